This is an optimization exercise on Yosys and OpenROAD, whose aim is small area, not a production implementation.
At most, simulation tests tie the RTL to the original design; equivalence was not proved.
Order is by start time. A run may have started before the one above it ended, and the first run may already hold edits.
The series may have gaps, and a smaller design here may also do less where the tests do not look.
The RTL of run 2 was laid out without a check of its function.
No activity file was given, so power comes from the tool's default toggle rates. The clock port is modelled as an ideal driver; clocking choices that lean on that would not hold on a real chip.

## flow/design.v

```verilog
module fir_stage1 (
    input  wire                   clk,       
    input  wire                   rst_n,
    input  wire                   en,        
    input  wire signed [15:0]    data_in, 
    output reg  signed [15:0]    data_out   
);
reg signed [15:0] shift_reg [0:101];
integer i;
always @(posedge clk or negedge rst_n) begin
    if (!rst_n) begin
        for (i=0; i<102; i=i+1) shift_reg[i] <= 0;
    end else if (en) begin   
        shift_reg[0] <= data_in;
        for (i=1; i<102; i=i+1) shift_reg[i] <= shift_reg[i-1];
    end
end
wire signed [16:0] pre_sum_0 = shift_reg[0] + shift_reg[101];
wire signed [16:0] pre_sum_1 = shift_reg[1] + shift_reg[100];
wire signed [16:0] pre_sum_2 = shift_reg[2] + shift_reg[99];
wire signed [16:0] pre_sum_3 = shift_reg[3] + shift_reg[98];
wire signed [16:0] pre_sum_4 = shift_reg[4] + shift_reg[97];
wire signed [16:0] pre_sum_5 = shift_reg[5] + shift_reg[96];
wire signed [16:0] pre_sum_6 = shift_reg[6] + shift_reg[95];
wire signed [16:0] pre_sum_7 = shift_reg[7] + shift_reg[94];
wire signed [16:0] pre_sum_8 = shift_reg[8] + shift_reg[93];
wire signed [16:0] pre_sum_9 = shift_reg[9] + shift_reg[92];
wire signed [16:0] pre_sum_10 = shift_reg[10] + shift_reg[91];
wire signed [16:0] pre_sum_11 = shift_reg[11] + shift_reg[90];
wire signed [16:0] pre_sum_12 = shift_reg[12] + shift_reg[89];
wire signed [16:0] pre_sum_13 = shift_reg[13] + shift_reg[88];
wire signed [16:0] pre_sum_14 = shift_reg[14] + shift_reg[87];
wire signed [16:0] pre_sum_15 = shift_reg[15] + shift_reg[86];
wire signed [16:0] pre_sum_16 = shift_reg[16] + shift_reg[85];
wire signed [16:0] pre_sum_17 = shift_reg[17] + shift_reg[84];
wire signed [16:0] pre_sum_18 = shift_reg[18] + shift_reg[83];
wire signed [16:0] pre_sum_19 = shift_reg[19] + shift_reg[82];
wire signed [16:0] pre_sum_20 = shift_reg[20] + shift_reg[81];
wire signed [16:0] pre_sum_21 = shift_reg[21] + shift_reg[80];
wire signed [16:0] pre_sum_22 = shift_reg[22] + shift_reg[79];
wire signed [16:0] pre_sum_23 = shift_reg[23] + shift_reg[78];
wire signed [16:0] pre_sum_24 = shift_reg[24] + shift_reg[77];
wire signed [16:0] pre_sum_25 = shift_reg[25] + shift_reg[76];
wire signed [16:0] pre_sum_26 = shift_reg[26] + shift_reg[75];
wire signed [16:0] pre_sum_27 = shift_reg[27] + shift_reg[74];
wire signed [16:0] pre_sum_28 = shift_reg[28] + shift_reg[73];
wire signed [16:0] pre_sum_29 = shift_reg[29] + shift_reg[72];
wire signed [16:0] pre_sum_30 = shift_reg[30] + shift_reg[71];
wire signed [16:0] pre_sum_31 = shift_reg[31] + shift_reg[70];
wire signed [16:0] pre_sum_32 = shift_reg[32] + shift_reg[69];
wire signed [16:0] pre_sum_33 = shift_reg[33] + shift_reg[68];
wire signed [16:0] pre_sum_34 = shift_reg[34] + shift_reg[67];
wire signed [16:0] pre_sum_35 = shift_reg[35] + shift_reg[66];
wire signed [16:0] pre_sum_36 = shift_reg[36] + shift_reg[65];
wire signed [16:0] pre_sum_37 = shift_reg[37] + shift_reg[64];
wire signed [16:0] pre_sum_38 = shift_reg[38] + shift_reg[63];
wire signed [16:0] pre_sum_39 = shift_reg[39] + shift_reg[62];
wire signed [16:0] pre_sum_40 = shift_reg[40] + shift_reg[61];
wire signed [16:0] pre_sum_41 = shift_reg[41] + shift_reg[60];
wire signed [16:0] pre_sum_42 = shift_reg[42] + shift_reg[59];
wire signed [16:0] pre_sum_43 = shift_reg[43] + shift_reg[58];
wire signed [16:0] pre_sum_44 = shift_reg[44] + shift_reg[57];
wire signed [16:0] pre_sum_45 = shift_reg[45] + shift_reg[56];
wire signed [16:0] pre_sum_46 = shift_reg[46] + shift_reg[55];
wire signed [16:0] pre_sum_47 = shift_reg[47] + shift_reg[54];
wire signed [16:0] pre_sum_48 = shift_reg[48] + shift_reg[53];
wire signed [16:0] pre_sum_49 = shift_reg[49] + shift_reg[52];
wire signed [16:0] pre_sum_50 = shift_reg[50] + shift_reg[51];
wire signed [34:0] prod_0 = -pre_sum_0;
wire signed [34:0] prod_1 = pre_sum_1;
wire signed [34:0] prod_2 = (pre_sum_2 << 2) - pre_sum_2;
wire signed [34:0] prod_3 = -(pre_sum_3 << 2) + pre_sum_3;
wire signed [34:0] prod_4 = -(pre_sum_4 << 2) - pre_sum_4;
wire signed [34:0] prod_5 = (pre_sum_5 << 3) - (pre_sum_5 << 1);
wire signed [34:0] prod_6 = (pre_sum_6 << 3) + (pre_sum_6 << 1);
wire signed [34:0] prod_7 = -(pre_sum_7 << 4) + (pre_sum_7 << 2) + pre_sum_7;
wire signed [34:0] prod_8 = -(pre_sum_8 << 4) - pre_sum_8;
wire signed [34:0] prod_9 = (pre_sum_9 << 4) + (pre_sum_9 << 2) - pre_sum_9;
wire signed [34:0] prod_10 = (pre_sum_10 << 5) - (pre_sum_10 << 2);
wire signed [34:0] prod_11 = -(pre_sum_11 << 5) + (pre_sum_11 << 1);
wire signed [34:0] prod_12 = -(pre_sum_12 << 6) + (pre_sum_12 << 4) + (pre_sum_12 << 2) + pre_sum_12;
wire signed [34:0] prod_13 = (pre_sum_13 << 6) - (pre_sum_13 << 4) - pre_sum_13;
wire signed [34:0] prod_14 = (pre_sum_14 << 6);
wire signed [34:0] prod_15 = -(pre_sum_15 << 6) - (pre_sum_15 << 2) - pre_sum_15;
wire signed [34:0] prod_16 = -(pre_sum_16 << 7) + (pre_sum_16 << 5) + (pre_sum_16 << 2) - pre_sum_16;
wire signed [34:0] prod_17 = (pre_sum_17 << 7) - (pre_sum_17 << 5) + (pre_sum_17 << 2);
wire signed [34:0] prod_18 = (pre_sum_18 << 7) + (pre_sum_18 << 2) - pre_sum_18;
wire signed [34:0] prod_19 = -(pre_sum_19 << 7) - (pre_sum_19 << 4) + (pre_sum_19 << 2) - pre_sum_19;
wire signed [34:0] prod_20 = -(pre_sum_20 << 8) + (pre_sum_20 << 6) + (pre_sum_20 << 4) - (pre_sum_20 << 2) - pre_sum_20;
wire signed [34:0] prod_21 = (pre_sum_21 << 8) - (pre_sum_21 << 6) + (pre_sum_21 << 1);
wire signed [34:0] prod_22 = (pre_sum_22 << 8) - (pre_sum_22 << 4) + (pre_sum_22 << 2);
wire signed [34:0] prod_23 = -(pre_sum_23 << 8) - (pre_sum_23 << 3) + (pre_sum_23 << 1);
wire signed [34:0] prod_24 = -(pre_sum_24 << 8) - (pre_sum_24 << 6) - (pre_sum_24 << 2) - pre_sum_24;
wire signed [34:0] prod_25 = (pre_sum_25 << 9) - (pre_sum_25 << 7) - (pre_sum_25 << 5) - (pre_sum_25 << 2);
wire signed [34:0] prod_26 = (pre_sum_26 << 9) - (pre_sum_26 << 7) + (pre_sum_26 << 5) + (pre_sum_26 << 3) + (pre_sum_26 << 1);
wire signed [34:0] prod_27 = -(pre_sum_27 << 9) + (pre_sum_27 << 6) - (pre_sum_27 << 3);
wire signed [34:0] prod_28 = -(pre_sum_28 << 9) - (pre_sum_28 << 5) - (pre_sum_28 << 3);
wire signed [34:0] prod_29 = (pre_sum_29 << 9) + (pre_sum_29 << 6) + (pre_sum_29 << 4) - pre_sum_29;
wire signed [34:0] prod_30 = (pre_sum_30 << 10) - (pre_sum_30 << 8) - (pre_sum_30 << 6) + (pre_sum_30 << 2) - pre_sum_30;
wire signed [34:0] prod_31 = -(pre_sum_31 << 10) + (pre_sum_31 << 8) + (pre_sum_31 << 3);
wire signed [34:0] prod_32 = -(pre_sum_32 << 10) + (pre_sum_32 << 7) - (pre_sum_32 << 2);
wire signed [34:0] prod_33 = (pre_sum_33 << 10) - (pre_sum_33 << 6) + (pre_sum_33 << 3) + pre_sum_33;
wire signed [34:0] prod_34 = (pre_sum_34 << 10) + (pre_sum_34 << 7) - (pre_sum_34 << 4) + (pre_sum_34 << 2);
wire signed [34:0] prod_35 = -(pre_sum_35 << 10) - (pre_sum_35 << 8) + (pre_sum_35 << 6) - (pre_sum_35 << 4) - (pre_sum_35 << 1);
wire signed [34:0] prod_36 = -(pre_sum_36 << 11) + (pre_sum_36 << 9) + (pre_sum_36 << 7) - (pre_sum_36 << 5) - (pre_sum_36 << 2) + pre_sum_36;
wire signed [34:0] prod_37 = (pre_sum_37 << 11) - (pre_sum_37 << 9) + (pre_sum_37 << 5) + (pre_sum_37 << 2);
wire signed [34:0] prod_38 = (pre_sum_38 << 11) - (pre_sum_38 << 8) + (pre_sum_38 << 6) - (pre_sum_38 << 4) - (pre_sum_38 << 2) - pre_sum_38;
wire signed [34:0] prod_39 = -(pre_sum_39 << 11) + (pre_sum_39 << 5) - (pre_sum_39 << 1);
wire signed [34:0] prod_40 = -(pre_sum_40 << 11) - (pre_sum_40 << 8) - (pre_sum_40 << 6) + (pre_sum_40 << 3) + pre_sum_40;
wire signed [34:0] prod_41 = (pre_sum_41 << 11) + (pre_sum_41 << 9) + (pre_sum_41 << 6) + (pre_sum_41 << 3) + pre_sum_41;
wire signed [34:0] prod_42 = (pre_sum_42 << 12) - (pre_sum_42 << 10) + (pre_sum_42 << 5) - (pre_sum_42 << 1);
wire signed [34:0] prod_43 = -(pre_sum_43 << 12) + (pre_sum_43 << 9) + (pre_sum_43 << 5) + (pre_sum_43 << 3) + pre_sum_43;
wire signed [34:0] prod_44 = -(pre_sum_44 << 12) - (pre_sum_44 << 7) - (pre_sum_44 << 5) - (pre_sum_44 << 2) + pre_sum_44;
wire signed [34:0] prod_45 = (pre_sum_45 << 12) + (pre_sum_45 << 10) - (pre_sum_45 << 6) + (pre_sum_45 << 3) - (pre_sum_45 << 1);
wire signed [34:0] prod_46 = (pre_sum_46 << 13) - (pre_sum_46 << 11) + (pre_sum_46 << 8) - (pre_sum_46 << 5) + (pre_sum_46 << 1);
wire signed [34:0] prod_47 = -(pre_sum_47 << 13) - (pre_sum_47 << 5) + (pre_sum_47 << 2) - pre_sum_47;
wire signed [34:0] prod_48 = -(pre_sum_48 << 14) + (pre_sum_48 << 12) + (pre_sum_48 << 9) + (pre_sum_48 << 6);
wire signed [34:0] prod_49 = (pre_sum_49 << 14) + (pre_sum_49 << 12) - (pre_sum_49 << 10) + (pre_sum_49 << 7) - (pre_sum_49 << 5) + (pre_sum_49 << 3) - (pre_sum_49 << 1);
wire signed [34:0] prod_50 = (pre_sum_50 << 16) - (pre_sum_50 << 13) + (pre_sum_50 << 11) - (pre_sum_50 << 9) + (pre_sum_50 << 7) + (pre_sum_50 << 2) + pre_sum_50;
wire signed [34:0] full_sum = 
    prod_0 + prod_1 + prod_2 + prod_3 + prod_4 + prod_5 + prod_6 + prod_7 + prod_8 + prod_9 + 
    prod_10 + prod_11 + prod_12 + prod_13 + prod_14 + prod_15 + prod_16 + prod_17 + prod_18 + prod_19 + 
    prod_20 + prod_21 + prod_22 + prod_23 + prod_24 + prod_25 + prod_26 + prod_27 + prod_28 + prod_29 + 
    prod_30 + prod_31 + prod_32 + prod_33 + prod_34 + prod_35 + prod_36 + prod_37 + prod_38 + prod_39 + 
    prod_40 + prod_41 + prod_42 + prod_43 + prod_44 + prod_45 + prod_46 + prod_47 + prod_48 + prod_49 + 
    prod_50;
always @(posedge clk or negedge rst_n) begin
    if (!rst_n) begin
        data_out <= 16'd0;
    end else if (en) begin
        data_out <= (full_sum + (1 << 16)) >>> 16;
    end
end
endmodule
module fir_stage2 (
    input  wire                   clk,       
    input  wire                   rst_n,
    input  wire                   en,        
    input  wire signed [15:0]    data_in, 
    output reg  signed [15:0]    data_out   
);
reg signed [15:0] shift_reg [0:41];
integer i;
always @(posedge clk or negedge rst_n) begin
    if (!rst_n) begin
        for (i=0; i<42; i=i+1) shift_reg[i] <= 0;
    end else if (en) begin
        shift_reg[0] <= data_in;
        for (i=1; i<42; i=i+1) shift_reg[i] <= shift_reg[i-1];
    end
end
wire signed [16:0] pre_sum_0 = shift_reg[0] + shift_reg[41];
wire signed [16:0] pre_sum_1 = shift_reg[1] + shift_reg[40];
wire signed [16:0] pre_sum_2 = shift_reg[2] + shift_reg[39];
wire signed [16:0] pre_sum_3 = shift_reg[3] + shift_reg[38];
wire signed [16:0] pre_sum_4 = shift_reg[4] + shift_reg[37];
wire signed [16:0] pre_sum_5 = shift_reg[5] + shift_reg[36];
wire signed [16:0] pre_sum_6 = shift_reg[6] + shift_reg[35];
wire signed [16:0] pre_sum_7 = shift_reg[7] + shift_reg[34];
wire signed [16:0] pre_sum_8 = shift_reg[8] + shift_reg[33];
wire signed [16:0] pre_sum_9 = shift_reg[9] + shift_reg[32];
wire signed [16:0] pre_sum_10 = shift_reg[10] + shift_reg[31];
wire signed [16:0] pre_sum_11 = shift_reg[11] + shift_reg[30];
wire signed [16:0] pre_sum_12 = shift_reg[12] + shift_reg[29];
wire signed [16:0] pre_sum_13 = shift_reg[13] + shift_reg[28];
wire signed [16:0] pre_sum_14 = shift_reg[14] + shift_reg[27];
wire signed [16:0] pre_sum_15 = shift_reg[15] + shift_reg[26];
wire signed [16:0] pre_sum_16 = shift_reg[16] + shift_reg[25];
wire signed [16:0] pre_sum_17 = shift_reg[17] + shift_reg[24];
wire signed [16:0] pre_sum_18 = shift_reg[18] + shift_reg[23];
wire signed [16:0] pre_sum_19 = shift_reg[19] + shift_reg[22];
wire signed [16:0] pre_sum_20 = shift_reg[20] + shift_reg[21];
wire signed [34:0] prod_0 = (pre_sum_0 << 2);
wire signed [34:0] prod_1 = (pre_sum_1 << 5) - (pre_sum_1 << 3) - pre_sum_1;
wire signed [34:0] prod_2 = (pre_sum_2 << 6) - (pre_sum_2 << 4) + pre_sum_2;
wire signed [34:0] prod_3 = (pre_sum_3 << 6) - (pre_sum_3 << 3);
wire signed [34:0] prod_4 = -(pre_sum_4 << 3);
wire signed [34:0] prod_5 = -(pre_sum_5 << 7) - (pre_sum_5 << 5) - (pre_sum_5 << 3) + (pre_sum_5 << 1);
wire signed [34:0] prod_6 = -(pre_sum_6 << 9) + (pre_sum_6 << 7) + (pre_sum_6 << 5) - (pre_sum_6 << 1);
wire signed [34:0] prod_7 = -(pre_sum_7 << 9) + (pre_sum_7 << 7) - (pre_sum_7 << 3) + (pre_sum_7 << 1);
wire signed [34:0] prod_8 = -(pre_sum_8 << 6) - (pre_sum_8 << 2) - pre_sum_8;
wire signed [34:0] prod_9 = (pre_sum_9 << 9) + (pre_sum_9 << 7) - (pre_sum_9 << 1);
wire signed [34:0] prod_10 = (pre_sum_10 << 11) - (pre_sum_10 << 9) - (pre_sum_10 << 7) - (pre_sum_10 << 3);
wire signed [34:0] prod_11 = (pre_sum_11 << 11) - (pre_sum_11 << 9) + (pre_sum_11 << 5) - (pre_sum_11 << 3);
wire signed [34:0] prod_12 = (pre_sum_12 << 9) - (pre_sum_12 << 3) - (pre_sum_12 << 1);
wire signed [34:0] prod_13 = -(pre_sum_13 << 11) + (pre_sum_13 << 8) + (pre_sum_13 << 4);
wire signed [34:0] prod_14 = -(pre_sum_14 << 12) - (pre_sum_14 << 7) - (pre_sum_14 << 5) + (pre_sum_14 << 3) - pre_sum_14;
wire signed [34:0] prod_15 = -(pre_sum_15 << 12) - (pre_sum_15 << 10) + (pre_sum_15 << 7) - (pre_sum_15 << 5) - (pre_sum_15 << 3);
wire signed [34:0] prod_16 = -(pre_sum_16 << 11) - (pre_sum_16 << 8) + (pre_sum_16 << 6) + (pre_sum_16 << 2) - pre_sum_16;
wire signed [34:0] prod_17 = (pre_sum_17 << 12) + (pre_sum_17 << 10) - (pre_sum_17 << 8) - (pre_sum_17 << 5) + (pre_sum_17 << 3) - pre_sum_17;
wire signed [34:0] prod_18 = (pre_sum_18 << 14) - (pre_sum_18 << 11) + (pre_sum_18 << 9) + (pre_sum_18 << 6) - (pre_sum_18 << 4);
wire signed [34:0] prod_19 = (pre_sum_19 << 15) - (pre_sum_19 << 13) + (pre_sum_19 << 8) + pre_sum_19;
wire signed [34:0] prod_20 = (pre_sum_20 << 15) - (pre_sum_20 << 11) + (pre_sum_20 << 8) + (pre_sum_20 << 5) + (pre_sum_20 << 3) + pre_sum_20;
wire signed [34:0] full_sum = 
    prod_0 + prod_1 + prod_2 + prod_3 + prod_4 + prod_5 + prod_6 + prod_7 + prod_8 + prod_9 + 
    prod_10 + prod_11 + prod_12 + prod_13 + prod_14 + prod_15 + prod_16 + prod_17 + prod_18 + prod_19 + 
    prod_20;
always @(posedge clk or negedge rst_n) begin
    if (!rst_n) begin
        data_out <= 16'd0;
    end else if (en) begin
        data_out <= (full_sum + (1 << 16)) >>> 15;
    end
end
endmodule
module interpolation_top (
    input  wire                   clk,       
    input  wire                   rst_n,
    input  wire signed [15:0]    data_in,   
    output wire signed [15:0]    data_out   
);
    reg [6:0] cnt;
    always @(posedge clk or negedge rst_n) begin
        if (!rst_n) cnt <= 7'd0;
        else cnt <= cnt + 7'd1;
    end
    wire en_50k  = (cnt[5:0] == 6'd0);    
    wire en_200k = (cnt[3:0] == 4'd0);    
    reg signed [15:0] s1_input;
    always @(*) begin
        if (cnt == 7'd0)      s1_input = data_in;  
        else if (cnt == 7'd64) s1_input = 16'd0;    
        else                   s1_input = 16'd0;
    end
    wire signed [15:0] s1_out;
    fir_stage1 u_stage1 (
        .clk(clk),
        .rst_n(rst_n),
        .en(en_50k),
        .data_in(s1_input),
        .data_out(s1_out)
    );
    reg signed [15:0] s2_input;
    always @(*) begin
        if (cnt == 7'd0 || cnt == 7'd64) 
            s2_input = s1_out;
        else if (cnt[3:0] == 4'd0)       
            s2_input = 16'd0;  
        else                             
            s2_input = 16'd0;
    end
    wire signed [15:0] s2_out;
    fir_stage2 u_stage2 (
        .clk(clk),
        .rst_n(rst_n),
        .en(en_200k),
        .data_in(s2_input),
        .data_out(s2_out)
    );
    reg signed [15:0] s3_hold;
    always @(posedge clk or negedge rst_n) begin
        if (!rst_n) s3_hold <= 16'd0;
        else if (en_200k) s3_hold <= s2_out;  
    end
    assign data_out = s3_hold;
endmodule
`timescale 1ns / 1ps
module sdm_cifb_3rd_4bit(
    input  wire        clk,         
    input  wire        rst_n,      
    input  wire signed [15:0] din_16,  
    output wire signed [3:0]  dout     
    );
    wire signed [31:0] din = {{7{din_16[15]}}, din_16, 9'd0}; 
    reg signed [31:0] int1, int2, int3;
    wire signed [31:0] v_fb;
    assign v_fb = {{7{dout[3]}}, dout, 21'd0}; 
    wire signed [31:0] term_a1_din = (din >>> 7)  + (din >>> 9)  + (din >>> 11);
    wire signed [31:0] term_a1_fb  = (v_fb >>> 7) + (v_fb >>> 9) + (v_fb >>> 11);
    wire signed [31:0] term_a2 = (v_fb >>> 5) - (v_fb >>> 7) + (v_fb >>> 11);
    wire signed [31:0] term_c1 = (int1 >>> 1) - (int1 >>> 3) + (int1 >>> 6) + (int1 >>> 7) - (int1 >>> 10);
    wire signed [31:0] term_c2 = int2 - (int2 >>> 2) + (int2 >>> 4) - (int2 >>> 7);
    wire signed [31:0] term_g1 = (int3 >>> 11) + (int3 >>> 17);
    wire signed [31:0] term_a3 = (v_fb >>> 4) - (v_fb >>> 6);
    wire signed [31:0] term_c3 = (int3 << 4) + (int3 << 2) - (int3 >>> 2);
    wire signed [31:0] sum_int1 = term_a1_din - term_a1_fb;
    wire signed [31:0] sum_int2 = term_c1 - term_a2 - term_g1;
    wire signed [31:0] sum_int3 = term_c2 - term_a3;
    always @(posedge clk or negedge rst_n) begin
        if (!rst_n) begin
            int1 <= 32'd0; int2 <= 32'd0; int3 <= 32'd0;
        end else begin
            int1 <= int1 + sum_int1;
            int2 <= int2 + sum_int2;
            int3 <= int3 + sum_int3;
        end
    end
    wire signed [31:0] quantizer_in = term_c3;
    wire signed [7:0]  int_part = quantizer_in[28:21];
    assign dout = (int_part > 8'sd7)  ? 4'sd7 :
                  (int_part < -8'sd8) ? -4'sd8 :
                  int_part[3:0];
endmodule
`timescale 1ns / 1ps
module system_top (
    input  wire               clk,      
    input  wire               rst_n,    
    input  wire signed [15:0] data_in,  
    output wire signed [3:0]  sdm_out    
);
    wire signed [15:0] interp_to_sdm; 
    interpolation_top u_interp_filter (
        .clk        (clk),
        .rst_n      (rst_n),
        .data_in    (data_in),      
        .data_out   (interp_to_sdm) 
    );
    sdm_cifb_3rd_4bit u_sdm_core (
        .clk        (clk),
        .rst_n      (rst_n),
        .din_16     (interp_to_sdm), 
        .dout       (sdm_out)        
    );
endmodule
```

## flow/run.sh

```bash
#!/bin/bash
# synth_recipe.tcl (not shown) runs the flow's synth.tcl, then flattens the netlist and writes it again
# the make line also repeats each setting of config.mk as NAME=value (left out here)
make -C /OpenROAD-flow-scripts/flow DESIGN_CONFIG=/design/flow/config.mk WORK_HOME=/design/flow/orfs CLKGATE_MAP_FILE= SYNTH_SCRIPT=/design/flow/synth_recipe.tcl finish
```

## flow/config.mk

```make
export PLATFORM = sky130hd
export DESIGN_NAME = system_top
export DESIGN_NICKNAME = system_top
export VERILOG_FILES = /design/flow/design.v
export SDC_FILE = /design/flow/constraint.sdc
export NUM_CORES = 4
export LEC_CHECK = 0
export CAP_MARGIN = 20
export CORE_MARGIN = 2
export CORE_UTILIZATION = 40
export PLACE_DENSITY = 0.6
export SLEW_MARGIN = 20
```

## flow/constraint.sdc

```tcl
create_clock -name core_clock -period 20.0 [get_ports {clk}]
set_input_delay 4.0000 -clock core_clock [delete_from_list [all_inputs] [get_ports {clk}]]
set_output_delay 4.0000 -clock core_clock [all_outputs]
set_load 0.01 [all_outputs]
```

==> run summary, run 1 <==
Setup path
The longest individual stage delay on the worst path is 790 ps. STA classifies the critical path startpoint as a register. The maximum fanout encountered on the critical timing path is 3. Counting both buffers and inverters, the worst setup path holds a total of 9. Among all stages on the critical path, the largest delay is contributed by sky130_fd_sc_hd__o41ai_1. The largest delay contributor family on the critical path is adder cells. The type of destination of the critical path is a register.

The most common cell type on the critical path is sky130_fd_sc_hd__fa_1. The required time reported for the critical path endpoint is 20,890 ps. The kind of critical path is register to register.

The data arrival time of the critical path is 15,310 ps.

Global routing
After global routing the overflow that remains totals 0. The number of antenna violations at the first check in global routing is 29. For this run, the total global-route usage over all layers was measured as 29.8%. The number of global-route vias before repair came to 213,000. The maximum number of pins on one net before global-route repair is 216. The global-route wire length before repair is 1,540,000 um.

Yosys
The cell accounting for the most synthesized area is sky130_fd_sc_hd__fa_1. The number of instances in the synthesized netlist is 29,700. Yosys attributes the largest share of cell area to sky130_fd_sc_hd__fa_1, sky130_fd_sc_hd__dfrtp_1, sky130_fd_sc_hd__nand2_1.

In the synthesized netlist the async set-or-reset flop fraction comes to 100%. The register area share after synthesis is 21.5%. The flip-flop cell with the highest count after synthesis is sky130_fd_sc_hd__dfrtp_1. The post-synthesis cell type count is 82. In this run, synthesis produced a sequential element count of 2,455.

The top cell type by area accounts for 39.3% of the synthesized area. The synthesized area divided by synthesized cell count is 9.65 um2. During synthesis, Yosys emitted a total of 6 warnings. After synthesis the cells add up to 286,000 um2.

The number of enable-type register cells in the synthesized netlist is 0.

Power
The relative contribution of sequential cells to total power is 39.2%. The proportion of total power due to net switching is 29.1%. Across the VDD grid, the largest voltage drop is 122 uV.

Overall power consumption after layout is estimated at 12.7 mW. The internal portion of the total power is 9.00 mW. Summed over all nets, the switching power comes to 3.69 mW. The reported leakage power is 166 nW. Power spread over the standard cell area amounts to 40.8 nW/um2. The share of total power in combinational logic is 12.9%. The power share of the clock group is 47.9%.

Route
In the routed design, unresolved DRC markers number 0. The wire length reported by the detailed router is 1,070,000 um. The average detailed-routed wire length per instance is 27.0 um. Across all layers, the routed design uses 204,000 vias. Before antenna repair, the detailed router went through 6 iterations. In the routed layout, each cell is associated on average with a via count of 5.15. The count of routing violations after the opening detailed-route iteration is 20,600. The number of antenna-violating nets in the routed design is 0.

Floorplanning
The placeable core area is 713,000 um2. From bottom edge to top edge, the die measures 850 um. The area enclosed by the die boundary is 723,000 um2. The floorplan has 310 rows. For this configuration, the core starts out at a cell density of 40.2%. The I/O pin count is 22. In this run the horizontal extent of the chip is 850 um.

STA
The final max-slew violation count is 0. The final count of hold timing violations is 0. Summed over all failing endpoints, the final setup total negative slack is 0 ps. At the pin with the least slew margin, the transition time is 1290 ps.

For this run, the top clock speed supported by timing is 69.3 MHz. Between clock sinks in the finished design, the worst skew comes to 108 ps. The final critical delay including setup and external delays is 14,420 ps. After layout, the worst path uses 72.1% of the clock period. The worst slew margin relative to its limit is 14.3%. Setup violations remaining at the end of the flow were counted as 0.

Setup repair after global routing left no endpoint under its margin.

Place
Detailed placement ended at an HPWL of 921,000 um. During placement, the flow inserted port buffers numbering 21. The congestion estimate from routability-driven global placement came to 1.07.

CTS
The clock tree from TritonCTS is yes. The clock transition at the registers of the reported paths is 60 ps. The number of buffers inserted by post-CTS setup repair is 0. The number of gates resized after CTS was 0. The clock tree synthesis step divided the H-tree into 5 levels. The clock passes through at most 4 buffers. The buffer type at the clock tree root is sky130_fd_sc_hd__clkbuf_16.

The clock reaches the later pin of the worst-skew pair after 1100 ps. The TritonCTS buffer count is 315. Clock tree synthesis found a total of 2,455 sinks. After clock tree synthesis, the flow added hold-fix buffers numbering 0.

Status
The flow ran to the end and the layout has no timing, DRC or antenna violations.

Min path
The path class of the lowest-slack min-delay path is register to register.

Finish
Of the cells placed in the final design, the portion with a size suffix greater than 1 is 3.93%. The layout-stage area growth over the synthesis result is 8.70%. The flip-flop count of the largest register after layout is 1,632. The net count of the finished layout is 37,400.

Run
The number of max-capacitance violations reported is 0.
[synth_stat cells (23+ instances only)]
library cell	instances
sky130_fd_sc_hd__a211oi_1	48
sky130_fd_sc_hd__mux2_2	25
sky130_fd_sc_hd__o31ai_1	28
sky130_fd_sc_hd__a31oi_1	35
sky130_fd_sc_hd__a21o_1	203
sky130_fd_sc_hd__dfrtp_1	2455
sky130_fd_sc_hd__clkbuf_1	532
sky130_fd_sc_hd__and3_1	69
sky130_fd_sc_hd__o41ai_1	44
sky130_fd_sc_hd__and2_1	32
sky130_fd_sc_hd__fa_1	5625
sky130_fd_sc_hd__o21bai_1	242
sky130_fd_sc_hd__inv_1	6920
sky130_fd_sc_hd__mux2i_1	30
sky130_fd_sc_hd__nand2b_1	104
sky130_fd_sc_hd__a21oi_1	671
sky130_fd_sc_hd__nor2b_1	108
sky130_fd_sc_hd__ha_1	1935
sky130_fd_sc_hd__nand3_1	160
sky130_fd_sc_hd__nor2_1	529
sky130_fd_sc_hd__o21a_1	89
sky130_fd_sc_hd__xor2_1	317
sky130_fd_sc_hd__nand4_1	28
sky130_fd_sc_hd__o211ai_1	46
sky130_fd_sc_hd__or2_2	88
sky130_fd_sc_hd__o21ai_0	509
sky130_fd_sc_hd__o21ai_1	57
sky130_fd_sc_hd__o31a_1	27
sky130_fd_sc_hd__nand2_1	7130
sky130_fd_sc_hd__or3_1	79
sky130_fd_sc_hd__xnor2_1	861
sky130_fd_sc_hd__a21boi_0	76
sky130_fd_sc_hd__o2111ai_1	36
sky130_fd_sc_hd__nor3_1	246
sky130_fd_sc_hd__nand3b_1	23
[power groups by stage]
stage	logic [mW]	registers, mW	clock network (mW)
detailed placement	1.62	5.07	0
global route	1.76	4.97	6.38
global placement	1.64	5.07	0
finish	1.64	4.98	6.08
floorplan	0.753	5.06	0
CTS	1.63	4.97	6.20
[routing by layer]
layer  vias to the layer above  share of wire (%)  global-route usage, %
met5                         -              0.014                      0
met4                        22                3.8                   8.95
met3                      1478                 10                   8.19
met2                      7603                 43                   43.7
met1                    107000                 44                   43.2
li1                      88400                  -                      -
[kinds of logic after synthesis]
logic type                 synth area share [%]
AOI/OAI and AO/OA                          5.09
xor gates and xnor gates                   3.62
adders and majority gates                  47.8
buffers and inverters                      9.79
DFF                                        21.5
muxes                                     0.203
and+or+nand+nor                            12.1
[per-stage QoR]
stage               instance area, um2  worst slack [ps]  hold WS [ps]  instances  util (%)
detailed placement              300000              5860           456      39000      42.1
finish                          311000              5580           470      39600      43.7
CTS                             311000              5760           472      39600      43.6
global placement                300000              5740           456      39000      42.1
floorplan                       286000              7110           439      29700         -
global route                    311000              5110           500      39600      43.7
[final cells by class]
| class | count | area, um2 |
|---|---|---|
| multi-input combinational | 19700 | 198000 |
| clock buffer | 430 | 9040 |
| timing repair buffer | 415 | 3430 |
| tap | 9516 | 11900 |
| clock inverter | 139 | 1690 |
| sequential | 2455 | 61400 |
| fill | 69400 | 402000 |
| antenna | 7 | 17.5 |
| inverter | 6921 | 26000 |
[cells in the final DEF (no fill, tap or decap), drive strengths merged, types with 50 or more instances in the layout]
master  netlist  layout
nor2        529     529
nand2b      104     104
o21ai       566     566
or2          90      90
fa         5625    5625
clkinv        0      77
a21boi       97      97
a21o        203     203
inv        6921    6942
or3          79      79
nor2b       108     108
xor2        318     318
nor3        247     247
nand2      7130    7130
a211oi       50      50
ha         1935    1935
a21oi       671     671
clkbuf      532     430
o21bai      242     242
and3         69      69
nand3       160     160
xnor2       861     861
buf          16     395
dfrtp      2455    2455
o21a         89      89
[worst min-delay path: stages (launching register included)]
cell,delay (ps)
sky130_fd_sc_hd__dfrtp_1,340
sky130_fd_sc_hd__nand2_1,50
sky130_fd_sc_hd__nand2_1,50
[path summary, 6_finish.rpt]
kind                                                      startpoint                                         to  cells after the start  slack (ps)
hold / removal                  u_interp_filter.u_stage2.data_out[1]                 u_interp_filter.s3_hold[1]                      2         470
setup / recovery           u_interp_filter.u_stage1.shift_reg[12][0]      u_interp_filter.u_stage1.data_out[15]                     46        5580
max in group asynchronous                                      rst_n                        u_sdm_core.int2[18]                      5       13290
min in group asynchronous                                      rst_n  u_interp_filter.u_stage1.shift_reg[57][7]                      1        2940
hold reg to reg                 u_interp_filter.u_stage2.data_out[1]                 u_interp_filter.s3_hold[1]                      2         470
setup reg to reg           u_interp_filter.u_stage1.shift_reg[12][0]      u_interp_filter.u_stage1.data_out[15]                     46        5580
## Run 2: large edit since run 1, in outline
flow/design.v: 314 -> 2281 lines; modules unchanged: 0
  system_top: edited, 20 -> 2273 lines, shown in part
  fa_cell: new, 4 lines
  ha_cell: new, 4 lines
  removed: fir_stage1, fir_stage2, interpolation_top, sdm_cifb_3rd_4bit
  code outside the modules changed too, not shown
==> module system_top, changes in run 2, first 55 of 2291 lines <==
@@ -1,20 +1,2273 @@
 module system_top (
-    input  wire               clk,      
-    input  wire               rst_n,    
-    input  wire signed [15:0] data_in,  
-    output wire signed [3:0]  sdm_out    
+    input  wire               clk,
+    input  wire               rst_n,
+    input  wire signed [15:0] data_in,
+    output wire signed [3:0]  sdm_out
 );
-    wire signed [15:0] interp_to_sdm; 
-    interpolation_top u_interp_filter (
-        .clk        (clk),
-        .rst_n      (rst_n),
-        .data_in    (data_in),      
-        .data_out   (interp_to_sdm) 
-    );
-    sdm_cifb_3rd_4bit u_sdm_core (
-        .clk        (clk),
-        .rst_n      (rst_n),
-        .din_16     (interp_to_sdm), 
-        .dout       (sdm_out)        
-    );
+    reg [6:0] cnt;
+    reg       fp;
+    always @(posedge clk or negedge rst_n) begin
+        if (!rst_n) begin cnt <= 7'd0; fp <= 1'b1; end
+        else begin
+            cnt <= cnt + 7'd1;
+            if (cnt == 7'd50) fp <= 1'b0;
+        end
+    end
+    wire c0 = (cnt == 7'd0);
+    reg [51*16-1:0] r1;
+    wire [15:0] r1_in = c0 ? data_in : (fp ? 16'd0 : r1[51*16-1:50*16]);
+    always @(posedge clk) r1 <= {r1[50*16-1:0], r1_in};
+    wire [15:0] x1 = r1[15:0];
+    reg [16:0] g1;
+    always @(*) begin
+        case (cnt)
+            7'd0: g1 = 17'd131069;
+            7'd14: g1 = 17'd59013;
+            7'd15: g1 = 17'd6370;
+            7'd16: g1 = 17'd3102;
+            7'd17: g1 = 17'd1835;
+            7'd18: g1 = 17'd1140;
+            7'd19: g1 = 17'd707;
+            7'd20: g1 = 17'd426;
+            7'd21: g1 = 17'd244;
+            7'd22: g1 = 17'd131;
+            7'd23: g1 = 17'd64;
+            7'd24: g1 = 17'd28;
+            7'd25: g1 = 17'd10;
+            7'd26: g1 = 17'd3;
==> module fa_cell as of run 2 <==
module fa_cell (input wire a, input wire b, input wire c, output wire s, output wire co);
    assign s  = a ^ b ^ c;
    assign co = (a & b) | (a & c) | (b & c);
endmodule
==> module ha_cell as of run 2 <==
module ha_cell (input wire a, input wire b, output wire s, output wire co);
    assign s  = a ^ b;
    assign co = a & b;
endmodule
--- a/flow/config.mk
+++ b/flow/config.mk
@@ -12 +12,2 @@
 export SLEW_MARGIN = 20
+export SYNTH_HIERARCHICAL = 1
==> run summary, run 2 <==
Status
The run finished with no timing, DRC or antenna violations.

Finish
The flip-flop count of the largest register after layout is 816 (-50%). The filler cell count in the final layout is 10,800 (-84%). The final standard cell count with taps included and fillers excluded is 5,296 (-87%). The ratio of cells with drive above 1 in the final layout is 7.95% (+4.0 points). The diode insertion count for antenna repair is 0 (-7). The most frequent standard cell in the layout excluding fill and tap cells is sky130_fd_sc_hd__dfxtp_1.

The net count of the finished layout is 4,445 (-88%). Relative to the synthesized area, the layout overhead comes to 11.5%. The top cell types in the final layout, fill and taps aside, are sky130_fd_sc_hd__dfxtp_1, sky130_fd_sc_hd__fa_1, sky130_fd_sc_hd__nand2_1, sky130_fd_sc_hd__inv_1, sky130_fd_sc_hd__dfrtp_1.

CTS
The TritonCTS buffer count was 110 (-65%). The maximum level of the CTS H-tree came to 3 (-2). The source-to-sink clock delay at the later pin of the worst-skew pair is 740 ps (-360 ps). The number of buffers inserted by post-CTS setup repair is 0 (unchanged). TritonCTS built the clock tree. The number of hold buffers added after cts came to 0 (unchanged).

The number of buffers on the longest clock path is 3 (-1). The clock transition at the registers of the reported paths is 60 ps (about the same). The post-cts gate resize count is 0 (unchanged). The buffer type at the clock tree root is sky130_fd_sc_hd__clkbuf_16.

The clock sink count is 1,178 (-52%).

STA
The summed negative setup slack over all endpoints is 0 ps (unchanged). The final count of hold timing violations came to 0 (unchanged). The final critical delay including setup and external delays is 17,840 ps (+3420 ps). The setup skew after layout is 58.5 ps (-49.8 ps).

The share of the clock period used by the worst path after layout came to 89.2% (+17 points). The number of setup violations in the final report was 0 (unchanged). The worst slew margin relative to its limit is 30.5% (+16 points). The upper clock frequency limit is 56.1 MHz (-19%).

Setup repair after global routing left no endpoint under its margin. The transition at the pin with the smallest max-transition slack came to 1040 ps (-243 ps). The final max-slew violation count was 0 (unchanged).

Floorplanning
The area enclosed by the die boundary is 123,000 um2 (-83%). The die boundary height was 351 um (-59%). The number of rows created at floorplan is 127 (-59%). The die width is 351 um (-59%).

The placeable core area is 120,000 um2 (-83%). The I/O pin count came to 22 (unchanged). The starting utilization of the core area is 40.3% (+0.12 points).

Global routing
The maximum number of pins on one net before global-route repair is 83 (-62%). The number of antenna violations at the first check in global routing was 1 (-97%). The remaining global-route overflow is 0 (unchanged). The global-route wire length before repair is 152,000 um (-90%). The number of global-route vias before repair is 27,200 (-87%).

The global routing usage summed across all routing layers came to 15.8% (-14 points).

Yosys
The post-synthesis cell type count is 91 (+11%). The area share of fa/ha/maj cells after synthesis is 33.1% (-15 points). After synthesis, the largest family of logic cells by area is adder cells. The synthesized-area fraction occupied by xor and xnor cells came to 0.942% (-2.7 points).

Yosys instantiated no cell more often than sky130_fd_sc_hd__dfxtp_1. The synthesized area divided by synthesized cell count was 13.5 um2 (+40%). The cell accounting for the most synthesized area is sky130_fd_sc_hd__dfxtp_1. The count of yosys warnings during synthesis came to 8 (+2).

Ranked by total cell area, the synthesized netlist is headed by sky130_fd_sc_hd__dfxtp_1, sky130_fd_sc_hd__fa_1, sky130_fd_sc_hd__dfrtp_1. The number of enable-type register cells in the synthesized netlist came to 0 (unchanged). The compound-gate portion of the synthesized area is 4.99% (-0.099 points). The multiplexer share of the synthesized area is 0.688% (+0.48 points). The fraction of synthesized cell area taken by the top area cell type was 43.3% (+4.0 points). The number of instances in the synthesized netlist is 3,568 (-88%). Counting instances in the post-synthesis netlist gives the leading cell types as sky130_fd_sc_hd__dfxtp_1, sky130_fd_sc_hd__fa_1, sky130_fd_sc_hd__nand2_1. The flip-flop cell with the highest count after synthesis is sky130_fd_sc_hd__dfxtp_1. The number of synthesized register bits is 1,178 (-52%). The proportion of register bits with asynchronous set or reset after synthesis came to 11.5% (-88 points). The post-synthesis instance area is 48,200 um2 (-83%). The simple-gate portion of the synthesized area was 6.46% (-5.6 points). The register area share after synthesis is 50.3% (+29 points).

Place
The number of cells in the design after placement was 5,095 (-87%). The count of buffers inserted at the top-level ports is 21 (unchanged). The final weighted congestion in routability-driven placement is 0.898 (-16%). The HPWL after detailed placement came to 63,200 um (-93%).

Route
The number of antenna-violating nets in the routed design came to 0 (unchanged). The via density per instance is 4.73 (-8.2%). The wire length reported by the detailed router came to 92,300 um (-91%).

The count of routing violations after the opening detailed-route iteration is 1,609 (-92%). The number of iterations in the first detailed-routing pass is 5 (-1). The total number of vias was 25,000 (-88%). The average detailed-routed wire length per instance was 17.4 um (-35%).

The total DRC errors in the routed layout is 0 (unchanged).

Setup path
The critical path is of the register to register type. The data arrival time of the critical path was 18,450 ps (+3140 ps). The required time reported for the critical path endpoint is 20,610 ps (-280 ps). Among all stages on the critical path, the largest delay is contributed by sky130_fd_sc_hd__fa_1.

The buffering stage count on the worst path with inverters included is 2 (-7). The largest delay contributor family on the critical path is adder cells. In this run the worst setup path begins at int3[14]. The longest individual stage delay on the worst path came to 550 ps (-240 ps). The category of the worst setup path launch point is a register. The worst register-to-register path begins at int3[14]. In this design, the critical path's most frequently occurring cell is sky130_fd_sc_hd__fa_1.

The type of destination of the critical path is a register. The maximum fanout encountered on the critical timing path is 18 (+15).

Run
The number of max-capacitance violations reported is 0 (unchanged).

Min path
The min-delay analysis places its worst path in the category register to register. The startpoint of the tightest hold check path is r1[84].
## run 2: cell count changes after synthesis, sizes merged, moves of 1042 or more
cell / delta
inv: -6663
dfxtp: +1042
nand2: -6695
fa: -4886
dfrtp: -2321
ha: -1842
## run 2: logic make-up (layout without fill, tap and decap cells)
| family | after synthesis | count (layout) |
|---|---|---|
| multiplexers | 29 | 29 |
| AO/OA/AOI/OAI | 365 | 365 |
| other | 2 | 7 |
| flip-flops | 1178 | 1178 |
| XOR/XNOR | 47 | 47 |
| AND/OR/NAND/NOR | 709 | 709 |
| buffers and inverters | 405 | 516 |
| adder cells (fa/ha/maj) | 833 | 833 |
## run 2: per-layer routing
metal  global-route usage, %  vias up  share of wire, %
li1                        -    11300                 -
met3                    2.53      160               5.2
met4                    5.21        0               2.7
met1                    22.0    13000                45
met5                       0        -                 0
met2                    25.3      656                47
## run 2: path summary, 6_finish.rpt
kind                       depth (start not counted)  endpoint  slack (ps)
min                                                0   r1[100]         300
min in group asynchronous                          1    cnt[0]        3380
min reg2reg                                        0   r1[100]         300
max reg2reg                                       45  int1[31]        2160
max                                               45  int1[31]        2160
max in group asynchronous                          2    cnt[4]       15280
## run 2: metrics by stage
step / hold slack [ps] / area, um2 / worst slack, ps / util, %
after floorplan: 310 / 48200 / 3600 / -
after global placement: 310 / 50100 / 2410 / 41.8
after detailed placement: 312 / 50100 / 2130 / 41.8
after CTS: 297 / 53700 / 2110 / 44.9
after global routing: 305 / 53700 / 1510 / 44.9
final: 301 / 53700 / 2160 / 44.9
## run 2: layout make-up
class                      instances  area, um2  area share, %
clock inverter                    55        651           1.21
tap                             1612       2020           3.75
sequential                      1178      24300           45.2
clock buffer                     146       3020           5.62
multi-input combinational       1990      22300           41.6
inverter                         258        971           1.81
timing repair buffer              57        482          0.896
## run 2: worst reg2reg max path, delay by kind of cell, from the launching register on
kind / cells / cell delay (ps)
simple gates: 4 / 950
xor+xnor: 4 / 970
buf+inv: 2 / 280
flops: 1 / 510
compound gates: 5 / 1350
fa+ha+maj: 30 / 13700
## run 2: Yosys stat by module, one instance, submodules excluded
module	cells	times used	cell area (um2)	flops+latches
system_top	2819	1	33300	1178
fa_cell	1	739	20.0	0
ha_cell	1	10	12.5	0
Power of run 2 is not shown: default switching activity piles up to over one toggle a cycle in this logic, so the estimate is an artifact.
--- run 3: outline of the changes from run 2 ---
flow/design.v: 2281 -> 2221 lines; modules unchanged: 2
  system_top: edited, 2273 -> 2213 lines, shown in part
==> module system_top, changes in run 3, first 30 of 1580 lines <==
@@ -686,21 +686,21 @@
     wire m_554, m_555;
-    fa_cell m_u554 (.a(m_257), .b(m_272), .c(m_515), .s(m_554), .co(m_555));
+    fa_cell m_u554 (.a(m_257), .b(m_272), .c(~x1[15]), .s(m_554), .co(m_555));
     wire m_556, m_557;
-    fa_cell m_u556 (.a(m_517), .b(m_519), .c(m_521), .s(m_556), .co(m_557));
+    fa_cell m_u556 (.a(m_515), .b(m_517), .c(m_519), .s(m_556), .co(m_557));
     wire m_558, m_559;
-    fa_cell m_u558 (.a(m_523), .b(m_544), .c(m_546), .s(m_558), .co(m_559));
+    fa_cell m_u558 (.a(m_521), .b(m_523), .c(m_544), .s(m_558), .co(m_559));
     wire m_560, m_561;
-    fa_cell m_u560 (.a(m_548), .b(m_550), .c(m_552), .s(m_560), .co(m_561));
+    fa_cell m_u560 (.a(m_546), .b(m_548), .c(m_550), .s(m_560), .co(m_561));
     wire m_562, m_563;
-    fa_cell m_u562 (.a(m_525), .b(m_527), .c(m_529), .s(m_562), .co(m_563));
+    fa_cell m_u562 (.a(m_552), .b(m_554), .c(m_525), .s(m_562), .co(m_563));
     wire m_564, m_565;
-    fa_cell m_u564 (.a(m_554), .b(m_556), .c(m_558), .s(m_564), .co(m_565));
+    fa_cell m_u564 (.a(m_527), .b(m_529), .c(m_556), .s(m_564), .co(m_565));
     wire m_566, m_567;
-    fa_cell m_u566 (.a(m_560), .b(m_531), .c(m_533), .s(m_566), .co(m_567));
+    fa_cell m_u566 (.a(m_558), .b(m_560), .c(m_531), .s(m_566), .co(m_567));
     wire m_568, m_569;
-    fa_cell m_u568 (.a(m_562), .b(m_564), .c(m_535), .s(m_568), .co(m_569));
+    fa_cell m_u568 (.a(m_533), .b(m_562), .c(m_564), .s(m_568), .co(m_569));
     wire m_570, m_571;
-    fa_cell m_u570 (.a(m_537), .b(m_566), .c(m_568), .s(m_570), .co(m_571));
+    fa_cell m_u570 (.a(m_535), .b(m_566), .c(m_537), .s(m_570), .co(m_571));
     wire m_572, m_573;
-    fa_cell m_u572 (.a(~x1[15]), .b(m_539), .c(m_570), .s(m_572), .co(m_573));
==> run summary, run 3 <==
Route
The routed metal-1 wirelength is 39,800 um (-4.0%). The average detailed-routed wire length per instance is 17.4 um (-0.28%). The wire length on met2 is 39,400 um (-9.5%). The number of antenna-violating nets in the routed design is 0 (unchanged). The via density per instance is 4.66 (-1.4%). The total DRC errors in the routed layout is 0 (unchanged). The total number of vias came to 23,300 (-7.1%). The detailed router used layers up to and including met4. The number of iterations in the first detailed-routing pass is 8 (+3). The sum of met3 wire segment lengths after detailed routing is 5390 um (+11%). The count of routing violations after the opening detailed-route iteration is 1,613 (+0.25%). The wire length reported by the detailed router is 86,700 um (-6.0%).

Setup path
The capture instance of the worst register-to-register path is int1[31]. The most common cell type on the critical path is sky130_fd_sc_hd__fa_1. The flop-to-flop setup slack is 2830 ps (+670 ps). The maximum fanout encountered on the critical timing path is 14 (-4). The longest individual stage delay on the worst path is 550 ps (about the same). The type of destination of the critical path is a register.

The end point of the critical path is int1[31]. The worst setup path is of the register to register kind. The startpoint of the most critical register-to-register path is int3[8]. The slowest library cell on the worst path is sky130_fd_sc_hd__fa_1. The start point of the critical path is int3[8]. The required time reported for the critical path endpoint is 20,630 ps (+20 ps). The category of the worst setup path launch point is a register.

The data arrival time of the critical path is 17,800 ps (-650 ps). The depth of the worst register-to-register path was 47 (+4.4%).

STA
The upper clock frequency limit is 58.2 MHz (+3.9%). The final max-slew violation count is 0 (unchanged). The setup skew after layout was 52.2 ps (-6.29 ps).

The share of the clock period used by the worst path after layout is 85.9% (-3.3 points). The transition at the pin with the smallest max-transition slack is 1210 ps (+167 ps). The worst slew margin relative to its limit is 19.2% (-11 points).

The final critical delay including setup and external delays is 17,170 ps (-666 ps). The summed negative setup slack over all endpoints is 0 ps (unchanged). The final count of hold timing violations is 0 (unchanged).

Setup repair after global routing left no endpoint under its margin. The number of setup violations in the final report is 0 (unchanged). The least setup slack across all paths after layout is 2830 ps (+666 ps).

Place
The count of buffers inserted at the top-level ports is 21 (unchanged). The HPWL after detailed placement is 59,600 um (-5.7%). The post-placement worst setup slack was 2750 ps (+619 ps). The number of cells in the design after placement was 4,785 (-6.1%). The final weighted congestion in routability-driven placement came to 0.865 (-3.7%).

CTS
The clock tree from TritonCTS is yes. The source-to-sink clock delay at the later pin of the worst-skew pair was 700 ps (-40 ps). The buffer type at the clock tree root is sky130_fd_sc_hd__clkbuf_16. The post-cts gate resize count is 0 (unchanged). The clock transition at the registers of the reported paths is 60 ps (about the same). The clock sink count came to 1,178 (unchanged). The number of buffers inserted by post-CTS setup repair is 0 (unchanged). The number of hold buffers added after cts is 0 (unchanged).

The TritonCTS buffer count was 109 (-0.91%). The maximum level of the CTS H-tree came to 3 (unchanged). The number of buffers on the longest clock path came to 3 (unchanged).

Floorplanning
The area enclosed by the die boundary is 120,000 um2 (-2.6%). The starting utilization of the core area is 40.4% (+0.10 points). The die boundary height is 347 um (-1.3%). The number of rows created at floorplan is 125 (-1.6%). The die width is 347 um (-1.3%).

The placeable core area was 116,000 um2 (-2.9%). The I/O pin count is 22 (unchanged).

Yosys
The fraction of synthesized cell area taken by the top area cell type is 44.5% (+1.2 points). The number of synthesized register bits is 1,178 (unchanged). The post-synthesis cell type count is 80 (-12%). In the synthesized netlist, the cells that appear most often are sky130_fd_sc_hd__dfxtp_1, sky130_fd_sc_hd__fa_1, sky130_fd_sc_hd__nand2_1.

By instance count, the leading cell after synthesis is sky130_fd_sc_hd__dfxtp_1. The register area share after synthesis is 51.8% (+1.5 points). The cell accounting for the most synthesized area is sky130_fd_sc_hd__dfxtp_1.

The post-synthesis instance area came to 46,900 um2 (-2.6%). In the synthesized netlist the dominant register cell turns out to be sky130_fd_sc_hd__dfxtp_1. The count of yosys warnings during synthesis is 8 (unchanged). The number of instances in the synthesized netlist was 3,320 (-7.0%). The proportion of register bits with asynchronous set or reset after synthesis came to 11.5% (unchanged).

The number of enable-type register cells in the synthesized netlist is 0 (unchanged). In the post-synthesis netlist, the biggest area contributors are sky130_fd_sc_hd__dfxtp_1, sky130_fd_sc_hd__fa_1, sky130_fd_sc_hd__dfrtp_1. The synthesized area divided by synthesized cell count is 14.1 um2 (+4.6%).

Finish
The most frequent standard cell in the layout excluding fill and tap cells is sky130_fd_sc_hd__dfxtp_1. The final standard cell count with taps included and fillers excluded was 4,990 (-5.8%). The top cell types in the final layout, fill and taps aside, are sky130_fd_sc_hd__dfxtp_1, sky130_fd_sc_hd__fa_1, sky130_fd_sc_hd__nand2_1, sky130_fd_sc_hd__inv_1, sky130_fd_sc_hd__clkbuf_16. The flip-flop count of the largest register after layout is 816 (unchanged). The net count of the finished layout is 4,200 (-5.5%). The layout-stage area growth over the synthesis result is 12.2%. The ratio of cells with drive above 1 in the final layout came to 10.5% (+2.5 points).

Status
The run finished with no timing, DRC or antenna violations.

Global routing
The number of global-route vias before repair came to 25,200 (-7.4%). The global routing usage summed across all routing layers is 15.2% (-0.60 points). The number of antenna violations at the first check in global routing is 3 (+2). The maximum number of pins on one net before global-route repair came to 82 (-1.2%).

The remaining global-route overflow is 0 (unchanged). The global-route wire length before repair is 143,000 um (-6.0%).

Min path
The min-delay analysis places its worst path in the category register to register.

Run
The number of max-capacitance violations reported is 0 (unchanged).
-- run 3: cells by family (layout without fill, tap and decap cells) --
| kind of cell | Yosys count | count (layout) | share of synthesized area, % |
|---|---|---|---|
| simple gates | 626 | 626 | 5.84 |
| compound gates | 306 | 306 | 4.30 |
| mux | 36 | 36 | 0.877 |
| xor+xnor | 47 | 47 | 0.965 |
| other cells | 1 | 6 | 0.00799 |
| buf+inv | 314 | 455 | 2.78 |
| flops | 1178 | 1178 | 51.8 |
| fa+ha+maj | 812 | 812 | 33.4 |
-- run 3: routing by layer --
layer / vias up / GRT usage [%]
met5: - / 0
met4: 0 / 4.75
met3: 154 / 3.20
met2: 608 / 23.3
met1: 12000 / 21.7
li1: 10500 / -
-- run 3: per-stage QoR --
step / hold slack [ps] / utilization (%) / cell area, um2
detailed placement: 312 / 42.0 / 48800
global route: 285 / 45.3 / 52600
finish: 283 / 45.3 / 52700
global placement: 309 / 42.0 / 48800
CTS: 277 / 45.3 / 52600
floorplan: 310 / - / 46900
-- run 3: per-module statistics from Yosys, one instance, submodules excluded --
module / flops+latches / cells inside
ha_cell: 0 / 1
fa_cell: 0 / 1
system_top: 1178 / 2573
-- run 3: cell type report --
| type | count | area, um2 |
|---|---|---|
| Multi-Input combinational cell | 1831 | 21300 |
| Inverter | 191 | 717 |
| Fill cell | 10200 | 63600 |
| Timing Repair Buffer | 61 | 512 |
| Tap cell | 1524 | 1910 |
| Sequential cell | 1178 | 24300 |
| Antenna cell | 2 | 5.00 |
| Clock inverter | 60 | 773 |
| Clock buffer | 143 | 3080 |
-- run 3: worst min-delay path by stage --
| stage | endpoint | cells past startpoint | start | slack (ps) |
|---|---|---|---|---|
| floorplan | r1[100] | 0 | r1[84] | 310 |
| global placement | r1[547] | 0 | r1[531] | 310 |
| finish | r1[92] | 0 | r1[76] | 280 |
| detailed placement | r1[102] | 0 | r1[86] | 310 |
| CTS | r1[139] | 0 | r1[123] | 280 |
| global route | r1[92] | 0 | r1[76] | 290 |
-- run 3: worst max-delay path, delay by kind of cell (launching register included) --
family / cells / cell delay (ps)
AOI/OAI and AO/OA: 4 / 800
buffers and inverters: 3 / 400
adders and majority gates: 31 / 13120
xor gates and xnor gates: 4 / 1010
DFF: 1 / 490
and+or+nand+nor: 5 / 1260
Power of run 3 is left out for the same reason.
==> inputs of run 4 (changes only) <==
--- a/flow/config.mk
+++ b/flow/config.mk
@@ -10,2 +10,3 @@
 export CORE_UTILIZATION = 40
+export CTS_BUF_LIST = sky130_fd_sc_hd__clkbuf_4
 export PLACE_DENSITY = 0.6
==> run summary, run 4 <==
Status
The run finished with no timing, DRC or antenna violations.

CTS
The number of buffers inserted by post-CTS setup repair was 0 (unchanged). The post-cts gate resize count is 0 (unchanged). The number of hold buffers added after cts is 0 (unchanged). The clock tree from TritonCTS is yes. The source-to-sink clock delay at the later pin of the worst-skew pair is 1200 ps (+500 ps). The tree is rooted in a sky130_fd_sc_hd__clkbuf_4. The number of buffers on the longest clock path was 4 (+1). The maximum level of the CTS H-tree is 5 (+2).

The clock sink count is 1,178 (unchanged). The TritonCTS buffer count was 303 (+180%). The clock transition at the registers of the reported paths is 70 ps (about the same).

Global routing
The maximum number of pins on one net before global-route repair is 82 (unchanged). The remaining global-route overflow is 0 (unchanged). The global routing usage summed across all routing layers was 15.5% (+0.34 points). The number of antenna violations at the first check in global routing was 4 (+1). The number of global-route vias before repair is 26,800 (+6.6%). The global-route wire length before repair was 145,000 um (+1.9%).

Floorplanning
The die width came to 347 um (unchanged). The number of rows created at floorplan is 125 (unchanged). The die boundary height is 347 um (unchanged). The placeable core area came to 116,000 um2 (unchanged). The starting utilization of the core area was 40.4% (unchanged). The area enclosed by the die boundary is 120,000 um2 (unchanged). The I/O pin count came to 22 (unchanged).

Route
The number of iterations in the first detailed-routing pass is 5 (-3). The average detailed-routed wire length per instance is 16.6 um (-4.7%). The via density per instance is 4.60 (-1.4%). The number of antenna-violating nets in the routed design is 0 (unchanged).

The routed metal-1 wirelength was 39,800 um (+0.12%). The count of routing violations after the opening detailed-route iteration is 1,502 (-6.9%). The total number of vias was 24,300 (+4.4%). The total DRC errors in the routed layout is 0 (unchanged). The highest metal layer used by the detailed router is met4. The sum of met3 wire segment lengths after detailed routing is 5300 um (-1.7%). The wire length reported by the detailed router was 87,600 um (+0.96%). The wire length on met2 is 40,200 um (+2.1%).

Finish
The flip-flop count of the largest register after layout was 816 (unchanged). The layout-stage area growth over the synthesis result is 11.8%. The area of all sequential standard cells is 24,300 um2 (unchanged).

The filler cell count in the final layout came to 10,400 (+2.0%). The area taken by multi-input logic gates is 21,300 um2 (unchanged). The most frequent standard cell in the layout excluding fill and tap cells is sky130_fd_sc_hd__dfxtp_1. The ratio of cells with drive above 1 in the final layout was 17.0% (+6.5 points). The net count of the finished layout is 4,394 (+4.6%). In the layout the commonest cells are sky130_fd_sc_hd__dfxtp_1, sky130_fd_sc_hd__fa_1, sky130_fd_sc_hd__clkbuf_4, sky130_fd_sc_hd__nand2_1, sky130_fd_sc_hd__inv_1.

The fraction of the core area covered by cells at the end of the flow is 45.2% (-0.15 points). The summed area of non-filler cells in the final layout was 52,500 um2 (-0.33%).

Yosys
The proportion of register bits with asynchronous set or reset after synthesis is 11.5% (unchanged). The register area share after synthesis is 51.8% (unchanged). The cell accounting for the most synthesized area is sky130_fd_sc_hd__dfxtp_1. The synthesized area divided by synthesized cell count was 14.1 um2 (unchanged). After synthesis, the cell types taking the most area are sky130_fd_sc_hd__dfxtp_1, sky130_fd_sc_hd__fa_1, sky130_fd_sc_hd__dfrtp_1.

The flip-flop cell with the highest count after synthesis is sky130_fd_sc_hd__dfxtp_1. The count of yosys warnings during synthesis is 8 (unchanged). The fraction of synthesized cell area taken by the top area cell type is 44.5% (unchanged). The number of enable-type register cells in the synthesized netlist was 0 (unchanged). In the synthesized netlist, the cells that appear most often are sky130_fd_sc_hd__dfxtp_1, sky130_fd_sc_hd__fa_1, sky130_fd_sc_hd__nand2_1. The number of synthesized register bits is 1,178 (unchanged).

The number of instances in the synthesized netlist was 3,320 (unchanged). The most instantiated library cell after synthesis is sky130_fd_sc_hd__dfxtp_1. The post-synthesis instance area was 46,900 um2 (unchanged). The post-synthesis cell type count is 80 (unchanged).

Setup path
The most common cell type on the critical path is sky130_fd_sc_hd__fa_1. The required time reported for the critical path endpoint is 21,090 ps (+460 ps). The kind of critical path is register to register.

The longest individual stage delay on the worst path is 550 ps (about the same). The data arrival time of the critical path was 18,160 ps (+360 ps). The worst setup path is launched from a register.

The maximum fanout encountered on the critical timing path is 14 (unchanged). STA classifies the critical path endpoint as a register. The slowest library cell on the worst path is sky130_fd_sc_hd__fa_1. The largest delay contributor family on the critical path is adder cells.

The buffering stage count on the worst path with inverters included came to 3 (unchanged).

STA
The final count of hold timing violations is 0 (unchanged). The final max-slew violation count is 0 (unchanged). The number of setup violations in the final report is 0 (unchanged).

The summed negative setup slack over all endpoints was 0 ps (unchanged). The setup skew after layout is 128 ps (+75.5 ps). The worst slew margin relative to its limit is 21.8% (+2.6 points).

The share of the clock period used by the worst path after layout is 85.4% (-0.49 points). The final critical delay including setup and external delays is 17,080 ps (-98.3 ps). Setup repair after global routing left no endpoint under its margin. The upper clock frequency limit was 58.6 MHz (+0.58%). The transition at the pin with the smallest max-transition slack is 1170 ps (-38.8 ps). The hold slack is 254 ps (-29.0 ps).

Place
The count of buffers inserted at the top-level ports came to 21 (unchanged). The HPWL after detailed placement was 59,600 um (unchanged). The placement-stage cell area is 48,800 um2 (unchanged).

The final weighted congestion in routability-driven placement is 0.865 (unchanged).

Min path
The worst hold path belongs to the class register to register.

Run
The number of max-capacitance violations reported is 0 (unchanged).
[run 4: area by class of cell]
cell class | instances | area share [%]
sequential | 1178 | 46.3
multi-input combinational | 1831 | 40.7
clock buffer | 441 | 6.31
tap | 1524 | 3.63
inverter | 191 | 1.37
timing repair buffer | 61 | 0.975
clock inverter | 55 | 0.691
antenna | 4 | 0.0191
[run 4: path summary, 6_finish.rpt]
| check | start | endpoint | slack (ps) | depth (start not counted) |
|---|---|---|---|---|
| hold reg to reg | r1[178] | r1[194] | 250 | 0 |
| min in group asynchronous | rst_n | int1[17] | 2910 | 1 |
| hold / removal | r1[178] | r1[194] | 250 | 0 |
| setup / recovery | int3[8] | int1[31] | 2920 | 47 |
| max in group asynchronous | rst_n | int2[0] | 15730 | 2 |
| setup reg to reg | int3[8] | int1[31] | 2920 | 47 |
[run 4: cells by family (layout without fill, tap and decap cells)]
family	after synthesis	in the layout	synth area share, %
DFF	1178	1178	51.8
other	1	8	0.00799
muxes	36	36	0.877
xor gates and xnor gates	47	47	0.965
AOI/OAI and AO/OA	306	306	4.30
buffers and inverters	314	748	2.78
and+or+nand+nor	626	626	5.84
adders and majority gates	812	812	33.4
[run 4: per-layer routing]
layer / vias to the layer above / track usage, %
met5: - / 0
met3: 162 / 4.35
met4: 0 / 6.03
li1: 11100 / -
met1: 12400 / 21.3
met2: 659 / 23.4
[run 4: per-module statistics from Yosys, one instance, submodules excluded]
module | cells | flops+latches | area [um2]
fa_cell | 1 | 0 | 20.0
system_top | 2573 | 1178 | 32000
ha_cell | 1 | 0 | 12.5
[run 4: through the flow]
| step | setup slack, ps | instances |
|---|---|---|
| 2_1_floorplan | 4230 | 3323 |
| 3_3_place_gp | 2920 | 4785 |
| 3_5_place_dp | 2750 | 4785 |
| 4_1_cts | 2820 | 5281 |
| 5_1_grt | 2090 | 5283 |
| 6_report | 2920 | 5285 |
Power of run 4 is left out for the same reason.
==> inputs of run 5 (changes only) <==
--- a/flow/config.mk
+++ b/flow/config.mk
@@ -10,3 +10,5 @@
 export CORE_UTILIZATION = 40
-export CTS_BUF_LIST = sky130_fd_sc_hd__clkbuf_4
+export CTS_BUF_LIST = sky130_fd_sc_hd__clkbuf_16
+export CTS_CLUSTER_DIAMETER = 100
+export CTS_CLUSTER_SIZE = 24
 export PLACE_DENSITY = 0.6
==> run summary, run 5 <==
Status
The run finished with no timing, DRC or antenna violations.

Finish
The flip-flop count of the largest register after layout was 816 (unchanged). The net count of the finished layout came to 4,152 (-5.5%). The library cell used most frequently in the layout, excluding fill and tap cells, is sky130_fd_sc_hd__dfxtp_1. The summed area of non-filler cells in the final layout is 50,600 um2 (-3.6%). The ratio of cells with drive above 1 in the final layout came to 7.47% (-9.5 points). The layout-stage area growth over the synthesis result is 7.85%. Leaving out fill and tap cells, the most frequent cells in the layout are sky130_fd_sc_hd__dfxtp_1, sky130_fd_sc_hd__fa_1, sky130_fd_sc_hd__nand2_1, sky130_fd_sc_hd__inv_1, sky130_fd_sc_hd__dfrtp_1.

Place
The final weighted congestion in routability-driven placement was 0.865 (unchanged). The HPWL after detailed placement is 59,600 um (unchanged). The count of buffers inserted at the top-level ports is 21 (unchanged). The placement-stage cell area came to 48,800 um2 (unchanged).

STA
The upper clock frequency limit is 58.2 MHz (-0.58%). The summed negative setup slack over all endpoints is 0 ps (unchanged). The setup skew after layout is 37.8 ps (-89.9 ps). The transition at the pin with the smallest max-transition slack is 1160 ps (-11.9 ps). The final count of hold timing violations is 0 (unchanged). The hold slack is 307 ps (+53.0 ps).

The share of the clock period used by the worst path after layout is 85.9% (+0.50 points). The final critical delay including setup and external delays came to 17,180 ps (+99.4 ps). The final max-slew violation count is 0 (unchanged). The worst slew margin relative to its limit is 22.6% (+0.79 points). Setup repair after global routing left no endpoint under its margin.

The number of setup violations in the final report is 0 (unchanged).

Yosys
The fraction of synthesized cell area taken by the top area cell type is 44.5% (unchanged). The proportion of register bits with asynchronous set or reset after synthesis is 11.5% (unchanged). The count of yosys warnings during synthesis is 8 (unchanged). The register area share after synthesis is 51.8% (unchanged).

The flip-flop cell with the highest count after synthesis is sky130_fd_sc_hd__dfxtp_1. The synthesized area divided by synthesized cell count is 14.1 um2 (unchanged). The number of synthesized register bits is 1,178 (unchanged). By area the synthesized netlist is led by sky130_fd_sc_hd__dfxtp_1, sky130_fd_sc_hd__fa_1, sky130_fd_sc_hd__dfrtp_1. The post-synthesis instance area is 46,900 um2 (unchanged). The most instantiated library cell after synthesis is sky130_fd_sc_hd__dfxtp_1. The cell accounting for the most synthesized area is sky130_fd_sc_hd__dfxtp_1. The post-synthesis cell type count came to 80 (unchanged). The number of instances in the synthesized netlist is 3,320 (unchanged). The number of enable-type register cells in the synthesized netlist is 0 (unchanged).

Sorting the synthesized cells by how often they occur yields sky130_fd_sc_hd__dfxtp_1, sky130_fd_sc_hd__fa_1, sky130_fd_sc_hd__nand2_1.

Floorplanning
The area enclosed by the die boundary came to 120,000 um2 (unchanged). The placeable core area was 116,000 um2 (unchanged). The starting utilization of the core area is 40.4% (unchanged). The die width is 347 um (unchanged).

The I/O pin count is 22 (unchanged). The number of rows created at floorplan is 125 (unchanged). The die boundary height is 347 um (unchanged).

CTS
The TritonCTS buffer count is 61 (-80%). The number of buffers inserted by post-CTS setup repair is 0 (unchanged). The maximum level of the CTS H-tree was 2 (-3).

The buffer type at the clock tree root is sky130_fd_sc_hd__clkbuf_16. The clock transition at the registers of the reported paths is 80 ps (about the same). The number of hold buffers added after cts is 0 (unchanged). The clock tree from TritonCTS is yes.

The number of buffers on the longest clock path is 3 (-1). The clock sink count is 1,178 (unchanged). The source-to-sink clock delay at the later pin of the worst-skew pair was 690 ps (-510 ps). The post-cts gate resize count came to 0 (unchanged).

Setup path
On the critical path, the stage with the largest delay is an instance of sky130_fd_sc_hd__fa_1. The most critical setup path has its endpoint at int1[31]. The most common cell type on the critical path is sky130_fd_sc_hd__fa_1. The kind of critical path is register to register. The data arrival time of the critical path is 17,770 ps (-390 ps). STA classifies the critical path startpoint as a register.

The depth of the worst register-to-register path is 47 (unchanged). STA classifies the critical path endpoint as a register. Tracing the worst setup path back leads to its startpoint at int3[8].

The startpoint identified for the worst register-to-register timing path is int3[8]. The flop-to-flop setup slack is 2820 ps (-100 ps). The capture instance of the worst register-to-register path is int1[31].

The required time reported for the critical path endpoint is 20,600 ps (-490 ps). The longest individual stage delay on the worst path is 550 ps (about the same). The maximum fanout encountered on the critical timing path was 14 (unchanged).

Min path
The startpoint of the tightest hold check path is r1[256]. The path class of the tightest hold or removal check is register to register. The number of cells on the worst hold path is 0 (unchanged).

Global routing
The number of global-route vias before repair came to 24,600 (-8.2%). The global routing usage summed across all routing layers is 14.9% (-0.66 points). The remaining global-route overflow was 0 (unchanged). The global-route wire length before repair is 140,000 um (-3.4%).

The maximum number of pins on one net before global-route repair was 82 (unchanged). The number of antenna violations at the first check in global routing is 3 (-1).

Route
The average detailed-routed wire length per instance is 17.5 um (+5.7%). The number of iterations in the first detailed-routing pass is 5 (unchanged). The total number of vias was 22,800 (-6.1%).

The count of routing violations after the opening detailed-route iteration is 1,457 (-3.0%). The number of antenna-violating nets in the routed design is 0 (unchanged). The wire length reported by the detailed router is 85,400 um (-2.5%). The total DRC errors in the routed layout was 0 (unchanged). The via density per instance is 4.68 (+1.9%).

Run
The number of max-capacitance violations reported is 0 (unchanged).
[run 5: cell counts after synthesis]
Identical to the previous run, type by type.
[run 5: final cells by class]
class	instances	area, um2
antenna	2	5.00
timing repair buffer	61	512
clock buffer	61	1530
clock inverter	26	284
sequential	1178	24300
inverter	191	717
tap	1524	1910
fill	10400	65600
multi-input combinational	1831	21300
[run 5: layer usage]
layer	share of wire (%)	track usage, %	up-vias
met1	47	21.7	11900
met4	2.3	3.89	0
li1	-	-	10300
met2	46	23.1	521
met3	5.3	2.50	115
met5	0	0	-
[run 5: how the worst min path moves through the flow]
stage,slack (ps),to
final,310,r1[272]
after global routing,300,r1[272]
after CTS,300,r1[165]
after detailed placement,310,r1[102]
after global placement,310,r1[547]
after floorplan,310,r1[100]
[run 5: per-module statistics from Yosys, one instance, submodules excluded]
module      flip-flops and latches  cells inside
system_top                    1178          2573
fa_cell                          0             1
ha_cell                          0             1
[run 5: logic make-up (layout without fill, tap and decap cells)]
kind of cell    after synthesis  count (layout)  synth area share, %
compound gates              306             306                 4.30
xor+xnor                     47              47                0.965
fa+ha+maj                   812             812                 33.4
buf+inv                     314             339                 2.78
flops                      1178            1178                 51.8
mux                          36              36                0.877
other cells                   1               6              0.00799
simple gates                626             626                 5.84
[run 5: worst max-delay path, delay by kind of cell, from the launching register on]
kind | cells | cell delay (ps)
compound gates | 4 | 810
xor+xnor | 4 | 1010
fa+ha+maj | 31 | 13160
buf+inv | 3 | 410
flops | 1 | 510
simple gates | 5 | 1250
[run 5: per-stage QoR]
step / cells / setup WS [ps] / util [%]
after CTS: 4872 / 2730 / 43.5
after floorplan: 3323 / 4230 / -
after global placement: 4785 / 2920 / 42.0
final: 4874 / 2820 / 43.6
after detailed placement: 4785 / 2750 / 42.0
after global routing: 4872 / 2050 / 43.5
Power of run 5 is left out for the same reason.
==> inputs of run 6 (changes only) <==
--- a/flow/config.mk
+++ b/flow/config.mk
@@ -11,4 +11,4 @@
 export CTS_BUF_LIST = sky130_fd_sc_hd__clkbuf_16
-export CTS_CLUSTER_DIAMETER = 100
-export CTS_CLUSTER_SIZE = 24
+export CTS_CLUSTER_DIAMETER = 80
+export CTS_CLUSTER_SIZE = 30
 export PLACE_DENSITY = 0.6
==> run summary, run 6 <==
Status
The run finished with no timing, DRC or antenna violations.

STA
The final critical delay including setup and external delays is 17,100 ps (-75.8 ps). Setup repair after global routing left no endpoint under its margin. The final count of hold timing violations is 0 (unchanged). The share of the clock period used by the worst path after layout is 85.5% (-0.38 points). The final max-slew violation count was 0 (unchanged). The transition at the pin with the smallest max-transition slack is 1160 ps (+1.08 ps). The number of setup violations in the final report was 0 (unchanged).

The upper clock frequency limit is 58.5 MHz (+0.44%). The worst slew margin relative to its limit is 22.6% (-0.072 points). The summed negative setup slack over all endpoints is 0 ps (unchanged). The setup skew after layout was 56.0 ps (+18.2 ps).

Place
The final weighted congestion in routability-driven placement is 0.865 (unchanged). The HPWL after detailed placement is 59,600 um (unchanged). The count of buffers inserted at the top-level ports is 21 (unchanged).

Finish
The layout-stage area growth over the synthesis result came to 7.91% (about the same). Leaving out fill and tap cells, the most frequent cell in the layout is sky130_fd_sc_hd__dfxtp_1. The ratio of cells with drive above 1 in the final layout is 7.53% (+0.066 points). In the layout the commonest cells are sky130_fd_sc_hd__dfxtp_1, sky130_fd_sc_hd__fa_1, sky130_fd_sc_hd__nand2_1, sky130_fd_sc_hd__inv_1, sky130_fd_sc_hd__dfrtp_1. The flip-flop count of the largest register after layout is 816 (unchanged). The net count of the finished layout is 4,146 (-0.14%).

Yosys
The post-synthesis cell type count came to 80 (unchanged). The fraction of synthesized cell area taken by the top area cell type was 44.5% (unchanged). The number of instances in the synthesized netlist is 3,320 (unchanged). The count of yosys warnings during synthesis is 8 (unchanged).

The post-synthesis instance area is 46,900 um2 (unchanged). By count the netlist is led by sky130_fd_sc_hd__dfxtp_1, sky130_fd_sc_hd__fa_1, sky130_fd_sc_hd__nand2_1. The number of synthesized register bits was 1,178 (unchanged).

Yosys attributes the largest share of cell area to sky130_fd_sc_hd__dfxtp_1, sky130_fd_sc_hd__fa_1, sky130_fd_sc_hd__dfrtp_1. The synthesized area divided by synthesized cell count was 14.1 um2 (unchanged). The number of enable-type register cells in the synthesized netlist is 0 (unchanged). Yosys instantiated no cell more often than sky130_fd_sc_hd__dfxtp_1. The synthesized design spends more area on one cell type than any other, namely sky130_fd_sc_hd__dfxtp_1.

The register area share after synthesis came to 51.8% (unchanged). The flip-flop cell with the highest count after synthesis is sky130_fd_sc_hd__dfxtp_1. The proportion of register bits with asynchronous set or reset after synthesis came to 11.5% (unchanged).

CTS
The number of buffers inserted by post-CTS setup repair was 0 (unchanged). The number of buffers on the longest clock path came to 3 (unchanged). The maximum level of the CTS H-tree is 2 (unchanged). The source-to-sink clock delay at the later pin of the worst-skew pair is 710 ps (+20 ps). The TritonCTS buffer count is 55 (-9.8%). The tree is rooted in a sky130_fd_sc_hd__clkbuf_16.

TritonCTS built the clock tree. The clock sink count was 1,178 (unchanged). The post-cts gate resize count is 0 (unchanged). The clock transition at the registers of the reported paths came to 100 ps (+20 ps).

The number of hold buffers added after cts was 0 (unchanged).

Floorplanning
The placeable core area is 116,000 um2 (unchanged). The I/O pin count was 22 (unchanged). The die width is 347 um (unchanged). The area enclosed by the die boundary came to 120,000 um2 (unchanged).

The die boundary height is 347 um (unchanged). The starting utilization of the core area is 40.4% (unchanged). The number of rows created at floorplan was 125 (unchanged).

Global routing
The number of antenna violations at the first check in global routing was 3 (unchanged). The remaining global-route overflow came to 0 (unchanged). The number of global-route vias before repair is 24,500 (-0.54%).

The global routing usage summed across all routing layers is 14.8% (-0.047 points). The global-route wire length before repair came to 140,000 um (-0.44%). The maximum number of pins on one net before global-route repair is 82 (unchanged).

Route
The count of routing violations after the opening detailed-route iteration is 1,578 (+8.3%). The total DRC errors in the routed layout was 0 (unchanged). The wire length reported by the detailed router was 85,000 um (-0.45%). The average detailed-routed wire length per instance is 17.4 um (-0.39%). The number of antenna-violating nets in the routed design is 0 (unchanged). The number of iterations in the first detailed-routing pass is 6 (+1). The total number of vias is 22,800 (-0.061%).

The via density per instance is 4.68 (about the same).

Setup path
Counting stages on the worst path, the most repeated cell is sky130_fd_sc_hd__fa_1. The kind of critical path is register to register. STA classifies the critical path endpoint as a register. The required time reported for the critical path endpoint is 20,620 ps (+20 ps). The longest individual stage delay on the worst path is 550 ps (about the same). The data arrival time of the critical path is 17,720 ps (-50 ps). The worst setup path is launched from a register. The maximum fanout encountered on the critical timing path is 14 (unchanged).

On the critical path, the stage with the largest delay is an instance of sky130_fd_sc_hd__fa_1.

Min path
The path class of the tightest hold or removal check is register to register.

Run
The number of max-capacitance violations reported is 0 (unchanged).
[run 6: cell types whose count changed in the layout (fill, tap and decap cells not counted)]
| cell | change |
|---|---|
| sky130_fd_sc_hd__bufinv_16 | +1 |
| sky130_fd_sc_hd__clkbuf_16 | -6 |
| sky130_fd_sc_hd__clkinv_1 | -1 |
| sky130_fd_sc_hd__clkinv_16 | +1 |
| sky130_fd_sc_hd__clkinv_2 | +1 |
| sky130_fd_sc_hd__inv_1 | -4 |
| sky130_fd_sc_hd__inv_12 | +3 |
| sky130_fd_sc_hd__inv_16 | +6 |
| sky130_fd_sc_hd__inv_6 | -3 |
| sky130_fd_sc_hd__inv_8 | -1 |
[run 6: stage by stage]
| step | util [%] | worst slack, ps | hold slack, ps | area [um2] | instances |
|---|---|---|---|---|---|
| after global routing | 43.6 | 2080 | 288 | 50600 | 4869 |
| after detailed placement | 42.0 | 2750 | 312 | 48800 | 4785 |
| after floorplan | - | 4230 | 310 | 46900 | 3323 |
| after global placement | 42.0 | 2920 | 309 | 48800 | 4785 |
| after CTS | 43.6 | 2760 | 282 | 50600 | 4869 |
| final | 43.6 | 2900 | 287 | 50600 | 4871 |
[run 6: per-layer routing]
layer,vias to the layer above,GRT usage (%),routed length [um]
met5,-,0,0
met4,0,4.03,2010
met3,120,2.55,4320
met2,477,22.8,38800
met1,11900,21.7,39800
li1,10300,-,-
[run 6: area by class of cell]
cell class | instances | area (um2)
fill | 10400 | 65600
clock inverter | 29 | 462
sequential | 1178 | 24300
inverter | 191 | 717
tap | 1524 | 1910
antenna | 2 | 5.00
clock buffer | 55 | 1380
timing repair buffer | 61 | 512
multi-input combinational | 1831 | 21300
[run 6: worst max-delay path: cells and delay by family (launching register included)]
family | cells | cell delay, ps
DFF | 1 | 500
AOI/OAI and AO/OA | 4 | 810
adders and majority gates | 31 | 13090
buffers and inverters | 3 | 400
and+or+nand+nor | 5 | 1250
xor gates and xnor gates | 4 | 1010
[run 6: kinds of logic after synthesis]
kind of cell	share of synthesized area, %
flip-flops	51.8
adder cells (fa/ha/maj)	33.4
AND/OR/NAND/NOR	5.84
buffers and inverters	2.78
AO/OA/AOI/OAI	4.30
XOR/XNOR	0.965
multiplexers	0.877
other	0.00799
[run 6: path summary, 6_finish.rpt]
check	from	end	slack [ps]	depth (start not counted)
setup / recovery	int3[8]	int1[31]	2900	47
hold / removal	r1[242]	r1[258]	290	0
setup reg to reg	int3[8]	int1[31]	2900	47
hold reg to reg	r1[242]	r1[258]	290	0
max in group asynchronous	rst_n	int3[7]	15290	2
min in group asynchronous	rst_n	int1[17]	3370	1
[run 6: per-module statistics from Yosys, one instance, submodules excluded]
| module | cells inside | cell area, um2 | times used |
|---|---|---|---|
| fa_cell | 1 | 20.0 | 737 |
| system_top | 2573 | 32000 | 1 |
| ha_cell | 1 | 12.5 | 10 |
Power of run 6 is left out for the same reason.
## Run 7: large edit since run 6, in outline
flow/design.v: 2221 -> 1876 lines; modules unchanged: 2
  system_top: edited, 2213 -> 1868 lines, shown in part
==> module system_top, changes in run 7, first 52 of 2555 lines <==
@@ -20,110 +20,73 @@
     wire [15:0] x1 = r1[15:0];
+    reg [5:0] v1;
+    always @(*) begin
+        if (cnt >= 7'd14 && cnt <= 7'd52) v1 = 7'd52 - cnt;
+        else if (cnt >= 7'd53 && cnt <= 7'd64) v1 = 7'd103 - cnt;
+        else if (cnt >= 7'd78) v1 = cnt - 7'd78;
+        else v1 = 6'd50;
+    end
     reg [16:0] g1;
     always @(*) begin
-        case (cnt)
-            7'd0: g1 = 17'd131069;
-            7'd14: g1 = 17'd59013;
-            7'd15: g1 = 17'd6370;
-            7'd16: g1 = 17'd3102;
-            7'd17: g1 = 17'd1835;
-            7'd18: g1 = 17'd1140;
-            7'd19: g1 = 17'd707;
-            7'd20: g1 = 17'd426;
-            7'd21: g1 = 17'd244;
-            7'd22: g1 = 17'd131;
-            7'd23: g1 = 17'd64;
-            7'd24: g1 = 17'd28;
-            7'd25: g1 = 17'd10;
-            7'd26: g1 = 17'd3;
-            7'd27: g1 = 17'd1;
-            7'd28: g1 = 17'd6;
-            7'd29: g1 = 17'd19;
-            7'd30: g1 = 17'd47;
-            7'd31: g1 = 17'd100;
-            7'd32: g1 = 17'd194;
-            7'd33: g1 = 17'd348;
-            7'd34: g1 = 17'd591;
-            7'd35: g1 = 17'd969;
-            7'd36: g1 = 17'd1572;
-            7'd37: g1 = 17'd2633;
-            7'd38: g1 = 17'd5062;
-            7'd39: g1 = 17'd19558;
-            7'd40: g1 = 17'd119360;
-            7'd41: g1 = 17'd126813;
-            7'd42: g1 = 17'd128713;
-            7'd43: g1 = 17'd129629;
-            7'd44: g1 = 17'd130172;
-            7'd45: g1 = 17'd130520;
-            7'd46: g1 = 17'd130747;
-            7'd47: g1 = 17'd130891;
-            7'd48: g1 = 17'd130979;
-            7'd49: g1 = 17'd131029;
-            7'd50: g1 = 17'd131055;
-            7'd51: g1 = 17'd131067;
-            7'd52: g1 = 17'd131071;
--- a/flow/config.mk
+++ b/flow/config.mk
@@ -7,2 +7,3 @@
 export LEC_CHECK = 0
+export ABC_AREA = 1
 export CAP_MARGIN = 20
@@ -11,3 +12,3 @@
 export CTS_BUF_LIST = sky130_fd_sc_hd__clkbuf_16
-export CTS_CLUSTER_DIAMETER = 80
+export CTS_CLUSTER_DIAMETER = 100
 export CTS_CLUSTER_SIZE = 30
==> run summary, run 7 <==
Status
The run finished with no timing, DRC or antenna violations.

Place
The count of buffers inserted at the top-level ports came to 21 (unchanged). The final weighted congestion in routability-driven placement came to 0.931 (+7.6%). The HPWL after detailed placement came to 64,400 um (+8.1%). The post-placement worst setup slack came to 2760 ps (+7.39 ps).

Setup path
The category of the worst setup path launch point is a register. The buffering stage count on the worst path with inverters included came to 2 (-1). The depth of the worst register-to-register path came to 54 (+15%). The most common cell type on the critical path is sky130_fd_sc_hd__fa_1.

The flop-to-flop setup slack is 2790 ps (-120 ps). On the critical path the largest part of the delay comes from adder cells. STA classifies the critical path endpoint as a register. The longest individual stage delay on the worst path is 760 ps (+210 ps). The data arrival time of the critical path came to 17,800 ps (+80 ps).

The maximum fanout encountered on the critical timing path is 11 (-3). The startpoint of the most critical register-to-register path is int3[0]. The capture instance of the worst register-to-register path is int1[31].

The required time reported for the critical path endpoint is 20,590 ps (-30 ps). The slowest library cell on the worst path is sky130_fd_sc_hd__xnor2_1. The worst setup path is of the register to register kind.

STA
The final critical delay including setup and external delays is 17,210 ps (+116 ps). The final count of hold timing violations came to 0 (unchanged). The final max-slew violation count is 0 (unchanged).

The number of setup violations in the final report is 0 (unchanged). The worst slew margin relative to its limit is 26.6% (+4.1 points). The upper clock frequency limit is 58.1 MHz (-0.67%). The transition at the pin with the smallest max-transition slack came to 1100 ps (-60.6 ps). The least setup slack across all paths after layout came to 2790 ps (-116 ps). The setup skew after layout was 33.0 ps (-23.1 ps). The share of the clock period used by the worst path after layout came to 86.1% (+0.58 points). Setup repair after global routing left no endpoint under its margin. The summed negative setup slack over all endpoints is 0 ps (unchanged).

Global routing
The global-route wire length before repair was 142,000 um (+1.5%). The global routing usage summed across all routing layers is 15.3% (+0.49 points). The remaining global-route overflow came to 0 (unchanged). The maximum number of pins on one net before global-route repair came to 80 (-2.4%). The number of global-route vias before repair is 25,200 (+3.0%). The number of antenna violations at the first check in global routing is 1 (-2).

Route
The total DRC errors in the routed layout was 0 (unchanged). The number of antenna-violating nets in the routed design was 0 (unchanged). The wire length reported by the detailed router is 86,900 um (+2.2%). The count of routing violations after the opening detailed-route iteration was 1,975 (+25%). The total number of vias is 24,300 (+6.4%). The average detailed-routed wire length per instance is 16.9 um (-2.9%). The via density per instance was 4.73 (+1.0%).

The number of iterations in the first detailed-routing pass is 6 (unchanged).

CTS
The number of hold buffers added after cts is 0 (unchanged). CTS placed an instance of sky130_fd_sc_hd__clkbuf_16 at the clock tree root. The TritonCTS buffer count came to 47 (-15%). The number of buffers on the longest clock path is 3 (unchanged). The source-to-sink clock delay at the later pin of the worst-skew pair is 650 ps (-60 ps). The clock transition at the registers of the reported paths is 120 ps (+20 ps). The post-cts gate resize count is 0 (unchanged). The clock sink count is 1,178 (unchanged). The maximum level of the CTS H-tree is 2 (unchanged). The clock tree from TritonCTS is yes. The number of buffers inserted by post-CTS setup repair is 0 (unchanged).

Yosys
The number of synthesized register bits came to 1,178 (unchanged). By area the synthesized netlist is led by sky130_fd_sc_hd__dfxtp_1, sky130_fd_sc_hd__fa_1, sky130_fd_sc_hd__dfrtp_1. Among all flip-flop cells after synthesis, the most frequent one is sky130_fd_sc_hd__dfxtp_1.

Sorting the synthesized cells by how often they occur yields sky130_fd_sc_hd__dfxtp_1, sky130_fd_sc_hd__fa_1, sky130_fd_sc_hd__nand2_1. The post-synthesis cell type count is 56 (-30%). The number of instances in the synthesized netlist came to 3,614 (+8.9%). The fraction of synthesized cell area taken by the top area cell type is 45.3% (+0.81 points). The synthesized area divided by synthesized cell count is 12.8 um2 (-9.8%). Of all cell types, the one taking the most synthesized area is sky130_fd_sc_hd__dfxtp_1. The register area share after synthesis is 52.8% (+0.94 points). The count of yosys warnings during synthesis was 8 (unchanged). The most instantiated library cell after synthesis is sky130_fd_sc_hd__dfxtp_1.

The post-synthesis instance area is 46,100 um2 (-1.8%). The proportion of register bits with asynchronous set or reset after synthesis is 11.5% (unchanged). The number of enable-type register cells in the synthesized netlist is 0 (unchanged).

Finish
The filler cell count in the final layout is 10,500 (+0.72%). The net count of the finished layout was 4,330 (+4.4%). In the layout the commonest cells are sky130_fd_sc_hd__dfxtp_1, sky130_fd_sc_hd__fa_1, sky130_fd_sc_hd__nand2_1, sky130_fd_sc_hd__nor2_1, sky130_fd_sc_hd__inv_1. The diode insertion count for antenna repair came to 0 (-2).

Relative to the synthesized area, the layout overhead comes to 6.51%. The most frequent standard cell in the layout excluding fill and tap cells is sky130_fd_sc_hd__dfxtp_1. The ratio of cells with drive above 1 in the final layout was 5.58% (-2.0 points). The flip-flop count of the largest register after layout came to 816 (unchanged). The area taken by multi-input logic gates was 20,100 um2 (-5.7%). The area of all sequential standard cells is 24,300 um2 (about the same).

Floorplanning
The placeable core area is 114,000 um2 (-1.6%). The number of rows created at floorplan is 124 (-0.80%). The I/O pin count was 22 (unchanged). The area enclosed by the die boundary is 118,000 um2 (-1.8%). The die width is 343 um (-0.89%).

The starting utilization of the core area came to 40.3% (-0.076 points). The die boundary height is 343 um (-0.89%).

Min path
The min-delay analysis places its worst path in the category register to register. The number of cells on the worst hold path is 0 (unchanged). The startpoint of the tightest hold check path is r2[1][9]. For hold timing, the worst endpoint is r2[1][8].

Run
The number of max-capacitance violations reported is 0 (unchanged).
## run 7: cell types whose count changed after synthesis, sizes merged, moves of 23 or more
cell | previous run | this run
nand4 | 0 | 23
fa | 737 | 645
xnor2 | 39 | 15
xor2 | 7 | 35
nand2 | 383 | 498
nor2 | 79 | 293
a21oi | 82 | 46
inv | 189 | 263
nand2b | 52 | 0
nand3 | 19 | 213
## run 7: worst reg2reg max path, delay by kind of cell (launching register included)
| family | cells | cell delay (ps) |
|---|---|---|
| AOI/OAI and AO/OA | 3 | 530 |
| and+or+nand+nor | 16 | 1170 |
| adders and majority gates | 29 | 13230 |
| DFF | 1 | 560 |
| xor gates and xnor gates | 4 | 1280 |
| buffers and inverters | 2 | 400 |
## run 7: area by class of cell
| type | count | share of cell area (%) |
|---|---|---|
| clock buffers | 49 | 2.50 |
| clock inverters | 16 | 0.278 |
| inverters | 274 | 2.13 |
| multi-input cells | 2062 | 41.0 |
| flip-flops and latches | 1178 | 49.5 |
| well taps | 1512 | 3.85 |
| repair buffers | 39 | 0.706 |
## run 7: stage by stage
stage / hold slack (ps) / std cells / util, % / area [um2]
2_1_floorplan: 310 / 3617 / - / 46100
5_1_grt: 321 / 5130 / 42.9 / 49100
4_1_cts: 307 / 5130 / 42.9 / 49100
6_report: 314 / 5130 / 42.9 / 49100
3_5_place_dp: 312 / 5065 / 41.7 / 47700
3_3_place_gp: 310 / 5065 / 41.7 / 47700
## run 7: how the worst max path moves through the flow
stage / from / endpoint / slack, ps / depth (start not counted)
after floorplan: int3[0] / int1[31] / 4330 / 56
after global placement: int3[0] / int1[31] / 3060 / 54
after detailed placement: int3[0] / int1[31] / 2760 / 54
after CTS: int3[0] / int1[31] / 2710 / 54
after global routing: cnt[3] / so[15] / 1660 / 69
final: int3[0] / int1[31] / 2790 / 54
## run 7: cells by family after synthesis
group / share of synthesized area [%]
DFF: 52.8
and+or+nand+nor: 10.2
adders and majority gates: 29.8
buffers and inverters: 3.59
AOI/OAI and AO/OA: 2.69
xor gates and xnor gates: 0.950
other: 0.00814
muxes: 0.0244
## run 7: Yosys stat by module, one instance, submodules excluded
module | copies in the design | cell area (um2) | cells
system_top | 1 | 33000 | 2957
fa_cell | 645 | 20.0 | 1
ha_cell | 12 | 12.5 | 1
## run 7: metal layers
| metal | GRT usage (%) | up-vias | wire length, um |
|---|---|---|---|
| li1 | - | 11100 | - |
| met1 | 22.4 | 12300 | 40300 |
| met2 | 23.3 | 697 | 38600 |
| met3 | 2.60 | 169 | 5270 |
| met4 | 4.77 | 0 | 2680 |
| met5 | 0 | - | 0 |
Power of run 7 is left out for the same reason.
==> inputs of run 8 (changes only) <==
--- a/flow/config.mk
+++ b/flow/config.mk
@@ -13,3 +13,3 @@
 export CTS_CLUSTER_DIAMETER = 100
-export CTS_CLUSTER_SIZE = 30
+export CTS_CLUSTER_SIZE = 24
 export PLACE_DENSITY = 0.6
==> run summary, run 8 <==
Status
The run finished with no timing, DRC or antenna violations.

Place
The count of buffers inserted at the top-level ports is 21 (unchanged). The final weighted congestion in routability-driven placement is 0.931 (unchanged). The HPWL after detailed placement is 64,400 um (unchanged).

STA
The worst slew margin relative to its limit is 27.3% (+0.71 points). The setup skew after layout came to 41.1 ps (+8.14 ps). The final critical delay including setup and external delays came to 17,180 ps (-31.8 ps).

The number of setup violations in the final report is 0 (unchanged). The transition at the pin with the smallest max-transition slack is 1090 ps (-10.6 ps). The share of the clock period used by the worst path after layout was 85.9% (-0.16 points). The final max-slew violation count is 0 (unchanged). The final count of hold timing violations is 0 (unchanged). The upper clock frequency limit was 58.2 MHz (+0.19%).

The summed negative setup slack over all endpoints came to 0 ps (unchanged). Setup repair after global routing left no endpoint under its margin.

Yosys
The fraction of synthesized cell area taken by the top area cell type is 45.3% (unchanged). The flip-flop cell with the highest count after synthesis is sky130_fd_sc_hd__dfxtp_1. The synthesized area divided by synthesized cell count is 12.8 um2 (unchanged). The count of yosys warnings during synthesis is 8 (unchanged). The register area share after synthesis is 52.8% (unchanged). The number of synthesized register bits is 1,178 (unchanged). The proportion of register bits with asynchronous set or reset after synthesis is 11.5% (unchanged). The post-synthesis cell type count is 56 (unchanged).

sky130_fd_sc_hd__dfxtp_1 is the most common cell in the netlist. Ranked by instance count, the synthesized netlist is headed by sky130_fd_sc_hd__dfxtp_1, sky130_fd_sc_hd__fa_1, sky130_fd_sc_hd__nand2_1. In the post-synthesis netlist, the biggest area contributors are sky130_fd_sc_hd__dfxtp_1, sky130_fd_sc_hd__fa_1, sky130_fd_sc_hd__dfrtp_1.

The cell accounting for the most synthesized area is sky130_fd_sc_hd__dfxtp_1. The number of instances in the synthesized netlist is 3,614 (unchanged). The post-synthesis instance area is 46,100 um2 (unchanged). The number of enable-type register cells in the synthesized netlist is 0 (unchanged).

Route
The number of iterations in the first detailed-routing pass is 10 (+4). The total DRC errors in the routed layout was 0 (unchanged). The total number of vias came to 24,300 (+0.11%).

The wire length reported by the detailed router is 87,400 um (+0.60%). The via density per instance came to 4.72 (-0.13%). The count of routing violations after the opening detailed-route iteration came to 1,999 (+1.2%). The average detailed-routed wire length per instance is 17.0 um (+0.37%).

The number of antenna-violating nets in the routed design came to 0 (unchanged).

Setup path
The buffering stage count on the worst path with inverters included is 2 (unchanged). The maximum fanout encountered on the critical timing path is 11 (unchanged). The flop-to-flop setup slack came to 2820 ps (+30 ps). The longest individual stage delay on the worst path came to 760 ps (about the same). The data arrival time of the critical path is 17,810 ps (about the same). The kind of critical path is register to register. The largest delay contributor family on the critical path is adder cells. The worst setup path is captured at a register. STA classifies the critical path startpoint as a register.

Counting stages on the worst path, the most repeated cell is sky130_fd_sc_hd__fa_1. The required time reported for the critical path endpoint came to 20,630 ps (+40 ps). The slowest stage of the critical path belongs to the cell sky130_fd_sc_hd__xnor2_1.

Finish
The area taken by multi-input logic gates came to 20,100 um2 (unchanged). The area of all sequential standard cells is 24,300 um2 (unchanged). The flip-flop count of the largest register after layout is 816 (unchanged). The ratio of cells with drive above 1 in the final layout was 5.79% (+0.20 points). Compared with the post-synthesis result, the final layout area differs by 7.10%. The net count of the finished layout is 4,340 (+0.23%).

The diode insertion count for antenna repair is 0 (unchanged). The most frequent standard cell in the layout excluding fill and tap cells is sky130_fd_sc_hd__dfxtp_1. The library cells used most frequently in the layout, excluding fill and tap cells, are sky130_fd_sc_hd__dfxtp_1, sky130_fd_sc_hd__fa_1, sky130_fd_sc_hd__nand2_1, sky130_fd_sc_hd__nor2_1, sky130_fd_sc_hd__inv_1.

The filler cell count in the final layout is 10,500 (-0.32%).

CTS
The post-cts gate resize count is 0 (unchanged). The clock tree from TritonCTS is yes. The clock sink count came to 1,178 (unchanged). The TritonCTS buffer count was 57 (+21%).

The maximum level of the CTS H-tree is 2 (unchanged). The number of buffers on the longest clock path is 3 (unchanged). The source-to-sink clock delay at the later pin of the worst-skew pair is 690 ps (+40 ps). The buffer type at the clock tree root is sky130_fd_sc_hd__clkbuf_16. The number of buffers inserted by post-CTS setup repair was 0 (unchanged). The clock transition at the registers of the reported paths came to 100 ps (-20 ps).

The number of hold buffers added after cts is 0 (unchanged).

Global routing
The maximum number of pins on one net before global-route repair was 80 (unchanged). The global-route wire length before repair came to 143,000 um (+0.57%). The number of antenna violations at the first check in global routing is 1 (unchanged).

The number of global-route vias before repair is 25,300 (+0.38%). The remaining global-route overflow was 0 (unchanged). The global routing usage summed across all routing layers is 15.4% (+0.10 points).

Floorplanning
The die boundary height was 343 um (unchanged). The placeable core area is 114,000 um2 (unchanged). The starting utilization of the core area is 40.3% (unchanged). The number of rows created at floorplan is 124 (unchanged). The area enclosed by the die boundary is 118,000 um2 (unchanged). The I/O pin count is 22 (unchanged). The die width is 343 um (unchanged).

Run
The number of max-capacitance violations reported came to 0 (unchanged).

Min path
The tightest min-delay check is of the register to register type.
[run 8: cell count changes in the layout (fill, tap and decap cells not counted), moves of 2 or more]
cell / previous run / this run
sky130_fd_sc_hd__clkbuf_16: 49 / 58
sky130_fd_sc_hd__inv_1: 258 / 262
sky130_fd_sc_hd__inv_4: 6 / 2
sky130_fd_sc_hd__inv_6: 0 / 3
sky130_fd_sc_hd__clkinv_8: 0 / 2
sky130_fd_sc_hd__inv_16: 2 / 0
[run 8: worst paths after layout]
check / from / to / cells past startpoint
worst max-delay path: int3[0] / int1[31] / 54
worst min-delay path: r2[5][1] / r2[5][0] / 0
worst max register to register: int3[0] / int1[31] / 54
worst min register to register: r2[5][1] / r2[5][0] / 0
max in group asynchronous: rst_n / so[3] / 2
min in group asynchronous: rst_n / int3[1] / 1
[run 8: routing by layer]
layer	up-vias	GRT usage, %	wire (um)
li1	11200	-	-
met1	12200	22.5	40400
met2	773	23.4	38500
met3	171	2.82	5720
met4	0	4.96	2760
met5	-	0	0
[run 8: modules after synthesis, one instance, submodules excluded]
module / cells inside / times used / flip-flops and latches
system_top: 2957 / 1 / 1178
fa_cell: 1 / 645 / 0
ha_cell: 1 / 12 / 0
[run 8: kinds of logic (layout without fill, tap and decap cells)]
group | Yosys count | count (layout) | synth area share (%)
flip-flops | 1178 | 1178 | 52.8
AND/OR/NAND/NOR | 1085 | 1085 | 10.2
adder cells (fa/ha/maj) | 710 | 710 | 29.8
buffers and inverters | 377 | 390 | 3.59
AO/OA/AOI/OAI | 212 | 212 | 2.69
XOR/XNOR | 50 | 50 | 0.950
other | 1 | 4 | 0.00814
multiplexers | 1 | 1 | 0.0244
[run 8: area by class of cell]
cell class / count / area share (%)
clock inverters: 19 / 0.373
well taps: 1512 / 3.83
inverters: 274 / 2.11
repair buffers: 39 / 0.702
flip-flops and latches: 1178 / 49.3
clock buffers: 58 / 2.94
multi-input cells: 2062 / 40.8
[run 8: metrics by stage]
step / setup WS [ps] / hold slack (ps) / cell area, um2 / utilization [%] / instances
2_1_floorplan: 4330 / 310 / 46100 / - / 3617
3_3_place_gp: 3060 / 310 / 47700 / 41.7 / 5065
3_5_place_dp: 2760 / 312 / 47700 / 41.7 / 5065
4_1_cts: 2740 / 306 / 49400 / 43.2 / 5142
5_1_grt: 1670 / 315 / 49400 / 43.2 / 5142
6_report: 2820 / 305 / 49400 / 43.2 / 5142
Power of run 8 is left out for the same reason.
==> inputs of run 9 (changes only) <==
--- a/flow/design.v
+++ b/flow/design.v
@@ -160,145 +160,281 @@
     wire m_32 = ~((sa[0] & x1[0]) | (sc[0] & x3[0]));
-    wire m_33 = ~((sa[0] & x1[1]) | (sb[0] & x1[0]) | (sc[0] & x3[1]));
-    wire m_34 = ~((sa[0] & x1[2]) | (sb[0] & x1[1]) | (sc[0] & x3[2]));
-    wire m_35 = ~((sa[0] & x1[3]) | (sb[0] & x1[2]) | (sc[0] & x3[3]));
-    wire m_36 = ~((sa[0] & x1[4]) | (sb[0] & x1[3]) | (sc[0] & x3[4]));
-    wire m_37 = ~((sa[0] & x1[5]) | (sb[0] & x1[4]) | (sc[0] & x3[5]));
-    wire m_38 = ~((sa[0] & x1[6]) | (sb[0] & x1[5]) | (sc[0] & x3[6]));
-    wire m_39 = ~((sa[0] & x1[7]) | (sb[0] & x1[6]) | (sc[0] & x3[7]));
-    wire m_40 = ~((sa[0] & x1[8]) | (sb[0] & x1[7]) | (sc[0] & x3[8]));
-    wire m_41 = ~((sa[0] & x1[9]) | (sb[0] & x1[8]) | (sc[0] & x3[9]));
-    wire m_42 = ~((sa[0] & x1[10]) | (sb[0] & x1[9]) | (sc[0] & x3[10]));
-    wire m_43 = ~((sa[0] & x1[11]) | (sb[0] & x1[10]) | (sc[0] & x3[11]));
-    wire m_44 = ~((sa[0] & x1[12]) | (sb[0] & x1[11]) | (sc[0] & x3[12]));
-    wire m_45 = ~((sa[0] & x1[13]) | (sb[0] & x1[12]) | (sc[0] & x3[13]));
-    wire m_46 = ~((sa[0] & x1[14]) | (sb[0] & x1[13]) | (sc[0] & x3[14]));
-    wire m_47 = ~((sa[0] & x1[15]) | (sb[0] & x1[14]) | (sc[0] & x3[15]));
-    wire m_48 = ~((sa[0] & x1[15]) | (sb[0] & x1[15]) | (sc[0] & x3[16]));
-    wire m_49 = ~((sa[0] & x1[15]) | (sb[0] & x1[15]) | (sc[0] & x3[17]));
+    wire m_33;
+    pp_cell m_33_u (.sa(sa[0]), .sb(sb[0]), .sc(sc[0]), .x1(x1[1]), .x2(x1[0]), .x3(x3[1]), .y(m_33));
+    wire m_34;
+    pp_cell m_34_u (.sa(sa[0]), .sb(sb[0]), .sc(sc[0]), .x1(x1[2]), .x2(x1[1]), .x3(x3[2]), .y(m_34));
+    wire m_35;
+    pp_cell m_35_u (.sa(sa[0]), .sb(sb[0]), .sc(sc[0]), .x1(x1[3]), .x2(x1[2]), .x3(x3[3]), .y(m_35));
+    wire m_36;
+    pp_cell m_36_u (.sa(sa[0]), .sb(sb[0]), .sc(sc[0]), .x1(x1[4]), .x2(x1[3]), .x3(x3[4]), .y(m_36));
+    wire m_37;
+    pp_cell m_37_u (.sa(sa[0]), .sb(sb[0]), .sc(sc[0]), .x1(x1[5]), .x2(x1[4]), .x3(x3[5]), .y(m_37));
+    wire m_38;
+    pp_cell m_38_u (.sa(sa[0]), .sb(sb[0]), .sc(sc[0]), .x1(x1[6]), .x2(x1[5]), .x3(x3[6]), .y(m_38));
+    wire m_39;
+    pp_cell m_39_u (.sa(sa[0]), .sb(sb[0]), .sc(sc[0]), .x1(x1[7]), .x2(x1[6]), .x3(x3[7]), .y(m_39));
+    wire m_40;
+    pp_cell m_40_u (.sa(sa[0]), .sb(sb[0]), .sc(sc[0]), .x1(x1[8]), .x2(x1[7]), .x3(x3[8]), .y(m_40));
+    wire m_41;
+    pp_cell m_41_u (.sa(sa[0]), .sb(sb[0]), .sc(sc[0]), .x1(x1[9]), .x2(x1[8]), .x3(x3[9]), .y(m_41));
+    wire m_42;
+    pp_cell m_42_u (.sa(sa[0]), .sb(sb[0]), .sc(sc[0]), .x1(x1[10]), .x2(x1[9]), .x3(x3[10]), .y(m_42));
+    wire m_43;
+    pp_cell m_43_u (.sa(sa[0]), .sb(sb[0]), .sc(sc[0]), .x1(x1[11]), .x2(x1[10]), .x3(x3[11]), .y(m_43));
+    wire m_44;
+    pp_cell m_44_u (.sa(sa[0]), .sb(sb[0]), .sc(sc[0]), .x1(x1[12]), .x2(x1[11]), .x3(x3[12]), .y(m_44));
+    wire m_45;
+    pp_cell m_45_u (.sa(sa[0]), .sb(sb[0]), .sc(sc[0]), .x1(x1[13]), .x2(x1[12]), .x3(x3[13]), .y(m_45));
+    wire m_46;
+    pp_cell m_46_u (.sa(sa[0]), .sb(sb[0]), .sc(sc[0]), .x1(x1[14]), .x2(x1[13]), .x3(x3[14]), .y(m_46));
+    wire m_47;
+    pp_cell m_47_u (.sa(sa[0]), .sb(sb[0]), .sc(sc[0]), .x1(x1[15]), .x2(x1[14]), .x3(x3[15]), .y(m_47));
+    wire m_48;
+    pp_cell m_48_u (.sa(sa[0]), .sb(sb[0]), .sc(sc[0]), .x1(x1[15]), .x2(x1[15]), .x3(x3[16]), .y(m_48));
+    wire m_49;
+    pp_cell m_49_u (.sa(sa[0]), .sb(sb[0]), .sc(sc[0]), .x1(x1[15]), .x2(x1[15]), .x3(x3[17]), .y(m_49));
     wire m_50 = ~((sa[1] & x1[0]) | (sc[1] & x3[0]));
-    wire m_51 = ~((sa[1] & x1[1]) | (sb[1] & x1[0]) | (sc[1] & x3[1]));
-    wire m_52 = ~((sa[1] & x1[2]) | (sb[1] & x1[1]) | (sc[1] & x3[2]));
-    wire m_53 = ~((sa[1] & x1[3]) | (sb[1] & x1[2]) | (sc[1] & x3[3]));
-    wire m_54 = ~((sa[1] & x1[4]) | (sb[1] & x1[3]) | (sc[1] & x3[4]));
-    wire m_55 = ~((sa[1] & x1[5]) | (sb[1] & x1[4]) | (sc[1] & x3[5]));
-    wire m_56 = ~((sa[1] & x1[6]) | (sb[1] & x1[5]) | (sc[1] & x3[6]));
-    wire m_57 = ~((sa[1] & x1[7]) | (sb[1] & x1[6]) | (sc[1] & x3[7]));
-    wire m_58 = ~((sa[1] & x1[8]) | (sb[1] & x1[7]) | (sc[1] & x3[8]));
-    wire m_59 = ~((sa[1] & x1[9]) | (sb[1] & x1[8]) | (sc[1] & x3[9]));
-    wire m_60 = ~((sa[1] & x1[10]) | (sb[1] & x1[9]) | (sc[1] & x3[10]));
-    wire m_61 = ~((sa[1] & x1[11]) | (sb[1] & x1[10]) | (sc[1] & x3[11]));
-    wire m_62 = ~((sa[1] & x1[12]) | (sb[1] & x1[11]) | (sc[1] & x3[12]));
-    wire m_63 = ~((sa[1] & x1[13]) | (sb[1] & x1[12]) | (sc[1] & x3[13]));
-    wire m_64 = ~((sa[1] & x1[14]) | (sb[1] & x1[13]) | (sc[1] & x3[14]));
-    wire m_65 = ~((sa[1] & x1[15]) | (sb[1] & x1[14]) | (sc[1] & x3[15]));
-    wire m_66 = ~((sa[1] & x1[15]) | (sb[1] & x1[15]) | (sc[1] & x3[16]));
-    wire m_67 = ~((sa[1] & x1[15]) | (sb[1] & x1[15]) | (sc[1] & x3[17]));
+    wire m_51;
+    pp_cell m_51_u (.sa(sa[1]), .sb(sb[1]), .sc(sc[1]), .x1(x1[1]), .x2(x1[0]), .x3(x3[1]), .y(m_51));
+    wire m_52;
+    pp_cell m_52_u (.sa(sa[1]), .sb(sb[1]), .sc(sc[1]), .x1(x1[2]), .x2(x1[1]), .x3(x3[2]), .y(m_52));
+    wire m_53;
+    pp_cell m_53_u (.sa(sa[1]), .sb(sb[1]), .sc(sc[1]), .x1(x1[3]), .x2(x1[2]), .x3(x3[3]), .y(m_53));
+    wire m_54;
+    pp_cell m_54_u (.sa(sa[1]), .sb(sb[1]), .sc(sc[1]), .x1(x1[4]), .x2(x1[3]), .x3(x3[4]), .y(m_54));
+    wire m_55;
+    pp_cell m_55_u (.sa(sa[1]), .sb(sb[1]), .sc(sc[1]), .x1(x1[5]), .x2(x1[4]), .x3(x3[5]), .y(m_55));
+    wire m_56;
+    pp_cell m_56_u (.sa(sa[1]), .sb(sb[1]), .sc(sc[1]), .x1(x1[6]), .x2(x1[5]), .x3(x3[6]), .y(m_56));
+    wire m_57;
+    pp_cell m_57_u (.sa(sa[1]), .sb(sb[1]), .sc(sc[1]), .x1(x1[7]), .x2(x1[6]), .x3(x3[7]), .y(m_57));
+    wire m_58;
+    pp_cell m_58_u (.sa(sa[1]), .sb(sb[1]), .sc(sc[1]), .x1(x1[8]), .x2(x1[7]), .x3(x3[8]), .y(m_58));
+    wire m_59;
+    pp_cell m_59_u (.sa(sa[1]), .sb(sb[1]), .sc(sc[1]), .x1(x1[9]), .x2(x1[8]), .x3(x3[9]), .y(m_59));
+    wire m_60;
+    pp_cell m_60_u (.sa(sa[1]), .sb(sb[1]), .sc(sc[1]), .x1(x1[10]), .x2(x1[9]), .x3(x3[10]), .y(m_60));
+    wire m_61;
+    pp_cell m_61_u (.sa(sa[1]), .sb(sb[1]), .sc(sc[1]), .x1(x1[11]), .x2(x1[10]), .x3(x3[11]), .y(m_61));
+    wire m_62;
+    pp_cell m_62_u (.sa(sa[1]), .sb(sb[1]), .sc(sc[1]), .x1(x1[12]), .x2(x1[11]), .x3(x3[12]), .y(m_62));
+    wire m_63;
+    pp_cell m_63_u (.sa(sa[1]), .sb(sb[1]), .sc(sc[1]), .x1(x1[13]), .x2(x1[12]), .x3(x3[13]), .y(m_63));
+    wire m_64;
+    pp_cell m_64_u (.sa(sa[1]), .sb(sb[1]), .sc(sc[1]), .x1(x1[14]), .x2(x1[13]), .x3(x3[14]), .y(m_64));
+    wire m_65;
+    pp_cell m_65_u (.sa(sa[1]), .sb(sb[1]), .sc(sc[1]), .x1(x1[15]), .x2(x1[14]), .x3(x3[15]), .y(m_65));
+    wire m_66;
+    pp_cell m_66_u (.sa(sa[1]), .sb(sb[1]), .sc(sc[1]), .x1(x1[15]), .x2(x1[15]), .x3(x3[16]), .y(m_66));
+    wire m_67;
+    pp_cell m_67_u (.sa(sa[1]), .sb(sb[1]), .sc(sc[1]), .x1(x1[15]), .x2(x1[15]), .x3(x3[17]), .y(m_67));
     wire m_68 = ~((sa[2] & x1[0]) | (sc[2] & x3[0]));
-    wire m_69 = ~((sa[2] & x1[1]) | (sb[2] & x1[0]) | (sc[2] & x3[1]));
-    wire m_70 = ~((sa[2] & x1[2]) | (sb[2] & x1[1]) | (sc[2] & x3[2]));
-    wire m_71 = ~((sa[2] & x1[3]) | (sb[2] & x1[2]) | (sc[2] & x3[3]));
-    wire m_72 = ~((sa[2] & x1[4]) | (sb[2] & x1[3]) | (sc[2] & x3[4]));
-    wire m_73 = ~((sa[2] & x1[5]) | (sb[2] & x1[4]) | (sc[2] & x3[5]));
-    wire m_74 = ~((sa[2] & x1[6]) | (sb[2] & x1[5]) | (sc[2] & x3[6]));
-    wire m_75 = ~((sa[2] & x1[7]) | (sb[2] & x1[6]) | (sc[2] & x3[7]));
-    wire m_76 = ~((sa[2] & x1[8]) | (sb[2] & x1[7]) | (sc[2] & x3[8]));
-    wire m_77 = ~((sa[2] & x1[9]) | (sb[2] & x1[8]) | (sc[2] & x3[9]));
-    wire m_78 = ~((sa[2] & x1[10]) | (sb[2] & x1[9]) | (sc[2] & x3[10]));
-    wire m_79 = ~((sa[2] & x1[11]) | (sb[2] & x1[10]) | (sc[2] & x3[11]));
-    wire m_80 = ~((sa[2] & x1[12]) | (sb[2] & x1[11]) | (sc[2] & x3[12]));
-    wire m_81 = ~((sa[2] & x1[13]) | (sb[2] & x1[12]) | (sc[2] & x3[13]));
-    wire m_82 = ~((sa[2] & x1[14]) | (sb[2] & x1[13]) | (sc[2] & x3[14]));
-    wire m_83 = ~((sa[2] & x1[15]) | (sb[2] & x1[14]) | (sc[2] & x3[15]));
-    wire m_84 = ~((sa[2] & x1[15]) | (sb[2] & x1[15]) | (sc[2] & x3[16]));
-    wire m_85 = ~((sa[2] & x1[15]) | (sb[2] & x1[15]) | (sc[2] & x3[17]));
+    wire m_69;
+    pp_cell m_69_u (.sa(sa[2]), .sb(sb[2]), .sc(sc[2]), .x1(x1[1]), .x2(x1[0]), .x3(x3[1]), .y(m_69));
+    wire m_70;
+    pp_cell m_70_u (.sa(sa[2]), .sb(sb[2]), .sc(sc[2]), .x1(x1[2]), .x2(x1[1]), .x3(x3[2]), .y(m_70));
+    wire m_71;
+    pp_cell m_71_u (.sa(sa[2]), .sb(sb[2]), .sc(sc[2]), .x1(x1[3]), .x2(x1[2]), .x3(x3[3]), .y(m_71));
+    wire m_72;
+    pp_cell m_72_u (.sa(sa[2]), .sb(sb[2]), .sc(sc[2]), .x1(x1[4]), .x2(x1[3]), .x3(x3[4]), .y(m_72));
+    wire m_73;
+    pp_cell m_73_u (.sa(sa[2]), .sb(sb[2]), .sc(sc[2]), .x1(x1[5]), .x2(x1[4]), .x3(x3[5]), .y(m_73));
+    wire m_74;
+    pp_cell m_74_u (.sa(sa[2]), .sb(sb[2]), .sc(sc[2]), .x1(x1[6]), .x2(x1[5]), .x3(x3[6]), .y(m_74));
+    wire m_75;
+    pp_cell m_75_u (.sa(sa[2]), .sb(sb[2]), .sc(sc[2]), .x1(x1[7]), .x2(x1[6]), .x3(x3[7]), .y(m_75));
+    wire m_76;
+    pp_cell m_76_u (.sa(sa[2]), .sb(sb[2]), .sc(sc[2]), .x1(x1[8]), .x2(x1[7]), .x3(x3[8]), .y(m_76));
+    wire m_77;
+    pp_cell m_77_u (.sa(sa[2]), .sb(sb[2]), .sc(sc[2]), .x1(x1[9]), .x2(x1[8]), .x3(x3[9]), .y(m_77));
+    wire m_78;
+    pp_cell m_78_u (.sa(sa[2]), .sb(sb[2]), .sc(sc[2]), .x1(x1[10]), .x2(x1[9]), .x3(x3[10]), .y(m_78));
+    wire m_79;
+    pp_cell m_79_u (.sa(sa[2]), .sb(sb[2]), .sc(sc[2]), .x1(x1[11]), .x2(x1[10]), .x3(x3[11]), .y(m_79));
+    wire m_80;
+    pp_cell m_80_u (.sa(sa[2]), .sb(sb[2]), .sc(sc[2]), .x1(x1[12]), .x2(x1[11]), .x3(x3[12]), .y(m_80));
+    wire m_81;
+    pp_cell m_81_u (.sa(sa[2]), .sb(sb[2]), .sc(sc[2]), .x1(x1[13]), .x2(x1[12]), .x3(x3[13]), .y(m_81));
+    wire m_82;
+    pp_cell m_82_u (.sa(sa[2]), .sb(sb[2]), .sc(sc[2]), .x1(x1[14]), .x2(x1[13]), .x3(x3[14]), .y(m_82));
+    wire m_83;
+    pp_cell m_83_u (.sa(sa[2]), .sb(sb[2]), .sc(sc[2]), .x1(x1[15]), .x2(x1[14]), .x3(x3[15]), .y(m_83));
+    wire m_84;
+    pp_cell m_84_u (.sa(sa[2]), .sb(sb[2]), .sc(sc[2]), .x1(x1[15]), .x2(x1[15]), .x3(x3[16]), .y(m_84));
+    wire m_85;
+    pp_cell m_85_u (.sa(sa[2]), .sb(sb[2]), .sc(sc[2]), .x1(x1[15]), .x2(x1[15]), .x3(x3[17]), .y(m_85));
     wire m_86 = ~((sa[3] & x1[0]) | (sc[3] & x3[0]));
-    wire m_87 = ~((sa[3] & x1[1]) | (sb[3] & x1[0]) | (sc[3] & x3[1]));
-    wire m_88 = ~((sa[3] & x1[2]) | (sb[3] & x1[1]) | (sc[3] & x3[2]));
-    wire m_89 = ~((sa[3] & x1[3]) | (sb[3] & x1[2]) | (sc[3] & x3[3]));
-    wire m_90 = ~((sa[3] & x1[4]) | (sb[3] & x1[3]) | (sc[3] & x3[4]));
-    wire m_91 = ~((sa[3] & x1[5]) | (sb[3] & x1[4]) | (sc[3] & x3[5]));
-    wire m_92 = ~((sa[3] & x1[6]) | (sb[3] & x1[5]) | (sc[3] & x3[6]));
-    wire m_93 = ~((sa[3] & x1[7]) | (sb[3] & x1[6]) | (sc[3] & x3[7]));
-    wire m_94 = ~((sa[3] & x1[8]) | (sb[3] & x1[7]) | (sc[3] & x3[8]));
-    wire m_95 = ~((sa[3] & x1[9]) | (sb[3] & x1[8]) | (sc[3] & x3[9]));
-    wire m_96 = ~((sa[3] & x1[10]) | (sb[3] & x1[9]) | (sc[3] & x3[10]));
-    wire m_97 = ~((sa[3] & x1[11]) | (sb[3] & x1[10]) | (sc[3] & x3[11]));
-    wire m_98 = ~((sa[3] & x1[12]) | (sb[3] & x1[11]) | (sc[3] & x3[12]));
-    wire m_99 = ~((sa[3] & x1[13]) | (sb[3] & x1[12]) | (sc[3] & x3[13]));
-    wire m_100 = ~((sa[3] & x1[14]) | (sb[3] & x1[13]) | (sc[3] & x3[14]));
-    wire m_101 = ~((sa[3] & x1[15]) | (sb[3] & x1[14]) | (sc[3] & x3[15]));
-    wire m_102 = ~((sa[3] & x1[15]) | (sb[3] & x1[15]) | (sc[3] & x3[16]));
-    wire m_103 = ~((sa[3] & x1[15]) | (sb[3] & x1[15]) | (sc[3] & x3[17]));
+    wire m_87;
+    pp_cell m_87_u (.sa(sa[3]), .sb(sb[3]), .sc(sc[3]), .x1(x1[1]), .x2(x1[0]), .x3(x3[1]), .y(m_87));
+    wire m_88;
+    pp_cell m_88_u (.sa(sa[3]), .sb(sb[3]), .sc(sc[3]), .x1(x1[2]), .x2(x1[1]), .x3(x3[2]), .y(m_88));
+    wire m_89;
+    pp_cell m_89_u (.sa(sa[3]), .sb(sb[3]), .sc(sc[3]), .x1(x1[3]), .x2(x1[2]), .x3(x3[3]), .y(m_89));
+    wire m_90;
+    pp_cell m_90_u (.sa(sa[3]), .sb(sb[3]), .sc(sc[3]), .x1(x1[4]), .x2(x1[3]), .x3(x3[4]), .y(m_90));
+    wire m_91;
+    pp_cell m_91_u (.sa(sa[3]), .sb(sb[3]), .sc(sc[3]), .x1(x1[5]), .x2(x1[4]), .x3(x3[5]), .y(m_91));
+    wire m_92;
+    pp_cell m_92_u (.sa(sa[3]), .sb(sb[3]), .sc(sc[3]), .x1(x1[6]), .x2(x1[5]), .x3(x3[6]), .y(m_92));
+    wire m_93;
+    pp_cell m_93_u (.sa(sa[3]), .sb(sb[3]), .sc(sc[3]), .x1(x1[7]), .x2(x1[6]), .x3(x3[7]), .y(m_93));
+    wire m_94;
+    pp_cell m_94_u (.sa(sa[3]), .sb(sb[3]), .sc(sc[3]), .x1(x1[8]), .x2(x1[7]), .x3(x3[8]), .y(m_94));
+    wire m_95;
+    pp_cell m_95_u (.sa(sa[3]), .sb(sb[3]), .sc(sc[3]), .x1(x1[9]), .x2(x1[8]), .x3(x3[9]), .y(m_95));
+    wire m_96;
+    pp_cell m_96_u (.sa(sa[3]), .sb(sb[3]), .sc(sc[3]), .x1(x1[10]), .x2(x1[9]), .x3(x3[10]), .y(m_96));
+    wire m_97;
+    pp_cell m_97_u (.sa(sa[3]), .sb(sb[3]), .sc(sc[3]), .x1(x1[11]), .x2(x1[10]), .x3(x3[11]), .y(m_97));
+    wire m_98;
+    pp_cell m_98_u (.sa(sa[3]), .sb(sb[3]), .sc(sc[3]), .x1(x1[12]), .x2(x1[11]), .x3(x3[12]), .y(m_98));
+    wire m_99;
+    pp_cell m_99_u (.sa(sa[3]), .sb(sb[3]), .sc(sc[3]), .x1(x1[13]), .x2(x1[12]), .x3(x3[13]), .y(m_99));
+    wire m_100;
+    pp_cell m_100_u (.sa(sa[3]), .sb(sb[3]), .sc(sc[3]), .x1(x1[14]), .x2(x1[13]), .x3(x3[14]), .y(m_100));
+    wire m_101;
+    pp_cell m_101_u (.sa(sa[3]), .sb(sb[3]), .sc(sc[3]), .x1(x1[15]), .x2(x1[14]), .x3(x3[15]), .y(m_101));
+    wire m_102;
+    pp_cell m_102_u (.sa(sa[3]), .sb(sb[3]), .sc(sc[3]), .x1(x1[15]), .x2(x1[15]), .x3(x3[16]), .y(m_102));
+    wire m_103;
+    pp_cell m_103_u (.sa(sa[3]), .sb(sb[3]), .sc(sc[3]), .x1(x1[15]), .x2(x1[15]), .x3(x3[17]), .y(m_103));
     wire m_104 = ~((sa[4] & x1[0]) | (sc[4] & x3[0]));
-    wire m_105 = ~((sa[4] & x1[1]) | (sb[4] & x1[0]) | (sc[4] & x3[1]));
-    wire m_106 = ~((sa[4] & x1[2]) | (sb[4] & x1[1]) | (sc[4] & x3[2]));
-    wire m_107 = ~((sa[4] & x1[3]) | (sb[4] & x1[2]) | (sc[4] & x3[3]));
-    wire m_108 = ~((sa[4] & x1[4]) | (sb[4] & x1[3]) | (sc[4] & x3[4]));
-    wire m_109 = ~((sa[4] & x1[5]) | (sb[4] & x1[4]) | (sc[4] & x3[5]));
-    wire m_110 = ~((sa[4] & x1[6]) | (sb[4] & x1[5]) | (sc[4] & x3[6]));
-    wire m_111 = ~((sa[4] & x1[7]) | (sb[4] & x1[6]) | (sc[4] & x3[7]));
-    wire m_112 = ~((sa[4] & x1[8]) | (sb[4] & x1[7]) | (sc[4] & x3[8]));
-    wire m_113 = ~((sa[4] & x1[9]) | (sb[4] & x1[8]) | (sc[4] & x3[9]));
-    wire m_114 = ~((sa[4] & x1[10]) | (sb[4] & x1[9]) | (sc[4] & x3[10]));
-    wire m_115 = ~((sa[4] & x1[11]) | (sb[4] & x1[10]) | (sc[4] & x3[11]));
-    wire m_116 = ~((sa[4] & x1[12]) | (sb[4] & x1[11]) | (sc[4] & x3[12]));
-    wire m_117 = ~((sa[4] & x1[13]) | (sb[4] & x1[12]) | (sc[4] & x3[13]));
-    wire m_118 = ~((sa[4] & x1[14]) | (sb[4] & x1[13]) | (sc[4] & x3[14]));
-    wire m_119 = ~((sa[4] & x1[15]) | (sb[4] & x1[14]) | (sc[4] & x3[15]));
-    wire m_120 = ~((sa[4] & x1[15]) | (sb[4] & x1[15]) | (sc[4] & x3[16]));
-    wire m_121 = ~((sa[4] & x1[15]) | (sb[4] & x1[15]) | (sc[4] & x3[17]));
+    wire m_105;
+    pp_cell m_105_u (.sa(sa[4]), .sb(sb[4]), .sc(sc[4]), .x1(x1[1]), .x2(x1[0]), .x3(x3[1]), .y(m_105));
+    wire m_106;
+    pp_cell m_106_u (.sa(sa[4]), .sb(sb[4]), .sc(sc[4]), .x1(x1[2]), .x2(x1[1]), .x3(x3[2]), .y(m_106));
+    wire m_107;
+    pp_cell m_107_u (.sa(sa[4]), .sb(sb[4]), .sc(sc[4]), .x1(x1[3]), .x2(x1[2]), .x3(x3[3]), .y(m_107));
+    wire m_108;
+    pp_cell m_108_u (.sa(sa[4]), .sb(sb[4]), .sc(sc[4]), .x1(x1[4]), .x2(x1[3]), .x3(x3[4]), .y(m_108));
+    wire m_109;
+    pp_cell m_109_u (.sa(sa[4]), .sb(sb[4]), .sc(sc[4]), .x1(x1[5]), .x2(x1[4]), .x3(x3[5]), .y(m_109));
+    wire m_110;
+    pp_cell m_110_u (.sa(sa[4]), .sb(sb[4]), .sc(sc[4]), .x1(x1[6]), .x2(x1[5]), .x3(x3[6]), .y(m_110));
+    wire m_111;
+    pp_cell m_111_u (.sa(sa[4]), .sb(sb[4]), .sc(sc[4]), .x1(x1[7]), .x2(x1[6]), .x3(x3[7]), .y(m_111));
+    wire m_112;
+    pp_cell m_112_u (.sa(sa[4]), .sb(sb[4]), .sc(sc[4]), .x1(x1[8]), .x2(x1[7]), .x3(x3[8]), .y(m_112));
+    wire m_113;
+    pp_cell m_113_u (.sa(sa[4]), .sb(sb[4]), .sc(sc[4]), .x1(x1[9]), .x2(x1[8]), .x3(x3[9]), .y(m_113));
+    wire m_114;
+    pp_cell m_114_u (.sa(sa[4]), .sb(sb[4]), .sc(sc[4]), .x1(x1[10]), .x2(x1[9]), .x3(x3[10]), .y(m_114));
+    wire m_115;
+    pp_cell m_115_u (.sa(sa[4]), .sb(sb[4]), .sc(sc[4]), .x1(x1[11]), .x2(x1[10]), .x3(x3[11]), .y(m_115));
+    wire m_116;
+    pp_cell m_116_u (.sa(sa[4]), .sb(sb[4]), .sc(sc[4]), .x1(x1[12]), .x2(x1[11]), .x3(x3[12]), .y(m_116));
+    wire m_117;
+    pp_cell m_117_u (.sa(sa[4]), .sb(sb[4]), .sc(sc[4]), .x1(x1[13]), .x2(x1[12]), .x3(x3[13]), .y(m_117));
+    wire m_118;
+    pp_cell m_118_u (.sa(sa[4]), .sb(sb[4]), .sc(sc[4]), .x1(x1[14]), .x2(x1[13]), .x3(x3[14]), .y(m_118));
+    wire m_119;
+    pp_cell m_119_u (.sa(sa[4]), .sb(sb[4]), .sc(sc[4]), .x1(x1[15]), .x2(x1[14]), .x3(x3[15]), .y(m_119));
+    wire m_120;
+    pp_cell m_120_u (.sa(sa[4]), .sb(sb[4]), .sc(sc[4]), .x1(x1[15]), .x2(x1[15]), .x3(x3[16]), .y(m_120));
+    wire m_121;
+    pp_cell m_121_u (.sa(sa[4]), .sb(sb[4]), .sc(sc[4]), .x1(x1[15]), .x2(x1[15]), .x3(x3[17]), .y(m_121));
     wire m_122 = ~((sa[5] & x1[0]) | (sc[5] & x3[0]));
-    wire m_123 = ~((sa[5] & x1[1]) | (sb[5] & x1[0]) | (sc[5] & x3[1]));
-    wire m_124 = ~((sa[5] & x1[2]) | (sb[5] & x1[1]) | (sc[5] & x3[2]));
-    wire m_125 = ~((sa[5] & x1[3]) | (sb[5] & x1[2]) | (sc[5] & x3[3]));
-    wire m_126 = ~((sa[5] & x1[4]) | (sb[5] & x1[3]) | (sc[5] & x3[4]));
-    wire m_127 = ~((sa[5] & x1[5]) | (sb[5] & x1[4]) | (sc[5] & x3[5]));
-    wire m_128 = ~((sa[5] & x1[6]) | (sb[5] & x1[5]) | (sc[5] & x3[6]));
-    wire m_129 = ~((sa[5] & x1[7]) | (sb[5] & x1[6]) | (sc[5] & x3[7]));
-    wire m_130 = ~((sa[5] & x1[8]) | (sb[5] & x1[7]) | (sc[5] & x3[8]));
-    wire m_131 = ~((sa[5] & x1[9]) | (sb[5] & x1[8]) | (sc[5] & x3[9]));
-    wire m_132 = ~((sa[5] & x1[10]) | (sb[5] & x1[9]) | (sc[5] & x3[10]));
-    wire m_133 = ~((sa[5] & x1[11]) | (sb[5] & x1[10]) | (sc[5] & x3[11]));
-    wire m_134 = ~((sa[5] & x1[12]) | (sb[5] & x1[11]) | (sc[5] & x3[12]));
-    wire m_135 = ~((sa[5] & x1[13]) | (sb[5] & x1[12]) | (sc[5] & x3[13]));
-    wire m_136 = ~((sa[5] & x1[14]) | (sb[5] & x1[13]) | (sc[5] & x3[14]));
-    wire m_137 = ~((sa[5] & x1[15]) | (sb[5] & x1[14]) | (sc[5] & x3[15]));
-    wire m_138 = ~((sa[5] & x1[15]) | (sb[5] & x1[15]) | (sc[5] & x3[16]));
-    wire m_139 = ~((sa[5] & x1[15]) | (sb[5] & x1[15]) | (sc[5] & x3[17]));
+    wire m_123;
+    pp_cell m_123_u (.sa(sa[5]), .sb(sb[5]), .sc(sc[5]), .x1(x1[1]), .x2(x1[0]), .x3(x3[1]), .y(m_123));
+    wire m_124;
+    pp_cell m_124_u (.sa(sa[5]), .sb(sb[5]), .sc(sc[5]), .x1(x1[2]), .x2(x1[1]), .x3(x3[2]), .y(m_124));
+    wire m_125;
+    pp_cell m_125_u (.sa(sa[5]), .sb(sb[5]), .sc(sc[5]), .x1(x1[3]), .x2(x1[2]), .x3(x3[3]), .y(m_125));
+    wire m_126;
+    pp_cell m_126_u (.sa(sa[5]), .sb(sb[5]), .sc(sc[5]), .x1(x1[4]), .x2(x1[3]), .x3(x3[4]), .y(m_126));
+    wire m_127;
+    pp_cell m_127_u (.sa(sa[5]), .sb(sb[5]), .sc(sc[5]), .x1(x1[5]), .x2(x1[4]), .x3(x3[5]), .y(m_127));
+    wire m_128;
+    pp_cell m_128_u (.sa(sa[5]), .sb(sb[5]), .sc(sc[5]), .x1(x1[6]), .x2(x1[5]), .x3(x3[6]), .y(m_128));
+    wire m_129;
+    pp_cell m_129_u (.sa(sa[5]), .sb(sb[5]), .sc(sc[5]), .x1(x1[7]), .x2(x1[6]), .x3(x3[7]), .y(m_129));
+    wire m_130;
+    pp_cell m_130_u (.sa(sa[5]), .sb(sb[5]), .sc(sc[5]), .x1(x1[8]), .x2(x1[7]), .x3(x3[8]), .y(m_130));
+    wire m_131;
+    pp_cell m_131_u (.sa(sa[5]), .sb(sb[5]), .sc(sc[5]), .x1(x1[9]), .x2(x1[8]), .x3(x3[9]), .y(m_131));
+    wire m_132;
+    pp_cell m_132_u (.sa(sa[5]), .sb(sb[5]), .sc(sc[5]), .x1(x1[10]), .x2(x1[9]), .x3(x3[10]), .y(m_132));
+    wire m_133;
+    pp_cell m_133_u (.sa(sa[5]), .sb(sb[5]), .sc(sc[5]), .x1(x1[11]), .x2(x1[10]), .x3(x3[11]), .y(m_133));
+    wire m_134;
+    pp_cell m_134_u (.sa(sa[5]), .sb(sb[5]), .sc(sc[5]), .x1(x1[12]), .x2(x1[11]), .x3(x3[12]), .y(m_134));
+    wire m_135;
+    pp_cell m_135_u (.sa(sa[5]), .sb(sb[5]), .sc(sc[5]), .x1(x1[13]), .x2(x1[12]), .x3(x3[13]), .y(m_135));
+    wire m_136;
+    pp_cell m_136_u (.sa(sa[5]), .sb(sb[5]), .sc(sc[5]), .x1(x1[14]), .x2(x1[13]), .x3(x3[14]), .y(m_136));
+    wire m_137;
+    pp_cell m_137_u (.sa(sa[5]), .sb(sb[5]), .sc(sc[5]), .x1(x1[15]), .x2(x1[14]), .x3(x3[15]), .y(m_137));
+    wire m_138;
+    pp_cell m_138_u (.sa(sa[5]), .sb(sb[5]), .sc(sc[5]), .x1(x1[15]), .x2(x1[15]), .x3(x3[16]), .y(m_138));
+    wire m_139;
+    pp_cell m_139_u (.sa(sa[5]), .sb(sb[5]), .sc(sc[5]), .x1(x1[15]), .x2(x1[15]), .x3(x3[17]), .y(m_139));
     wire m_140 = ~((sa[6] & x1[0]) | (sc[6] & x3[0]));
-    wire m_141 = ~((sa[6] & x1[1]) | (sb[6] & x1[0]) | (sc[6] & x3[1]));
-    wire m_142 = ~((sa[6] & x1[2]) | (sb[6] & x1[1]) | (sc[6] & x3[2]));
-    wire m_143 = ~((sa[6] & x1[3]) | (sb[6] & x1[2]) | (sc[6] & x3[3]));
-    wire m_144 = ~((sa[6] & x1[4]) | (sb[6] & x1[3]) | (sc[6] & x3[4]));
-    wire m_145 = ~((sa[6] & x1[5]) | (sb[6] & x1[4]) | (sc[6] & x3[5]));
-    wire m_146 = ~((sa[6] & x1[6]) | (sb[6] & x1[5]) | (sc[6] & x3[6]));
-    wire m_147 = ~((sa[6] & x1[7]) | (sb[6] & x1[6]) | (sc[6] & x3[7]));
-    wire m_148 = ~((sa[6] & x1[8]) | (sb[6] & x1[7]) | (sc[6] & x3[8]));
-    wire m_149 = ~((sa[6] & x1[9]) | (sb[6] & x1[8]) | (sc[6] & x3[9]));
-    wire m_150 = ~((sa[6] & x1[10]) | (sb[6] & x1[9]) | (sc[6] & x3[10]));
-    wire m_151 = ~((sa[6] & x1[11]) | (sb[6] & x1[10]) | (sc[6] & x3[11]));
-    wire m_152 = ~((sa[6] & x1[12]) | (sb[6] & x1[11]) | (sc[6] & x3[12]));
-    wire m_153 = ~((sa[6] & x1[13]) | (sb[6] & x1[12]) | (sc[6] & x3[13]));
-    wire m_154 = ~((sa[6] & x1[14]) | (sb[6] & x1[13]) | (sc[6] & x3[14]));
-    wire m_155 = ~((sa[6] & x1[15]) | (sb[6] & x1[14]) | (sc[6] & x3[15]));
-    wire m_156 = ~((sa[6] & x1[15]) | (sb[6] & x1[15]) | (sc[6] & x3[16]));
-    wire m_157 = ~((sa[6] & x1[15]) | (sb[6] & x1[15]) | (sc[6] & x3[17]));
+    wire m_141;
+    pp_cell m_141_u (.sa(sa[6]), .sb(sb[6]), .sc(sc[6]), .x1(x1[1]), .x2(x1[0]), .x3(x3[1]), .y(m_141));
+    wire m_142;
+    pp_cell m_142_u (.sa(sa[6]), .sb(sb[6]), .sc(sc[6]), .x1(x1[2]), .x2(x1[1]), .x3(x3[2]), .y(m_142));
+    wire m_143;
+    pp_cell m_143_u (.sa(sa[6]), .sb(sb[6]), .sc(sc[6]), .x1(x1[3]), .x2(x1[2]), .x3(x3[3]), .y(m_143));
+    wire m_144;
+    pp_cell m_144_u (.sa(sa[6]), .sb(sb[6]), .sc(sc[6]), .x1(x1[4]), .x2(x1[3]), .x3(x3[4]), .y(m_144));
+    wire m_145;
+    pp_cell m_145_u (.sa(sa[6]), .sb(sb[6]), .sc(sc[6]), .x1(x1[5]), .x2(x1[4]), .x3(x3[5]), .y(m_145));
+    wire m_146;
+    pp_cell m_146_u (.sa(sa[6]), .sb(sb[6]), .sc(sc[6]), .x1(x1[6]), .x2(x1[5]), .x3(x3[6]), .y(m_146));
+    wire m_147;
+    pp_cell m_147_u (.sa(sa[6]), .sb(sb[6]), .sc(sc[6]), .x1(x1[7]), .x2(x1[6]), .x3(x3[7]), .y(m_147));
+    wire m_148;
+    pp_cell m_148_u (.sa(sa[6]), .sb(sb[6]), .sc(sc[6]), .x1(x1[8]), .x2(x1[7]), .x3(x3[8]), .y(m_148));
+    wire m_149;
+    pp_cell m_149_u (.sa(sa[6]), .sb(sb[6]), .sc(sc[6]), .x1(x1[9]), .x2(x1[8]), .x3(x3[9]), .y(m_149));
+    wire m_150;
+    pp_cell m_150_u (.sa(sa[6]), .sb(sb[6]), .sc(sc[6]), .x1(x1[10]), .x2(x1[9]), .x3(x3[10]), .y(m_150));
+    wire m_151;
+    pp_cell m_151_u (.sa(sa[6]), .sb(sb[6]), .sc(sc[6]), .x1(x1[11]), .x2(x1[10]), .x3(x3[11]), .y(m_151));
+    wire m_152;
+    pp_cell m_152_u (.sa(sa[6]), .sb(sb[6]), .sc(sc[6]), .x1(x1[12]), .x2(x1[11]), .x3(x3[12]), .y(m_152));
+    wire m_153;
+    pp_cell m_153_u (.sa(sa[6]), .sb(sb[6]), .sc(sc[6]), .x1(x1[13]), .x2(x1[12]), .x3(x3[13]), .y(m_153));
+    wire m_154;
+    pp_cell m_154_u (.sa(sa[6]), .sb(sb[6]), .sc(sc[6]), .x1(x1[14]), .x2(x1[13]), .x3(x3[14]), .y(m_154));
+    wire m_155;
+    pp_cell m_155_u (.sa(sa[6]), .sb(sb[6]), .sc(sc[6]), .x1(x1[15]), .x2(x1[14]), .x3(x3[15]), .y(m_155));
+    wire m_156;
+    pp_cell m_156_u (.sa(sa[6]), .sb(sb[6]), .sc(sc[6]), .x1(x1[15]), .x2(x1[15]), .x3(x3[16]), .y(m_156));
+    wire m_157;
+    pp_cell m_157_u (.sa(sa[6]), .sb(sb[6]), .sc(sc[6]), .x1(x1[15]), .x2(x1[15]), .x3(x3[17]), .y(m_157));
     wire m_158 = ~((sa[7] & x1[0]) | (sc[7] & x3[0]));
-    wire m_159 = ~((sa[7] & x1[1]) | (sb[7] & x1[0]) | (sc[7] & x3[1]));
-    wire m_160 = ~((sa[7] & x1[2]) | (sb[7] & x1[1]) | (sc[7] & x3[2]));
-    wire m_161 = ~((sa[7] & x1[3]) | (sb[7] & x1[2]) | (sc[7] & x3[3]));
-    wire m_162 = ~((sa[7] & x1[4]) | (sb[7] & x1[3]) | (sc[7] & x3[4]));
-    wire m_163 = ~((sa[7] & x1[5]) | (sb[7] & x1[4]) | (sc[7] & x3[5]));
-    wire m_164 = ~((sa[7] & x1[6]) | (sb[7] & x1[5]) | (sc[7] & x3[6]));
-    wire m_165 = ~((sa[7] & x1[7]) | (sb[7] & x1[6]) | (sc[7] & x3[7]));
-    wire m_166 = ~((sa[7] & x1[8]) | (sb[7] & x1[7]) | (sc[7] & x3[8]));
-    wire m_167 = ~((sa[7] & x1[9]) | (sb[7] & x1[8]) | (sc[7] & x3[9]));
-    wire m_168 = ~((sa[7] & x1[10]) | (sb[7] & x1[9]) | (sc[7] & x3[10]));
-    wire m_169 = ~((sa[7] & x1[11]) | (sb[7] & x1[10]) | (sc[7] & x3[11]));
-    wire m_170 = ~((sa[7] & x1[12]) | (sb[7] & x1[11]) | (sc[7] & x3[12]));
-    wire m_171 = ~((sa[7] & x1[13]) | (sb[7] & x1[12]) | (sc[7] & x3[13]));
-    wire m_172 = ~((sa[7] & x1[14]) | (sb[7] & x1[13]) | (sc[7] & x3[14]));
-    wire m_173 = ~((sa[7] & x1[15]) | (sb[7] & x1[14]) | (sc[7] & x3[15]));
-    wire m_174 = ~((sa[7] & x1[15]) | (sb[7] & x1[15]) | (sc[7] & x3[16]));
-    wire m_175 = ~((sa[7] & x1[15]) | (sb[7] & x1[15]) | (sc[7] & x3[17]));
+    wire m_159;
+    pp_cell m_159_u (.sa(sa[7]), .sb(sb[7]), .sc(sc[7]), .x1(x1[1]), .x2(x1[0]), .x3(x3[1]), .y(m_159));
+    wire m_160;
+    pp_cell m_160_u (.sa(sa[7]), .sb(sb[7]), .sc(sc[7]), .x1(x1[2]), .x2(x1[1]), .x3(x3[2]), .y(m_160));
+    wire m_161;
+    pp_cell m_161_u (.sa(sa[7]), .sb(sb[7]), .sc(sc[7]), .x1(x1[3]), .x2(x1[2]), .x3(x3[3]), .y(m_161));
+    wire m_162;
+    pp_cell m_162_u (.sa(sa[7]), .sb(sb[7]), .sc(sc[7]), .x1(x1[4]), .x2(x1[3]), .x3(x3[4]), .y(m_162));
+    wire m_163;
+    pp_cell m_163_u (.sa(sa[7]), .sb(sb[7]), .sc(sc[7]), .x1(x1[5]), .x2(x1[4]), .x3(x3[5]), .y(m_163));
+    wire m_164;
+    pp_cell m_164_u (.sa(sa[7]), .sb(sb[7]), .sc(sc[7]), .x1(x1[6]), .x2(x1[5]), .x3(x3[6]), .y(m_164));
+    wire m_165;
+    pp_cell m_165_u (.sa(sa[7]), .sb(sb[7]), .sc(sc[7]), .x1(x1[7]), .x2(x1[6]), .x3(x3[7]), .y(m_165));
+    wire m_166;
+    pp_cell m_166_u (.sa(sa[7]), .sb(sb[7]), .sc(sc[7]), .x1(x1[8]), .x2(x1[7]), .x3(x3[8]), .y(m_166));
+    wire m_167;
+    pp_cell m_167_u (.sa(sa[7]), .sb(sb[7]), .sc(sc[7]), .x1(x1[9]), .x2(x1[8]), .x3(x3[9]), .y(m_167));
+    wire m_168;
+    pp_cell m_168_u (.sa(sa[7]), .sb(sb[7]), .sc(sc[7]), .x1(x1[10]), .x2(x1[9]), .x3(x3[10]), .y(m_168));
+    wire m_169;
+    pp_cell m_169_u (.sa(sa[7]), .sb(sb[7]), .sc(sc[7]), .x1(x1[11]), .x2(x1[10]), .x3(x3[11]), .y(m_169));
+    wire m_170;
+    pp_cell m_170_u (.sa(sa[7]), .sb(sb[7]), .sc(sc[7]), .x1(x1[12]), .x2(x1[11]), .x3(x3[12]), .y(m_170));
+    wire m_171;
+    pp_cell m_171_u (.sa(sa[7]), .sb(sb[7]), .sc(sc[7]), .x1(x1[13]), .x2(x1[12]), .x3(x3[13]), .y(m_171));
+    wire m_172;
+    pp_cell m_172_u (.sa(sa[7]), .sb(sb[7]), .sc(sc[7]), .x1(x1[14]), .x2(x1[13]), .x3(x3[14]), .y(m_172));
+    wire m_173;
+    pp_cell m_173_u (.sa(sa[7]), .sb(sb[7]), .sc(sc[7]), .x1(x1[15]), .x2(x1[14]), .x3(x3[15]), .y(m_173));
+    wire m_174;
+    pp_cell m_174_u (.sa(sa[7]), .sb(sb[7]), .sc(sc[7]), .x1(x1[15]), .x2(x1[15]), .x3(x3[16]), .y(m_174));
+    wire m_175;
+    pp_cell m_175_u (.sa(sa[7]), .sb(sb[7]), .sc(sc[7]), .x1(x1[15]), .x2(x1[15]), .x3(x3[17]), .y(m_175));
     wire m_176 = ~(g1[16] & ~x1[0]);
@@ -1872,2 +2008,5 @@
 endmodule
+module pp_cell (input wire sa, input wire sb, input wire sc, input wire x1, input wire x2, input wire x3, output wire y);
+    assign y = ~((sa & x1) | (sb & x2) | (sc & x3));
+endmodule
 module ha_cell (input wire a, input wire b, output wire s, output wire co);
--- a/flow/config.mk
+++ b/flow/config.mk
@@ -7,3 +7,2 @@
 export LEC_CHECK = 0
-export ABC_AREA = 1
 export CAP_MARGIN = 20
==> run summary, run 9 <==
STA
Setup repair after global routing left no endpoint under its margin. The upper clock frequency limit is 54.1 MHz (-7.1%). The number of setup violations in the final report is 0 (unchanged). The final critical delay including setup and external delays was 18,500 ps (+1320 ps). The setup skew after layout is 37.7 ps (-3.42 ps). The least setup slack across all paths after layout is 1500 ps (-1320 ps). The transition at the pin with the smallest max-transition slack is 1090 ps (-3.11 ps).

The worst slew margin relative to its limit is 27.5% (+0.15 points). The summed negative setup slack over all endpoints was 0 ps (unchanged). The share of the clock period used by the worst path after layout is 92.5% (+6.6 points). The final max-slew violation count is 0 (unchanged). The hold slack was 318 ps (+13.0 ps).

The final count of hold timing violations came to 0 (unchanged).

Route
The sum of met3 wire segment lengths after detailed routing came to 6300 um (+10%). The highest metal layer used by the detailed router is met5. The number of antenna-violating nets in the routed design came to 0 (unchanged). The via density per instance is 4.92 (+4.2%). The average detailed-routed wire length per instance is 18.4 um (+8.4%). The total DRC errors in the routed layout is 0 (unchanged).

The wire length on met2 is 36,700 um (-4.8%). The wire length reported by the detailed router was 83,100 um (-5.0%). The routed metal-1 wirelength is 37,600 um (-7.0%). The count of routing violations after the opening detailed-route iteration was 2,766 (+38%). The number of iterations in the first detailed-routing pass is 13 (+3). The total number of vias is 22,200 (-8.6%).

Global routing
The global routing usage summed across all routing layers came to 14.9% (-0.53 points). The remaining global-route overflow was 0 (unchanged). The number of antenna violations at the first check in global routing came to 0 (-1).

The maximum number of pins on one net before global-route repair is 72 (-10%). The global-route wire length before repair was 135,000 um (-5.1%). The number of global-route vias before repair is 23,500 (-7.4%).

Floorplanning
The starting utilization of the core area is 40.4% (+0.057 points). The number of rows created at floorplan is 122 (-1.6%). The placeable core area is 111,000 um2 (-3.2%). The area enclosed by the die boundary is 114,000 um2 (-3.0%).

The die boundary height came to 338 um (-1.5%). The die width is 338 um (-1.5%). The I/O pin count was 22 (unchanged).

Setup path
The capture instance of the worst register-to-register path is so[15]. In this run the worst setup path begins at cnt[4]. The startpoint of the most critical register-to-register path is cnt[4]. The flop-to-flop setup slack is 1500 ps (-1320 ps). STA classifies the critical path startpoint as a register. The worst setup path is captured at a register. The slowest library cell on the worst path is sky130_fd_sc_hd__a211oi_2.

The depth of the worst register-to-register path came to 63 (+17%). The kind of critical path is register to register. The longest individual stage delay on the worst path is 890 ps (+130 ps). The most common cell type on the critical path is sky130_fd_sc_hd__fa_1. The data arrival time of the critical path is 19,020 ps (+1210 ps). The maximum fanout encountered on the critical timing path was 17 (+6). The required time reported for the critical path endpoint is 20,520 ps (-110 ps).

CTS
The clock sink count is 1,178 (unchanged). The number of buffers inserted by post-CTS setup repair is 0 (unchanged). The number of hold buffers added after cts is 0 (unchanged). The root buffer cell chosen for the clock tree is sky130_fd_sc_hd__clkbuf_16. The post-cts gate resize count is 0 (unchanged). The source-to-sink clock delay at the later pin of the worst-skew pair is 680 ps (about the same).

The number of buffers on the longest clock path is 3 (unchanged). The maximum level of the CTS H-tree is 2 (unchanged). The TritonCTS buffer count is 58 (+1.8%). The clock transition at the registers of the reported paths is 100 ps (about the same). The clock tree from TritonCTS is yes.

Run
The number of max-capacitance violations reported came to 0 (unchanged).

Yosys
The proportion of register bits with asynchronous set or reset after synthesis is 11.5% (unchanged). The number of synthesized register bits is 1,178 (unchanged). The number of instances in the synthesized netlist was 2,937 (-19%). The count of yosys warnings during synthesis is 8 (unchanged).

The post-synthesis cell type count is 87 (+55%). The fraction of synthesized cell area taken by the top area cell type is 46.7% (+1.4 points). The biggest area contributor in the post-synthesis netlist is sky130_fd_sc_hd__dfxtp_1.

By area the synthesized netlist is led by sky130_fd_sc_hd__dfxtp_1, sky130_fd_sc_hd__fa_1, sky130_fd_sc_hd__dfrtp_1. By count the netlist is led by sky130_fd_sc_hd__dfxtp_1, sky130_fd_sc_hd__fa_1, sky130_fd_sc_hd__inv_1. The register area share after synthesis is 54.4% (+1.7 points). The synthesized area divided by synthesized cell count is 15.2 um2 (+19%).

The number of enable-type register cells in the synthesized netlist came to 0 (unchanged). The flip-flop cell with the highest count after synthesis is sky130_fd_sc_hd__dfxtp_1. The post-synthesis instance area was 44,700 um2 (-3.1%). The most instantiated library cell after synthesis is sky130_fd_sc_hd__dfxtp_1.

Place
The count of buffers inserted at the top-level ports was 21 (unchanged). The post-placement worst setup slack came to 1490 ps (-1260 ps). The HPWL after detailed placement is 59,000 um (-8.5%). The number of cells in the design after placement came to 4,423 (-13%).

The final weighted congestion in routability-driven placement came to 0.902 (-3.1%).

Finish
The area taken by multi-input logic gates is 19,500 um2 (-2.9%). The filler cell count in the final layout is 9,900 (-5.4%). The top cell types in the final layout, fill and taps aside, are sky130_fd_sc_hd__dfxtp_1, sky130_fd_sc_hd__fa_1, sky130_fd_sc_hd__inv_1, sky130_fd_sc_hd__a222oi_1, sky130_fd_sc_hd__nand2_1. The ratio of cells with drive above 1 in the final layout is 7.15% (+1.4 points). The most frequent standard cell in the layout excluding fill and tap cells is sky130_fd_sc_hd__dfxtp_1. The area of all sequential standard cells is 24,300 um2 (unchanged).

The final standard cell count with taps included and fillers excluded is 4,508 (-12%). The flip-flop count of the largest register after layout is 816 (unchanged). The net count of the finished layout is 3,726 (-14%). Relative to the synthesized area, the layout overhead comes to 8.61%.

Status
The run finished with no timing, DRC or antenna violations.

Min path
The path with the worst hold slack has its endpoint at r1[44]. The worst hold path belongs to the class register to register. The number of cells on the worst hold path is 0 (unchanged).

The startpoint identified for the worst hold timing path is r1[28].
[run 9: changes by cell type after synthesis, sizes merged, moves of 31 or more]
cell / delta
nand2: -368
nor2: -228
a222oi: +136
xnor2: +31
buf: -36
inv: -114
nand3: -200
o21ai: -43
nand2b: +50
[run 9: cell families (layout without fill, tap and decap cells)]
kind of cell | Yosys count | after routing | share of synthesized area [%]
flip-flops | 1178 | 1178 | 54.4
adder cells (fa/ha/maj) | 714 | 714 | 30.8
AO/OA/AOI/OAI | 393 | 393 | 7.05
AND/OR/NAND/NOR | 334 | 334 | 3.60
buffers and inverters | 219 | 298 | 1.95
XOR/XNOR | 53 | 53 | 1.07
multiplexers | 45 | 45 | 1.08
other | 1 | 5 | 0.00839
[run 9: how the worst max path moves through the flow]
stage                     slack, ps      to
after floorplan                2910  so[15]
after global placement         1730  so[15]
after detailed placement       1490  so[15]
after CTS                      1480  so[15]
after global routing            420  so[15]
final                          1500  so[15]
[run 9: per-layer routing]
layer	up-vias	track usage [%]
met4	2	4.14
li1	9912	-
met3	165	3.27
met2	769	22.5
met1	11400	21.7
met5	-	0.250
[run 9: final cells by class]
class                           count  area share [%]
Antenna cell                        1         0.00516
Clock buffer                       58            2.99
Clock inverter                     23           0.477
Inverter                          151            1.17
Multi-Input combinational cell   1543            40.3
Sequential cell                  1178            50.1
Tap cell                         1488            3.84
Timing Repair Buffer               66            1.13
[run 9: per-module statistics from Yosys (local to each module, per instance)]
module / area [um2] / cells inside / times used
fa_cell: 20.0 / 1 / 645
ha_cell: 12.5 / 1 / 12
pp_cell: 10.0 / 1 / 136
system_top: 30200 / 2144 / 1
[run 9: critical path, delay by kind of cell, from the launching register on]
family / cells / cell delay, ps
AOI/OAI and AO/OA: 10 / 3150
xor gates and xnor gates: 5 / 810
adders and majority gates: 31 / 11640
buffers and inverters: 15 / 1530
DFF: 1 / 670
and+or+nand+nor: 2 / 550
[run 9: through the flow]
stage          instance area, um2  utilization, %
6_report                    48500            43.8
5_1_grt                     48500            43.8
4_1_cts                     48500            43.8
3_5_place_dp                46800            42.3
3_3_place_gp                46800            42.3
2_1_floorplan               44700               -
Power of run 9 is left out for the same reason.
==> inputs of run 10 (changes only) <==
--- a/flow/config.mk
+++ b/flow/config.mk
@@ -9,7 +9,7 @@
 export CORE_MARGIN = 2
-export CORE_UTILIZATION = 40
+export CORE_UTILIZATION = 65
 export CTS_BUF_LIST = sky130_fd_sc_hd__clkbuf_16
 export CTS_CLUSTER_DIAMETER = 100
-export CTS_CLUSTER_SIZE = 24
-export PLACE_DENSITY = 0.6
+export CTS_CLUSTER_SIZE = 30
+export PLACE_DENSITY = 0.75
 export SLEW_MARGIN = 20
==> run summary, run 10 <==
Status
The flow ran to the end and the layout has no timing, DRC or antenna violations.

Setup path
The category of the worst setup path launch point is a register. The worst setup path is captured at a register. Counting stages on the worst path, the most repeated cell is sky130_fd_sc_hd__fa_1. The required time reported for the critical path endpoint came to 20,500 ps (-20 ps). On the critical path, the stage with the largest delay is an instance of sky130_fd_sc_hd__a211oi_2. The kind of critical path is register to register. The data arrival time of the critical path came to 19,030 ps (about the same). The maximum fanout encountered on the critical timing path is 17 (unchanged). The longest individual stage delay on the worst path came to 880 ps (about the same).

Yosys
The fraction of synthesized cell area taken by the top area cell type came to 46.7% (unchanged). The post-synthesis cell type count was 87 (unchanged). The post-synthesis instance area is 44,700 um2 (unchanged). The register area share after synthesis is 54.4% (unchanged). The most instantiated library cell after synthesis is sky130_fd_sc_hd__dfxtp_1. The flip-flop cell with the highest count after synthesis is sky130_fd_sc_hd__dfxtp_1. The number of instances in the synthesized netlist is 2,937 (unchanged).

The proportion of register bits with asynchronous set or reset after synthesis was 11.5% (unchanged). The count of yosys warnings during synthesis is 8 (unchanged). After synthesis, the cell types taking the most area are sky130_fd_sc_hd__dfxtp_1, sky130_fd_sc_hd__fa_1, sky130_fd_sc_hd__dfrtp_1. The synthesized area divided by synthesized cell count was 15.2 um2 (unchanged).

The cell accounting for the most synthesized area is sky130_fd_sc_hd__dfxtp_1. The number of synthesized register bits is 1,178 (unchanged). The commonest cells after synthesis are sky130_fd_sc_hd__dfxtp_1, sky130_fd_sc_hd__fa_1, sky130_fd_sc_hd__inv_1. The number of enable-type register cells in the synthesized netlist came to 0 (unchanged).

Place
The post-placement worst setup slack is 1400 ps (-87.9 ps). The count of buffers inserted at the top-level ports came to 21 (unchanged). The HPWL after detailed placement is 63,000 um (+6.8%). The final weighted congestion in routability-driven placement is 0.911 (+1.0%).

CTS
The clock sink count is 1,178 (unchanged). The post-cts gate resize count is 0 (unchanged). The source-to-sink clock delay at the later pin of the worst-skew pair is 670 ps (about the same). The maximum level of the CTS H-tree is 2 (unchanged). The clock transition at the registers of the reported paths is 100 ps (about the same). CTS placed an instance of sky130_fd_sc_hd__clkbuf_16 at the clock tree root. The TritonCTS buffer count is 50 (-14%). The number of buffers inserted by post-CTS setup repair is 0 (unchanged). The number of buffers on the longest clock path was 3 (unchanged). The number of hold buffers added after cts is 0 (unchanged). TritonCTS built the clock tree.

STA
The final count of hold timing violations is 0 (unchanged). The worst slew margin relative to its limit is 28.7% (+1.2 points). The number of setup violations in the final report is 0 (unchanged). The upper clock frequency limit is 54.0 MHz (-0.20%). The final critical delay including setup and external delays is 18,540 ps (+36.8 ps). The final max-slew violation count was 0 (unchanged).

The hold slack was 307 ps (-11.5 ps). The share of the clock period used by the worst path after layout is 92.7% (+0.18 points). The transition at the pin with the smallest max-transition slack is 1070 ps (-17.7 ps). The setup skew after layout is 44.0 ps (+6.32 ps). Setup repair after global routing left no endpoint under its margin. The summed negative setup slack over all endpoints came to 0 ps (unchanged).

The least setup slack across all paths after layout is 1460 ps (-36.8 ps).

Global routing
The maximum number of pins on one net before global-route repair is 78 (+8.3%). The number of global-route vias before repair came to 25,000 (+6.4%). The global routing usage summed across all routing layers was 26.9% (+12 points). The remaining global-route overflow is 0 (unchanged). The global-route wire length before repair was 145,000 um (+7.4%). The number of antenna violations at the first check in global routing is 0 (unchanged).

Floorplanning
The die boundary height was 266 um (-21%). The die width is 266 um (-21%). The area enclosed by the die boundary is 70,800 um2 (-38%). The starting utilization of the core area is 65.4% (+25 points). The number of rows created at floorplan is 96 (-21%). The I/O pin count is 22 (unchanged). The placeable core area is 68,300 um2 (-38%).

Run
The number of max-capacitance violations reported is 0 (unchanged).

Finish
The diode insertion count for antenna repair is 0 (-1). In the layout the commonest cells are sky130_fd_sc_hd__dfxtp_1, sky130_fd_sc_hd__fa_1, sky130_fd_sc_hd__inv_1, sky130_fd_sc_hd__a222oi_1, sky130_fd_sc_hd__nand2_1. The net count of the finished layout came to 3,718 (-0.21%).

From synthesis to final layout, the design area changed by 6.59%. The ratio of cells with drive above 1 in the final layout is 6.96% (-0.20 points). The library cell used most frequently in the layout, excluding fill and tap cells, is sky130_fd_sc_hd__dfxtp_1. The flip-flop count of the largest register after layout was 816 (unchanged).

Route
The wire length reported by the detailed router came to 90,900 um (+9.4%). The number of iterations in the first detailed-routing pass is 13 (unchanged). The number of antenna-violating nets in the routed design is 0 (unchanged). The total DRC errors in the routed layout is 0 (unchanged). The total number of vias is 22,600 (+1.8%). The via density per instance was 5.81 (+18%). The count of routing violations after the opening detailed-route iteration is 2,730 (-1.3%). The average detailed-routed wire length per instance is 23.4 um (+27%).

Min path
The path class of the lowest-slack min-delay path is register to register.
## run 10: modules after synthesis (local to each module, per instance)
module / cells inside / flops+latches / copies in the design
pp_cell: 1 / 0 / 136
ha_cell: 1 / 0 / 12
fa_cell: 1 / 0 / 645
system_top: 2144 / 1178 / 1
## run 10: cell type report
class / count / area (um2)
Sequential cell: 1178 / 24300
Fill cell: 4358 / 20700
Multi-Input combinational cell: 1543 / 19500
Clock buffer: 51 / 1280
Tap cell: 882 / 1100
Inverter: 151 / 567
Timing Repair Buffer: 66 / 549
Clock inverter: 16 / 280
## run 10: per-layer routing
metal  global-route usage (%)  part of all wire, %  wire length, um  vias up
li1                         -                    -                -     9868
met1                     38.9                   43            39300    11700
met2                     42.9                   48            43300      855
met3                     4.94                  6.3             5740      194
met4                     6.95                  2.7             2460        0
met5                        0                    0                0        -
## run 10: critical path, delay by kind of cell (launching register included)
kind	cells	cell delay [ps]
AOI/OAI and AO/OA	10	3180
adders and majority gates	31	11570
buffers and inverters	15	1580
DFF	1	690
and+or+nand+nor	2	570
xor gates and xnor gates	5	790
## run 10: worst paths after layout
check	startpoint	end	slack [ps]	cells after the start
setup / recovery	cnt[4]	so[15]	1460	63
min in group asynchronous	rst_n	int3[8]	3370	1
setup reg to reg	cnt[4]	so[15]	1460	63
hold reg to reg	r1[503]	r1[519]	310	0
hold / removal	r1[503]	r1[519]	310	0
max in group asynchronous	rst_n	so[15]	15290	2
## run 10: kinds of logic after synthesis
| logic type | after synthesis | share of synthesized area [%] |
|---|---|---|
| AO/OA/AOI/OAI | 393 | 7.05 |
| XOR/XNOR | 53 | 1.07 |
| adder cells (fa/ha/maj) | 714 | 30.8 |
| buffers and inverters | 219 | 1.95 |
| flip-flops | 1178 | 54.4 |
| multiplexers | 45 | 1.08 |
| other | 1 | 0.00839 |
| AND/OR/NAND/NOR | 334 | 3.60 |
## run 10: through the flow
stage	utilization [%]	instance area [um2]	std cells
3_3_place_gp	67.4	46000	3818
2_1_floorplan	-	44700	2940
4_1_cts	69.7	47600	3886
5_1_grt	69.7	47600	3887
3_5_place_dp	67.4	46000	3819
6_report	69.7	47600	3887
Power of run 10 is left out for the same reason.
==> inputs of run 11 (changes only) <==
==> flow/config.mk (replaced) <==
export PLATFORM = sky130hd
export DESIGN_NAME = system_top
export DESIGN_NICKNAME = system_top
export VERILOG_FILES = /design/flow/design.v
export SDC_FILE = /design/flow/constraint.sdc
export NUM_CORES = 4
export LEC_CHECK = 0
export CAP_MARGIN = 5
export CORE_MARGIN = 2
export CORE_UTILIZATION = 40
export CTS_BUF_LIST = sky130_fd_sc_hd__clkbuf_16
export CTS_CLUSTER_DIAMETER = 100
export CTS_CLUSTER_SIZE = 24
export PLACE_DENSITY = 0.6
export SLEW_MARGIN = 5
export SYNTH_HIERARCHICAL = 1
==> run summary, run 11 <==
Yosys
The post-synthesis cell type count came to 87 (unchanged). The number of enable-type register cells in the synthesized netlist is 0 (unchanged). The synthesized area divided by synthesized cell count is 15.2 um2 (unchanged).

The number of instances in the synthesized netlist is 2,937 (unchanged). The fraction of synthesized cell area taken by the top area cell type is 46.7% (unchanged). The proportion of register bits with asynchronous set or reset after synthesis was 11.5% (unchanged). After synthesis, the cell types taking the most area are sky130_fd_sc_hd__dfxtp_1, sky130_fd_sc_hd__fa_1, sky130_fd_sc_hd__dfrtp_1. Among all cell types in the netlist, the one instantiated most often is sky130_fd_sc_hd__dfxtp_1. The number of synthesized register bits was 1,178 (unchanged). The commonest cells after synthesis are sky130_fd_sc_hd__dfxtp_1, sky130_fd_sc_hd__fa_1, sky130_fd_sc_hd__inv_1. The post-synthesis instance area is 44,700 um2 (unchanged). In the synthesized netlist the dominant register cell turns out to be sky130_fd_sc_hd__dfxtp_1. The register area share after synthesis is 54.4% (unchanged). The count of yosys warnings during synthesis is 8 (unchanged). The largest total area in the synthesized netlist belongs to sky130_fd_sc_hd__dfxtp_1.

Setup path
The kind of critical path is register to register. The startpoint of the most critical register-to-register path is cnt[4]. The worst register-to-register path ends at so[15]. The largest individual stage delay along the critical path comes from the cell sky130_fd_sc_hd__a211oi_2.

The maximum fanout encountered on the critical timing path came to 17 (unchanged). The flop-to-flop setup slack came to 1460 ps (about the same). The worst setup path is launched from a register.

The required time reported for the critical path endpoint was 20,520 ps (+20 ps). The longest individual stage delay on the worst path is 910 ps (+30 ps). The most common cell type on the critical path is sky130_fd_sc_hd__fa_1. The depth of the worst register-to-register path is 63 (unchanged). The worst setup path is captured at a register. The data arrival time of the critical path is 19,060 ps (+30 ps).

Route
The total DRC errors in the routed layout is 0 (unchanged). The average detailed-routed wire length per instance is 18.4 um (-21%). The routed metal-1 wirelength is 37,500 um (-4.7%). The wire length reported by the detailed router is 82,800 um (-8.8%). The total number of vias is 22,100 (-2.0%). The sum of met3 wire segment lengths after detailed routing is 6260 um (+9.2%).

The count of routing violations after the opening detailed-route iteration came to 2,650 (-2.9%). The number of antenna-violating nets in the routed design is 0 (unchanged). The number of iterations in the first detailed-routing pass is 13 (unchanged). The via density per instance is 4.91 (-16%). The wire length on met2 was 36,600 um (-16%).

The highest metal layer used by the detailed router is met5.

Finish
The flip-flop count of the largest register after layout is 816 (unchanged). The net count of the finished layout is 3,724 (+0.16%). The filler cell count in the final layout is 9,895 (+130%). Leaving out fill and tap cells, the most frequent cells in the layout are sky130_fd_sc_hd__dfxtp_1, sky130_fd_sc_hd__fa_1, sky130_fd_sc_hd__inv_1, sky130_fd_sc_hd__a222oi_1, sky130_fd_sc_hd__nand2_1. The ratio of cells with drive above 1 in the final layout is 7.09% (+0.14 points). The most frequent standard cell in the layout excluding fill and tap cells is sky130_fd_sc_hd__dfxtp_1. The layout-stage area growth over the synthesis result is 8.58%.

CTS
The clock sink count is 1,178 (unchanged). The tree is rooted in a sky130_fd_sc_hd__clkbuf_16. The number of buffers inserted by post-CTS setup repair came to 0 (unchanged). The maximum level of the CTS H-tree came to 2 (unchanged).

TritonCTS built the clock tree. The number of buffers on the longest clock path is 3 (unchanged). The source-to-sink clock delay at the later pin of the worst-skew pair is 680 ps (about the same). The clock transition at the registers of the reported paths is 100 ps (about the same). The number of hold buffers added after cts came to 0 (unchanged). The post-cts gate resize count is 0 (unchanged).

The TritonCTS buffer count is 58 (+16%).

STA
The upper clock frequency limit is 53.9 MHz (about the same). The summed negative setup slack over all endpoints was 0 ps (unchanged). Setup repair after global routing left no endpoint under its margin. The hold slack is 318 ps (+11.2 ps). The setup skew after layout is 37.6 ps (-6.47 ps). The share of the clock period used by the worst path after layout is 92.7% (about the same). The final critical delay including setup and external delays is 18,540 ps (+6.18 ps). The least setup slack across all paths after layout is 1460 ps (-6.18 ps). The final max-slew violation count is 0 (unchanged). The transition at the pin with the smallest max-transition slack is 1130 ps (+58.5 ps). The final count of hold timing violations is 0 (unchanged). The worst slew margin relative to its limit is 24.8% (-3.9 points). The number of setup violations in the final report was 0 (unchanged).

Place
The final weighted congestion in routability-driven placement came to 0.902 (-1.0%). The HPWL after detailed placement came to 59,000 um (-6.4%). The count of buffers inserted at the top-level ports is 21 (unchanged).

The post-placement worst setup slack is 1490 ps (+87.9 ps).

Floorplanning
The starting utilization of the core area is 40.4% (-25 points). The placeable core area was 111,000 um2 (+62%). The area enclosed by the die boundary is 114,000 um2 (+61%). The die boundary height is 338 um (+27%). The I/O pin count is 22 (unchanged).

The die width was 338 um (+27%). The number of rows created at floorplan is 122 (+27%).

Global routing
The global-route wire length before repair is 135,000 um (-6.9%). The number of antenna violations at the first check in global routing was 0 (unchanged). The maximum number of pins on one net before global-route repair is 72 (-7.7%). The number of global-route vias before repair is 23,500 (-6.0%). The remaining global-route overflow was 0 (unchanged). The global routing usage summed across all routing layers came to 14.9% (-12 points).

Run
The number of max-capacitance violations reported is 0 (unchanged).

Min path
The endpoint with the worst hold slack is r1[44]. The tightest min-delay check is of the register to register type. The number of cells on the worst hold path is 0 (unchanged). The startpoint of the tightest hold check path is r1[28].

Status
The run finished with no timing, DRC or antenna violations.
==> run 11: cell counts after synthesis <==
No cell type changed its count.
==> run 11: worst max-delay path: cells and delay by family (launching register included) <==
| family | cells | cell delay [ps] |
|---|---|---|
| buf+inv | 15 | 1550 |
| fa+ha+maj | 31 | 11640 |
| xor+xnor | 5 | 810 |
| flops | 1 | 670 |
| simple gates | 2 | 570 |
| compound gates | 10 | 3170 |
==> run 11: how the worst max path moves through the flow <==
stage / startpoint / endpoint / slack (ps) / cells past startpoint
5_1_grt: cnt[4] / so[15] / 430 / 63
3_3_place_gp: cnt[4] / so[15] / 1730 / 66
4_1_cts: cnt[4] / so[15] / 1480 / 66
6_report: cnt[4] / so[15] / 1460 / 63
3_5_place_dp: cnt[4] / so[15] / 1490 / 66
2_1_floorplan: cnt[4] / so[15] / 2910 / 66
==> run 11: logic make-up after synthesis <==
kind of cell,Yosys count,share of synthesized area [%]
AOI/OAI and AO/OA,393,7.05
adders and majority gates,714,30.8
DFF,1178,54.4
xor gates and xnor gates,53,1.07
and+or+nand+nor,334,3.60
buffers and inverters,219,1.95
muxes,45,1.08
other,1,0.00839
==> run 11: area by class of cell <==
| class | count | area (um2) | area share [%] |
|---|---|---|---|
| timing repair buffer | 64 | 534 | 1.10 |
| clock buffer | 58 | 1450 | 2.99 |
| inverter | 151 | 567 | 1.17 |
| antenna | 1 | 2.50 | 0.00516 |
| multi-input combinational | 1543 | 19500 | 40.3 |
| tap | 1488 | 1860 | 3.84 |
| clock inverter | 23 | 231 | 0.477 |
| sequential | 1178 | 24300 | 50.1 |
==> run 11: modules after synthesis (local to each module, per instance) <==
module	times used	cell area, um2	flip-flops and latches	cells
system_top	1	30200	1178	2144
fa_cell	645	20.0	0	1
ha_cell	12	12.5	0	1
pp_cell	136	10.0	0	1
==> run 11: stage by stage <==
stage | instances | util [%] | instance area (um2)
2_1_floorplan | 2940 | - | 44700
3_3_place_gp | 4423 | 42.3 | 46800
3_5_place_dp | 4423 | 42.3 | 46800
4_1_cts | 4504 | 43.8 | 48500
5_1_grt | 4505 | 43.8 | 48500
6_report | 4506 | 43.8 | 48500
==> run 11: routing by layer <==
layer | track usage, % | up-vias
met5 | 0.250 | -
met1 | 21.7 | 11300
li1 | - | 9909
met2 | 22.5 | 777
met4 | 4.14 | 2
met3 | 3.27 | 159
Power of run 11 is left out for the same reason.
==> inputs of run 12 (changes only) <==
--- a/flow/design.v
+++ b/flow/design.v
@@ -27,66 +27,64 @@
     end
-    reg [16:0] g1;
+    reg [25:0] gd;
     always @(*) begin
         case (v1)
-            6'd0: g1 = 17'd131071;
-            6'd1: g1 = 17'd131067;
-            6'd2: g1 = 17'd131055;
-            6'd3: g1 = 17'd131029;
-            6'd4: g1 = 17'd130979;
-            6'd5: g1 = 17'd130891;
-            6'd6: g1 = 17'd130747;
-            6'd7: g1 = 17'd130520;
-            6'd8: g1 = 17'd130172;
-            6'd9: g1 = 17'd129629;
-            6'd10: g1 = 17'd128713;
-            6'd11: g1 = 17'd126813;
-            6'd12: g1 = 17'd119360;
-            6'd13: g1 = 17'd19558;
-            6'd14: g1 = 17'd5062;
-            6'd15: g1 = 17'd2633;
-            6'd16: g1 = 17'd1572;
-            6'd17: g1 = 17'd969;
-            6'd18: g1 = 17'd591;
-            6'd19: g1 = 17'd348;
-            6'd20: g1 = 17'd194;
-            6'd21: g1 = 17'd100;
-            6'd22: g1 = 17'd47;
-            6'd23: g1 = 17'd19;
-            6'd24: g1 = 17'd6;
-            6'd25: g1 = 17'd1;
-            6'd26: g1 = 17'd3;
-            6'd27: g1 = 17'd10;
-            6'd28: g1 = 17'd28;
-            6'd29: g1 = 17'd64;
-            6'd30: g1 = 17'd131;
-            6'd31: g1 = 17'd244;
-            6'd32: g1 = 17'd426;
-            6'd33: g1 = 17'd707;
-            6'd34: g1 = 17'd1140;
-            6'd35: g1 = 17'd1835;
-            6'd36: g1 = 17'd3102;
-            6'd37: g1 = 17'd6370;
-            6'd38: g1 = 17'd59013;
-            6'd39: g1 = 17'd122851;
-            6'd40: g1 = 17'd127529;
-            6'd41: g1 = 17'd129054;
-            6'd42: g1 = 17'd129838;
-            6'd43: g1 = 17'd130312;
-            6'd44: g1 = 17'd130616;
-            6'd45: g1 = 17'd130810;
-            6'd46: g1 = 17'd130931;
-            6'd47: g1 = 17'd131003;
-            6'd48: g1 = 17'd131042;
-            6'd49: g1 = 17'd131061;
-            6'd50: g1 = 17'd131069;
-            default: g1 = 17'bx;
+            6'd0: gd = 26'd65536;
+            6'd1: gd = 26'd196608;
+            6'd2: gd = 26'd327680;
+            6'd3: gd = 26'd524295;
+            6'd4: gd = 26'd1117186;
+            6'd5: gd = 26'd1245196;
+            6'd6: gd = 26'd1769472;
+            6'd7: gd = 26'd2626052;
+            6'd8: gd = 26'd2230272;
+            6'd9: gd = 26'd4338697;
+            6'd10: gd = 26'd5775873;
+            6'd11: gd = 26'd5374985;
+            6'd12: gd = 26'd8392776;
+            6'd13: gd = 26'd2098634;
+            6'd14: gd = 26'd524642;
+            6'd15: gd = 26'd12809;
+            6'd16: gd = 26'd5154;
+            6'd17: gd = 26'd524833;
+            6'd18: gd = 26'd69644;
+            6'd19: gd = 26'd132120;
+            6'd20: gd = 26'd524560;
+            6'd21: gd = 26'd1034;
+            6'd22: gd = 26'd327688;
+            6'd23: gd = 26'd65542;
+            6'd24: gd = 26'd258;
+            6'd25: gd = 26'd1;
+            6'd26: gd = 26'd65538;
+            6'd27: gd = 26'd768;
+            6'd28: gd = 26'd132096;
+            6'd29: gd = 26'd8;
+            6'd30: gd = 26'd67586;
+            6'd31: gd = 26'd262162;
+            6'd32: gd = 26'd3856;
+            6'd33: gd = 26'd1638434;
+            6'd34: gd = 26'd264226;
+            6'd35: gd = 26'd1515528;
+            6'd36: gd = 26'd2229568;
+            6'd37: gd = 26'd533840;
+            6'd38: gd = 26'd25188387;
+            6'd39: gd = 26'd8995842;
+            6'd40: gd = 26'd4199937;
+            6'd41: gd = 26'd4334848;
+            6'd42: gd = 26'd3539208;
+            6'd43: gd = 26'd2097680;
+            6'd44: gd = 26'd2363912;
+            6'd45: gd = 26'd1311488;
+            6'd46: gd = 26'd1378306;
+            6'd47: gd = 26'd720896;
+            6'd48: gd = 26'd525568;
+            6'd49: gd = 26'd262147;
+            6'd50: gd = 26'd131073;
+            default: gd = 26'bx;
         endcase
     end
-    wire [7:0] sa, sb, sc;
-    genvar di;
-    generate for (di = 0; di < 8; di = di + 1) begin : dg
-        assign sa[di] = g1[2*di] & ~g1[2*di+1];
-        assign sb[di] = ~g1[2*di] & g1[2*di+1];
-        assign sc[di] = g1[2*di] & g1[2*di+1];
-    end endgenerate
+    wire [7:0] gp1 = gd[7:0], gp2 = gd[15:8], gn1 = gd[23:16];
+    wire gp8 = gd[24], gn8 = gd[25];
+    wire [7:0] gn1n = ~gn1;
+    wire gn8n = ~gn8;
+    wire [15:0] x1n = ~x1;
     wire mac_first = (cnt == 7'd14) | (cnt == 7'd78);
@@ -94,50 +92,17 @@
     reg  [31:0] acc1;      
-    wire t_0, t_1;
-    ha_cell t_u0 (.a(x1[1]), .b(x1[0]), .s(t_0), .co(t_1));
-    wire t_2, t_3;
-    fa_cell t_u2 (.a(x1[2]), .b(x1[1]), .c(t_1), .s(t_2), .co(t_3));
-    wire t_4, t_5;
-    fa_cell t_u4 (.a(x1[3]), .b(x1[2]), .c(t_3), .s(t_4), .co(t_5));
-    wire t_6, t_7;
-    fa_cell t_u6 (.a(x1[4]), .b(x1[3]), .c(t_5), .s(t_6), .co(t_7));
-    wire t_8, t_9;
-    fa_cell t_u8 (.a(x1[5]), .b(x1[4]), .c(t_7), .s(t_8), .co(t_9));
-    wire t_10, t_11;
-    fa_cell t_u10 (.a(x1[6]), .b(x1[5]), .c(t_9), .s(t_10), .co(t_11));
-    wire t_12, t_13;
-    fa_cell t_u12 (.a(x1[7]), .b(x1[6]), .c(t_11), .s(t_12), .co(t_13));
-    wire t_14, t_15;
-    fa_cell t_u14 (.a(x1[8]), .b(x1[7]), .c(t_13), .s(t_14), .co(t_15));
-    wire t_16, t_17;
-    fa_cell t_u16 (.a(x1[9]), .b(x1[8]), .c(t_15), .s(t_16), .co(t_17));
-    wire t_18, t_19;
-    fa_cell t_u18 (.a(x1[10]), .b(x1[9]), .c(t_17), .s(t_18), .co(t_19));
-    wire t_20, t_21;
-    fa_cell t_u20 (.a(x1[11]), .b(x1[10]), .c(t_19), .s(t_20), .co(t_21));
-    wire t_22, t_23;
-    fa_cell t_u22 (.a(x1[12]), .b(x1[11]), .c(t_21), .s(t_22), .co(t_23));
-    wire t_24, t_25;
-    fa_cell t_u24 (.a(x1[13]), .b(x1[12]), .c(t_23), .s(t_24), .co(t_25));
-    wire t_26, t_27;
-    fa_cell t_u26 (.a(x1[14]), .b(x1[13]), .c(t_25), .s(t_26), .co(t_27));
-    wire t_28, t_29;
-    fa_cell t_u28 (.a(~x1[15]), .b(x1[14]), .c(t_27), .s(t_28), .co(t_29));
-    wire t_30, t_31;
-    fa_cell t_u30 (.a(~x1[15]), .b(t_29), .c(t_28), .s(t_30), .co(t_31));
-    wire [17:0] x3 = {~t_31, t_30, ~t_28, t_26, t_24, t_22, t_20, t_18, t_16, t_14, t_12, t_10, t_8, t_6, t_4, t_2, t_0, x1[0]};
-    wire m_0 = ~(acc1[0] & ~mac_first);
+    wire m_0 = ~(~acc1[0] & ~mac_first);
     wire m_1 = ~(~acc1[1] & ~mac_first);
-    wire m_2 = ~(acc1[2] & ~mac_first);
+    wire m_2 = ~(~acc1[2] & ~mac_first);
     wire m_3 = ~(~acc1[3] & ~mac_first);
-    wire m_4 = ~(acc1[4] & ~mac_first);
+    wire m_4 = ~(~acc1[4] & ~mac_first);
     wire m_5 = ~(~acc1[5] & ~mac_first);
-    wire m_6 = ~(acc1[6] & ~mac_first);
+    wire m_6 = ~(~acc1[6] & ~mac_first);
     wire m_7 = ~(~acc1[7] & ~mac_first);
-    wire m_8 = ~(acc1[8] & ~mac_first);
+    wire m_8 = ~(~acc1[8] & ~mac_first);
     wire m_9 = ~(~acc1[9] & ~mac_first);
-    wire m_10 = ~(acc1[10] & ~mac_first);
+    wire m_10 = ~(~acc1[10] & ~mac_first);
     wire m_11 = ~(~acc1[11] & ~mac_first);
-    wire m_12 = ~(acc1[12] & ~mac_first);
+    wire m_12 = ~(~acc1[12] & ~mac_first);
     wire m_13 = ~(~acc1[13] & ~mac_first);
-    wire m_14 = ~(acc1[14] & ~mac_first);
+    wire m_14 = ~(~acc1[14] & ~mac_first);
     wire m_15 = ~(~acc1[15] & ~mac_first);
@@ -159,300 +124,300 @@
     wire m_31 = ~(~acc1[31] & ~mac_first);
-    wire m_32 = ~((sa[0] & x1[0]) | (sc[0] & x3[0]));
+    wire m_32 = ~((gp1[0] & x1[0]) | (gn1[0] & x1n[0]));
     wire m_33;
-    pp_cell m_33_u (.sa(sa[0]), .sb(sb[0]), .sc(sc[0]), .x1(x1[1]), .x2(x1[0]), .x3(x3[1]), .y(m_33));
+    pp_cell m_33_u (.sa(gp1[0]), .sb(gp2[0]), .sc(gn1[0]), .x1(x1[1]), .x2(x1[0]), .x3(x1n[1]), .y(m_33));
     wire m_34;
-    pp_cell m_34_u (.sa(sa[0]), .sb(sb[0]), .sc(sc[0]), .x1(x1[2]), .x2(x1[1]), .x3(x3[2]), .y(m_34));
+    pp_cell m_34_u (.sa(gp1[0]), .sb(gp2[0]), .sc(gn1[0]), .x1(x1[2]), .x2(x1[1]), .x3(x1n[2]), .y(m_34));
     wire m_35;
-    pp_cell m_35_u (.sa(sa[0]), .sb(sb[0]), .sc(sc[0]), .x1(x1[3]), .x2(x1[2]), .x3(x3[3]), .y(m_35));
+    pp_cell m_35_u (.sa(gp1[0]), .sb(gp2[0]), .sc(gn1[0]), .x1(x1[3]), .x2(x1[2]), .x3(x1n[3]), .y(m_35));
     wire m_36;
-    pp_cell m_36_u (.sa(sa[0]), .sb(sb[0]), .sc(sc[0]), .x1(x1[4]), .x2(x1[3]), .x3(x3[4]), .y(m_36));
+    pp_cell m_36_u (.sa(gp1[0]), .sb(gp2[0]), .sc(gn1[0]), .x1(x1[4]), .x2(x1[3]), .x3(x1n[4]), .y(m_36));
     wire m_37;
-    pp_cell m_37_u (.sa(sa[0]), .sb(sb[0]), .sc(sc[0]), .x1(x1[5]), .x2(x1[4]), .x3(x3[5]), .y(m_37));
+    pp_cell m_37_u (.sa(gp1[0]), .sb(gp2[0]), .sc(gn1[0]), .x1(x1[5]), .x2(x1[4]), .x3(x1n[5]), .y(m_37));
     wire m_38;
-    pp_cell m_38_u (.sa(sa[0]), .sb(sb[0]), .sc(sc[0]), .x1(x1[6]), .x2(x1[5]), .x3(x3[6]), .y(m_38));
+    pp_cell m_38_u (.sa(gp1[0]), .sb(gp2[0]), .sc(gn1[0]), .x1(x1[6]), .x2(x1[5]), .x3(x1n[6]), .y(m_38));
     wire m_39;
-    pp_cell m_39_u (.sa(sa[0]), .sb(sb[0]), .sc(sc[0]), .x1(x1[7]), .x2(x1[6]), .x3(x3[7]), .y(m_39));
+    pp_cell m_39_u (.sa(gp1[0]), .sb(gp2[0]), .sc(gn1[0]), .x1(x1[7]), .x2(x1[6]), .x3(x1n[7]), .y(m_39));
     wire m_40;
-    pp_cell m_40_u (.sa(sa[0]), .sb(sb[0]), .sc(sc[0]), .x1(x1[8]), .x2(x1[7]), .x3(x3[8]), .y(m_40));
+    pp_cell m_40_u (.sa(gp1[0]), .sb(gp2[0]), .sc(gn1[0]), .x1(x1[8]), .x2(x1[7]), .x3(x1n[8]), .y(m_40));
     wire m_41;
-    pp_cell m_41_u (.sa(sa[0]), .sb(sb[0]), .sc(sc[0]), .x1(x1[9]), .x2(x1[8]), .x3(x3[9]), .y(m_41));
+    pp_cell m_41_u (.sa(gp1[0]), .sb(gp2[0]), .sc(gn1[0]), .x1(x1[9]), .x2(x1[8]), .x3(x1n[9]), .y(m_41));
     wire m_42;
-    pp_cell m_42_u (.sa(sa[0]), .sb(sb[0]), .sc(sc[0]), .x1(x1[10]), .x2(x1[9]), .x3(x3[10]), .y(m_42));
+    pp_cell m_42_u (.sa(gp1[0]), .sb(gp2[0]), .sc(gn1[0]), .x1(x1[10]), .x2(x1[9]), .x3(x1n[10]), .y(m_42));
     wire m_43;
-    pp_cell m_43_u (.sa(sa[0]), .sb(sb[0]), .sc(sc[0]), .x1(x1[11]), .x2(x1[10]), .x3(x3[11]), .y(m_43));
+    pp_cell m_43_u (.sa(gp1[0]), .sb(gp2[0]), .sc(gn1[0]), .x1(x1[11]), .x2(x1[10]), .x3(x1n[11]), .y(m_43));
     wire m_44;
-    pp_cell m_44_u (.sa(sa[0]), .sb(sb[0]), .sc(sc[0]), .x1(x1[12]), .x2(x1[11]), .x3(x3[12]), .y(m_44));
+    pp_cell m_44_u (.sa(gp1[0]), .sb(gp2[0]), .sc(gn1[0]), .x1(x1[12]), .x2(x1[11]), .x3(x1n[12]), .y(m_44));
     wire m_45;
-    pp_cell m_45_u (.sa(sa[0]), .sb(sb[0]), .sc(sc[0]), .x1(x1[13]), .x2(x1[12]), .x3(x3[13]), .y(m_45));
+    pp_cell m_45_u (.sa(gp1[0]), .sb(gp2[0]), .sc(gn1[0]), .x1(x1[13]), .x2(x1[12]), .x3(x1n[13]), .y(m_45));
     wire m_46;
-    pp_cell m_46_u (.sa(sa[0]), .sb(sb[0]), .sc(sc[0]), .x1(x1[14]), .x2(x1[13]), .x3(x3[14]), .y(m_46));
+    pp_cell m_46_u (.sa(gp1[0]), .sb(gp2[0]), .sc(gn1[0]), .x1(x1[14]), .x2(x1[13]), .x3(x1n[14]), .y(m_46));
     wire m_47;
-    pp_cell m_47_u (.sa(sa[0]), .sb(sb[0]), .sc(sc[0]), .x1(x1[15]), .x2(x1[14]), .x3(x3[15]), .y(m_47));
+    pp_cell m_47_u (.sa(gp1[0]), .sb(gp2[0]), .sc(gn1[0]), .x1(x1[15]), .x2(x1[14]), .x3(x1n[15]), .y(m_47));
     wire m_48;
-    pp_cell m_48_u (.sa(sa[0]), .sb(sb[0]), .sc(sc[0]), .x1(x1[15]), .x2(x1[15]), .x3(x3[16]), .y(m_48));
+    pp_cell m_48_u (.sa(gp1[0]), .sb(gp2[0]), .sc(gn1[0]), .x1(x1[15]), .x2(x1[15]), .x3(x1n[15]), .y(m_48));
     wire m_49;
-    pp_cell m_49_u (.sa(sa[0]), .sb(sb[0]), .sc(sc[0]), .x1(x1[15]), .x2(x1[15]), .x3(x3[17]), .y(m_49));
-    wire m_50 = ~((sa[1] & x1[0]) | (sc[1] & x3[0]));
+    pp_cell m_49_u (.sa(gp1[0]), .sb(gp2[0]), .sc(gn1[0]), .x1(x1[15]), .x2(x1[15]), .x3(x1n[15]), .y(m_49));
+    wire m_50 = ~((gp1[1] & x1[0]) | (gn1[1] & x1n[0]));
     wire m_51;
-    pp_cell m_51_u (.sa(sa[1]), .sb(sb[1]), .sc(sc[1]), .x1(x1[1]), .x2(x1[0]), .x3(x3[1]), .y(m_51));
+    pp_cell m_51_u (.sa(gp1[1]), .sb(gp2[1]), .sc(gn1[1]), .x1(x1[1]), .x2(x1[0]), .x3(x1n[1]), .y(m_51));
     wire m_52;
-    pp_cell m_52_u (.sa(sa[1]), .sb(sb[1]), .sc(sc[1]), .x1(x1[2]), .x2(x1[1]), .x3(x3[2]), .y(m_52));
+    pp_cell m_52_u (.sa(gp1[1]), .sb(gp2[1]), .sc(gn1[1]), .x1(x1[2]), .x2(x1[1]), .x3(x1n[2]), .y(m_52));
     wire m_53;
-    pp_cell m_53_u (.sa(sa[1]), .sb(sb[1]), .sc(sc[1]), .x1(x1[3]), .x2(x1[2]), .x3(x3[3]), .y(m_53));
+    pp_cell m_53_u (.sa(gp1[1]), .sb(gp2[1]), .sc(gn1[1]), .x1(x1[3]), .x2(x1[2]), .x3(x1n[3]), .y(m_53));
     wire m_54;
-    pp_cell m_54_u (.sa(sa[1]), .sb(sb[1]), .sc(sc[1]), .x1(x1[4]), .x2(x1[3]), .x3(x3[4]), .y(m_54));
+    pp_cell m_54_u (.sa(gp1[1]), .sb(gp2[1]), .sc(gn1[1]), .x1(x1[4]), .x2(x1[3]), .x3(x1n[4]), .y(m_54));
     wire m_55;
-    pp_cell m_55_u (.sa(sa[1]), .sb(sb[1]), .sc(sc[1]), .x1(x1[5]), .x2(x1[4]), .x3(x3[5]), .y(m_55));
+    pp_cell m_55_u (.sa(gp1[1]), .sb(gp2[1]), .sc(gn1[1]), .x1(x1[5]), .x2(x1[4]), .x3(x1n[5]), .y(m_55));
     wire m_56;
-    pp_cell m_56_u (.sa(sa[1]), .sb(sb[1]), .sc(sc[1]), .x1(x1[6]), .x2(x1[5]), .x3(x3[6]), .y(m_56));
+    pp_cell m_56_u (.sa(gp1[1]), .sb(gp2[1]), .sc(gn1[1]), .x1(x1[6]), .x2(x1[5]), .x3(x1n[6]), .y(m_56));
     wire m_57;
-    pp_cell m_57_u (.sa(sa[1]), .sb(sb[1]), .sc(sc[1]), .x1(x1[7]), .x2(x1[6]), .x3(x3[7]), .y(m_57));
+    pp_cell m_57_u (.sa(gp1[1]), .sb(gp2[1]), .sc(gn1[1]), .x1(x1[7]), .x2(x1[6]), .x3(x1n[7]), .y(m_57));
     wire m_58;
-    pp_cell m_58_u (.sa(sa[1]), .sb(sb[1]), .sc(sc[1]), .x1(x1[8]), .x2(x1[7]), .x3(x3[8]), .y(m_58));
+    pp_cell m_58_u (.sa(gp1[1]), .sb(gp2[1]), .sc(gn1[1]), .x1(x1[8]), .x2(x1[7]), .x3(x1n[8]), .y(m_58));
     wire m_59;
-    pp_cell m_59_u (.sa(sa[1]), .sb(sb[1]), .sc(sc[1]), .x1(x1[9]), .x2(x1[8]), .x3(x3[9]), .y(m_59));
+    pp_cell m_59_u (.sa(gp1[1]), .sb(gp2[1]), .sc(gn1[1]), .x1(x1[9]), .x2(x1[8]), .x3(x1n[9]), .y(m_59));
     wire m_60;
-    pp_cell m_60_u (.sa(sa[1]), .sb(sb[1]), .sc(sc[1]), .x1(x1[10]), .x2(x1[9]), .x3(x3[10]), .y(m_60));
+    pp_cell m_60_u (.sa(gp1[1]), .sb(gp2[1]), .sc(gn1[1]), .x1(x1[10]), .x2(x1[9]), .x3(x1n[10]), .y(m_60));
     wire m_61;
-    pp_cell m_61_u (.sa(sa[1]), .sb(sb[1]), .sc(sc[1]), .x1(x1[11]), .x2(x1[10]), .x3(x3[11]), .y(m_61));
+    pp_cell m_61_u (.sa(gp1[1]), .sb(gp2[1]), .sc(gn1[1]), .x1(x1[11]), .x2(x1[10]), .x3(x1n[11]), .y(m_61));
     wire m_62;
-    pp_cell m_62_u (.sa(sa[1]), .sb(sb[1]), .sc(sc[1]), .x1(x1[12]), .x2(x1[11]), .x3(x3[12]), .y(m_62));
+    pp_cell m_62_u (.sa(gp1[1]), .sb(gp2[1]), .sc(gn1[1]), .x1(x1[12]), .x2(x1[11]), .x3(x1n[12]), .y(m_62));
     wire m_63;
-    pp_cell m_63_u (.sa(sa[1]), .sb(sb[1]), .sc(sc[1]), .x1(x1[13]), .x2(x1[12]), .x3(x3[13]), .y(m_63));
+    pp_cell m_63_u (.sa(gp1[1]), .sb(gp2[1]), .sc(gn1[1]), .x1(x1[13]), .x2(x1[12]), .x3(x1n[13]), .y(m_63));
     wire m_64;
-    pp_cell m_64_u (.sa(sa[1]), .sb(sb[1]), .sc(sc[1]), .x1(x1[14]), .x2(x1[13]), .x3(x3[14]), .y(m_64));
+    pp_cell m_64_u (.sa(gp1[1]), .sb(gp2[1]), .sc(gn1[1]), .x1(x1[14]), .x2(x1[13]), .x3(x1n[14]), .y(m_64));
     wire m_65;
-    pp_cell m_65_u (.sa(sa[1]), .sb(sb[1]), .sc(sc[1]), .x1(x1[15]), .x2(x1[14]), .x3(x3[15]), .y(m_65));
+    pp_cell m_65_u (.sa(gp1[1]), .sb(gp2[1]), .sc(gn1[1]), .x1(x1[15]), .x2(x1[14]), .x3(x1n[15]), .y(m_65));
     wire m_66;
-    pp_cell m_66_u (.sa(sa[1]), .sb(sb[1]), .sc(sc[1]), .x1(x1[15]), .x2(x1[15]), .x3(x3[16]), .y(m_66));
+    pp_cell m_66_u (.sa(gp1[1]), .sb(gp2[1]), .sc(gn1[1]), .x1(x1[15]), .x2(x1[15]), .x3(x1n[15]), .y(m_66));
     wire m_67;
-    pp_cell m_67_u (.sa(sa[1]), .sb(sb[1]), .sc(sc[1]), .x1(x1[15]), .x2(x1[15]), .x3(x3[17]), .y(m_67));
-    wire m_68 = ~((sa[2] & x1[0]) | (sc[2] & x3[0]));
+    pp_cell m_67_u (.sa(gp1[1]), .sb(gp2[1]), .sc(gn1[1]), .x1(x1[15]), .x2(x1[15]), .x3(x1n[15]), .y(m_67));
+    wire m_68 = ~((gp1[2] & x1[0]) | (gn1[2] & x1n[0]));
     wire m_69;
-    pp_cell m_69_u (.sa(sa[2]), .sb(sb[2]), .sc(sc[2]), .x1(x1[1]), .x2(x1[0]), .x3(x3[1]), .y(m_69));
+    pp_cell m_69_u (.sa(gp1[2]), .sb(gp2[2]), .sc(gn1[2]), .x1(x1[1]), .x2(x1[0]), .x3(x1n[1]), .y(m_69));
     wire m_70;
-    pp_cell m_70_u (.sa(sa[2]), .sb(sb[2]), .sc(sc[2]), .x1(x1[2]), .x2(x1[1]), .x3(x3[2]), .y(m_70));
+    pp_cell m_70_u (.sa(gp1[2]), .sb(gp2[2]), .sc(gn1[2]), .x1(x1[2]), .x2(x1[1]), .x3(x1n[2]), .y(m_70));
     wire m_71;
-    pp_cell m_71_u (.sa(sa[2]), .sb(sb[2]), .sc(sc[2]), .x1(x1[3]), .x2(x1[2]), .x3(x3[3]), .y(m_71));
+    pp_cell m_71_u (.sa(gp1[2]), .sb(gp2[2]), .sc(gn1[2]), .x1(x1[3]), .x2(x1[2]), .x3(x1n[3]), .y(m_71));
     wire m_72;
-    pp_cell m_72_u (.sa(sa[2]), .sb(sb[2]), .sc(sc[2]), .x1(x1[4]), .x2(x1[3]), .x3(x3[4]), .y(m_72));
+    pp_cell m_72_u (.sa(gp1[2]), .sb(gp2[2]), .sc(gn1[2]), .x1(x1[4]), .x2(x1[3]), .x3(x1n[4]), .y(m_72));
     wire m_73;
-    pp_cell m_73_u (.sa(sa[2]), .sb(sb[2]), .sc(sc[2]), .x1(x1[5]), .x2(x1[4]), .x3(x3[5]), .y(m_73));
+    pp_cell m_73_u (.sa(gp1[2]), .sb(gp2[2]), .sc(gn1[2]), .x1(x1[5]), .x2(x1[4]), .x3(x1n[5]), .y(m_73));
     wire m_74;
-    pp_cell m_74_u (.sa(sa[2]), .sb(sb[2]), .sc(sc[2]), .x1(x1[6]), .x2(x1[5]), .x3(x3[6]), .y(m_74));
+    pp_cell m_74_u (.sa(gp1[2]), .sb(gp2[2]), .sc(gn1[2]), .x1(x1[6]), .x2(x1[5]), .x3(x1n[6]), .y(m_74));
     wire m_75;
-    pp_cell m_75_u (.sa(sa[2]), .sb(sb[2]), .sc(sc[2]), .x1(x1[7]), .x2(x1[6]), .x3(x3[7]), .y(m_75));
+    pp_cell m_75_u (.sa(gp1[2]), .sb(gp2[2]), .sc(gn1[2]), .x1(x1[7]), .x2(x1[6]), .x3(x1n[7]), .y(m_75));
     wire m_76;
-    pp_cell m_76_u (.sa(sa[2]), .sb(sb[2]), .sc(sc[2]), .x1(x1[8]), .x2(x1[7]), .x3(x3[8]), .y(m_76));
+    pp_cell m_76_u (.sa(gp1[2]), .sb(gp2[2]), .sc(gn1[2]), .x1(x1[8]), .x2(x1[7]), .x3(x1n[8]), .y(m_76));
     wire m_77;
-    pp_cell m_77_u (.sa(sa[2]), .sb(sb[2]), .sc(sc[2]), .x1(x1[9]), .x2(x1[8]), .x3(x3[9]), .y(m_77));
+    pp_cell m_77_u (.sa(gp1[2]), .sb(gp2[2]), .sc(gn1[2]), .x1(x1[9]), .x2(x1[8]), .x3(x1n[9]), .y(m_77));
     wire m_78;
-    pp_cell m_78_u (.sa(sa[2]), .sb(sb[2]), .sc(sc[2]), .x1(x1[10]), .x2(x1[9]), .x3(x3[10]), .y(m_78));
+    pp_cell m_78_u (.sa(gp1[2]), .sb(gp2[2]), .sc(gn1[2]), .x1(x1[10]), .x2(x1[9]), .x3(x1n[10]), .y(m_78));
     wire m_79;
-    pp_cell m_79_u (.sa(sa[2]), .sb(sb[2]), .sc(sc[2]), .x1(x1[11]), .x2(x1[10]), .x3(x3[11]), .y(m_79));
+    pp_cell m_79_u (.sa(gp1[2]), .sb(gp2[2]), .sc(gn1[2]), .x1(x1[11]), .x2(x1[10]), .x3(x1n[11]), .y(m_79));
     wire m_80;
-    pp_cell m_80_u (.sa(sa[2]), .sb(sb[2]), .sc(sc[2]), .x1(x1[12]), .x2(x1[11]), .x3(x3[12]), .y(m_80));
+    pp_cell m_80_u (.sa(gp1[2]), .sb(gp2[2]), .sc(gn1[2]), .x1(x1[12]), .x2(x1[11]), .x3(x1n[12]), .y(m_80));
     wire m_81;
-    pp_cell m_81_u (.sa(sa[2]), .sb(sb[2]), .sc(sc[2]), .x1(x1[13]), .x2(x1[12]), .x3(x3[13]), .y(m_81));
+    pp_cell m_81_u (.sa(gp1[2]), .sb(gp2[2]), .sc(gn1[2]), .x1(x1[13]), .x2(x1[12]), .x3(x1n[13]), .y(m_81));
     wire m_82;
-    pp_cell m_82_u (.sa(sa[2]), .sb(sb[2]), .sc(sc[2]), .x1(x1[14]), .x2(x1[13]), .x3(x3[14]), .y(m_82));
+    pp_cell m_82_u (.sa(gp1[2]), .sb(gp2[2]), .sc(gn1[2]), .x1(x1[14]), .x2(x1[13]), .x3(x1n[14]), .y(m_82));
     wire m_83;
-    pp_cell m_83_u (.sa(sa[2]), .sb(sb[2]), .sc(sc[2]), .x1(x1[15]), .x2(x1[14]), .x3(x3[15]), .y(m_83));
+    pp_cell m_83_u (.sa(gp1[2]), .sb(gp2[2]), .sc(gn1[2]), .x1(x1[15]), .x2(x1[14]), .x3(x1n[15]), .y(m_83));
     wire m_84;
-    pp_cell m_84_u (.sa(sa[2]), .sb(sb[2]), .sc(sc[2]), .x1(x1[15]), .x2(x1[15]), .x3(x3[16]), .y(m_84));
+    pp_cell m_84_u (.sa(gp1[2]), .sb(gp2[2]), .sc(gn1[2]), .x1(x1[15]), .x2(x1[15]), .x3(x1n[15]), .y(m_84));
     wire m_85;
-    pp_cell m_85_u (.sa(sa[2]), .sb(sb[2]), .sc(sc[2]), .x1(x1[15]), .x2(x1[15]), .x3(x3[17]), .y(m_85));
-    wire m_86 = ~((sa[3] & x1[0]) | (sc[3] & x3[0]));
+    pp_cell m_85_u (.sa(gp1[2]), .sb(gp2[2]), .sc(gn1[2]), .x1(x1[15]), .x2(x1[15]), .x3(x1n[15]), .y(m_85));
+    wire m_86 = ~((gp1[3] & x1[0]) | (gn1[3] & x1n[0]));
     wire m_87;
-    pp_cell m_87_u (.sa(sa[3]), .sb(sb[3]), .sc(sc[3]), .x1(x1[1]), .x2(x1[0]), .x3(x3[1]), .y(m_87));
+    pp_cell m_87_u (.sa(gp1[3]), .sb(gp2[3]), .sc(gn1[3]), .x1(x1[1]), .x2(x1[0]), .x3(x1n[1]), .y(m_87));
     wire m_88;
-    pp_cell m_88_u (.sa(sa[3]), .sb(sb[3]), .sc(sc[3]), .x1(x1[2]), .x2(x1[1]), .x3(x3[2]), .y(m_88));
+    pp_cell m_88_u (.sa(gp1[3]), .sb(gp2[3]), .sc(gn1[3]), .x1(x1[2]), .x2(x1[1]), .x3(x1n[2]), .y(m_88));
     wire m_89;
-    pp_cell m_89_u (.sa(sa[3]), .sb(sb[3]), .sc(sc[3]), .x1(x1[3]), .x2(x1[2]), .x3(x3[3]), .y(m_89));
+    pp_cell m_89_u (.sa(gp1[3]), .sb(gp2[3]), .sc(gn1[3]), .x1(x1[3]), .x2(x1[2]), .x3(x1n[3]), .y(m_89));
     wire m_90;
-    pp_cell m_90_u (.sa(sa[3]), .sb(sb[3]), .sc(sc[3]), .x1(x1[4]), .x2(x1[3]), .x3(x3[4]), .y(m_90));
+    pp_cell m_90_u (.sa(gp1[3]), .sb(gp2[3]), .sc(gn1[3]), .x1(x1[4]), .x2(x1[3]), .x3(x1n[4]), .y(m_90));
     wire m_91;
-    pp_cell m_91_u (.sa(sa[3]), .sb(sb[3]), .sc(sc[3]), .x1(x1[5]), .x2(x1[4]), .x3(x3[5]), .y(m_91));
+    pp_cell m_91_u (.sa(gp1[3]), .sb(gp2[3]), .sc(gn1[3]), .x1(x1[5]), .x2(x1[4]), .x3(x1n[5]), .y(m_91));
     wire m_92;
-    pp_cell m_92_u (.sa(sa[3]), .sb(sb[3]), .sc(sc[3]), .x1(x1[6]), .x2(x1[5]), .x3(x3[6]), .y(m_92));
+    pp_cell m_92_u (.sa(gp1[3]), .sb(gp2[3]), .sc(gn1[3]), .x1(x1[6]), .x2(x1[5]), .x3(x1n[6]), .y(m_92));
     wire m_93;
-    pp_cell m_93_u (.sa(sa[3]), .sb(sb[3]), .sc(sc[3]), .x1(x1[7]), .x2(x1[6]), .x3(x3[7]), .y(m_93));
+    pp_cell m_93_u (.sa(gp1[3]), .sb(gp2[3]), .sc(gn1[3]), .x1(x1[7]), .x2(x1[6]), .x3(x1n[7]), .y(m_93));
     wire m_94;
-    pp_cell m_94_u (.sa(sa[3]), .sb(sb[3]), .sc(sc[3]), .x1(x1[8]), .x2(x1[7]), .x3(x3[8]), .y(m_94));
+    pp_cell m_94_u (.sa(gp1[3]), .sb(gp2[3]), .sc(gn1[3]), .x1(x1[8]), .x2(x1[7]), .x3(x1n[8]), .y(m_94));
     wire m_95;
-    pp_cell m_95_u (.sa(sa[3]), .sb(sb[3]), .sc(sc[3]), .x1(x1[9]), .x2(x1[8]), .x3(x3[9]), .y(m_95));
+    pp_cell m_95_u (.sa(gp1[3]), .sb(gp2[3]), .sc(gn1[3]), .x1(x1[9]), .x2(x1[8]), .x3(x1n[9]), .y(m_95));
     wire m_96;
-    pp_cell m_96_u (.sa(sa[3]), .sb(sb[3]), .sc(sc[3]), .x1(x1[10]), .x2(x1[9]), .x3(x3[10]), .y(m_96));
+    pp_cell m_96_u (.sa(gp1[3]), .sb(gp2[3]), .sc(gn1[3]), .x1(x1[10]), .x2(x1[9]), .x3(x1n[10]), .y(m_96));
     wire m_97;
-    pp_cell m_97_u (.sa(sa[3]), .sb(sb[3]), .sc(sc[3]), .x1(x1[11]), .x2(x1[10]), .x3(x3[11]), .y(m_97));
+    pp_cell m_97_u (.sa(gp1[3]), .sb(gp2[3]), .sc(gn1[3]), .x1(x1[11]), .x2(x1[10]), .x3(x1n[11]), .y(m_97));
     wire m_98;
-    pp_cell m_98_u (.sa(sa[3]), .sb(sb[3]), .sc(sc[3]), .x1(x1[12]), .x2(x1[11]), .x3(x3[12]), .y(m_98));
+    pp_cell m_98_u (.sa(gp1[3]), .sb(gp2[3]), .sc(gn1[3]), .x1(x1[12]), .x2(x1[11]), .x3(x1n[12]), .y(m_98));
     wire m_99;
-    pp_cell m_99_u (.sa(sa[3]), .sb(sb[3]), .sc(sc[3]), .x1(x1[13]), .x2(x1[12]), .x3(x3[13]), .y(m_99));
+    pp_cell m_99_u (.sa(gp1[3]), .sb(gp2[3]), .sc(gn1[3]), .x1(x1[13]), .x2(x1[12]), .x3(x1n[13]), .y(m_99));
     wire m_100;
-    pp_cell m_100_u (.sa(sa[3]), .sb(sb[3]), .sc(sc[3]), .x1(x1[14]), .x2(x1[13]), .x3(x3[14]), .y(m_100));
+    pp_cell m_100_u (.sa(gp1[3]), .sb(gp2[3]), .sc(gn1[3]), .x1(x1[14]), .x2(x1[13]), .x3(x1n[14]), .y(m_100));
     wire m_101;
-    pp_cell m_101_u (.sa(sa[3]), .sb(sb[3]), .sc(sc[3]), .x1(x1[15]), .x2(x1[14]), .x3(x3[15]), .y(m_101));
+    pp_cell m_101_u (.sa(gp1[3]), .sb(gp2[3]), .sc(gn1[3]), .x1(x1[15]), .x2(x1[14]), .x3(x1n[15]), .y(m_101));
     wire m_102;
-    pp_cell m_102_u (.sa(sa[3]), .sb(sb[3]), .sc(sc[3]), .x1(x1[15]), .x2(x1[15]), .x3(x3[16]), .y(m_102));
+    pp_cell m_102_u (.sa(gp1[3]), .sb(gp2[3]), .sc(gn1[3]), .x1(x1[15]), .x2(x1[15]), .x3(x1n[15]), .y(m_102));
     wire m_103;
-    pp_cell m_103_u (.sa(sa[3]), .sb(sb[3]), .sc(sc[3]), .x1(x1[15]), .x2(x1[15]), .x3(x3[17]), .y(m_103));
-    wire m_104 = ~((sa[4] & x1[0]) | (sc[4] & x3[0]));
+    pp_cell m_103_u (.sa(gp1[3]), .sb(gp2[3]), .sc(gn1[3]), .x1(x1[15]), .x2(x1[15]), .x3(x1n[15]), .y(m_103));
+    wire m_104 = ~((gp1[4] & x1[0]) | (gn1[4] & x1n[0]));
     wire m_105;
-    pp_cell m_105_u (.sa(sa[4]), .sb(sb[4]), .sc(sc[4]), .x1(x1[1]), .x2(x1[0]), .x3(x3[1]), .y(m_105));
+    pp_cell m_105_u (.sa(gp1[4]), .sb(gp2[4]), .sc(gn1[4]), .x1(x1[1]), .x2(x1[0]), .x3(x1n[1]), .y(m_105));
     wire m_106;
-    pp_cell m_106_u (.sa(sa[4]), .sb(sb[4]), .sc(sc[4]), .x1(x1[2]), .x2(x1[1]), .x3(x3[2]), .y(m_106));
+    pp_cell m_106_u (.sa(gp1[4]), .sb(gp2[4]), .sc(gn1[4]), .x1(x1[2]), .x2(x1[1]), .x3(x1n[2]), .y(m_106));
     wire m_107;
-    pp_cell m_107_u (.sa(sa[4]), .sb(sb[4]), .sc(sc[4]), .x1(x1[3]), .x2(x1[2]), .x3(x3[3]), .y(m_107));
+    pp_cell m_107_u (.sa(gp1[4]), .sb(gp2[4]), .sc(gn1[4]), .x1(x1[3]), .x2(x1[2]), .x3(x1n[3]), .y(m_107));
     wire m_108;
-    pp_cell m_108_u (.sa(sa[4]), .sb(sb[4]), .sc(sc[4]), .x1(x1[4]), .x2(x1[3]), .x3(x3[4]), .y(m_108));
+    pp_cell m_108_u (.sa(gp1[4]), .sb(gp2[4]), .sc(gn1[4]), .x1(x1[4]), .x2(x1[3]), .x3(x1n[4]), .y(m_108));
     wire m_109;
-    pp_cell m_109_u (.sa(sa[4]), .sb(sb[4]), .sc(sc[4]), .x1(x1[5]), .x2(x1[4]), .x3(x3[5]), .y(m_109));
+    pp_cell m_109_u (.sa(gp1[4]), .sb(gp2[4]), .sc(gn1[4]), .x1(x1[5]), .x2(x1[4]), .x3(x1n[5]), .y(m_109));
     wire m_110;
-    pp_cell m_110_u (.sa(sa[4]), .sb(sb[4]), .sc(sc[4]), .x1(x1[6]), .x2(x1[5]), .x3(x3[6]), .y(m_110));
+    pp_cell m_110_u (.sa(gp1[4]), .sb(gp2[4]), .sc(gn1[4]), .x1(x1[6]), .x2(x1[5]), .x3(x1n[6]), .y(m_110));
     wire m_111;
-    pp_cell m_111_u (.sa(sa[4]), .sb(sb[4]), .sc(sc[4]), .x1(x1[7]), .x2(x1[6]), .x3(x3[7]), .y(m_111));
+    pp_cell m_111_u (.sa(gp1[4]), .sb(gp2[4]), .sc(gn1[4]), .x1(x1[7]), .x2(x1[6]), .x3(x1n[7]), .y(m_111));
     wire m_112;
-    pp_cell m_112_u (.sa(sa[4]), .sb(sb[4]), .sc(sc[4]), .x1(x1[8]), .x2(x1[7]), .x3(x3[8]), .y(m_112));
+    pp_cell m_112_u (.sa(gp1[4]), .sb(gp2[4]), .sc(gn1[4]), .x1(x1[8]), .x2(x1[7]), .x3(x1n[8]), .y(m_112));
     wire m_113;
-    pp_cell m_113_u (.sa(sa[4]), .sb(sb[4]), .sc(sc[4]), .x1(x1[9]), .x2(x1[8]), .x3(x3[9]), .y(m_113));
+    pp_cell m_113_u (.sa(gp1[4]), .sb(gp2[4]), .sc(gn1[4]), .x1(x1[9]), .x2(x1[8]), .x3(x1n[9]), .y(m_113));
     wire m_114;
-    pp_cell m_114_u (.sa(sa[4]), .sb(sb[4]), .sc(sc[4]), .x1(x1[10]), .x2(x1[9]), .x3(x3[10]), .y(m_114));
+    pp_cell m_114_u (.sa(gp1[4]), .sb(gp2[4]), .sc(gn1[4]), .x1(x1[10]), .x2(x1[9]), .x3(x1n[10]), .y(m_114));
     wire m_115;
-    pp_cell m_115_u (.sa(sa[4]), .sb(sb[4]), .sc(sc[4]), .x1(x1[11]), .x2(x1[10]), .x3(x3[11]), .y(m_115));
+    pp_cell m_115_u (.sa(gp1[4]), .sb(gp2[4]), .sc(gn1[4]), .x1(x1[11]), .x2(x1[10]), .x3(x1n[11]), .y(m_115));
     wire m_116;
-    pp_cell m_116_u (.sa(sa[4]), .sb(sb[4]), .sc(sc[4]), .x1(x1[12]), .x2(x1[11]), .x3(x3[12]), .y(m_116));
+    pp_cell m_116_u (.sa(gp1[4]), .sb(gp2[4]), .sc(gn1[4]), .x1(x1[12]), .x2(x1[11]), .x3(x1n[12]), .y(m_116));
     wire m_117;
-    pp_cell m_117_u (.sa(sa[4]), .sb(sb[4]), .sc(sc[4]), .x1(x1[13]), .x2(x1[12]), .x3(x3[13]), .y(m_117));
+    pp_cell m_117_u (.sa(gp1[4]), .sb(gp2[4]), .sc(gn1[4]), .x1(x1[13]), .x2(x1[12]), .x3(x1n[13]), .y(m_117));
     wire m_118;
-    pp_cell m_118_u (.sa(sa[4]), .sb(sb[4]), .sc(sc[4]), .x1(x1[14]), .x2(x1[13]), .x3(x3[14]), .y(m_118));
+    pp_cell m_118_u (.sa(gp1[4]), .sb(gp2[4]), .sc(gn1[4]), .x1(x1[14]), .x2(x1[13]), .x3(x1n[14]), .y(m_118));
     wire m_119;
-    pp_cell m_119_u (.sa(sa[4]), .sb(sb[4]), .sc(sc[4]), .x1(x1[15]), .x2(x1[14]), .x3(x3[15]), .y(m_119));
+    pp_cell m_119_u (.sa(gp1[4]), .sb(gp2[4]), .sc(gn1[4]), .x1(x1[15]), .x2(x1[14]), .x3(x1n[15]), .y(m_119));
     wire m_120;
-    pp_cell m_120_u (.sa(sa[4]), .sb(sb[4]), .sc(sc[4]), .x1(x1[15]), .x2(x1[15]), .x3(x3[16]), .y(m_120));
+    pp_cell m_120_u (.sa(gp1[4]), .sb(gp2[4]), .sc(gn1[4]), .x1(x1[15]), .x2(x1[15]), .x3(x1n[15]), .y(m_120));
     wire m_121;
-    pp_cell m_121_u (.sa(sa[4]), .sb(sb[4]), .sc(sc[4]), .x1(x1[15]), .x2(x1[15]), .x3(x3[17]), .y(m_121));
-    wire m_122 = ~((sa[5] & x1[0]) | (sc[5] & x3[0]));
+    pp_cell m_121_u (.sa(gp1[4]), .sb(gp2[4]), .sc(gn1[4]), .x1(x1[15]), .x2(x1[15]), .x3(x1n[15]), .y(m_121));
+    wire m_122 = ~((gp1[5] & x1[0]) | (gn1[5] & x1n[0]));
     wire m_123;
-    pp_cell m_123_u (.sa(sa[5]), .sb(sb[5]), .sc(sc[5]), .x1(x1[1]), .x2(x1[0]), .x3(x3[1]), .y(m_123));
+    pp_cell m_123_u (.sa(gp1[5]), .sb(gp2[5]), .sc(gn1[5]), .x1(x1[1]), .x2(x1[0]), .x3(x1n[1]), .y(m_123));
     wire m_124;
-    pp_cell m_124_u (.sa(sa[5]), .sb(sb[5]), .sc(sc[5]), .x1(x1[2]), .x2(x1[1]), .x3(x3[2]), .y(m_124));
+    pp_cell m_124_u (.sa(gp1[5]), .sb(gp2[5]), .sc(gn1[5]), .x1(x1[2]), .x2(x1[1]), .x3(x1n[2]), .y(m_124));
     wire m_125;
-    pp_cell m_125_u (.sa(sa[5]), .sb(sb[5]), .sc(sc[5]), .x1(x1[3]), .x2(x1[2]), .x3(x3[3]), .y(m_125));
+    pp_cell m_125_u (.sa(gp1[5]), .sb(gp2[5]), .sc(gn1[5]), .x1(x1[3]), .x2(x1[2]), .x3(x1n[3]), .y(m_125));
     wire m_126;
-    pp_cell m_126_u (.sa(sa[5]), .sb(sb[5]), .sc(sc[5]), .x1(x1[4]), .x2(x1[3]), .x3(x3[4]), .y(m_126));
+    pp_cell m_126_u (.sa(gp1[5]), .sb(gp2[5]), .sc(gn1[5]), .x1(x1[4]), .x2(x1[3]), .x3(x1n[4]), .y(m_126));
     wire m_127;
-    pp_cell m_127_u (.sa(sa[5]), .sb(sb[5]), .sc(sc[5]), .x1(x1[5]), .x2(x1[4]), .x3(x3[5]), .y(m_127));
+    pp_cell m_127_u (.sa(gp1[5]), .sb(gp2[5]), .sc(gn1[5]), .x1(x1[5]), .x2(x1[4]), .x3(x1n[5]), .y(m_127));
     wire m_128;
-    pp_cell m_128_u (.sa(sa[5]), .sb(sb[5]), .sc(sc[5]), .x1(x1[6]), .x2(x1[5]), .x3(x3[6]), .y(m_128));
+    pp_cell m_128_u (.sa(gp1[5]), .sb(gp2[5]), .sc(gn1[5]), .x1(x1[6]), .x2(x1[5]), .x3(x1n[6]), .y(m_128));
     wire m_129;
-    pp_cell m_129_u (.sa(sa[5]), .sb(sb[5]), .sc(sc[5]), .x1(x1[7]), .x2(x1[6]), .x3(x3[7]), .y(m_129));
+    pp_cell m_129_u (.sa(gp1[5]), .sb(gp2[5]), .sc(gn1[5]), .x1(x1[7]), .x2(x1[6]), .x3(x1n[7]), .y(m_129));
     wire m_130;
-    pp_cell m_130_u (.sa(sa[5]), .sb(sb[5]), .sc(sc[5]), .x1(x1[8]), .x2(x1[7]), .x3(x3[8]), .y(m_130));
+    pp_cell m_130_u (.sa(gp1[5]), .sb(gp2[5]), .sc(gn1[5]), .x1(x1[8]), .x2(x1[7]), .x3(x1n[8]), .y(m_130));
     wire m_131;
-    pp_cell m_131_u (.sa(sa[5]), .sb(sb[5]), .sc(sc[5]), .x1(x1[9]), .x2(x1[8]), .x3(x3[9]), .y(m_131));
+    pp_cell m_131_u (.sa(gp1[5]), .sb(gp2[5]), .sc(gn1[5]), .x1(x1[9]), .x2(x1[8]), .x3(x1n[9]), .y(m_131));
     wire m_132;
-    pp_cell m_132_u (.sa(sa[5]), .sb(sb[5]), .sc(sc[5]), .x1(x1[10]), .x2(x1[9]), .x3(x3[10]), .y(m_132));
+    pp_cell m_132_u (.sa(gp1[5]), .sb(gp2[5]), .sc(gn1[5]), .x1(x1[10]), .x2(x1[9]), .x3(x1n[10]), .y(m_132));
     wire m_133;
-    pp_cell m_133_u (.sa(sa[5]), .sb(sb[5]), .sc(sc[5]), .x1(x1[11]), .x2(x1[10]), .x3(x3[11]), .y(m_133));
+    pp_cell m_133_u (.sa(gp1[5]), .sb(gp2[5]), .sc(gn1[5]), .x1(x1[11]), .x2(x1[10]), .x3(x1n[11]), .y(m_133));
     wire m_134;
-    pp_cell m_134_u (.sa(sa[5]), .sb(sb[5]), .sc(sc[5]), .x1(x1[12]), .x2(x1[11]), .x3(x3[12]), .y(m_134));
+    pp_cell m_134_u (.sa(gp1[5]), .sb(gp2[5]), .sc(gn1[5]), .x1(x1[12]), .x2(x1[11]), .x3(x1n[12]), .y(m_134));
     wire m_135;
-    pp_cell m_135_u (.sa(sa[5]), .sb(sb[5]), .sc(sc[5]), .x1(x1[13]), .x2(x1[12]), .x3(x3[13]), .y(m_135));
+    pp_cell m_135_u (.sa(gp1[5]), .sb(gp2[5]), .sc(gn1[5]), .x1(x1[13]), .x2(x1[12]), .x3(x1n[13]), .y(m_135));
     wire m_136;
-    pp_cell m_136_u (.sa(sa[5]), .sb(sb[5]), .sc(sc[5]), .x1(x1[14]), .x2(x1[13]), .x3(x3[14]), .y(m_136));
+    pp_cell m_136_u (.sa(gp1[5]), .sb(gp2[5]), .sc(gn1[5]), .x1(x1[14]), .x2(x1[13]), .x3(x1n[14]), .y(m_136));
     wire m_137;
-    pp_cell m_137_u (.sa(sa[5]), .sb(sb[5]), .sc(sc[5]), .x1(x1[15]), .x2(x1[14]), .x3(x3[15]), .y(m_137));
+    pp_cell m_137_u (.sa(gp1[5]), .sb(gp2[5]), .sc(gn1[5]), .x1(x1[15]), .x2(x1[14]), .x3(x1n[15]), .y(m_137));
     wire m_138;
-    pp_cell m_138_u (.sa(sa[5]), .sb(sb[5]), .sc(sc[5]), .x1(x1[15]), .x2(x1[15]), .x3(x3[16]), .y(m_138));
+    pp_cell m_138_u (.sa(gp1[5]), .sb(gp2[5]), .sc(gn1[5]), .x1(x1[15]), .x2(x1[15]), .x3(x1n[15]), .y(m_138));
     wire m_139;
-    pp_cell m_139_u (.sa(sa[5]), .sb(sb[5]), .sc(sc[5]), .x1(x1[15]), .x2(x1[15]), .x3(x3[17]), .y(m_139));
-    wire m_140 = ~((sa[6] & x1[0]) | (sc[6] & x3[0]));
+    pp_cell m_139_u (.sa(gp1[5]), .sb(gp2[5]), .sc(gn1[5]), .x1(x1[15]), .x2(x1[15]), .x3(x1n[15]), .y(m_139));
+    wire m_140 = ~((gp1[6] & x1[0]) | (gn1[6] & x1n[0]));
     wire m_141;
-    pp_cell m_141_u (.sa(sa[6]), .sb(sb[6]), .sc(sc[6]), .x1(x1[1]), .x2(x1[0]), .x3(x3[1]), .y(m_141));
+    pp_cell m_141_u (.sa(gp1[6]), .sb(gp2[6]), .sc(gn1[6]), .x1(x1[1]), .x2(x1[0]), .x3(x1n[1]), .y(m_141));
     wire m_142;
-    pp_cell m_142_u (.sa(sa[6]), .sb(sb[6]), .sc(sc[6]), .x1(x1[2]), .x2(x1[1]), .x3(x3[2]), .y(m_142));
+    pp_cell m_142_u (.sa(gp1[6]), .sb(gp2[6]), .sc(gn1[6]), .x1(x1[2]), .x2(x1[1]), .x3(x1n[2]), .y(m_142));
     wire m_143;
-    pp_cell m_143_u (.sa(sa[6]), .sb(sb[6]), .sc(sc[6]), .x1(x1[3]), .x2(x1[2]), .x3(x3[3]), .y(m_143));
+    pp_cell m_143_u (.sa(gp1[6]), .sb(gp2[6]), .sc(gn1[6]), .x1(x1[3]), .x2(x1[2]), .x3(x1n[3]), .y(m_143));
     wire m_144;
-    pp_cell m_144_u (.sa(sa[6]), .sb(sb[6]), .sc(sc[6]), .x1(x1[4]), .x2(x1[3]), .x3(x3[4]), .y(m_144));
+    pp_cell m_144_u (.sa(gp1[6]), .sb(gp2[6]), .sc(gn1[6]), .x1(x1[4]), .x2(x1[3]), .x3(x1n[4]), .y(m_144));
     wire m_145;
-    pp_cell m_145_u (.sa(sa[6]), .sb(sb[6]), .sc(sc[6]), .x1(x1[5]), .x2(x1[4]), .x3(x3[5]), .y(m_145));
+    pp_cell m_145_u (.sa(gp1[6]), .sb(gp2[6]), .sc(gn1[6]), .x1(x1[5]), .x2(x1[4]), .x3(x1n[5]), .y(m_145));
     wire m_146;
-    pp_cell m_146_u (.sa(sa[6]), .sb(sb[6]), .sc(sc[6]), .x1(x1[6]), .x2(x1[5]), .x3(x3[6]), .y(m_146));
+    pp_cell m_146_u (.sa(gp1[6]), .sb(gp2[6]), .sc(gn1[6]), .x1(x1[6]), .x2(x1[5]), .x3(x1n[6]), .y(m_146));
     wire m_147;
-    pp_cell m_147_u (.sa(sa[6]), .sb(sb[6]), .sc(sc[6]), .x1(x1[7]), .x2(x1[6]), .x3(x3[7]), .y(m_147));
+    pp_cell m_147_u (.sa(gp1[6]), .sb(gp2[6]), .sc(gn1[6]), .x1(x1[7]), .x2(x1[6]), .x3(x1n[7]), .y(m_147));
     wire m_148;
-    pp_cell m_148_u (.sa(sa[6]), .sb(sb[6]), .sc(sc[6]), .x1(x1[8]), .x2(x1[7]), .x3(x3[8]), .y(m_148));
+    pp_cell m_148_u (.sa(gp1[6]), .sb(gp2[6]), .sc(gn1[6]), .x1(x1[8]), .x2(x1[7]), .x3(x1n[8]), .y(m_148));
     wire m_149;
-    pp_cell m_149_u (.sa(sa[6]), .sb(sb[6]), .sc(sc[6]), .x1(x1[9]), .x2(x1[8]), .x3(x3[9]), .y(m_149));
+    pp_cell m_149_u (.sa(gp1[6]), .sb(gp2[6]), .sc(gn1[6]), .x1(x1[9]), .x2(x1[8]), .x3(x1n[9]), .y(m_149));
     wire m_150;
-    pp_cell m_150_u (.sa(sa[6]), .sb(sb[6]), .sc(sc[6]), .x1(x1[10]), .x2(x1[9]), .x3(x3[10]), .y(m_150));
+    pp_cell m_150_u (.sa(gp1[6]), .sb(gp2[6]), .sc(gn1[6]), .x1(x1[10]), .x2(x1[9]), .x3(x1n[10]), .y(m_150));
     wire m_151;
-    pp_cell m_151_u (.sa(sa[6]), .sb(sb[6]), .sc(sc[6]), .x1(x1[11]), .x2(x1[10]), .x3(x3[11]), .y(m_151));
+    pp_cell m_151_u (.sa(gp1[6]), .sb(gp2[6]), .sc(gn1[6]), .x1(x1[11]), .x2(x1[10]), .x3(x1n[11]), .y(m_151));
     wire m_152;
-    pp_cell m_152_u (.sa(sa[6]), .sb(sb[6]), .sc(sc[6]), .x1(x1[12]), .x2(x1[11]), .x3(x3[12]), .y(m_152));
+    pp_cell m_152_u (.sa(gp1[6]), .sb(gp2[6]), .sc(gn1[6]), .x1(x1[12]), .x2(x1[11]), .x3(x1n[12]), .y(m_152));
     wire m_153;
-    pp_cell m_153_u (.sa(sa[6]), .sb(sb[6]), .sc(sc[6]), .x1(x1[13]), .x2(x1[12]), .x3(x3[13]), .y(m_153));
+    pp_cell m_153_u (.sa(gp1[6]), .sb(gp2[6]), .sc(gn1[6]), .x1(x1[13]), .x2(x1[12]), .x3(x1n[13]), .y(m_153));
     wire m_154;
-    pp_cell m_154_u (.sa(sa[6]), .sb(sb[6]), .sc(sc[6]), .x1(x1[14]), .x2(x1[13]), .x3(x3[14]), .y(m_154));
+    pp_cell m_154_u (.sa(gp1[6]), .sb(gp2[6]), .sc(gn1[6]), .x1(x1[14]), .x2(x1[13]), .x3(x1n[14]), .y(m_154));
     wire m_155;
-    pp_cell m_155_u (.sa(sa[6]), .sb(sb[6]), .sc(sc[6]), .x1(x1[15]), .x2(x1[14]), .x3(x3[15]), .y(m_155));
+    pp_cell m_155_u (.sa(gp1[6]), .sb(gp2[6]), .sc(gn1[6]), .x1(x1[15]), .x2(x1[14]), .x3(x1n[15]), .y(m_155));
     wire m_156;
-    pp_cell m_156_u (.sa(sa[6]), .sb(sb[6]), .sc(sc[6]), .x1(x1[15]), .x2(x1[15]), .x3(x3[16]), .y(m_156));
+    pp_cell m_156_u (.sa(gp1[6]), .sb(gp2[6]), .sc(gn1[6]), .x1(x1[15]), .x2(x1[15]), .x3(x1n[15]), .y(m_156));
     wire m_157;
-    pp_cell m_157_u (.sa(sa[6]), .sb(sb[6]), .sc(sc[6]), .x1(x1[15]), .x2(x1[15]), .x3(x3[17]), .y(m_157));
-    wire m_158 = ~((sa[7] & x1[0]) | (sc[7] & x3[0]));
+    pp_cell m_157_u (.sa(gp1[6]), .sb(gp2[6]), .sc(gn1[6]), .x1(x1[15]), .x2(x1[15]), .x3(x1n[15]), .y(m_157));
+    wire m_158 = ~((gp1[7] & x1[0]) | (gn1[7] & x1n[0]));
     wire m_159;
-    pp_cell m_159_u (.sa(sa[7]), .sb(sb[7]), .sc(sc[7]), .x1(x1[1]), .x2(x1[0]), .x3(x3[1]), .y(m_159));
+    pp_cell m_159_u (.sa(gp1[7]), .sb(gp2[7]), .sc(gn1[7]), .x1(x1[1]), .x2(x1[0]), .x3(x1n[1]), .y(m_159));
     wire m_160;
-    pp_cell m_160_u (.sa(sa[7]), .sb(sb[7]), .sc(sc[7]), .x1(x1[2]), .x2(x1[1]), .x3(x3[2]), .y(m_160));
+    pp_cell m_160_u (.sa(gp1[7]), .sb(gp2[7]), .sc(gn1[7]), .x1(x1[2]), .x2(x1[1]), .x3(x1n[2]), .y(m_160));
     wire m_161;
-    pp_cell m_161_u (.sa(sa[7]), .sb(sb[7]), .sc(sc[7]), .x1(x1[3]), .x2(x1[2]), .x3(x3[3]), .y(m_161));
+    pp_cell m_161_u (.sa(gp1[7]), .sb(gp2[7]), .sc(gn1[7]), .x1(x1[3]), .x2(x1[2]), .x3(x1n[3]), .y(m_161));
     wire m_162;
-    pp_cell m_162_u (.sa(sa[7]), .sb(sb[7]), .sc(sc[7]), .x1(x1[4]), .x2(x1[3]), .x3(x3[4]), .y(m_162));
+    pp_cell m_162_u (.sa(gp1[7]), .sb(gp2[7]), .sc(gn1[7]), .x1(x1[4]), .x2(x1[3]), .x3(x1n[4]), .y(m_162));
     wire m_163;
-    pp_cell m_163_u (.sa(sa[7]), .sb(sb[7]), .sc(sc[7]), .x1(x1[5]), .x2(x1[4]), .x3(x3[5]), .y(m_163));
+    pp_cell m_163_u (.sa(gp1[7]), .sb(gp2[7]), .sc(gn1[7]), .x1(x1[5]), .x2(x1[4]), .x3(x1n[5]), .y(m_163));
     wire m_164;
-    pp_cell m_164_u (.sa(sa[7]), .sb(sb[7]), .sc(sc[7]), .x1(x1[6]), .x2(x1[5]), .x3(x3[6]), .y(m_164));
+    pp_cell m_164_u (.sa(gp1[7]), .sb(gp2[7]), .sc(gn1[7]), .x1(x1[6]), .x2(x1[5]), .x3(x1n[6]), .y(m_164));
     wire m_165;
-    pp_cell m_165_u (.sa(sa[7]), .sb(sb[7]), .sc(sc[7]), .x1(x1[7]), .x2(x1[6]), .x3(x3[7]), .y(m_165));
+    pp_cell m_165_u (.sa(gp1[7]), .sb(gp2[7]), .sc(gn1[7]), .x1(x1[7]), .x2(x1[6]), .x3(x1n[7]), .y(m_165));
     wire m_166;
-    pp_cell m_166_u (.sa(sa[7]), .sb(sb[7]), .sc(sc[7]), .x1(x1[8]), .x2(x1[7]), .x3(x3[8]), .y(m_166));
+    pp_cell m_166_u (.sa(gp1[7]), .sb(gp2[7]), .sc(gn1[7]), .x1(x1[8]), .x2(x1[7]), .x3(x1n[8]), .y(m_166));
     wire m_167;
-    pp_cell m_167_u (.sa(sa[7]), .sb(sb[7]), .sc(sc[7]), .x1(x1[9]), .x2(x1[8]), .x3(x3[9]), .y(m_167));
+    pp_cell m_167_u (.sa(gp1[7]), .sb(gp2[7]), .sc(gn1[7]), .x1(x1[9]), .x2(x1[8]), .x3(x1n[9]), .y(m_167));
     wire m_168;
-    pp_cell m_168_u (.sa(sa[7]), .sb(sb[7]), .sc(sc[7]), .x1(x1[10]), .x2(x1[9]), .x3(x3[10]), .y(m_168));
+    pp_cell m_168_u (.sa(gp1[7]), .sb(gp2[7]), .sc(gn1[7]), .x1(x1[10]), .x2(x1[9]), .x3(x1n[10]), .y(m_168));
     wire m_169;
-    pp_cell m_169_u (.sa(sa[7]), .sb(sb[7]), .sc(sc[7]), .x1(x1[11]), .x2(x1[10]), .x3(x3[11]), .y(m_169));
+    pp_cell m_169_u (.sa(gp1[7]), .sb(gp2[7]), .sc(gn1[7]), .x1(x1[11]), .x2(x1[10]), .x3(x1n[11]), .y(m_169));
     wire m_170;
-    pp_cell m_170_u (.sa(sa[7]), .sb(sb[7]), .sc(sc[7]), .x1(x1[12]), .x2(x1[11]), .x3(x3[12]), .y(m_170));
+    pp_cell m_170_u (.sa(gp1[7]), .sb(gp2[7]), .sc(gn1[7]), .x1(x1[12]), .x2(x1[11]), .x3(x1n[12]), .y(m_170));
     wire m_171;
-    pp_cell m_171_u (.sa(sa[7]), .sb(sb[7]), .sc(sc[7]), .x1(x1[13]), .x2(x1[12]), .x3(x3[13]), .y(m_171));
+    pp_cell m_171_u (.sa(gp1[7]), .sb(gp2[7]), .sc(gn1[7]), .x1(x1[13]), .x2(x1[12]), .x3(x1n[13]), .y(m_171));
     wire m_172;
-    pp_cell m_172_u (.sa(sa[7]), .sb(sb[7]), .sc(sc[7]), .x1(x1[14]), .x2(x1[13]), .x3(x3[14]), .y(m_172));
+    pp_cell m_172_u (.sa(gp1[7]), .sb(gp2[7]), .sc(gn1[7]), .x1(x1[14]), .x2(x1[13]), .x3(x1n[14]), .y(m_172));
     wire m_173;
-    pp_cell m_173_u (.sa(sa[7]), .sb(sb[7]), .sc(sc[7]), .x1(x1[15]), .x2(x1[14]), .x3(x3[15]), .y(m_173));
+    pp_cell m_173_u (.sa(gp1[7]), .sb(gp2[7]), .sc(gn1[7]), .x1(x1[15]), .x2(x1[14]), .x3(x1n[15]), .y(m_173));
     wire m_174;
-    pp_cell m_174_u (.sa(sa[7]), .sb(sb[7]), .sc(sc[7]), .x1(x1[15]), .x2(x1[15]), .x3(x3[16]), .y(m_174));
+    pp_cell m_174_u (.sa(gp1[7]), .sb(gp2[7]), .sc(gn1[7]), .x1(x1[15]), .x2(x1[15]), .x3(x1n[15]), .y(m_174));
     wire m_175;
-    pp_cell m_175_u (.sa(sa[7]), .sb(sb[7]), .sc(sc[7]), .x1(x1[15]), .x2(x1[15]), .x3(x3[17]), .y(m_175));
-    wire m_176 = ~(g1[16] & ~x1[0]);
-    wire m_177 = ~(g1[16] & ~x1[1]);
-    wire m_178 = ~(g1[16] & ~x1[2]);
-    wire m_179 = ~(g1[16] & ~x1[3]);
-    wire m_180 = ~(g1[16] & ~x1[4]);
-    wire m_181 = ~(g1[16] & ~x1[5]);
-    wire m_182 = ~(g1[16] & ~x1[6]);
-    wire m_183 = ~(g1[16] & ~x1[7]);
-    wire m_184 = ~(g1[16] & ~x1[8]);
-    wire m_185 = ~(g1[16] & ~x1[9]);
-    wire m_186 = ~(g1[16] & ~x1[10]);
-    wire m_187 = ~(g1[16] & ~x1[11]);
-    wire m_188 = ~(g1[16] & ~x1[12]);
-    wire m_189 = ~(g1[16] & ~x1[13]);
-    wire m_190 = ~(g1[16] & ~x1[14]);
-    wire m_191 = ~(g1[16] & ~x1[15]);
-    wire m_192 = m_0 ^ m_32;
-    wire m_193 = m_0 | m_32;
+    pp_cell m_175_u (.sa(gp1[7]), .sb(gp2[7]), .sc(gn1[7]), .x1(x1[15]), .x2(x1[15]), .x3(x1n[15]), .y(m_175));
+    wire m_176 = ~((gp8 & x1[0]) | (gn8 & x1n[0]));
+    wire m_177 = ~((gp8 & x1[1]) | (gn8 & x1n[1]));
+    wire m_178 = ~((gp8 & x1[2]) | (gn8 & x1n[2]));
+    wire m_179 = ~((gp8 & x1[3]) | (gn8 & x1n[3]));
+    wire m_180 = ~((gp8 & x1[4]) | (gn8 & x1n[4]));
+    wire m_181 = ~((gp8 & x1[5]) | (gn8 & x1n[5]));
+    wire m_182 = ~((gp8 & x1[6]) | (gn8 & x1n[6]));
+    wire m_183 = ~((gp8 & x1[7]) | (gn8 & x1n[7]));
+    wire m_184 = ~((gp8 & x1[8]) | (gn8 & x1n[8]));
+    wire m_185 = ~((gp8 & x1[9]) | (gn8 & x1n[9]));
+    wire m_186 = ~((gp8 & x1[10]) | (gn8 & x1n[10]));
+    wire m_187 = ~((gp8 & x1[11]) | (gn8 & x1n[11]));
+    wire m_188 = ~((gp8 & x1[12]) | (gn8 & x1n[12]));
+    wire m_189 = ~((gp8 & x1[13]) | (gn8 & x1n[13]));
+    wire m_190 = ~((gp8 & x1[14]) | (gn8 & x1n[14]));
+    wire m_191 = ~((gp8 & x1[15]) | (gn8 & x1n[15]));
+    wire m_192, m_193;
+    fa_cell m_u192 (.a(m_0), .b(gn1n[0]), .c(m_32), .s(m_192), .co(m_193));
     wire m_194, m_195;
@@ -460,5 +425,5 @@
     wire m_196, m_197;
-    fa_cell m_u196 (.a(m_2), .b(m_34), .c(m_50), .s(m_196), .co(m_197));
-    wire m_198 = m_196 ^ m_195;
-    wire m_199 = m_196 | m_195;
+    fa_cell m_u196 (.a(m_2), .b(m_34), .c(gn1n[1]), .s(m_196), .co(m_197));
+    wire m_198, m_199;
+    fa_cell m_u198 (.a(m_50), .b(m_196), .c(m_195), .s(m_198), .co(m_199));
     wire m_200, m_201;
@@ -468,11 +433,11 @@
     wire m_204, m_205;
-    fa_cell m_u204 (.a(m_4), .b(m_52), .c(m_68), .s(m_204), .co(m_205));
+    fa_cell m_u204 (.a(m_4), .b(m_36), .c(m_52), .s(m_204), .co(m_205));
     wire m_206, m_207;
-    fa_cell m_u206 (.a(m_36), .b(m_201), .c(m_204), .s(m_206), .co(m_207));
-    wire m_208 = m_206 ^ m_203;
-    wire m_209 = m_206 | m_203;
+    fa_cell m_u206 (.a(gn1n[2]), .b(m_68), .c(m_201), .s(m_206), .co(m_207));
+    wire m_208, m_209;
+    fa_cell m_u208 (.a(m_204), .b(m_206), .c(m_203), .s(m_208), .co(m_209));
     wire m_210, m_211;
-    fa_cell m_u210 (.a(m_5), .b(m_53), .c(m_69), .s(m_210), .co(m_211));
+    fa_cell m_u210 (.a(m_5), .b(m_37), .c(m_53), .s(m_210), .co(m_211));
     wire m_212, m_213;
-    fa_cell m_u212 (.a(m_205), .b(m_210), .c(m_37), .s(m_212), .co(m_213));
+    fa_cell m_u212 (.a(m_69), .b(m_205), .c(m_210), .s(m_212), .co(m_213));
     wire m_214, m_215;
@@ -480,35 +445,35 @@
     wire m_216, m_217;
-    fa_cell m_u216 (.a(m_6), .b(m_70), .c(m_86), .s(m_216), .co(m_217));
+    fa_cell m_u216 (.a(m_6), .b(m_38), .c(m_54), .s(m_216), .co(m_217));
     wire m_218, m_219;
-    fa_cell m_u218 (.a(m_54), .b(m_211), .c(m_216), .s(m_218), .co(m_219));
+    fa_cell m_u218 (.a(m_70), .b(gn1n[3]), .c(m_86), .s(m_218), .co(m_219));
     wire m_220, m_221;
-    fa_cell m_u220 (.a(m_38), .b(m_213), .c(m_218), .s(m_220), .co(m_221));
-    wire m_222 = m_220 ^ m_215;
-    wire m_223 = m_220 | m_215;
+    fa_cell m_u220 (.a(m_211), .b(m_216), .c(m_218), .s(m_220), .co(m_221));
+    wire m_222, m_223;
+    fa_cell m_u222 (.a(m_213), .b(m_220), .c(m_215), .s(m_222), .co(m_223));
     wire m_224, m_225;
-    fa_cell m_u224 (.a(m_7), .b(m_71), .c(m_87), .s(m_224), .co(m_225));
+    fa_cell m_u224 (.a(m_7), .b(m_39), .c(m_55), .s(m_224), .co(m_225));
     wire m_226, m_227;
-    fa_cell m_u226 (.a(m_217), .b(m_224), .c(m_55), .s(m_226), .co(m_227));
+    fa_cell m_u226 (.a(m_71), .b(m_87), .c(m_217), .s(m_226), .co(m_227));
     wire m_228, m_229;
-    fa_cell m_u228 (.a(m_219), .b(m_226), .c(m_39), .s(m_228), .co(m_229));
+    fa_cell m_u228 (.a(m_219), .b(m_224), .c(m_221), .s(m_228), .co(m_229));
     wire m_230, m_231;
-    fa_cell m_u230 (.a(m_221), .b(m_228), .c(m_223), .s(m_230), .co(m_231));
+    fa_cell m_u230 (.a(m_226), .b(m_228), .c(m_223), .s(m_230), .co(m_231));
     wire m_232, m_233;
-    fa_cell m_u232 (.a(m_8), .b(m_88), .c(m_104), .s(m_232), .co(m_233));
+    fa_cell m_u232 (.a(m_8), .b(m_40), .c(m_56), .s(m_232), .co(m_233));
     wire m_234, m_235;
-    fa_cell m_u234 (.a(m_72), .b(m_225), .c(m_232), .s(m_234), .co(m_235));
+    fa_cell m_u234 (.a(m_72), .b(m_88), .c(gn1n[4]), .s(m_234), .co(m_235));
     wire m_236, m_237;
-    fa_cell m_u236 (.a(m_56), .b(m_227), .c(m_234), .s(m_236), .co(m_237));
+    fa_cell m_u236 (.a(m_104), .b(m_225), .c(m_232), .s(m_236), .co(m_237));
     wire m_238, m_239;
-    fa_cell m_u238 (.a(m_236), .b(m_40), .c(m_229), .s(m_238), .co(m_239));
-    wire m_240 = m_238 ^ m_231;
-    wire m_241 = m_238 | m_231;
+    fa_cell m_u238 (.a(m_234), .b(m_227), .c(m_236), .s(m_238), .co(m_239));
+    wire m_240, m_241;
+    fa_cell m_u240 (.a(m_229), .b(m_238), .c(m_231), .s(m_240), .co(m_241));
     wire m_242, m_243;
-    fa_cell m_u242 (.a(m_9), .b(m_89), .c(m_105), .s(m_242), .co(m_243));
+    fa_cell m_u242 (.a(m_9), .b(m_41), .c(m_57), .s(m_242), .co(m_243));
     wire m_244, m_245;
-    fa_cell m_u244 (.a(m_233), .b(m_242), .c(m_73), .s(m_244), .co(m_245));
+    fa_cell m_u244 (.a(m_73), .b(m_89), .c(m_105), .s(m_244), .co(m_245));
     wire m_246, m_247;
-    fa_cell m_u246 (.a(m_235), .b(m_244), .c(m_57), .s(m_246), .co(m_247));
+    fa_cell m_u246 (.a(m_233), .b(m_235), .c(m_242), .s(m_246), .co(m_247));
     wire m_248, m_249;
-    fa_cell m_u248 (.a(m_237), .b(m_246), .c(m_41), .s(m_248), .co(m_249));
+    fa_cell m_u248 (.a(m_244), .b(m_237), .c(m_246), .s(m_248), .co(m_249));
     wire m_250, m_251;
@@ -516,119 +481,119 @@
     wire m_252, m_253;
-    fa_cell m_u252 (.a(m_10), .b(m_106), .c(m_122), .s(m_252), .co(m_253));
+    fa_cell m_u252 (.a(m_10), .b(m_42), .c(m_58), .s(m_252), .co(m_253));
     wire m_254, m_255;
-    fa_cell m_u254 (.a(m_90), .b(m_243), .c(m_252), .s(m_254), .co(m_255));
+    fa_cell m_u254 (.a(m_74), .b(m_90), .c(m_106), .s(m_254), .co(m_255));
     wire m_256, m_257;
-    fa_cell m_u256 (.a(m_74), .b(m_245), .c(m_254), .s(m_256), .co(m_257));
+    fa_cell m_u256 (.a(gn1n[5]), .b(m_122), .c(m_243), .s(m_256), .co(m_257));
     wire m_258, m_259;
-    fa_cell m_u258 (.a(m_256), .b(m_58), .c(m_247), .s(m_258), .co(m_259));
+    fa_cell m_u258 (.a(m_245), .b(m_252), .c(m_254), .s(m_258), .co(m_259));
     wire m_260, m_261;
-    fa_cell m_u260 (.a(m_258), .b(m_42), .c(m_249), .s(m_260), .co(m_261));
-    wire m_262 = m_260 ^ m_251;
-    wire m_263 = m_260 | m_251;
+    fa_cell m_u260 (.a(m_247), .b(m_256), .c(m_258), .s(m_260), .co(m_261));
+    wire m_262, m_263;
+    fa_cell m_u262 (.a(m_249), .b(m_260), .c(m_251), .s(m_262), .co(m_263));
     wire m_264, m_265;
-    fa_cell m_u264 (.a(m_11), .b(m_107), .c(m_123), .s(m_264), .co(m_265));
+    fa_cell m_u264 (.a(m_11), .b(m_43), .c(m_59), .s(m_264), .co(m_265));
     wire m_266, m_267;
-    fa_cell m_u266 (.a(m_253), .b(m_264), .c(m_91), .s(m_266), .co(m_267));
+    fa_cell m_u266 (.a(m_75), .b(m_91), .c(m_107), .s(m_266), .co(m_267));
     wire m_268, m_269;
-    fa_cell m_u268 (.a(m_255), .b(m_266), .c(m_75), .s(m_268), .co(m_269));
+    fa_cell m_u268 (.a(m_123), .b(m_253), .c(m_255), .s(m_268), .co(m_269));
     wire m_270, m_271;
-    fa_cell m_u270 (.a(m_257), .b(m_268), .c(m_59), .s(m_270), .co(m_271));
+    fa_cell m_u270 (.a(m_264), .b(m_266), .c(m_257), .s(m_270), .co(m_271));
     wire m_272, m_273;
-    fa_cell m_u272 (.a(m_259), .b(m_270), .c(m_43), .s(m_272), .co(m_273));
+    fa_cell m_u272 (.a(m_259), .b(m_268), .c(m_270), .s(m_272), .co(m_273));
     wire m_274, m_275;
-    fa_cell m_u274 (.a(m_261), .b(m_263), .c(m_272), .s(m_274), .co(m_275));
+    fa_cell m_u274 (.a(m_261), .b(m_272), .c(m_263), .s(m_274), .co(m_275));
     wire m_276, m_277;
-    fa_cell m_u276 (.a(m_12), .b(m_124), .c(m_140), .s(m_276), .co(m_277));
+    fa_cell m_u276 (.a(m_12), .b(m_44), .c(m_60), .s(m_276), .co(m_277));
     wire m_278, m_279;
-    fa_cell m_u278 (.a(m_108), .b(m_265), .c(m_276), .s(m_278), .co(m_279));
+    fa_cell m_u278 (.a(m_76), .b(m_92), .c(m_108), .s(m_278), .co(m_279));
     wire m_280, m_281;
-    fa_cell m_u280 (.a(m_92), .b(m_267), .c(m_278), .s(m_280), .co(m_281));
+    fa_cell m_u280 (.a(m_124), .b(gn1n[6]), .c(m_140), .s(m_280), .co(m_281));
     wire m_282, m_283;
-    fa_cell m_u282 (.a(m_280), .b(m_76), .c(m_269), .s(m_282), .co(m_283));
+    fa_cell m_u282 (.a(m_265), .b(m_267), .c(m_276), .s(m_282), .co(m_283));
     wire m_284, m_285;
-    fa_cell m_u284 (.a(m_282), .b(m_60), .c(m_271), .s(m_284), .co(m_285));
+    fa_cell m_u284 (.a(m_278), .b(m_280), .c(m_269), .s(m_284), .co(m_285));
     wire m_286, m_287;
-    fa_cell m_u286 (.a(m_284), .b(m_44), .c(m_273), .s(m_286), .co(m_287));
-    wire m_288 = m_275 ^ m_286;
-    wire m_289 = m_275 | m_286;
+    fa_cell m_u286 (.a(m_282), .b(m_271), .c(m_284), .s(m_286), .co(m_287));
+    wire m_288, m_289;
+    fa_cell m_u288 (.a(m_273), .b(m_286), .c(m_275), .s(m_288), .co(m_289));
     wire m_290, m_291;
-    fa_cell m_u290 (.a(m_13), .b(m_125), .c(m_141), .s(m_290), .co(m_291));
+    fa_cell m_u290 (.a(m_13), .b(m_45), .c(m_61), .s(m_290), .co(m_291));
     wire m_292, m_293;
-    fa_cell m_u292 (.a(m_277), .b(m_290), .c(m_109), .s(m_292), .co(m_293));
+    fa_cell m_u292 (.a(m_77), .b(m_93), .c(m_109), .s(m_292), .co(m_293));
     wire m_294, m_295;
-    fa_cell m_u294 (.a(m_279), .b(m_292), .c(m_93), .s(m_294), .co(m_295));
+    fa_cell m_u294 (.a(m_125), .b(m_141), .c(m_277), .s(m_294), .co(m_295));
     wire m_296, m_297;
-    fa_cell m_u296 (.a(m_281), .b(m_294), .c(m_77), .s(m_296), .co(m_297));
+    fa_cell m_u296 (.a(m_279), .b(m_281), .c(m_290), .s(m_296), .co(m_297));
     wire m_298, m_299;
-    fa_cell m_u298 (.a(m_283), .b(m_296), .c(m_61), .s(m_298), .co(m_299));
+    fa_cell m_u298 (.a(m_292), .b(m_283), .c(m_294), .s(m_298), .co(m_299));
     wire m_300, m_301;
-    fa_cell m_u300 (.a(m_285), .b(m_298), .c(m_45), .s(m_300), .co(m_301));
+    fa_cell m_u300 (.a(m_296), .b(m_285), .c(m_298), .s(m_300), .co(m_301));
     wire m_302, m_303;
-    fa_cell m_u302 (.a(m_287), .b(m_289), .c(m_300), .s(m_302), .co(m_303));
+    fa_cell m_u302 (.a(m_287), .b(m_300), .c(m_289), .s(m_302), .co(m_303));
     wire m_304, m_305;
-    fa_cell m_u304 (.a(m_14), .b(m_142), .c(m_158), .s(m_304), .co(m_305));
+    fa_cell m_u304 (.a(m_14), .b(m_46), .c(m_62), .s(m_304), .co(m_305));
     wire m_306, m_307;
-    fa_cell m_u306 (.a(m_126), .b(m_291), .c(m_304), .s(m_306), .co(m_307));
+    fa_cell m_u306 (.a(m_78), .b(m_94), .c(m_110), .s(m_306), .co(m_307));
     wire m_308, m_309;
-    fa_cell m_u308 (.a(m_110), .b(m_293), .c(m_306), .s(m_308), .co(m_309));
+    fa_cell m_u308 (.a(m_126), .b(m_142), .c(gn1n[7]), .s(m_308), .co(m_309));
     wire m_310, m_311;
-    fa_cell m_u310 (.a(m_308), .b(m_94), .c(m_295), .s(m_310), .co(m_311));
+    fa_cell m_u310 (.a(m_158), .b(m_291), .c(m_293), .s(m_310), .co(m_311));
     wire m_312, m_313;
-    fa_cell m_u312 (.a(m_310), .b(m_78), .c(m_297), .s(m_312), .co(m_313));
+    fa_cell m_u312 (.a(m_304), .b(m_306), .c(m_308), .s(m_312), .co(m_313));
     wire m_314, m_315;
-    fa_cell m_u314 (.a(m_312), .b(m_62), .c(m_299), .s(m_314), .co(m_315));
+    fa_cell m_u314 (.a(m_295), .b(m_297), .c(m_310), .s(m_314), .co(m_315));
     wire m_316, m_317;
-    fa_cell m_u316 (.a(m_314), .b(m_46), .c(m_301), .s(m_316), .co(m_317));
-    wire m_318 = m_303 ^ m_316;
-    wire m_319 = m_303 | m_316;
+    fa_cell m_u316 (.a(m_312), .b(m_299), .c(m_314), .s(m_316), .co(m_317));
+    wire m_318, m_319;
+    fa_cell m_u318 (.a(m_301), .b(m_316), .c(m_303), .s(m_318), .co(m_319));
     wire m_320, m_321;
-    fa_cell m_u320 (.a(m_15), .b(m_143), .c(m_159), .s(m_320), .co(m_321));
+    fa_cell m_u320 (.a(m_15), .b(m_47), .c(m_63), .s(m_320), .co(m_321));
     wire m_322, m_323;
-    fa_cell m_u322 (.a(m_305), .b(m_320), .c(m_127), .s(m_322), .co(m_323));
+    fa_cell m_u322 (.a(m_79), .b(m_95), .c(m_111), .s(m_322), .co(m_323));
     wire m_324, m_325;
-    fa_cell m_u324 (.a(m_307), .b(m_322), .c(m_111), .s(m_324), .co(m_325));
+    fa_cell m_u324 (.a(m_127), .b(m_143), .c(m_159), .s(m_324), .co(m_325));
     wire m_326, m_327;
-    fa_cell m_u326 (.a(m_309), .b(m_324), .c(m_95), .s(m_326), .co(m_327));
+    fa_cell m_u326 (.a(m_305), .b(m_307), .c(m_309), .s(m_326), .co(m_327));
     wire m_328, m_329;
-    fa_cell m_u328 (.a(m_311), .b(m_326), .c(m_79), .s(m_328), .co(m_329));
+    fa_cell m_u328 (.a(m_320), .b(m_322), .c(m_324), .s(m_328), .co(m_329));
     wire m_330, m_331;
-    fa_cell m_u330 (.a(m_313), .b(m_328), .c(m_63), .s(m_330), .co(m_331));
+    fa_cell m_u330 (.a(m_311), .b(m_313), .c(m_326), .s(m_330), .co(m_331));
     wire m_332, m_333;
-    fa_cell m_u332 (.a(m_315), .b(m_330), .c(m_47), .s(m_332), .co(m_333));
+    fa_cell m_u332 (.a(m_328), .b(m_315), .c(m_330), .s(m_332), .co(m_333));
     wire m_334, m_335;
-    fa_cell m_u334 (.a(m_317), .b(m_319), .c(m_332), .s(m_334), .co(m_335));
+    fa_cell m_u334 (.a(m_317), .b(m_332), .c(m_319), .s(m_334), .co(m_335));
     wire m_336, m_337;
-    fa_cell m_u336 (.a(m_16), .b(m_160), .c(m_176), .s(m_336), .co(m_337));
+    fa_cell m_u336 (.a(m_16), .b(m_48), .c(m_64), .s(m_336), .co(m_337));
     wire m_338, m_339;
-    fa_cell m_u338 (.a(~g1[16]), .b(m_144), .c(m_321), .s(m_338), .co(m_339));
+    fa_cell m_u338 (.a(m_80), .b(m_96), .c(m_112), .s(m_338), .co(m_339));
     wire m_340, m_341;
-    fa_cell m_u340 (.a(m_336), .b(m_338), .c(m_128), .s(m_340), .co(m_341));
+    fa_cell m_u340 (.a(m_128), .b(m_144), .c(m_160), .s(m_340), .co(m_341));
     wire m_342, m_343;
-    fa_cell m_u342 (.a(m_323), .b(m_340), .c(m_112), .s(m_342), .co(m_343));
+    fa_cell m_u342 (.a(gn8n), .b(m_176), .c(m_321), .s(m_342), .co(m_343));
     wire m_344, m_345;
-    fa_cell m_u344 (.a(m_325), .b(m_342), .c(m_96), .s(m_344), .co(m_345));
+    fa_cell m_u344 (.a(m_323), .b(m_325), .c(m_336), .s(m_344), .co(m_345));
     wire m_346, m_347;
-    fa_cell m_u346 (.a(m_327), .b(m_344), .c(m_80), .s(m_346), .co(m_347));
+    fa_cell m_u346 (.a(m_338), .b(m_340), .c(m_327), .s(m_346), .co(m_347));
     wire m_348, m_349;
-    fa_cell m_u348 (.a(m_329), .b(m_346), .c(m_64), .s(m_348), .co(m_349));
+    fa_cell m_u348 (.a(m_329), .b(m_342), .c(m_344), .s(m_348), .co(m_349));
     wire m_350, m_351;
-    fa_cell m_u350 (.a(m_331), .b(m_348), .c(m_333), .s(m_350), .co(m_351));
+    fa_cell m_u350 (.a(m_331), .b(m_346), .c(m_348), .s(m_350), .co(m_351));
     wire m_352, m_353;
-    fa_cell m_u352 (.a(m_48), .b(m_335), .c(m_350), .s(m_352), .co(m_353));
+    fa_cell m_u352 (.a(m_333), .b(m_350), .c(m_335), .s(m_352), .co(m_353));
     wire m_354, m_355;
-    fa_cell m_u354 (.a(m_17), .b(m_161), .c(m_177), .s(m_354), .co(m_355));
+    fa_cell m_u354 (.a(m_17), .b(~m_49), .c(m_65), .s(m_354), .co(m_355));
     wire m_356, m_357;
-    fa_cell m_u356 (.a(m_337), .b(m_354), .c(m_145), .s(m_356), .co(m_357));
+    fa_cell m_u356 (.a(m_81), .b(m_97), .c(m_113), .s(m_356), .co(m_357));
     wire m_358, m_359;
-    fa_cell m_u358 (.a(m_339), .b(m_356), .c(m_129), .s(m_358), .co(m_359));
+    fa_cell m_u358 (.a(m_129), .b(m_145), .c(m_161), .s(m_358), .co(m_359));
     wire m_360, m_361;
-    fa_cell m_u360 (.a(m_341), .b(m_358), .c(m_113), .s(m_360), .co(m_361));
+    fa_cell m_u360 (.a(m_177), .b(m_337), .c(m_339), .s(m_360), .co(m_361));
     wire m_362, m_363;
-    fa_cell m_u362 (.a(m_343), .b(m_360), .c(m_97), .s(m_362), .co(m_363));
+    fa_cell m_u362 (.a(m_341), .b(m_354), .c(m_356), .s(m_362), .co(m_363));
     wire m_364, m_365;
-    fa_cell m_u364 (.a(m_345), .b(m_362), .c(m_81), .s(m_364), .co(m_365));
+    fa_cell m_u364 (.a(m_358), .b(m_343), .c(m_345), .s(m_364), .co(m_365));
     wire m_366, m_367;
-    fa_cell m_u366 (.a(m_347), .b(m_364), .c(m_65), .s(m_366), .co(m_367));
+    fa_cell m_u366 (.a(m_360), .b(m_362), .c(m_347), .s(m_366), .co(m_367));
     wire m_368, m_369;
-    fa_cell m_u368 (.a(m_349), .b(~m_49), .c(m_366), .s(m_368), .co(m_369));
+    fa_cell m_u368 (.a(m_349), .b(m_364), .c(m_366), .s(m_368), .co(m_369));
     wire m_370, m_371;
@@ -636,17 +601,17 @@
     wire m_372, m_373;
-    fa_cell m_u372 (.a(m_18), .b(m_178), .c(m_162), .s(m_372), .co(m_373));
+    fa_cell m_u372 (.a(m_18), .b(m_66), .c(m_82), .s(m_372), .co(m_373));
     wire m_374, m_375;
-    fa_cell m_u374 (.a(m_355), .b(m_372), .c(m_146), .s(m_374), .co(m_375));
+    fa_cell m_u374 (.a(m_98), .b(m_114), .c(m_130), .s(m_374), .co(m_375));
     wire m_376, m_377;
-    fa_cell m_u376 (.a(m_357), .b(m_374), .c(m_130), .s(m_376), .co(m_377));
+    fa_cell m_u376 (.a(m_146), .b(m_162), .c(m_178), .s(m_376), .co(m_377));
     wire m_378, m_379;
-    fa_cell m_u378 (.a(m_359), .b(m_376), .c(m_114), .s(m_378), .co(m_379));
+    fa_cell m_u378 (.a(m_355), .b(m_357), .c(m_359), .s(m_378), .co(m_379));
     wire m_380, m_381;
-    fa_cell m_u380 (.a(m_361), .b(m_378), .c(m_98), .s(m_380), .co(m_381));
+    fa_cell m_u380 (.a(m_372), .b(m_374), .c(m_376), .s(m_380), .co(m_381));
     wire m_382, m_383;
-    fa_cell m_u382 (.a(m_363), .b(m_380), .c(m_82), .s(m_382), .co(m_383));
+    fa_cell m_u382 (.a(m_361), .b(m_363), .c(m_378), .s(m_382), .co(m_383));
     wire m_384, m_385;
-    fa_cell m_u384 (.a(m_365), .b(m_382), .c(m_367), .s(m_384), .co(m_385));
+    fa_cell m_u384 (.a(m_380), .b(m_365), .c(m_382), .s(m_384), .co(m_385));
     wire m_386, m_387;
-    fa_cell m_u386 (.a(m_66), .b(m_369), .c(m_384), .s(m_386), .co(m_387));
+    fa_cell m_u386 (.a(m_367), .b(m_384), .c(m_369), .s(m_386), .co(m_387));
     wire m_388, m_389;
@@ -654,15 +619,15 @@
     wire m_390, m_391;
-    fa_cell m_u390 (.a(m_19), .b(m_179), .c(m_163), .s(m_390), .co(m_391));
+    fa_cell m_u390 (.a(m_19), .b(~m_67), .c(m_83), .s(m_390), .co(m_391));
     wire m_392, m_393;
-    fa_cell m_u392 (.a(m_373), .b(m_390), .c(m_147), .s(m_392), .co(m_393));
+    fa_cell m_u392 (.a(m_99), .b(m_115), .c(m_131), .s(m_392), .co(m_393));
     wire m_394, m_395;
-    fa_cell m_u394 (.a(m_375), .b(m_392), .c(m_131), .s(m_394), .co(m_395));
+    fa_cell m_u394 (.a(m_147), .b(m_163), .c(m_179), .s(m_394), .co(m_395));
     wire m_396, m_397;
-    fa_cell m_u396 (.a(m_377), .b(m_394), .c(m_115), .s(m_396), .co(m_397));
+    fa_cell m_u396 (.a(m_373), .b(m_375), .c(m_377), .s(m_396), .co(m_397));
     wire m_398, m_399;
-    fa_cell m_u398 (.a(m_379), .b(m_396), .c(m_99), .s(m_398), .co(m_399));
+    fa_cell m_u398 (.a(m_390), .b(m_392), .c(m_394), .s(m_398), .co(m_399));
     wire m_400, m_401;
-    fa_cell m_u400 (.a(m_381), .b(m_398), .c(m_83), .s(m_400), .co(m_401));
+    fa_cell m_u400 (.a(m_379), .b(m_381), .c(m_396), .s(m_400), .co(m_401));
     wire m_402, m_403;
-    fa_cell m_u402 (.a(m_383), .b(~m_67), .c(m_400), .s(m_402), .co(m_403));
+    fa_cell m_u402 (.a(m_398), .b(m_383), .c(m_400), .s(m_402), .co(m_403));
     wire m_404, m_405;
@@ -672,15 +637,15 @@
     wire m_408, m_409;
-    fa_cell m_u408 (.a(m_20), .b(m_180), .c(m_164), .s(m_408), .co(m_409));
+    fa_cell m_u408 (.a(m_20), .b(m_84), .c(m_100), .s(m_408), .co(m_409));
     wire m_410, m_411;
-    fa_cell m_u410 (.a(m_391), .b(m_408), .c(m_148), .s(m_410), .co(m_411));
+    fa_cell m_u410 (.a(m_116), .b(m_132), .c(m_148), .s(m_410), .co(m_411));
     wire m_412, m_413;
-    fa_cell m_u412 (.a(m_393), .b(m_410), .c(m_132), .s(m_412), .co(m_413));
+    fa_cell m_u412 (.a(m_164), .b(m_180), .c(m_391), .s(m_412), .co(m_413));
     wire m_414, m_415;
-    fa_cell m_u414 (.a(m_395), .b(m_412), .c(m_116), .s(m_414), .co(m_415));
+    fa_cell m_u414 (.a(m_393), .b(m_395), .c(m_408), .s(m_414), .co(m_415));
     wire m_416, m_417;
-    fa_cell m_u416 (.a(m_397), .b(m_414), .c(m_100), .s(m_416), .co(m_417));
+    fa_cell m_u416 (.a(m_410), .b(m_397), .c(m_399), .s(m_416), .co(m_417));
     wire m_418, m_419;
-    fa_cell m_u418 (.a(m_399), .b(m_416), .c(m_401), .s(m_418), .co(m_419));
+    fa_cell m_u418 (.a(m_412), .b(m_414), .c(m_401), .s(m_418), .co(m_419));
     wire m_420, m_421;
-    fa_cell m_u420 (.a(m_84), .b(m_403), .c(m_418), .s(m_420), .co(m_421));
+    fa_cell m_u420 (.a(m_416), .b(m_403), .c(m_418), .s(m_420), .co(m_421));
     wire m_422, m_423;
@@ -688,13 +653,13 @@
     wire m_424, m_425;
-    fa_cell m_u424 (.a(m_21), .b(m_181), .c(m_165), .s(m_424), .co(m_425));
+    fa_cell m_u424 (.a(m_21), .b(~m_85), .c(m_101), .s(m_424), .co(m_425));
     wire m_426, m_427;
-    fa_cell m_u426 (.a(m_409), .b(m_424), .c(m_149), .s(m_426), .co(m_427));
+    fa_cell m_u426 (.a(m_117), .b(m_133), .c(m_149), .s(m_426), .co(m_427));
     wire m_428, m_429;
-    fa_cell m_u428 (.a(m_411), .b(m_426), .c(m_133), .s(m_428), .co(m_429));
+    fa_cell m_u428 (.a(m_165), .b(m_181), .c(m_409), .s(m_428), .co(m_429));
     wire m_430, m_431;
-    fa_cell m_u430 (.a(m_413), .b(m_428), .c(m_117), .s(m_430), .co(m_431));
+    fa_cell m_u430 (.a(m_411), .b(m_424), .c(m_426), .s(m_430), .co(m_431));
     wire m_432, m_433;
-    fa_cell m_u432 (.a(m_415), .b(m_430), .c(m_101), .s(m_432), .co(m_433));
+    fa_cell m_u432 (.a(m_413), .b(m_415), .c(m_428), .s(m_432), .co(m_433));
     wire m_434, m_435;
-    fa_cell m_u434 (.a(m_417), .b(~m_85), .c(m_432), .s(m_434), .co(m_435));
+    fa_cell m_u434 (.a(m_430), .b(m_417), .c(m_432), .s(m_434), .co(m_435));
     wire m_436, m_437;
@@ -704,13 +669,13 @@
     wire m_440, m_441;
-    fa_cell m_u440 (.a(m_22), .b(m_182), .c(m_166), .s(m_440), .co(m_441));
+    fa_cell m_u440 (.a(m_22), .b(m_102), .c(m_118), .s(m_440), .co(m_441));
     wire m_442, m_443;
-    fa_cell m_u442 (.a(m_425), .b(m_440), .c(m_150), .s(m_442), .co(m_443));
+    fa_cell m_u442 (.a(m_134), .b(m_150), .c(m_166), .s(m_442), .co(m_443));
     wire m_444, m_445;
-    fa_cell m_u444 (.a(m_427), .b(m_442), .c(m_134), .s(m_444), .co(m_445));
+    fa_cell m_u444 (.a(m_182), .b(m_425), .c(m_427), .s(m_444), .co(m_445));
     wire m_446, m_447;
-    fa_cell m_u446 (.a(m_429), .b(m_444), .c(m_118), .s(m_446), .co(m_447));
+    fa_cell m_u446 (.a(m_440), .b(m_442), .c(m_429), .s(m_446), .co(m_447));
     wire m_448, m_449;
-    fa_cell m_u448 (.a(m_431), .b(m_446), .c(m_433), .s(m_448), .co(m_449));
+    fa_cell m_u448 (.a(m_431), .b(m_444), .c(m_433), .s(m_448), .co(m_449));
     wire m_450, m_451;
-    fa_cell m_u450 (.a(m_102), .b(m_435), .c(m_448), .s(m_450), .co(m_451));
+    fa_cell m_u450 (.a(m_446), .b(m_435), .c(m_448), .s(m_450), .co(m_451));
     wire m_452, m_453;
@@ -718,11 +683,11 @@
     wire m_454, m_455;
-    fa_cell m_u454 (.a(m_23), .b(m_183), .c(m_167), .s(m_454), .co(m_455));
+    fa_cell m_u454 (.a(m_23), .b(~m_103), .c(m_119), .s(m_454), .co(m_455));
     wire m_456, m_457;
-    fa_cell m_u456 (.a(m_441), .b(m_454), .c(m_151), .s(m_456), .co(m_457));
+    fa_cell m_u456 (.a(m_135), .b(m_151), .c(m_167), .s(m_456), .co(m_457));
     wire m_458, m_459;
-    fa_cell m_u458 (.a(m_443), .b(m_456), .c(m_135), .s(m_458), .co(m_459));
+    fa_cell m_u458 (.a(m_183), .b(m_441), .c(m_443), .s(m_458), .co(m_459));
     wire m_460, m_461;
-    fa_cell m_u460 (.a(m_445), .b(m_458), .c(m_119), .s(m_460), .co(m_461));
+    fa_cell m_u460 (.a(m_454), .b(m_456), .c(m_445), .s(m_460), .co(m_461));
     wire m_462, m_463;
-    fa_cell m_u462 (.a(m_447), .b(~m_103), .c(m_460), .s(m_462), .co(m_463));
+    fa_cell m_u462 (.a(m_458), .b(m_447), .c(m_460), .s(m_462), .co(m_463));
     wire m_464, m_465;
@@ -732,11 +697,11 @@
     wire m_468, m_469;
-    fa_cell m_u468 (.a(m_24), .b(m_184), .c(m_168), .s(m_468), .co(m_469));
+    fa_cell m_u468 (.a(m_24), .b(m_120), .c(m_136), .s(m_468), .co(m_469));
     wire m_470, m_471;
-    fa_cell m_u470 (.a(m_455), .b(m_468), .c(m_152), .s(m_470), .co(m_471));
+    fa_cell m_u470 (.a(m_152), .b(m_168), .c(m_184), .s(m_470), .co(m_471));
     wire m_472, m_473;
-    fa_cell m_u472 (.a(m_457), .b(m_470), .c(m_136), .s(m_472), .co(m_473));
+    fa_cell m_u472 (.a(m_455), .b(m_457), .c(m_468), .s(m_472), .co(m_473));
     wire m_474, m_475;
-    fa_cell m_u474 (.a(m_459), .b(m_472), .c(m_461), .s(m_474), .co(m_475));
+    fa_cell m_u474 (.a(m_470), .b(m_459), .c(m_472), .s(m_474), .co(m_475));
     wire m_476, m_477;
-    fa_cell m_u476 (.a(m_120), .b(m_463), .c(m_474), .s(m_476), .co(m_477));
+    fa_cell m_u476 (.a(m_461), .b(m_474), .c(m_463), .s(m_476), .co(m_477));
     wire m_478, m_479;
@@ -744,9 +709,9 @@
     wire m_480, m_481;
-    fa_cell m_u480 (.a(m_25), .b(m_185), .c(m_169), .s(m_480), .co(m_481));
+    fa_cell m_u480 (.a(m_25), .b(~m_121), .c(m_137), .s(m_480), .co(m_481));
     wire m_482, m_483;
-    fa_cell m_u482 (.a(m_469), .b(m_480), .c(m_153), .s(m_482), .co(m_483));
+    fa_cell m_u482 (.a(m_153), .b(m_169), .c(m_185), .s(m_482), .co(m_483));
     wire m_484, m_485;
-    fa_cell m_u484 (.a(m_471), .b(m_482), .c(m_137), .s(m_484), .co(m_485));
+    fa_cell m_u484 (.a(m_469), .b(m_471), .c(m_480), .s(m_484), .co(m_485));
     wire m_486, m_487;
-    fa_cell m_u486 (.a(m_473), .b(~m_121), .c(m_484), .s(m_486), .co(m_487));
+    fa_cell m_u486 (.a(m_482), .b(m_473), .c(m_484), .s(m_486), .co(m_487));
     wire m_488, m_489;
@@ -756,9 +721,9 @@
     wire m_492, m_493;
-    fa_cell m_u492 (.a(m_26), .b(m_186), .c(m_170), .s(m_492), .co(m_493));
+    fa_cell m_u492 (.a(m_26), .b(m_138), .c(m_154), .s(m_492), .co(m_493));
     wire m_494, m_495;
-    fa_cell m_u494 (.a(m_481), .b(m_492), .c(m_154), .s(m_494), .co(m_495));
+    fa_cell m_u494 (.a(m_170), .b(m_186), .c(m_481), .s(m_494), .co(m_495));
     wire m_496, m_497;
-    fa_cell m_u496 (.a(m_483), .b(m_494), .c(m_485), .s(m_496), .co(m_497));
+    fa_cell m_u496 (.a(m_483), .b(m_492), .c(m_485), .s(m_496), .co(m_497));
     wire m_498, m_499;
-    fa_cell m_u498 (.a(m_138), .b(m_487), .c(m_496), .s(m_498), .co(m_499));
+    fa_cell m_u498 (.a(m_494), .b(m_487), .c(m_496), .s(m_498), .co(m_499));
     wire m_500, m_501;
@@ -766,7 +731,7 @@
     wire m_502, m_503;
-    fa_cell m_u502 (.a(m_27), .b(m_187), .c(m_171), .s(m_502), .co(m_503));
+    fa_cell m_u502 (.a(m_27), .b(~m_139), .c(m_155), .s(m_502), .co(m_503));
     wire m_504, m_505;
-    fa_cell m_u504 (.a(m_493), .b(m_502), .c(m_155), .s(m_504), .co(m_505));
+    fa_cell m_u504 (.a(m_171), .b(m_187), .c(m_493), .s(m_504), .co(m_505));
     wire m_506, m_507;
-    fa_cell m_u506 (.a(m_495), .b(~m_139), .c(m_504), .s(m_506), .co(m_507));
+    fa_cell m_u506 (.a(m_502), .b(m_495), .c(m_504), .s(m_506), .co(m_507));
     wire m_508, m_509;
@@ -776,7 +741,7 @@
     wire m_512, m_513;
-    fa_cell m_u512 (.a(m_28), .b(m_188), .c(m_172), .s(m_512), .co(m_513));
+    fa_cell m_u512 (.a(m_28), .b(m_156), .c(m_172), .s(m_512), .co(m_513));
     wire m_514, m_515;
-    fa_cell m_u514 (.a(m_503), .b(m_512), .c(m_505), .s(m_514), .co(m_515));
+    fa_cell m_u514 (.a(m_188), .b(m_503), .c(m_512), .s(m_514), .co(m_515));
     wire m_516, m_517;
-    fa_cell m_u516 (.a(m_156), .b(m_507), .c(m_514), .s(m_516), .co(m_517));
+    fa_cell m_u516 (.a(m_505), .b(m_514), .c(m_507), .s(m_516), .co(m_517));
     wire m_518, m_519;
@@ -784,5 +749,5 @@
     wire m_520, m_521;
-    fa_cell m_u520 (.a(m_29), .b(m_189), .c(m_173), .s(m_520), .co(m_521));
+    fa_cell m_u520 (.a(m_29), .b(~m_157), .c(m_173), .s(m_520), .co(m_521));
     wire m_522, m_523;
-    fa_cell m_u522 (.a(m_513), .b(~m_157), .c(m_520), .s(m_522), .co(m_523));
+    fa_cell m_u522 (.a(m_189), .b(m_513), .c(m_520), .s(m_522), .co(m_523));
     wire m_524, m_525;
@@ -792,8 +757,8 @@
     wire m_528, m_529;
-    fa_cell m_u528 (.a(m_30), .b(m_190), .c(m_521), .s(m_528), .co(m_529));
+    fa_cell m_u528 (.a(m_30), .b(m_174), .c(m_190), .s(m_528), .co(m_529));
     wire m_530, m_531;
-    fa_cell m_u530 (.a(m_174), .b(m_523), .c(m_528), .s(m_530), .co(m_531));
+    fa_cell m_u530 (.a(m_521), .b(m_528), .c(m_523), .s(m_530), .co(m_531));
     wire m_532, m_533;
     fa_cell m_u532 (.a(m_530), .b(m_525), .c(m_527), .s(m_532), .co(m_533));
-    wire m_534 = m_31 ^ m_191 ^ ~m_175;
+    wire m_534 = m_31 ^ ~m_175 ^ m_191;
     wire m_535 = m_529 ^ m_534 ^ m_531;
@@ -801,3 +766,3 @@
     wire [31:0] s1raw = {m_536, m_532, m_526, m_518, m_510, m_500, m_490, m_478, m_466, m_452, m_438, m_422, m_406, m_388, m_370, m_352, m_334, m_318, m_302, m_288, m_274, m_262, m_250, m_240, m_230, m_222, m_214, m_208, m_202, m_198, m_194, m_192};
-    wire [31:0] s1 = {~m_536, m_532, ~m_526, m_518, ~m_510, m_500, ~m_490, m_478, ~m_466, m_452, ~m_438, m_422, ~m_406, m_388, m_370, ~m_352, ~m_334, m_318, ~m_302, m_288, ~m_274, m_262, ~m_250, m_240, ~m_230, m_222, ~m_214, m_208, ~m_202, m_198, ~m_194, m_192};
+    wire [31:0] s1 = {~m_536, m_532, ~m_526, m_518, ~m_510, m_500, ~m_490, m_478, ~m_466, m_452, ~m_438, m_422, ~m_406, m_388, m_370, ~m_352, ~m_334, ~m_318, ~m_302, ~m_288, ~m_274, ~m_262, ~m_250, ~m_240, ~m_230, ~m_222, ~m_214, ~m_208, ~m_202, ~m_198, ~m_194, ~m_192};
     always @(posedge clk) acc1 <= s1raw;
--- a/flow/config.mk
+++ b/flow/config.mk
@@ -7,3 +7,5 @@
 export LEC_CHECK = 0
-export CAP_MARGIN = 5
+export CAP_MARGIN = 20
+export CELL_PAD_IN_SITES_DETAIL_PLACEMENT = 1
+export CELL_PAD_IN_SITES_GLOBAL_PLACEMENT = 1
 export CORE_MARGIN = 2
@@ -14,3 +16,3 @@
 export PLACE_DENSITY = 0.6
-export SLEW_MARGIN = 5
+export SLEW_MARGIN = 20
 export SYNTH_HIERARCHICAL = 1
==> run summary, run 12 <==
Run
The number of max-capacitance violations reported is 0 (unchanged).

Yosys
The largest total area in the synthesized netlist belongs to sky130_fd_sc_hd__dfxtp_1. The post-synthesis instance area came to 44,300 um2 (-0.85%). The number of synthesized register bits is 1,178 (unchanged).

The compound-gate portion of the synthesized area is 6.64% (-0.40 points). By count the netlist is led by sky130_fd_sc_hd__dfxtp_1, sky130_fd_sc_hd__fa_1, sky130_fd_sc_hd__nand2_1. The post-synthesis cell type count is 79 (-9.2%). The proportion of register bits with asynchronous set or reset after synthesis is 11.5% (unchanged). After synthesis, the cell types taking the most area are sky130_fd_sc_hd__dfxtp_1, sky130_fd_sc_hd__fa_1, sky130_fd_sc_hd__dfrtp_1. The fraction of synthesized cell area taken by the top area cell type is 47.1% (+0.40 points). The synthesized area divided by synthesized cell count is 15.1 um2 (-0.72%). The largest family of logic cells by synthesized area is adder cells. The flip-flop cell with the highest count after synthesis is sky130_fd_sc_hd__dfxtp_1. The register area share after synthesis is 54.9% (+0.47 points). In the post-synthesis netlist, the cell with the most instances is sky130_fd_sc_hd__dfxtp_1. The count of yosys warnings during synthesis came to 8 (unchanged). The number of enable-type register cells in the synthesized netlist is 0 (unchanged). The area share of fa/ha/maj cells after synthesis was 30.5% (-0.33 points). The synthesized-area fraction occupied by xor and xnor cells was 1.12% (+0.054 points). The number of instances in the synthesized netlist was 2,933 (-0.14%). The multiplexer share of the synthesized area is 1.16% (+0.077 points). The simple-gate portion of the synthesized area is 3.77% (+0.17 points).

CTS
The maximum level of the CTS H-tree was 3 (+1). The clock transition at the registers of the reported paths is 90 ps (about the same). The post-cts gate resize count came to 0 (unchanged). The clock sink count is 1,178 (unchanged). The number of hold buffers added after cts is 0 (unchanged). The source-to-sink clock delay at the later pin of the worst-skew pair is 660 ps (-20 ps). The buffer type at the clock tree root is sky130_fd_sc_hd__clkbuf_16. TritonCTS built the clock tree. The TritonCTS buffer count is 66 (+14%). The number of buffers inserted by post-CTS setup repair is 0 (unchanged). The number of buffers on the longest clock path is 3 (unchanged).

Finish
The layout-stage area growth over the synthesis result is 9.85%. The ratio of cells with drive above 1 in the final layout is 7.88% (+0.79 points). Leaving out fill and tap cells, the most frequent cell in the layout is sky130_fd_sc_hd__dfxtp_1. The top cell types in the final layout, fill and taps aside, are sky130_fd_sc_hd__dfxtp_1, sky130_fd_sc_hd__fa_1, sky130_fd_sc_hd__nand2_1, sky130_fd_sc_hd__inv_1, sky130_fd_sc_hd__a222oi_1.

The final standard cell count with taps included and fillers excluded is 4,547 (+0.91%). The summed area of non-filler cells in the final layout came to 48,700 um2 (+0.31%). The flip-flop count of the largest register after layout is 816 (unchanged). The net count of the finished layout is 3,743 (+0.51%).

Route
The number of antenna-violating nets in the routed design is 0 (unchanged). The number of iterations in the first detailed-routing pass is 14 (+1). The total DRC errors in the routed layout came to 0 (unchanged).

The wire length reported by the detailed router is 92,300 um (+11%). The count of routing violations after the opening detailed-route iteration is 1,876 (-29%). The average detailed-routed wire length per instance is 20.3 um (+10%).

The via density per instance is 4.94 (+0.46%). The total number of vias is 22,400 (+1.4%).

Setup path
The critical path in this run is classified as register to register. The worst setup path is launched from a register. The maximum fanout encountered on the critical timing path is 17 (unchanged). The required time reported for the critical path endpoint is 20,510 ps (about the same). The most numerous cell type found on the critical path is sky130_fd_sc_hd__fa_1. The longest individual stage delay on the worst path came to 700 ps (-210 ps). The data arrival time of the critical path is 19,240 ps (+180 ps).

STA classifies the critical path endpoint as a register. The slowest library cell on the worst path is sky130_fd_sc_hd__dfrtp_1.

Min path
The tightest min-delay check is of the register to register type.

Global routing
The met1 routing resource usage after global routing is 24.1% (+2.4 points). The fraction of met2 tracks used by global routing is 27.2% (+4.7 points). The number of global-route vias before repair is 25,900 (+11%). The layer flagged by global routing as most heavily used is met2. The global routing usage summed across all routing layers is 17.1% (+2.2 points). The met3 global-route usage was 3.24% (-0.030 points). The number of antenna violations at the first check in global routing came to 3 (+3). The remaining global-route overflow is 0 (unchanged). The maximum number of pins on one net before global-route repair came to 77 (+6.9%). The global-route wire length before repair is 151,000 um (+11%).

Floorplanning
The I/O pin count is 22 (unchanged). The starting utilization of the core area is 40.2% (-0.18 points). The area enclosed by the die boundary came to 113,000 um2 (-0.84%). The number of rows created at floorplan is 122 (unchanged). The die boundary height is 337 um (-0.42%). The placeable core area is 110,000 um2 (-0.41%). The die width is 337 um (-0.42%).

STA
The final max-slew violation count was 0 (unchanged). The share of the clock period used by the worst path after layout is 93.7% (+0.95 points). The summed negative setup slack over all endpoints came to 0 ps (unchanged). Setup repair after global routing left no endpoint under its margin. The worst slew margin relative to its limit is 22.5% (-2.3 points). The upper clock frequency limit is 53.4 MHz (-1.0%). The number of setup violations in the final report came to 0 (unchanged). The final count of hold timing violations is 0 (unchanged).

The transition at the pin with the smallest max-transition slack was 1160 ps (+36.7 ps). The final critical delay including setup and external delays is 18,730 ps (+190 ps). The setup skew after layout is 50.8 ps (+13.2 ps).

Place
The placement-stage cell area is 46,600 um2 (-0.41%). The HPWL after detailed placement is 67,100 um (+14%). The number of cells in the design after placement was 4,450 (+0.61%). The count of buffers inserted at the top-level ports was 21 (unchanged). The final weighted congestion in routability-driven placement came to 0.864 (-4.1%).

Status
The flow ran to the end and the layout has no timing, DRC or antenna violations.
run 12: cell types whose count changed after synthesis, moves of 8 or more:
| cell | change |
|---|---|
| sky130_fd_sc_hd__clkbuf_1 | +8 |
| sky130_fd_sc_hd__nand3_1 | +18 |
| sky130_fd_sc_hd__a21oi_1 | +10 |
| sky130_fd_sc_hd__o21ai_0 | -12 |
| sky130_fd_sc_hd__nand2_1 | +30 |
| sky130_fd_sc_hd__nand2b_1 | -23 |
| sky130_fd_sc_hd__ha_1 | -9 |
| sky130_fd_sc_hd__nor2_1 | +15 |
| sky130_fd_sc_hd__and2_1 | -8 |
run 12: path summary, 6_finish.rpt:
check	to	cells after the start	startpoint	slack, ps
worst max-delay path	so[15]	50	cnt[4]	1270
min in group asynchronous	int3[4]	1	rst_n	3390
worst min-delay path	r1[767]	0	r1[751]	310
max in group asynchronous	int3[24]	2	rst_n	15240
worst min register to register	r1[767]	0	r1[751]	310
worst max register to register	so[15]	50	cnt[4]	1270
run 12: stage by stage:
stage / worst slack, ps / hold slack, ps / util (%)
3_3_place_gp: 1430 / 310 / 42.3
6_report: 1270 / 312 / 44.1
2_1_floorplan: 2580 / 310 / -
5_1_grt: 271 / 318 / 44.1
3_5_place_dp: 1110 / 313 / 42.3
4_1_cts: 1140 / 310 / 44.1
run 12: cells by family (layout without fill, tap and decap cells):
| kind of cell | Yosys count | after routing |
|---|---|---|
| AOI/OAI and AO/OA | 370 | 370 |
| xor gates and xnor gates | 56 | 56 |
| adders and majority gates | 697 | 697 |
| buffers and inverters | 215 | 320 |
| DFF | 1178 | 1178 |
| muxes | 48 | 48 |
| other | 2 | 23 |
| and+or+nand+nor | 367 | 367 |
run 12: routing by layer:
layer | routed length (um) | vias to the layer above
met2 | 43300 | 560
met1 | 42400 | 11800
met4 | 1860 | 0
li1 | - | 9925
met3 | 4770 | 138
met5 | 0 | -
run 12: layout make-up:
cell class	count	area, um2
well taps	1488	1860
clock buffers	68	1700
clock inverters	27	317
flip-flops and latches	1178	24300
diodes	1	2.50
multi-input cells	1560	19300
fillers	10900	61600
inverters	148	556
repair buffers	77	639
run 12: worst max-delay path: cells and delay by family, from the launching register on:
| family | cells | cell delay, ps |
|---|---|---|
| fa+ha+maj | 32 | 13520 |
| simple gates | 1 | 80 |
| mux | 1 | 260 |
| flops | 1 | 700 |
| xor+xnor | 5 | 840 |
| compound gates | 8 | 2370 |
| buf+inv | 3 | 800 |
run 12: per-module statistics from Yosys (local to each module, per instance):
module      flops+latches  cells  cell area, um2
system_top           1178   2148           30000
pp_cell                 0      1            10.0
ha_cell                 0      1            12.5
fa_cell                 0      1            20.0
Power of run 12 is left out for the same reason.
==> inputs of run 13 (changes only) <==
--- a/flow/config.mk
+++ b/flow/config.mk
@@ -8,4 +8,2 @@
 export CAP_MARGIN = 20
-export CELL_PAD_IN_SITES_DETAIL_PLACEMENT = 1
-export CELL_PAD_IN_SITES_GLOBAL_PLACEMENT = 1
 export CORE_MARGIN = 2
==> run summary, run 13 <==
Setup path
The data arrival time of the critical path is 18,960 ps (-280 ps). The kind of critical path is register to register. The type of destination of the critical path is a register. The longest individual stage delay on the worst path is 730 ps (+30 ps). The required time reported for the critical path endpoint is 20,550 ps (+40 ps). The maximum fanout encountered on the critical timing path came to 20 (+3). The slowest library cell on the worst path is sky130_fd_sc_hd__or3b_1. The most common cell type on the critical path is sky130_fd_sc_hd__fa_1. The category of the worst setup path launch point is a register.

Yosys
The fraction of synthesized cell area taken by the top area cell type is 47.1% (unchanged). The register area share after synthesis is 54.9% (unchanged). The most common cell in the synthesized netlist is sky130_fd_sc_hd__dfxtp_1. The synthesized area divided by synthesized cell count was 15.1 um2 (unchanged). The synthesized-area fraction occupied by xor and xnor cells is 1.12% (unchanged).

The number of enable-type register cells in the synthesized netlist is 0 (unchanged). By area, the combinational part of the netlist is dominated by adder cells. The post-synthesis instance area is 44,300 um2 (unchanged). The count of yosys warnings during synthesis is 8 (unchanged). The commonest cells after synthesis are sky130_fd_sc_hd__dfxtp_1, sky130_fd_sc_hd__fa_1, sky130_fd_sc_hd__nand2_1. The simple-gate portion of the synthesized area is 3.77% (unchanged). The area share of fa/ha/maj cells after synthesis came to 30.5% (unchanged). The number of instances in the synthesized netlist is 2,933 (unchanged). The number of synthesized register bits is 1,178 (unchanged). The proportion of register bits with asynchronous set or reset after synthesis is 11.5% (unchanged).

The cell accounting for the most synthesized area is sky130_fd_sc_hd__dfxtp_1. The flip-flop cell with the highest count after synthesis is sky130_fd_sc_hd__dfxtp_1. The post-synthesis cell type count is 79 (unchanged). Sorting the synthesized cells by area gives the leading types as sky130_fd_sc_hd__dfxtp_1, sky130_fd_sc_hd__fa_1, sky130_fd_sc_hd__dfrtp_1. The compound-gate portion of the synthesized area was 6.64% (unchanged). The multiplexer share of the synthesized area is 1.16% (unchanged).

Route
The count of routing violations after the opening detailed-route iteration is 2,145 (+14%). The average detailed-routed wire length per instance is 17.8 um (-12%). The wire length reported by the detailed router is 80,500 um (-13%).

The number of iterations in the first detailed-routing pass is 17 (+3). The via density per instance was 4.86 (-1.5%). The total number of vias is 22,000 (-2.0%).

The number of antenna-violating nets in the routed design was 0 (unchanged). The total DRC errors in the routed layout is 0 (unchanged).

CTS
The clock transition at the registers of the reported paths came to 90 ps (about the same). The TritonCTS buffer count is 58 (-12%). The clock sink count is 1,178 (unchanged). The number of buffers inserted by post-CTS setup repair is 0 (unchanged). The post-cts gate resize count was 0 (unchanged). The source-to-sink clock delay at the later pin of the worst-skew pair is 690 ps (+30 ps). The maximum level of the CTS H-tree is 2 (-1). TritonCTS built the clock tree. The number of buffers on the longest clock path was 3 (unchanged). The number of hold buffers added after cts was 0 (unchanged). The buffer type at the clock tree root is sky130_fd_sc_hd__clkbuf_16.

Place
The placement-stage cell area is 46,600 um2 (about the same). The final weighted congestion in routability-driven placement is 0.874 (+1.1%). The count of buffers inserted at the top-level ports is 21 (unchanged). The post-placement worst setup slack was 1500 ps (+393 ps).

The HPWL after detailed placement is 57,400 um (-14%).

Finish
Leaving out fill and tap cells, the most frequent cells in the layout are sky130_fd_sc_hd__dfxtp_1, sky130_fd_sc_hd__fa_1, sky130_fd_sc_hd__nand2_1, sky130_fd_sc_hd__inv_1, sky130_fd_sc_hd__a222oi_1. The filler cell count in the final layout is 10,000 (-8.1%). The diode insertion count for antenna repair is 0 (-1). Relative to the synthesized area, the layout overhead comes to 9.00%. The ratio of cells with drive above 1 in the final layout is 7.07% (-0.81 points). The most frequent standard cell in the layout excluding fill and tap cells is sky130_fd_sc_hd__dfxtp_1. The net count of the finished layout was 3,728 (-0.40%). The summed area of non-filler cells in the final layout is 48,300 um2 (-0.77%).

The flip-flop count of the largest register after layout came to 816 (unchanged).

Global routing
The remaining global-route overflow is 0 (unchanged). The global-route wire length before repair is 133,000 um (-11%). The number of global-route vias before repair is 23,900 (-7.8%). The maximum number of pins on one net before global-route repair was 89 (+16%). The global routing usage summed across all routing layers is 14.9% (-2.2 points). The number of antenna violations at the first check in global routing came to 0 (-3).

Floorplanning
The number of rows created at floorplan is 122 (unchanged). The starting utilization of the core area is 40.2% (unchanged). The area enclosed by the die boundary is 113,000 um2 (unchanged). The I/O pin count is 22 (unchanged). The placeable core area came to 110,000 um2 (unchanged).

The die width is 337 um (unchanged). The die boundary height is 337 um (unchanged).

STA
The share of the clock period used by the worst path after layout came to 92.1% (-1.6 points). The transition at the pin with the smallest max-transition slack is 1140 ps (-27.8 ps). Setup repair after global routing left no endpoint under its margin.

The worst slew margin relative to its limit was 24.3% (+1.9 points). The final critical delay including setup and external delays is 18,410 ps (-320 ps). The upper clock frequency limit is 54.3 MHz (+1.7%). The least setup slack across all paths after layout was 1590 ps (+320 ps). The final count of hold timing violations is 0 (unchanged). The setup skew after layout was 52.4 ps (+1.62 ps).

The final max-slew violation count came to 0 (unchanged). The summed negative setup slack over all endpoints came to 0 ps (unchanged). The number of setup violations in the final report is 0 (unchanged).

Status
The run finished with no timing, DRC or antenna violations.

Run
The number of max-capacitance violations reported is 0 (unchanged).

Min path
The path class of the lowest-slack min-delay path is register to register.
==> run 13: worst paths after layout <==
| kind | from | endpoint | slack [ps] | cells after the start |
|---|---|---|---|---|
| worst max-delay path | cnt[4] | so[15] | 1590 | 48 |
| worst min-delay path | r1[197] | r1[213] | 280 | 0 |
| worst max register to register | cnt[4] | so[15] | 1590 | 48 |
| worst min register to register | r1[197] | r1[213] | 280 | 0 |
| max in group asynchronous | rst_n | int2[24] | 15470 | 2 |
| min in group asynchronous | rst_n | int1[4] | 3380 | 1 |
==> run 13: kinds of logic after synthesis <==
| family | Yosys count |
|---|---|
| AOI/OAI and AO/OA | 370 |
| muxes | 48 |
| adders and majority gates | 697 |
| and+or+nand+nor | 367 |
| other | 2 |
| DFF | 1178 |
| buffers and inverters | 215 |
| xor gates and xnor gates | 56 |
==> run 13: worst max-delay path: cells and delay by family, from the launching register on <==
family                   cells  cell delay [ps]
AND/OR/NAND/NOR              2              920
multiplexers                 1              210
XOR/XNOR                     5              820
flip-flops                   1              680
buffers and inverters        2              530
adder cells (fa/ha/maj)     31            13200
AO/OA/AOI/OAI                7             1930
==> run 13: final cells by class <==
type                            count  area [um2]  area share, %
Clock buffer                       58        1450           3.01
Sequential cell                  1178       24300           50.4
Clock inverter                     25         245          0.508
Tap cell                         1488        1860           3.86
Timing Repair Buffer               70         579           1.20
Multi-Input combinational cell   1560       19300           39.9
Inverter                          148         556           1.15
==> run 13: routing by layer <==
metal	vias up	track usage, %	routed length (um)
met5	-	0	0
met4	0	4.57	2050
met3	156	2.86	5000
met2	632	22.7	35900
met1	11300	21.5	37600
li1	9898	-	-
==> run 13: stage by stage <==
stage	cells	hold WS, ps	utilization [%]
2_1_floorplan	2953	310	-
3_3_place_gp	4444	310	42.3
3_5_place_dp	4444	312	42.3
4_1_cts	4527	284	43.8
5_1_grt	4527	305	43.8
6_report	4527	285	43.8
==> run 13: Yosys stat by module, one instance, submodules excluded <==
module	cells inside	copies in the design	cell area, um2
ha_cell	1	11	12.5
system_top	2148	1	30000
fa_cell	1	638	20.0
pp_cell	1	136	10.0
Power of run 13 is left out for the same reason.
==> inputs of run 14 (changes only) <==
==> flow/flow/run.sh (new file) <==
#!/bin/bash
set -e
export CTS_ARGS="-sink_clustering_enable -repair_clock_nets -buf_list sky130_fd_sc_hd__clkbuf_16 -sink_clustering_size 28 -sink_clustering_max_diameter 120 -dont_use_dummy_load"
cp standard.sh standard_sh.log
bash standard.sh > standard.log 2>&1
==> flow/standard.sh (new file) <==
#!/bin/bash
# synth_recipe.tcl (not shown) runs the flow's synth.tcl, then flattens the netlist and writes it again
# the make line also repeats each setting of config.mk as NAME=value (left out here)
make -C /OpenROAD-flow-scripts/flow DESIGN_CONFIG=/design/flow/config.mk WORK_HOME=/design/flow/orfs CLKGATE_MAP_FILE= SYNTH_SCRIPT=/design/flow/synth_recipe.tcl "${@:-finish}"
--- a/flow/config.mk
+++ b/flow/config.mk
@@ -10,5 +10,2 @@
 export CORE_UTILIZATION = 40
-export CTS_BUF_LIST = sky130_fd_sc_hd__clkbuf_16
-export CTS_CLUSTER_DIAMETER = 100
-export CTS_CLUSTER_SIZE = 24
 export PLACE_DENSITY = 0.6
removed: flow/run.sh
==> run summary, run 14 <==
Global routing
The number of antenna violations at the first check in global routing is 0 (unchanged). The maximum number of pins on one net before global-route repair is 89 (unchanged). The number of global-route vias before repair is 23,700 (-0.86%).

The global routing usage summed across all routing layers is 14.8% (-0.071 points). The remaining global-route overflow is 0 (unchanged). The global-route wire length before repair is 133,000 um (-0.60%).

Yosys
The cell accounting for the most synthesized area is sky130_fd_sc_hd__dfxtp_1. The fraction of synthesized cell area taken by the top area cell type is 47.1% (unchanged). The most used flip-flop cell after synthesis is sky130_fd_sc_hd__dfxtp_1. By area the synthesized netlist is led by sky130_fd_sc_hd__dfxtp_1, sky130_fd_sc_hd__fa_1, sky130_fd_sc_hd__dfrtp_1. The number of synthesized register bits came to 1,178 (unchanged). The proportion of register bits with asynchronous set or reset after synthesis is 11.5% (unchanged). The post-synthesis cell type count came to 79 (unchanged). The post-synthesis instance area was 44,300 um2 (unchanged). The register area share after synthesis came to 54.9% (unchanged). By instance count, the leading cell after synthesis is sky130_fd_sc_hd__dfxtp_1. The number of enable-type register cells in the synthesized netlist is 0 (unchanged). The synthesized area divided by synthesized cell count was 15.1 um2 (unchanged). The count of yosys warnings during synthesis is 8 (unchanged). Ranked by instance count, the synthesized netlist is headed by sky130_fd_sc_hd__dfxtp_1, sky130_fd_sc_hd__fa_1, sky130_fd_sc_hd__nand2_1.

The number of instances in the synthesized netlist came to 2,933 (unchanged).

CTS
The tree is rooted in a sky130_fd_sc_hd__clkbuf_16. The number of hold buffers added after cts is 0 (unchanged). TritonCTS built the clock tree. The source-to-sink clock delay at the later pin of the worst-skew pair is 650 ps (-40 ps). The clock sink count is 1,178 (unchanged). The number of buffers inserted by post-CTS setup repair was 0 (unchanged). The maximum level of the CTS H-tree was 2 (unchanged). The TritonCTS buffer count is 49 (-16%). The number of buffers on the longest clock path is 3 (unchanged). The post-cts gate resize count is 0 (unchanged). The clock transition at the registers of the reported paths came to 110 ps (+20 ps).

Floorplanning
The die boundary height came to 337 um (unchanged). The die width is 337 um (unchanged). The area enclosed by the die boundary is 113,000 um2 (unchanged).

The number of rows created at floorplan is 122 (unchanged). The placeable core area was 110,000 um2 (unchanged). The starting utilization of the core area is 40.2% (unchanged). The I/O pin count is 22 (unchanged).

Route
The number of iterations in the first detailed-routing pass is 12 (-5). The via density per instance is 4.87 (+0.11%). The total DRC errors in the routed layout was 0 (unchanged). The total number of vias is 21,900 (-0.64%).

The count of routing violations after the opening detailed-route iteration is 2,604 (+21%). The average detailed-routed wire length per instance came to 17.8 um (+0.28%). The wire length reported by the detailed router is 80,200 um (-0.47%). The number of antenna-violating nets in the routed design came to 0 (unchanged).

STA
The setup skew after layout is 83.7 ps (+31.3 ps). The hold slack is 294 ps (+9.15 ps). Setup repair after global routing left no endpoint under its margin. The final count of hold timing violations is 0 (unchanged).

The final critical delay including setup and external delays is 18,390 ps (-22.2 ps). The final max-slew violation count is 0 (unchanged). The number of setup violations in the final report is 0 (unchanged). The worst slew margin relative to its limit came to 23.9% (-0.44 points). The share of the clock period used by the worst path after layout is 91.9% (-0.11 points).

The transition at the pin with the smallest max-transition slack came to 1140 ps (+6.53 ps). The summed negative setup slack over all endpoints is 0 ps (unchanged). The upper clock frequency limit came to 54.4 MHz (+0.12%).

Finish
The filler cell count in the final layout came to 10,100 (+0.27%). The flip-flop count of the largest register after layout was 816 (unchanged). The library cells used most frequently in the layout, excluding fill and tap cells, are sky130_fd_sc_hd__dfxtp_1, sky130_fd_sc_hd__fa_1, sky130_fd_sc_hd__nand2_1, sky130_fd_sc_hd__inv_1, sky130_fd_sc_hd__a222oi_1. The ratio of cells with drive above 1 in the final layout is 6.49% (-0.59 points). The final standard cell count with taps included and fillers excluded came to 4,493 (-0.75%). The diode insertion count for antenna repair is 0 (unchanged).

The net count of the finished layout is 3,719 (-0.24%). The layout-stage area growth over the synthesis result is 7.94%. The fraction of the core area covered by cells at the end of the flow is 43.4% (-0.43 points).

The most frequent standard cell in the layout excluding fill and tap cells is sky130_fd_sc_hd__dfxtp_1.

Setup path
The longest individual stage delay on the worst path is 750 ps (+20 ps). The data arrival time of the critical path is 18,890 ps (-70 ps). The most common cell type on the critical path is sky130_fd_sc_hd__fa_1. The category of the worst setup path launch point is a register. The required time reported for the critical path endpoint is 20,500 ps (-50 ps). The type of destination of the critical path is a register.

The kind of critical path is register to register. The maximum fanout encountered on the critical timing path is 20 (unchanged). Among all stages on the critical path, the largest delay is contributed by sky130_fd_sc_hd__or3b_1.

Place
The HPWL after detailed placement came to 57,400 um (unchanged). The count of buffers inserted at the top-level ports was 21 (unchanged). The number of cells in the design after placement is 4,444 (unchanged). The final weighted congestion in routability-driven placement is 0.874 (unchanged).

Status
The run finished with no timing, DRC or antenna violations.

Run
The number of max-capacitance violations reported came to 0 (unchanged).

Min path
The tightest min-delay check is of the register to register type.
## run 14: cell types whose count changed in the layout (fill, tap and decap cells not counted), sizes merged
cell | previous run | this run
inv | 165 | 145
clkbuf | 58 | 49
clkinv | 7 | 3
clkinvlp | 1 | 0
## run 14: final timing paths
path | cells after the start | end | slack [ps] | from
max | 48 | so[15] | 1610 | cnt[4]
min | 0 | r1[502] | 290 | r1[486]
max reg2reg | 48 | so[15] | 1610 | cnt[4]
min reg2reg | 0 | r1[502] | 290 | r1[486]
max in group asynchronous | 2 | int2[25] | 15370 | rst_n
min in group asynchronous | 1 | int1[4] | 3430 | rst_n
## run 14: layout make-up
class / instances / area, um2 / share of cell area (%)
well taps: 1488 / 1860 / 3.89
multi-input cells: 1560 / 19300 / 40.3
flip-flops and latches: 1178 / 24300 / 50.9
clock buffers: 49 / 1230 / 2.56
inverters: 148 / 556 / 1.16
repair buffers: 70 / 579 / 1.21
## run 14: through the flow
stage | worst slack (ps) | cell area (um2)
5_1_grt | 690 | 47800
4_1_cts | 1590 | 47800
6_report | 1610 | 47800
3_5_place_dp | 1500 | 46600
2_1_floorplan | 2580 | 44400
3_3_place_gp | 1630 | 46600
## run 14: critical path, delay by kind of cell (launching register included)
kind / cells / cell delay [ps]
flip-flops: 1 / 670
AO/OA/AOI/OAI: 7 / 1930
AND/OR/NAND/NOR: 2 / 940
buffers and inverters: 2 / 530
XOR/XNOR: 5 / 820
adder cells (fa/ha/maj): 31 / 13200
multiplexers: 1 / 210
## run 14: layer usage
layer	GRT usage [%]	share of wire (%)	vias to the layer above
met5	0	0	-
met4	4.37	2.5	0
met3	2.58	6.3	133
met2	22.7	45	625
met1	21.6	47	11300
li1	-	-	9846
## run 14: cells by family after synthesis
kind of cell | after synthesis | synth area share, %
xor gates and xnor gates | 56 | 1.12
and+or+nand+nor | 367 | 3.77
muxes | 48 | 1.16
other | 2 | 0.0170
buffers and inverters | 215 | 1.90
adders and majority gates | 697 | 30.5
AOI/OAI and AO/OA | 370 | 6.64
DFF | 1178 | 54.9
## run 14: modules after synthesis, one instance, submodules excluded
module      area, um2  copies in the design  flops+latches
fa_cell          20.0                   638              0
ha_cell          12.5                    11              0
pp_cell          10.0                   136              0
system_top      30000                     1           1178
Power of run 14 is left out for the same reason.
==> inputs of run 15 (changes only) <==
==> flow/run.sh (new file) <==
#!/bin/bash
# synth_recipe.tcl (not shown) runs the flow's synth.tcl, then flattens the netlist and writes it again
# the make line also repeats each setting of config.mk as NAME=value (left out here)
make -C /OpenROAD-flow-scripts/flow DESIGN_CONFIG=/design/flow/config.mk WORK_HOME=/design/flow/orfs CLKGATE_MAP_FILE= SYNTH_SCRIPT=/design/flow/synth_recipe.tcl finish
--- a/flow/config.mk
+++ b/flow/config.mk
@@ -10,2 +10,5 @@
 export CORE_UTILIZATION = 40
+export CTS_BUF_LIST = sky130_fd_sc_hd__clkbuf_16
+export CTS_CLUSTER_DIAMETER = 120
+export CTS_CLUSTER_SIZE = 28
 export PLACE_DENSITY = 0.6
removed: flow/flow/run.sh
removed: flow/standard.sh
==> run summary, run 15 <==
Status
The flow ran to the end and the layout has no timing, DRC or antenna violations.

Finish
The filler cell count in the final layout is 10,000 (-0.16%). The ratio of cells with drive above 1 in the final layout is 6.68% (+0.19 points). The most frequent standard cell in the layout excluding fill and tap cells is sky130_fd_sc_hd__dfxtp_1. The area of all sequential standard cells was 24,300 um2 (unchanged). The net count of the finished layout is 3,719 (unchanged). The flip-flop count of the largest register after layout came to 816 (unchanged). The diode insertion count for antenna repair is 0 (unchanged). Leaving out fill and tap cells, the most frequent cells in the layout are sky130_fd_sc_hd__dfxtp_1, sky130_fd_sc_hd__fa_1, sky130_fd_sc_hd__nand2_1, sky130_fd_sc_hd__inv_1, sky130_fd_sc_hd__a222oi_1. The layout-stage area growth over the synthesis result is 8.36%. The area taken by multi-input logic gates is 19,300 um2 (unchanged).

Floorplanning
The die width came to 337 um (unchanged). The I/O pin count came to 22 (unchanged). The placeable core area was 110,000 um2 (unchanged). The area enclosed by the die boundary is 113,000 um2 (unchanged). The starting utilization of the core area is 40.2% (unchanged).

The number of rows created at floorplan is 122 (unchanged). The die boundary height came to 337 um (unchanged).

Place
The count of buffers inserted at the top-level ports is 21 (unchanged). The final weighted congestion in routability-driven placement is 0.874 (unchanged). The HPWL after detailed placement is 57,400 um (unchanged).

Setup path
The kind of critical path is register to register. Counting stages on the worst path, the most repeated cell is sky130_fd_sc_hd__fa_1. The longest individual stage delay on the worst path was 730 ps (-20 ps).

The required time reported for the critical path endpoint came to 20,540 ps (+40 ps). The largest individual stage delay along the critical path comes from the cell sky130_fd_sc_hd__or3b_1. The worst setup path is captured at a register. The category of the worst setup path launch point is a register. The maximum fanout encountered on the critical timing path came to 20 (unchanged). The start point of the critical path is cnt[4]. The data arrival time of the critical path came to 18,980 ps (+90 ps). The startpoint of the most critical register-to-register path is cnt[4].

Yosys
The synthesized area divided by synthesized cell count is 15.1 um2 (unchanged). The most instantiated library cell after synthesis is sky130_fd_sc_hd__dfxtp_1. The number of instances in the synthesized netlist was 2,933 (unchanged).

The proportion of register bits with asynchronous set or reset after synthesis came to 11.5% (unchanged). The number of synthesized register bits came to 1,178 (unchanged). The register area share after synthesis is 54.9% (unchanged). The number of enable-type register cells in the synthesized netlist is 0 (unchanged). Yosys attributes the largest share of cell area to sky130_fd_sc_hd__dfxtp_1, sky130_fd_sc_hd__fa_1, sky130_fd_sc_hd__dfrtp_1.

Sorting the synthesized cells by how often they occur yields sky130_fd_sc_hd__dfxtp_1, sky130_fd_sc_hd__fa_1, sky130_fd_sc_hd__nand2_1. sky130_fd_sc_hd__dfxtp_1 takes more of the synthesized area than any other cell. The fraction of synthesized cell area taken by the top area cell type is 47.1% (unchanged).

The flip-flop cell with the highest count after synthesis is sky130_fd_sc_hd__dfxtp_1. The count of yosys warnings during synthesis is 8 (unchanged). The post-synthesis instance area is 44,300 um2 (unchanged). The post-synthesis cell type count was 79 (unchanged).

Global routing
The global-route wire length before repair came to 133,000 um (+0.16%). The met3 global-route usage is 2.68% (+0.098 points). The number of global-route vias before repair is 23,800 (+0.25%). The layer flagged by global routing as most heavily used is met2. The fraction of met2 tracks used by global routing is 22.7% (about the same). The maximum number of pins on one net before global-route repair came to 89 (unchanged). The remaining global-route overflow came to 0 (unchanged). The global routing usage summed across all routing layers came to 14.8% (about the same). The number of antenna violations at the first check in global routing is 0 (unchanged). The met1 routing resource usage after global routing came to 21.6% (about the same).

Route
The total DRC errors in the routed layout was 0 (unchanged). The count of routing violations after the opening detailed-route iteration is 2,510 (-3.6%). The number of iterations in the first detailed-routing pass was 13 (+1).

The total number of vias is 22,000 (+0.53%). The average detailed-routed wire length per instance is 17.8 um (-0.34%). The via density per instance came to 4.87 (+0.13%).

The number of antenna-violating nets in the routed design is 0 (unchanged). The wire length reported by the detailed router is 80,200 um (about the same).

Run
The number of max-capacitance violations reported is 0 (unchanged).

STA
The final count of hold timing violations was 0 (unchanged). The final max-slew violation count was 0 (unchanged). The number of setup violations in the final report came to 0 (unchanged). The upper clock frequency limit is 54.2 MHz (-0.27%). The summed negative setup slack over all endpoints is 0 ps (unchanged).

The worst slew margin relative to its limit is 26.7% (+2.8 points). The setup skew after layout came to 85.8 ps (+2.07 ps). The final critical delay including setup and external delays is 18,440 ps (+49.9 ps). The transition at the pin with the smallest max-transition slack is 1100 ps (-42.0 ps). Setup repair after global routing left no endpoint under its margin.

The share of the clock period used by the worst path after layout was 92.2% (+0.25 points).

Min path
The startpoint of the tightest hold check path is r1[422]. The min-delay analysis places its worst path in the category register to register.

CTS
The clock transition at the registers of the reported paths is 110 ps (about the same). The number of buffers on the longest clock path was 3 (unchanged). The cell sitting at the root of the clock tree is a sky130_fd_sc_hd__clkbuf_16. The clock sink count is 1,178 (unchanged). The source-to-sink clock delay at the later pin of the worst-skew pair was 690 ps (+40 ps). The number of hold buffers added after cts is 0 (unchanged). The clock tree from TritonCTS is yes. The TritonCTS buffer count is 49 (unchanged). The number of buffers inserted by post-CTS setup repair is 0 (unchanged). The maximum level of the CTS H-tree is 2 (unchanged). The post-cts gate resize count was 0 (unchanged).
run 15: cell counts after synthesis:
No cell type changed its count.
run 15: cell families (layout without fill, tap and decap cells):
group / count (synthesis) / count (layout) / share of synthesized area, %
multiplexers: 48 / 48 / 1.16
other: 2 / 22 / 0.0170
AND/OR/NAND/NOR: 367 / 367 / 3.77
XOR/XNOR: 56 / 56 / 1.12
adder cells (fa/ha/maj): 697 / 697 / 30.5
flip-flops: 1178 / 1178 / 54.9
AO/OA/AOI/OAI: 370 / 370 / 6.64
buffers and inverters: 215 / 285 / 1.90
run 15: metrics by stage:
step	hold WS [ps]	instances	setup slack (ps)	utilization, %	cell area [um2]
4_1_cts	296	4511	1570	43.5	48000
6_report	289	4511	1560	43.5	48000
2_1_floorplan	310	2953	2580	-	44400
5_1_grt	297	4511	677	43.5	48000
3_3_place_gp	310	4444	1630	42.3	46600
3_5_place_dp	312	4444	1500	42.3	46600
run 15: per-layer routing:
| layer | wire [um] | vias to the layer above |
|---|---|---|
| li1 | - | 9869 |
| met1 | 37500 | 11300 |
| met2 | 35700 | 654 |
| met3 | 4920 | 149 |
| met4 | 2040 | 0 |
| met5 | 0 | - |
run 15: final timing paths:
| path | to | slack (ps) | depth (start not counted) |
|---|---|---|---|
| max | so[15] | 1560 | 48 |
| min | r1[438] | 290 | 0 |
| max reg2reg | so[15] | 1560 | 48 |
| min reg2reg | r1[438] | 290 | 0 |
| max in group asynchronous | int2[25] | 15460 | 2 |
| min in group asynchronous | int1[3] | 3380 | 1 |
run 15: modules after synthesis, one instance, submodules excluded:
module	cells	cell area, um2	times used	flip-flops and latches
system_top	2148	30000	1	1178
fa_cell	1	20.0	638	0
ha_cell	1	12.5	11	0
pp_cell	1	10.0	136	0
run 15: worst max-delay path: cells and delay by family (launching register included):
kind                     cells  cell delay (ps)
adder cells (fa/ha/maj)     31            13200
AND/OR/NAND/NOR              2              920
XOR/XNOR                     5              820
AO/OA/AOI/OAI                7             1950
multiplexers                 1              230
buffers and inverters        2              530
flip-flops                   1              680
run 15: cell type report:
class,count,area share [%]
multi-input cells,1560,40.1
clock buffers,49,2.55
repair buffers,70,1.21
inverters,148,1.16
flip-flops and latches,1178,50.7
well taps,1488,3.88
clock inverters,18,0.394
Power of run 15 is left out for the same reason.
==> inputs of run 16 (changes only) <==
--- a/flow/config.mk
+++ b/flow/config.mk
@@ -13,2 +13,3 @@
 export CTS_CLUSTER_SIZE = 28
+export GPL_TIMING_DRIVEN = 0
 export PLACE_DENSITY = 0.6
==> run summary, run 16 <==
Yosys
The commonest cells after synthesis are sky130_fd_sc_hd__dfxtp_1, sky130_fd_sc_hd__fa_1, sky130_fd_sc_hd__nand2_1. In the post-synthesis netlist, the biggest area contributors are sky130_fd_sc_hd__dfxtp_1, sky130_fd_sc_hd__fa_1, sky130_fd_sc_hd__dfrtp_1. The cell accounting for the most synthesized area is sky130_fd_sc_hd__dfxtp_1. The post-synthesis cell type count was 79 (unchanged). The synthesized area divided by synthesized cell count is 15.1 um2 (unchanged).

The number of synthesized register bits is 1,178 (unchanged). The register area share after synthesis was 54.9% (unchanged). The post-synthesis instance area came to 44,300 um2 (unchanged). The proportion of register bits with asynchronous set or reset after synthesis is 11.5% (unchanged). The number of instances in the synthesized netlist is 2,933 (unchanged).

The most used flip-flop cell after synthesis is sky130_fd_sc_hd__dfxtp_1. The fraction of synthesized cell area taken by the top area cell type is 47.1% (unchanged). The count of yosys warnings during synthesis came to 8 (unchanged).

The most common cell in the synthesized netlist is sky130_fd_sc_hd__dfxtp_1. The number of enable-type register cells in the synthesized netlist is 0 (unchanged).

CTS
The TritonCTS buffer count is 50 (+2.0%). The maximum level of the CTS H-tree is 2 (unchanged). The source-to-sink clock delay at the later pin of the worst-skew pair is 690 ps (about the same).

The clock transition at the registers of the reported paths was 100 ps (about the same). The number of buffers inserted by post-CTS setup repair is 0 (unchanged). The clock sink count was 1,178 (unchanged).

The number of buffers on the longest clock path is 3 (unchanged). The clock tree from TritonCTS is yes. The tree is rooted in a sky130_fd_sc_hd__clkbuf_16.

STA
The final critical delay including setup and external delays was 19,270 ps (+832 ps). The transition at the pin with the smallest max-transition slack was 1080 ps (-21.5 ps). The hold slack is 272 ps (-17.5 ps).

The final max-slew violation count is 0 (unchanged). The number of setup violations in the final report is 0 (unchanged). The least setup slack across all paths after layout is 728 ps (-832 ps).

The final count of hold timing violations is 0 (unchanged). The worst slew margin relative to its limit was 28.0% (+1.4 points). The upper clock frequency limit is 51.9 MHz (-4.3%). The share of the clock period used by the worst path after layout is 96.4% (+4.2 points). Setup repair after global routing left no endpoint under its margin. The setup skew after layout is 67.3 ps (-18.5 ps).

Setup path
The flop-to-flop setup slack came to 730 ps (-830 ps). The worst setup path is captured at a register. The capture instance of the worst register-to-register path is so[15]. The most numerous cell type found on the critical path is sky130_fd_sc_hd__fa_1. The worst setup path is launched from a register. The maximum fanout encountered on the critical timing path is 17 (-15%).

The data arrival time of the critical path is 19,840 ps (+860 ps). The longest individual stage delay on the worst path is 700 ps (-30 ps). The required time reported for the critical path endpoint came to 20,570 ps (+30 ps). By startpoint and endpoint, the worst setup path is classified as register to register.

The slowest library cell on the worst path is sky130_fd_sc_hd__o22ai_1. The depth of the worst register-to-register path is 51 (+6.3%). The startpoint identified for the worst register-to-register timing path is cnt[4].

Finish
The final standard cell count with taps included and fillers excluded is 4,546 (+0.78%). In the layout the commonest cells are sky130_fd_sc_hd__dfxtp_1, sky130_fd_sc_hd__fa_1, sky130_fd_sc_hd__nand2_1, sky130_fd_sc_hd__inv_1, sky130_fd_sc_hd__a222oi_1. The library cell used most frequently in the layout, excluding fill and tap cells, is sky130_fd_sc_hd__dfxtp_1.

The fraction of the core area covered by cells at the end of the flow came to 43.8% (+0.20 points). The diode insertion count for antenna repair is 0 (unchanged). The net count of the finished layout is 3,754 (+0.94%).

The ratio of cells with drive above 1 in the final layout is 6.64% (-0.044 points). The filler cell count in the final layout is 9,999 (-0.35%). The layout-stage area growth over the synthesis result is 8.87%. The flip-flop count of the largest register after layout is 816 (unchanged).

Floorplanning
The number of rows created at floorplan is 122 (unchanged). The I/O pin count was 22 (unchanged). The die width is 337 um (unchanged).

The area enclosed by the die boundary came to 113,000 um2 (unchanged). The starting utilization of the core area is 40.2% (unchanged). The die boundary height is 337 um (unchanged). The placeable core area is 110,000 um2 (unchanged).

Global routing
The global-route wire length before repair is 136,000 um (+2.7%). The global routing usage summed across all routing layers came to 15.2% (+0.38 points). The remaining global-route overflow is 0 (unchanged). The number of antenna violations at the first check in global routing is 0 (unchanged). The maximum number of pins on one net before global-route repair is 95 (+6.7%). The number of global-route vias before repair is 23,800 (+0.12%).

Route
The number of antenna-violating nets in the routed design came to 0 (unchanged). The total DRC errors in the routed layout is 0 (unchanged). The number of iterations in the first detailed-routing pass is 14 (+1). The total number of vias is 22,200 (+0.94%). The average detailed-routed wire length per instance is 18.2 um (+2.6%). The count of routing violations after the opening detailed-route iteration was 2,516 (+0.24%).

The via density per instance is 4.88 (+0.16%). The wire length reported by the detailed router is 83,000 um (+3.4%).

Run
The number of max-capacitance violations reported came to 0 (unchanged).

Min path
In this run the most critical hold path is launched from r1[75]. The number of cells on the worst hold path is 0 (unchanged). For hold timing, the worst endpoint is r1[91].

The path class of the tightest hold or removal check is register to register.

Place
The final weighted congestion in routability-driven placement is 0.893 (+2.2%). The number of cells in the design after placement is 4,478 (+0.77%). The HPWL after detailed placement is 60,100 um (+4.7%).

The post-placement worst setup slack was 475 ps (-1020 ps). The count of buffers inserted at the top-level ports was 21 (unchanged).

Status
The flow ran to the end and the layout has no timing, DRC or antenna violations.
==> run 16: per-stage QoR <==
stage          area (um2)  setup TNS (ps)
2_1_floorplan       44400               0
3_3_place_gp        46400            -983
3_5_place_dp        46800               0
4_1_cts             48200               0
5_1_grt             48200               0
6_report            48200               0
==> run 16: worst max path at each step <==
stage                start     end  slack [ps]
global route        cnt[4]  so[15]          10
global placement    cnt[4]  so[15]        -560
finish              cnt[4]  so[15]         730
detailed placement  cnt[4]  so[15]         470
floorplan           cnt[4]  so[15]        2580
CTS                 cnt[4]  so[15]         470
==> run 16: layout make-up <==
type | count | area (um2) | area share (%)
Inverter | 148 | 556 | 1.15
Buffer | 67 | 287 | 0.594
Clock buffer | 50 | 1250 | 2.59
Clock inverter | 18 | 200 | 0.415
Sequential cell | 1178 | 24300 | 50.4
Multi-Input combinational cell | 1560 | 19300 | 40.1
Tap cell | 1488 | 1860 | 3.86
Timing Repair Buffer | 37 | 429 | 0.890
==> run 16: per-module statistics from Yosys (local to each module, per instance) <==
module | cells | times used | flip-flops and latches
fa_cell | 1 | 638 | 0
system_top | 2148 | 1 | 1178
pp_cell | 1 | 136 | 0
ha_cell | 1 | 11 | 0
==> run 16: cells by family (layout without fill, tap and decap cells) <==
| kind of cell | Yosys count | in the layout | share of synthesized area (%) |
|---|---|---|---|
| buffers and inverters | 215 | 320 | 1.90 |
| muxes | 48 | 48 | 1.16 |
| xor gates and xnor gates | 56 | 56 | 1.12 |
| adders and majority gates | 697 | 697 | 30.5 |
| and+or+nand+nor | 367 | 367 | 3.77 |
| other | 2 | 22 | 0.0170 |
| AOI/OAI and AO/OA | 370 | 370 | 6.64 |
| DFF | 1178 | 1178 | 54.9 |
==> run 16: routing by layer <==
| metal | global-route usage, % | up-vias | part of all wire [%] |
|---|---|---|---|
| met1 | 22.3 | 11400 | 46 |
| met5 | 0 | - | 0 |
| met2 | 23.7 | 675 | 46 |
| met3 | 2.20 | 121 | 6.0 |
| li1 | - | 9946 | - |
| met4 | 4.06 | 0 | 2.0 |
==> run 16: worst max-delay path, delay by kind of cell, from the launching register on <==
kind | cells | cell delay, ps
adders and majority gates | 32 | 13670
muxes | 1 | 290
and+or+nand+nor | 1 | 90
xor gates and xnor gates | 5 | 870
AOI/OAI and AO/OA | 8 | 2690
DFF | 1 | 480
buffers and inverters | 4 | 1110
==> run 16: timing repair <==
| item | in CTS | in global routing |
|---|---|---|
| setup endpoints to repair | 0 | 2 |
| hold buffers | 0 | 0 |
| gates resized for setup | 0 | 2 |
Power of run 16 is left out for the same reason.
==> inputs of run 17 (changes only) <==
==> flow/flow/run.sh (new file) <==
#!/bin/bash
set -e
export CTS_ARGS="-sink_clustering_enable -repair_clock_nets -buf_list sky130_fd_sc_hd__clkbuf_16 -sink_clustering_size 34 -sink_clustering_max_diameter 100 -dont_use_dummy_load"
cp standard.sh standard_sh.log
bash standard.sh > standard.log 2>&1
==> flow/standard.sh (new file) <==
#!/bin/bash
# synth_recipe.tcl (not shown) runs the flow's synth.tcl, then flattens the netlist and writes it again
# the make line also repeats each setting of config.mk as NAME=value (left out here)
make -C /OpenROAD-flow-scripts/flow DESIGN_CONFIG=/design/flow/config.mk WORK_HOME=/design/flow/orfs CLKGATE_MAP_FILE= SYNTH_SCRIPT=/design/flow/synth_recipe.tcl "${@:-finish}"
--- a/flow/config.mk
+++ b/flow/config.mk
@@ -9,8 +9,4 @@
 export CORE_MARGIN = 2
-export CORE_UTILIZATION = 40
-export CTS_BUF_LIST = sky130_fd_sc_hd__clkbuf_16
-export CTS_CLUSTER_DIAMETER = 120
-export CTS_CLUSTER_SIZE = 28
-export GPL_TIMING_DRIVEN = 0
-export PLACE_DENSITY = 0.6
+export CORE_UTILIZATION = 65
+export PLACE_DENSITY = 0.75
 export SLEW_MARGIN = 20
removed: flow/run.sh
==> run summary, run 17 <==
Finish
The fraction of the core area covered by cells at the end of the flow is 69.8% (+26 points). The net count of the finished layout was 3,714 (-1.1%). The summed area of non-filler cells in the final layout came to 47,000 um2 (-2.6%). The ratio of cells with drive above 1 in the final layout was 6.37% (-0.27 points). The diode insertion count for antenna repair is 0 (unchanged). The library cells used most frequently in the layout, excluding fill and tap cells, are sky130_fd_sc_hd__dfxtp_1, sky130_fd_sc_hd__fa_1, sky130_fd_sc_hd__nand2_1, sky130_fd_sc_hd__inv_1, sky130_fd_sc_hd__a222oi_1. The area of all sequential standard cells came to 24,300 um2 (about the same). The most frequent standard cell in the layout excluding fill and tap cells is sky130_fd_sc_hd__dfxtp_1. The layout-stage area growth over the synthesis result is 6.02%. The flip-flop count of the largest register after layout was 816 (unchanged). The filler cell count in the final layout was 4,435 (-56%). The area taken by multi-input logic gates was 19,300 um2 (-0.16%).

STA
The worst slew margin relative to its limit is 26.1% (-1.9 points). The share of the clock period used by the worst path after layout was 95.6% (-0.75 points). Setup repair after global routing left no endpoint under its margin. The final count of hold timing violations is 0 (unchanged). The upper clock frequency limit is 52.3 MHz (+0.79%). The setup skew after layout is 133 ps (+65.9 ps). The hold slack came to 246 ps (-25.4 ps). The final max-slew violation count is 0 (unchanged).

The final critical delay including setup and external delays came to 19,120 ps (-151 ps). The summed negative setup slack over all endpoints is 0 ps (unchanged). The transition at the pin with the smallest max-transition slack was 1110 ps (+29.4 ps). The number of setup violations in the final report came to 0 (unchanged).

Yosys
The synthesized area divided by synthesized cell count was 15.1 um2 (unchanged). The area share of fa/ha/maj cells after synthesis is 30.5% (unchanged). The largest family of logic cells by synthesized area is adder cells. The multiplexer share of the synthesized area is 1.16% (unchanged). The number of synthesized register bits is 1,178 (unchanged). The most used flip-flop cell after synthesis is sky130_fd_sc_hd__dfxtp_1. The simple-gate portion of the synthesized area is 3.77% (unchanged).

The fraction of synthesized cell area taken by the top area cell type was 47.1% (unchanged). The synthesized-area fraction occupied by xor and xnor cells is 1.12% (unchanged). The number of instances in the synthesized netlist is 2,933 (unchanged). The compound-gate portion of the synthesized area came to 6.64% (unchanged). The register area share after synthesis is 54.9% (unchanged).

The proportion of register bits with asynchronous set or reset after synthesis is 11.5% (unchanged). The cell accounting for the most synthesized area is sky130_fd_sc_hd__dfxtp_1. By area the synthesized netlist is led by sky130_fd_sc_hd__dfxtp_1, sky130_fd_sc_hd__fa_1, sky130_fd_sc_hd__dfrtp_1. The count of yosys warnings during synthesis is 8 (unchanged). The number of enable-type register cells in the synthesized netlist was 0 (unchanged). The most instantiated library cell after synthesis is sky130_fd_sc_hd__dfxtp_1. The post-synthesis cell type count is 79 (unchanged). Ranked by instance count, the synthesized netlist is headed by sky130_fd_sc_hd__dfxtp_1, sky130_fd_sc_hd__fa_1, sky130_fd_sc_hd__nand2_1.

The post-synthesis instance area is 44,300 um2 (unchanged).

Place
The final weighted congestion in routability-driven placement is 0.916 (+2.6%). The placement-stage cell area is 45,800 um2 (-2.0%). The HPWL after detailed placement is 60,500 um (+0.77%). The count of buffers inserted at the top-level ports is 21 (unchanged).

CTS
The buffer type at the clock tree root is sky130_fd_sc_hd__clkbuf_16. The maximum level of the CTS H-tree came to 2 (unchanged). The clock transition at the registers of the reported paths is 110 ps (about the same). The number of hold buffers added after cts is 0 (unchanged). The source-to-sink clock delay at the later pin of the worst-skew pair is 640 ps (-50 ps). The post-cts gate resize count was 0 (unchanged). The clock tree from TritonCTS is yes. The clock sink count was 1,178 (unchanged). The number of buffers on the longest clock path came to 3 (unchanged). The number of buffers inserted by post-CTS setup repair is 0 (unchanged). The TritonCTS buffer count is 45 (-10%).

Setup path
The worst setup path is captured at a register. The most common cell type on the critical path is sky130_fd_sc_hd__fa_1. The kind of critical path is register to register. The flop-to-flop setup slack is 880 ps (+150 ps). On the critical path, the stage with the largest delay is an instance of sky130_fd_sc_hd__dfrtp_1. The longest individual stage delay on the worst path is 670 ps (-30 ps). The data arrival time of the critical path was 19,640 ps (-200 ps).

The required time reported for the critical path endpoint is 20,520 ps (-50 ps). STA classifies the critical path startpoint as a register. The maximum fanout encountered on the critical timing path is 17 (unchanged).

Floorplanning
The I/O pin count is 22 (unchanged). The number of rows created at floorplan is 95 (-22%). The die boundary height was 265 um (-21%). The area enclosed by the die boundary is 70,200 um2 (-38%). The placeable core area is 67,300 um2 (-39%). The die width is 265 um (-21%).

The starting utilization of the core area came to 65.8% (+26 points).

Route
The total DRC errors in the routed layout is 0 (unchanged). In this run the top signal layer used is met4. The count of routing violations after the opening detailed-route iteration is 3,086 (+23%). The routed metal-1 wirelength is 37,300 um (-3.2%). The number of iterations in the first detailed-routing pass came to 19 (+5). The via density per instance was 5.80 (+19%). The wire length reported by the detailed router is 85,600 um (+3.2%). The average detailed-routed wire length per instance is 22.1 um (+21%).

The wire length on met2 came to 39,100 um (+3.6%). The number of antenna-violating nets in the routed design came to 0 (unchanged). The total number of vias is 22,400 (+1.2%). The sum of met3 wire segment lengths after detailed routing was 6170 um (+23%).

Global routing
The maximum number of pins on one net before global-route repair was 87 (-8.4%). The global routing usage summed across all routing layers is 25.7% (+10 points). The number of antenna violations at the first check in global routing is 0 (unchanged).

The remaining global-route overflow is 0 (unchanged). The global-route wire length before repair is 139,000 um (+2.2%). The number of global-route vias before repair is 24,900 (+4.5%).

Run
The number of max-capacitance violations reported came to 0 (unchanged).

Status
The run finished with no timing, DRC or antenna violations.

Min path
The worst hold path belongs to the class register to register.
## run 17: cell counts after synthesis
Identical to the previous run, type by type.
## run 17: final cells by class
class	count	area share, %
clock buffers	45	2.40
multi-input cells	1560	41.1
inverters	148	1.18
flip-flops and latches	1178	51.8
repair buffers	69	1.23
well taps	873	2.33
## run 17: per-layer routing
metal  GRT usage, %  vias up
met5          0.208        -
met4           8.51        0
met3           4.72      236
met2           39.4      901
met1           37.8    11500
li1               -     9853
## run 17: final timing paths
check / cells after the start / end / startpoint
max: 51 / so[15] / cnt[4]
min: 0 / r1[314] / r1[298]
max reg2reg: 51 / so[15] / cnt[4]
min reg2reg: 0 / r1[314] / r1[298]
max in group asynchronous: 2 / int1[18] / rst_n
min in group asynchronous: 1 / so[0] / rst_n
## run 17: cell families after synthesis
kind of cell / Yosys count
flip-flops: 1178
buffers and inverters: 215
XOR/XNOR: 56
AO/OA/AOI/OAI: 370
adder cells (fa/ha/maj): 697
AND/OR/NAND/NOR: 367
multiplexers: 48
other: 2
## run 17: worst max-delay path, delay by kind of cell (launching register included)
| family | cells | cell delay (ps) |
|---|---|---|
| adder cells (fa/ha/maj) | 32 | 13450 |
| AND/OR/NAND/NOR | 1 | 90 |
| buffers and inverters | 4 | 980 |
| flip-flops | 1 | 670 |
| XOR/XNOR | 5 | 1030 |
| multiplexers | 1 | 270 |
| AO/OA/AOI/OAI | 8 | 2550 |
## run 17: per-stage QoR
stage	setup WS, ps	instances
finish	879	3873
floorplan	2580	2953
CTS	982	3872
detailed placement	1080	3827
global placement	1440	3827
global route	143	3873
## run 17: per-module statistics from Yosys, one instance, submodules excluded
module | cells inside | flip-flops and latches | copies in the design
ha_cell | 1 | 0 | 11
system_top | 2148 | 1178 | 1
fa_cell | 1 | 0 | 638
pp_cell | 1 | 0 | 136
Power of run 17 is left out for the same reason.

-- separate check: timing with driven ports --
How much do the figures lean on ideal ports? The routed layouts below were timed once more, with nothing changed but the port constraints.
Step 1 assumes that a clkbuf_16 drives the clock port and a buf_2 every other input.
Step 2 also shifts input and output timing later by t, the mid clock arrival at the registers, as if the neighbouring blocks saw the same clock.
a / b / c = ideal / step 1 / step 2; a / b = the first two.
run | shift t [ns] | setup WS [ns] | worst hold slack (ns) | pins driven straight from the clock port
run 1 | 1.179 | 5.578 / 5.578 / 5.578 | 0.470 / 0.470 / 0.470 | 1
run 2 | 0.769 | 2.160 / 2.160 / 2.160 | 0.301 / 0.301 / 0.301 | 1
run 3 | 0.762 | 2.826 / 2.826 / 2.826 | 0.283 / 0.283 / 0.283 | 1
run 4 | 1.188 | 2.924 / 2.924 / 2.924 | 0.254 / 0.254 / 0.254 | 1
run 5 | 0.745 | 2.825 / 2.825 / 2.825 | 0.307 / 0.307 / 0.307 | 1
run 6 | 0.744 | 2.901 / 2.901 / 2.901 | 0.287 / 0.287 / 0.287 | 1
run 7 | 0.705 | 2.785 / 2.785 / 2.785 | 0.314 / 0.314 / 0.314 | 1
run 8 | 0.734 | 2.817 / 2.817 / 2.817 | 0.305 / 0.305 / 0.305 | 1
run 9 | 0.730 | 1.501 / 1.501 / 1.501 | 0.318 / 0.318 / 0.318 | 1
run 10 | 0.714 | 1.464 / 1.464 / 1.464 | 0.307 / 0.307 / 0.307 | 1
run 11 | 0.731 | 1.458 / 1.458 / 1.458 | 0.318 / 0.318 / 0.318 | 1
run 12 | 0.700 | 1.268 / 1.268 / 1.268 | 0.312 / 0.312 / 0.312 | 1
run 13 | 0.736 | 1.588 / 1.588 / 1.588 | 0.285 / 0.285 / 0.285 | 1
run 14 | 0.675 | 1.610 / 1.610 / 1.610 | 0.294 / 0.294 / 0.294 | 1
run 15 | 0.717 | 1.560 / 1.560 / 1.560 | 0.289 / 0.289 / 0.289 | 1
run 16 | 0.723 | 0.728 / 0.728 / 0.728 | 0.272 / 0.272 / 0.272 | 1
run 17 | 0.638 | 0.879 / 0.879 / 0.879 | 0.246 / 0.246 / 0.246 | 1
After both steps every run listed still meets setup and hold.
